Source: an optimization exercise on an open RTL-to-GDS flow (aim: small area, a short achievable clock period and few clock cycles). Production flows keep margins and buffers that such runs may drop.
Where RTL was checked, it was by simulation tests only, not by an equivalence proof against the original.
Runs are listed by start time; runs that overlapped did not see each other's results, and the first one shown may already differ from the original design.
Some runs may be left out. An edit can pass the tests and still lose a function that they never use.
Only the layout flow was run in runs 9, 10, 14 to 16, 18, 19, 30, 33 and 34; the RTL was not checked for function there.
Power is estimated from default activity; no workload was simulated.

==> design/flow/run.sh <==
#!/bin/bash
# synth_recipe.tcl (not shown) runs the flow's synth.tcl, then flattens the netlist and writes it again
# the make line also repeats each setting of config.mk as NAME=value (left out here)
make -C /OpenROAD-flow-scripts/flow DESIGN_CONFIG=/design/flow/config.mk WORK_HOME=/design/flow/orfs CLKGATE_MAP_FILE= SYNTH_SCRIPT=/design/flow/synth_recipe.tcl finish
==> design/flow/config.mk <==
export PLATFORM = sky130hd
export DESIGN_NAME = muldiv_unit
export DESIGN_NICKNAME = muldiv_unit
export VERILOG_FILES = /design/flow/design.v
export SDC_FILE = /design/flow/constraint.sdc
export NUM_CORES = 8
export LEC_CHECK = 0
export CAP_MARGIN = 20
export CORE_MARGIN = 2
export CORE_UTILIZATION = 40
export SLEW_MARGIN = 20
==> design/flow/constraint.sdc <==
create_clock -name core_clock -period 20.0 [get_ports {clk}]
set_input_delay 4.0000 -clock core_clock [delete_from_list [all_inputs] [get_ports {clk}]]
set_output_delay 4.0000 -clock core_clock [all_outputs]
set_load 0.01 [all_outputs]
==> design/flow/design.v <==
`timescale 1ns / 1ps
module Divider16t(
    input               clk,
    input               rst,
    input               en,
    input       [31:0]  divident,
    input       [31:0]  divisor,
    output      [31:0]  quotient,
    output      [31:0]  remainder,
    output  reg         div0,
    output              done
);
    parameter kDivFree = 2'b00, kDivByZero = 2'b01,
              kDivOn = 2'b10, kDivEnd = 2'b11;
    reg[64:0] reg_result;     
    reg[64:0] reg_d;          
    reg[5:0] i;
    reg[1:0] state;
    wire[64:0] mind;          
    wire[64:0] maxd;          
    reg[31:0] last_divident, last_divisor;
    wire start_flag = {last_divident, last_divisor} != {divident, divisor};
    assign mind = reg_d >> 1;
    assign maxd = reg_d + mind;
    assign quotient = reg_result[31:0];
    assign remainder = reg_result[64:33];
    assign done = state == kDivFree;
    always @(posedge clk) begin
        if (!rst) begin
            state <= kDivFree;
            div0 <= 0;
            reg_result <= 0;
            last_divident <= 0;
            last_divisor <= 0;
        end
        else begin
            case (state)
                kDivFree: begin
                    if (en && start_flag) begin
                        last_divident <= divident;
                        last_divisor <= divisor;
                        if (!divisor) begin
                            state <= kDivByZero;
                        end
                        else begin
                            state <= kDivOn;
                            reg_result <= {32'b0, divident, 1'b0};
                            reg_d <= {1'b0, divisor, 32'b0};
                            i <= 6'b0;
                        end
                    end
                    else begin
                        state <= kDivFree;
                    end
                end
                kDivByZero: begin
                    div0 <= 1;
                    state <= kDivEnd;
                end
                kDivOn: begin
                    i <= i + 1;
                    div0 <= 0;
                    if (reg_result >= maxd) begin
                        reg_result <= ((reg_result - maxd) << 2) + 2'b11;
                    end
                    else if (reg_result < maxd && reg_result >= reg_d) begin
                        reg_result <= ((reg_result - reg_d) << 2) + 2'b10;
                    end
                    else if (reg_result < reg_d && reg_result >= mind) begin
                        reg_result <= ((reg_result - mind) << 2) + 2'b01;
                    end
                    else begin
                        reg_result <= reg_result << 2;
                    end
                    if (i == 15) begin
                        i <= 0;
                        state <= kDivEnd;
                    end
                end
                kDivEnd: begin
                    div0 <= 0;
                    state <= kDivFree;
                end
                default:;
            endcase
        end
    end
endmodule   
`timescale 1ns / 1ps
module MultDiv(
    input                           clk,
    input                           rst,
    input                           flush,
    input                           stall,       
    input       [5:0]        funct,
    input       [31:0]         operand_1,
    input       [31:0]         operand_2,
    input       [31:0]         hi,
    input       [31:0]         lo,
    output                          done,
    output  reg [63:0]  result
);
    parameter kDivCycle = 17, kMultCycle = 1;
    reg[kDivCycle - 1:0] cycle_counter;
    reg ex_new;      
    reg[63:0] mult_result;
    reg done_flag;
    wire signed_flag, result_neg_flag, remainder_neg_flag;
    wire div_div0, div_done;
    wire[31:0] op_1, op_2;
    wire[31:0] quotient, remainder;
    assign signed_flag = funct == 6'b011000 || funct == 6'b011010   || 
                        funct == 6'b111010 || funct == 6'b111000 ||
                        funct == 6'b111011;
    assign result_neg_flag = signed_flag && (operand_1[31] ^ operand_2[31]);
    assign remainder_neg_flag = signed_flag && (operand_1[31] ^ remainder[31]);
    assign op_1 = (signed_flag && operand_1[31]) ? -operand_1 : operand_1;
    assign op_2 = (signed_flag && operand_2[31]) ? -operand_2 : operand_2;
    assign done = !ex_new && (cycle_counter[0] | done_flag);
    Divider16t divider(
        clk, rst && !flush, funct == 6'b011010 || funct == 6'b011011,
        op_1, op_2, quotient, remainder,
        div_div0, div_done
    );
    always @(posedge clk) begin
        mult_result <= op_1 * op_2;
    end
    always @(*) begin
        case (funct)
            6'b011000, 6'b011001,
            6'b111010: begin
                result <= result_neg_flag ? -mult_result : mult_result;
            end
            6'b111000, 6'b111001:    begin
                result <= result_neg_flag ? -mult_result + {hi, lo} : mult_result + {hi, lo};
            end
            6'b111011, 6'b111100: begin
                result <= result_neg_flag ? mult_result + {hi, lo} : -mult_result + {hi, lo};
            end
            6'b011010, 6'b011011: begin
                result <= {
                    remainder_neg_flag ? -remainder : remainder,
                    result_neg_flag ? -quotient : quotient
                };
            end
            default: result <= 0;
        endcase
    end
    always @(posedge clk) begin
        if (!rst || flush) begin
            ex_new <= 1;
        end
        else begin
            ex_new <= !stall;
        end
    end
    always @(posedge clk) begin
        if (!rst || flush) begin
            cycle_counter <= 0;
        end
        else if (ex_new) begin
            case (funct)
                6'b011000, 6'b011001,
                6'b111010, 6'b111000, 6'b111001,
                6'b111011, 6'b111100: begin
                    cycle_counter <= 1'b1 << (kMultCycle - 1);
                end
                6'b011010, 6'b011011: begin
                    cycle_counter <= 1'b1 << (kDivCycle - 1);
                end
                default: begin
                    cycle_counter <= 0;
                end
            endcase
        end
        else if (cycle_counter) begin
            cycle_counter <= cycle_counter >> 1;
        end
    end
    always @(posedge clk) begin
        if (!rst || flush) begin
            done_flag <= 0;
        end
        else if (ex_new) begin
            done_flag <= 0;
        end
        else if (cycle_counter[0]) begin
            done_flag <= 1;
        end
    end
endmodule  
`timescale 1ns / 1ps
module muldiv_unit (
    input               clk,
    input               resetn,
    input               req_valid,
    output              req_ready,
    input       [2:0]   req_op,      
    input       [31:0]  req_a,
    input       [31:0]  req_b,
    input       [31:0]  req_hi,      
    input       [31:0]  req_lo,
    output              resp_valid,
    output      [31:0]  resp_hi,
    output      [31:0]  resp_lo
);
    reg         busy;
    reg [5:0]   funct_r;
    reg [31:0]  a_r, b_r, hi_r, lo_r;
    reg [5:0]   req_funct;
    wire        done;
    wire [63:0] result;
    always @(*) begin
        case (req_op)
            3'd0: req_funct = 6'b011000;
            3'd1: req_funct = 6'b011001;
            3'd2: req_funct = 6'b011010;
            3'd3: req_funct = 6'b011011;
            3'd4: req_funct = 6'b111000;
            3'd5: req_funct = 6'b111001;
            3'd6: req_funct = 6'b111011;
            default: req_funct = 6'b111100;
        endcase
    end
    assign resp_valid = busy && done;
    assign req_ready  = !busy || done;
    assign resp_hi    = result[63:32];
    assign resp_lo    = result[31:0];
    always @(posedge clk) begin
        if (!resetn) begin
            busy <= 1'b0;
        end
        else if (req_valid && req_ready) begin
            busy    <= 1'b1;
            funct_r <= req_funct;
            a_r     <= req_a;
            b_r     <= req_b;
            hi_r    <= req_hi;
            lo_r    <= req_lo;
        end
        else if (done) begin
            busy <= 1'b0;
        end
    end
    MultDiv u_MultDiv (
        .clk         ( clk                        ),
        .rst         ( resetn                     ),
        .flush       ( 1'b0                       ),
        .stall       ( busy && !done              ),
        .funct       ( busy ? funct_r : 6'b111111 ),
        .operand_1   ( a_r                        ),
        .operand_2   ( b_r                        ),
        .hi          ( hi_r                       ),
        .lo          ( lo_r                       ),
        .done        ( done                       ),
        .result      ( result                     )
    );
endmodule
==> impl_summary.txt, run 1 <==
----------------------------------------------------
[Outcome]
  Status ... complete, no violations

[Placement]
  Total of buffers placed on input and output ports ... approximately 200
  Global placement routability congestion ... 1.001
  Worst slack at placement ... 7.725 ns
  Detailed-placement wirelength estimate ... 215900 um
  Number of cells after detailed placement ... ~10000

[Clocking]
  Number of buffers inserted during clock tree synthesis ... 50
  Buffers inserted by post-CTS timing repair ... 0
  Clock Path Buffers ... 3
  Clock tree from TritonCTS ... built
  Cells resized by post-CTS repair ... 0
  Number of buffers inserted by hold repair at cts ... 0
  Clock root buffer master ... sky130_fd_sc_hd__clkbuf_16
  Sinks on the clock net ... 385
  Insertion delay to the later sink of the worst-skew pair ... 0.69 ns
  CTS H-tree lvls ... 2
  Clock transition at path regs ... 0.06 ns

[Worst hold path]
  Hold WC Path Type ... register to register
  Min-Delay Startpoint ... u_MultDiv.cycle_counter[2]$_SDFFE_PN0P_

[Global route]
  Overflow left after global routing ... 0
  Largest net degree at the start of global routing ... 76
  First-pass GRT wire length ... 401500 um
  Vias in the first global route ... 59030
  Initial antenna violation count ... 14
  GRT Util Overall ... 32.34%

[Critical path]
  Reg-to-Reg Start ... a_r[0]$_DFFE_PP_
  Master of the slowest instance on the critical path ... sky130_fd_sc_hd__o31ai_1
  Count of buffering cells on the critical path with inverters included ... 6
  Max Fanout on Critical Path ... 14
  Data arrival time of the critical path ... roughly 13 ns
  Launching element of the worst setup path ... a_r[0]$_DFFE_PP_
  Slowest cell delay on critical path ... about 0.72 ns
  Category of cells accounting for the largest share of critical-path delay ... adder cells
  Worst Setup End Kind ... register
  Worst setup path class ... register to register
  Cell with the most instances on the worst path ... sky130_fd_sc_hd__fa_1
  Critical path launch point type ... register
  WP data required ... 20.56 ns

[Drt]
  Via total after detailed routing ... approximately 60000
  Routed vias/inst ... approximately 6
  Drt first-iter violations ... 5908
  Number of routed nets with antenna violations ... 0
  Total wire length after detailed routing ... 277700 um
  Pre-Repair DR Iteration Count ... 9
  Average detailed-routed wire length per instance ... 27.40 um
  DRC Markers ... 0

[Timing]
  Worst slew pin tran ... between 1 and 1.5 ns
  Final setup vio count ... 0
  Maximum achievable frequency ... about 0.081 GHz
  Fin Setup TNS ... 0 ns
  RSZ-0062 raised after global routing ... false
  Worst-case headroom to the max-slew limit ... 24.56%
  Min Clock Period, post-route ... between 10 and 15 ns
  Final setup slack of the worst path ... approximately 7.6 ns
  Hold violation count in the final report ... 0
  Maximum clock skew at final layout ... 0.07952 ns
  Period utilization ... about three fifths
  Final max-slew violation count ... 0

[Logic synthesis]
  FF+latch count, synth ... 385
  Syn avg cell area ... 8.445 um^2
  Netlist cell types ... 100
  Register area share after synthesis ... ~14%
  Number of enable flip-flop cells after synthesis ... 170
  Share of flip-flops with an asynchronous set or reset ... 0%
  Count of warnings emitted by yosys ... 3
  Dominant register cell in the synthesized netlist ... sky130_fd_sc_hd__dfxtp_1
  Netlist Area Pre-Place ... between 60000 and 70000 um^2
  Number of instances in the synthesized netlist ... 7854

[Floorplan]
  Die Height ... between 400 and 500 um
  Die boundary width ... 411.2 um
  Initial Utilization ... 40.25%
  Row Count ... 149
  Die area ... 169100 um^2
  Boundary pin count ... 200
  Area of the core ... 164800 um^2

[Layout]
  Combined area of the multi-input logic cells ... 52060 um^2
  Synth-to-Final Area Change ... 10.34%
  Final net count ... 9457
  Area used by sequential logic in the layout ... between 9000 and 10000 um^2
  Fraction of layout cells with a size suffix above 1 ... 5.040%
  Post-layout instance count excluding filler cells ... 10140
  Fillcell total ... 16380

[Job]
  Count of maximum capacitance violations ... 0

----------------------------------------------------
## kinds of logic after synthesis
logic type,after synthesis,synth area share [%]
flops,385,14.19
fa+ha+maj,1430,37.18
buf+inv,1427,8.253
xor+xnor,602,8.040
compound gates,1429,13.94
simple gates,2443,16.30
mux,138,2.092
## synth_stat cells (25+ instances only)
cell type	instances	area share [%]
sky130_fd_sc_hd__inv_1	1044	5.9
sky130_fd_sc_hd__nor2_1	957	5.4
sky130_fd_sc_hd__fa_1	902	27
sky130_fd_sc_hd__nand2_1	807	4.6
sky130_fd_sc_hd__ha_1	527	9.9
sky130_fd_sc_hd__a21oi_1	410	3.1
sky130_fd_sc_hd__xnor2_1	335	4.4
sky130_fd_sc_hd__clkbuf_1	331	1.9
sky130_fd_sc_hd__o21ai_0	311	2.3
sky130_fd_sc_hd__xor2_1	260	3.4
sky130_fd_sc_hd__dfxtp_1	215	6.5
sky130_fd_sc_hd__a21o_1	171	1.9
sky130_fd_sc_hd__edfxtp_1	170	7.7
sky130_fd_sc_hd__mux2i_1	133	2.0
sky130_fd_sc_hd__nor3_1	116	0.88
sky130_fd_sc_hd__nand3_1	93	0.70
sky130_fd_sc_hd__nand4_1	71	0.67
sky130_fd_sc_hd__or3_1	55	0.52
sky130_fd_sc_hd__o21bai_1	54	0.61
sky130_fd_sc_hd__a31oi_1	49	0.46
sky130_fd_sc_hd__nand2b_1	49	0.46
sky130_fd_sc_hd__nor2b_1	47	0.44
sky130_fd_sc_hd__a222oi_1	46	0.69
sky130_fd_sc_hd__nor4_1	46	0.43
sky130_fd_sc_hd__and3_1	42	0.40
sky130_fd_sc_hd__and2_1	40	0.38
sky130_fd_sc_hd__o21a_1	39	0.44
sky130_fd_sc_hd__o22ai_1	37	0.35
sky130_fd_sc_hd__o31ai_1	36	0.41
sky130_fd_sc_hd__a211oi_1	33	0.37
sky130_fd_sc_hd__o211ai_1	30	0.34
sky130_fd_sc_hd__or2_2	25	0.24
## flip-flops by register name, indices dropped and copies added, names as in the netlist
name / cells
u_MultDiv.divider.reg_result: 65
u_MultDiv.mult_result: 64
a_r: 32
b_r: 32
hi_r: 32
lo_r: 32
u_MultDiv.divider.last_divident: 32
u_MultDiv.divider.last_divisor: 32
u_MultDiv.divider.reg_d: 32
u_MultDiv.cycle_counter: 17
u_MultDiv.divider.i: 6
funct_r: 4
u_MultDiv.divider.state: 2
busy: 1
u_MultDiv.done_flag: 1
u_MultDiv.ex_new: 1
## worst paths after layout
path	slack, ns	end	depth (start not counted)
setup / recovery	7.62	u_MultDiv.mult_result[57]$_DFF_P_	34
hold reg to reg	0.46	u_MultDiv.cycle_counter[1]$_SDFFE_PN0P_	1
setup reg to reg	7.62	u_MultDiv.mult_result[57]$_DFF_P_	34
hold / removal	0.46	u_MultDiv.cycle_counter[1]$_SDFFE_PN0P_	1
## placed cells by master (no fill, tap or decap), types with 93 or more instances in the layout
cell type	n
sky130_fd_sc_hd__xnor2_1	303
sky130_fd_sc_hd__fa_1	902
sky130_fd_sc_hd__dfxtp_1	215
sky130_fd_sc_hd__nor2_1	955
sky130_fd_sc_hd__edfxtp_1	170
sky130_fd_sc_hd__inv_1	1043
sky130_fd_sc_hd__nand2_1	806
sky130_fd_sc_hd__ha_1	526
sky130_fd_sc_hd__o21ai_0	308
sky130_fd_sc_hd__nor3_1	115
sky130_fd_sc_hd__xor2_1	232
sky130_fd_sc_hd__a21o_1	171
sky130_fd_sc_hd__a21oi_1	410
sky130_fd_sc_hd__nand3_1	93
sky130_fd_sc_hd__clkdlybuf4s50_1	199
sky130_fd_sc_hd__buf_4	160
sky130_fd_sc_hd__mux2i_1	132
## metal layers
metal  GRT usage, %  wire (um)
met1          42.69     111800
met2          50.71     122600
met3          6.614      27430
met4          15.32      15820
met5              0         60
## final cells by class
type,count,share of cell area (%)
clock buffers,59,1.826
flip-flops and latches,385,12.86
well taps,2189,3.742
repair buffers,359,4.363
diodes,11,0.03761
inverters,1056,5.419
multi-input cells,6042,71.13
clock inverters,35,0.6240
## stage by stage
step | cell area, um^2 | utilization, % | hold WS [ns]
floorplan | 66330 | - | 0.4205
global placement | 71330 | 43.28 | 0.4311
detailed placement | 71340 | 43.29 | 0.4442
CTS | 73140 | 44.38 | 0.4604
global route | 73170 | 44.40 | 0.4802
finish | 73190 | 44.41 | 0.4563
Testbench counts, summed over its fixed seeds: cycles 18,568.
Power of run 1 is not shown: default switching activity piles up to over one toggle a cycle in this logic, so the estimate is an artifact.
==> run 2: too many edits to list; what changed since run 1 <==
design/flow/design.v: 258 -> 3289 lines; modules unchanged: 0
  Divider16t: edited, 87 -> 98 lines, not shown
  MultDiv: edited, 102 -> 3118 lines, shown in part
  muldiv_unit: edited, 66 -> 71 lines
  code outside the modules changed too, not shown
==> module MultDiv, changes in run 2, first 47 of 3220 lines <==
@@ -1,102 +1,3118 @@
-module MultDiv(
-    input                           clk,
-    input                           rst,
-    input                           flush,
-    input                           stall,       
-    input       [5:0]        funct,
-    input       [31:0]         operand_1,
-    input       [31:0]         operand_2,
-    input       [31:0]         hi,
-    input       [31:0]         lo,
-    output                          done,
-    output  reg [63:0]  result
+module MultDiv (
+    input  [31:0] a,
+    input  [31:0] b,
+    input  [63:0] x,
+    input         sgn,
+    input         sub,
+    output [63:0] p
 );
-    parameter kDivCycle = 17, kMultCycle = 1;
-    reg[kDivCycle - 1:0] cycle_counter;
-    reg ex_new;      
-    reg[63:0] mult_result;
-    reg done_flag;
-    wire signed_flag, result_neg_flag, remainder_neg_flag;
-    wire div_div0, div_done;
-    wire[31:0] op_1, op_2;
-    wire[31:0] quotient, remainder;
-    assign signed_flag = funct == 6'b011000 || funct == 6'b011010   || 
-                        funct == 6'b111010 || funct == 6'b111000 ||
-                        funct == 6'b111011;
-    assign result_neg_flag = signed_flag && (operand_1[31] ^ operand_2[31]);
-    assign remainder_neg_flag = signed_flag && (operand_1[31] ^ remainder[31]);
-    assign op_1 = (signed_flag && operand_1[31]) ? -operand_1 : operand_1;
-    assign op_2 = (signed_flag && operand_2[31]) ? -operand_2 : operand_2;
-    assign done = !ex_new && (cycle_counter[0] | done_flag);
-    Divider16t divider(
-        clk, rst && !flush, funct == 6'b011010 || funct == 6'b011011,
-        op_1, op_2, quotient, remainder,
-        div_div0, div_done
-    );
-    always @(posedge clk) begin
-        mult_result <= op_1 * op_2;
-    end
-    always @(*) begin
==> module muldiv_unit as of run 2 <==
module muldiv_unit (
    input               clk,
    input               resetn,
    input               req_valid,
    output              req_ready,
    input       [2:0]   req_op,      
    input       [31:0]  req_a,
    input       [31:0]  req_b,
    input       [31:0]  req_hi,      
    input       [31:0]  req_lo,
    output              resp_valid,
    output      [31:0]  resp_hi,
    output      [31:0]  resp_lo
);
    reg         ir_valid;
    reg [2:0]   ir_op;
    reg [31:0]  ir_a, ir_b, ir_hi, ir_lo;
    reg         out_valid;
    reg [63:0]  out_res;
    wire        ir_div = !ir_op[2] && ir_op[1];
    wire        ir_sgn = !ir_op[0];
    wire        ir_sub = ir_op[2] && ir_op[1];
    wire        div_idle, div_wr;
    wire [63:0] div_res, mac_res;
    wire        mul_issue = ir_valid && !ir_div && div_idle;
    wire        div_issue = ir_valid &&  ir_div && div_idle;
    wire        consume   = mul_issue || div_issue;
    assign req_ready  = !ir_valid || consume;
    assign resp_valid = out_valid;
    assign resp_hi    = out_res[63:32];
    assign resp_lo    = out_res[31:0];
    always @(posedge clk) begin
        if (!resetn) begin
            ir_valid  <= 1'b0;
            out_valid <= 1'b0;
        end
        else begin
            ir_valid  <= req_ready ? req_valid : ir_valid;
            out_valid <= mul_issue || div_wr;
        end
    end
    always @(posedge clk) begin
        if (req_ready) begin
            ir_op <= req_op;
            ir_a  <= req_a;
            ir_b  <= req_b;
            ir_hi <= req_op[2] ? req_hi : 32'd0;
            ir_lo <= req_op[2] ? req_lo : 32'd0;
        end
        out_res <= div_wr ? div_res : mac_res;
    end
    MultDiv u_mac (
        .a   ( ir_a            ),
        .b   ( ir_b            ),
        .x   ( {ir_hi, ir_lo}  ),
        .sgn ( ir_sgn          ),
        .sub ( ir_sub          ),
        .p   ( mac_res         )
    );
    Divider16t u_div (
        .clk    ( clk       ),
        .resetn ( resetn    ),
        .start  ( div_issue ),
        .sgn    ( ir_sgn    ),
        .a      ( ir_a      ),
        .b      ( ir_b      ),
        .idle   ( div_idle  ),
        .wr     ( div_wr    ),
        .res    ( div_res   )
    );
endmodule
==> run 2 against run 1 <==
Critical endpoint is now u_div.rr[8]$_DFFE_PP_. Largest cell class unchanged. Global-route usage shrank 1.3 points. Design area shrank 14%. First-iteration DRC count is 4.0% higher. Die area shrank 13%.
==> impl_summary.txt, run 2 <==
----------------------------------------------------
[Logic synthesis]
  Area share of and/or/nand/nor cells after synthesis ... 9.836% (was 16.30%)
  Count of warnings emitted by yosys ... 2 (was 3)
  Netlist Area Pre-Place ... 57440 um^2 (was 66330 um^2)
  Area share of fa/ha/maj cells after synthesis ... 27.64% (was 37.18%)
  Leading cell type by number of instances after synthesis ... sky130_fd_sc_hd__inv_1 (unchanged)
  Most frequent cells after synthesis ... sky130_fd_sc_hd__inv_1, sky130_fd_sc_hd__xnor2_1, sky130_fd_sc_hd__fa_1 (was sky130_fd_sc_hd__inv_1, sky130_fd_sc_hd__nor2_1, sky130_fd_sc_hd__fa_1)
  Share of flip-flops with an asynchronous set or reset ... 0% (unchanged)
  Main combinational cell family by area after synthesis ... adder cells (unchanged)
  Proportion of netlist area held by the largest area contributor ... 19.27% (was 27.22%)
  Leading cell types by total area after synthesis ... sky130_fd_sc_hd__fa_1, sky130_fd_sc_hd__edfxtp_1, sky130_fd_sc_hd__xnor2_1, sky130_fd_sc_hd__ha_1, sky130_fd_sc_hd__a22oi_1 (was sky130_fd_sc_hd__fa_1, sky130_fd_sc_hd__ha_1, sky130_fd_sc_hd__edfxtp_1, sky130_fd_sc_hd__dfxtp_1, sky130_fd_sc_hd__inv_1)
  Synthesized-area fraction occupied by ao, oa, aoi and oai cells ... 22.47% (was 13.94%)
  Register area share after synthesis ... 16.27% (was 14.19%)
  Syn avg cell area ... 8.696 um^2 (was 8.445 um^2)
  Number of instances in the synthesized netlist ... 6606 (was 7854)
  Netlist cell types ... 102 (was 100)
  Cell accounting for the most synthesized area ... sky130_fd_sc_hd__fa_1 (unchanged)
  Dominant register cell in the synthesized netlist ... sky130_fd_sc_hd__edfxtp_1 (was sky130_fd_sc_hd__dfxtp_1)
  Share of the synthesized netlist area taken by xor and xnor gates ... 14.39% (was 8.040%)
  Share of cell area taken by muxes after synthesis ... 0.9954% (was 2.092%)
  FF+latch count, synth ... 334 (was 385)
  Number of enable flip-flop cells after synthesis ... 266 (was 170)

[Drt]
  DRC Markers ... 0 (unchanged)
  Drt first-iter violations ... 6142 (was 5908)
  Average detailed-routed wire length per instance ... 27.43 um (was 27.40 um)
  Via total after detailed routing ... 51810 (was 59540)
  Total wire length after detailed routing ... 233300 um (was 277700 um)
  Pre-Repair DR Iteration Count ... 6 (was 9)
  Routed vias/inst ... 6.091 (was 5.874)
  Number of routed nets with antenna violations ... 0 (unchanged)

[Clocking]
  Sinks on the clock net ... 334 (was 385)
  Clock transition at path regs ... 0.07 ns (was 0.06 ns)
  Buffers inserted by post-CTS timing repair ... 0 (unchanged)
  Clock Path Buffers ... 3 (unchanged)
  Number of buffers inserted by hold repair at cts ... 0 (unchanged)
  CTS H-tree lvls ... 2 (unchanged)
  Insertion delay to the later sink of the worst-skew pair ... 0.68 ns (was 0.69 ns)
  Clock root buffer master ... sky130_fd_sc_hd__clkbuf_16 (unchanged)
  Number of buffers inserted during clock tree synthesis ... 45 (was 50)
  Cells resized by post-CTS repair ... 0 (unchanged)
  Clock tree from TritonCTS ... built (unchanged)

[Worst hold path]
  Min-Delay Startpoint ... u_div.state[0]$_SDFFE_PN0P_ (was u_MultDiv.cycle_counter[2]$_SDFFE_PN0P_)
  Hold WC Path Type ... register to register (unchanged)

[Floorplan]
  Boundary pin count ... 200 (unchanged)
  Die area ... 146700 um^2 (was 169100 um^2)
  Die boundary width ... 383.0 um (was 411.2 um)
  Die Height ... 383.0 um (was 411.2 um)
  Row Count ... 139 (was 149)
  Area of the core ... 143100 um^2 (was 164800 um^2)
  Initial Utilization ... 40.13% (was 40.25%)

[Layout]
  Final design utilization ... 44.02% (was 44.41%)
  Count of antenna diodes in the layout ... 0 (was 11)
  Max FFs per register ... 64 (was 65)
  Most common cell after layout, fill and taps aside ... sky130_fd_sc_hd__inv_1 (unchanged)
  Registers with the most flip-flops ... out_res x64, u_div.d3 x34 (was u_MultDiv.divider.reg_result x65, u_MultDiv.mult_result x64)
  Fraction of layout cells with a size suffix above 1 ... 5.377% (was 5.040%)
  Synth-to-Final Area Change ... 9.695% (was 10.34%)
  Final net count ... 7636 (was 9457)
  Largest reg by FF count ... out_res (was u_MultDiv.divider.reg_result)
  Commonest cells after routing, fill and taps aside ... sky130_fd_sc_hd__inv_1, sky130_fd_sc_hd__xnor2_1, sky130_fd_sc_hd__fa_1, sky130_fd_sc_hd__a22oi_1, sky130_fd_sc_hd__ha_1 (was sky130_fd_sc_hd__inv_1, sky130_fd_sc_hd__nor2_1, sky130_fd_sc_hd__fa_1, sky130_fd_sc_hd__nand2_1, sky130_fd_sc_hd__ha_1)

[Timing]
  Final max-slew violation count ... 0 (unchanged)
  Maximum clock skew at final layout ... 0.05112 ns (was 0.07952 ns)
  Fin Setup TNS ... 0 ns (unchanged)
  Min Clock Period, post-route ... 10.07 ns (was 12.38 ns)
  Worst-case headroom to the max-slew limit ... 23.20% (was 24.56%)
  Final setup vio count ... 0 (unchanged)
  RSZ-0062 raised after global routing ... false (unchanged)
  Period utilization ... 50.35% (was 61.91%)
  Maximum achievable frequency ... 0.09931 GHz (was 0.08076 GHz)
  Hold violation count in the final report ... 0 (unchanged)
  Worst slew pin tran ... 1.140 ns (was 1.103 ns)
  Final setup slack of the worst path ... 9.931 ns (was 7.618 ns)

[Critical path]
  Worst reg-to-reg setup slack ... 9.93 ns (was 7.62 ns)
  WP data required ... 20.36 ns (was 20.56 ns)
  Master of the slowest instance on the critical path ... sky130_fd_sc_hd__clkinv_1 (was sky130_fd_sc_hd__o31ai_1)
  Max Fanout on Critical Path ... 40 (was 14)
  Slowest cell delay on critical path ... 0.75 ns (was 0.72 ns)
  Critical path launch point type ... register (unchanged)
  Cell with the most instances on the worst path ... sky130_fd_sc_hd__ha_1 (was sky130_fd_sc_hd__fa_1)
  Data arrival time of the critical path ... 10.43 ns (was 12.94 ns)
  Worst setup path class ... register to register (unchanged)
  Worst Setup End Kind ... register (unchanged)
  Reg-to-Reg Start ... ir_b[0]$_DFFE_PP_ (was a_r[0]$_DFFE_PP_)
  Launching element of the worst setup path ... ir_b[0]$_DFFE_PP_ (was a_r[0]$_DFFE_PP_)
  Count of buffering cells on the critical path with inverters included ... 7 (was 6)
  Category of cells accounting for the largest share of critical-path delay ... buffers and inverters (was adder cells)

[Placement]
  Detailed-placement wirelength estimate ... 166800 um (was 215900 um)
  Global placement routability congestion ... 0.9926 (was 1.001)
  Total of buffers placed on input and output ports ... 199 (unchanged)
  Worst slack at placement ... 10.22 ns (was 7.725 ns)

[Global route]
  Vias in the first global route ... 51360 (was 59030)
  First-pass GRT wire length ... 339800 um (was 401500 um)
  Overflow left after global routing ... 0 (unchanged)
  Routing usage on met1 ... 41.03% (was 42.69%)
  Met2 usage ... 47.79% (was 50.71%)
  GRT Util Overall ... 31.07% (was 32.34%)
  Initial antenna violation count ... 13 (was 14)
  Largest net degree at the start of global routing ... 113 (was 76)
  GR peak layer ... met2 (unchanged)
  Met3 track demand over resource in global routing ... 8.121% (was 6.614%)

[Job]
  Count of maximum capacitance violations ... 0 (unchanged)

[Outcome]
  Status ... complete, no violations (unchanged)

----------------------------------------------------
-- run 2: cell types whose count changed in the layout (fill, tap and decap cells not counted), sizes merged, moves of 52 or more --
cell	delta
ha	-143
xor2	-54
inv	-198
a21oi	-57
a22oi	+504
edfxtp	+96
mux2i	-86
nor3	-52
dfxtp	-147
nand2	-473
nor2	-665
fa	-349
xnor2	+397
-- run 2: per-stage QoR --
stage,std cells,area [um^2],hold WS [ns]
after floorplan,6606,57440,0.4713
after global placement,8421,61500,0.5200
after detailed placement,8421,61500,0.5346
after CTS,8505,63010,0.5381
after global routing,8505,63010,0.5522
final,8505,63010,0.5384
-- run 2: cell type report --
cell class                 instances  area (um^2)
clock inverter                    34        321.6
tap                             1903         2381
inverter                         850         3192
fill                           14010        80120
timing repair buffer             339         3050
sequential                       334         9349
clock buffer                      50         1187
multi-input combinational       4995        43530
-- run 2: layer usage --
metal | wire length [um] | vias up
met1 | 93480 | 25320
met4 | 11720 | 8
li1 | - | 22760
met5 | 48 | -
met3 | 26560 | 628
met2 | 101500 | 3090
-- run 2: worst paths after layout --
path,cells past startpoint,endpoint
worst max-delay path,34,u_div.rr[8]$_DFFE_PP_
worst min-delay path,1,u_div.state[1]$_SDFFE_PN0P_
worst max register to register,34,u_div.rr[8]$_DFFE_PP_
worst min register to register,1,u_div.state[1]$_SDFFE_PN0P_
-- run 2: cell families (layout without fill, tap and decap cells) --
family,after synthesis,in the layout
flops,334,334
simple gates,1155,1155
compound gates,1903,1903
xor+xnor,944,944
buf+inv,1277,1273
mux,56,56
fa+ha+maj,937,937
Testbench counts for the RTL of run 2, summed over its fixed seeds: cycles 6,101.
Power of run 2 is left out for the same reason.
==> inputs of run 3 (changes only) <==
--- a/design/flow/design.v
+++ b/design/flow/design.v
@@ -6,11 +6,12 @@
     input               sgn,         
     input       [31:0]  a,
     input       [31:0]  b,
+    input               take,        
     output              idle,        
-    output              wr,          
+    output              done,        
     output      [63:0]  res          
 );
-    localparam S_IDLE = 2'd0, S_ITER = 2'd1, S_POST = 2'd2;
+    localparam S_IDLE = 2'd0, S_ITER = 2'd1, S_DONE = 2'd2;
     reg [1:0]   state;
     reg [3:0]   cnt;
     reg [31:0]  rr, qq;          
@@ -63,32 +64,35 @@
     endfunction
     wire [33:0] st1 = r4(rr, qq[31:30], dd, d3);
     wire [33:0] st2 = r4(st1[33:2], qq[29:28], dd, d3);
+    wire        load = start && (state == S_IDLE || (state == S_DONE && take));
     assign idle = state == S_IDLE;
-    assign wr   = (start && qzero) || state == S_POST;
-    wire [31:0] rem_f = r_neg ? -rr : rr;
-    wire [31:0] quo_f = q_neg ? -qq : qq;
-    assign res  = state == S_POST ? {rem_f, quo_f} : {a, 32'd0};
+    assign done = state == S_DONE;
+    assign res  = {(rr ^ {32{r_neg}}) + {31'd0, r_neg},
+                   (qq ^ {32{q_neg}}) + {31'd0, q_neg}};
     always @(posedge clk) begin
         if (!resetn) begin
             state <= S_IDLE;
         end
+        else if (load) begin
+            state <= qzero ? S_DONE : S_ITER;
+        end
         else begin
             case (state)
-                S_IDLE: if (start && !qzero) state <= S_ITER;
-                S_ITER: if (cnt == 4'd1) state <= S_POST;
-                default: state <= S_IDLE;
+                S_ITER: if (cnt == 4'd1) state <= S_DONE;
+                S_DONE: if (take) state <= S_IDLE;
+                default: ;
             endcase
         end
     end
     always @(posedge clk) begin
-        if (state == S_IDLE) begin
+        if (load) begin
             cnt   <= kq;
-            rr    <= w0[63:32];
-            qq    <= w0[31:0];
+            rr    <= qzero ? a : w0[63:32];
+            qq    <= qzero ? 32'd0 : w0[31:0];
             dd    <= ab;
             d3    <= {2'b0, ab} + {1'b0, ab, 1'b0};
-            q_neg <= a_neg ^ b_neg;
-            r_neg <= a_neg;
+            q_neg <= !qzero && (a_neg ^ b_neg);
+            r_neg <= !qzero && a_neg;
         end
         else if (state == S_ITER) begin
             cnt   <= cnt - 4'd1;
@@ -3233,28 +3237,40 @@
     reg         ir_valid;
     reg [2:0]   ir_op;
     reg [31:0]  ir_a, ir_b, ir_hi, ir_lo;
-    reg         out_valid;
-    reg [63:0]  out_res;
+    reg         or_full;         
+    reg         or_wait;         
+    reg [63:0]  or_res;
     wire        ir_div = !ir_op[2] && ir_op[1];
     wire        ir_sgn = !ir_op[0];
     wire        ir_sub = ir_op[2] && ir_op[1];
-    wire        div_idle, div_wr;
+    wire        div_idle, div_done;
     wire [63:0] div_res, mac_res;
-    wire        mul_issue = ir_valid && !ir_div && div_idle;
-    wire        div_issue = ir_valid &&  ir_div && div_idle;
+    wire        or_resp   = or_full && !or_wait;
+    wire        div_resp  = div_done && !or_resp;
+    wire        mul_issue = ir_valid && !ir_div && (!or_full || or_resp);
+    wire        div_issue = ir_valid &&  ir_div && (div_idle || div_resp);
     wire        consume   = mul_issue || div_issue;
+    wire        div_busy  = div_issue || !(div_idle || div_resp);
     assign req_ready  = !ir_valid || consume;
-    assign resp_valid = out_valid;
-    assign resp_hi    = out_res[63:32];
-    assign resp_lo    = out_res[31:0];
+    assign resp_valid = or_resp || div_resp;
+    assign resp_hi    = div_resp ? div_res[63:32] : or_res[63:32];
+    assign resp_lo    = div_resp ? div_res[31:0]  : or_res[31:0];
     always @(posedge clk) begin
         if (!resetn) begin
-            ir_valid  <= 1'b0;
-            out_valid <= 1'b0;
+            ir_valid <= 1'b0;
+            or_full  <= 1'b0;
+            or_wait  <= 1'b0;
         end
         else begin
-            ir_valid  <= req_ready ? req_valid : ir_valid;
-            out_valid <= mul_issue || div_wr;
+            ir_valid <= req_ready ? req_valid : ir_valid;
+            if (mul_issue) begin
+                or_full <= 1'b1;
+                or_wait <= div_busy;
+            end
+            else begin
+                if (or_resp) or_full <= 1'b0;
+                if (div_resp) or_wait <= 1'b0;
+            end
         end
     end
     always @(posedge clk) begin
@@ -3265,7 +3281,8 @@
             ir_hi <= req_op[2] ? req_hi : 32'd0;
             ir_lo <= req_op[2] ? req_lo : 32'd0;
         end
-        out_res <= div_wr ? div_res : mac_res;
+        if (mul_issue)
+            or_res <= mac_res;
     end
     MultDiv u_mac (
         .a   ( ir_a            ),
@@ -3282,8 +3299,9 @@
         .sgn    ( ir_sgn    ),
         .a      ( ir_a      ),
         .b      ( ir_b      ),
+        .take   ( div_resp  ),
         .idle   ( div_idle  ),
-        .wr     ( div_wr    ),
+        .done   ( div_done  ),
         .res    ( div_res   )
     );
 endmodule
==> run 3 against run 2 <==
Utilization increased by 0.17 points. Still clean. Highest routed layer unchanged. Routed wire length increased by 1.0%. Register-to-register slack got worse by 0.55 ns. Synthesized cell count increased by 2.7%.
==> impl_summary.txt, run 3 <==
----------------------------------------------------
[Layout]
  Final net count ... 7818 (was 7636)
  Post-layout instance count excluding filler cells ... 8696 (was 8505)
  Synth-to-Final Area Change ... 9.452% (was 9.695%)
  Combined area of the multi-input logic cells ... 44400 um^2 (was 43530 um^2)
  Largest reg by FF count ... or_res (was out_res)
  Most common cell after layout, fill and taps aside ... sky130_fd_sc_hd__inv_1 (unchanged)
  Area used by sequential logic in the layout ... 10010 um^2 (was 9349 um^2)
  Fraction of layout cells with a size suffix above 1 ... 4.885% (was 5.377%)
  Max FFs per register ... 64 (unchanged)
  Fillcell total ... 14280 (was 14010)
  Registers with the most flip-flops ... or_res x64, u_div.d3 x34 (was out_res x64, u_div.d3 x34)
  Final design utilization ... 44.19% (was 44.02%)
  Commonest cells after routing, fill and taps aside ... sky130_fd_sc_hd__inv_1, sky130_fd_sc_hd__xnor2_1, sky130_fd_sc_hd__fa_1, sky130_fd_sc_hd__a22oi_1, sky130_fd_sc_hd__o21ai_0 (was sky130_fd_sc_hd__inv_1, sky130_fd_sc_hd__xnor2_1, sky130_fd_sc_hd__fa_1, sky130_fd_sc_hd__a22oi_1, sky130_fd_sc_hd__ha_1)

[Logic synthesis]
  Number of instances in the synthesized netlist ... 6784 (was 6606)
  Cell accounting for the most synthesized area ... sky130_fd_sc_hd__fa_1 (unchanged)
  Number of enable flip-flop cells after synthesis ... 330 (was 266)
  Netlist Area Pre-Place ... 58990 um^2 (was 57440 um^2)
  Dominant register cell in the synthesized netlist ... sky130_fd_sc_hd__edfxtp_1 (unchanged)
  Register area share after synthesis ... 16.97% (was 16.27%)
  Netlist cell types ... 99 (was 102)
  Proportion of netlist area held by the largest area contributor ... 18.77% (was 19.27%)
  Most frequent cells after synthesis ... sky130_fd_sc_hd__inv_1, sky130_fd_sc_hd__xnor2_1, sky130_fd_sc_hd__fa_1 (unchanged)
  Share of flip-flops with an asynchronous set or reset ... 0% (unchanged)
  Syn avg cell area ... 8.695 um^2 (was 8.696 um^2)
  Leading cell type by number of instances after synthesis ... sky130_fd_sc_hd__inv_1 (unchanged)
  Leading cell types by total area after synthesis ... sky130_fd_sc_hd__fa_1, sky130_fd_sc_hd__edfxtp_1, sky130_fd_sc_hd__xnor2_1, sky130_fd_sc_hd__ha_1, sky130_fd_sc_hd__a22oi_1 (unchanged)
  FF+latch count, synth ... 335 (was 334)
  Count of warnings emitted by yosys ... 2 (unchanged)

[Floorplan]
  Initial Utilization ... 40.38% (was 40.13%)
  Row Count ... 140 (was 139)
  Die Height ... 388.0 um (was 383.0 um)
  Area of the core ... 146100 um^2 (was 143100 um^2)
  Boundary pin count ... 200 (unchanged)
  Die boundary width ... 388.0 um (was 383.0 um)
  Die area ... 150600 um^2 (was 146700 um^2)

[Drt]
  Total wire length after detailed routing ... 235600 um (was 233300 um)
  Via total after detailed routing ... 52920 (was 51810)
  Drt first-iter violations ... 6108 (was 6142)
  Number of routed nets with antenna violations ... 0 (unchanged)
  Average detailed-routed wire length per instance ... 27.10 um (was 27.43 um)
  Routed vias/inst ... 6.085 (was 6.091)
  Pre-Repair DR Iteration Count ... 6 (unchanged)
  DRC Markers ... 0 (unchanged)

[Global route]
  Largest net degree at the start of global routing ... 69 (was 113)
  Vias in the first global route ... 52130 (was 51360)
  Initial antenna violation count ... 15 (was 13)
  Overflow left after global routing ... 0 (unchanged)
  First-pass GRT wire length ... 343900 um (was 339800 um)
  GRT Util Overall ... 30.38% (was 31.07%)

[Clocking]
  Clock root buffer master ... sky130_fd_sc_hd__clkbuf_16 (unchanged)
  Sinks on the clock net ... 335 (was 334)
  CTS H-tree lvls ... 2 (unchanged)
  Clock Path Buffers ... 3 (unchanged)
  Clock tree from TritonCTS ... built (unchanged)
  Number of buffers inserted by hold repair at cts ... 0 (unchanged)
  Clock transition at path regs ... 0.07 ns (about the same)
  Cells resized by post-CTS repair ... 0 (unchanged)
  Number of buffers inserted during clock tree synthesis ... 43 (was 45)
  Buffers inserted by post-CTS timing repair ... 0 (unchanged)
  Insertion delay to the later sink of the worst-skew pair ... 0.66 ns (was 0.68 ns)

[Critical path]
  Critical path launch point type ... register (unchanged)
  Slowest cell delay on critical path ... 1.14 ns (was 0.75 ns)
  Crit path capture ... u_div.rr[11]$_DFFE_PP_ (was u_div.rr[8]$_DFFE_PP_)
  Reg-to-Reg Start ... ir_b[0]$_DFFE_PP_ (unchanged)
  Crit Reg-Reg Endpoint ... u_div.rr[11]$_DFFE_PP_ (was u_div.rr[8]$_DFFE_PP_)
  Worst setup path class ... register to register (unchanged)
  Reg2Reg Depth ... 30 (was 34)
  Cell with the most instances on the worst path ... sky130_fd_sc_hd__ha_1 (unchanged)
  Max Fanout on Critical Path ... 33 (was 40)
  Worst Setup End Kind ... register (unchanged)
  Master of the slowest instance on the critical path ... sky130_fd_sc_hd__ha_1 (was sky130_fd_sc_hd__clkinv_1)
  Launching element of the worst setup path ... ir_b[0]$_DFFE_PP_ (unchanged)
  WP data required ... 20.39 ns (was 20.36 ns)
  Worst reg-to-reg setup slack ... 9.38 ns (was 9.93 ns)
  Data arrival time of the critical path ... 11.01 ns (was 10.43 ns)

[Timing]
  Worst-case headroom to the max-slew limit ... 20.49% (was 23.20%)
  Hold violation count in the final report ... 0 (unchanged)
  Final max-slew violation count ... 0 (unchanged)
  Tightest hold margin ... 0.5225 ns (was 0.5384 ns)
  Worst slew pin tran ... 1.180 ns (was 1.140 ns)
  Min Clock Period, post-route ... 10.62 ns (was 10.07 ns)
  Maximum clock skew at final layout ... 0.08012 ns (was 0.05112 ns)
  Fin Setup TNS ... 0 ns (unchanged)
  Maximum achievable frequency ... 0.09420 GHz (was 0.09931 GHz)
  RSZ-0062 raised after global routing ... false (unchanged)
  Period utilization ... 53.08% (was 50.35%)
  Final setup vio count ... 0 (unchanged)

[Job]
  Count of maximum capacitance violations ... 0 (unchanged)

[Placement]
  Global placement routability congestion ... 0.9775 (was 0.9926)
  Total of buffers placed on input and output ports ... 199 (unchanged)
  Number of cells after detailed placement ... 8614 (was 8421)
  Detailed-placement wirelength estimate ... 175600 um (was 166800 um)

[Worst hold path]
  Hold WC Path Type ... register to register (unchanged)

[Outcome]
  Status ... complete, no violations (unchanged)

----------------------------------------------------
## run 3: cell families after synthesis
logic type                 share of synthesized area (%)
adders and majority gates                          27.02
muxes                                             0.9142
and+or+nand+nor                                    10.75
buffers and inverters                              8.241
xor gates and xnor gates                           14.36
AOI/OAI and AO/OA                                  21.75
DFF                                                16.97
## run 3: per-stage QoR
step           instance area, um^2  setup WS [ns]
6_report                     64560          9.385
5_1_grt                      64550          8.586
4_1_cts                      64550          9.503
3_5_place_dp                 63080          9.528
3_3_place_gp                 63080          9.612
2_1_floorplan                58990          11.39
## run 3: area by class of cell
type | instances | share of cell area (%)
Antenna cell | 3 | 0.01163
Clock buffer | 52 | 1.719
Clock inverter | 27 | 0.5601
Inverter | 860 | 5.002
Multi-Input combinational cell | 5162 | 68.77
Sequential cell | 335 | 15.50
Tap cell | 1917 | 3.715
Timing Repair Buffer | 340 | 4.717
## run 3: worst max-delay path, delay by kind of cell (launching register included)
kind	cells	cell delay, ns
adder cells (fa/ha/maj)	5	2.31
buffers and inverters	4	1.71
multiplexers	1	0.49
AO/OA/AOI/OAI	7	1.33
XOR/XNOR	2	0.66
AND/OR/NAND/NOR	11	3.34
flip-flops	1	0.54
## run 3: how the worst min path moves through the flow
stage                     startpoint                   end  cells past startpoint
6_report        or_full$_SDFFE_PN0P_  or_full$_SDFFE_PN0P_                      2
5_1_grt         or_wait$_SDFFE_PN0P_  or_full$_SDFFE_PN0P_                      2
3_5_place_dp    or_full$_SDFFE_PN0P_  or_full$_SDFFE_PN0P_                      2
2_1_floorplan  ir_valid$_SDFFE_PN0P_  or_full$_SDFFE_PN0P_                      2
4_1_cts         or_full$_SDFFE_PN0P_  or_full$_SDFFE_PN0P_                      2
3_3_place_gp    or_full$_SDFFE_PN0P_  or_full$_SDFFE_PN0P_                      2
## run 3: routing by layer
| layer | share of wire [%] | vias up | GRT usage [%] |
|---|---|---|---|
| met5 | 0.029 | - | 0 |
| met4 | 5.8 | 10 | 14.89 |
| met3 | 10 | 652 | 6.787 |
| met2 | 44 | 2914 | 47.04 |
| met1 | 40 | 25960 | 39.98 |
| li1 | - | 23390 | - |
Testbench counts for the RTL of run 3, summed over its fixed seeds: cycles 5,426.
Power of run 3 is left out for the same reason.
## Run 4: large edit since run 3, in outline
design/flow/design.v: 3307 -> 3258 lines; modules unchanged: 0
  Divider16t: edited, 102 -> 103 lines
  MultDiv: edited, 3118 -> 3048 lines, shown in part
  muldiv_unit: edited, 85 -> 105 lines
==> module Divider16t, changes in run 4 <==
@@ -2,9 +2,10 @@
     input               clk,
     input               resetn,
     input               start,       
-    input               sgn,         
-    input       [31:0]  a,
-    input       [31:0]  b,
+    input               sa,          
+    input               sb,          
+    input       [31:0]  a,           
+    input       [31:0]  b,           
     input               take,        
     output              idle,        
     output              done,        
@@ -31,10 +32,10 @@
                 end
         end
     endfunction
-    wire        a_neg = sgn & a[31];
-    wire        b_neg = sgn & b[31];
-    wire [31:0] aa = a_neg ? -a : a;
-    wire [31:0] ab = b_neg ? -b : b;
+    wire        a_neg = sa;
+    wire        b_neg = sb;
+    wire [31:0] aa = a;
+    wire [31:0] ab = b;
     wire [5:0]  za = clz32(aa);
     wire [5:0]  zb = clz32(ab);
     wire        qzero = za > zb;                 
@@ -91,7 +92,7 @@
             dd    <= ab;
             d3    <= {2'b0, ab} + {1'b0, ab, 1'b0};
             q_neg <= !qzero && (a_neg ^ b_neg);
-            r_neg <= !qzero && a_neg;
+            r_neg <= a_neg;
         end
         else if (state == S_ITER) begin
             cnt   <= cnt - 4'd1;
==> module MultDiv as of run 4, first 125 of 3048 lines <==
module MultDiv (
    input  [31:0] a,
    input  [16:0] one,
    input  [16:0] two,
    input  [16:0] neg,
    input  [63:0] x,
    output [63:0] p
);
    wire s1;
    wire c2;
    wire s3;
    wire c4;
    wire s5;
    wire c6;
    wire s7;
    wire c8;
    wire s9;
    wire c10;
    wire s11;
    wire c12;
    wire s13;
    wire c14;
    wire s15;
    wire c16;
    wire s17;
    wire c18;
    wire s19;
    wire c20;
    wire s21;
    wire c22;
    wire s23;
    wire c24;
    wire s25;
    wire c26;
    wire s27;
    wire c28;
    wire s29;
    wire c30;
    wire s31;
    wire c32;
    wire s33;
    wire c34;
    wire s35;
    wire c36;
    wire s37;
    wire c38;
    wire s39;
    wire c40;
    wire s41;
    wire c42;
    wire s43;
    wire c44;
    wire s45;
    wire c46;
    wire s47;
    wire c48;
    wire s49;
    wire c50;
    wire s51;
    wire c52;
    wire s53;
    wire c54;
    wire s55;
    wire c56;
    wire s57;
    wire c58;
    wire s59;
    wire c60;
    wire s61;
    wire c62;
    wire s63;
    wire c64;
    wire s65;
    wire c66;
    wire s67;
    wire c68;
    wire s69;
    wire c70;
    wire s71;
    wire c72;
    wire s73;
    wire c74;
    wire s75;
    wire c76;
    wire s77;
    wire c78;
    wire s79;
    wire c80;
    wire s81;
    wire c82;
    wire s83;
    wire c84;
    wire s85;
    wire c86;
    wire s87;
    wire c88;
    wire s89;
    wire c90;
    wire s91;
    wire c92;
    wire s93;
    wire c94;
    wire s95;
    wire c96;
    wire s97;
    wire c98;
    wire s99;
    wire c100;
    wire s101;
    wire c102;
    wire s103;
    wire c104;
    wire s105;
    wire c106;
    wire s107;
    wire c108;
    wire s109;
    wire c110;
    wire s111;
    wire c112;
    wire s113;
    wire c114;
    wire s115;
    wire c116;
    wire s117;
==> module muldiv_unit, changes in run 4 <==
@@ -13,14 +13,28 @@
     output      [31:0]  resp_lo
 );
     reg         ir_valid;
-    reg [2:0]   ir_op;
+    reg         ir_div, ir_sa, ir_sb;
     reg [31:0]  ir_a, ir_b, ir_hi, ir_lo;
+    reg [16:0]  ir_one, ir_two, ir_neg;
     reg         or_full;         
     reg         or_wait;         
     reg [63:0]  or_res;
-    wire        ir_div = !ir_op[2] && ir_op[1];
-    wire        ir_sgn = !ir_op[0];
-    wire        ir_sub = ir_op[2] && ir_op[1];
+    wire        rq_sgn = !req_op[0];
+    wire        rq_sub = req_op[2] && req_op[1];
+    wire        rq_sa  = rq_sgn && req_a[31];
+    wire        rq_sb  = rq_sgn && req_b[31];
+    wire [34:0] rq_bx  = {{2{rq_sb}}, req_b, 1'b0};
+    wire        rq_flip = rq_sub ^ rq_sa;       
+    reg  [16:0] rq_one, rq_two, rq_neg;
+    integer j;
+    always @(*) begin
+        for (j = 0; j < 17; j = j + 1) begin
+            rq_one[j] = rq_bx[2*j+1] ^ rq_bx[2*j];
+            rq_two[j] = (rq_bx[2*j+2] & !rq_bx[2*j+1] & !rq_bx[2*j]) |
+                        (!rq_bx[2*j+2] & rq_bx[2*j+1] & rq_bx[2*j]);
+            rq_neg[j] = rq_bx[2*j+2] ^ rq_flip;
+        end
+    end
     wire        div_idle, div_done;
     wire [63:0] div_res, mac_res;
     wire        or_resp   = or_full && !or_wait;
@@ -53,9 +67,14 @@
     end
     always @(posedge clk) begin
         if (req_ready) begin
-            ir_op <= req_op;
-            ir_a  <= req_a;
-            ir_b  <= req_b;
+            ir_div <= !req_op[2] && req_op[1];
+            ir_sa  <= rq_sa;
+            ir_sb  <= rq_sb;
+            ir_a   <= rq_sa ? -req_a : req_a;
+            ir_b   <= rq_sb ? -req_b : req_b;
+            ir_one <= rq_one;
+            ir_two <= rq_two;
+            ir_neg <= rq_neg;
             ir_hi <= req_op[2] ? req_hi : 32'd0;
             ir_lo <= req_op[2] ? req_lo : 32'd0;
         end
@@ -64,17 +83,18 @@
     end
     MultDiv u_mac (
         .a   ( ir_a            ),
-        .b   ( ir_b            ),
+        .one ( ir_one          ),
+        .two ( ir_two          ),
+        .neg ( ir_neg          ),
         .x   ( {ir_hi, ir_lo}  ),
-        .sgn ( ir_sgn          ),
-        .sub ( ir_sub          ),
         .p   ( mac_res         )
     );
     Divider16t u_div (
         .clk    ( clk       ),
         .resetn ( resetn    ),
         .start  ( div_issue ),
-        .sgn    ( ir_sgn    ),
+        .sa     ( ir_sa     ),
+        .sb     ( ir_sb     ),
         .a      ( ir_a      ),
         .b      ( ir_b      ),
         .take   ( div_resp  ),
==> run 4 against run 3 <==
Still clean on timing, DRC and antenna. Worst setup slack improved by 1.0 ns. Critical path depth decreased by 16. Clock-buffer cell count increased by 7. Cell count increased by 1.9%. Highest routed layer unchanged.
==> impl_summary.txt, run 4 <==
----------------------------------------------------
[Placement]
  Total of buffers placed on input and output ports ... 199 (unchanged)
  Detailed-placement wirelength estimate ... 179300 um (was 175600 um)
  Number of cells after detailed placement ... 8766 (was 8614)
  Global placement routability congestion ... 0.9789 (was 0.9775)

[Clocking]
  Cells resized by post-CTS repair ... 0 (unchanged)
  Buffers inserted by post-CTS timing repair ... 0 (unchanged)
  CTS H-tree lvls ... 2 (unchanged)
  Sinks on the clock net ... 384 (was 335)
  Clock Path Buffers ... 3 (unchanged)
  Insertion delay to the later sink of the worst-skew pair ... 0.68 ns (was 0.66 ns)
  Number of buffers inserted by hold repair at cts ... 0 (unchanged)
  Clock tree from TritonCTS ... built (unchanged)
  Clock root buffer master ... sky130_fd_sc_hd__clkbuf_16 (unchanged)
  Number of buffers inserted during clock tree synthesis ... 48 (was 43)
  Clock transition at path regs ... 0.06 ns (was 0.07 ns)

[Floorplan]
  Boundary pin count ... 200 (unchanged)
  Die area ... 154600 um^2 (was 150600 um^2)
  Row Count ... 142 (was 140)
  Initial Utilization ... 40.37% (was 40.38%)
  Area of the core ... 150100 um^2 (was 146100 um^2)
  Die Height ... 393.2 um (was 388.0 um)
  Die boundary width ... 393.2 um (was 388.0 um)

[Global route]
  GRT Util Overall ... 31.00% (was 30.38%)
  Largest net degree at the start of global routing ... 116 (was 69)
  Overflow left after global routing ... 0 (unchanged)
  First-pass GRT wire length ... 355500 um (was 343900 um)
  Met2 usage ... 47.85% (was 47.04%)
  Routing usage on met1 ... 41.27% (was 39.98%)
  GR peak layer ... met2 (unchanged)
  Initial antenna violation count ... 11 (was 15)
  Vias in the first global route ... 53850 (was 52130)
  Met3 track demand over resource in global routing ... 6.673% (was 6.787%)

[Timing]
  Maximum clock skew at final layout ... 0.02962 ns (was 0.08012 ns)
  Hold violation count in the final report ... 0 (unchanged)
  Final max-slew violation count ... 0 (unchanged)
  Min Clock Period, post-route ... 9.593 ns (was 10.62 ns)
  Worst-case headroom to the max-slew limit ... 24.66% (was 20.49%)
  Final setup vio count ... 0 (unchanged)
  Maximum achievable frequency ... 0.1042 GHz (was 0.09420 GHz)
  Tightest hold margin ... 0.5151 ns (was 0.5225 ns)
  Worst slew pin tran ... 1.130 ns (was 1.180 ns)
  Period utilization ... 47.96% (was 53.08%)
  RSZ-0062 raised after global routing ... false (unchanged)
  Fin Setup TNS ... 0 ns (unchanged)

[Layout]
  Final net count ... 7878 (was 7818)
  Max FFs per register ... 64 (unchanged)
  Post-layout instance count excluding filler cells ... 8858 (was 8696)
  Most common cell after layout, fill and taps aside ... sky130_fd_sc_hd__inv_1 (unchanged)
  Final design utilization ... 44.11% (was 44.19%)
  Registers with the most flip-flops ... or_res x64, u_div.d3 x33 (was or_res x64, u_div.d3 x34)
  Largest reg by FF count ... or_res (unchanged)
  Synth-to-Final Area Change ... 9.281% (was 9.452%)
  Fillcell total ... 14650 (was 14280)
  Fraction of layout cells with a size suffix above 1 ... 4.255% (was 4.885%)
  Commonest cells after routing, fill and taps aside ... sky130_fd_sc_hd__inv_1, sky130_fd_sc_hd__xnor2_1, sky130_fd_sc_hd__fa_1, sky130_fd_sc_hd__a22oi_1, sky130_fd_sc_hd__nand2_1 (was sky130_fd_sc_hd__inv_1, sky130_fd_sc_hd__xnor2_1, sky130_fd_sc_hd__fa_1, sky130_fd_sc_hd__a22oi_1, sky130_fd_sc_hd__o21ai_0)

[Drt]
  Average detailed-routed wire length per instance ... 27.58 um (was 27.10 um)
  Routed vias/inst ... 6.138 (was 6.085)
  Drt first-iter violations ... 6441 (was 6108)
  Via total after detailed routing ... 54370 (was 52920)
  DRC Markers ... 0 (unchanged)
  Total wire length after detailed routing ... 244300 um (was 235600 um)
  Pre-Repair DR Iteration Count ... 6 (unchanged)
  Number of routed nets with antenna violations ... 0 (unchanged)

[Critical path]
  Cell chain of the critical path ... buf_4 -> ha_1 -> ha_1 -> nand2_1 -> a211oi_1 -> and2_1 -> o21ai_0 -> a21o_1 -> nor3b_1 -> a21boi_0 -> o21ai_0 -> xnor2_1 -> o21ai_0 -> clkdlybuf4s50_1
  Worst Setup End Kind ... primary output (was register)
  Count of buffering cells on the critical path with inverters included ... 2 (was 4)
  Worst setup path class ... register to primary output (was register to register)
  WP data required ... 16.00 ns (was 20.39 ns)
  Slowest cell delay on critical path ... 0.61 ns (was 1.14 ns)
  Critical path launch point type ... register (unchanged)
  Data arrival time of the critical path ... 5.59 ns (was 11.01 ns)
  Cell with the most instances on the worst path ... sky130_fd_sc_hd__o21ai_0 (was sky130_fd_sc_hd__ha_1)
  Max Fanout on Critical Path ... 61 (was 33)
  Master of the slowest instance on the critical path ... sky130_fd_sc_hd__clkdlybuf4s50_1 (was sky130_fd_sc_hd__ha_1)
  Category of cells accounting for the largest share of critical-path delay ... compound AO/OA/AOI/OAI gates (was simple AND/OR/NAND/NOR gates)

[Logic synthesis]
  Dominant register cell in the synthesized netlist ... sky130_fd_sc_hd__edfxtp_1 (unchanged)
  Leading cell types by total area after synthesis ... sky130_fd_sc_hd__edfxtp_1, sky130_fd_sc_hd__fa_1, sky130_fd_sc_hd__xnor2_1, sky130_fd_sc_hd__ha_1, sky130_fd_sc_hd__a22oi_1 (was sky130_fd_sc_hd__fa_1, sky130_fd_sc_hd__edfxtp_1, sky130_fd_sc_hd__xnor2_1, sky130_fd_sc_hd__ha_1, sky130_fd_sc_hd__a22oi_1)
  Number of instances in the synthesized netlist ... 6852 (was 6784)
  Most frequent cells after synthesis ... sky130_fd_sc_hd__inv_1, sky130_fd_sc_hd__xnor2_1, sky130_fd_sc_hd__fa_1 (unchanged)
  Share of the synthesized netlist area taken by xor and xnor gates ... 13.98% (was 14.36%)
  Syn avg cell area ... 8.844 um^2 (was 8.695 um^2)
  Netlist cell types ... 97 (was 99)
  Proportion of netlist area held by the largest area contributor ... 18.78% (was 18.77%)
  Synthesized-area fraction occupied by ao, oa, aoi and oai cells ... 20.91% (was 21.75%)
  Share of flip-flops with an asynchronous set or reset ... 0% (unchanged)
  FF+latch count, synth ... 384 (was 335)
  Register area share after synthesis ... 18.95% (was 16.97%)
  Area share of fa/ha/maj cells after synthesis ... 26.32% (was 27.02%)
  Netlist Area Pre-Place ... 60600 um^2 (was 58990 um^2)
  Leading cell type by number of instances after synthesis ... sky130_fd_sc_hd__inv_1 (unchanged)
  Share of cell area taken by muxes after synthesis ... 1.354% (was 0.9142%)
  Area share of and/or/nand/nor cells after synthesis ... 10.31% (was 10.75%)
  Number of enable flip-flop cells after synthesis ... 379 (was 330)
  Main combinational cell family by area after synthesis ... adder cells (unchanged)
  Cell accounting for the most synthesized area ... sky130_fd_sc_hd__edfxtp_1 (was sky130_fd_sc_hd__fa_1)
  Count of warnings emitted by yosys ... 2 (unchanged)

[Job]
  Count of maximum capacitance violations ... 0 (unchanged)

[Worst hold path]
  Hold WC Path Type ... register to register (unchanged)

[Outcome]
  Status ... complete, no violations (unchanged)

----------------------------------------------------
==> run 4: changes by cell type after synthesis, sizes merged, moves of 18 or more <==
cell,before,now
o21ai,403,308
nand2,373,450
edfxtp,330,379
a21o,120,165
xnor2,784,820
xor2,183,147
buf,65,91
inv,856,877
mux2i,46,67
a21oi,380,360
nor2b,66,47
nor2,294,276
==> run 4: final cells by class <==
class | count | area [um^2] | area share, %
sequential | 384 | 11480 | 17.34
inverter | 881 | 3308 | 4.995
tap | 2016 | 2522 | 3.809
clock buffer | 59 | 1252 | 1.891
multi-input combinational | 5151 | 44230 | 66.80
clock inverter | 29 | 400.4 | 0.6046
antenna | 3 | 7.507 | 0.01134
timing repair buffer | 335 | 3018 | 4.557
==> run 4: final timing paths <==
| path | startpoint | endpoint | slack (ns) | depth (start not counted) |
|---|---|---|---|---|
| setup / recovery | u_div.q_neg$_DFFE_PP_ | resp_lo[30] | 10.41 | 14 |
| hold / removal | or_full$_SDFFE_PN0P_ | or_full$_SDFFE_PN0P_ | 0.52 | 2 |
| setup reg to reg | ir_neg[9]$_DFFE_PP_ | or_res[61]$_DFFE_PP_ | 11.13 | 21 |
| hold reg to reg | or_full$_SDFFE_PN0P_ | or_full$_SDFFE_PN0P_ | 0.52 | 2 |
==> run 4: stage by stage <==
stage	setup WS (ns)	cell area (um^2)
6_report	10.41	66220
5_1_grt	10.10	66220
4_1_cts	10.55	66200
3_5_place_dp	11.33	64550
3_3_place_gp	11.23	64550
2_1_floorplan	10.45	60600
==> run 4: worst min-delay path: stages (launching register included) <==
cell	delay [ns]
sky130_fd_sc_hd__dfxtp_1	0.32
sky130_fd_sc_hd__nand2_1	0.07
sky130_fd_sc_hd__a21boi_0	0.08
==> run 4: routing by layer <==
layer	routed length [um]	vias up
met1	98930	26690
li1	-	23610
met2	106200	3304
met5	48	-
met3	25510	760
met4	13680	6
==> run 4: cells by family (layout without fill, tap and decap cells) <==
| kind of cell | count (synthesis) | after routing |
|---|---|---|
| AO/OA/AOI/OAI | 1865 | 1865 |
| XOR/XNOR | 967 | 967 |
| adder cells (fa/ha/maj) | 943 | 943 |
| buffers and inverters | 1317 | 1304 |
| flip-flops | 384 | 384 |
| multiplexers | 78 | 78 |
| other | 0 | 3 |
| AND/OR/NAND/NOR | 1298 | 1298 |
Testbench counts for the RTL of run 4, summed over its fixed seeds: cycles 5,426.
Power of run 4 is left out for the same reason.
==> inputs of run 5 (changes only) <==
==> design/flow/flow/run.sh (new file) <==
#!/bin/bash
# The standard layout (standard.sh), with ORFS's setup repair asked to leave a
# larger slack margin: the design's 20 ns clock leaves every path with slack,
# so without a margin the repair never works on the critical paths.
set -euo pipefail
MARGIN=13
sed "s|\"\${@:-finish}\"|SETUP_SLACK_MARGIN=$MARGIN \"\${@:-finish}\"|" standard.sh > standard_margin.sh
grep -q "SETUP_SLACK_MARGIN=$MARGIN" standard_margin.sh
bash standard_margin.sh > layout.log 2>&1
==> design/flow/standard.sh (new file) <==
#!/bin/bash
# synth_recipe.tcl (not shown) runs the flow's synth.tcl, then flattens the netlist and writes it again
# the make line also repeats each setting of config.mk as NAME=value (left out here)
make -C /OpenROAD-flow-scripts/flow DESIGN_CONFIG=/design/flow/config.mk WORK_HOME=/design/flow/orfs CLKGATE_MAP_FILE= SYNTH_SCRIPT=/design/flow/synth_recipe.tcl "${@:-finish}"
removed: design/flow/run.sh
==> run 5 against run 4 <==
Hold slack improved by 0.027 ns. First-iteration DRC count up 0.76%. Worst setup slack improved by 2.0 ns. Utilization increased by 3.8 points. Global-route usage rose by 1.1 points. Critical path type unchanged. Largest cell class unchanged.
==> impl_summary.txt, run 5 <==
----------------------------------------------------
[Clocking]
  Number of buffers inserted by hold repair at cts ... 0 (unchanged)
  Clock root buffer master ... sky130_fd_sc_hd__clkbuf_16 (unchanged)
  Clock Path Buffers ... 3 (unchanged)
  Sinks on the clock net ... 384 (unchanged)
  Insertion delay to the later sink of the worst-skew pair ... 0.69 ns (was 0.68 ns)
  CTS H-tree lvls ... 2 (unchanged)
  Clock tree from TritonCTS ... built (unchanged)
  Clock transition at path regs ... 0.06 ns (about the same)
  Number of buffers inserted during clock tree synthesis ... 48 (unchanged)

[Timing]
  Worst-case headroom to the max-slew limit ... 26.93% (was 24.66%)
  Maximum clock skew at final layout ... 0.04557 ns (was 0.02962 ns)
  Fin Setup TNS ... 0 ns (unchanged)
  Maximum achievable frequency ... 0.1312 GHz (was 0.1042 GHz)
  RSZ-0062 raised after global routing ... true (was false)
  Final max-slew violation count ... 0 (unchanged)
  Period utilization ... 38.10% (was 47.96%)
  Final setup slack of the worst path ... 12.38 ns (was 10.41 ns)
  Hold violation count in the final report ... 0 (unchanged)
  Final setup vio count ... 0 (unchanged)
  Min Clock Period, post-route ... 7.620 ns (was 9.593 ns)
  Worst slew pin tran ... 1.096 ns (was 1.130 ns)

[Layout]
  Largest reg by FF count ... or_res (unchanged)
  Commonest cells after routing, fill and taps aside ... sky130_fd_sc_hd__inv_1, sky130_fd_sc_hd__xnor2_1, sky130_fd_sc_hd__fa_1, sky130_fd_sc_hd__a22oi_1, sky130_fd_sc_hd__nand2_1 (unchanged)
  Fraction of layout cells with a size suffix above 1 ... 13.15% (was 4.255%)
  Final net count ... 8161 (was 7878)
  Synth-to-Final Area Change ... 18.79% (was 9.281%)
  Max FFs per register ... 64 (unchanged)
  Fillcell total ... 14150 (was 14650)
  Registers with the most flip-flops ... or_res x64, u_div.d3 x33 (unchanged)
  Most common cell after layout, fill and taps aside ... sky130_fd_sc_hd__inv_1 (unchanged)

[Logic synthesis]
  Register area share after synthesis ... 18.95% (unchanged)
  Leading cell types by total area after synthesis ... sky130_fd_sc_hd__edfxtp_1, sky130_fd_sc_hd__fa_1, sky130_fd_sc_hd__xnor2_1, sky130_fd_sc_hd__ha_1, sky130_fd_sc_hd__a22oi_1 (unchanged)
  Most frequent cells after synthesis ... sky130_fd_sc_hd__inv_1, sky130_fd_sc_hd__xnor2_1, sky130_fd_sc_hd__fa_1 (unchanged)
  Count of warnings emitted by yosys ... 2 (unchanged)
  Netlist Area Pre-Place ... 60600 um^2 (unchanged)
  Syn avg cell area ... 8.844 um^2 (unchanged)
  Dominant register cell in the synthesized netlist ... sky130_fd_sc_hd__edfxtp_1 (unchanged)
  Number of instances in the synthesized netlist ... 6852 (unchanged)
  Share of flip-flops with an asynchronous set or reset ... 0% (unchanged)
  Number of enable flip-flop cells after synthesis ... 379 (unchanged)
  Leading cell type by number of instances after synthesis ... sky130_fd_sc_hd__inv_1 (unchanged)
  Cell accounting for the most synthesized area ... sky130_fd_sc_hd__edfxtp_1 (unchanged)
  FF+latch count, synth ... 384 (unchanged)
  Netlist cell types ... 97 (unchanged)
  Proportion of netlist area held by the largest area contributor ... 18.78% (unchanged)

[Outcome]
  Status ... complete, no violations (unchanged)

[Critical path]
  Cell with the most instances on the worst path ... sky130_fd_sc_hd__and2_4 (was sky130_fd_sc_hd__o21ai_0)
  Reg2Reg Depth ... 20 (was 21)
  Max Fanout on Critical Path ... 8 (was 61)
  Data arrival time of the critical path ... 3.62 ns (was 5.59 ns)
  Worst reg-to-reg setup slack ... 13.07 ns (was 11.13 ns)
  Worst Setup End Kind ... primary output (unchanged)
  Slowest cell delay on critical path ... 0.41 ns (was 0.61 ns)
  Worst setup path class ... register to primary output (unchanged)
  Category of cells accounting for the largest share of critical-path delay ... compound AO/OA/AOI/OAI gates (unchanged)
  Cell chain of the critical path ... buf_12 -> or3b_4 -> a211o_1 -> a221oi_4 -> and2_4 -> and3_4 -> and2_4 -> nand2b_4 -> o31a_1 -> a21oi_2 -> xnor2_1 -> o21ai_1 -> buf_2 (was buf_4 -> ha_1 -> ha_1 -> nand2_1 -> a211oi_1 -> and2_1 -> o21ai_0 -> a21o_1 -> nor3b_1 -> a21boi_0 -> o21ai_0 -> xnor2_1 -> o21ai_0 -> clkdlybuf4s50_1)
  Critical path launch point type ... register (unchanged)
  WP data required ... 16.00 ns (about the same)
  Crit Reg-Reg Endpoint ... or_res[63]$_DFFE_PP_ (was or_res[61]$_DFFE_PP_)
  Count of buffering cells on the critical path with inverters included ... 2 (unchanged)
  Master of the slowest instance on the critical path ... sky130_fd_sc_hd__edfxtp_1 (was sky130_fd_sc_hd__clkdlybuf4s50_1)
  Reg-to-Reg Start ... ir_a[20]$_DFFE_PP_ (was ir_neg[9]$_DFFE_PP_)

[Drt]
  Number of routed nets with antenna violations ... 0 (unchanged)
  Drt first-iter violations ... 6490 (was 6441)
  Pre-Repair DR Iteration Count ... 6 (unchanged)
  Average detailed-routed wire length per instance ... 28.85 um (was 27.58 um)
  Via total after detailed routing ... 56540 (was 54370)
  Routed vias/inst ... 6.185 (was 6.138)
  DRC Markers ... 0 (unchanged)
  Total wire length after detailed routing ... 263800 um (was 244300 um)

[Worst hold path]
  Min-Delay Endpoint ... or_full$_SDFFE_PN0P_ (unchanged)
  Min-Delay Startpoint ... or_full$_SDFFE_PN0P_ (unchanged)
  Hold WC Path Type ... register to register (unchanged)
  Cell count of the worst hold path ... 2 (unchanged)

[Placement]
  Worst slack at placement ... 11.40 ns (was 11.33 ns)
  Detailed-placement wirelength estimate ... 180100 um (was 179300 um)
  Global placement routability congestion ... 0.9888 (was 0.9789)
  Total of buffers placed on input and output ports ... 199 (unchanged)

[Global route]
  Vias in the first global route ... 55010 (was 53850)
  Overflow left after global routing ... 0 (unchanged)
  Largest net degree at the start of global routing ... 108 (was 116)
  First-pass GRT wire length ... 365800 um (was 355500 um)
  Initial antenna violation count ... 7 (was 11)
  GRT Util Overall ... 32.06% (was 31.00%)

[Floorplan]
  Die area ... 154600 um^2 (unchanged)
  Area of the core ... 150100 um^2 (unchanged)
  Boundary pin count ... 200 (unchanged)
  Row Count ... 142 (unchanged)
  Initial Utilization ... 40.37% (unchanged)
  Die boundary width ... 393.2 um (unchanged)
  Die Height ... 393.2 um (unchanged)

[Job]
  Count of maximum capacitance violations ... 0 (unchanged)

----------------------------------------------------
[run 5: through the flow]
step / utilization [%] / hold slack (ns) / std cells / instance area (um^2)
CTS: 45.93 / 0.5278 / 8979 / 68950
finish: 47.95 / 0.5422 / 9142 / 71990
global placement: 43.06 / 0.4950 / 8772 / 64640
global route: 47.94 / 0.5620 / 9139 / 71980
detailed placement: 43.06 / 0.5080 / 8773 / 64650
floorplan: - / 0.4487 / 6852 / 60680
[run 5: cell type report]
class / count / area [um^2] / area share, %
inverters: 881 / 3376 / 4.689
well taps: 2016 / 2522 / 3.504
multi-input cells: 5154 / 46260 / 64.27
diodes: 3 / 7.507 / 0.01043
flip-flops and latches: 384 / 11480 / 15.95
clock inverters: 36 / 396.6 / 0.5510
repair buffers: 615 / 6720 / 9.335
clock buffers: 53 / 1220 / 1.695
[run 5: worst max-delay path by stage]
| stage | endpoint | depth (start not counted) | start | slack, ns |
|---|---|---|---|---|
| finish | resp_lo[31] | 13 | u_div.q_neg$_DFFE_PP_ | 12.38 |
| global route | resp_lo[31] | 13 | u_div.q_neg$_DFFE_PP_ | 12.27 |
| CTS | resp_lo[31] | 13 | u_div.q_neg$_DFFE_PP_ | 12.37 |
| detailed placement | or_res[61]$_DFFE_PP_ | 23 | ir_neg[2]$_DFFE_PP_ | 11.40 |
| global placement | or_res[61]$_DFFE_PP_ | 23 | ir_neg[2]$_DFFE_PP_ | 11.40 |
| floorplan | resp_hi[31] | 12 | u_div.rr[3]$_DFFE_PP_ | 13.00 |
[run 5: cells by family (layout without fill, tap and decap cells)]
family                     Yosys count  in the layout  share of synthesized area, %
buffers and inverters             1317           1585                         8.188
and+or+nand+nor                   1298           1301                         10.31
adders and majority gates          943            943                         26.32
muxes                               78             78                         1.354
xor gates and xnor gates           967            967                         13.98
other                                0              3                             0
DFF                                384            384                         18.95
AOI/OAI and AO/OA                 1865           1865                         20.91
[run 5: tightest hold or removal path, stage by stage (launching register included)]
cell	delay, ns
sky130_fd_sc_hd__dfxtp_1	0.33
sky130_fd_sc_hd__nand2_1	0.09
sky130_fd_sc_hd__a21boi_0	0.08
[run 5: per-layer routing]
metal  routed length [um]  GRT usage (%)  vias up
li1                     -              -    24210
met1               100300          41.74    27800
met2               113100          48.94     3631
met3                30590          7.619      893
met4                19760          17.69       10
met5                   72              0        -
[run 5: timing repair]
action	4_1_cts	5_1_grt
cloned	14	19
setup buffers	103	141
resized for setup	557	422
pin swaps	59	137
setup endpoints to repair	145	141
Power of run 5 is left out for the same reason.
==> inputs of run 6 (changes only) <==
--- a/design/flow/design.v
+++ b/design/flow/design.v
@@ -12,7 +12,7 @@
     output              done,        
     output      [63:0]  res          
 );
-    localparam S_IDLE = 2'd0, S_ITER = 2'd1, S_DONE = 2'd2;
+    localparam S_IDLE = 2'd0, S_ITER = 2'd1, S_DONE = 2'd2, S_FIX = 2'd3;
     reg [1:0]   state;
     reg [3:0]   cnt;
     reg [31:0]  rr, qq;          
@@ -68,18 +68,19 @@
     wire        load = start && (state == S_IDLE || (state == S_DONE && take));
     assign idle = state == S_IDLE;
     assign done = state == S_DONE;
-    assign res  = {(rr ^ {32{r_neg}}) + {31'd0, r_neg},
-                   (qq ^ {32{q_neg}}) + {31'd0, q_neg}};
+    assign res  = {rr, qq};
+    wire        fix = r_neg || q_neg;
     always @(posedge clk) begin
         if (!resetn) begin
             state <= S_IDLE;
         end
         else if (load) begin
-            state <= qzero ? S_DONE : S_ITER;
+            state <= !qzero ? S_ITER : a_neg ? S_FIX : S_DONE;
         end
         else begin
             case (state)
-                S_ITER: if (cnt == 4'd1) state <= S_DONE;
+                S_ITER: if (cnt == 4'd1) state <= fix ? S_FIX : S_DONE;
+                S_FIX:  state <= S_DONE;
                 S_DONE: if (take) state <= S_IDLE;
                 default: ;
             endcase
@@ -100,6 +101,10 @@
             rr    <= st2[33:2];
             qq    <= {qq[27:0], st1[1:0], st2[1:0]};
         end
+        else if (state == S_FIX) begin
+            rr    <= (rr ^ {32{r_neg}}) + {31'd0, r_neg};
+            qq    <= (qq ^ {32{q_neg}}) + {31'd0, q_neg};
+        end
     end
 endmodule
 module MultDiv (
@@ -3169,9 +3174,9 @@
     reg         ir_div, ir_sa, ir_sb;
     reg [31:0]  ir_a, ir_b, ir_hi, ir_lo;
     reg [16:0]  ir_one, ir_two, ir_neg;
-    reg         or_full;         
-    reg         or_wait;         
-    reg [63:0]  or_res;
+    reg         e0_full, e1_full;    
+    reg         e0_wait, e1_wait;    
+    reg [63:0]  e0_res, e1_res;
     wire        rq_sgn = !req_op[0];
     wire        rq_sub = req_op[2] && req_op[1];
     wire        rq_sa  = rq_sgn && req_a[31];
@@ -3190,32 +3195,40 @@
     end
     wire        div_idle, div_done;
     wire [63:0] div_res, mac_res;
-    wire        or_resp   = or_full && !or_wait;
+    wire        or_resp   = e0_full && !e0_wait;
     wire        div_resp  = div_done && !or_resp;
-    wire        mul_issue = ir_valid && !ir_div && (!or_full || or_resp);
+    wire        q_one     = or_resp ? e1_full : (e0_full && !e1_full);
+    wire        q_two     = !or_resp && e1_full;
+    wire        mul_issue = ir_valid && !ir_div && !q_two;
     wire        div_issue = ir_valid &&  ir_div && (div_idle || div_resp);
     wire        consume   = mul_issue || div_issue;
     wire        div_busy  = div_issue || !(div_idle || div_resp);
     assign req_ready  = !ir_valid || consume;
     assign resp_valid = or_resp || div_resp;
-    assign resp_hi    = div_resp ? div_res[63:32] : or_res[63:32];
-    assign resp_lo    = div_resp ? div_res[31:0]  : or_res[31:0];
+    assign resp_hi    = div_resp ? div_res[63:32] : e0_res[63:32];
+    assign resp_lo    = div_resp ? div_res[31:0]  : e0_res[31:0];
     always @(posedge clk) begin
         if (!resetn) begin
             ir_valid <= 1'b0;
-            or_full  <= 1'b0;
-            or_wait  <= 1'b0;
+            e0_full  <= 1'b0;
+            e1_full  <= 1'b0;
+            e0_wait  <= 1'b0;
+            e1_wait  <= 1'b0;
         end
         else begin
             ir_valid <= req_ready ? req_valid : ir_valid;
-            if (mul_issue) begin
-                or_full <= 1'b1;
-                or_wait <= div_busy;
-            end
-            else begin
-                if (or_resp) or_full <= 1'b0;
-                if (div_resp) or_wait <= 1'b0;
-            end
+            e0_full  <= q_one || q_two || mul_issue;
+            e1_full  <= q_two || (q_one && mul_issue);
+            if (or_resp)
+                e0_wait <= e1_full ? e1_wait : div_busy;
+            else if (!e0_full)
+                e0_wait <= div_busy;
+            else if (div_resp)
+                e0_wait <= 1'b0;
+            if (q_one)
+                e1_wait <= div_busy;
+            else if (div_resp)
+                e1_wait <= 1'b0;
         end
     end
     always @(posedge clk) begin
@@ -3231,8 +3244,12 @@
             ir_hi <= req_op[2] ? req_hi : 32'd0;
             ir_lo <= req_op[2] ? req_lo : 32'd0;
         end
-        if (mul_issue)
-            or_res <= mac_res;
+        if (or_resp && e1_full)
+            e0_res <= e1_res;
+        else if (!q_one && !q_two)
+            e0_res <= mac_res;
+        if (q_one)
+            e1_res <= mac_res;
     end
     MultDiv u_mac (
         .a   ( ir_a            ),
==> run 6 against run 5 <==
Design area is 6.3% higher. Clock-buffer cell count is 10 higher. First-iteration DRC count is 13% higher. Synthesized area is 5.1% higher.
==> impl_summary.txt, run 6 <==
----------------------------------------------------
[Drt]
  Pre-Repair DR Iteration Count ... 9 (was 6)
  DRC Markers ... 0 (unchanged)
  Number of routed nets with antenna violations ... 0 (unchanged)
  Total wire length after detailed routing ... 268300 um (was 263800 um)
  Routed vias/inst ... 6.179 (was 6.185)
  Average detailed-routed wire length per instance ... 28.38 um (was 28.85 um)
  Drt first-iter violations ... 7316 (was 6490)
  Via total after detailed routing ... 58400 (was 56540)

[Logic synthesis]
  Leading cell type by number of instances after synthesis ... sky130_fd_sc_hd__inv_1 (unchanged)
  Most frequent cells after synthesis ... sky130_fd_sc_hd__inv_1, sky130_fd_sc_hd__xnor2_1, sky130_fd_sc_hd__fa_1 (unchanged)
  Proportion of netlist area held by the largest area contributor ... 20.89% (was 18.78%)
  FF+latch count, synth ... 450 (was 384)
  Main combinational cell family by area after synthesis ... adder cells (unchanged)
  Area share of and/or/nand/nor cells after synthesis ... 10.82% (was 10.31%)
  Number of enable flip-flop cells after synthesis ... 443 (was 379)
  Share of the synthesized netlist area taken by xor and xnor gates ... 13.13% (was 13.98%)
  Register area share after synthesis ... 21.11% (was 18.95%)
  Share of flip-flops with an asynchronous set or reset ... 0% (unchanged)
  Share of cell area taken by muxes after synthesis ... 2.399% (was 1.354%)
  Leading cell types by total area after synthesis ... sky130_fd_sc_hd__edfxtp_1, sky130_fd_sc_hd__fa_1, sky130_fd_sc_hd__xnor2_1, sky130_fd_sc_hd__ha_1, sky130_fd_sc_hd__a22oi_1 (unchanged)
  Dominant register cell in the synthesized netlist ... sky130_fd_sc_hd__edfxtp_1 (unchanged)
  Synthesized-area fraction occupied by ao, oa, aoi and oai cells ... 19.87% (was 20.91%)
  Cell accounting for the most synthesized area ... sky130_fd_sc_hd__edfxtp_1 (unchanged)
  Syn avg cell area ... 8.981 um^2 (was 8.844 um^2)
  Count of warnings emitted by yosys ... 2 (unchanged)
  Number of instances in the synthesized netlist ... 7091 (was 6852)
  Netlist cell types ... 112 (was 97)
  Area share of fa/ha/maj cells after synthesis ... 24.99% (was 26.32%)
  Netlist Area Pre-Place ... 63690 um^2 (was 60600 um^2)

[Critical path]
  Data arrival time of the critical path ... 7.60 ns (was 3.62 ns)
  Worst setup path class ... register to register (was register to primary output)
  Worst Setup End Kind ... register (was primary output)
  Critical path launch point type ... register (unchanged)
  Worst reg-to-reg setup slack ... 12.82 ns (was 13.07 ns)
  Launching element of the worst setup path ... ir_a[24]$_DFFE_PP_ (was u_div.q_neg$_DFFE_PP_)
  Max Fanout on Critical Path ... 6 (was 8)
  Crit Reg-Reg Endpoint ... e0_res[62]$_DFFE_PP_ (was or_res[63]$_DFFE_PP_)
  WP data required ... 20.42 ns (was 16.00 ns)
  Reg2Reg Depth ... 24 (was 20)
  Reg-to-Reg Start ... ir_a[24]$_DFFE_PP_ (was ir_a[20]$_DFFE_PP_)

[Global route]
  Largest net degree at the start of global routing ... 122 (was 108)
  Overflow left after global routing ... 0 (unchanged)
  GRT Util Overall ... 31.92% (was 32.06%)
  Vias in the first global route ... 57440 (was 55010)
  Initial antenna violation count ... 6 (was 7)
  First-pass GRT wire length ... 384400 um (was 365800 um)

[Timing]
  RSZ-0062 raised after global routing ... true (unchanged)
  Fin Setup TNS ... 0 ns (unchanged)
  Worst slew pin tran ... 1.331 ns (was 1.096 ns)
  Maximum achievable frequency ... 0.1394 GHz (was 0.1312 GHz)
  Final max-slew violation count ... 0 (unchanged)
  Min Clock Period, post-route ... 7.176 ns (was 7.620 ns)
  Hold violation count in the final report ... 0 (unchanged)
  Worst-case headroom to the max-slew limit ... 11.25% (was 26.93%)
  Period utilization ... 35.88% (was 38.10%)
  Final setup vio count ... 0 (unchanged)
  Maximum clock skew at final layout ... 0.06910 ns (was 0.04557 ns)

[Worst hold path]
  Cell count of the worst hold path ... 2 (unchanged)
  Min-Delay Endpoint ... e0_res[24]$_DFFE_PP_ (was or_full$_SDFFE_PN0P_)
  Min-Delay Startpoint ... e1_res[24]$_DFFE_PP_ (was or_full$_SDFFE_PN0P_)
  Hold WC Path Type ... register to register (unchanged)

[Layout]
  Fraction of layout cells with a size suffix above 1 ... 14.74% (was 13.15%)
  Final design utilization ... 48.36% (was 47.95%)
  Commonest cells after routing, fill and taps aside ... sky130_fd_sc_hd__inv_1, sky130_fd_sc_hd__xnor2_1, sky130_fd_sc_hd__nand2_1, sky130_fd_sc_hd__fa_1 (was sky130_fd_sc_hd__inv_1, sky130_fd_sc_hd__xnor2_1, sky130_fd_sc_hd__fa_1, sky130_fd_sc_hd__a22oi_1, sky130_fd_sc_hd__nand2_1)
  Registers with the most flip-flops ... e0_res x64, e1_res x64, u_div.d3 x33 (was or_res x64, u_div.d3 x33)
  Post-layout instance count excluding filler cells ... 9451 (was 9142)
  Fillcell total ... 14820 (was 14150)
  Synth-to-Final Area Change ... 20.12% (was 18.79%)
  Most common cell after layout, fill and taps aside ... sky130_fd_sc_hd__inv_1 (unchanged)
  Final net count ... 8404 (was 8161)

[Placement]
  Detailed-placement wirelength estimate ... 181400 um (was 180100 um)
  Total of buffers placed on input and output ports ... 199 (unchanged)
  Number of cells after detailed placement ... 9072 (was 8773)
  Global placement routability congestion ... 0.9981 (was 0.9888)

[Job]
  Count of maximum capacitance violations ... 0 (unchanged)

[Clocking]
  Clock tree from TritonCTS ... built (unchanged)
  Sinks on the clock net ... 450 (was 384)
  Insertion delay to the later sink of the worst-skew pair ... 0.73 ns (was 0.69 ns)
  Number of buffers inserted during clock tree synthesis ... 57 (was 48)
  Clock transition at path regs ... 0.06 ns (about the same)
  Clock Path Buffers ... 3 (unchanged)
  CTS H-tree lvls ... 2 (unchanged)
  Clock root buffer master ... sky130_fd_sc_hd__clkbuf_16 (unchanged)

[Floorplan]
  Die Height ... 403.0 um (was 393.2 um)
  Initial Utilization ... 40.26% (was 40.37%)
  Die area ... 162400 um^2 (was 154600 um^2)
  Area of the core ... 158200 um^2 (was 150100 um^2)
  Die boundary width ... 403.0 um (was 393.2 um)
  Row Count ... 146 (was 142)
  Boundary pin count ... 200 (unchanged)

[Outcome]
  Status ... complete, no violations (unchanged)

----------------------------------------------------
run 6: cell count changes in the layout (fill, tap and decap cells not counted), moves of 40 or more:
cell | before | now
sky130_fd_sc_hd__nand2_1 | 441 | 507
sky130_fd_sc_hd__edfxtp_1 | 379 | 443
sky130_fd_sc_hd__mux2_2 | 8 | 62
sky130_fd_sc_hd__inv_1 | 853 | 802
sky130_fd_sc_hd__clkdlybuf4s50_1 | 144 | 194
sky130_fd_sc_hd__nor2_1 | 257 | 300
sky130_fd_sc_hd__a22oi_2 | 40 | 81
sky130_fd_sc_hd__o21ai_0 | 212 | 253
sky130_fd_sc_hd__a21o_1 | 162 | 122
run 6: critical path, cell delays in order, from the launching register on:
cell and delay [ns]:
sky130_fd_sc_hd__edfxtp_1 0.48, sky130_fd_sc_hd__buf_6 0.17, sky130_fd_sc_hd__buf_8 0.13, sky130_fd_sc_hd__buf_16 0.15
sky130_fd_sc_hd__a22oi_2 0.18, sky130_fd_sc_hd__xnor2_1 0.16, sky130_fd_sc_hd__fa_1 0.46, sky130_fd_sc_hd__fa_1 0.53
sky130_fd_sc_hd__fa_1 0.46, sky130_fd_sc_hd__fa_2 0.35, sky130_fd_sc_hd__inv_2 0.06, sky130_fd_sc_hd__fa_1 0.42
sky130_fd_sc_hd__fa_1 0.54, sky130_fd_sc_hd__ha_4 0.32, sky130_fd_sc_hd__and4_4 0.23, sky130_fd_sc_hd__nand3_2 0.09
sky130_fd_sc_hd__or4_4 0.58, sky130_fd_sc_hd__a211oi_4 0.27, sky130_fd_sc_hd__o41ai_4 0.11, sky130_fd_sc_hd__o21a_2 0.25
sky130_fd_sc_hd__o31a_1 0.31, sky130_fd_sc_hd__a21oi_2 0.14, sky130_fd_sc_hd__a21oi_2 0.08, sky130_fd_sc_hd__xnor2_2 0.14
sky130_fd_sc_hd__mux2_4 0.25
run 6: how the worst max path moves through the flow:
stage	end	slack (ns)	cells past startpoint
2_1_floorplan	req_ready	12.99	7
3_3_place_gp	e0_res[62]$_DFFE_PP_	11.38	25
3_5_place_dp	e0_res[61]$_DFFE_PP_	11.37	24
4_1_cts	e0_res[62]$_DFFE_PP_	12.86	24
5_1_grt	e0_res[59]$_DFFE_PP_	12.70	28
6_report	e0_res[62]$_DFFE_PP_	12.82	24
run 6: repair_timing:
action	CTS	global route
pin swaps	189	144
hold buffers	0	0
buffers inserted	148	85
endpoints found under the setup margin	198	103
gates cloned	32	6
resized for setup	642	214
run 6: kinds of logic after synthesis:
group | Yosys count
XOR/XNOR | 955
adder cells (fa/ha/maj) | 940
AND/OR/NAND/NOR | 1442
multiplexers | 141
flip-flops | 450
AO/OA/AOI/OAI | 1873
buffers and inverters | 1290
run 6: cell type report:
class / instances / area [um^2] / share of cell area (%)
antenna: 4 / 10.01 / 0.01308
inverter: 841 / 3262 / 4.264
timing repair buffer: 625 / 7352 / 9.611
clock inverter: 41 / 503.0 / 0.6575
clock buffer: 63 / 1449 / 1.894
multi-input combinational: 5355 / 47880 / 62.60
sequential: 450 / 13440 / 17.57
tap: 2072 / 2592 / 3.389
run 6: through the flow:
stage / worst slack (ns) / cell area, um^2 / hold WS [ns]
floorplan: 12.99 / 63840 / 0.4550
global placement: 11.38 / 67830 / 0.4853
detailed placement: 11.37 / 67830 / 0.4923
CTS: 12.86 / 74700 / 0.4895
global route: 12.70 / 76490 / 0.5089
finish: 12.82 / 76500 / 0.4830
run 6: routing by layer:
layer  wire length, um  up-vias  track usage (%)
met5                42        -                0
met4             16480        6            15.69
met3             36030      889            11.84
met2            112600     3848            47.32
met1            103100    28520            40.80
li1                  -    25140                -
Testbench counts for the RTL of run 6, summed over its fixed seeds: cycles 5,243.
Power of run 6 is left out for the same reason.
==> inputs of run 7 (changes only) <==
==> design/flow/flow/run.sh (replaced) <==
#!/bin/bash
# The standard layout (standard.sh), with ORFS's setup repair asked to leave a
# larger slack margin: the design's 20 ns clock leaves every path with slack,
# so without a margin the repair never works on the critical paths.
set -euo pipefail
MARGIN=14
sed "s|\"\${@:-finish}\"|SETUP_SLACK_MARGIN=$MARGIN \"\${@:-finish}\"|" standard.sh > standard_margin.sh
grep -q "SETUP_SLACK_MARGIN=$MARGIN" standard_margin.sh
bash standard_margin.sh > layout.log 2>&1
==> run 7 against run 6 <==
Highest routed layer unchanged. Utilization rose by 2.4 points. Still clean. Synthesized area did not move. Global-route usage is 0.77 points higher. Routed wire length increased by 3.0%. Register-to-register slack got worse by 0.04 ns.
==> impl_summary.txt, run 7 <==
----------------------------------------------------
[Outcome]
  Status ... complete, no violations (unchanged)

[Layout]
  Registers with the most flip-flops ... e0_res x64, e1_res x64, u_div.d3 x33 (unchanged)
  Fillcell total ... 14340 (was 14820)
  Most common cell after layout, fill and taps aside ... sky130_fd_sc_hd__inv_1 (unchanged)
  Fraction of layout cells with a size suffix above 1 ... 20.78% (was 14.74%)
  Final net count ... 8574 (was 8404)
  Synth-to-Final Area Change ... 26.14% (was 20.12%)
  Final design utilization ... 50.78% (was 48.36%)
  Final instance area ... 80330 um^2 (was 76500 um^2)
  Commonest cells after routing, fill and taps aside ... sky130_fd_sc_hd__inv_1, sky130_fd_sc_hd__xnor2_1, sky130_fd_sc_hd__fa_1, sky130_fd_sc_hd__nand2_1, sky130_fd_sc_hd__edfxtp_1 (was sky130_fd_sc_hd__inv_1, sky130_fd_sc_hd__xnor2_1, sky130_fd_sc_hd__nand2_1, sky130_fd_sc_hd__fa_1)

[Timing]
  Fin Setup TNS ... 0 ns (unchanged)
  Maximum achievable frequency ... 0.1386 GHz (was 0.1394 GHz)
  Final max-slew violation count ... 0 (unchanged)
  Final setup vio count ... 0 (unchanged)
  Min Clock Period, post-route ... 7.213 ns (was 7.176 ns)
  Hold violation count in the final report ... 0 (unchanged)
  Worst-case headroom to the max-slew limit ... 28.66% (was 11.25%)
  Period utilization ... 36.06% (was 35.88%)
  Worst slew pin tran ... 1.070 ns (was 1.331 ns)
  RSZ-0062 raised after global routing ... true (unchanged)
  Maximum clock skew at final layout ... 0.05240 ns (was 0.06910 ns)

[Critical path]
  Master of the slowest instance on the critical path ... sky130_fd_sc_hd__or4_4 (unchanged)
  WP data required ... 20.43 ns (was 20.42 ns)
  Category of cells accounting for the largest share of critical-path delay ... adder cells (unchanged)
  Worst setup path class ... register to register (unchanged)
  Reg-to-Reg Start ... ir_a[20]$_DFFE_PP_ (was ir_a[24]$_DFFE_PP_)
  Max Fanout on Critical Path ... 10 (was 6)
  Cell with the most instances on the worst path ... sky130_fd_sc_hd__fa_1 (unchanged)
  Cell chain of the critical path ... buf_4 -> buf_12 -> a22oi_2 -> xnor2_1 -> ha_1 -> fa_1 -> inv_1 -> fa_1 -> inv_1 -> fa_2 -> fa_1 -> fa_2 -> ha_4 -> buf_4 -> nand4_1 -> or4_4 -> a211oi_4 -> o41ai_4 -> o21a_2 -> o31a_1 -> a21oi_2 -> a21oi_1 -> xnor2_1 -> mux2_4 (was buf_6 -> buf_8 -> buf_16 -> a22oi_2 -> xnor2_1 -> fa_1 -> fa_1 -> fa_1 -> fa_2 -> inv_2 -> fa_1 -> fa_1 -> ha_4 -> and4_4 -> nand3_2 -> or4_4 -> a211oi_4 -> o41ai_4 -> o21a_2 -> o31a_1 -> a21oi_2 -> a21oi_2 -> xnor2_2 -> mux2_4)
  Worst Setup End Kind ... register (unchanged)
  Crit Reg-Reg Endpoint ... e0_res[62]$_DFFE_PP_ (unchanged)
  Critical path launch point type ... register (unchanged)
  Slowest cell delay on critical path ... 0.61 ns (was 0.58 ns)
  Reg2Reg Depth ... 24 (unchanged)
  Data arrival time of the critical path ... 7.64 ns (was 7.60 ns)
  Count of buffering cells on the critical path with inverters included ... 5 (was 4)
  Worst reg-to-reg setup slack ... 12.79 ns (was 12.82 ns)

[Logic synthesis]
  Leading cell types by total area after synthesis ... sky130_fd_sc_hd__edfxtp_1, sky130_fd_sc_hd__fa_1, sky130_fd_sc_hd__xnor2_1, sky130_fd_sc_hd__ha_1, sky130_fd_sc_hd__a22oi_1 (unchanged)
  Most frequent cells after synthesis ... sky130_fd_sc_hd__inv_1, sky130_fd_sc_hd__xnor2_1, sky130_fd_sc_hd__fa_1 (unchanged)
  FF+latch count, synth ... 450 (unchanged)
  Syn avg cell area ... 8.981 um^2 (unchanged)
  Number of enable flip-flop cells after synthesis ... 443 (unchanged)
  Cell accounting for the most synthesized area ... sky130_fd_sc_hd__edfxtp_1 (unchanged)
  Netlist cell types ... 112 (unchanged)
  Number of instances in the synthesized netlist ... 7091 (unchanged)
  Register area share after synthesis ... 21.11% (unchanged)
  Leading cell type by number of instances after synthesis ... sky130_fd_sc_hd__inv_1 (unchanged)
  Proportion of netlist area held by the largest area contributor ... 20.89% (unchanged)
  Share of the synthesized netlist area taken by xor and xnor gates ... 13.13% (unchanged)
  Share of flip-flops with an asynchronous set or reset ... 0% (unchanged)
  Dominant register cell in the synthesized netlist ... sky130_fd_sc_hd__edfxtp_1 (unchanged)
  Area share of fa/ha/maj cells after synthesis ... 24.99% (unchanged)
  Count of warnings emitted by yosys ... 2 (unchanged)
  Synthesized-area fraction occupied by ao, oa, aoi and oai cells ... 19.87% (unchanged)
  Netlist Area Pre-Place ... 63690 um^2 (unchanged)
  Share of cell area taken by muxes after synthesis ... 2.399% (unchanged)
  Main combinational cell family by area after synthesis ... adder cells (unchanged)
  Area share of and/or/nand/nor cells after synthesis ... 10.82% (unchanged)

[Drt]
  Number of routed nets with antenna violations ... 0 (unchanged)
  Total wire length after detailed routing ... 276300 um (was 268300 um)
  Drt first-iter violations ... 7672 (was 7316)
  DRC Markers ... 0 (unchanged)
  Via total after detailed routing ... 59340 (was 58400)
  Pre-Repair DR Iteration Count ... 9 (unchanged)
  Average detailed-routed wire length per instance ... 28.72 um (was 28.38 um)
  Routed vias/inst ... 6.168 (was 6.179)

[Global route]
  Initial antenna violation count ... 3 (was 6)
  Largest net degree at the start of global routing ... 71 (was 122)
  First-pass GRT wire length ... 394500 um (was 384400 um)
  Vias in the first global route ... 58530 (was 57440)
  GRT Util Overall ... 32.68% (was 31.92%)
  Overflow left after global routing ... 0 (unchanged)

[Floorplan]
  Boundary pin count ... 200 (unchanged)
  Row Count ... 146 (unchanged)
  Die Height ... 403.0 um (unchanged)
  Die area ... 162400 um^2 (unchanged)
  Area of the core ... 158200 um^2 (unchanged)
  Die boundary width ... 403.0 um (unchanged)
  Initial Utilization ... 40.26% (unchanged)

[Clocking]
  Clock Path Buffers ... 3 (unchanged)
  Sinks on the clock net ... 450 (unchanged)
  CTS H-tree lvls ... 2 (unchanged)
  Clock tree from TritonCTS ... built (unchanged)
  Number of buffers inserted by hold repair at cts ... 0 (unchanged)
  Clock root buffer master ... sky130_fd_sc_hd__clkbuf_16 (unchanged)
  Insertion delay to the later sink of the worst-skew pair ... 0.71 ns (was 0.73 ns)
  Number of buffers inserted during clock tree synthesis ... 57 (unchanged)
  Clock transition at path regs ... 0.07 ns (was 0.06 ns)

[Placement]
  Placed cell areas ... 69060 um^2 (was 67830 um^2)
  Total of buffers placed on input and output ports ... 199 (unchanged)
  Detailed-placement wirelength estimate ... 184700 um (was 181400 um)
  Global placement routability congestion ... 1.014 (was 0.9981)

[Worst hold path]
  Min-Delay Endpoint ... e0_res[37]$_DFFE_PP_ (was e0_res[24]$_DFFE_PP_)
  Min-Delay Startpoint ... e1_res[37]$_DFFE_PP_ (was e1_res[24]$_DFFE_PP_)
  Cell count of the worst hold path ... 2 (unchanged)
  Hold WC Path Type ... register to register (unchanged)

[Job]
  Count of maximum capacitance violations ... 0 (unchanged)

----------------------------------------------------
## run 7: cell counts after synthesis
No cell type changed its count.
## run 7: per-stage QoR
stage,std cells,worst slack [ns],hold slack (ns)
after floorplan,7091,13.38,0.4561
after global placement,9066,12.08,0.4809
after detailed placement,9066,12.04,0.4957
after CTS,9476,12.86,0.5002
after global routing,9618,12.64,0.5080
final,9621,12.79,0.4742
## run 7: layout make-up
type / count / area (um^2) / area share, %
Multi-Input combinational cell: 5352 / 49800 / 61.99
Timing Repair Buffer: 798 / 9259 / 11.53
Clock buffer: 68 / 1489 / 1.853
Inverter: 841 / 3312 / 4.123
Tap cell: 2072 / 2592 / 3.227
Sequential cell: 450 / 13460 / 16.75
Clock inverter: 37 / 415.4 / 0.5171
Antenna cell: 3 / 7.507 / 0.009345
## run 7: layer usage
layer	global-route usage [%]	share of wire, %	vias to the layer above
met5	0	0.052	-
met4	16.97	6.6	6
met3	10.02	13	966
met2	48.28	42	3927
met1	42.92	38	28980
li1	-	-	25460
## run 7: logic make-up (layout without fill, tap and decap cells)
family | count (synthesis) | in the layout
DFF | 450 | 450
and+or+nand+nor | 1442 | 1443
buffers and inverters | 1290 | 1744
xor gates and xnor gates | 955 | 955
muxes | 141 | 141
AOI/OAI and AO/OA | 1873 | 1873
adders and majority gates | 940 | 940
other | 0 | 3
## run 7: worst min-delay path, delay by kind of cell (launching register included)
kind | cells | cell delay, ns
simple gates | 2 | 0.10
flops | 1 | 0.32
## run 7: timing repair
action                                  4_1_cts  5_1_grt
gates cloned                                 34        9
buffers inserted                            271      133
endpoints found under the setup margin      236      231
pin swaps                                   189      178
resized for setup                          1018      410
## run 7: how the worst max path moves through the flow
stage / from / end / slack [ns] / cells after the start
final: ir_a[20]$_DFFE_PP_ / e0_res[62]$_DFFE_PP_ / 12.79 / 24
after global routing: ir_a[27]$_DFFE_PP_ / e0_res[62]$_DFFE_PP_ / 12.64 / 27
after floorplan: e0_full$_SDFF_PN0_ / req_ready / 13.38 / 7
after global placement: req_b[1] / ir_b[30]$_DFFE_PP_ / 12.08 / 14
after CTS: ir_a[27]$_DFFE_PP_ / e0_res[62]$_DFFE_PP_ / 12.86 / 27
after detailed placement: req_b[1] / ir_b[30]$_DFFE_PP_ / 12.04 / 14
Power of run 7 is left out for the same reason.
==> run 8: too many edits to list; what changed since run 7 <==
design/flow/design.v: 3275 -> 2696 lines; modules unchanged: 2
  MultDiv: edited, 3048 -> 2458 lines, shown in part
  mac_fa: new, 4 lines
  mac_ha: new, 4 lines
  mac_pp: new, 3 lines
==> module MultDiv as of run 8, first 125 of 2458 lines <==
module MultDiv (
    input  [31:0] a,
    input  [16:0] one,
    input  [16:0] two,
    input  [16:0] neg,
    input  [63:0] x,
    output [63:0] p
);
    wire s1;
    wire c2;
    wire s3;
    wire c4;
    wire s5;
    wire c6;
    wire s7;
    wire c8;
    wire s9;
    wire c10;
    wire s11;
    wire c12;
    wire s13;
    wire c14;
    wire s15;
    wire c16;
    wire s17;
    wire c18;
    wire s19;
    wire c20;
    wire s21;
    wire c22;
    wire s23;
    wire c24;
    wire s25;
    wire c26;
    wire s27;
    wire c28;
    wire s29;
    wire c30;
    wire s31;
    wire c32;
    wire s33;
    wire c34;
    wire s35;
    wire c36;
    wire s37;
    wire c38;
    wire s39;
    wire c40;
    wire s41;
    wire c42;
    wire s43;
    wire c44;
    wire s45;
    wire c46;
    wire s47;
    wire c48;
    wire s49;
    wire c50;
    wire s51;
    wire c52;
    wire s53;
    wire c54;
    wire s55;
    wire c56;
    wire s57;
    wire c58;
    wire s59;
    wire c60;
    wire s61;
    wire c62;
    wire s63;
    wire c64;
    wire s65;
    wire c66;
    wire s67;
    wire c68;
    wire s69;
    wire c70;
    wire s71;
    wire c72;
    wire s73;
    wire c74;
    wire s75;
    wire c76;
    wire s77;
    wire c78;
    wire s79;
    wire c80;
    wire s81;
    wire c82;
    wire s83;
    wire c84;
    wire s85;
    wire c86;
    wire s87;
    wire c88;
    wire s89;
    wire c90;
    wire s91;
    wire c92;
    wire s93;
    wire c94;
    wire s95;
    wire c96;
    wire s97;
    wire c98;
    wire s99;
    wire c100;
    wire s101;
    wire c102;
    wire s103;
    wire c104;
    wire s105;
    wire c106;
    wire s107;
    wire c108;
    wire s109;
    wire c110;
    wire s111;
    wire c112;
    wire s113;
    wire c114;
    wire s115;
    wire c116;
    wire s117;
==> module mac_fa as of run 8 <==
module mac_fa (input a, input b, input c, output s, output co);
    assign s  = a ^ b ^ c;
    assign co = (a & b) | (a & c) | (b & c);
endmodule
==> module mac_ha as of run 8 <==
module mac_ha (input a, input b, output s, output co);
    assign s  = a ^ b;
    assign co = a & b;
endmodule
==> module mac_pp as of run 8 <==
module mac_pp (input one, input two, input neg, input ak, input ak1, output p);
    assign p = ((one & ak) | (two & ak1)) ^ neg;
endmodule
==> design/flow/flow/run.sh (replaced) <==
#!/bin/bash
# The standard layout (standard.sh) with two changes to how it is made:
#  - ORFS's setup repair is asked to leave a larger slack margin: the design's
#    20 ns clock leaves every path with slack, so without a margin the repair
#    never works on the critical paths;
#  - the port buffers that placement inserts on every input and output are
#    plain buffers (buf_4) rather than the slow delay cells it picks by itself.
set -euo pipefail
MARGIN=13
PORTBUF=sky130_fd_sc_hd__buf_4
sed "s|\"\${@:-finish}\"|SETUP_SLACK_MARGIN=$MARGIN 'BUFFER_PORTS_ARGS=-buffer_cell $PORTBUF' \"\${@:-finish}\"|" standard.sh > standard_mod.sh
grep -q "SETUP_SLACK_MARGIN=$MARGIN" standard_mod.sh
bash standard_mod.sh > layout.log 2>&1
--- a/design/flow/config.mk
+++ b/design/flow/config.mk
@@ -9,3 +9,5 @@
 export CORE_MARGIN = 2
 export CORE_UTILIZATION = 40
 export SLEW_MARGIN = 20
+export SYNTH_HIERARCHICAL = 1
+export SYNTH_MINIMUM_KEEP_SIZE = 0
==> run 8 against run 7 <==
Critical endpoint is now e0_res[54]$_DFFE_PP_. Via count is 8.2% lower. Global-route usage fell by 2.2 points. Synthesized cell count is 14% lower. Fmax increased by 3.4%. Design area is 9.0% lower. Sequential share of layout area rose by 1.6 points. Non-clock buffer count is 350 lower. Cell count down 11%. Worst setup slack gained 0.24 ns. Die area fell by 0.15%. Clock skew is 0.020 ns lower. Sequential cell count stayed put.
==> impl_summary.txt, run 8 <==
----------------------------------------------------
[Logic synthesis]
  Leading cell type by number of instances after synthesis ... sky130_fd_sc_hd__xnor2_1 (was sky130_fd_sc_hd__inv_1)
  Share of cell area taken by muxes after synthesis ... 3.493% (was 2.399%)
  Area share of fa/ha/maj cells after synthesis ... 25.08% (was 24.99%)
  Register area share after synthesis ... 21.14% (was 21.11%)
  Netlist cell types ... 124 (was 112)
  Netlist Area Pre-Place ... 63590 um^2 (was 63690 um^2)
  Dominant register cell in the synthesized netlist ... sky130_fd_sc_hd__edfxtp_1 (unchanged)
  Cell accounting for the most synthesized area ... sky130_fd_sc_hd__edfxtp_1 (unchanged)
  Most frequent cells after synthesis ... sky130_fd_sc_hd__xnor2_1, sky130_fd_sc_hd__fa_1, sky130_fd_sc_hd__a22oi_2 (was sky130_fd_sc_hd__inv_1, sky130_fd_sc_hd__xnor2_1, sky130_fd_sc_hd__fa_1)
  FF+latch count, synth ... 450 (unchanged)
  Proportion of netlist area held by the largest area contributor ... 20.92% (was 20.89%)
  Synthesized-area fraction occupied by ao, oa, aoi and oai cells ... 24.54% (was 19.87%)
  Area share of and/or/nand/nor cells after synthesis ... 9.567% (was 10.82%)
  Leading cell types by total area after synthesis ... sky130_fd_sc_hd__edfxtp_1, sky130_fd_sc_hd__fa_1, sky130_fd_sc_hd__xnor2_1, sky130_fd_sc_hd__a22oi_2, sky130_fd_sc_hd__ha_1 (was sky130_fd_sc_hd__edfxtp_1, sky130_fd_sc_hd__fa_1, sky130_fd_sc_hd__xnor2_1, sky130_fd_sc_hd__ha_1, sky130_fd_sc_hd__a22oi_1)
  Syn avg cell area ... 10.40 um^2 (was 8.981 um^2)
  Main combinational cell family by area after synthesis ... adder cells (unchanged)
  Number of instances in the synthesized netlist ... 6112 (was 7091)
  Count of warnings emitted by yosys ... 8 (was 2)
  Share of flip-flops with an asynchronous set or reset ... 0% (unchanged)
  Number of enable flip-flop cells after synthesis ... 443 (unchanged)
  Share of the synthesized netlist area taken by xor and xnor gates ... 13.32% (was 13.13%)

[Layout]
  Fraction of layout cells with a size suffix above 1 ... 22.19% (was 20.78%)
  Commonest cells after routing, fill and taps aside ... sky130_fd_sc_hd__xnor2_1, sky130_fd_sc_hd__fa_1, sky130_fd_sc_hd__a22oi_2, sky130_fd_sc_hd__edfxtp_1, sky130_fd_sc_hd__a21oi_1 (was sky130_fd_sc_hd__inv_1, sky130_fd_sc_hd__xnor2_1, sky130_fd_sc_hd__fa_1, sky130_fd_sc_hd__nand2_1, sky130_fd_sc_hd__edfxtp_1)
  Area used by sequential logic in the layout ... 13450 um^2 (was 13460 um^2)
  Registers with the most flip-flops ... e0_res x64, e1_res x64, u_div.d3 x33 (unchanged)
  Synth-to-Final Area Change ... 14.92% (was 26.14%)
  Fillcell total ... 14750 (was 14340)
  Final net count ... 7557 (was 8574)
  Combined area of the multi-input logic cells ... 49450 um^2 (was 49800 um^2)
  Most common cell after layout, fill and taps aside ... sky130_fd_sc_hd__xnor2_1 (was sky130_fd_sc_hd__inv_1)

[Timing]
  Maximum achievable frequency ... 0.1433 GHz (was 0.1386 GHz)
  Min Clock Period, post-route ... 6.977 ns (was 7.213 ns)
  Period utilization ... 34.88% (was 36.06%)
  Maximum clock skew at final layout ... 0.03201 ns (was 0.05240 ns)
  Final setup vio count ... 0 (unchanged)
  Hold violation count in the final report ... 0 (unchanged)
  Fin Setup TNS ... 0 ns (unchanged)
  Final max-slew violation count ... 0 (unchanged)
  Worst-case headroom to the max-slew limit ... 26.94% (was 28.66%)
  Worst slew pin tran ... 1.096 ns (was 1.070 ns)
  Tightest hold margin ... 0.5032 ns (was 0.4742 ns)
  RSZ-0062 raised after global routing ... true (unchanged)

[Floorplan]
  Initial Utilization ... 40.20% (was 40.26%)
  Area of the core ... 158200 um^2 (unchanged)
  Boundary pin count ... 200 (unchanged)
  Die boundary width ... 402.7 um (was 403.0 um)
  Die Height ... 402.7 um (was 403.0 um)
  Row Count ... 146 (unchanged)
  Die area ... 162200 um^2 (was 162400 um^2)

[Job]
  Count of maximum capacitance violations ... 0 (unchanged)

[Drt]
  Pre-Repair DR Iteration Count ... 6 (was 9)
  Drt first-iter violations ... 5875 (was 7672)
  Via total after detailed routing ... 54500 (was 59340)
  DRC Markers ... 0 (unchanged)
  Total wire length after detailed routing ... 255000 um (was 276300 um)
  Routed vias/inst ... 6.336 (was 6.168)
  Average detailed-routed wire length per instance ... 29.65 um (was 28.72 um)
  Number of routed nets with antenna violations ... 0 (unchanged)

[Global route]
  Overflow left after global routing ... 0 (unchanged)
  Initial antenna violation count ... 8 (was 3)
  GRT Util Overall ... 30.49% (was 32.68%)
  First-pass GRT wire length ... 368900 um (was 394500 um)
  Vias in the first global route ... 54990 (was 58530)
  Largest net degree at the start of global routing ... 70 (was 71)

[Clocking]
  Clock tree from TritonCTS ... built (unchanged)
  Sinks on the clock net ... 450 (unchanged)
  Number of buffers inserted by hold repair at cts ... 0 (unchanged)
  Clock root buffer master ... sky130_fd_sc_hd__clkbuf_16 (unchanged)
  Clock Path Buffers ... 3 (unchanged)
  CTS H-tree lvls ... 2 (unchanged)
  Clock transition at path regs ... 0.06 ns (was 0.07 ns)
  Number of buffers inserted during clock tree synthesis ... 56 (was 57)
  Insertion delay to the later sink of the worst-skew pair ... 0.70 ns (was 0.71 ns)

[Critical path]
  WP data required ... 20.43 ns (about the same)
  Max Fanout on Critical Path ... 19 (was 10)
  Worst Setup End Kind ... register (unchanged)
  Launching element of the worst setup path ... ir_neg[14]$_DFFE_PP_ (was ir_a[20]$_DFFE_PP_)
  Reg-to-Reg Start ... ir_neg[14]$_DFFE_PP_ (was ir_a[20]$_DFFE_PP_)
  Worst setup path class ... register to register (unchanged)
  Data arrival time of the critical path ... 7.41 ns (was 7.64 ns)
  Critical path launch point type ... register (unchanged)

[Placement]
  Detailed-placement wirelength estimate ... 177300 um (was 184700 um)
  Total of buffers placed on input and output ports ... 199 (unchanged)
  Global placement routability congestion ... 0.9521 (was 1.014)

[Outcome]
  Status ... complete, no violations (unchanged)

[Worst hold path]
  Min-Delay Startpoint ... e1_wait$_SDFFE_PN0P_ (was e1_res[37]$_DFFE_PP_)
  Hold WC Path Type ... register to register (unchanged)

----------------------------------------------------
## run 8: changes by cell type after synthesis, moves of 33 or more
cell,change
sky130_fd_sc_hd__inv_1,-551
sky130_fd_sc_hd__a22oi_1,-503
sky130_fd_sc_hd__clkbuf_1,-220
sky130_fd_sc_hd__nand2_1,-186
sky130_fd_sc_hd__mux2_2,+64
sky130_fd_sc_hd__o21ai_0,-33
sky130_fd_sc_hd__buf_1,-99
sky130_fd_sc_hd__a22oi_2,+528
## run 8: repair_timing
action / 4_1_cts / 5_1_grt
buffers inserted: 37 / 49
gates resized for setup: 245 / 177
endpoints found under the setup margin: 131 / 98
hold endpoints to repair: 0 / 0
cloned: 13 / 5
pin swaps: 11 / 33
## run 8: final timing paths
| check | endpoint | slack [ns] | depth (start not counted) |
|---|---|---|---|
| worst max-delay path | e0_res[54]$_DFFE_PP_ | 13.02 | 19 |
| worst min-delay path | e1_wait$_SDFFE_PN0P_ | 0.50 | 2 |
| worst max register to register | e0_res[54]$_DFFE_PP_ | 13.02 | 19 |
| worst min register to register | e1_wait$_SDFFE_PN0P_ | 0.50 | 2 |
## run 8: logic make-up (layout without fill, tap and decap cells)
group / count (synthesis) / in the layout
compound gates: 1889 / 1889
xor+xnor: 966 / 966
fa+ha+maj: 942 / 942
buf+inv: 450 / 833
flops: 450 / 450
mux: 205 / 205
other cells: 1 / 34
simple gates: 1209 / 1210
## run 8: final cells by class
cell class | instances | area share [%]
antenna | 3 | 0.01027
tap | 2072 | 3.548
clock inverter | 32 | 0.4863
sequential | 450 | 18.40
timing repair buffer | 448 | 6.385
inverter | 282 | 1.471
multi-input combinational | 5243 | 67.67
clock buffer | 71 | 2.036
## run 8: Yosys stat by module, one instance, submodules excluded
| module | flops+latches | cell area [um^2] | times used | cells |
|---|---|---|---|---|
| Divider16t | 137 | 22760 | 1 | 2918 |
| muldiv_unit | 313 | 13640 | 1 | 865 |
| MultDiv | 0 | 4503 | 1 | 685 |
| mac_pp | 0 | 21.27 | 527 | 2 |
| mac_fa | 0 | 20.02 | 545 | 1 |
| mac_ha | 0 | 12.51 | 45 | 1 |
## run 8: stage by stage
step / instance area, um^2 / setup WS [ns] / cells / utilization, %
2_1_floorplan: 63770 / 12.42 / 6142 / -
3_3_place_gp: 68250 / 11.37 / 8391 / 43.14
3_5_place_dp: 68250 / 11.42 / 8391 / 43.14
4_1_cts: 71800 / 12.99 / 8544 / 45.39
5_1_grt: 73070 / 12.95 / 8598 / 46.19
6_report: 73080 / 13.02 / 8601 / 46.19
## run 8: per-layer routing
metal / track usage [%] / part of all wire, %
met5: 0 / 0.013
met4: 12.70 / 4.7
met3: 6.868 / 11
met2: 47.38 / 44
met1: 40.91 / 40
## run 8: critical path: stages (launching register included)
cell,delay (ns)
sky130_fd_sc_hd__edfxtp_1,0.33
sky130_fd_sc_hd__buf_4,0.37
sky130_fd_sc_hd__buf_6,0.37
sky130_fd_sc_hd__xnor2_1,0.15
sky130_fd_sc_hd__fa_1,0.47
sky130_fd_sc_hd__fa_1,0.50
sky130_fd_sc_hd__fa_1,0.51
sky130_fd_sc_hd__fa_1,0.41
sky130_fd_sc_hd__fa_1,0.46
sky130_fd_sc_hd__fa_1,0.62
sky130_fd_sc_hd__ha_2,0.37
sky130_fd_sc_hd__a21oi_1,0.29
sky130_fd_sc_hd__o21ai_0,0.21
sky130_fd_sc_hd__a21oi_1,0.24
sky130_fd_sc_hd__o41ai_4,0.18
sky130_fd_sc_hd__a21o_4,0.30
sky130_fd_sc_hd__a21bo_2,0.23
sky130_fd_sc_hd__a21oi_1,0.19
sky130_fd_sc_hd__xnor2_1,0.17
sky130_fd_sc_hd__mux2_2,0.30
Testbench counts for the RTL of run 8, summed over its fixed seeds: cycles 5,243.
Power of run 8 is left out for the same reason.
==> inputs of run 9 (changes only) <==
--- a/design/flow/design.v
+++ b/design/flow/design.v
@@ -7,6 +7,8 @@
     input               sb,          
     input       [31:0]  a,           
     input       [31:0]  b,           
+    input               qz,          
+    input       [3:0]   kq,          
     input               take,        
     output              idle,        
     output              done,        
@@ -19,52 +21,24 @@
     reg [31:0]  dd;              
     reg [33:0]  d3;              
     reg         q_neg, r_neg;
-    function [5:0] clz32;
-        input [31:0] v;
-        integer i;
-        reg found;
-        begin
-            clz32 = 6'd32;
-            found = 1'b0;
-            for (i = 31; i >= 0; i = i - 1)
-                if (!found && v[i]) begin
-                    clz32 = 31 - i;
-                    found = 1'b1;
-                end
-        end
-    endfunction
-    wire        a_neg = sa;
-    wire        b_neg = sb;
-    wire [31:0] aa = a;
-    wire [31:0] ab = b;
-    wire [5:0]  za = clz32(aa);
-    wire [5:0]  zb = clz32(ab);
-    wire        qzero = za > zb;                 
-    wire [5:0]  nq = zb - za + 6'd1;             
-    wire [3:0]  kq0 = (nq + 6'd3) >> 2;          
-    wire [3:0]  kq = kq0[3] ? 4'd8 : kq0;
     wire [2:0]  sh = 3'd0 - kq[2:0];             
-    wire [63:0] w0 = {32'd0, aa} << {sh, 2'b00};
-    function [33:0] r4;      
-        input [31:0] r;
-        input [1:0]  nb;
-        input [31:0] d;
-        input [33:0] dx3;
-        reg [33:0] x;
-        reg [34:0] t1, t2, t3;
-        begin
-            x  = {r, nb};
-            t1 = {1'b0, x} - {3'b0, d};
-            t2 = {1'b0, x} - {2'b0, d, 1'b0};
-            t3 = {1'b0, x} - {1'b0, dx3};
-            if (!t3[34])      r4 = {t3[31:0], 2'd3};
-            else if (!t2[34]) r4 = {t2[31:0], 2'd2};
-            else if (!t1[34]) r4 = {t1[31:0], 2'd1};
-            else              r4 = {x[31:0], 2'd0};
-        end
-    endfunction
-    wire [33:0] st1 = r4(rr, qq[31:30], dd, d3);
-    wire [33:0] st2 = r4(st1[33:2], qq[29:28], dd, d3);
+    wire [63:0] w0 = {32'd0, a} << {sh, 2'b00};
+    wire [33:0] x1 = {rr, qq[31:30]};
+    wire [34:0] t11, t12, t13, t21, t22, t23;
+    wire        c11, c12, c13, c21, c22, c23;
+    div_sub35 u_s11 ({1'b0, x1}, ~{3'b0, dd},       1'b1, t11, c11);
+    div_sub35 u_s12 ({1'b0, x1}, ~{2'b0, dd, 1'b0}, 1'b1, t12, c12);
+    div_sub35 u_s13 ({1'b0, x1}, ~{1'b0, d3},       1'b1, t13, c13);
+    wire [33:0] st1 = !t13[34] ? {t13[31:0], 2'd3} :
+                      !t12[34] ? {t12[31:0], 2'd2} :
+                      !t11[34] ? {t11[31:0], 2'd1} : {x1[31:0], 2'd0};
+    wire [33:0] x2 = {st1[33:2], qq[29:28]};
+    div_sub35 u_s21 ({1'b0, x2}, ~{3'b0, dd},       1'b1, t21, c21);
+    div_sub35 u_s22 ({1'b0, x2}, ~{2'b0, dd, 1'b0}, 1'b1, t22, c22);
+    div_sub35 u_s23 ({1'b0, x2}, ~{1'b0, d3},       1'b1, t23, c23);
+    wire [33:0] st2 = !t23[34] ? {t23[31:0], 2'd3} :
+                      !t22[34] ? {t22[31:0], 2'd2} :
+                      !t21[34] ? {t21[31:0], 2'd1} : {x2[31:0], 2'd0};
     wire        load = start && (state == S_IDLE || (state == S_DONE && take));
     assign idle = state == S_IDLE;
     assign done = state == S_DONE;
@@ -75,7 +49,7 @@
             state <= S_IDLE;
         end
         else if (load) begin
-            state <= !qzero ? S_ITER : a_neg ? S_FIX : S_DONE;
+            state <= !qz ? S_ITER : sa ? S_FIX : S_DONE;
         end
         else begin
             case (state)
@@ -89,12 +63,12 @@
     always @(posedge clk) begin
         if (load) begin
             cnt   <= kq;
-            rr    <= qzero ? a : w0[63:32];
-            qq    <= qzero ? 32'd0 : w0[31:0];
-            dd    <= ab;
-            d3    <= {2'b0, ab} + {1'b0, ab, 1'b0};
-            q_neg <= !qzero && (a_neg ^ b_neg);
-            r_neg <= a_neg;
+            rr    <= qz ? a : w0[63:32];
+            qq    <= qz ? 32'd0 : w0[31:0];
+            dd    <= b;
+            d3    <= {2'b0, b} + {1'b0, b, 1'b0};
+            q_neg <= !qz && (sa ^ sb);
+            r_neg <= sa;
         end
         else if (state == S_ITER) begin
             cnt   <= cnt - 4'd1;
@@ -106,6 +80,327 @@
             qq    <= (qq ^ {32{q_neg}}) + {31'd0, q_neg};
         end
     end
+endmodule  
+module div_sub35 (input [34:0] a, input [34:0] b, input cin, output [34:0] s, output cout);
+    wire g7_34;
+    wire g7_32;
+    wire g7_30;
+    wire g7_28;
+    wire g7_26;
+    wire g7_24;
+    wire g7_22;
+    wire g7_20;
+    wire g7_18;
+    wire g7_16;
+    wire g7_14;
+    wire g7_12;
+    wire g7_10;
+    wire g7_8;
+    wire g7_6;
+    wire g7_4;
+    wire g7_2;
+    wire g6_35;
+    wire g6_33;
+    wire p5_35;
+    wire g5_35;
+    wire p5_33;
+    wire g5_33;
+    wire g5_31;
+    wire g5_29;
+    wire g5_27;
+    wire g5_25;
+    wire g5_23;
+    wire g5_21;
+    wire g5_19;
+    wire g5_17;
+    wire p4_35;
+    wire g4_35;
+    wire p4_33;
+    wire g4_33;
+    wire p4_31;
+    wire g4_31;
+    wire p4_29;
+    wire g4_29;
+    wire p4_27;
+    wire g4_27;
+    wire p4_25;
+    wire g4_25;
+    wire p4_23;
+    wire g4_23;
+    wire p4_21;
+    wire g4_21;
+    wire p4_19;
+    wire g4_19;
+    wire p4_17;
+    wire g4_17;
+    wire g4_15;
+    wire g4_13;
+    wire g4_11;
+    wire g4_9;
+    wire p3_35;
+    wire g3_35;
+    wire p3_33;
+    wire g3_33;
+    wire p3_31;
+    wire g3_31;
+    wire p3_29;
+    wire g3_29;
+    wire p3_27;
+    wire g3_27;
+    wire p3_25;
+    wire g3_25;
+    wire p3_23;
+    wire g3_23;
+    wire p3_21;
+    wire g3_21;
+    wire p3_19;
+    wire g3_19;
+    wire p3_17;
+    wire g3_17;
+    wire p3_15;
+    wire g3_15;
+    wire p3_13;
+    wire g3_13;
+    wire p3_11;
+    wire g3_11;
+    wire p3_9;
+    wire g3_9;
+    wire g3_7;
+    wire g3_5;
+    wire p2_35;
+    wire g2_35;
+    wire p2_33;
+    wire g2_33;
+    wire p2_31;
+    wire g2_31;
+    wire p2_29;
+    wire g2_29;
+    wire p2_27;
+    wire g2_27;
+    wire p2_25;
+    wire g2_25;
+    wire p2_23;
+    wire g2_23;
+    wire p2_21;
+    wire g2_21;
+    wire p2_19;
+    wire g2_19;
+    wire p2_17;
+    wire g2_17;
+    wire p2_15;
+    wire g2_15;
+    wire p2_13;
+    wire g2_13;
+    wire p2_11;
+    wire g2_11;
+    wire p2_9;
+    wire g2_9;
+    wire p2_7;
+    wire g2_7;
+    wire p2_5;
+    wire g2_5;
+    wire g2_3;
+    wire p1_35;
+    wire g1_35;
+    wire p1_33;
+    wire g1_33;
+    wire p1_31;
+    wire g1_31;
+    wire p1_29;
+    wire g1_29;
+    wire p1_27;
+    wire g1_27;
+    wire p1_25;
+    wire g1_25;
+    wire p1_23;
+    wire g1_23;
+    wire p1_21;
+    wire g1_21;
+    wire p1_19;
+    wire g1_19;
+    wire p1_17;
+    wire g1_17;
+    wire p1_15;
+    wire g1_15;
+    wire p1_13;
+    wire g1_13;
+    wire p1_11;
+    wire g1_11;
+    wire p1_9;
+    wire g1_9;
+    wire p1_7;
+    wire g1_7;
+    wire p1_5;
+    wire g1_5;
+    wire p1_3;
+    wire g1_3;
+    wire g1_1;
+    wire [34:0] p0, g0;
+    pfx_pg u_pg0 (a[0], b[0], p0[0], g0[0]);
+    pfx_pg u_pg1 (a[1], b[1], p0[1], g0[1]);
+    pfx_pg u_pg2 (a[2], b[2], p0[2], g0[2]);
+    pfx_pg u_pg3 (a[3], b[3], p0[3], g0[3]);
+    pfx_pg u_pg4 (a[4], b[4], p0[4], g0[4]);
+    pfx_pg u_pg5 (a[5], b[5], p0[5], g0[5]);
+    pfx_pg u_pg6 (a[6], b[6], p0[6], g0[6]);
+    pfx_pg u_pg7 (a[7], b[7], p0[7], g0[7]);
+    pfx_pg u_pg8 (a[8], b[8], p0[8], g0[8]);
+    pfx_pg u_pg9 (a[9], b[9], p0[9], g0[9]);
+    pfx_pg u_pg10 (a[10], b[10], p0[10], g0[10]);
+    pfx_pg u_pg11 (a[11], b[11], p0[11], g0[11]);
+    pfx_pg u_pg12 (a[12], b[12], p0[12], g0[12]);
+    pfx_pg u_pg13 (a[13], b[13], p0[13], g0[13]);
+    pfx_pg u_pg14 (a[14], b[14], p0[14], g0[14]);
+    pfx_pg u_pg15 (a[15], b[15], p0[15], g0[15]);
+    pfx_pg u_pg16 (a[16], b[16], p0[16], g0[16]);
+    pfx_pg u_pg17 (a[17], b[17], p0[17], g0[17]);
+    pfx_pg u_pg18 (a[18], b[18], p0[18], g0[18]);
+    pfx_pg u_pg19 (a[19], b[19], p0[19], g0[19]);
+    pfx_pg u_pg20 (a[20], b[20], p0[20], g0[20]);
+    pfx_pg u_pg21 (a[21], b[21], p0[21], g0[21]);
+    pfx_pg u_pg22 (a[22], b[22], p0[22], g0[22]);
+    pfx_pg u_pg23 (a[23], b[23], p0[23], g0[23]);
+    pfx_pg u_pg24 (a[24], b[24], p0[24], g0[24]);
+    pfx_pg u_pg25 (a[25], b[25], p0[25], g0[25]);
+    pfx_pg u_pg26 (a[26], b[26], p0[26], g0[26]);
+    pfx_pg u_pg27 (a[27], b[27], p0[27], g0[27]);
+    pfx_pg u_pg28 (a[28], b[28], p0[28], g0[28]);
+    pfx_pg u_pg29 (a[29], b[29], p0[29], g0[29]);
+    pfx_pg u_pg30 (a[30], b[30], p0[30], g0[30]);
+    pfx_pg u_pg31 (a[31], b[31], p0[31], g0[31]);
+    pfx_pg u_pg32 (a[32], b[32], p0[32], g0[32]);
+    pfx_pg u_pg33 (a[33], b[33], p0[33], g0[33]);
+    pfx_pg u_pg34 (a[34], b[34], p0[34], g0[34]);
+    pfx_grey u_gr1_1 (g0[0], p0[0], cin, g1_1);
+    pfx_black u_bk1_3 (g0[2], p0[2], g0[1], p0[1], g1_3, p1_3);
+    pfx_black u_bk1_5 (g0[4], p0[4], g0[3], p0[3], g1_5, p1_5);
+    pfx_black u_bk1_7 (g0[6], p0[6], g0[5], p0[5], g1_7, p1_7);
+    pfx_black u_bk1_9 (g0[8], p0[8], g0[7], p0[7], g1_9, p1_9);
+    pfx_black u_bk1_11 (g0[10], p0[10], g0[9], p0[9], g1_11, p1_11);
+    pfx_black u_bk1_13 (g0[12], p0[12], g0[11], p0[11], g1_13, p1_13);
+    pfx_black u_bk1_15 (g0[14], p0[14], g0[13], p0[13], g1_15, p1_15);
+    pfx_black u_bk1_17 (g0[16], p0[16], g0[15], p0[15], g1_17, p1_17);
+    pfx_black u_bk1_19 (g0[18], p0[18], g0[17], p0[17], g1_19, p1_19);
+    pfx_black u_bk1_21 (g0[20], p0[20], g0[19], p0[19], g1_21, p1_21);
+    pfx_black u_bk1_23 (g0[22], p0[22], g0[21], p0[21], g1_23, p1_23);
+    pfx_black u_bk1_25 (g0[24], p0[24], g0[23], p0[23], g1_25, p1_25);
+    pfx_black u_bk1_27 (g0[26], p0[26], g0[25], p0[25], g1_27, p1_27);
+    pfx_black u_bk1_29 (g0[28], p0[28], g0[27], p0[27], g1_29, p1_29);
+    pfx_black u_bk1_31 (g0[30], p0[30], g0[29], p0[29], g1_31, p1_31);
+    pfx_black u_bk1_33 (g0[32], p0[32], g0[31], p0[31], g1_33, p1_33);
+    pfx_black u_bk1_35 (g0[34], p0[34], g0[33], p0[33], g1_35, p1_35);
+    pfx_grey u_gr2_3 (g1_3, p1_3, g1_1, g2_3);
+    pfx_black u_bk2_5 (g1_5, p1_5, g1_3, p1_3, g2_5, p2_5);
+    pfx_black u_bk2_7 (g1_7, p1_7, g1_5, p1_5, g2_7, p2_7);
+    pfx_black u_bk2_9 (g1_9, p1_9, g1_7, p1_7, g2_9, p2_9);
+    pfx_black u_bk2_11 (g1_11, p1_11, g1_9, p1_9, g2_11, p2_11);
+    pfx_black u_bk2_13 (g1_13, p1_13, g1_11, p1_11, g2_13, p2_13);
+    pfx_black u_bk2_15 (g1_15, p1_15, g1_13, p1_13, g2_15, p2_15);
+    pfx_black u_bk2_17 (g1_17, p1_17, g1_15, p1_15, g2_17, p2_17);
+    pfx_black u_bk2_19 (g1_19, p1_19, g1_17, p1_17, g2_19, p2_19);
+    pfx_black u_bk2_21 (g1_21, p1_21, g1_19, p1_19, g2_21, p2_21);
+    pfx_black u_bk2_23 (g1_23, p1_23, g1_21, p1_21, g2_23, p2_23);
+    pfx_black u_bk2_25 (g1_25, p1_25, g1_23, p1_23, g2_25, p2_25);
+    pfx_black u_bk2_27 (g1_27, p1_27, g1_25, p1_25, g2_27, p2_27);
+    pfx_black u_bk2_29 (g1_29, p1_29, g1_27, p1_27, g2_29, p2_29);
+    pfx_black u_bk2_31 (g1_31, p1_31, g1_29, p1_29, g2_31, p2_31);
+    pfx_black u_bk2_33 (g1_33, p1_33, g1_31, p1_31, g2_33, p2_33);
+    pfx_black u_bk2_35 (g1_35, p1_35, g1_33, p1_33, g2_35, p2_35);
+    pfx_grey u_gr3_5 (g2_5, p2_5, g1_1, g3_5);
+    pfx_grey u_gr3_7 (g2_7, p2_7, g2_3, g3_7);
+    pfx_black u_bk3_9 (g2_9, p2_9, g2_5, p2_5, g3_9, p3_9);
+    pfx_black u_bk3_11 (g2_11, p2_11, g2_7, p2_7, g3_11, p3_11);
+    pfx_black u_bk3_13 (g2_13, p2_13, g2_9, p2_9, g3_13, p3_13);
+    pfx_black u_bk3_15 (g2_15, p2_15, g2_11, p2_11, g3_15, p3_15);
+    pfx_black u_bk3_17 (g2_17, p2_17, g2_13, p2_13, g3_17, p3_17);
+    pfx_black u_bk3_19 (g2_19, p2_19, g2_15, p2_15, g3_19, p3_19);
+    pfx_black u_bk3_21 (g2_21, p2_21, g2_17, p2_17, g3_21, p3_21);
+    pfx_black u_bk3_23 (g2_23, p2_23, g2_19, p2_19, g3_23, p3_23);
+    pfx_black u_bk3_25 (g2_25, p2_25, g2_21, p2_21, g3_25, p3_25);
+    pfx_black u_bk3_27 (g2_27, p2_27, g2_23, p2_23, g3_27, p3_27);
+    pfx_black u_bk3_29 (g2_29, p2_29, g2_25, p2_25, g3_29, p3_29);
+    pfx_black u_bk3_31 (g2_31, p2_31, g2_27, p2_27, g3_31, p3_31);
+    pfx_black u_bk3_33 (g2_33, p2_33, g2_29, p2_29, g3_33, p3_33);
+    pfx_black u_bk3_35 (g2_35, p2_35, g2_31, p2_31, g3_35, p3_35);
+    pfx_grey u_gr4_9 (g3_9, p3_9, g1_1, g4_9);
+    pfx_grey u_gr4_11 (g3_11, p3_11, g2_3, g4_11);
+    pfx_grey u_gr4_13 (g3_13, p3_13, g3_5, g4_13);
+    pfx_grey u_gr4_15 (g3_15, p3_15, g3_7, g4_15);
+    pfx_black u_bk4_17 (g3_17, p3_17, g3_9, p3_9, g4_17, p4_17);
+    pfx_black u_bk4_19 (g3_19, p3_19, g3_11, p3_11, g4_19, p4_19);
+    pfx_black u_bk4_21 (g3_21, p3_21, g3_13, p3_13, g4_21, p4_21);
+    pfx_black u_bk4_23 (g3_23, p3_23, g3_15, p3_15, g4_23, p4_23);
+    pfx_black u_bk4_25 (g3_25, p3_25, g3_17, p3_17, g4_25, p4_25);
+    pfx_black u_bk4_27 (g3_27, p3_27, g3_19, p3_19, g4_27, p4_27);
+    pfx_black u_bk4_29 (g3_29, p3_29, g3_21, p3_21, g4_29, p4_29);
+    pfx_black u_bk4_31 (g3_31, p3_31, g3_23, p3_23, g4_31, p4_31);
+    pfx_black u_bk4_33 (g3_33, p3_33, g3_25, p3_25, g4_33, p4_33);
+    pfx_black u_bk4_35 (g3_35, p3_35, g3_27, p3_27, g4_35, p4_35);
+    pfx_grey u_gr5_17 (g4_17, p4_17, g1_1, g5_17);
+    pfx_grey u_gr5_19 (g4_19, p4_19, g2_3, g5_19);
+    pfx_grey u_gr5_21 (g4_21, p4_21, g3_5, g5_21);
+    pfx_grey u_gr5_23 (g4_23, p4_23, g3_7, g5_23);
+    pfx_grey u_gr5_25 (g4_25, p4_25, g4_9, g5_25);
+    pfx_grey u_gr5_27 (g4_27, p4_27, g4_11, g5_27);
+    pfx_grey u_gr5_29 (g4_29, p4_29, g4_13, g5_29);
+    pfx_grey u_gr5_31 (g4_31, p4_31, g4_15, g5_31);
+    pfx_black u_bk5_33 (g4_33, p4_33, g4_17, p4_17, g5_33, p5_33);
+    pfx_black u_bk5_35 (g4_35, p4_35, g4_19, p4_19, g5_35, p5_35);
+    pfx_grey u_gr6_33 (g5_33, p5_33, g1_1, g6_33);
+    pfx_grey u_gr6_35 (g5_35, p5_35, g2_3, g6_35);
+    pfx_grey u_gr7_2 (g0[1], p0[1], g1_1, g7_2);
+    pfx_grey u_gr7_4 (g0[3], p0[3], g2_3, g7_4);
+    pfx_grey u_gr7_6 (g0[5], p0[5], g3_5, g7_6);
+    pfx_grey u_gr7_8 (g0[7], p0[7], g3_7, g7_8);
+    pfx_grey u_gr7_10 (g0[9], p0[9], g4_9, g7_10);
+    pfx_grey u_gr7_12 (g0[11], p0[11], g4_11, g7_12);
+    pfx_grey u_gr7_14 (g0[13], p0[13], g4_13, g7_14);
+    pfx_grey u_gr7_16 (g0[15], p0[15], g4_15, g7_16);
+    pfx_grey u_gr7_18 (g0[17], p0[17], g5_17, g7_18);
+    pfx_grey u_gr7_20 (g0[19], p0[19], g5_19, g7_20);
+    pfx_grey u_gr7_22 (g0[21], p0[21], g5_21, g7_22);
+    pfx_grey u_gr7_24 (g0[23], p0[23], g5_23, g7_24);
+    pfx_grey u_gr7_26 (g0[25], p0[25], g5_25, g7_26);
+    pfx_grey u_gr7_28 (g0[27], p0[27], g5_27, g7_28);
+    pfx_grey u_gr7_30 (g0[29], p0[29], g5_29, g7_30);
+    pfx_grey u_gr7_32 (g0[31], p0[31], g5_31, g7_32);
+    pfx_grey u_gr7_34 (g0[33], p0[33], g6_33, g7_34);
+    assign s[0] = p0[0] ^ cin;
+    assign s[1] = p0[1] ^ g1_1;
+    assign s[2] = p0[2] ^ g7_2;
+    assign s[3] = p0[3] ^ g2_3;
+    assign s[4] = p0[4] ^ g7_4;
+    assign s[5] = p0[5] ^ g3_5;
+    assign s[6] = p0[6] ^ g7_6;
+    assign s[7] = p0[7] ^ g3_7;
+    assign s[8] = p0[8] ^ g7_8;
+    assign s[9] = p0[9] ^ g4_9;
+    assign s[10] = p0[10] ^ g7_10;
+    assign s[11] = p0[11] ^ g4_11;
+    assign s[12] = p0[12] ^ g7_12;
+    assign s[13] = p0[13] ^ g4_13;
+    assign s[14] = p0[14] ^ g7_14;
+    assign s[15] = p0[15] ^ g4_15;
+    assign s[16] = p0[16] ^ g7_16;
+    assign s[17] = p0[17] ^ g5_17;
+    assign s[18] = p0[18] ^ g7_18;
+    assign s[19] = p0[19] ^ g5_19;
+    assign s[20] = p0[20] ^ g7_20;
+    assign s[21] = p0[21] ^ g5_21;
+    assign s[22] = p0[22] ^ g7_22;
+    assign s[23] = p0[23] ^ g5_23;
+    assign s[24] = p0[24] ^ g7_24;
+    assign s[25] = p0[25] ^ g5_25;
+    assign s[26] = p0[26] ^ g7_26;
+    assign s[27] = p0[27] ^ g5_27;
+    assign s[28] = p0[28] ^ g7_28;
+    assign s[29] = p0[29] ^ g5_29;
+    assign s[30] = p0[30] ^ g7_30;
+    assign s[31] = p0[31] ^ g5_31;
+    assign s[32] = p0[32] ^ g7_32;
+    assign s[33] = p0[33] ^ g6_33;
+    assign s[34] = p0[34] ^ g7_34;
+    assign cout = g6_35;
 endmodule
 module MultDiv (
     input  [31:0] a,
@@ -2563,7 +2858,8 @@
     mac_fa u_s1211 (c958, s1083, c1082, s1211, c1212);
     wire [63:0] r0 = {c1210, c1208, c1206, c1204, c1202, c1200, c1198, c1196, c1194, c1192, c1190, c1188, c1186, c1184, c1182, c1180, c1178, c1176, c1174, c1172, c1170, c1168, c1166, c1164, c1162, c1160, c1158, c1156, c1154, c1152, c1150, c1148, c1146, c1144, c1142, c1140, c1138, c1136, c1134, c1132, c1130, c1128, c1126, c1124, c1122, c1120, c1118, c1116, c1114, c1112, c1110, c1108, c1106, c1104, c1102, c1100, c1098, c1096, c1094, c1092, c1090, c1088, c1086, s1085};
     wire [63:0] r1 = {s1211, s1209, s1207, s1205, s1203, s1201, s1199, s1197, s1195, s1193, s1191, s1189, s1187, s1185, s1183, s1181, s1179, s1177, s1175, s1173, s1171, s1169, s1167, s1165, s1163, s1161, s1159, s1157, s1155, s1153, s1151, s1149, s1147, s1145, s1143, s1141, s1139, s1137, s1135, s1133, s1131, s1129, s1127, s1125, s1123, s1121, s1119, s1117, s1115, s1113, s1111, s1109, s1107, s1105, s1103, s1101, s1099, s1097, s1095, s1093, s1091, s1089, s1087, pp_0[0]};
-    assign p = r0 + r1;
+    wire cpa_co;
+    mac_add64 u_cpa (r0, r1, 1'b0, p, cpa_co);
 endmodule
 module mac_fa (input a, input b, input c, output s, output co);
     assign s  = a ^ b ^ c;
@@ -2576,6 +2872,1069 @@
 module mac_pp (input one, input two, input neg, input ak, input ak1, output p);
     assign p = ((one & ak) | (two & ak1)) ^ neg;
 endmodule
+module mac_add64 (input [63:0] a, input [63:0] b, input cin, output [63:0] s, output cout);
+    wire g7_64;
+    wire p6_64;
+    wire g6_64;
+    wire g6_63;
+    wire g6_62;
+    wire g6_61;
+    wire g6_60;
+    wire g6_59;
+    wire g6_58;
+    wire g6_57;
+    wire g6_56;
+    wire g6_55;
+    wire g6_54;
+    wire g6_53;
+    wire g6_52;
+    wire g6_51;
+    wire g6_50;
+    wire g6_49;
+    wire g6_48;
+    wire g6_47;
+    wire g6_46;
+    wire g6_45;
+    wire g6_44;
+    wire g6_43;
+    wire g6_42;
+    wire g6_41;
+    wire g6_40;
+    wire g6_39;
+    wire g6_38;
+    wire g6_37;
+    wire g6_36;
+    wire g6_35;
+    wire g6_34;
+    wire g6_33;
+    wire g6_32;
+    wire p5_64;
+    wire g5_64;
+    wire p5_63;
+    wire g5_63;
+    wire p5_62;
+    wire g5_62;
+    wire p5_61;
+    wire g5_61;
+    wire p5_60;
+    wire g5_60;
+    wire p5_59;
+    wire g5_59;
+    wire p5_58;
+    wire g5_58;
+    wire p5_57;
+    wire g5_57;
+    wire p5_56;
+    wire g5_56;
+    wire p5_55;
+    wire g5_55;
+    wire p5_54;
+    wire g5_54;
+    wire p5_53;
+    wire g5_53;
+    wire p5_52;
+    wire g5_52;
+    wire p5_51;
+    wire g5_51;
+    wire p5_50;
+    wire g5_50;
+    wire p5_49;
+    wire g5_49;
+    wire p5_48;
+    wire g5_48;
+    wire p5_47;
+    wire g5_47;
+    wire p5_46;
+    wire g5_46;
+    wire p5_45;
+    wire g5_45;
+    wire p5_44;
+    wire g5_44;
+    wire p5_43;
+    wire g5_43;
+    wire p5_42;
+    wire g5_42;
+    wire p5_41;
+    wire g5_41;
+    wire p5_40;
+    wire g5_40;
+    wire p5_39;
+    wire g5_39;
+    wire p5_38;
+    wire g5_38;
+    wire p5_37;
+    wire g5_37;
+    wire p5_36;
+    wire g5_36;
+    wire p5_35;
+    wire g5_35;
+    wire p5_34;
+    wire g5_34;
+    wire p5_33;
+    wire g5_33;
+    wire p5_32;
+    wire g5_32;
+    wire g5_31;
+    wire g5_30;
+    wire g5_29;
+    wire g5_28;
+    wire g5_27;
+    wire g5_26;
+    wire g5_25;
+    wire g5_24;
+    wire g5_23;
+    wire g5_22;
+    wire g5_21;
+    wire g5_20;
+    wire g5_19;
+    wire g5_18;
+    wire g5_17;
+    wire g5_16;
+    wire p4_64;
+    wire g4_64;
+    wire p4_63;
+    wire g4_63;
+    wire p4_62;
+    wire g4_62;
+    wire p4_61;
+    wire g4_61;
+    wire p4_60;
+    wire g4_60;
+    wire p4_59;
+    wire g4_59;
+    wire p4_58;
+    wire g4_58;
+    wire p4_57;
+    wire g4_57;
+    wire p4_56;
+    wire g4_56;
+    wire p4_55;
+    wire g4_55;
+    wire p4_54;
+    wire g4_54;
+    wire p4_53;
+    wire g4_53;
+    wire p4_52;
+    wire g4_52;
+    wire p4_51;
+    wire g4_51;
+    wire p4_50;
+    wire g4_50;
+    wire p4_49;
+    wire g4_49;
+    wire p4_48;
+    wire g4_48;
+    wire p4_47;
+    wire g4_47;
+    wire p4_46;
+    wire g4_46;
+    wire p4_45;
+    wire g4_45;
+    wire p4_44;
+    wire g4_44;
+    wire p4_43;
+    wire g4_43;
+    wire p4_42;
+    wire g4_42;
+    wire p4_41;
+    wire g4_41;
+    wire p4_40;
+    wire g4_40;
+    wire p4_39;
+    wire g4_39;
+    wire p4_38;
+    wire g4_38;
+    wire p4_37;
+    wire g4_37;
+    wire p4_36;
+    wire g4_36;
+    wire p4_35;
+    wire g4_35;
+    wire p4_34;
+    wire g4_34;
+    wire p4_33;
+    wire g4_33;
+    wire p4_32;
+    wire g4_32;
+    wire p4_31;
+    wire g4_31;
+    wire p4_30;
+    wire g4_30;
+    wire p4_29;
+    wire g4_29;
+    wire p4_28;
+    wire g4_28;
+    wire p4_27;
+    wire g4_27;
+    wire p4_26;
+    wire g4_26;
+    wire p4_25;
+    wire g4_25;
+    wire p4_24;
+    wire g4_24;
+    wire p4_23;
+    wire g4_23;
+    wire p4_22;
+    wire g4_22;
+    wire p4_21;
+    wire g4_21;
+    wire p4_20;
+    wire g4_20;
+    wire p4_19;
+    wire g4_19;
+    wire p4_18;
+    wire g4_18;
+    wire p4_17;
+    wire g4_17;
+    wire p4_16;
+    wire g4_16;
+    wire g4_15;
+    wire g4_14;
+    wire g4_13;
+    wire g4_12;
+    wire g4_11;
+    wire g4_10;
+    wire g4_9;
+    wire g4_8;
+    wire p3_64;
+    wire g3_64;
+    wire p3_63;
+    wire g3_63;
+    wire p3_62;
+    wire g3_62;
+    wire p3_61;
+    wire g3_61;
+    wire p3_60;
+    wire g3_60;
+    wire p3_59;
+    wire g3_59;
+    wire p3_58;
+    wire g3_58;
+    wire p3_57;
+    wire g3_57;
+    wire p3_56;
+    wire g3_56;
+    wire p3_55;
+    wire g3_55;
+    wire p3_54;
+    wire g3_54;
+    wire p3_53;
+    wire g3_53;
+    wire p3_52;
+    wire g3_52;
+    wire p3_51;
+    wire g3_51;
+    wire p3_50;
+    wire g3_50;
+    wire p3_49;
+    wire g3_49;
+    wire p3_48;
+    wire g3_48;
+    wire p3_47;
+    wire g3_47;
+    wire p3_46;
+    wire g3_46;
+    wire p3_45;
+    wire g3_45;
+    wire p3_44;
+    wire g3_44;
+    wire p3_43;
+    wire g3_43;
+    wire p3_42;
+    wire g3_42;
+    wire p3_41;
+    wire g3_41;
+    wire p3_40;
+    wire g3_40;
+    wire p3_39;
+    wire g3_39;
+    wire p3_38;
+    wire g3_38;
+    wire p3_37;
+    wire g3_37;
+    wire p3_36;
+    wire g3_36;
+    wire p3_35;
+    wire g3_35;
+    wire p3_34;
+    wire g3_34;
+    wire p3_33;
+    wire g3_33;
+    wire p3_32;
+    wire g3_32;
+    wire p3_31;
+    wire g3_31;
+    wire p3_30;
+    wire g3_30;
+    wire p3_29;
+    wire g3_29;
+    wire p3_28;
+    wire g3_28;
+    wire p3_27;
+    wire g3_27;
+    wire p3_26;
+    wire g3_26;
+    wire p3_25;
+    wire g3_25;
+    wire p3_24;
+    wire g3_24;
+    wire p3_23;
+    wire g3_23;
+    wire p3_22;
+    wire g3_22;
+    wire p3_21;
+    wire g3_21;
+    wire p3_20;
+    wire g3_20;
+    wire p3_19;
+    wire g3_19;
+    wire p3_18;
+    wire g3_18;
+    wire p3_17;
+    wire g3_17;
+    wire p3_16;
+    wire g3_16;
+    wire p3_15;
+    wire g3_15;
+    wire p3_14;
+    wire g3_14;
+    wire p3_13;
+    wire g3_13;
+    wire p3_12;
+    wire g3_12;
+    wire p3_11;
+    wire g3_11;
+    wire p3_10;
+    wire g3_10;
+    wire p3_9;
+    wire g3_9;
+    wire p3_8;
+    wire g3_8;
+    wire g3_7;
+    wire g3_6;
+    wire g3_5;
+    wire g3_4;
+    wire p2_64;
+    wire g2_64;
+    wire p2_63;
+    wire g2_63;
+    wire p2_62;
+    wire g2_62;
+    wire p2_61;
+    wire g2_61;
+    wire p2_60;
+    wire g2_60;
+    wire p2_59;
+    wire g2_59;
+    wire p2_58;
+    wire g2_58;
+    wire p2_57;
+    wire g2_57;
+    wire p2_56;
+    wire g2_56;
+    wire p2_55;
+    wire g2_55;
+    wire p2_54;
+    wire g2_54;
+    wire p2_53;
+    wire g2_53;
+    wire p2_52;
+    wire g2_52;
+    wire p2_51;
+    wire g2_51;
+    wire p2_50;
+    wire g2_50;
+    wire p2_49;
+    wire g2_49;
+    wire p2_48;
+    wire g2_48;
+    wire p2_47;
+    wire g2_47;
+    wire p2_46;
+    wire g2_46;
+    wire p2_45;
+    wire g2_45;
+    wire p2_44;
+    wire g2_44;
+    wire p2_43;
+    wire g2_43;
+    wire p2_42;
+    wire g2_42;
+    wire p2_41;
+    wire g2_41;
+    wire p2_40;
+    wire g2_40;
+    wire p2_39;
+    wire g2_39;
+    wire p2_38;
+    wire g2_38;
+    wire p2_37;
+    wire g2_37;
+    wire p2_36;
+    wire g2_36;
+    wire p2_35;
+    wire g2_35;
+    wire p2_34;
+    wire g2_34;
+    wire p2_33;
+    wire g2_33;
+    wire p2_32;
+    wire g2_32;
+    wire p2_31;
+    wire g2_31;
+    wire p2_30;
+    wire g2_30;
+    wire p2_29;
+    wire g2_29;
+    wire p2_28;
+    wire g2_28;
+    wire p2_27;
+    wire g2_27;
+    wire p2_26;
+    wire g2_26;
+    wire p2_25;
+    wire g2_25;
+    wire p2_24;
+    wire g2_24;
+    wire p2_23;
+    wire g2_23;
+    wire p2_22;
+    wire g2_22;
+    wire p2_21;
+    wire g2_21;
+    wire p2_20;
+    wire g2_20;
+    wire p2_19;
+    wire g2_19;
+    wire p2_18;
+    wire g2_18;
+    wire p2_17;
+    wire g2_17;
+    wire p2_16;
+    wire g2_16;
+    wire p2_15;
+    wire g2_15;
+    wire p2_14;
+    wire g2_14;
+    wire p2_13;
+    wire g2_13;
+    wire p2_12;
+    wire g2_12;
+    wire p2_11;
+    wire g2_11;
+    wire p2_10;
+    wire g2_10;
+    wire p2_9;
+    wire g2_9;
+    wire p2_8;
+    wire g2_8;
+    wire p2_7;
+    wire g2_7;
+    wire p2_6;
+    wire g2_6;
+    wire p2_5;
+    wire g2_5;
+    wire p2_4;
+    wire g2_4;
+    wire g2_3;
+    wire g2_2;
+    wire p1_64;
+    wire g1_64;
+    wire p1_63;
+    wire g1_63;
+    wire p1_62;
+    wire g1_62;
+    wire p1_61;
+    wire g1_61;
+    wire p1_60;
+    wire g1_60;
+    wire p1_59;
+    wire g1_59;
+    wire p1_58;
+    wire g1_58;
+    wire p1_57;
+    wire g1_57;
+    wire p1_56;
+    wire g1_56;
+    wire p1_55;
+    wire g1_55;
+    wire p1_54;
+    wire g1_54;
+    wire p1_53;
+    wire g1_53;
+    wire p1_52;
+    wire g1_52;
+    wire p1_51;
+    wire g1_51;
+    wire p1_50;
+    wire g1_50;
+    wire p1_49;
+    wire g1_49;
+    wire p1_48;
+    wire g1_48;
+    wire p1_47;
+    wire g1_47;
+    wire p1_46;
+    wire g1_46;
+    wire p1_45;
+    wire g1_45;
+    wire p1_44;
+    wire g1_44;
+    wire p1_43;
+    wire g1_43;
+    wire p1_42;
+    wire g1_42;
+    wire p1_41;
+    wire g1_41;
+    wire p1_40;
+    wire g1_40;
+    wire p1_39;
+    wire g1_39;
+    wire p1_38;
+    wire g1_38;
+    wire p1_37;
+    wire g1_37;
+    wire p1_36;
+    wire g1_36;
+    wire p1_35;
+    wire g1_35;
+    wire p1_34;
+    wire g1_34;
+    wire p1_33;
+    wire g1_33;
+    wire p1_32;
+    wire g1_32;
+    wire p1_31;
+    wire g1_31;
+    wire p1_30;
+    wire g1_30;
+    wire p1_29;
+    wire g1_29;
+    wire p1_28;
+    wire g1_28;
+    wire p1_27;
+    wire g1_27;
+    wire p1_26;
+    wire g1_26;
+    wire p1_25;
+    wire g1_25;
+    wire p1_24;
+    wire g1_24;
+    wire p1_23;
+    wire g1_23;
+    wire p1_22;
+    wire g1_22;
+    wire p1_21;
+    wire g1_21;
+    wire p1_20;
+    wire g1_20;
+    wire p1_19;
+    wire g1_19;
+    wire p1_18;
+    wire g1_18;
+    wire p1_17;
+    wire g1_17;
+    wire p1_16;
+    wire g1_16;
+    wire p1_15;
+    wire g1_15;
+    wire p1_14;
+    wire g1_14;
+    wire p1_13;
+    wire g1_13;
+    wire p1_12;
+    wire g1_12;
+    wire p1_11;
+    wire g1_11;
+    wire p1_10;
+    wire g1_10;
+    wire p1_9;
+    wire g1_9;
+    wire p1_8;
+    wire g1_8;
+    wire p1_7;
+    wire g1_7;
+    wire p1_6;
+    wire g1_6;
+    wire p1_5;
+    wire g1_5;
+    wire p1_4;
+    wire g1_4;
+    wire p1_3;
+    wire g1_3;
+    wire p1_2;
+    wire g1_2;
+    wire g1_1;
+    wire [63:0] p0, g0;
+    pfx_pg u_pg0 (a[0], b[0], p0[0], g0[0]);
+    pfx_pg u_pg1 (a[1], b[1], p0[1], g0[1]);
+    pfx_pg u_pg2 (a[2], b[2], p0[2], g0[2]);
+    pfx_pg u_pg3 (a[3], b[3], p0[3], g0[3]);
+    pfx_pg u_pg4 (a[4], b[4], p0[4], g0[4]);
+    pfx_pg u_pg5 (a[5], b[5], p0[5], g0[5]);
+    pfx_pg u_pg6 (a[6], b[6], p0[6], g0[6]);
+    pfx_pg u_pg7 (a[7], b[7], p0[7], g0[7]);
+    pfx_pg u_pg8 (a[8], b[8], p0[8], g0[8]);
+    pfx_pg u_pg9 (a[9], b[9], p0[9], g0[9]);
+    pfx_pg u_pg10 (a[10], b[10], p0[10], g0[10]);
+    pfx_pg u_pg11 (a[11], b[11], p0[11], g0[11]);
+    pfx_pg u_pg12 (a[12], b[12], p0[12], g0[12]);
+    pfx_pg u_pg13 (a[13], b[13], p0[13], g0[13]);
+    pfx_pg u_pg14 (a[14], b[14], p0[14], g0[14]);
+    pfx_pg u_pg15 (a[15], b[15], p0[15], g0[15]);
+    pfx_pg u_pg16 (a[16], b[16], p0[16], g0[16]);
+    pfx_pg u_pg17 (a[17], b[17], p0[17], g0[17]);
+    pfx_pg u_pg18 (a[18], b[18], p0[18], g0[18]);
+    pfx_pg u_pg19 (a[19], b[19], p0[19], g0[19]);
+    pfx_pg u_pg20 (a[20], b[20], p0[20], g0[20]);
+    pfx_pg u_pg21 (a[21], b[21], p0[21], g0[21]);
+    pfx_pg u_pg22 (a[22], b[22], p0[22], g0[22]);
+    pfx_pg u_pg23 (a[23], b[23], p0[23], g0[23]);
+    pfx_pg u_pg24 (a[24], b[24], p0[24], g0[24]);
+    pfx_pg u_pg25 (a[25], b[25], p0[25], g0[25]);
+    pfx_pg u_pg26 (a[26], b[26], p0[26], g0[26]);
+    pfx_pg u_pg27 (a[27], b[27], p0[27], g0[27]);
+    pfx_pg u_pg28 (a[28], b[28], p0[28], g0[28]);
+    pfx_pg u_pg29 (a[29], b[29], p0[29], g0[29]);
+    pfx_pg u_pg30 (a[30], b[30], p0[30], g0[30]);
+    pfx_pg u_pg31 (a[31], b[31], p0[31], g0[31]);
+    pfx_pg u_pg32 (a[32], b[32], p0[32], g0[32]);
+    pfx_pg u_pg33 (a[33], b[33], p0[33], g0[33]);
+    pfx_pg u_pg34 (a[34], b[34], p0[34], g0[34]);
+    pfx_pg u_pg35 (a[35], b[35], p0[35], g0[35]);
+    pfx_pg u_pg36 (a[36], b[36], p0[36], g0[36]);
+    pfx_pg u_pg37 (a[37], b[37], p0[37], g0[37]);
+    pfx_pg u_pg38 (a[38], b[38], p0[38], g0[38]);
+    pfx_pg u_pg39 (a[39], b[39], p0[39], g0[39]);
+    pfx_pg u_pg40 (a[40], b[40], p0[40], g0[40]);
+    pfx_pg u_pg41 (a[41], b[41], p0[41], g0[41]);
+    pfx_pg u_pg42 (a[42], b[42], p0[42], g0[42]);
+    pfx_pg u_pg43 (a[43], b[43], p0[43], g0[43]);
+    pfx_pg u_pg44 (a[44], b[44], p0[44], g0[44]);
+    pfx_pg u_pg45 (a[45], b[45], p0[45], g0[45]);
+    pfx_pg u_pg46 (a[46], b[46], p0[46], g0[46]);
+    pfx_pg u_pg47 (a[47], b[47], p0[47], g0[47]);
+    pfx_pg u_pg48 (a[48], b[48], p0[48], g0[48]);
+    pfx_pg u_pg49 (a[49], b[49], p0[49], g0[49]);
+    pfx_pg u_pg50 (a[50], b[50], p0[50], g0[50]);
+    pfx_pg u_pg51 (a[51], b[51], p0[51], g0[51]);
+    pfx_pg u_pg52 (a[52], b[52], p0[52], g0[52]);
+    pfx_pg u_pg53 (a[53], b[53], p0[53], g0[53]);
+    pfx_pg u_pg54 (a[54], b[54], p0[54], g0[54]);
+    pfx_pg u_pg55 (a[55], b[55], p0[55], g0[55]);
+    pfx_pg u_pg56 (a[56], b[56], p0[56], g0[56]);
+    pfx_pg u_pg57 (a[57], b[57], p0[57], g0[57]);
+    pfx_pg u_pg58 (a[58], b[58], p0[58], g0[58]);
+    pfx_pg u_pg59 (a[59], b[59], p0[59], g0[59]);
+    pfx_pg u_pg60 (a[60], b[60], p0[60], g0[60]);
+    pfx_pg u_pg61 (a[61], b[61], p0[61], g0[61]);
+    pfx_pg u_pg62 (a[62], b[62], p0[62], g0[62]);
+    pfx_pg u_pg63 (a[63], b[63], p0[63], g0[63]);
+    pfx_grey u_gr1_1 (g0[0], p0[0], cin, g1_1);
+    pfx_black u_bk1_2 (g0[1], p0[1], g0[0], p0[0], g1_2, p1_2);
+    pfx_black u_bk1_3 (g0[2], p0[2], g0[1], p0[1], g1_3, p1_3);
+    pfx_black u_bk1_4 (g0[3], p0[3], g0[2], p0[2], g1_4, p1_4);
+    pfx_black u_bk1_5 (g0[4], p0[4], g0[3], p0[3], g1_5, p1_5);
+    pfx_black u_bk1_6 (g0[5], p0[5], g0[4], p0[4], g1_6, p1_6);
+    pfx_black u_bk1_7 (g0[6], p0[6], g0[5], p0[5], g1_7, p1_7);
+    pfx_black u_bk1_8 (g0[7], p0[7], g0[6], p0[6], g1_8, p1_8);
+    pfx_black u_bk1_9 (g0[8], p0[8], g0[7], p0[7], g1_9, p1_9);
+    pfx_black u_bk1_10 (g0[9], p0[9], g0[8], p0[8], g1_10, p1_10);
+    pfx_black u_bk1_11 (g0[10], p0[10], g0[9], p0[9], g1_11, p1_11);
+    pfx_black u_bk1_12 (g0[11], p0[11], g0[10], p0[10], g1_12, p1_12);
+    pfx_black u_bk1_13 (g0[12], p0[12], g0[11], p0[11], g1_13, p1_13);
+    pfx_black u_bk1_14 (g0[13], p0[13], g0[12], p0[12], g1_14, p1_14);
+    pfx_black u_bk1_15 (g0[14], p0[14], g0[13], p0[13], g1_15, p1_15);
+    pfx_black u_bk1_16 (g0[15], p0[15], g0[14], p0[14], g1_16, p1_16);
+    pfx_black u_bk1_17 (g0[16], p0[16], g0[15], p0[15], g1_17, p1_17);
+    pfx_black u_bk1_18 (g0[17], p0[17], g0[16], p0[16], g1_18, p1_18);
+    pfx_black u_bk1_19 (g0[18], p0[18], g0[17], p0[17], g1_19, p1_19);
+    pfx_black u_bk1_20 (g0[19], p0[19], g0[18], p0[18], g1_20, p1_20);
+    pfx_black u_bk1_21 (g0[20], p0[20], g0[19], p0[19], g1_21, p1_21);
+    pfx_black u_bk1_22 (g0[21], p0[21], g0[20], p0[20], g1_22, p1_22);
+    pfx_black u_bk1_23 (g0[22], p0[22], g0[21], p0[21], g1_23, p1_23);
+    pfx_black u_bk1_24 (g0[23], p0[23], g0[22], p0[22], g1_24, p1_24);
+    pfx_black u_bk1_25 (g0[24], p0[24], g0[23], p0[23], g1_25, p1_25);
+    pfx_black u_bk1_26 (g0[25], p0[25], g0[24], p0[24], g1_26, p1_26);
+    pfx_black u_bk1_27 (g0[26], p0[26], g0[25], p0[25], g1_27, p1_27);
+    pfx_black u_bk1_28 (g0[27], p0[27], g0[26], p0[26], g1_28, p1_28);
+    pfx_black u_bk1_29 (g0[28], p0[28], g0[27], p0[27], g1_29, p1_29);
+    pfx_black u_bk1_30 (g0[29], p0[29], g0[28], p0[28], g1_30, p1_30);
+    pfx_black u_bk1_31 (g0[30], p0[30], g0[29], p0[29], g1_31, p1_31);
+    pfx_black u_bk1_32 (g0[31], p0[31], g0[30], p0[30], g1_32, p1_32);
+    pfx_black u_bk1_33 (g0[32], p0[32], g0[31], p0[31], g1_33, p1_33);
+    pfx_black u_bk1_34 (g0[33], p0[33], g0[32], p0[32], g1_34, p1_34);
+    pfx_black u_bk1_35 (g0[34], p0[34], g0[33], p0[33], g1_35, p1_35);
+    pfx_black u_bk1_36 (g0[35], p0[35], g0[34], p0[34], g1_36, p1_36);
+    pfx_black u_bk1_37 (g0[36], p0[36], g0[35], p0[35], g1_37, p1_37);
+    pfx_black u_bk1_38 (g0[37], p0[37], g0[36], p0[36], g1_38, p1_38);
+    pfx_black u_bk1_39 (g0[38], p0[38], g0[37], p0[37], g1_39, p1_39);
+    pfx_black u_bk1_40 (g0[39], p0[39], g0[38], p0[38], g1_40, p1_40);
+    pfx_black u_bk1_41 (g0[40], p0[40], g0[39], p0[39], g1_41, p1_41);
+    pfx_black u_bk1_42 (g0[41], p0[41], g0[40], p0[40], g1_42, p1_42);
+    pfx_black u_bk1_43 (g0[42], p0[42], g0[41], p0[41], g1_43, p1_43);
+    pfx_black u_bk1_44 (g0[43], p0[43], g0[42], p0[42], g1_44, p1_44);
+    pfx_black u_bk1_45 (g0[44], p0[44], g0[43], p0[43], g1_45, p1_45);
+    pfx_black u_bk1_46 (g0[45], p0[45], g0[44], p0[44], g1_46, p1_46);
+    pfx_black u_bk1_47 (g0[46], p0[46], g0[45], p0[45], g1_47, p1_47);
+    pfx_black u_bk1_48 (g0[47], p0[47], g0[46], p0[46], g1_48, p1_48);
+    pfx_black u_bk1_49 (g0[48], p0[48], g0[47], p0[47], g1_49, p1_49);
+    pfx_black u_bk1_50 (g0[49], p0[49], g0[48], p0[48], g1_50, p1_50);
+    pfx_black u_bk1_51 (g0[50], p0[50], g0[49], p0[49], g1_51, p1_51);
+    pfx_black u_bk1_52 (g0[51], p0[51], g0[50], p0[50], g1_52, p1_52);
+    pfx_black u_bk1_53 (g0[52], p0[52], g0[51], p0[51], g1_53, p1_53);
+    pfx_black u_bk1_54 (g0[53], p0[53], g0[52], p0[52], g1_54, p1_54);
+    pfx_black u_bk1_55 (g0[54], p0[54], g0[53], p0[53], g1_55, p1_55);
+    pfx_black u_bk1_56 (g0[55], p0[55], g0[54], p0[54], g1_56, p1_56);
+    pfx_black u_bk1_57 (g0[56], p0[56], g0[55], p0[55], g1_57, p1_57);
+    pfx_black u_bk1_58 (g0[57], p0[57], g0[56], p0[56], g1_58, p1_58);
+    pfx_black u_bk1_59 (g0[58], p0[58], g0[57], p0[57], g1_59, p1_59);
+    pfx_black u_bk1_60 (g0[59], p0[59], g0[58], p0[58], g1_60, p1_60);
+    pfx_black u_bk1_61 (g0[60], p0[60], g0[59], p0[59], g1_61, p1_61);
+    pfx_black u_bk1_62 (g0[61], p0[61], g0[60], p0[60], g1_62, p1_62);
+    pfx_black u_bk1_63 (g0[62], p0[62], g0[61], p0[61], g1_63, p1_63);
+    pfx_black u_bk1_64 (g0[63], p0[63], g0[62], p0[62], g1_64, p1_64);
+    pfx_grey u_gr2_2 (g1_2, p1_2, cin, g2_2);
+    pfx_grey u_gr2_3 (g1_3, p1_3, g1_1, g2_3);
+    pfx_black u_bk2_4 (g1_4, p1_4, g1_2, p1_2, g2_4, p2_4);
+    pfx_black u_bk2_5 (g1_5, p1_5, g1_3, p1_3, g2_5, p2_5);
+    pfx_black u_bk2_6 (g1_6, p1_6, g1_4, p1_4, g2_6, p2_6);
+    pfx_black u_bk2_7 (g1_7, p1_7, g1_5, p1_5, g2_7, p2_7);
+    pfx_black u_bk2_8 (g1_8, p1_8, g1_6, p1_6, g2_8, p2_8);
+    pfx_black u_bk2_9 (g1_9, p1_9, g1_7, p1_7, g2_9, p2_9);
+    pfx_black u_bk2_10 (g1_10, p1_10, g1_8, p1_8, g2_10, p2_10);
+    pfx_black u_bk2_11 (g1_11, p1_11, g1_9, p1_9, g2_11, p2_11);
+    pfx_black u_bk2_12 (g1_12, p1_12, g1_10, p1_10, g2_12, p2_12);
+    pfx_black u_bk2_13 (g1_13, p1_13, g1_11, p1_11, g2_13, p2_13);
+    pfx_black u_bk2_14 (g1_14, p1_14, g1_12, p1_12, g2_14, p2_14);
+    pfx_black u_bk2_15 (g1_15, p1_15, g1_13, p1_13, g2_15, p2_15);
+    pfx_black u_bk2_16 (g1_16, p1_16, g1_14, p1_14, g2_16, p2_16);
+    pfx_black u_bk2_17 (g1_17, p1_17, g1_15, p1_15, g2_17, p2_17);
+    pfx_black u_bk2_18 (g1_18, p1_18, g1_16, p1_16, g2_18, p2_18);
+    pfx_black u_bk2_19 (g1_19, p1_19, g1_17, p1_17, g2_19, p2_19);
+    pfx_black u_bk2_20 (g1_20, p1_20, g1_18, p1_18, g2_20, p2_20);
+    pfx_black u_bk2_21 (g1_21, p1_21, g1_19, p1_19, g2_21, p2_21);
+    pfx_black u_bk2_22 (g1_22, p1_22, g1_20, p1_20, g2_22, p2_22);
+    pfx_black u_bk2_23 (g1_23, p1_23, g1_21, p1_21, g2_23, p2_23);
+    pfx_black u_bk2_24 (g1_24, p1_24, g1_22, p1_22, g2_24, p2_24);
+    pfx_black u_bk2_25 (g1_25, p1_25, g1_23, p1_23, g2_25, p2_25);
+    pfx_black u_bk2_26 (g1_26, p1_26, g1_24, p1_24, g2_26, p2_26);
+    pfx_black u_bk2_27 (g1_27, p1_27, g1_25, p1_25, g2_27, p2_27);
+    pfx_black u_bk2_28 (g1_28, p1_28, g1_26, p1_26, g2_28, p2_28);
+    pfx_black u_bk2_29 (g1_29, p1_29, g1_27, p1_27, g2_29, p2_29);
+    pfx_black u_bk2_30 (g1_30, p1_30, g1_28, p1_28, g2_30, p2_30);
+    pfx_black u_bk2_31 (g1_31, p1_31, g1_29, p1_29, g2_31, p2_31);
+    pfx_black u_bk2_32 (g1_32, p1_32, g1_30, p1_30, g2_32, p2_32);
+    pfx_black u_bk2_33 (g1_33, p1_33, g1_31, p1_31, g2_33, p2_33);
+    pfx_black u_bk2_34 (g1_34, p1_34, g1_32, p1_32, g2_34, p2_34);
+    pfx_black u_bk2_35 (g1_35, p1_35, g1_33, p1_33, g2_35, p2_35);
+    pfx_black u_bk2_36 (g1_36, p1_36, g1_34, p1_34, g2_36, p2_36);
+    pfx_black u_bk2_37 (g1_37, p1_37, g1_35, p1_35, g2_37, p2_37);
+    pfx_black u_bk2_38 (g1_38, p1_38, g1_36, p1_36, g2_38, p2_38);
+    pfx_black u_bk2_39 (g1_39, p1_39, g1_37, p1_37, g2_39, p2_39);
+    pfx_black u_bk2_40 (g1_40, p1_40, g1_38, p1_38, g2_40, p2_40);
+    pfx_black u_bk2_41 (g1_41, p1_41, g1_39, p1_39, g2_41, p2_41);
+    pfx_black u_bk2_42 (g1_42, p1_42, g1_40, p1_40, g2_42, p2_42);
+    pfx_black u_bk2_43 (g1_43, p1_43, g1_41, p1_41, g2_43, p2_43);
+    pfx_black u_bk2_44 (g1_44, p1_44, g1_42, p1_42, g2_44, p2_44);
+    pfx_black u_bk2_45 (g1_45, p1_45, g1_43, p1_43, g2_45, p2_45);
+    pfx_black u_bk2_46 (g1_46, p1_46, g1_44, p1_44, g2_46, p2_46);
+    pfx_black u_bk2_47 (g1_47, p1_47, g1_45, p1_45, g2_47, p2_47);
+    pfx_black u_bk2_48 (g1_48, p1_48, g1_46, p1_46, g2_48, p2_48);
+    pfx_black u_bk2_49 (g1_49, p1_49, g1_47, p1_47, g2_49, p2_49);
+    pfx_black u_bk2_50 (g1_50, p1_50, g1_48, p1_48, g2_50, p2_50);
+    pfx_black u_bk2_51 (g1_51, p1_51, g1_49, p1_49, g2_51, p2_51);
+    pfx_black u_bk2_52 (g1_52, p1_52, g1_50, p1_50, g2_52, p2_52);
+    pfx_black u_bk2_53 (g1_53, p1_53, g1_51, p1_51, g2_53, p2_53);
+    pfx_black u_bk2_54 (g1_54, p1_54, g1_52, p1_52, g2_54, p2_54);
+    pfx_black u_bk2_55 (g1_55, p1_55, g1_53, p1_53, g2_55, p2_55);
+    pfx_black u_bk2_56 (g1_56, p1_56, g1_54, p1_54, g2_56, p2_56);
+    pfx_black u_bk2_57 (g1_57, p1_57, g1_55, p1_55, g2_57, p2_57);
+    pfx_black u_bk2_58 (g1_58, p1_58, g1_56, p1_56, g2_58, p2_58);
+    pfx_black u_bk2_59 (g1_59, p1_59, g1_57, p1_57, g2_59, p2_59);
+    pfx_black u_bk2_60 (g1_60, p1_60, g1_58, p1_58, g2_60, p2_60);
+    pfx_black u_bk2_61 (g1_61, p1_61, g1_59, p1_59, g2_61, p2_61);
+    pfx_black u_bk2_62 (g1_62, p1_62, g1_60, p1_60, g2_62, p2_62);
+    pfx_black u_bk2_63 (g1_63, p1_63, g1_61, p1_61, g2_63, p2_63);
+    pfx_black u_bk2_64 (g1_64, p1_64, g1_62, p1_62, g2_64, p2_64);
+    pfx_grey u_gr3_4 (g2_4, p2_4, cin, g3_4);
+    pfx_grey u_gr3_5 (g2_5, p2_5, g1_1, g3_5);
+    pfx_grey u_gr3_6 (g2_6, p2_6, g2_2, g3_6);
+    pfx_grey u_gr3_7 (g2_7, p2_7, g2_3, g3_7);
+    pfx_black u_bk3_8 (g2_8, p2_8, g2_4, p2_4, g3_8, p3_8);
+    pfx_black u_bk3_9 (g2_9, p2_9, g2_5, p2_5, g3_9, p3_9);
+    pfx_black u_bk3_10 (g2_10, p2_10, g2_6, p2_6, g3_10, p3_10);
+    pfx_black u_bk3_11 (g2_11, p2_11, g2_7, p2_7, g3_11, p3_11);
+    pfx_black u_bk3_12 (g2_12, p2_12, g2_8, p2_8, g3_12, p3_12);
+    pfx_black u_bk3_13 (g2_13, p2_13, g2_9, p2_9, g3_13, p3_13);
+    pfx_black u_bk3_14 (g2_14, p2_14, g2_10, p2_10, g3_14, p3_14);
+    pfx_black u_bk3_15 (g2_15, p2_15, g2_11, p2_11, g3_15, p3_15);
+    pfx_black u_bk3_16 (g2_16, p2_16, g2_12, p2_12, g3_16, p3_16);
+    pfx_black u_bk3_17 (g2_17, p2_17, g2_13, p2_13, g3_17, p3_17);
+    pfx_black u_bk3_18 (g2_18, p2_18, g2_14, p2_14, g3_18, p3_18);
+    pfx_black u_bk3_19 (g2_19, p2_19, g2_15, p2_15, g3_19, p3_19);
+    pfx_black u_bk3_20 (g2_20, p2_20, g2_16, p2_16, g3_20, p3_20);
+    pfx_black u_bk3_21 (g2_21, p2_21, g2_17, p2_17, g3_21, p3_21);
+    pfx_black u_bk3_22 (g2_22, p2_22, g2_18, p2_18, g3_22, p3_22);
+    pfx_black u_bk3_23 (g2_23, p2_23, g2_19, p2_19, g3_23, p3_23);
+    pfx_black u_bk3_24 (g2_24, p2_24, g2_20, p2_20, g3_24, p3_24);
+    pfx_black u_bk3_25 (g2_25, p2_25, g2_21, p2_21, g3_25, p3_25);
+    pfx_black u_bk3_26 (g2_26, p2_26, g2_22, p2_22, g3_26, p3_26);
+    pfx_black u_bk3_27 (g2_27, p2_27, g2_23, p2_23, g3_27, p3_27);
+    pfx_black u_bk3_28 (g2_28, p2_28, g2_24, p2_24, g3_28, p3_28);
+    pfx_black u_bk3_29 (g2_29, p2_29, g2_25, p2_25, g3_29, p3_29);
+    pfx_black u_bk3_30 (g2_30, p2_30, g2_26, p2_26, g3_30, p3_30);
+    pfx_black u_bk3_31 (g2_31, p2_31, g2_27, p2_27, g3_31, p3_31);
+    pfx_black u_bk3_32 (g2_32, p2_32, g2_28, p2_28, g3_32, p3_32);
+    pfx_black u_bk3_33 (g2_33, p2_33, g2_29, p2_29, g3_33, p3_33);
+    pfx_black u_bk3_34 (g2_34, p2_34, g2_30, p2_30, g3_34, p3_34);
+    pfx_black u_bk3_35 (g2_35, p2_35, g2_31, p2_31, g3_35, p3_35);
+    pfx_black u_bk3_36 (g2_36, p2_36, g2_32, p2_32, g3_36, p3_36);
+    pfx_black u_bk3_37 (g2_37, p2_37, g2_33, p2_33, g3_37, p3_37);
+    pfx_black u_bk3_38 (g2_38, p2_38, g2_34, p2_34, g3_38, p3_38);
+    pfx_black u_bk3_39 (g2_39, p2_39, g2_35, p2_35, g3_39, p3_39);
+    pfx_black u_bk3_40 (g2_40, p2_40, g2_36, p2_36, g3_40, p3_40);
+    pfx_black u_bk3_41 (g2_41, p2_41, g2_37, p2_37, g3_41, p3_41);
+    pfx_black u_bk3_42 (g2_42, p2_42, g2_38, p2_38, g3_42, p3_42);
+    pfx_black u_bk3_43 (g2_43, p2_43, g2_39, p2_39, g3_43, p3_43);
+    pfx_black u_bk3_44 (g2_44, p2_44, g2_40, p2_40, g3_44, p3_44);
+    pfx_black u_bk3_45 (g2_45, p2_45, g2_41, p2_41, g3_45, p3_45);
+    pfx_black u_bk3_46 (g2_46, p2_46, g2_42, p2_42, g3_46, p3_46);
+    pfx_black u_bk3_47 (g2_47, p2_47, g2_43, p2_43, g3_47, p3_47);
+    pfx_black u_bk3_48 (g2_48, p2_48, g2_44, p2_44, g3_48, p3_48);
+    pfx_black u_bk3_49 (g2_49, p2_49, g2_45, p2_45, g3_49, p3_49);
+    pfx_black u_bk3_50 (g2_50, p2_50, g2_46, p2_46, g3_50, p3_50);
+    pfx_black u_bk3_51 (g2_51, p2_51, g2_47, p2_47, g3_51, p3_51);
+    pfx_black u_bk3_52 (g2_52, p2_52, g2_48, p2_48, g3_52, p3_52);
+    pfx_black u_bk3_53 (g2_53, p2_53, g2_49, p2_49, g3_53, p3_53);
+    pfx_black u_bk3_54 (g2_54, p2_54, g2_50, p2_50, g3_54, p3_54);
+    pfx_black u_bk3_55 (g2_55, p2_55, g2_51, p2_51, g3_55, p3_55);
+    pfx_black u_bk3_56 (g2_56, p2_56, g2_52, p2_52, g3_56, p3_56);
+    pfx_black u_bk3_57 (g2_57, p2_57, g2_53, p2_53, g3_57, p3_57);
+    pfx_black u_bk3_58 (g2_58, p2_58, g2_54, p2_54, g3_58, p3_58);
+    pfx_black u_bk3_59 (g2_59, p2_59, g2_55, p2_55, g3_59, p3_59);
+    pfx_black u_bk3_60 (g2_60, p2_60, g2_56, p2_56, g3_60, p3_60);
+    pfx_black u_bk3_61 (g2_61, p2_61, g2_57, p2_57, g3_61, p3_61);
+    pfx_black u_bk3_62 (g2_62, p2_62, g2_58, p2_58, g3_62, p3_62);
+    pfx_black u_bk3_63 (g2_63, p2_63, g2_59, p2_59, g3_63, p3_63);
+    pfx_black u_bk3_64 (g2_64, p2_64, g2_60, p2_60, g3_64, p3_64);
+    pfx_grey u_gr4_8 (g3_8, p3_8, cin, g4_8);
+    pfx_grey u_gr4_9 (g3_9, p3_9, g1_1, g4_9);
+    pfx_grey u_gr4_10 (g3_10, p3_10, g2_2, g4_10);
+    pfx_grey u_gr4_11 (g3_11, p3_11, g2_3, g4_11);
+    pfx_grey u_gr4_12 (g3_12, p3_12, g3_4, g4_12);
+    pfx_grey u_gr4_13 (g3_13, p3_13, g3_5, g4_13);
+    pfx_grey u_gr4_14 (g3_14, p3_14, g3_6, g4_14);
+    pfx_grey u_gr4_15 (g3_15, p3_15, g3_7, g4_15);
+    pfx_black u_bk4_16 (g3_16, p3_16, g3_8, p3_8, g4_16, p4_16);
+    pfx_black u_bk4_17 (g3_17, p3_17, g3_9, p3_9, g4_17, p4_17);
+    pfx_black u_bk4_18 (g3_18, p3_18, g3_10, p3_10, g4_18, p4_18);
+    pfx_black u_bk4_19 (g3_19, p3_19, g3_11, p3_11, g4_19, p4_19);
+    pfx_black u_bk4_20 (g3_20, p3_20, g3_12, p3_12, g4_20, p4_20);
+    pfx_black u_bk4_21 (g3_21, p3_21, g3_13, p3_13, g4_21, p4_21);
+    pfx_black u_bk4_22 (g3_22, p3_22, g3_14, p3_14, g4_22, p4_22);
+    pfx_black u_bk4_23 (g3_23, p3_23, g3_15, p3_15, g4_23, p4_23);
+    pfx_black u_bk4_24 (g3_24, p3_24, g3_16, p3_16, g4_24, p4_24);
+    pfx_black u_bk4_25 (g3_25, p3_25, g3_17, p3_17, g4_25, p4_25);
+    pfx_black u_bk4_26 (g3_26, p3_26, g3_18, p3_18, g4_26, p4_26);
+    pfx_black u_bk4_27 (g3_27, p3_27, g3_19, p3_19, g4_27, p4_27);
+    pfx_black u_bk4_28 (g3_28, p3_28, g3_20, p3_20, g4_28, p4_28);
+    pfx_black u_bk4_29 (g3_29, p3_29, g3_21, p3_21, g4_29, p4_29);
+    pfx_black u_bk4_30 (g3_30, p3_30, g3_22, p3_22, g4_30, p4_30);
+    pfx_black u_bk4_31 (g3_31, p3_31, g3_23, p3_23, g4_31, p4_31);
+    pfx_black u_bk4_32 (g3_32, p3_32, g3_24, p3_24, g4_32, p4_32);
+    pfx_black u_bk4_33 (g3_33, p3_33, g3_25, p3_25, g4_33, p4_33);
+    pfx_black u_bk4_34 (g3_34, p3_34, g3_26, p3_26, g4_34, p4_34);
+    pfx_black u_bk4_35 (g3_35, p3_35, g3_27, p3_27, g4_35, p4_35);
+    pfx_black u_bk4_36 (g3_36, p3_36, g3_28, p3_28, g4_36, p4_36);
+    pfx_black u_bk4_37 (g3_37, p3_37, g3_29, p3_29, g4_37, p4_37);
+    pfx_black u_bk4_38 (g3_38, p3_38, g3_30, p3_30, g4_38, p4_38);
+    pfx_black u_bk4_39 (g3_39, p3_39, g3_31, p3_31, g4_39, p4_39);
+    pfx_black u_bk4_40 (g3_40, p3_40, g3_32, p3_32, g4_40, p4_40);
+    pfx_black u_bk4_41 (g3_41, p3_41, g3_33, p3_33, g4_41, p4_41);
+    pfx_black u_bk4_42 (g3_42, p3_42, g3_34, p3_34, g4_42, p4_42);
+    pfx_black u_bk4_43 (g3_43, p3_43, g3_35, p3_35, g4_43, p4_43);
+    pfx_black u_bk4_44 (g3_44, p3_44, g3_36, p3_36, g4_44, p4_44);
+    pfx_black u_bk4_45 (g3_45, p3_45, g3_37, p3_37, g4_45, p4_45);
+    pfx_black u_bk4_46 (g3_46, p3_46, g3_38, p3_38, g4_46, p4_46);
+    pfx_black u_bk4_47 (g3_47, p3_47, g3_39, p3_39, g4_47, p4_47);
+    pfx_black u_bk4_48 (g3_48, p3_48, g3_40, p3_40, g4_48, p4_48);
+    pfx_black u_bk4_49 (g3_49, p3_49, g3_41, p3_41, g4_49, p4_49);
+    pfx_black u_bk4_50 (g3_50, p3_50, g3_42, p3_42, g4_50, p4_50);
+    pfx_black u_bk4_51 (g3_51, p3_51, g3_43, p3_43, g4_51, p4_51);
+    pfx_black u_bk4_52 (g3_52, p3_52, g3_44, p3_44, g4_52, p4_52);
+    pfx_black u_bk4_53 (g3_53, p3_53, g3_45, p3_45, g4_53, p4_53);
+    pfx_black u_bk4_54 (g3_54, p3_54, g3_46, p3_46, g4_54, p4_54);
+    pfx_black u_bk4_55 (g3_55, p3_55, g3_47, p3_47, g4_55, p4_55);
+    pfx_black u_bk4_56 (g3_56, p3_56, g3_48, p3_48, g4_56, p4_56);
+    pfx_black u_bk4_57 (g3_57, p3_57, g3_49, p3_49, g4_57, p4_57);
+    pfx_black u_bk4_58 (g3_58, p3_58, g3_50, p3_50, g4_58, p4_58);
+    pfx_black u_bk4_59 (g3_59, p3_59, g3_51, p3_51, g4_59, p4_59);
+    pfx_black u_bk4_60 (g3_60, p3_60, g3_52, p3_52, g4_60, p4_60);
+    pfx_black u_bk4_61 (g3_61, p3_61, g3_53, p3_53, g4_61, p4_61);
+    pfx_black u_bk4_62 (g3_62, p3_62, g3_54, p3_54, g4_62, p4_62);
+    pfx_black u_bk4_63 (g3_63, p3_63, g3_55, p3_55, g4_63, p4_63);
+    pfx_black u_bk4_64 (g3_64, p3_64, g3_56, p3_56, g4_64, p4_64);
+    pfx_grey u_gr5_16 (g4_16, p4_16, cin, g5_16);
+    pfx_grey u_gr5_17 (g4_17, p4_17, g1_1, g5_17);
+    pfx_grey u_gr5_18 (g4_18, p4_18, g2_2, g5_18);
+    pfx_grey u_gr5_19 (g4_19, p4_19, g2_3, g5_19);
+    pfx_grey u_gr5_20 (g4_20, p4_20, g3_4, g5_20);
+    pfx_grey u_gr5_21 (g4_21, p4_21, g3_5, g5_21);
+    pfx_grey u_gr5_22 (g4_22, p4_22, g3_6, g5_22);
+    pfx_grey u_gr5_23 (g4_23, p4_23, g3_7, g5_23);
+    pfx_grey u_gr5_24 (g4_24, p4_24, g4_8, g5_24);
+    pfx_grey u_gr5_25 (g4_25, p4_25, g4_9, g5_25);
+    pfx_grey u_gr5_26 (g4_26, p4_26, g4_10, g5_26);
+    pfx_grey u_gr5_27 (g4_27, p4_27, g4_11, g5_27);
+    pfx_grey u_gr5_28 (g4_28, p4_28, g4_12, g5_28);
+    pfx_grey u_gr5_29 (g4_29, p4_29, g4_13, g5_29);
+    pfx_grey u_gr5_30 (g4_30, p4_30, g4_14, g5_30);
+    pfx_grey u_gr5_31 (g4_31, p4_31, g4_15, g5_31);
+    pfx_black u_bk5_32 (g4_32, p4_32, g4_16, p4_16, g5_32, p5_32);
+    pfx_black u_bk5_33 (g4_33, p4_33, g4_17, p4_17, g5_33, p5_33);
+    pfx_black u_bk5_34 (g4_34, p4_34, g4_18, p4_18, g5_34, p5_34);
+    pfx_black u_bk5_35 (g4_35, p4_35, g4_19, p4_19, g5_35, p5_35);
+    pfx_black u_bk5_36 (g4_36, p4_36, g4_20, p4_20, g5_36, p5_36);
+    pfx_black u_bk5_37 (g4_37, p4_37, g4_21, p4_21, g5_37, p5_37);
+    pfx_black u_bk5_38 (g4_38, p4_38, g4_22, p4_22, g5_38, p5_38);
+    pfx_black u_bk5_39 (g4_39, p4_39, g4_23, p4_23, g5_39, p5_39);
+    pfx_black u_bk5_40 (g4_40, p4_40, g4_24, p4_24, g5_40, p5_40);
+    pfx_black u_bk5_41 (g4_41, p4_41, g4_25, p4_25, g5_41, p5_41);
+    pfx_black u_bk5_42 (g4_42, p4_42, g4_26, p4_26, g5_42, p5_42);
+    pfx_black u_bk5_43 (g4_43, p4_43, g4_27, p4_27, g5_43, p5_43);
+    pfx_black u_bk5_44 (g4_44, p4_44, g4_28, p4_28, g5_44, p5_44);
+    pfx_black u_bk5_45 (g4_45, p4_45, g4_29, p4_29, g5_45, p5_45);
+    pfx_black u_bk5_46 (g4_46, p4_46, g4_30, p4_30, g5_46, p5_46);
+    pfx_black u_bk5_47 (g4_47, p4_47, g4_31, p4_31, g5_47, p5_47);
+    pfx_black u_bk5_48 (g4_48, p4_48, g4_32, p4_32, g5_48, p5_48);
+    pfx_black u_bk5_49 (g4_49, p4_49, g4_33, p4_33, g5_49, p5_49);
+    pfx_black u_bk5_50 (g4_50, p4_50, g4_34, p4_34, g5_50, p5_50);
+    pfx_black u_bk5_51 (g4_51, p4_51, g4_35, p4_35, g5_51, p5_51);
+    pfx_black u_bk5_52 (g4_52, p4_52, g4_36, p4_36, g5_52, p5_52);
+    pfx_black u_bk5_53 (g4_53, p4_53, g4_37, p4_37, g5_53, p5_53);
+    pfx_black u_bk5_54 (g4_54, p4_54, g4_38, p4_38, g5_54, p5_54);
+    pfx_black u_bk5_55 (g4_55, p4_55, g4_39, p4_39, g5_55, p5_55);
+    pfx_black u_bk5_56 (g4_56, p4_56, g4_40, p4_40, g5_56, p5_56);
+    pfx_black u_bk5_57 (g4_57, p4_57, g4_41, p4_41, g5_57, p5_57);
+    pfx_black u_bk5_58 (g4_58, p4_58, g4_42, p4_42, g5_58, p5_58);
+    pfx_black u_bk5_59 (g4_59, p4_59, g4_43, p4_43, g5_59, p5_59);
+    pfx_black u_bk5_60 (g4_60, p4_60, g4_44, p4_44, g5_60, p5_60);
+    pfx_black u_bk5_61 (g4_61, p4_61, g4_45, p4_45, g5_61, p5_61);
+    pfx_black u_bk5_62 (g4_62, p4_62, g4_46, p4_46, g5_62, p5_62);
+    pfx_black u_bk5_63 (g4_63, p4_63, g4_47, p4_47, g5_63, p5_63);
+    pfx_black u_bk5_64 (g4_64, p4_64, g4_48, p4_48, g5_64, p5_64);
+    pfx_grey u_gr6_32 (g5_32, p5_32, cin, g6_32);
+    pfx_grey u_gr6_33 (g5_33, p5_33, g1_1, g6_33);
+    pfx_grey u_gr6_34 (g5_34, p5_34, g2_2, g6_34);
+    pfx_grey u_gr6_35 (g5_35, p5_35, g2_3, g6_35);
+    pfx_grey u_gr6_36 (g5_36, p5_36, g3_4, g6_36);
+    pfx_grey u_gr6_37 (g5_37, p5_37, g3_5, g6_37);
+    pfx_grey u_gr6_38 (g5_38, p5_38, g3_6, g6_38);
+    pfx_grey u_gr6_39 (g5_39, p5_39, g3_7, g6_39);
+    pfx_grey u_gr6_40 (g5_40, p5_40, g4_8, g6_40);
+    pfx_grey u_gr6_41 (g5_41, p5_41, g4_9, g6_41);
+    pfx_grey u_gr6_42 (g5_42, p5_42, g4_10, g6_42);
+    pfx_grey u_gr6_43 (g5_43, p5_43, g4_11, g6_43);
+    pfx_grey u_gr6_44 (g5_44, p5_44, g4_12, g6_44);
+    pfx_grey u_gr6_45 (g5_45, p5_45, g4_13, g6_45);
+    pfx_grey u_gr6_46 (g5_46, p5_46, g4_14, g6_46);
+    pfx_grey u_gr6_47 (g5_47, p5_47, g4_15, g6_47);
+    pfx_grey u_gr6_48 (g5_48, p5_48, g5_16, g6_48);
+    pfx_grey u_gr6_49 (g5_49, p5_49, g5_17, g6_49);
+    pfx_grey u_gr6_50 (g5_50, p5_50, g5_18, g6_50);
+    pfx_grey u_gr6_51 (g5_51, p5_51, g5_19, g6_51);
+    pfx_grey u_gr6_52 (g5_52, p5_52, g5_20, g6_52);
+    pfx_grey u_gr6_53 (g5_53, p5_53, g5_21, g6_53);
+    pfx_grey u_gr6_54 (g5_54, p5_54, g5_22, g6_54);
+    pfx_grey u_gr6_55 (g5_55, p5_55, g5_23, g6_55);
+    pfx_grey u_gr6_56 (g5_56, p5_56, g5_24, g6_56);
+    pfx_grey u_gr6_57 (g5_57, p5_57, g5_25, g6_57);
+    pfx_grey u_gr6_58 (g5_58, p5_58, g5_26, g6_58);
+    pfx_grey u_gr6_59 (g5_59, p5_59, g5_27, g6_59);
+    pfx_grey u_gr6_60 (g5_60, p5_60, g5_28, g6_60);
+    pfx_grey u_gr6_61 (g5_61, p5_61, g5_29, g6_61);
+    pfx_grey u_gr6_62 (g5_62, p5_62, g5_30, g6_62);
+    pfx_grey u_gr6_63 (g5_63, p5_63, g5_31, g6_63);
+    pfx_black u_bk6_64 (g5_64, p5_64, g5_32, p5_32, g6_64, p6_64);
+    pfx_grey u_gr7_64 (g6_64, p6_64, cin, g7_64);
+    assign s[0] = p0[0] ^ cin;
+    assign s[1] = p0[1] ^ g1_1;
+    assign s[2] = p0[2] ^ g2_2;
+    assign s[3] = p0[3] ^ g2_3;
+    assign s[4] = p0[4] ^ g3_4;
+    assign s[5] = p0[5] ^ g3_5;
+    assign s[6] = p0[6] ^ g3_6;
+    assign s[7] = p0[7] ^ g3_7;
+    assign s[8] = p0[8] ^ g4_8;
+    assign s[9] = p0[9] ^ g4_9;
+    assign s[10] = p0[10] ^ g4_10;
+    assign s[11] = p0[11] ^ g4_11;
+    assign s[12] = p0[12] ^ g4_12;
+    assign s[13] = p0[13] ^ g4_13;
+    assign s[14] = p0[14] ^ g4_14;
+    assign s[15] = p0[15] ^ g4_15;
+    assign s[16] = p0[16] ^ g5_16;
+    assign s[17] = p0[17] ^ g5_17;
+    assign s[18] = p0[18] ^ g5_18;
+    assign s[19] = p0[19] ^ g5_19;
+    assign s[20] = p0[20] ^ g5_20;
+    assign s[21] = p0[21] ^ g5_21;
+    assign s[22] = p0[22] ^ g5_22;
+    assign s[23] = p0[23] ^ g5_23;
+    assign s[24] = p0[24] ^ g5_24;
+    assign s[25] = p0[25] ^ g5_25;
+    assign s[26] = p0[26] ^ g5_26;
+    assign s[27] = p0[27] ^ g5_27;
+    assign s[28] = p0[28] ^ g5_28;
+    assign s[29] = p0[29] ^ g5_29;
+    assign s[30] = p0[30] ^ g5_30;
+    assign s[31] = p0[31] ^ g5_31;
+    assign s[32] = p0[32] ^ g6_32;
+    assign s[33] = p0[33] ^ g6_33;
+    assign s[34] = p0[34] ^ g6_34;
+    assign s[35] = p0[35] ^ g6_35;
+    assign s[36] = p0[36] ^ g6_36;
+    assign s[37] = p0[37] ^ g6_37;
+    assign s[38] = p0[38] ^ g6_38;
+    assign s[39] = p0[39] ^ g6_39;
+    assign s[40] = p0[40] ^ g6_40;
+    assign s[41] = p0[41] ^ g6_41;
+    assign s[42] = p0[42] ^ g6_42;
+    assign s[43] = p0[43] ^ g6_43;
+    assign s[44] = p0[44] ^ g6_44;
+    assign s[45] = p0[45] ^ g6_45;
+    assign s[46] = p0[46] ^ g6_46;
+    assign s[47] = p0[47] ^ g6_47;
+    assign s[48] = p0[48] ^ g6_48;
+    assign s[49] = p0[49] ^ g6_49;
+    assign s[50] = p0[50] ^ g6_50;
+    assign s[51] = p0[51] ^ g6_51;
+    assign s[52] = p0[52] ^ g6_52;
+    assign s[53] = p0[53] ^ g6_53;
+    assign s[54] = p0[54] ^ g6_54;
+    assign s[55] = p0[55] ^ g6_55;
+    assign s[56] = p0[56] ^ g6_56;
+    assign s[57] = p0[57] ^ g6_57;
+    assign s[58] = p0[58] ^ g6_58;
+    assign s[59] = p0[59] ^ g6_59;
+    assign s[60] = p0[60] ^ g6_60;
+    assign s[61] = p0[61] ^ g6_61;
+    assign s[62] = p0[62] ^ g6_62;
+    assign s[63] = p0[63] ^ g6_63;
+    assign cout = g7_64;
+endmodule
+module pfx_pg (input a, input b, output p, output g);
+    assign p = a ^ b;
+    assign g = a & b;
+endmodule
+module pfx_black (input gh, input ph, input gl, input pl, output g, output p);
+    assign g = gh | (ph & gl);
+    assign p = ph & pl;
+endmodule
+module pfx_grey (input gh, input ph, input gl, output g);
+    assign g = gh | (ph & gl);
+endmodule
 `timescale 1ns / 1ps
 module muldiv_unit (
     input               clk,
@@ -2593,6 +3952,8 @@
 );
     reg         ir_valid;
     reg         ir_div, ir_sa, ir_sb;
+    reg         ir_qz;               
+    reg [3:0]   ir_kq;               
     reg [31:0]  ir_a, ir_b, ir_hi, ir_lo;
     reg [16:0]  ir_one, ir_two, ir_neg;
     reg         e0_full, e1_full;    
@@ -2605,6 +3966,28 @@
     wire [34:0] rq_bx  = {{2{rq_sb}}, req_b, 1'b0};
     wire        rq_flip = rq_sub ^ rq_sa;       
     reg  [16:0] rq_one, rq_two, rq_neg;
+    function [5:0] lzc32;
+        input [31:0] v;
+        reg   [7:0]  nz;
+        reg   [1:0]  lz [0:7];
+        reg   [2:0]  k;
+        integer i;
+        begin
+            for (i = 0; i < 8; i = i + 1) begin
+                nz[i] = |v[4*i +: 4];
+                lz[i] = v[4*i+3] ? 2'd0 : v[4*i+2] ? 2'd1 : v[4*i+1] ? 2'd2 : 2'd3;
+            end
+            k = nz[7] ? 3'd7 : nz[6] ? 3'd6 : nz[5] ? 3'd5 : nz[4] ? 3'd4 :
+                nz[3] ? 3'd3 : nz[2] ? 3'd2 : nz[1] ? 3'd1 : 3'd0;
+            lzc32 = (nz == 8'd0) ? 6'd32 : {1'b0, 3'd7 - k, lz[k]};
+        end
+    endfunction
+    wire [5:0]  rq_lsa = lzc32(req_a ^ {32{rq_sa}});
+    wire [5:0]  rq_za  = rq_lsa - {5'd0, rq_sa};
+    wire [5:0]  rq_zb  = lzc32(req_b ^ {32{rq_sb}});
+    wire        rq_qz  = rq_za > rq_zb;
+    wire [6:0]  rq_nq  = {1'b0, rq_zb} - {1'b0, rq_za} + 7'd4;     
+    wire [3:0]  rq_kq  = rq_nq[6:2] > 5'd8 ? 4'd8 : rq_nq[5:2];
     integer j;
     always @(*) begin
         for (j = 0; j < 17; j = j + 1) begin
@@ -2657,6 +4040,8 @@
             ir_div <= !req_op[2] && req_op[1];
             ir_sa  <= rq_sa;
             ir_sb  <= rq_sb;
+            ir_qz  <= rq_qz;
+            ir_kq  <= rq_kq;
             ir_a   <= rq_sa ? -req_a : req_a;
             ir_b   <= rq_sb ? -req_b : req_b;
             ir_one <= rq_one;
@@ -2687,6 +4072,8 @@
         .sa     ( ir_sa     ),
         .sb     ( ir_sb     ),
         .a      ( ir_a      ),
+        .qz     ( ir_qz     ),
+        .kq     ( ir_kq     ),
         .b      ( ir_b      ),
         .take   ( div_resp  ),
         .idle   ( div_idle  ),
==> run 9 against run 8 <==
Still clean. Clock-buffer cell count down 6. Routed wire length up 12%. Design area increased by 7.7%. Sequential cell count is 5 higher. First-iteration DRC count up 6.5%. Worst setup slack got worse by 0.50 ns.
==> impl_summary.txt, run 9 <==
----------------------------------------------------
[Outcome]
  Status ... complete, no violations (unchanged)

[Drt]
  DRC Markers ... 0 (unchanged)
  Routed vias/inst ... 6.249 (was 6.336)
  Number of routed nets with antenna violations ... 0 (unchanged)
  Average detailed-routed wire length per instance ... 30.99 um (was 29.65 um)
  Via total after detailed routing ... 57580 (was 54500)
  Pre-Repair DR Iteration Count ... 6 (unchanged)
  Total wire length after detailed routing ... 285600 um (was 255000 um)
  Drt first-iter violations ... 6258 (was 5875)

[Timing]
  Worst-case headroom to the max-slew limit ... 24.74% (was 26.94%)
  Final max-slew violation count ... 0 (unchanged)
  Final setup slack of the worst path ... 12.52 ns (was 13.02 ns)
  Hold violation count in the final report ... 0 (unchanged)
  Worst slew pin tran ... 1.120 ns (was 1.096 ns)
  Min Clock Period, post-route ... 7.478 ns (was 6.977 ns)
  Period utilization ... 37.39% (was 34.88%)
  Final setup vio count ... 0 (unchanged)
  Maximum clock skew at final layout ... 0.04339 ns (was 0.03201 ns)
  RSZ-0062 raised after global routing ... true (unchanged)
  Maximum achievable frequency ... 0.1337 GHz (was 0.1433 GHz)
  Fin Setup TNS ... 0 ns (unchanged)

[Global route]
  Overflow left after global routing ... 0 (unchanged)
  GRT Util Overall ... 31.70% (was 30.49%)
  First-pass GRT wire length ... 403500 um (was 368900 um)
  Largest net degree at the start of global routing ... 78 (was 70)
  Vias in the first global route ... 57910 (was 54990)
  Initial antenna violation count ... 11 (was 8)

[Floorplan]
  Boundary pin count ... 200 (unchanged)
  Area of the core ... 167600 um^2 (was 158200 um^2)
  Die Height ... 415.4 um (was 402.7 um)
  Row Count ... 150 (was 146)
  Die area ... 172600 um^2 (was 162200 um^2)
  Initial Utilization ... 40.40% (was 40.20%)
  Die boundary width ... 415.4 um (was 402.7 um)

[Clocking]
  Insertion delay to the later sink of the worst-skew pair ... 0.70 ns (about the same)
  CTS H-tree lvls ... 2 (unchanged)
  Clock tree from TritonCTS ... built (unchanged)
  Clock Path Buffers ... 3 (unchanged)
  Clock root buffer master ... sky130_fd_sc_hd__clkbuf_16 (unchanged)
  Sinks on the clock net ... 455 (was 450)
  Number of buffers inserted during clock tree synthesis ... 57 (was 56)
  Number of buffers inserted by hold repair at cts ... 0 (unchanged)
  Clock transition at path regs ... 0.06 ns (about the same)

[Critical path]
  Critical path launch point type ... input port (was register)
  Worst setup path class ... input port to register (was register to register)
  Data arrival time of the critical path ... 7.92 ns (was 7.41 ns)
  Worst Setup End Kind ... register (unchanged)
  Max Fanout on Critical Path ... 7 (was 19)
  WP data required ... 20.44 ns (was 20.43 ns)

[Worst hold path]
  Hold WC Path Type ... register to register (unchanged)

[Layout]
  Post-layout instance count excluding filler cells ... 9214 (was 8601)
  Synth-to-Final Area Change ... 16.21% (was 14.92%)
  Commonest cells after routing, fill and taps aside ... sky130_fd_sc_hd__a21o_1, sky130_fd_sc_hd__xnor2_1, sky130_fd_sc_hd__and2_1, sky130_fd_sc_hd__fa_1, sky130_fd_sc_hd__a22oi_2 (was sky130_fd_sc_hd__xnor2_1, sky130_fd_sc_hd__fa_1, sky130_fd_sc_hd__a22oi_2, sky130_fd_sc_hd__edfxtp_1, sky130_fd_sc_hd__a21oi_1)
  Registers with the most flip-flops ... e0_res x64, e1_res x64, u_div.d3 x34 (was e0_res x64, e1_res x64, u_div.d3 x33)
  Most common cell after layout, fill and taps aside ... sky130_fd_sc_hd__a21o_1 (was sky130_fd_sc_hd__xnor2_1)
  Final net count ... 8045 (was 7557)
  Fraction of layout cells with a size suffix above 1 ... 22.93% (was 22.19%)
  Final instance area ... 78690 um^2 (was 73080 um^2)

[Placement]
  Detailed-placement wirelength estimate ... 204500 um (was 177300 um)
  Number of cells after detailed placement ... 8880 (was 8391)
  Global placement routability congestion ... 1.002 (was 0.9521)
  Worst slack at placement ... 10.36 ns (was 11.42 ns)
  Placed cell areas ... 72530 um^2 (was 68250 um^2)
  Total of buffers placed on input and output ports ... 199 (unchanged)

[Logic synthesis]
  Netlist Area Pre-Place ... 67710 um^2 (was 63590 um^2)
  Syn avg cell area ... 10.47 um^2 (was 10.40 um^2)
  Count of warnings emitted by yosys ... 10 (was 8)
  Number of instances in the synthesized netlist ... 6469 (was 6112)

[Job]
  Count of maximum capacitance violations ... 0 (unchanged)

----------------------------------------------------
[run 9: cell count changes in the layout (fill, tap and decap cells not counted), moves of 115 or more]
cell	change
sky130_fd_sc_hd__a21o_1	+735
sky130_fd_sc_hd__and2_1	+564
sky130_fd_sc_hd__a21oi_1	-222
sky130_fd_sc_hd__xor2_1	+183
sky130_fd_sc_hd__xnor2_1	-138
sky130_fd_sc_hd__buf_4	+128
sky130_fd_sc_hd__nor2_1	-124
sky130_fd_sc_hd__nand2_1	-115
[run 9: final timing paths]
check / slack [ns] / end / depth (start not counted) / startpoint
worst max-delay path: 12.52 / ir_kq[1]$_SDFFCE_PN0P_ / 19 / req_a[24]
worst min-delay path: 0.51 / u_div.dd[11]$_DFFE_PP_ / 0 / ir_b[11]$_DFFE_PP_
worst max register to register: 12.98 / u_div.rr[20]$_DFFE_PP_ / 28 / u_div.rr[0]$_DFFE_PP_
worst min register to register: 0.51 / u_div.dd[11]$_DFFE_PP_ / 0 / ir_b[11]$_DFFE_PP_
[run 9: critical path, cell delays in order]
cell and delay (ns):
sky130_fd_sc_hd__buf_4 0.14, sky130_fd_sc_hd__or2_2 0.32, sky130_fd_sc_hd__o32ai_4 0.29, sky130_fd_sc_hd__o21ai_1 0.16, sky130_fd_sc_hd__o21a_4 0.27, sky130_fd_sc_hd__or3_1 0.37
sky130_fd_sc_hd__o31ai_2 0.08, sky130_fd_sc_hd__a211oi_2 0.11, sky130_fd_sc_hd__ha_2 0.23, sky130_fd_sc_hd__and3_4 0.17, sky130_fd_sc_hd__a211oi_1 0.27, sky130_fd_sc_hd__ha_1 0.34
sky130_fd_sc_hd__xnor2_1 0.26, sky130_fd_sc_hd__a22oi_2 0.11, sky130_fd_sc_hd__nand2b_1 0.18, sky130_fd_sc_hd__o21ai_1 0.10, sky130_fd_sc_hd__o211ai_1 0.17, sky130_fd_sc_hd__nor3b_4 0.27
sky130_fd_sc_hd__nor2_1 0.07
[run 9: routing by layer]
layer | wire, um | track usage, %
met1 | 116600 | 42.21
met2 | 126100 | 48.73
met3 | 26580 | 6.465
met4 | 16270 | 16.05
met5 | 70 | 0
[run 9: area by class of cell]
cell class                      count  area (um^2)
Timing Repair inverter              2        13.76
Inverter                          204        855.8
Tap cell                         2204         2758
Fill cell                       15750        88910
Timing Repair Buffer              540         4867
Sequential cell                   455        13590
Multi-Input combinational cell   5698        54600
Clock inverter                     40        489.2
Antenna cell                        6        15.01
Clock buffer                       65         1498
[run 9: stage by stage]
step | hold WS, ns | util, %
after floorplan | 0.4613 | -
after global placement | 0.4941 | 43.28
after detailed placement | 0.4958 | 43.28
after CTS | 0.5115 | 45.51
after global routing | 0.5344 | 46.94
final | 0.5111 | 46.95
[run 9: timing repair]
action	4_1_cts	5_1_grt
setup endpoints to repair	95	85
setup buffers	113	89
resized for setup	154	213
pin swaps	19	51
gates cloned	7	14
Power of run 9 is left out for the same reason.
## Run 10: large edit since run 9, in outline
design/flow/design.v: 4083 -> 5321 lines; modules unchanged: 4
  Divider16t: edited, 82 -> 85 lines
  div_sub35: edited, 321 -> 841 lines, not shown
  MultDiv: edited, 2459 -> 2460 lines, shown in part
  mac_ppn: new, 3 lines
  mac_add64: edited, 1052 -> 1749 lines, not shown
  pfx_bn: new, 4 lines
  pfx_bp: new, 4 lines
  pfx_gn: new, 3 lines
  pfx_gp: new, 3 lines
  muldiv_unit: edited, 145 -> 152 lines, not shown
  removed: pfx_black, pfx_grey
==> module Divider16t, changes in run 10 <==
@@ -6,8 +6,8 @@
     input               sb,          
     input       [31:0]  a,           
     input       [31:0]  b,           
-    input               qz,          
-    input       [3:0]   kq,          
+    input       [5:0]   lza,         
+    input       [5:0]   lzb,         
     input               take,        
     output              idle,        
     output              done,        
@@ -20,7 +20,10 @@
     reg [31:0]  dd;              
     reg [33:0]  d3;              
     reg         q_neg, r_neg;
-    wire [2:0]  sh = 3'd0 - kq[2:0];             
+    wire [6:0]  nq3 = {1'b0, lzb} - {1'b0, lza} + {6'd0, sa} + 7'd4;    
+    wire        qz  = nq3[6] || nq3[5:0] < 6'd4;                       
+    wire [3:0]  kq  = nq3[5] ? 4'd8 : {1'b0, nq3[4:2]};                 
+    wire [2:0]  sh  = 3'd0 - kq[2:0];             
     wire [63:0] w0 = {32'd0, a} << {sh, 2'b00};
     wire [33:0] x1 = {rr, qq[31:30]};
     wire [34:0] t11, t12, t13, t21, t22, t23;
@@ -59,24 +62,24 @@
             endcase
         end
     end
+    wire        iter   = state == S_ITER;
+    wire        w_en   = load || iter || state == S_FIX;
+    wire [31:0] rr_alt = load ? (qz ? a : w0[63:32]) : (rr ^ {32{r_neg}}) + {31'd0, r_neg};
+    wire [31:0] qq_alt = load ? (qz ? 32'd0 : w0[31:0]) : (qq ^ {32{q_neg}}) + {31'd0, q_neg};
     always @(posedge clk) begin
+        if (w_en) begin
+            rr    <= iter ? st2[33:2] : rr_alt;
+            qq    <= iter ? {qq[27:0], st1[1:0], st2[1:0]} : qq_alt;
+        end
         if (load) begin
             cnt   <= kq;
-            rr    <= qz ? a : w0[63:32];
-            qq    <= qz ? 32'd0 : w0[31:0];
             dd    <= b;
             d3    <= {2'b0, b} + {1'b0, b, 1'b0};
             q_neg <= !qz && (sa ^ sb);
             r_neg <= sa;
         end
-        else if (state == S_ITER) begin
+        else if (iter) begin
             cnt   <= cnt - 4'd1;
-            rr    <= st2[33:2];
-            qq    <= {qq[27:0], st1[1:0], st2[1:0]};
-        end
-        else if (state == S_FIX) begin
-            rr    <= (rr ^ {32{r_neg}}) + {31'd0, r_neg};
-            qq    <= (qq ^ {32{q_neg}}) + {31'd0, q_neg};
         end
     end
 endmodule  
==> module MultDiv, changes in run 10, first 32 of 632 lines <==
@@ -1,5 +1,6 @@
 module MultDiv (
     input  [31:0] a,
+    input  [31:0] an,      
     input  [16:0] one,
     input  [16:0] two,
     input  [16:0] neg,
@@ -1507,327 +1508,327 @@
     assign pp_7[33] = (1'b0) ^ neg[7];
     assign pp_7[34] = (1'b0) ^ neg[7];
     wire [34:0] pp_8;
-    assign pp_8[0] = ((one[8] & a[0])) ^ neg[8];
-    mac_pp u_pp_8_1 (one[8], two[8], neg[8], a[1], a[0], pp_8[1]);
-    mac_pp u_pp_8_2 (one[8], two[8], neg[8], a[2], a[1], pp_8[2]);
-    mac_pp u_pp_8_3 (one[8], two[8], neg[8], a[3], a[2], pp_8[3]);
-    mac_pp u_pp_8_4 (one[8], two[8], neg[8], a[4], a[3], pp_8[4]);
-    mac_pp u_pp_8_5 (one[8], two[8], neg[8], a[5], a[4], pp_8[5]);
-    mac_pp u_pp_8_6 (one[8], two[8], neg[8], a[6], a[5], pp_8[6]);
-    mac_pp u_pp_8_7 (one[8], two[8], neg[8], a[7], a[6], pp_8[7]);
-    mac_pp u_pp_8_8 (one[8], two[8], neg[8], a[8], a[7], pp_8[8]);
-    mac_pp u_pp_8_9 (one[8], two[8], neg[8], a[9], a[8], pp_8[9]);
-    mac_pp u_pp_8_10 (one[8], two[8], neg[8], a[10], a[9], pp_8[10]);
-    mac_pp u_pp_8_11 (one[8], two[8], neg[8], a[11], a[10], pp_8[11]);
-    mac_pp u_pp_8_12 (one[8], two[8], neg[8], a[12], a[11], pp_8[12]);
-    mac_pp u_pp_8_13 (one[8], two[8], neg[8], a[13], a[12], pp_8[13]);
-    mac_pp u_pp_8_14 (one[8], two[8], neg[8], a[14], a[13], pp_8[14]);
-    mac_pp u_pp_8_15 (one[8], two[8], neg[8], a[15], a[14], pp_8[15]);
-    mac_pp u_pp_8_16 (one[8], two[8], neg[8], a[16], a[15], pp_8[16]);
-    mac_pp u_pp_8_17 (one[8], two[8], neg[8], a[17], a[16], pp_8[17]);
-    mac_pp u_pp_8_18 (one[8], two[8], neg[8], a[18], a[17], pp_8[18]);
-    mac_pp u_pp_8_19 (one[8], two[8], neg[8], a[19], a[18], pp_8[19]);
-    mac_pp u_pp_8_20 (one[8], two[8], neg[8], a[20], a[19], pp_8[20]);
==> module mac_ppn as of run 10 <==
module mac_ppn (input one, input two, input neg, input akn, input ak1n, output p);
    assign p = ((one & ~akn) | (two & ~ak1n)) ^ neg;
endmodule
==> module pfx_bn as of run 10 <==
module pfx_bn (input gh, input ph, input gl, input pl, output g_n, output p_n);
    assign g_n = ~(gh | (ph & gl));
    assign p_n = ~(ph & pl);
endmodule
==> module pfx_bp as of run 10 <==
module pfx_bp (input gh_n, input ph_n, input gl_n, input pl_n, output g, output p);
    assign g = ~(gh_n & (ph_n | gl_n));
    assign p = ~(ph_n | pl_n);
endmodule
==> module pfx_gn as of run 10 <==
module pfx_gn (input gh, input ph, input gl, output g_n);
    assign g_n = ~(gh | (ph & gl));
endmodule
==> module pfx_gp as of run 10 <==
module pfx_gp (input gh_n, input ph_n, input gl_n, output g);
    assign g = ~(gh_n & (ph_n | gl_n));
endmodule
==> run 10 against run 9 <==
Worst setup slack improved by 0.42 ns. Sequential share of layout area grew 1.6 points. Non-clock buffer count fell by 97. Clock-buffer cell count fell by 2.
==> impl_summary.txt, run 10 <==
----------------------------------------------------
[Timing]
  Min Clock Period, post-route ... 7.053 ns (was 7.478 ns)
  Fin Setup TNS ... 0 ns (unchanged)
  Final max-slew violation count ... 0 (unchanged)
  Worst slew pin tran ... 1.147 ns (was 1.120 ns)
  Period utilization ... 35.27% (was 37.39%)
  Worst-case headroom to the max-slew limit ... 21.38% (was 24.74%)
  Tightest hold margin ... 0.5087 ns (was 0.5111 ns)
  Hold violation count in the final report ... 0 (unchanged)
  Maximum clock skew at final layout ... 0.08647 ns (was 0.04339 ns)
  Final setup vio count ... 0 (unchanged)
  RSZ-0062 raised after global routing ... true (unchanged)
  Maximum achievable frequency ... 0.1418 GHz (was 0.1337 GHz)

[Floorplan]
  Initial Utilization ... 40.33% (was 40.40%)
  Area of the core ... 171900 um^2 (was 167600 um^2)
  Row Count ... 152 (was 150)
  Boundary pin count ... 200 (unchanged)
  Die area ... 176700 um^2 (was 172600 um^2)
  Die boundary width ... 420.3 um (was 415.4 um)
  Die Height ... 420.3 um (was 415.4 um)

[Clocking]
  Number of buffers inserted during clock tree synthesis ... 61 (was 57)
  Insertion delay to the later sink of the worst-skew pair ... 0.74 ns (was 0.70 ns)
  Sinks on the clock net ... 494 (was 455)
  Number of buffers inserted by hold repair at cts ... 0 (unchanged)
  Clock Path Buffers ... 3 (unchanged)
  CTS H-tree lvls ... 2 (unchanged)
  Clock root buffer master ... sky130_fd_sc_hd__clkbuf_16 (unchanged)
  Clock tree from TritonCTS ... built (unchanged)
  Clock transition at path regs ... 0.06 ns (about the same)

[Critical path]
  Worst setup path class ... register to register (was input port to register)
  Max Fanout on Critical Path ... 16 (was 7)
  Data arrival time of the critical path ... 7.49 ns (was 7.92 ns)
  Worst Setup End Kind ... register (unchanged)
  Cell with the most instances on the worst path ... sky130_fd_sc_hd__nand2_1 (was sky130_fd_sc_hd__o21ai_1)
  Slowest cell delay on critical path ... 0.45 ns (was 0.37 ns)
  Critical path launch point type ... register (was input port)
  Master of the slowest instance on the critical path ... sky130_fd_sc_hd__edfxtp_1 (was sky130_fd_sc_hd__or3_1)
  WP data required ... 20.44 ns (about the same)

[Logic synthesis]
  Number of instances in the synthesized netlist ... 6957 (was 6469)
  Count of warnings emitted by yosys ... 8 (was 10)
  Syn avg cell area ... 9.966 um^2 (was 10.47 um^2)
  Netlist Area Pre-Place ... 69330 um^2 (was 67710 um^2)

[Outcome]
  Status ... complete, no violations (unchanged)

[Global route]
  Largest net degree at the start of global routing ... 160 (was 78)
  First-pass GRT wire length ... 428200 um (was 403500 um)
  Initial antenna violation count ... 10 (was 11)
  GRT Util Overall ... 33.89% (was 31.70%)
  Vias in the first global route ... 57310 (was 57910)
  Overflow left after global routing ... 0 (unchanged)

[Placement]
  Detailed-placement wirelength estimate ... 226700 um (was 204500 um)
  Global placement routability congestion ... 1.121 (was 1.002)
  Total of buffers placed on input and output ports ... 199 (unchanged)
  Number of cells after detailed placement ... 9494 (was 8880)

[Drt]
  Via total after detailed routing ... 58820 (was 57580)
  DRC Markers ... 0 (unchanged)
  Drt first-iter violations ... 6894 (was 6258)
  Total wire length after detailed routing ... 306800 um (was 285600 um)
  Pre-Repair DR Iteration Count ... 9 (was 6)
  Routed vias/inst ... 6.059 (was 6.249)
  Average detailed-routed wire length per instance ... 31.61 um (was 30.99 um)
  Number of routed nets with antenna violations ... 0 (unchanged)

[Layout]
  Combined area of the multi-input logic cells ... 51130 um^2 (was 54600 um^2)
  Area used by sequential logic in the layout ... 14760 um^2 (was 13590 um^2)
  Fraction of layout cells with a size suffix above 1 ... 26.69% (was 22.93%)
  Registers with the most flip-flops ... e0_res x64, e1_res x64, u_div.d3 x34 (unchanged)
  Synth-to-Final Area Change ... 12.84% (was 16.21%)
  Final design utilization ... 45.51% (was 46.95%)
  Final net count ... 8422 (was 8045)
  Commonest cells after routing, fill and taps aside ... sky130_fd_sc_hd__inv_1, sky130_fd_sc_hd__xnor2_1, sky130_fd_sc_hd__fa_1, sky130_fd_sc_hd__edfxtp_1, sky130_fd_sc_hd__nand2_1 (was sky130_fd_sc_hd__a21o_1, sky130_fd_sc_hd__xnor2_1, sky130_fd_sc_hd__and2_1, sky130_fd_sc_hd__fa_1, sky130_fd_sc_hd__a22oi_2)
  Fillcell total ... 16540 (was 15750)
  Most common cell after layout, fill and taps aside ... sky130_fd_sc_hd__inv_1 (was sky130_fd_sc_hd__a21o_1)
  Post-layout instance count excluding filler cells ... 9707 (was 9214)

[Worst hold path]
  Hold WC Path Type ... register to register (unchanged)

[Job]
  Count of maximum capacitance violations ... 0 (unchanged)

----------------------------------------------------
[run 10: final timing paths]
| kind | depth (start not counted) | slack, ns | start | end |
|---|---|---|---|---|
| worst min-delay path | 0 | 0.51 | ir_b[14]$_DFFE_PP_ | u_div.dd[14]$_DFFE_PP_ |
| worst min register to register | 0 | 0.51 | ir_b[14]$_DFFE_PP_ | u_div.dd[14]$_DFFE_PP_ |
| worst max register to register | 32 | 12.95 | u_div.dd[28]$_DFFE_PP_ | u_div.rr[23]$_DFFE_PP_ |
| worst max-delay path | 32 | 12.95 | u_div.dd[28]$_DFFE_PP_ | u_div.rr[23]$_DFFE_PP_ |
[run 10: metal layers]
metal  routed length, um  part of all wire [%]  GRT usage (%)  vias to the layer above
met5                 195                 0.064         0.7502                        -
met1              117900                    38          43.00                    29230
met3               26580                   8.7          5.849                      904
met4               26260                   8.6          22.71                        4
li1                    -                     -              -                    25060
met2              136000                    44          52.80                     3612
[run 10: stage by stage]
stage	worst slack [ns]	area [um^2]
global route	12.79	78230
detailed placement	12.21	74500
CTS	12.89	77060
finish	12.95	78240
floorplan	13.37	69570
global placement	12.24	74500
[run 10: repair_timing]
action,CTS,global route
pin swaps,3,12
setup buffers,37,49
setup endpoints to repair,101,126
cloned,2,6
gates resized for setup,30,170
[run 10: layout make-up]
class                   count  share of cell area (%)
clock inverters            49                  0.7661
diodes                      6                 0.01919
multi-input cells        5410                   65.36
inverters                 932                   4.521
well taps                2310                   3.694
repair buffers            443                   4.811
flip-flops and latches    494                   18.87
clock buffers              63                   1.961
[run 10: worst max-delay path, delay by kind of cell, from the launching register on]
family | cells | cell delay [ns]
compound gates | 13 | 2.10
simple gates | 9 | 1.29
buf+inv | 4 | 1.05
fa+ha+maj | 2 | 0.75
mux | 2 | 0.61
xor+xnor | 2 | 0.50
flops | 1 | 0.45
Power of run 10 is left out for the same reason.
==> inputs of run 11 (changes only) <==
==> design/flow/design.v: back to that of run 8 <==
--- a/design/flow/config.mk
+++ b/design/flow/config.mk
@@ -7,7 +7,8 @@
 export LEC_CHECK = 0
 export CAP_MARGIN = 20
 export CORE_MARGIN = 2
-export CORE_UTILIZATION = 40
+export CORE_UTILIZATION = 55
+export PLACE_DENSITY = 0.75
 export SLEW_MARGIN = 20
 export SYNTH_HIERARCHICAL = 1
 export SYNTH_MINIMUM_KEEP_SIZE = 0
==> run 11 against run 10 <==
Still clean. Non-clock buffer count shrank 4. Routed wire length decreased by 22%. Sequential cell count decreased by 44. Highest routed layer unchanged.
==> impl_summary.txt, run 11 <==
----------------------------------------------------
[Timing]
  Fin Setup TNS ... 0 ns (unchanged)
  Hold violation count in the final report ... 0 (unchanged)
  RSZ-0062 raised after global routing ... true (unchanged)
  Final setup vio count ... 0 (unchanged)
  Min Clock Period, post-route ... 7.112 ns (was 7.053 ns)
  Period utilization ... 35.56% (was 35.27%)
  Maximum achievable frequency ... 0.1406 GHz (was 0.1418 GHz)
  Worst slew pin tran ... 1.147 ns (about the same)
  Maximum clock skew at final layout ... 0.03285 ns (was 0.08647 ns)
  Worst-case headroom to the max-slew limit ... 23.40% (was 21.38%)
  Final max-slew violation count ... 0 (unchanged)

[Logic synthesis]
  Proportion of netlist area held by the largest area contributor ... roughly a fifth
  Number of instances in the synthesized netlist ... 6112 (was 6957)
  Most frequent cells after synthesis ... sky130_fd_sc_hd__xnor2_1, sky130_fd_sc_hd__fa_1, sky130_fd_sc_hd__a22oi_2
  Leading cell type by number of instances after synthesis ... sky130_fd_sc_hd__xnor2_1
  FF+latch count, synth ... 450
  Number of enable flip-flop cells after synthesis ... 443
  Count of warnings emitted by yosys ... 8 (unchanged)
  Dominant register cell in the synthesized netlist ... sky130_fd_sc_hd__edfxtp_1
  Register area share after synthesis ... 21.14%
  Cell accounting for the most synthesized area ... sky130_fd_sc_hd__edfxtp_1
  Leading cell types by total area after synthesis ... sky130_fd_sc_hd__edfxtp_1, sky130_fd_sc_hd__fa_1, sky130_fd_sc_hd__xnor2_1, sky130_fd_sc_hd__a22oi_2, sky130_fd_sc_hd__ha_1
  Netlist Area Pre-Place ... 63590 um^2 (was 69330 um^2)
  Syn avg cell area ... 10.40 um^2 (was 9.966 um^2)
  Share of flip-flops with an asynchronous set or reset ... 0%
  Netlist cell types ... between 100 and 150

[Global route]
  Vias in the first global route ... 55400 (was 57310)
  GRT Util Overall ... 39.30% (was 33.89%)
  Largest net degree at the start of global routing ... 84 (was 160)
  First-pass GRT wire length ... 349700 um (was 428200 um)
  Overflow left after global routing ... 0 (unchanged)
  Initial antenna violation count ... 4 (was 10)

[Drt]
  DRC Markers ... 0 (unchanged)
  Routed vias/inst ... 6.978 (was 6.059)
  Via total after detailed routing ... 55980 (was 58820)
  Total wire length after detailed routing ... 239800 um (was 306800 um)
  Pre-Repair DR Iteration Count ... 8 (was 9)
  Number of routed nets with antenna violations ... 0 (unchanged)
  Drt first-iter violations ... 7321 (was 6894)
  Average detailed-routed wire length per instance ... 29.88 um (was 31.61 um)

[Layout]
  Registers with the most flip-flops ... e0_res x64, e1_res x64, u_div.d3 x33 (was e0_res x64, e1_res x64, u_div.d3 x34)
  Synth-to-Final Area Change ... 13.13% (was 12.84%)
  Area used by sequential logic in the layout ... 13450 um^2 (was 14760 um^2)
  Combined area of the multi-input logic cells ... 49320 um^2 (was 51130 um^2)
  Fraction of layout cells with a size suffix above 1 ... 21.89% (was 26.69%)
  Fillcell total ... 9161 (was 16540)
  Final net count ... 7544 (was 8422)
  Most common cell after layout, fill and taps aside ... sky130_fd_sc_hd__xnor2_1 (was sky130_fd_sc_hd__inv_1)
  Final design utilization ... 62.83% (was 45.51%)
  Commonest cells after routing, fill and taps aside ... sky130_fd_sc_hd__xnor2_1, sky130_fd_sc_hd__fa_1, sky130_fd_sc_hd__a22oi_2, sky130_fd_sc_hd__edfxtp_1, sky130_fd_sc_hd__a21oi_1 (was sky130_fd_sc_hd__inv_1, sky130_fd_sc_hd__xnor2_1, sky130_fd_sc_hd__fa_1, sky130_fd_sc_hd__edfxtp_1, sky130_fd_sc_hd__nand2_1)

[Floorplan]
  Die area ... 118400 um^2 (was 176700 um^2)
  Row Count ... 124 (was 152)
  Boundary pin count ... 200 (unchanged)
  Initial Utilization ... 55.54% (was 40.33%)
  Area of the core ... 114500 um^2 (was 171900 um^2)
  Die boundary width ... 344.0 um (was 420.3 um)
  Die Height ... 344.0 um (was 420.3 um)

[Clocking]
  Clock root buffer master ... sky130_fd_sc_hd__clkbuf_16 (unchanged)
  CTS H-tree lvls ... 2 (unchanged)
  Clock transition at path regs ... 0.06 ns (about the same)
  Sinks on the clock net ... 450 (was 494)
  Clock tree from TritonCTS ... built (unchanged)
  Number of buffers inserted during clock tree synthesis ... 52 (was 61)
  Clock Path Buffers ... 3 (unchanged)
  Insertion delay to the later sink of the worst-skew pair ... 0.68 ns (was 0.74 ns)

[Critical path]
  WP data required ... 20.41 ns (was 20.44 ns)
  Critical path launch point type ... register (unchanged)
  Max Fanout on Critical Path ... 40 (was 16)
  Worst setup path class ... register to register (unchanged)
  Worst Setup End Kind ... register (unchanged)
  Data arrival time of the critical path ... 7.52 ns (was 7.49 ns)

[Worst hold path]
  Hold WC Path Type ... register to register (unchanged)

[Placement]
  Detailed-placement wirelength estimate ... 164200 um (was 226700 um)
  Global placement routability congestion ... 1.024 (was 1.121)
  Total of buffers placed on input and output ports ... 199 (unchanged)

[Job]
  Count of maximum capacitance violations ... 0 (unchanged)

[Outcome]
  Status ... complete, no violations (unchanged)

----------------------------------------------------
## run 11: kinds of logic (layout without fill, tap and decap cells)
family          Yosys count  in the layout  synth area share, %
fa+ha+maj               942            942                25.08
xor+xnor                966            966                13.32
other cells               1             32             0.005897
mux                     205            205                3.493
flops                   450            450                21.14
compound gates         1889           1889                24.54
simple gates           1209           1210                9.567
buf+inv                 450            817                2.861
## run 11: stage by stage
step / cells / hold WS (ns) / cell area [um^2] / setup WS (ns)
after CTS: 7935 / 0.5022 / 70280 / 12.90
after global routing: 8022 / 0.5521 / 71930 / 12.92
after detailed placement: 7814 / 0.4905 / 67410 / 11.35
after global placement: 7814 / 0.4805 / 67410 / 11.43
after floorplan: 6142 / 0.4668 / 63770 / 12.42
final: 8023 / 0.5012 / 71940 / 12.89
## run 11: critical path, cell delays in order, from the launching register on
cell	delay, ns
sky130_fd_sc_hd__edfxtp_1	0.34
sky130_fd_sc_hd__clkbuf_8	0.54
sky130_fd_sc_hd__a22oi_2	0.18
sky130_fd_sc_hd__xnor2_1	0.21
sky130_fd_sc_hd__fa_1	0.52
sky130_fd_sc_hd__fa_1	0.53
sky130_fd_sc_hd__fa_1	0.56
sky130_fd_sc_hd__fa_1	0.43
sky130_fd_sc_hd__fa_1	0.49
sky130_fd_sc_hd__fa_1	0.60
sky130_fd_sc_hd__ha_2	0.34
sky130_fd_sc_hd__a21oi_1	0.28
sky130_fd_sc_hd__o21ai_1	0.19
sky130_fd_sc_hd__a21oi_2	0.20
sky130_fd_sc_hd__o41ai_4	0.10
sky130_fd_sc_hd__buf_4	0.18
sky130_fd_sc_hd__a21o_4	0.25
sky130_fd_sc_hd__a21bo_2	0.22
sky130_fd_sc_hd__a21oi_1	0.21
sky130_fd_sc_hd__xnor2_1	0.16
sky130_fd_sc_hd__mux2_2	0.29
## run 11: cell type report
cell class	count	area share, %
timing repair buffer	439	6.235
clock inverter	35	0.5009
multi-input combinational	5243	68.57
clock buffer	61	1.885
antenna	1	0.003479
inverter	282	1.489
tap	1512	2.630
sequential	450	18.69
## run 11: per-module statistics from Yosys, one instance, submodules excluded
| module | flops+latches | copies in the design |
|---|---|---|
| mac_ha | 0 | 45 |
| muldiv_unit | 313 | 1 |
| MultDiv | 0 | 1 |
| mac_fa | 0 | 545 |
| mac_pp | 0 | 527 |
| Divider16t | 137 | 1 |
## run 11: final timing paths
path	from	end	slack (ns)	cells after the start
worst min-delay path	e1_wait$_SDFFE_PN0P_	e1_wait$_SDFFE_PN0P_	0.50	2
worst min register to register	e1_wait$_SDFFE_PN0P_	e1_wait$_SDFFE_PN0P_	0.50	2
worst max-delay path	ir_a[6]$_DFFE_PP_	e0_res[54]$_DFFE_PP_	12.89	20
worst max register to register	ir_a[6]$_DFFE_PP_	e0_res[54]$_DFFE_PP_	12.89	20
## run 11: layer usage
| layer | vias to the layer above | track usage (%) | wire (um) | part of all wire [%] |
|---|---|---|---|---|
| met5 | - | 0.3205 | 178 | 0.074 |
| met4 | 14 | 19.61 | 14880 | 6.2 |
| met3 | 1055 | 13.14 | 33230 | 14 |
| met2 | 4404 | 58.67 | 101900 | 42 |
| met1 | 27230 | 50.98 | 89580 | 37 |
| li1 | 23280 | - | - | - |
## run 11: what timing repair did
item,in CTS,in global routing
pin swaps,8,31
hold buffers,0,0
endpoints found under the setup margin,127,91
gates cloned,6,7
buffers inserted,19,79
gates resized for setup,199,203
Testbench counts for the RTL of run 11, summed over its fixed seeds: cycles 5,243.
Power of run 11 is left out for the same reason.
==> inputs of run 12 (changes only) <==
--- a/design/flow/flow/run.sh
+++ b/design/flow/flow/run.sh
@@ -6,7 +6,7 @@
 #  - the port buffers that placement inserts on every input and output are
 #    plain buffers (buf_4) rather than the slow delay cells it picks by itself.
 set -euo pipefail
-MARGIN=13
+MARGIN=12.5
 PORTBUF=sky130_fd_sc_hd__buf_4
 sed "s|\"\${@:-finish}\"|SETUP_SLACK_MARGIN=$MARGIN 'BUFFER_PORTS_ARGS=-buffer_cell $PORTBUF' \"\${@:-finish}\"|" standard.sh > standard_mod.sh
 grep -q "SETUP_SLACK_MARGIN=$MARGIN" standard_mod.sh
--- a/design/flow/config.mk
+++ b/design/flow/config.mk
@@ -7,8 +7,7 @@
 export LEC_CHECK = 0
 export CAP_MARGIN = 20
 export CORE_MARGIN = 2
-export CORE_UTILIZATION = 55
-export PLACE_DENSITY = 0.75
+export CORE_UTILIZATION = 40
 export SLEW_MARGIN = 20
 export SYNTH_HIERARCHICAL = 1
 export SYNTH_MINIMUM_KEEP_SIZE = 0
==> run 12 against run 11 <==
Utilization decreased by 18 points. Clock-buffer cell count rose by 8. Routed wire length grew 4.0%. Non-clock buffer count is 81 lower. Fmax fell by 4.8%. Still clean. Cell count increased by 6.0%. Critical path depth fell by 1. Synthesized area unchanged. First-iteration DRC count decreased by 17%. Design area down 1.4%.
==> impl_summary.txt, run 12 <==
----------------------------------------------------
[Drt]
  Routed vias/inst ... 6.311 (was 6.978)
  DRC Markers ... 0 (unchanged)
  Pre-Repair DR Iteration Count ... 6 (was 8)
  Drt first-iter violations ... 6062 (was 7321)
  Average detailed-routed wire length per instance ... 29.31 um (was 29.88 um)
  Total wire length after detailed routing ... 249300 um (was 239800 um)
  Number of routed nets with antenna violations ... 0 (unchanged)
  Via total after detailed routing ... 53670 (was 55980)

[Layout]
  Fillcell total ... 15010 (was 9161)
  Registers with the most flip-flops ... e0_res x64, e1_res x64, u_div.d3 x33 (unchanged)
  Fraction of layout cells with a size suffix above 1 ... 19.98% (was 21.89%)
  Final net count ... 7465 (was 7544)
  Most common cell after layout, fill and taps aside ... sky130_fd_sc_hd__xnor2_1 (unchanged)
  Final instance area ... 70900 um^2 (was 71940 um^2)
  Post-layout instance count excluding filler cells ... 8504 (was 8023)
  Synth-to-Final Area Change ... 11.50% (was 13.13%)
  Count of antenna diodes in the layout ... 0 (was 1)
  Commonest cells after routing, fill and taps aside ... sky130_fd_sc_hd__xnor2_1, sky130_fd_sc_hd__fa_1, sky130_fd_sc_hd__a22oi_2, sky130_fd_sc_hd__edfxtp_1, sky130_fd_sc_hd__a21oi_1 (unchanged)

[Worst hold path]
  Hold WC Path Type ... register to register (unchanged)

[Floorplan]
  Initial Utilization ... 40.20% (was 55.54%)
  Area of the core ... 158200 um^2 (was 114500 um^2)
  Die area ... 162200 um^2 (was 118400 um^2)
  Die Height ... 402.7 um (was 344.0 um)
  Die boundary width ... 402.7 um (was 344.0 um)
  Boundary pin count ... 200 (unchanged)
  Row Count ... 146 (was 124)

[Logic synthesis]
  Number of enable flip-flop cells after synthesis ... 443 (unchanged)
  Syn avg cell area ... 10.40 um^2 (unchanged)
  Count of warnings emitted by yosys ... 8 (unchanged)
  Share of flip-flops with an asynchronous set or reset ... 0% (unchanged)
  Number of instances in the synthesized netlist ... 6112 (unchanged)
  Cell accounting for the most synthesized area ... sky130_fd_sc_hd__edfxtp_1 (unchanged)
  Netlist Area Pre-Place ... 63590 um^2 (unchanged)
  Leading cell type by number of instances after synthesis ... sky130_fd_sc_hd__xnor2_1 (unchanged)
  Register area share after synthesis ... 21.14% (unchanged)
  Dominant register cell in the synthesized netlist ... sky130_fd_sc_hd__edfxtp_1 (unchanged)
  Proportion of netlist area held by the largest area contributor ... 20.92% (unchanged)
  Leading cell types by total area after synthesis ... sky130_fd_sc_hd__edfxtp_1, sky130_fd_sc_hd__fa_1, sky130_fd_sc_hd__xnor2_1, sky130_fd_sc_hd__a22oi_2, sky130_fd_sc_hd__ha_1 (unchanged)
  FF+latch count, synth ... 450 (unchanged)
  Netlist cell types ... 124 (unchanged)
  Most frequent cells after synthesis ... sky130_fd_sc_hd__xnor2_1, sky130_fd_sc_hd__fa_1, sky130_fd_sc_hd__a22oi_2 (unchanged)

[Critical path]
  Critical path launch point type ... register (unchanged)
  Crit path capture ... e0_res[56]$_DFFE_PP_ (was e0_res[54]$_DFFE_PP_)
  WP data required ... 20.41 ns (about the same)
  Data arrival time of the critical path ... 7.89 ns (was 7.52 ns)
  Worst setup path class ... register to register (unchanged)
  Worst Setup End Kind ... register (unchanged)
  Worst reg-to-reg setup slack ... 12.53 ns (was 12.89 ns)
  Crit Reg-Reg Endpoint ... e0_res[56]$_DFFE_PP_ (was e0_res[54]$_DFFE_PP_)
  Reg2Reg Depth ... 19 (was 20)
  Launching element of the worst setup path ... ir_a[7]$_DFFE_PP_ (was ir_a[6]$_DFFE_PP_)
  Reg-to-Reg Start ... ir_a[7]$_DFFE_PP_ (was ir_a[6]$_DFFE_PP_)
  Max Fanout on Critical Path ... 38 (was 40)

[Global route]
  Overflow left after global routing ... 0 (unchanged)
  Initial antenna violation count ... 5 (was 4)
  Largest net degree at the start of global routing ... 73 (was 84)
  GRT Util Overall ... 29.99% (was 39.30%)
  Vias in the first global route ... 54880 (was 55400)
  First-pass GRT wire length ... 364600 um (was 349700 um)

[Timing]
  RSZ-0062 raised after global routing ... true (unchanged)
  Fin Setup TNS ... 0 ns (unchanged)
  Worst-case headroom to the max-slew limit ... 19.46% (was 23.40%)
  Final max-slew violation count ... 0 (unchanged)
  Worst slew pin tran ... 1.208 ns (was 1.147 ns)
  Min Clock Period, post-route ... 7.473 ns (was 7.112 ns)
  Maximum achievable frequency ... 0.1338 GHz (was 0.1406 GHz)
  Final setup vio count ... 0 (unchanged)
  Hold violation count in the final report ... 0 (unchanged)
  Period utilization ... 37.36% (was 35.56%)
  Maximum clock skew at final layout ... 0.03910 ns (was 0.03285 ns)

[Clocking]
  Insertion delay to the later sink of the worst-skew pair ... 0.69 ns (was 0.68 ns)
  Clock Path Buffers ... 3 (unchanged)
  Number of buffers inserted during clock tree synthesis ... 54 (was 52)
  Sinks on the clock net ... 450 (unchanged)
  Clock transition at path regs ... 0.07 ns (was 0.06 ns)
  CTS H-tree lvls ... 2 (unchanged)
  Clock root buffer master ... sky130_fd_sc_hd__clkbuf_16 (unchanged)
  Clock tree from TritonCTS ... built (unchanged)

[Placement]
  Total of buffers placed on input and output ports ... 199 (unchanged)
  Global placement routability congestion ... 0.9793 (was 1.024)
  Number of cells after detailed placement ... 8383 (was 7814)
  Detailed-placement wirelength estimate ... 176700 um (was 164200 um)
  Placed cell areas ... 68190 um^2 (was 67410 um^2)

[Job]
  Count of maximum capacitance violations ... 0 (unchanged)

[Outcome]
  Status ... complete, no violations (unchanged)

----------------------------------------------------
-- run 12: cell counts after synthesis --
No cell type changed its count.
-- run 12: cell type report --
| cell class | instances | area (um^2) | area share [%] |
|---|---|---|---|
| well taps | 2072 | 2592 | 3.657 |
| clock buffers | 69 | 1438 | 2.028 |
| multi-input cells | 5243 | 48910 | 68.99 |
| repair buffers | 358 | 3079 | 4.343 |
| inverters | 282 | 1066 | 1.504 |
| flip-flops and latches | 450 | 13450 | 18.96 |
| clock inverters | 30 | 366.6 | 0.5171 |
-- run 12: modules after synthesis (local to each module, per instance) --
module       flops+latches  cell area (um^2)  cells inside  copies in the design
MultDiv                  0              4503           685                     1
mac_pp                   0             21.27             2                   527
mac_fa                   0             20.02             1                   545
muldiv_unit            313             13640           865                     1
Divider16t             137             22760          2918                     1
mac_ha                   0             12.51             1                    45
-- run 12: kinds of logic (layout without fill, tap and decap cells) --
logic type / count (synthesis) / after routing / synth area share, %
xor+xnor: 966 / 966 / 13.32
mux: 205 / 205 / 3.493
simple gates: 1209 / 1210 / 9.567
other cells: 1 / 31 / 0.005897
flops: 450 / 450 / 21.14
compound gates: 1889 / 1889 / 24.54
buf+inv: 450 / 739 / 2.861
fa+ha+maj: 942 / 942 / 25.08
-- run 12: per-stage QoR --
stage | utilization [%] | hold slack (ns) | setup WS, ns
after floorplan | - | 0.4668 | 12.42
after detailed placement | 43.11 | 0.4857 | 11.27
after global placement | 43.10 | 0.4829 | 11.32
final | 44.82 | 0.4950 | 12.53
after CTS | 44.47 | 0.4968 | 12.50
after global routing | 44.82 | 0.5408 | 12.45
-- run 12: critical path: stages (launching register included) --
cell                       delay (ns)
sky130_fd_sc_hd__edfxtp_1        0.32
sky130_fd_sc_hd__buf_4           0.72
sky130_fd_sc_hd__a22oi_2         0.18
sky130_fd_sc_hd__xnor2_1         0.20
sky130_fd_sc_hd__fa_1            0.47
sky130_fd_sc_hd__fa_1            0.60
sky130_fd_sc_hd__fa_1            0.46
sky130_fd_sc_hd__fa_1            0.40
sky130_fd_sc_hd__fa_1            0.55
sky130_fd_sc_hd__fa_1            0.51
sky130_fd_sc_hd__ha_1            0.47
sky130_fd_sc_hd__nand4_1         0.23
sky130_fd_sc_hd__or4_1           0.61
sky130_fd_sc_hd__o22ai_2         0.25
sky130_fd_sc_hd__o31a_1          0.18
sky130_fd_sc_hd__buf_4           0.16
sky130_fd_sc_hd__a21oi_1         0.13
sky130_fd_sc_hd__o21ai_1         0.26
sky130_fd_sc_hd__xor2_2          0.15
sky130_fd_sc_hd__mux2_2          0.33
-- run 12: timing repair --
action | 4_1_cts | 5_1_grt
setup endpoints to repair | 102 | 68
hold buffers | 0 | 0
pin swaps | 1 | 4
gates cloned | 0 | 3
setup buffers | 6 | 13
gates resized for setup | 76 | 92
-- run 12: worst min path at each step --
stage,from,to,depth (start not counted)
floorplan,ir_sa$_DFFE_PP_,u_div.r_neg$_DFFE_PP_,0
global placement,e1_wait$_SDFFE_PN0P_,e1_wait$_SDFFE_PN0P_,2
detailed placement,e1_wait$_SDFFE_PN0P_,e1_wait$_SDFFE_PN0P_,2
CTS,e1_wait$_SDFFE_PN0P_,e1_wait$_SDFFE_PN0P_,2
global route,u_div.state[1]$_SDFFE_PN0P_,u_div.state[0]$_SDFFE_PN0P_,1
finish,e1_wait$_SDFFE_PN0P_,e1_wait$_SDFFE_PN0P_,2
-- run 12: layer usage --
| metal | GRT usage [%] | wire, um | vias to the layer above |
|---|---|---|---|
| li1 | - | - | 23110 |
| met1 | 40.01 | 102900 | 26890 |
| met2 | 46.77 | 110300 | 3087 |
| met3 | 7.562 | 26240 | 570 |
| met4 | 11.39 | 9751 | 6 |
| met5 | 0 | 43 | - |
Power of run 12 is left out for the same reason.
==> inputs of run 13 (changes only) <==
==> design/flow/flow/run.sh (replaced) <==
#!/bin/bash
# The standard layout (standard.sh), with ORFS's setup repair asked to leave a
# larger slack margin: the design's 20 ns clock leaves every path with slack,
# so without a margin the repair never works on the critical paths.
set -euo pipefail
MARGIN=13
sed "s|\"\${@:-finish}\"|SETUP_SLACK_MARGIN=$MARGIN \"\${@:-finish}\"|" standard.sh > standard_margin.sh
grep -q "SETUP_SLACK_MARGIN=$MARGIN" standard_margin.sh
bash standard_margin.sh > layout.log 2>&1
==> run 13 against run 12 <==
Still clean. Routed wire length rose by 1.5%. Utilization rose by 1.6 points. Largest cell class unchanged. Sequential cell count did not move. Non-clock buffer count rose by 92.
==> impl_summary.txt, run 13 <==
----------------------------------------------------
[Outcome]
  Status ... complete, no violations (unchanged)

[Critical path]
  Critical path launch point type ... register (unchanged)
  Cell chain of the critical path ... buf_6 -> a22oi_2 -> xnor2_1 -> fa_1 -> fa_1 -> fa_1 -> fa_1 -> fa_1 -> ha_1 -> nand4_1 -> or3_4 -> or4_1 -> o22ai_2 -> o31a_1 -> buf_6 -> a21oi_2 -> o21ai_2 -> xor2_2 -> mux2_2 (was buf_4 -> a22oi_2 -> xnor2_1 -> fa_1 -> fa_1 -> fa_1 -> fa_1 -> fa_1 -> fa_1 -> ha_1 -> nand4_1 -> or4_1 -> o22ai_2 -> o31a_1 -> buf_4 -> a21oi_1 -> o21ai_1 -> xor2_2 -> mux2_2)
  Max Fanout on Critical Path ... 35 (was 38)
  WP data required ... 20.42 ns (was 20.41 ns)
  Slowest cell delay on critical path ... 0.62 ns (was 0.72 ns)
  Worst Setup End Kind ... register (unchanged)
  Worst setup path class ... register to register (unchanged)
  Master of the slowest instance on the critical path ... sky130_fd_sc_hd__fa_1 (was sky130_fd_sc_hd__buf_4)
  Data arrival time of the critical path ... 7.35 ns (was 7.89 ns)
  Cell with the most instances on the worst path ... sky130_fd_sc_hd__fa_1 (unchanged)

[Placement]
  Placed cell areas ... 68630 um^2 (was 68190 um^2)
  Worst slack at placement ... 10.95 ns (was 11.27 ns)
  Global placement routability congestion ... 0.9742 (was 0.9793)
  Detailed-placement wirelength estimate ... 173800 um (was 176700 um)
  Total of buffers placed on input and output ports ... 199 (unchanged)

[Logic synthesis]
  Count of warnings emitted by yosys ... 8 (unchanged)
  Proportion of netlist area held by the largest area contributor ... 20.92% (unchanged)
  Number of enable flip-flop cells after synthesis ... 443 (unchanged)
  Area share of and/or/nand/nor cells after synthesis ... 9.567% (unchanged)
  Share of flip-flops with an asynchronous set or reset ... 0% (unchanged)
  Share of the synthesized netlist area taken by xor and xnor gates ... 13.32% (unchanged)
  Leading cell type by number of instances after synthesis ... sky130_fd_sc_hd__xnor2_1 (unchanged)
  Register area share after synthesis ... 21.14% (unchanged)
  Main combinational cell family by area after synthesis ... adder cells (unchanged)
  Syn avg cell area ... 10.40 um^2 (unchanged)
  Netlist Area Pre-Place ... 63590 um^2 (unchanged)
  Area share of fa/ha/maj cells after synthesis ... 25.08% (unchanged)
  FF+latch count, synth ... 450 (unchanged)
  Dominant register cell in the synthesized netlist ... sky130_fd_sc_hd__edfxtp_1 (unchanged)
  Cell accounting for the most synthesized area ... sky130_fd_sc_hd__edfxtp_1 (unchanged)
  Number of instances in the synthesized netlist ... 6112 (unchanged)
  Netlist cell types ... 124 (unchanged)
  Most frequent cells after synthesis ... sky130_fd_sc_hd__xnor2_1, sky130_fd_sc_hd__fa_1, sky130_fd_sc_hd__a22oi_2 (unchanged)
  Share of cell area taken by muxes after synthesis ... 3.493% (unchanged)
  Leading cell types by total area after synthesis ... sky130_fd_sc_hd__edfxtp_1, sky130_fd_sc_hd__fa_1, sky130_fd_sc_hd__xnor2_1, sky130_fd_sc_hd__a22oi_2, sky130_fd_sc_hd__ha_1 (unchanged)
  Synthesized-area fraction occupied by ao, oa, aoi and oai cells ... 24.54% (unchanged)

[Clocking]
  Insertion delay to the later sink of the worst-skew pair ... 0.70 ns (was 0.69 ns)
  Clock root buffer master ... sky130_fd_sc_hd__clkbuf_16 (unchanged)
  Clock transition at path regs ... 0.06 ns (was 0.07 ns)
  Sinks on the clock net ... 450 (unchanged)
  CTS H-tree lvls ... 2 (unchanged)
  Clock Path Buffers ... 3 (unchanged)
  Number of buffers inserted during clock tree synthesis ... 56 (was 54)
  Clock tree from TritonCTS ... built (unchanged)

[Drt]
  DRC Markers ... 0 (unchanged)
  Routed vias/inst ... 6.319 (was 6.311)
  Via total after detailed routing ... 54350 (was 53670)
  Average detailed-routed wire length per instance ... 29.41 um (was 29.31 um)
  Pre-Repair DR Iteration Count ... 7 (was 6)
  Number of routed nets with antenna violations ... 0 (unchanged)
  Drt first-iter violations ... 6286 (was 6062)
  Total wire length after detailed routing ... 252900 um (was 249300 um)

[Timing]
  Final setup slack of the worst path ... 13.07 ns (was 12.53 ns)
  Tightest hold margin ... 0.4923 ns (was 0.4950 ns)
  Period utilization ... 34.66% (was 37.36%)
  Fin Setup TNS ... 0 ns (unchanged)
  Final setup vio count ... 0 (unchanged)
  Worst-case headroom to the max-slew limit ... 27.92% (was 19.46%)
  Min Clock Period, post-route ... 6.932 ns (was 7.473 ns)
  RSZ-0062 raised after global routing ... true (unchanged)
  Hold violation count in the final report ... 0 (unchanged)
  Maximum achievable frequency ... 0.1443 GHz (was 0.1338 GHz)
  Worst slew pin tran ... 1.081 ns (was 1.208 ns)
  Final max-slew violation count ... 0 (unchanged)
  Maximum clock skew at final layout ... 0.03674 ns (was 0.03910 ns)

[Layout]
  Fillcell total ... 14710 (was 15010)
  Synth-to-Final Area Change ... 15.42% (was 11.50%)
  Most common cell after layout, fill and taps aside ... sky130_fd_sc_hd__xnor2_1 (unchanged)
  Commonest cells after routing, fill and taps aside ... sky130_fd_sc_hd__xnor2_1, sky130_fd_sc_hd__fa_1, sky130_fd_sc_hd__a22oi_2, sky130_fd_sc_hd__edfxtp_1, sky130_fd_sc_hd__a21oi_1 (unchanged)
  Registers with the most flip-flops ... e0_res x64, e1_res x64, u_div.d3 x33 (unchanged)
  Fraction of layout cells with a size suffix above 1 ... 18.80% (was 19.98%)
  Final net count ... 7559 (was 7465)
  Final instance area ... 73390 um^2 (was 70900 um^2)

[Global route]
  Largest net degree at the start of global routing ... 69 (was 73)
  Initial antenna violation count ... 7 (was 5)
  GRT Util Overall ... 30.17% (was 29.99%)
  Vias in the first global route ... 54980 (was 54880)
  First-pass GRT wire length ... 366300 um (was 364600 um)
  Overflow left after global routing ... 0 (unchanged)

[Floorplan]
  Die boundary width ... 402.7 um (unchanged)
  Initial Utilization ... 40.20% (unchanged)
  Area of the core ... 158200 um^2 (unchanged)
  Row Count ... 146 (unchanged)
  Die area ... 162200 um^2 (unchanged)
  Die Height ... 402.7 um (unchanged)
  Boundary pin count ... 200 (unchanged)

[Job]
  Count of maximum capacitance violations ... 0 (unchanged)

[Worst hold path]
  Hold WC Path Type ... register to register (unchanged)

----------------------------------------------------
==> run 13: cell families (layout without fill, tap and decap cells) <==
logic type / after synthesis / count (layout)
adders and majority gates: 942 / 942
DFF: 450 / 450
muxes: 205 / 205
xor gates and xnor gates: 966 / 966
other: 1 / 33
AOI/OAI and AO/OA: 1889 / 1889
and+or+nand+nor: 1209 / 1210
buffers and inverters: 450 / 834
==> run 13: what timing repair did <==
item	4_1_cts	5_1_grt
buffers inserted	27	76
endpoints found under the setup margin	176	87
pin swaps	10	25
resized for setup	225	179
hold buffers	0	0
gates cloned	9	9
==> run 13: worst paths after layout <==
path	end	slack (ns)	from	depth (start not counted)
min reg2reg	e1_wait$_SDFFE_PN0P_	0.49	e1_wait$_SDFFE_PN0P_	2
min	e1_wait$_SDFFE_PN0P_	0.49	e1_wait$_SDFFE_PN0P_	2
max reg2reg	e0_res[56]$_DFFE_PP_	13.07	ir_a[2]$_DFFE_PP_	19
max	e0_res[56]$_DFFE_PP_	13.07	ir_a[2]$_DFFE_PP_	19
==> run 13: routing by layer <==
layer  vias up  share of wire [%]  GRT usage (%)
li1      23340                  -              -
met3       595                 11          8.049
met5         -              0.034         0.3866
met2      3204                 44          46.35
met4         2                4.5          12.30
met1     27210                 40          40.18
==> run 13: final cells by class <==
cell class	count	area (um^2)	share of cell area [%]
Inverter	282	1075	1.464
Sequential cell	450	13450	18.32
Multi-Input combinational cell	5243	49360	67.25
Timing Repair Buffer	450	5045	6.874
Clock buffer	72	1461	1.991
Clock inverter	30	409.1	0.5575
Antenna cell	2	5.005	0.006819
Tap cell	2072	2592	3.532
==> run 13: modules after synthesis, one instance, submodules excluded <==
| module | flip-flops and latches | times used |
|---|---|---|
| Divider16t | 137 | 1 |
| muldiv_unit | 313 | 1 |
| MultDiv | 0 | 1 |
| mac_pp | 0 | 527 |
| mac_fa | 0 | 545 |
| mac_ha | 0 | 45 |
==> run 13: metrics by stage <==
step	utilization, %	instances
global route	46.39	8600
finish	46.39	8601
floorplan	-	6142
detailed placement	43.38	8376
global placement	43.38	8376
CTS	45.46	8514
==> run 13: critical path: cells and delay by family (launching register included) <==
kind,cells,cell delay (ns)
fa+ha+maj,6,2.90
simple gates,3,1.08
compound gates,5,0.90
buf+inv,2,0.63
flops,1,0.46
xor+xnor,2,0.37
mux,1,0.29
Power of run 13 is left out for the same reason.
==> run 14: too many edits to list; what changed since run 13 <==
design/flow/design.v: 2696 -> 5382 lines; modules unchanged: 3
  Divider16t: edited, 108 -> 84 lines, not shown
  div_step: new, 26 lines
  div_mux8: new, 6 lines
  div_sgn: new, 3 lines
  MultDiv: edited, 2458 -> 2458 lines, not shown
  mac_add64: new, 1751 lines, shown in part
  div_sub35: new, 843 lines, not shown
  pfx_pg: new, 4 lines
  pfx_p: new, 3 lines
  pfx_g: new, 3 lines
  pfx_bn: new, 4 lines
  pfx_bp: new, 4 lines
  pfx_gn: new, 3 lines
  pfx_gp: new, 3 lines
  muldiv_unit: edited, 117 -> 174 lines, not shown
==> module div_step as of run 14 <==
module div_step (
    input  [33:0] x,
    input  [34:0] nd1,
    input  [34:0] nd2,
    input  [34:0] nd3,
    output [31:0] r,
    output [1:0]  q
);
    wire [34:0] t1, t2, t3;
    wire        co1, co2, co3, c1, c2, c3, p1, p2, p3;
    div_sub35 u_s1 ({1'b0, x}, nd1, 1'b1, t1, co1, c1, p1);
    div_sub35 u_s2 ({1'b0, x}, nd2, 1'b1, t2, co2, c2, p2);
    div_sub35 u_s3 ({1'b0, x}, nd3, 1'b1, t3, co3, c3, p3);
    wire [3:0]  k1, k2, k3;      
    genvar g;
    generate
        for (g = 0; g < 4; g = g + 1) begin : grp
            div_sgn u_k1 (p1, c1, k1[g]);
            div_sgn u_k2 (p2, c2, k2[g]);
            div_sgn u_k3 (p3, c3, k3[g]);
            div_mux8 u_m (k3[g], k2[g], k1[g], t3[8*g +: 8], t2[8*g +: 8], t1[8*g +: 8],
                          x[8*g +: 8], r[8*g +: 8]);
        end
    endgenerate
    assign q = {k2[3], k3[3] | (!k2[3] & k1[3])};
endmodule
==> module div_mux8 as of run 14 <==
module div_mux8 (input c3, input c2, input c1, input [7:0] t3, input [7:0] t2,
                 input [7:0] t1, input [7:0] x, output [7:0] r);
    wire [7:0] u = c3 ? t3 : t2;
    wire [7:0] v = c1 ? t1 : x;
    assign r = c2 ? u : v;
endmodule
==> module div_sgn as of run 14 <==
module div_sgn (input p, input c, output nonneg);
    assign nonneg = ~(p ^ c);
endmodule
==> module mac_add64 as of run 14, first 107 of 1751 lines <==
module mac_add64 (input [63:0] a, input [63:0] b, input cin, output [63:0] s, output cout, output ctop, output ptop);
    wire g1_0;
    wire g1_1;
    wire g1_2;
    wire p1_2;
    wire g1_3;
    wire p1_3;
    wire g1_4;
    wire p1_4;
    wire g1_5;
    wire p1_5;
    wire g1_6;
    wire p1_6;
    wire g1_7;
    wire p1_7;
    wire g1_8;
    wire p1_8;
    wire g1_9;
    wire p1_9;
    wire g1_10;
    wire p1_10;
    wire g1_11;
    wire p1_11;
    wire g1_12;
    wire p1_12;
    wire g1_13;
    wire p1_13;
    wire g1_14;
    wire p1_14;
    wire g1_15;
    wire p1_15;
    wire g1_16;
    wire p1_16;
    wire g1_17;
    wire p1_17;
    wire g1_18;
    wire p1_18;
    wire g1_19;
    wire p1_19;
    wire g1_20;
    wire p1_20;
    wire g1_21;
    wire p1_21;
    wire g1_22;
    wire p1_22;
    wire g1_23;
    wire p1_23;
    wire g1_24;
    wire p1_24;
    wire g1_25;
    wire p1_25;
    wire g1_26;
    wire p1_26;
    wire g1_27;
    wire p1_27;
    wire g1_28;
    wire p1_28;
    wire g1_29;
    wire p1_29;
    wire g1_30;
    wire p1_30;
    wire g1_31;
    wire p1_31;
    wire g1_32;
    wire p1_32;
    wire g1_33;
    wire p1_33;
    wire g1_34;
    wire p1_34;
    wire g1_35;
    wire p1_35;
    wire g1_36;
    wire p1_36;
    wire g1_37;
    wire p1_37;
    wire g1_38;
    wire p1_38;
    wire g1_39;
    wire p1_39;
    wire g1_40;
    wire p1_40;
    wire g1_41;
    wire p1_41;
    wire g1_42;
    wire p1_42;
    wire g1_43;
    wire p1_43;
    wire g1_44;
    wire p1_44;
    wire g1_45;
    wire p1_45;
    wire g1_46;
    wire p1_46;
    wire g1_47;
    wire p1_47;
    wire g1_48;
    wire p1_48;
    wire g1_49;
    wire p1_49;
    wire g1_50;
    wire p1_50;
    wire g1_51;
    wire p1_51;
    wire g1_52;
    wire p1_52;
    wire g1_53;
    wire p1_53;
==> module pfx_pg as of run 14 <==
module pfx_pg (input a, input b, output p, output g);
    assign p = a ^ b;
    assign g = a & b;
endmodule
==> module pfx_p as of run 14 <==
module pfx_p (input a, input b, output p);
    assign p = a ^ b;
endmodule
==> module pfx_g as of run 14 <==
module pfx_g (input a, input b, output g);
    assign g = a & b;
endmodule
==> module pfx_bn as of run 14 <==
module pfx_bn (input gh, input ph, input gl, input pl, output g_n, output p_n);
    assign g_n = ~(gh | (ph & gl));
    assign p_n = ~(ph & pl);
endmodule
==> module pfx_bp as of run 14 <==
module pfx_bp (input gh_n, input ph_n, input gl_n, input pl_n, output g, output p);
    assign g = ~(gh_n & (ph_n | gl_n));
    assign p = ~(ph_n | pl_n);
endmodule
==> module pfx_gn as of run 14 <==
module pfx_gn (input gh, input ph, input gl, output g_n);
    assign g_n = ~(gh | (ph & gl));
endmodule
==> module pfx_gp as of run 14 <==
module pfx_gp (input gh_n, input ph_n, input gl_n, output g);
    assign g = ~(gh_n & (ph_n | gl_n));
endmodule
==> design/flow/flow/run.sh (replaced) <==
#!/bin/bash
# The standard layout (standard.sh) with two changes to how it is made:
#  - ORFS's setup repair is asked to leave a larger slack margin: the design's
#    20 ns clock leaves every path with slack, so without a margin the repair
#    never works on the critical paths;
#  - the port buffers that placement inserts on every input and output are
#    plain buffers (buf_4) rather than the slow delay cells it picks by itself.
set -euo pipefail
MARGIN=13
PORTBUF=sky130_fd_sc_hd__buf_4
sed "s|\"\${@:-finish}\"|SETUP_SLACK_MARGIN=$MARGIN 'BUFFER_PORTS_ARGS=-buffer_cell $PORTBUF' \"\${@:-finish}\"|" standard.sh > standard_mod.sh
grep -q "SETUP_SLACK_MARGIN=$MARGIN" standard_mod.sh
bash standard_mod.sh > layout.log 2>&1
==> run 14 against run 13 <==
Clock skew up 0.016 ns. Synthesized cell count up 5.3%. Fmax up 0.48%. Worst setup slack better by 0.033 ns. Global-route usage up 1.7 points. Critical path depth up 6. Sequential cell count up 146. Non-clock buffer count down 51. Routed wire length up 14%. Design area up 5.1%. Critical path type unchanged. Largest cell class unchanged.
==> impl_summary.txt, run 14 <==
----------------------------------------------------
[Worst hold path]
  Cell count of the worst hold path ... 1 (was 2)
  Hold WC Path Type ... register to register (unchanged)

[Critical path]
  Max Fanout on Critical Path ... 8 (was 35)
  Data arrival time of the critical path ... 7.36 ns (was 7.35 ns)
  Worst Setup End Kind ... register (unchanged)
  Worst setup path class ... register to register (unchanged)
  Crit Reg-Reg Endpoint ... u_div.rr[28]$_DFFE_PP_ (was e0_res[56]$_DFFE_PP_)
  Crit path capture ... u_div.rr[28]$_DFFE_PP_ (was e0_res[56]$_DFFE_PP_)
  Critical path launch point type ... register (unchanged)
  WP data required ... 20.46 ns (was 20.42 ns)
  Worst reg-to-reg setup slack ... 13.10 ns (was 13.07 ns)
  Reg2Reg Depth ... 25 (was 19)
  Reg-to-Reg Start ... u_div.rr[22]$_DFFE_PP_ (was ir_a[2]$_DFFE_PP_)
  Launching element of the worst setup path ... u_div.rr[22]$_DFFE_PP_ (was ir_a[2]$_DFFE_PP_)

[Timing]
  Worst slew pin tran ... 1.177 ns (was 1.081 ns)
  Worst-case headroom to the max-slew limit ... 21.53% (was 27.92%)
  Fin Setup TNS ... 0 ns (unchanged)
  Period utilization ... 34.50% (was 34.66%)
  Maximum achievable frequency ... 0.1449 GHz (was 0.1443 GHz)
  Maximum clock skew at final layout ... 0.05300 ns (was 0.03674 ns)
  Final max-slew violation count ... 0 (unchanged)
  RSZ-0062 raised after global routing ... false (was true)
  Min Clock Period, post-route ... 6.899 ns (was 6.932 ns)
  Final setup vio count ... 0 (unchanged)
  Hold violation count in the final report ... 0 (unchanged)

[Drt]
  Drt first-iter violations ... 5462 (was 6286)
  DRC Markers ... 0 (unchanged)
  Pre-Repair DR Iteration Count ... 8 (was 7)
  Total wire length after detailed routing ... 289500 um (was 252900 um)
  Average detailed-routed wire length per instance ... 31.92 um (was 29.41 um)
  Number of routed nets with antenna violations ... 0 (unchanged)
  Via total after detailed routing ... 55010 (was 54350)
  Routed vias/inst ... 6.064 (was 6.319)

[Floorplan]
  Area of the core ... 173400 um^2 (was 158200 um^2)
  Die boundary width ... 421.4 um (was 402.7 um)
  Row Count ... 153 (was 146)
  Boundary pin count ... 200 (unchanged)
  Die area ... 177600 um^2 (was 162200 um^2)
  Die Height ... 421.4 um (was 402.7 um)
  Initial Utilization ... 40.18% (was 40.20%)

[Clocking]
  CTS H-tree lvls ... 3 (was 2)
  Clock root buffer master ... sky130_fd_sc_hd__clkbuf_16 (unchanged)
  Clock tree from TritonCTS ... built (unchanged)
  Insertion delay to the later sink of the worst-skew pair ... 0.74 ns (was 0.70 ns)
  Clock Path Buffers ... 3 (unchanged)
  Number of buffers inserted by hold repair at cts ... 0 (unchanged)
  Sinks on the clock net ... 596 (was 450)
  Number of buffers inserted during clock tree synthesis ... 76 (was 56)
  Clock transition at path regs ... 0.06 ns (about the same)

[Logic synthesis]
  Syn avg cell area ... 10.83 um^2 (was 10.40 um^2)
  Count of warnings emitted by yosys ... 8 (unchanged)
  Number of instances in the synthesized netlist ... 6437 (was 6112)
  Netlist Area Pre-Place ... 69690 um^2 (was 63590 um^2)

[Layout]
  Synth-to-Final Area Change ... 10.68% (was 15.42%)
  Commonest cells after routing, fill and taps aside ... sky130_fd_sc_hd__xnor2_1, sky130_fd_sc_hd__fa_1, sky130_fd_sc_hd__a22oi_2, sky130_fd_sc_hd__edfxtp_1, sky130_fd_sc_hd__a21oi_2 (was sky130_fd_sc_hd__xnor2_1, sky130_fd_sc_hd__fa_1, sky130_fd_sc_hd__a22oi_2, sky130_fd_sc_hd__edfxtp_1, sky130_fd_sc_hd__a21oi_1)
  Most common cell after layout, fill and taps aside ... sky130_fd_sc_hd__xnor2_1 (unchanged)
  Fraction of layout cells with a size suffix above 1 ... 28.48% (was 18.80%)
  Fillcell total ... 16440 (was 14710)
  Final net count ... 7776 (was 7559)

[Outcome]
  Status ... complete, no violations (unchanged)

[Global route]
  First-pass GRT wire length ... 409600 um (was 366300 um)
  Overflow left after global routing ... 0 (unchanged)
  Largest net degree at the start of global routing ... 68 (was 69)
  Vias in the first global route ... 56430 (was 54980)
  Initial antenna violation count ... 12 (was 7)
  GRT Util Overall ... 31.83% (was 30.17%)

[Placement]
  Detailed-placement wirelength estimate ... 213600 um (was 173800 um)
  Total of buffers placed on input and output ports ... 199 (unchanged)
  Global placement routability congestion ... 1.008 (was 0.9742)

[Job]
  Count of maximum capacitance violations ... 0 (unchanged)

----------------------------------------------------
## run 14: layout make-up
cell class,instances,area (um^2),area share (%)
multi-input cells,5281,50720,65.76
flip-flops and latches,596,16490,21.38
repair buffers,399,3020,3.916
well taps,2325,2909,3.772
clock buffers,90,2110,2.735
inverters,325,1221,1.583
clock inverters,51,651.9,0.8452
diodes,4,10.01,0.01298
## run 14: routing by layer
layer	vias to the layer above	track usage [%]	routed length, um
met2	3001	51.01	132500
met1	27830	40.72	116000
met5	-	0	34
met4	4	16.86	17310
li1	23440	-	-
met3	733	5.967	23720
## run 14: worst max-delay path, stage by stage, from the launching register on
cell	delay [ns]
sky130_fd_sc_hd__edfxtp_1	0.55
sky130_fd_sc_hd__buf_4	0.21
sky130_fd_sc_hd__ha_1	0.34
sky130_fd_sc_hd__nand2_1	0.12
sky130_fd_sc_hd__nor2_1	0.36
sky130_fd_sc_hd__nand2_1	0.21
sky130_fd_sc_hd__nor2_1	0.22
sky130_fd_sc_hd__nand2_1	0.08
sky130_fd_sc_hd__o21ai_1	0.16
sky130_fd_sc_hd__a21oi_2	0.07
sky130_fd_sc_hd__inv_1	0.22
sky130_fd_sc_hd__xnor2_1	0.22
sky130_fd_sc_hd__buf_4	0.29
sky130_fd_sc_hd__mux2i_1	0.65
sky130_fd_sc_hd__ha_1	0.31
sky130_fd_sc_hd__nand2_1	0.12
sky130_fd_sc_hd__nor2_1	0.64
sky130_fd_sc_hd__nand2_1	0.16
sky130_fd_sc_hd__o21ai_1	0.71
sky130_fd_sc_hd__a21oi_2	0.15
sky130_fd_sc_hd__inv_1	0.11
sky130_fd_sc_hd__a21oi_2	0.06
sky130_fd_sc_hd__xnor2_1	0.13
sky130_fd_sc_hd__mux2i_1	0.15
sky130_fd_sc_hd__mux2i_1	0.10
sky130_fd_sc_hd__a221o_1	0.31
## run 14: worst min-delay path by stage
stage                           from                 end  slack (ns)
6_report         resp_div$_SDFF_PN0_  e1_wait$_SDFF_PN0_        0.45
3_5_place_dp     resp_div$_SDFF_PN0_  e1_wait$_SDFF_PN0_        0.44
5_1_grt          resp_div$_SDFF_PN0_  e1_wait$_SDFF_PN0_        0.46
2_1_floorplan  ir_valid$_SDFFE_PN0P_  b_valid$_SDFF_PN0_        0.47
3_3_place_gp     resp_div$_SDFF_PN0_  e1_wait$_SDFF_PN0_        0.44
4_1_cts          resp_div$_SDFF_PN0_  e1_wait$_SDFF_PN0_        0.45
## run 14: per-stage QoR
stage / util [%] / area (um^2) / hold WS, ns / cells / worst slack (ns)
2_1_floorplan: - / 69920 / 0.4727 / 6496 / 12.98
3_3_place_gp: 42.42 / 73570 / 0.4419 / 8858 / 12.75
3_5_place_dp: 42.44 / 73600 / 0.4432 / 8858 / 12.83
4_1_cts: 44.04 / 76380 / 0.4495 / 8999 / 13.01
5_1_grt: 44.46 / 77120 / 0.4644 / 9067 / 12.97
6_report: 44.47 / 77130 / 0.4468 / 9071 / 13.10
## run 14: what timing repair did
| action | in CTS | in global routing |
|---|---|---|
| setup endpoints to repair | 11 | 33 |
| buffers inserted | 0 | 68 |
| resized for setup | 5 | 40 |
Power of run 14 is not shown: the default activity estimate is doubtful for this run.
==> inputs of run 15 (changes only) <==
--- a/design/flow/flow/run.sh
+++ b/design/flow/flow/run.sh
@@ -6,7 +6,7 @@
 #  - the port buffers that placement inserts on every input and output are
 #    plain buffers (buf_4) rather than the slow delay cells it picks by itself.
 set -euo pipefail
-MARGIN=13
+MARGIN=14
 PORTBUF=sky130_fd_sc_hd__buf_4
 sed "s|\"\${@:-finish}\"|SETUP_SLACK_MARGIN=$MARGIN 'BUFFER_PORTS_ARGS=-buffer_cell $PORTBUF' \"\${@:-finish}\"|" standard.sh > standard_mod.sh
 grep -q "SETUP_SLACK_MARGIN=$MARGIN" standard_mod.sh
==> run 15 against run 14 <==
Still clean on timing, DRC and antenna. Synthesized area stayed put. Worst setup slack gained 0.90 ns. Register-to-register slack improved by 0.99 ns.
==> impl_summary.txt, run 15 <==
----------------------------------------------------
[Global route]
  GRT Util Overall ... 32.10% (was 31.83%)
  Overflow left after global routing ... 0 (unchanged)
  Initial antenna violation count ... 11 (was 12)
  Largest net degree at the start of global routing ... 67 (was 68)
  Vias in the first global route ... 57680 (was 56430)
  First-pass GRT wire length ... 414200 um (was 409600 um)

[Drt]
  Drt first-iter violations ... 5483 (was 5462)
  DRC Markers ... 0 (unchanged)
  Pre-Repair DR Iteration Count ... 6 (was 8)
  Via total after detailed routing ... 55900 (was 55010)
  Average detailed-routed wire length per instance ... 31.77 um (was 31.92 um)
  Routed vias/inst ... 6.053 (was 6.064)
  Number of routed nets with antenna violations ... 0 (unchanged)
  Total wire length after detailed routing ... 293300 um (was 289500 um)

[Floorplan]
  Die area ... 177600 um^2 (unchanged)
  Die boundary width ... 421.4 um (unchanged)
  Boundary pin count ... 200 (unchanged)
  Initial Utilization ... 40.18% (unchanged)
  Row Count ... 153 (unchanged)
  Area of the core ... 173400 um^2 (unchanged)
  Die Height ... 421.4 um (unchanged)

[Clocking]
  Clock tree from TritonCTS ... built (unchanged)
  Clock root buffer master ... sky130_fd_sc_hd__clkbuf_16 (unchanged)
  CTS H-tree lvls ... 3 (unchanged)
  Sinks on the clock net ... 596 (unchanged)
  Insertion delay to the later sink of the worst-skew pair ... 0.74 ns (about the same)
  Clock transition at path regs ... 0.06 ns (about the same)
  Number of buffers inserted during clock tree synthesis ... 77 (was 76)
  Clock Path Buffers ... 3 (unchanged)

[Critical path]
  Cell with the most instances on the worst path ... sky130_fd_sc_hd__buf_4 (was sky130_fd_sc_hd__nand2_1)
  Worst Setup End Kind ... primary output (was register)
  Data arrival time of the critical path ... 2.00 ns (was 7.36 ns)
  Cell chain of the critical path ... buf_4 -> buf_4 -> mux2_4 -> buf_4
  WP data required ... 16.00 ns (was 20.46 ns)
  Slowest cell delay on critical path ... 0.39 ns (was 0.71 ns)
  Master of the slowest instance on the critical path ... sky130_fd_sc_hd__edfxtp_1 (was sky130_fd_sc_hd__o21ai_1)
  Worst setup path class ... register to primary output (was register to register)
  Max Fanout on Critical Path ... 8 (unchanged)
  Critical path launch point type ... register (unchanged)

[Layout]
  Final design utilization ... 46.50% (was 44.47%)
  Fillcell total ... 16340 (was 16440)
  Commonest cells after routing, fill and taps aside ... sky130_fd_sc_hd__xnor2_1, sky130_fd_sc_hd__fa_1, sky130_fd_sc_hd__buf_4, sky130_fd_sc_hd__a22oi_2, sky130_fd_sc_hd__edfxtp_1 (was sky130_fd_sc_hd__xnor2_1, sky130_fd_sc_hd__fa_1, sky130_fd_sc_hd__a22oi_2, sky130_fd_sc_hd__edfxtp_1, sky130_fd_sc_hd__a21oi_2)
  Most common cell after layout, fill and taps aside ... sky130_fd_sc_hd__xnor2_1 (unchanged)
  Area used by sequential logic in the layout ... 16490 um^2 (unchanged)
  Final net count ... 7939 (was 7776)
  Synth-to-Final Area Change ... 15.73% (was 10.68%)
  Fraction of layout cells with a size suffix above 1 ... 33.39% (was 28.48%)
  Post-layout instance count excluding filler cells ... 9234 (was 9071)
  Combined area of the multi-input logic cells ... 53040 um^2 (was 50720 um^2)

[Job]
  Count of maximum capacitance violations ... 0 (unchanged)

[Outcome]
  Status ... complete, no violations (unchanged)

[Worst hold path]
  Hold WC Path Type ... register to register (unchanged)

[Logic synthesis]
  Syn avg cell area ... 10.83 um^2 (unchanged)
  Count of warnings emitted by yosys ... 8 (unchanged)
  Number of instances in the synthesized netlist ... 6437 (unchanged)
  Netlist Area Pre-Place ... 69690 um^2 (unchanged)

[Timing]
  Final max-slew violation count ... 0 (unchanged)
  Min Clock Period, post-route ... 5.997 ns (was 6.899 ns)
  RSZ-0062 raised after global routing ... true (was false)
  Worst slew pin tran ... 1.165 ns (was 1.177 ns)
  Maximum clock skew at final layout ... 0.06115 ns (was 0.05300 ns)
  Worst-case headroom to the max-slew limit ... 22.32% (was 21.53%)
  Hold violation count in the final report ... 0 (unchanged)
  Period utilization ... 29.98% (was 34.50%)
  Maximum achievable frequency ... 0.1668 GHz (was 0.1449 GHz)
  Final setup vio count ... 0 (unchanged)
  Fin Setup TNS ... 0 ns (unchanged)

[Placement]
  Global placement routability congestion ... 1.031 (was 1.008)
  Number of cells after detailed placement ... 8856 (was 8858)
  Detailed-placement wirelength estimate ... 209100 um (was 213600 um)
  Total of buffers placed on input and output ports ... 199 (unchanged)

----------------------------------------------------
-- run 15: repair_timing --
action / in CTS / in global routing
gates resized for setup: 210 / 259
gates cloned: 0 / 1
endpoints found under the setup margin: 99 / 43
buffers inserted: 126 / 105
pin swaps: 4 / 71
hold buffers: 0 / 0
-- run 15: per-layer routing --
metal / vias to the layer above / wire [um] / global-route usage, %
met5: - / 47 / 0
met4: 6 / 18400 / 17.34
met3: 725 / 25570 / 7.038
met2: 3076 / 131700 / 50.27
met1: 28320 / 117600 / 41.25
li1: 23770 / - / -
-- run 15: final timing paths --
path,start,endpoint,slack (ns),cells past startpoint
hold reg to reg,ir_lo[1]$_SDFFCE_PN0P_,b_r1[1]$_DFF_P_,0.50,1
hold / removal,ir_lo[1]$_SDFFCE_PN0P_,b_r1[1]$_DFF_P_,0.50,1
setup / recovery,u_div.rr[8]$_DFFE_PP_,resp_hi[8],14.00,4
setup reg to reg,u_div.rr[25]$_DFFE_PP_,u_div.rr[3]$_DFFE_PP_,14.09,30
-- run 15: stage by stage --
stage / hold slack (ns) / setup slack (ns) / cell area [um^2]
after CTS: 0.5056 / 13.96 / 78340
after global routing: 0.5256 / 13.94 / 80640
after floorplan: 0.4965 / 14.05 / 69920
final: 0.5001 / 14.00 / 80650
after global placement: 0.4802 / 12.86 / 73550
after detailed placement: 0.4944 / 12.88 / 73570
-- run 15: final cells by class --
type / instances / area share [%]
Inverter: 325 / 1.534
Sequential cell: 596 / 20.45
Timing Repair Buffer: 561 / 5.422
Antenna cell: 2 / 0.006206
Multi-Input combinational cell: 5281 / 65.77
Tap cell: 2325 / 3.607
Clock buffer: 101 / 2.578
Clock inverter: 43 / 0.6330
-- run 15: critical path: cells and delay by family, from the launching register on --
kind | cells | cell delay [ns]
flops | 1 | 0.39
buf+inv | 3 | 0.54
mux | 1 | 0.33
Power of run 15 is not shown: the default activity estimate is doubtful for this run.
==> inputs of run 16 (changes only) <==
--- a/design/flow/flow/run.sh
+++ b/design/flow/flow/run.sh
@@ -6,7 +6,7 @@
 #  - the port buffers that placement inserts on every input and output are
 #    plain buffers (buf_4) rather than the slow delay cells it picks by itself.
 set -euo pipefail
-MARGIN=14
+MARGIN=15
 PORTBUF=sky130_fd_sc_hd__buf_4
 sed "s|\"\${@:-finish}\"|SETUP_SLACK_MARGIN=$MARGIN 'BUFFER_PORTS_ARGS=-buffer_cell $PORTBUF' \"\${@:-finish}\"|" standard.sh > standard_mod.sh
 grep -q "SETUP_SLACK_MARGIN=$MARGIN" standard_mod.sh
==> run 16 against run 15 <==
Critical path depth decreased by 1. Synthesized cell count unchanged. Synthesized area unchanged. Hold slack got worse by 0.016 ns. Fmax about the same. Worst setup slack got worse by 0.0049 ns. Design area increased by 6.4%. Die area unchanged. Routed wire length increased by 0.29%.
==> impl_summary.txt, run 16 <==
----------------------------------------------------
[Floorplan]
  Row Count ... 153 (unchanged)
  Die area ... 177600 um^2 (unchanged)
  Die Height ... 421.4 um (unchanged)
  Die boundary width ... 421.4 um (unchanged)
  Boundary pin count ... 200 (unchanged)
  Area of the core ... 173400 um^2 (unchanged)
  Initial Utilization ... 40.18% (unchanged)

[Timing]
  Worst slew pin tran ... 1.168 ns (was 1.165 ns)
  Min Clock Period, post-route ... 6.002 ns (was 5.997 ns)
  Hold violation count in the final report ... 0 (unchanged)
  Worst-case headroom to the max-slew limit ... 22.15% (was 22.32%)
  RSZ-0062 raised after global routing ... true (unchanged)
  Final max-slew violation count ... 0 (unchanged)
  Period utilization ... 30.01% (was 29.98%)
  Maximum achievable frequency ... 0.1666 GHz (was 0.1668 GHz)
  Final setup vio count ... 0 (unchanged)
  Maximum clock skew at final layout ... 0.03986 ns (was 0.06115 ns)
  Fin Setup TNS ... 0 ns (unchanged)

[Layout]
  Synth-to-Final Area Change ... 23.09% (was 15.73%)
  Fraction of layout cells with a size suffix above 1 ... 39.25% (was 33.39%)
  Combined area of the multi-input logic cells ... 55870 um^2 (was 53040 um^2)
  Area used by sequential logic in the layout ... 16490 um^2 (unchanged)
  Fillcell total ... 15650 (was 16340)
  Most common cell after layout, fill and taps aside ... sky130_fd_sc_hd__xnor2_1 (unchanged)
  Final net count ... 8111 (was 7939)
  Commonest cells after routing, fill and taps aside ... sky130_fd_sc_hd__xnor2_1, sky130_fd_sc_hd__buf_4, sky130_fd_sc_hd__fa_1, sky130_fd_sc_hd__a22oi_2, sky130_fd_sc_hd__edfxtp_1 (was sky130_fd_sc_hd__xnor2_1, sky130_fd_sc_hd__fa_1, sky130_fd_sc_hd__buf_4, sky130_fd_sc_hd__a22oi_2, sky130_fd_sc_hd__edfxtp_1)

[Drt]
  Total wire length after detailed routing ... 294200 um (was 293300 um)
  Drt first-iter violations ... 6378 (was 5483)
  Via total after detailed routing ... 57390 (was 55900)
  Average detailed-routed wire length per instance ... 31.27 um (was 31.77 um)
  Routed vias/inst ... 6.101 (was 6.053)
  Pre-Repair DR Iteration Count ... 7 (was 6)
  Number of routed nets with antenna violations ... 0 (unchanged)
  DRC Markers ... 0 (unchanged)

[Placement]
  Total of buffers placed on input and output ports ... 199 (unchanged)
  Detailed-placement wirelength estimate ... 206300 um (was 209100 um)
  Global placement routability congestion ... 1.037 (was 1.031)

[Logic synthesis]
  Number of instances in the synthesized netlist ... 6437 (unchanged)
  Syn avg cell area ... 10.83 um^2 (unchanged)
  Count of warnings emitted by yosys ... 8 (unchanged)
  Netlist Area Pre-Place ... 69690 um^2 (unchanged)

[Critical path]
  Crit path capture ... resp_hi[0] (was resp_hi[8])
  Reg-to-Reg Start ... u_div.rr[28]$_DFFE_PP_ (was u_div.rr[25]$_DFFE_PP_)
  Crit Reg-Reg Endpoint ... u_div.rr[8]$_DFFE_PP_ (was u_div.rr[3]$_DFFE_PP_)
  Worst setup path class ... register to primary output (unchanged)
  Max Fanout on Critical Path ... 9 (was 8)
  Data arrival time of the critical path ... 2.00 ns (about the same)
  Launching element of the worst setup path ... resp_div$_SDFF_PN0_ (was u_div.rr[8]$_DFFE_PP_)
  WP data required ... 16.00 ns (about the same)
  Critical path launch point type ... register (unchanged)
  Cell with the most instances on the worst path ... sky130_fd_sc_hd__buf_4 (unchanged)
  Master of the slowest instance on the critical path ... sky130_fd_sc_hd__mux2_2 (was sky130_fd_sc_hd__edfxtp_1)
  Worst reg-to-reg setup slack ... 14.27 ns (was 14.09 ns)
  Slowest cell delay on critical path ... 0.44 ns (was 0.39 ns)
  Cell chain of the critical path ... buf_4 -> mux2_2 -> buf_4 (was buf_4 -> buf_4 -> mux2_4 -> buf_4)
  Worst Setup End Kind ... primary output (unchanged)
  Reg2Reg Depth ... 33 (was 30)

[Global route]
  Initial antenna violation count ... 13 (was 11)
  First-pass GRT wire length ... 420000 um (was 414200 um)
  GRT Util Overall ... 32.31% (was 32.10%)
  Vias in the first global route ... 58890 (was 57680)
  Largest net degree at the start of global routing ... 77 (was 67)
  Overflow left after global routing ... 0 (unchanged)

[Clocking]
  Clock Path Buffers ... 3 (unchanged)
  Clock transition at path regs ... 0.06 ns (about the same)
  Clock root buffer master ... sky130_fd_sc_hd__clkbuf_16 (unchanged)
  Insertion delay to the later sink of the worst-skew pair ... 0.73 ns (was 0.74 ns)
  Clock tree from TritonCTS ... built (unchanged)
  Sinks on the clock net ... 596 (unchanged)
  CTS H-tree lvls ... 3 (unchanged)
  Number of buffers inserted during clock tree synthesis ... 76 (was 77)

[Worst hold path]
  Hold WC Path Type ... register to register (unchanged)

[Job]
  Count of maximum capacitance violations ... 0 (unchanged)

[Outcome]
  Status ... complete, no violations (unchanged)

----------------------------------------------------
## run 16: per-layer routing
metal | up-vias | GRT usage (%) | part of all wire, %
met1 | 29090 | 41.61 | 39
met3 | 818 | 6.360 | 9.1
li1 | 24140 | - | -
met4 | 12 | 18.23 | 6.6
met2 | 3337 | 50.70 | 45
met5 | - | 0 | 0.026
## run 16: area by class of cell
type	count	area share, %
Antenna cell	5	0.01459
Clock buffer	94	2.331
Inverter	325	1.526
Multi-Input combinational cell	5283	65.14
Sequential cell	596	19.22
Clock inverter	47	0.7556
Tap cell	2325	3.391
Timing Repair Buffer	732	7.624
## run 16: how the worst min path moves through the flow
| stage | depth (start not counted) | slack [ns] | start | end |
|---|---|---|---|---|
| 6_report | 1 | 0.48 | ir_lo[0]$_SDFFCE_PN0P_ | b_r0[0]$_DFF_P_ |
| 3_5_place_dp | 1 | 0.46 | ir_lo[0]$_SDFFCE_PN0P_ | b_r0[0]$_DFF_P_ |
| 3_3_place_gp | 1 | 0.48 | ir_lo[0]$_SDFFCE_PN0P_ | b_r0[0]$_DFF_P_ |
| 4_1_cts | 1 | 0.48 | ir_lo[0]$_SDFFCE_PN0P_ | b_r0[0]$_DFF_P_ |
| 2_1_floorplan | 2 | 0.50 | ir_valid$_SDFFE_PN0P_ | b_valid$_SDFF_PN0_ |
| 5_1_grt | 1 | 0.53 | ir_lo[0]$_SDFFCE_PN0P_ | b_r0[1]$_DFF_P_ |
## run 16: stage by stage
stage / utilization [%] / hold WS (ns) / setup slack [ns] / instances / area (um^2)
4_1_cts: 48.51 / 0.4829 / 13.97 / 9320 / 84140
3_3_place_gp: 42.83 / 0.4802 / 13.36 / 8855 / 74280
2_1_floorplan: - / 0.4965 / 14.05 / 6496 / 70930
3_5_place_dp: 42.83 / 0.4614 / 13.25 / 8856 / 74290
6_report: 49.46 / 0.4840 / 14.00 / 9407 / 85780
5_1_grt: 49.45 / 0.5311 / 13.97 / 9402 / 85770
## run 16: repair_timing
action,in CTS,in global routing
pin swaps,169,120
endpoints found under the setup margin,185,179
gates resized for setup,720,164
hold buffers,0,0
buffers inserted,314,80
cloned,9,2
## run 16: worst max-delay path, delay by kind of cell (launching register included)
family / cells / cell delay, ns
mux: 1 / 0.44
flops: 1 / 0.41
buf+inv: 2 / 0.41
Power of run 16 is not shown: the default activity estimate is doubtful for this run.
==> inputs of run 17 (changes only) <==
--- a/design/flow/design.v
+++ b/design/flow/design.v
@@ -66,10 +66,13 @@
     wire        w_en   = load || iter || state == S_FIX;
     wire [31:0] rr_alt = load ? (qz ? a : w0[63:32]) : (rr ^ {32{r_neg}}) + {31'd0, r_neg};
     wire [31:0] qq_alt = load ? (qz ? 32'd0 : w0[31:0]) : (qq ^ {32{q_neg}}) + {31'd0, q_neg};
+    wire [31:0] rr_d, qq_d;
+    div_nsel u_nr (iter, st2[33:2], rr_alt, rr_d);
+    div_nsel u_nq (iter, {qq[27:0], st1[1:0], st2[1:0]}, qq_alt, qq_d);
     always @(posedge clk) begin
         if (w_en) begin
-            rr    <= iter ? st2[33:2] : rr_alt;
-            qq    <= iter ? {qq[27:0], st1[1:0], st2[1:0]} : qq_alt;
+            rr    <= rr_d;
+            qq    <= qq_d;
         end
         if (load) begin
             cnt   <= kq;
@@ -115,8 +118,11 @@
     wire [7:0] v = c1 ? t1 : x;
     assign r = c2 ? u : v;
 endmodule
-module div_sgn (input p, input c, output nonneg);
-    assign nonneg = ~(p ^ c);
+module div_sgn (input p, input c_n, output nonneg);
+    assign nonneg = p ^ c_n;
+endmodule
+module div_nsel (input iter, input [31:0] st, input [31:0] alt, output [31:0] d);
+    assign d = iter ? st : alt;
 endmodule
 module MultDiv (
     input  [31:0] a,
@@ -4335,7 +4341,7 @@
     assign s[62] = p0[62] ^ g8_62;
     assign s[63] = p0[63] ^ g8_63;
     assign cout = g8_64;
-    assign ctop = g8_63;
+    assign ctop = g8_63;     
     assign ptop = p0[63];
 endmodule
 module div_sub35 (input [34:0] a, input [34:0] b, input cin, output [34:0] s, output cout, output ctop, output ptop);
@@ -5178,7 +5184,7 @@
     assign s[33] = ~(p0[33] ^ g7_33);
     assign s[34] = ~(p0[34] ^ g7_34);
     assign cout = ~g7_35;
-    assign ctop = ~g7_34;
+    assign ctop = g7_34;     
     assign ptop = p0[34];
 endmodule
 module pfx_pg (input a, input b, output p, output g);
@@ -5275,7 +5281,9 @@
     reg         e0_wait, e1_wait;    
     reg [63:0]  e0_res, e1_res;
     reg         resp_e0, resp_div;   
+    reg         resp_any;            
     reg         mul_ok, div_ok;      
+    reg         rdy;                 
     wire        div_idle, div_done;
     wire        dv_idle_n, dv_done_n;    
     wire [63:0] div_res;
@@ -5286,8 +5294,8 @@
     wire        mul_issue = ir_valid && !ir_div && mul_ok;
     wire        div_issue = ir_valid &&  ir_div && div_ok;
     wire        consume   = mul_issue || div_issue;
-    assign req_ready  = !ir_valid || consume;
-    assign resp_valid = resp_e0 || resp_div;
+    assign req_ready  = rdy;             
+    assign resp_valid = resp_any;
     assign resp_hi    = resp_div ? div_res[63:32] : e0_res[63:32];
     assign resp_lo    = resp_div ? div_res[31:0]  : e0_res[31:0];
     wire        q1     = resp_e0 ? e1_full : (e0_full && !e1_full);     
@@ -5300,6 +5308,10 @@
                                  : (e0_full ? e0_wait && !resp_div : b_wait_l);
     wire        e1_nw  = q1 ? b_wait_l : (e1_wait && !resp_div);
     wire        e0_rn  = e0_nf && !e0_nw;        
+    wire        mul_ok_n = !e0_nf || (!e1_nf && (!mul_issue || e0_rn)) || (e1_nf && e0_rn && !mul_issue);
+    wire        div_ok_n = dv_idle_n || (dv_done_n && !e0_rn);
+    wire        ir_valid_n = req_ready ? req_valid : (ir_valid && !consume);
+    wire        ir_div_n   = req_ready ? (!req_op[2] && req_op[1]) : ir_div;
     always @(posedge clk) begin
         if (!resetn) begin
             ir_valid <= 1'b0;
@@ -5311,11 +5323,13 @@
             e1_wait  <= 1'b0;
             resp_e0  <= 1'b0;
             resp_div <= 1'b0;
+            resp_any <= 1'b0;
+            rdy      <= 1'b1;
             mul_ok   <= 1'b1;
             div_ok   <= 1'b1;
         end
         else begin
-            ir_valid <= req_ready ? req_valid : ir_valid;
+            ir_valid <= ir_valid_n;
             b_valid  <= mul_issue;
             b_wait   <= div_busy;
             e0_full  <= e0_nf;
@@ -5324,8 +5338,10 @@
             e1_wait  <= e1_nw;
             resp_e0  <= e0_rn;
             resp_div <= dv_done_n && !e0_rn;
-            mul_ok   <= !e0_nf || (!e1_nf && (!mul_issue || e0_rn)) || (e1_nf && e0_rn && !mul_issue);
-            div_ok   <= dv_idle_n || (dv_done_n && !e0_rn);
+            resp_any <= e0_rn || dv_done_n;
+            mul_ok   <= mul_ok_n;
+            div_ok   <= div_ok_n;
+            rdy      <= !ir_valid_n || (ir_div_n ? div_ok_n : mul_ok_n);
         end
     end
     always @(posedge clk) begin
--- a/design/flow/flow/run.sh
+++ b/design/flow/flow/run.sh
@@ -6,7 +6,7 @@
 #  - the port buffers that placement inserts on every input and output are
 #    plain buffers (buf_4) rather than the slow delay cells it picks by itself.
 set -euo pipefail
-MARGIN=15
+MARGIN=14
 PORTBUF=sky130_fd_sc_hd__buf_4
 sed "s|\"\${@:-finish}\"|SETUP_SLACK_MARGIN=$MARGIN 'BUFFER_PORTS_ARGS=-buffer_cell $PORTBUF' \"\${@:-finish}\"|" standard.sh > standard_mod.sh
 grep -q "SETUP_SLACK_MARGIN=$MARGIN" standard_mod.sh
==> run 17 against run 16 <==
Still clean on timing, DRC and antenna. Clock-buffer cell count grew 6. Synthesized cell count is essentially flat. Cell count shrank 3.1%. Design area shrank 7.9%. Synthesized area grew 1.0%. Critical path depth grew 1.
==> impl_summary.txt, run 17 <==
----------------------------------------------------
[Outcome]
  Status ... complete, no violations (unchanged)

[Critical path]
  Worst Setup End Kind ... primary output (unchanged)
  Critical path launch point type ... register (unchanged)
  Reg-to-Reg Start ... u_div.rr[9]$_DFFE_PP_ (was u_div.rr[28]$_DFFE_PP_)
  Max Fanout on Critical Path ... 9 (unchanged)
  Worst setup path class ... register to primary output (unchanged)
  Data arrival time of the critical path ... 2.00 ns (about the same)
  WP data required ... 16.00 ns (about the same)
  Reg2Reg Depth ... 27 (was 33)
  Launching element of the worst setup path ... resp_div$_SDFF_PN0_ (unchanged)

[Drt]
  Via total after detailed routing ... 55670 (was 57390)
  Routed vias/inst ... 6.110 (was 6.101)
  Average detailed-routed wire length per instance ... 30.42 um (was 31.27 um)
  Drt first-iter violations ... 6494 (was 6378)
  DRC Markers ... 0 (unchanged)
  Pre-Repair DR Iteration Count ... 6 (was 7)
  Number of routed nets with antenna violations ... 0 (unchanged)
  Total wire length after detailed routing ... 277200 um (was 294200 um)

[Timing]
  Fin Setup TNS ... 0 ns (unchanged)
  Final setup vio count ... 0 (unchanged)
  Min Clock Period, post-route ... 5.996 ns (was 6.002 ns)
  Worst-case headroom to the max-slew limit ... 24.04% (was 22.15%)
  Worst slew pin tran ... 1.136 ns (was 1.168 ns)
  Final setup slack of the worst path ... 14.00 ns (about the same)
  Period utilization ... 29.98% (was 30.01%)
  RSZ-0062 raised after global routing ... true (unchanged)
  Maximum achievable frequency ... 0.1668 GHz (was 0.1666 GHz)
  Final max-slew violation count ... 0 (unchanged)
  Hold violation count in the final report ... 0 (unchanged)
  Maximum clock skew at final layout ... 0.06031 ns (was 0.03986 ns)

[Placement]
  Global placement routability congestion ... 1.057 (was 1.037)
  Detailed-placement wirelength estimate ... 195600 um (was 206300 um)
  Worst slack at placement ... 12.83 ns (was 13.25 ns)
  Number of cells after detailed placement ... 8855 (was 8856)
  Total of buffers placed on input and output ports ... 199 (unchanged)

[Global route]
  GRT Util Overall ... 29.94% (was 32.31%)
  Vias in the first global route ... 56630 (was 58890)
  Initial antenna violation count ... 14 (was 13)
  First-pass GRT wire length ... 394500 um (was 420000 um)
  Overflow left after global routing ... 0 (unchanged)
  Largest net degree at the start of global routing ... 70 (was 77)

[Power and ir drop]
  Reported leakage power ... 28.68 nW
  VDD IR max ... 0.3267 mV
  Cell area power density ... just under 200 nW/um^2
  Power after layout ... 15.17 mW

[Logic synthesis]
  Syn avg cell area ... 10.94 um^2 (was 10.83 um^2)
  Count of warnings emitted by yosys ... 8 (unchanged)
  Number of instances in the synthesized netlist ... 6433 (was 6437)
  Netlist Area Pre-Place ... 70400 um^2 (was 69690 um^2)

[Layout]
  Post-layout instance count excluding filler cells ... 9112 (was 9407)
  Fillcell total ... 16180 (was 15650)
  Final net count ... 7817 (was 8111)
  Commonest cells after routing, fill and taps aside ... sky130_fd_sc_hd__xnor2_1, sky130_fd_sc_hd__fa_1, sky130_fd_sc_hd__a22oi_2, sky130_fd_sc_hd__edfxtp_1, sky130_fd_sc_hd__nand2_1 (was sky130_fd_sc_hd__xnor2_1, sky130_fd_sc_hd__buf_4, sky130_fd_sc_hd__fa_1, sky130_fd_sc_hd__a22oi_2, sky130_fd_sc_hd__edfxtp_1)
  Most common cell after layout, fill and taps aside ... sky130_fd_sc_hd__xnor2_1 (unchanged)
  Synth-to-Final Area Change ... 12.20% (was 23.09%)
  Final design utilization ... 45.29% (was 49.46%)
  Combined area of the multi-input logic cells ... 52210 um^2 (was 55870 um^2)
  Area used by sequential logic in the layout ... 16520 um^2 (was 16490 um^2)
  Fraction of layout cells with a size suffix above 1 ... 30.66% (was 39.25%)

[Floorplan]
  Die boundary width ... 423.5 um (was 421.4 um)
  Initial Utilization ... 40.37% (was 40.18%)
  Die area ... 179400 um^2 (was 177600 um^2)
  Row Count ... 153 (unchanged)
  Boundary pin count ... 200 (unchanged)
  Area of the core ... 174400 um^2 (was 173400 um^2)
  Die Height ... 423.5 um (was 421.4 um)

[Worst hold path]
  Min-Delay Startpoint ... ir_lo[1]$_SDFFCE_PN0P_ (was ir_lo[0]$_SDFFCE_PN0P_)
  Hold WC Path Type ... register to register (unchanged)
  Cell count of the worst hold path ... 1 (unchanged)

[Clocking]
  Insertion delay to the later sink of the worst-skew pair ... 0.72 ns (was 0.73 ns)
  Clock transition at path regs ... 0.06 ns (about the same)
  Clock tree from TritonCTS ... built (unchanged)
  CTS H-tree lvls ... 3 (unchanged)
  Sinks on the clock net ... 598 (was 596)
  Clock Path Buffers ... 3 (unchanged)
  Number of buffers inserted during clock tree synthesis ... 76 (unchanged)
  Clock root buffer master ... sky130_fd_sc_hd__clkbuf_16 (unchanged)
  Number of buffers inserted by hold repair at cts ... 0 (unchanged)

[Job]
  Count of maximum capacitance violations ... 0 (unchanged)

----------------------------------------------------
[run 17: timing repair]
item                       4_1_cts  5_1_grt
gates cloned                     2        3
setup endpoints to repair       98       76
pin swaps                       18       25
gates resized for setup        103      117
buffers inserted                66       41
[run 17: final cells by class]
type	count	share of cell area [%]
Antenna cell	4	0.01267
Clock buffer	100	2.606
Clock inverter	41	0.5481
Inverter	335	1.611
Multi-Input combinational cell	5280	66.10
Sequential cell	598	20.92
Tap cell	2325	3.683
Timing Repair Buffer	429	4.524
[run 17: report_power, final]
part | internal (mW) | leakage (nW) | switching (mW)
sequential | 2.06 | 5.81 | 0.138
combinational | 4.87 | 21.7 | 6.71
clock | 0.779 | 1.21 | 0.622
total | 7.71 | 28.7 | 7.47
[run 17: metal layers]
layer	wire length, um	GRT usage, %	up-vias
met5	46	0	-
met4	18670	16.71	6
met3	25330	6.251	829
met2	123200	46.51	3312
met1	109900	38.79	28000
li1	-	-	23530
[run 17: through the flow]
stage	cell area [um^2]	hold WS, ns
final	78990	0.5025
after global routing	78990	0.5306
after CTS	77950	0.5140
after detailed placement	74090	0.5006
after global placement	74060	0.5081
after floorplan	70630	0.5042
[run 17: worst max-delay path, stage by stage (launching register included)]
cell,delay (ns)
sky130_fd_sc_hd__dfxtp_4,0.37
sky130_fd_sc_hd__buf_12,0.15
sky130_fd_sc_hd__buf_16,0.18
sky130_fd_sc_hd__mux2_2,0.40
sky130_fd_sc_hd__buf_4,0.16
[run 17: final timing paths]
path | to | slack (ns)
min | b_r1[1]$_DFF_P_ | 0.50
max reg2reg | u_div.qq[0]$_DFFE_PP_ | 14.02
max | resp_lo[29] | 14.00
min reg2reg | b_r1[1]$_DFF_P_ | 0.50
Testbench counts for the RTL of run 17, summed over its fixed seeds: cycles 5,290.
==> inputs of run 18 (changes only) <==
--- a/design/flow/design.v
+++ b/design/flow/design.v
@@ -126,9 +126,8 @@
 endmodule
 module MultDiv (
     input  [31:0] a,
-    input  [16:0] one,
-    input  [16:0] two,
-    input  [16:0] neg,
+    input  [31:0] b,
+    input         flip,    
     input  [63:0] x,
     output [63:0] r0,      
     output [63:0] r1
@@ -1345,6 +1344,16 @@
     wire c1210;
     wire s1211;
     wire c1212;
+    wire [34:0] bx = {2'b00, b, 1'b0};
+    wire [16:0] one, two, neg;
+    genvar j;
+    generate
+        for (j = 0; j < 17; j = j + 1) begin : enc
+            assign one[j] = bx[2*j+1] ^ bx[2*j];
+            assign two[j] = (bx[2*j+2] & !bx[2*j+1] & !bx[2*j]) | (!bx[2*j+2] & bx[2*j+1] & bx[2*j]);
+            assign neg[j] = bx[2*j+2] ^ flip;
+        end
+    endgenerate
     wire [34:0] pp_0;
     assign pp_0[0] = ((one[0] & a[0])) ^ neg[0];
     mac_pp u_pp_0_1 (one[0], two[0], neg[0], a[1], a[0], pp_0[1]);
@@ -5187,6 +5196,360 @@
     assign ctop = g7_34;     
     assign ptop = p0[34];
 endmodule
+module neg32 (input [31:0] x, output [31:0] y);
+    wire z1_0;
+    wire z1_1;
+    wire z1_2;
+    wire z1_3;
+    wire z1_4;
+    wire z1_5;
+    wire z1_6;
+    wire z1_7;
+    wire z1_8;
+    wire z1_9;
+    wire z1_10;
+    wire z1_11;
+    wire z1_12;
+    wire z1_13;
+    wire z1_14;
+    wire z1_15;
+    wire z1_16;
+    wire z1_17;
+    wire z1_18;
+    wire z1_19;
+    wire z1_20;
+    wire z1_21;
+    wire z1_22;
+    wire z1_23;
+    wire z1_24;
+    wire z1_25;
+    wire z1_26;
+    wire z1_27;
+    wire z1_28;
+    wire z1_29;
+    wire z1_30;
+    wire z1_31;
+    wire z2_0;
+    wire z2_1;
+    wire z2_2;
+    wire z2_3;
+    wire z2_4;
+    wire z2_5;
+    wire z2_6;
+    wire z2_7;
+    wire z2_8;
+    wire z2_9;
+    wire z2_10;
+    wire z2_11;
+    wire z2_12;
+    wire z2_13;
+    wire z2_14;
+    wire z2_15;
+    wire z2_16;
+    wire z2_17;
+    wire z2_18;
+    wire z2_19;
+    wire z2_20;
+    wire z2_21;
+    wire z2_22;
+    wire z2_23;
+    wire z2_24;
+    wire z2_25;
+    wire z2_26;
+    wire z2_27;
+    wire z2_28;
+    wire z2_29;
+    wire z2_30;
+    wire z2_31;
+    wire z3_0;
+    wire z3_1;
+    wire z3_2;
+    wire z3_3;
+    wire z3_4;
+    wire z3_5;
+    wire z3_6;
+    wire z3_7;
+    wire z3_8;
+    wire z3_9;
+    wire z3_10;
+    wire z3_11;
+    wire z3_12;
+    wire z3_13;
+    wire z3_14;
+    wire z3_15;
+    wire z3_16;
+    wire z3_17;
+    wire z3_18;
+    wire z3_19;
+    wire z3_20;
+    wire z3_21;
+    wire z3_22;
+    wire z3_23;
+    wire z3_24;
+    wire z3_25;
+    wire z3_26;
+    wire z3_27;
+    wire z3_28;
+    wire z3_29;
+    wire z3_30;
+    wire z3_31;
+    wire z4_0;
+    wire z4_1;
+    wire z4_2;
+    wire z4_3;
+    wire z4_4;
+    wire z4_5;
+    wire z4_6;
+    wire z4_7;
+    wire z4_8;
+    wire z4_9;
+    wire z4_10;
+    wire z4_11;
+    wire z4_12;
+    wire z4_13;
+    wire z4_14;
+    wire z4_15;
+    wire z4_16;
+    wire z4_17;
+    wire z4_18;
+    wire z4_19;
+    wire z4_20;
+    wire z4_21;
+    wire z4_22;
+    wire z4_23;
+    wire z4_24;
+    wire z4_25;
+    wire z4_26;
+    wire z4_27;
+    wire z4_28;
+    wire z4_29;
+    wire z4_30;
+    wire z4_31;
+    wire z5_0;
+    wire z5_1;
+    wire z5_2;
+    wire z5_3;
+    wire z5_4;
+    wire z5_5;
+    wire z5_6;
+    wire z5_7;
+    wire z5_8;
+    wire z5_9;
+    wire z5_10;
+    wire z5_11;
+    wire z5_12;
+    wire z5_13;
+    wire z5_14;
+    wire z5_15;
+    wire z5_16;
+    wire z5_17;
+    wire z5_18;
+    wire z5_19;
+    wire z5_20;
+    wire z5_21;
+    wire z5_22;
+    wire z5_23;
+    wire z5_24;
+    wire z5_25;
+    wire z5_26;
+    wire z5_27;
+    wire z5_28;
+    wire z5_29;
+    wire z5_30;
+    wire z5_31;
+    assign z1_0 = ~x[0];
+    pfx_and_p u_z1_1 (x[1], x[0], z1_1);
+    pfx_and_p u_z1_2 (x[2], x[1], z1_2);
+    pfx_and_p u_z1_3 (x[3], x[2], z1_3);
+    pfx_and_p u_z1_4 (x[4], x[3], z1_4);
+    pfx_and_p u_z1_5 (x[5], x[4], z1_5);
+    pfx_and_p u_z1_6 (x[6], x[5], z1_6);
+    pfx_and_p u_z1_7 (x[7], x[6], z1_7);
+    pfx_and_p u_z1_8 (x[8], x[7], z1_8);
+    pfx_and_p u_z1_9 (x[9], x[8], z1_9);
+    pfx_and_p u_z1_10 (x[10], x[9], z1_10);
+    pfx_and_p u_z1_11 (x[11], x[10], z1_11);
+    pfx_and_p u_z1_12 (x[12], x[11], z1_12);
+    pfx_and_p u_z1_13 (x[13], x[12], z1_13);
+    pfx_and_p u_z1_14 (x[14], x[13], z1_14);
+    pfx_and_p u_z1_15 (x[15], x[14], z1_15);
+    pfx_and_p u_z1_16 (x[16], x[15], z1_16);
+    pfx_and_p u_z1_17 (x[17], x[16], z1_17);
+    pfx_and_p u_z1_18 (x[18], x[17], z1_18);
+    pfx_and_p u_z1_19 (x[19], x[18], z1_19);
+    pfx_and_p u_z1_20 (x[20], x[19], z1_20);
+    pfx_and_p u_z1_21 (x[21], x[20], z1_21);
+    pfx_and_p u_z1_22 (x[22], x[21], z1_22);
+    pfx_and_p u_z1_23 (x[23], x[22], z1_23);
+    pfx_and_p u_z1_24 (x[24], x[23], z1_24);
+    pfx_and_p u_z1_25 (x[25], x[24], z1_25);
+    pfx_and_p u_z1_26 (x[26], x[25], z1_26);
+    pfx_and_p u_z1_27 (x[27], x[26], z1_27);
+    pfx_and_p u_z1_28 (x[28], x[27], z1_28);
+    pfx_and_p u_z1_29 (x[29], x[28], z1_29);
+    pfx_and_p u_z1_30 (x[30], x[29], z1_30);
+    pfx_and_p u_z1_31 (x[31], x[30], z1_31);
+    assign z2_0 = ~z1_0;
+    assign z2_1 = ~z1_1;
+    pfx_and_n u_z2_2 (z1_2, z1_0, z2_2);
+    pfx_and_n u_z2_3 (z1_3, z1_1, z2_3);
+    pfx_and_n u_z2_4 (z1_4, z1_2, z2_4);
+    pfx_and_n u_z2_5 (z1_5, z1_3, z2_5);
+    pfx_and_n u_z2_6 (z1_6, z1_4, z2_6);
+    pfx_and_n u_z2_7 (z1_7, z1_5, z2_7);
+    pfx_and_n u_z2_8 (z1_8, z1_6, z2_8);
+    pfx_and_n u_z2_9 (z1_9, z1_7, z2_9);
+    pfx_and_n u_z2_10 (z1_10, z1_8, z2_10);
+    pfx_and_n u_z2_11 (z1_11, z1_9, z2_11);
+    pfx_and_n u_z2_12 (z1_12, z1_10, z2_12);
+    pfx_and_n u_z2_13 (z1_13, z1_11, z2_13);
+    pfx_and_n u_z2_14 (z1_14, z1_12, z2_14);
+    pfx_and_n u_z2_15 (z1_15, z1_13, z2_15);
+    pfx_and_n u_z2_16 (z1_16, z1_14, z2_16);
+    pfx_and_n u_z2_17 (z1_17, z1_15, z2_17);
+    pfx_and_n u_z2_18 (z1_18, z1_16, z2_18);
+    pfx_and_n u_z2_19 (z1_19, z1_17, z2_19);
+    pfx_and_n u_z2_20 (z1_20, z1_18, z2_20);
+    pfx_and_n u_z2_21 (z1_21, z1_19, z2_21);
+    pfx_and_n u_z2_22 (z1_22, z1_20, z2_22);
+    pfx_and_n u_z2_23 (z1_23, z1_21, z2_23);
+    pfx_and_n u_z2_24 (z1_24, z1_22, z2_24);
+    pfx_and_n u_z2_25 (z1_25, z1_23, z2_25);
+    pfx_and_n u_z2_26 (z1_26, z1_24, z2_26);
+    pfx_and_n u_z2_27 (z1_27, z1_25, z2_27);
+    pfx_and_n u_z2_28 (z1_28, z1_26, z2_28);
+    pfx_and_n u_z2_29 (z1_29, z1_27, z2_29);
+    pfx_and_n u_z2_30 (z1_30, z1_28, z2_30);
+    pfx_and_n u_z2_31 (z1_31, z1_29, z2_31);
+    assign z3_0 = ~z2_0;
+    assign z3_1 = ~z2_1;
+    assign z3_2 = ~z2_2;
+    assign z3_3 = ~z2_3;
+    pfx_and_p u_z3_4 (z2_4, z2_0, z3_4);
+    pfx_and_p u_z3_5 (z2_5, z2_1, z3_5);
+    pfx_and_p u_z3_6 (z2_6, z2_2, z3_6);
+    pfx_and_p u_z3_7 (z2_7, z2_3, z3_7);
+    pfx_and_p u_z3_8 (z2_8, z2_4, z3_8);
+    pfx_and_p u_z3_9 (z2_9, z2_5, z3_9);
+    pfx_and_p u_z3_10 (z2_10, z2_6, z3_10);
+    pfx_and_p u_z3_11 (z2_11, z2_7, z3_11);
+    pfx_and_p u_z3_12 (z2_12, z2_8, z3_12);
+    pfx_and_p u_z3_13 (z2_13, z2_9, z3_13);
+    pfx_and_p u_z3_14 (z2_14, z2_10, z3_14);
+    pfx_and_p u_z3_15 (z2_15, z2_11, z3_15);
+    pfx_and_p u_z3_16 (z2_16, z2_12, z3_16);
+    pfx_and_p u_z3_17 (z2_17, z2_13, z3_17);
+    pfx_and_p u_z3_18 (z2_18, z2_14, z3_18);
+    pfx_and_p u_z3_19 (z2_19, z2_15, z3_19);
+    pfx_and_p u_z3_20 (z2_20, z2_16, z3_20);
+    pfx_and_p u_z3_21 (z2_21, z2_17, z3_21);
+    pfx_and_p u_z3_22 (z2_22, z2_18, z3_22);
+    pfx_and_p u_z3_23 (z2_23, z2_19, z3_23);
+    pfx_and_p u_z3_24 (z2_24, z2_20, z3_24);
+    pfx_and_p u_z3_25 (z2_25, z2_21, z3_25);
+    pfx_and_p u_z3_26 (z2_26, z2_22, z3_26);
+    pfx_and_p u_z3_27 (z2_27, z2_23, z3_27);
+    pfx_and_p u_z3_28 (z2_28, z2_24, z3_28);
+    pfx_and_p u_z3_29 (z2_29, z2_25, z3_29);
+    pfx_and_p u_z3_30 (z2_30, z2_26, z3_30);
+    pfx_and_p u_z3_31 (z2_31, z2_27, z3_31);
+    assign z4_0 = ~z3_0;
+    assign z4_1 = ~z3_1;
+    assign z4_2 = ~z3_2;
+    assign z4_3 = ~z3_3;
+    assign z4_4 = ~z3_4;
+    assign z4_5 = ~z3_5;
+    assign z4_6 = ~z3_6;
+    assign z4_7 = ~z3_7;
+    pfx_and_n u_z4_8 (z3_8, z3_0, z4_8);
+    pfx_and_n u_z4_9 (z3_9, z3_1, z4_9);
+    pfx_and_n u_z4_10 (z3_10, z3_2, z4_10);
+    pfx_and_n u_z4_11 (z3_11, z3_3, z4_11);
+    pfx_and_n u_z4_12 (z3_12, z3_4, z4_12);
+    pfx_and_n u_z4_13 (z3_13, z3_5, z4_13);
+    pfx_and_n u_z4_14 (z3_14, z3_6, z4_14);
+    pfx_and_n u_z4_15 (z3_15, z3_7, z4_15);
+    pfx_and_n u_z4_16 (z3_16, z3_8, z4_16);
+    pfx_and_n u_z4_17 (z3_17, z3_9, z4_17);
+    pfx_and_n u_z4_18 (z3_18, z3_10, z4_18);
+    pfx_and_n u_z4_19 (z3_19, z3_11, z4_19);
+    pfx_and_n u_z4_20 (z3_20, z3_12, z4_20);
+    pfx_and_n u_z4_21 (z3_21, z3_13, z4_21);
+    pfx_and_n u_z4_22 (z3_22, z3_14, z4_22);
+    pfx_and_n u_z4_23 (z3_23, z3_15, z4_23);
+    pfx_and_n u_z4_24 (z3_24, z3_16, z4_24);
+    pfx_and_n u_z4_25 (z3_25, z3_17, z4_25);
+    pfx_and_n u_z4_26 (z3_26, z3_18, z4_26);
+    pfx_and_n u_z4_27 (z3_27, z3_19, z4_27);
+    pfx_and_n u_z4_28 (z3_28, z3_20, z4_28);
+    pfx_and_n u_z4_29 (z3_29, z3_21, z4_29);
+    pfx_and_n u_z4_30 (z3_30, z3_22, z4_30);
+    pfx_and_n u_z4_31 (z3_31, z3_23, z4_31);
+    assign z5_0 = ~z4_0;
+    assign z5_1 = ~z4_1;
+    assign z5_2 = ~z4_2;
+    assign z5_3 = ~z4_3;
+    assign z5_4 = ~z4_4;
+    assign z5_5 = ~z4_5;
+    assign z5_6 = ~z4_6;
+    assign z5_7 = ~z4_7;
+    assign z5_8 = ~z4_8;
+    assign z5_9 = ~z4_9;
+    assign z5_10 = ~z4_10;
+    assign z5_11 = ~z4_11;
+    assign z5_12 = ~z4_12;
+    assign z5_13 = ~z4_13;
+    assign z5_14 = ~z4_14;
+    assign z5_15 = ~z4_15;
+    pfx_and_p u_z5_16 (z4_16, z4_0, z5_16);
+    pfx_and_p u_z5_17 (z4_17, z4_1, z5_17);
+    pfx_and_p u_z5_18 (z4_18, z4_2, z5_18);
+    pfx_and_p u_z5_19 (z4_19, z4_3, z5_19);
+    pfx_and_p u_z5_20 (z4_20, z4_4, z5_20);
+    pfx_and_p u_z5_21 (z4_21, z4_5, z5_21);
+    pfx_and_p u_z5_22 (z4_22, z4_6, z5_22);
+    pfx_and_p u_z5_23 (z4_23, z4_7, z5_23);
+    pfx_and_p u_z5_24 (z4_24, z4_8, z5_24);
+    pfx_and_p u_z5_25 (z4_25, z4_9, z5_25);
+    pfx_and_p u_z5_26 (z4_26, z4_10, z5_26);
+    pfx_and_p u_z5_27 (z4_27, z4_11, z5_27);
+    pfx_and_p u_z5_28 (z4_28, z4_12, z5_28);
+    pfx_and_p u_z5_29 (z4_29, z4_13, z5_29);
+    pfx_and_p u_z5_30 (z4_30, z4_14, z5_30);
+    pfx_and_p u_z5_31 (z4_31, z4_15, z5_31);
+    assign y[0] = x[0];
+    assign y[1] = ~x[1] ^ z5_0;
+    assign y[2] = ~x[2] ^ z5_1;
+    assign y[3] = ~x[3] ^ z5_2;
+    assign y[4] = ~x[4] ^ z5_3;
+    assign y[5] = ~x[5] ^ z5_4;
+    assign y[6] = ~x[6] ^ z5_5;
+    assign y[7] = ~x[7] ^ z5_6;
+    assign y[8] = ~x[8] ^ z5_7;
+    assign y[9] = ~x[9] ^ z5_8;
+    assign y[10] = ~x[10] ^ z5_9;
+    assign y[11] = ~x[11] ^ z5_10;
+    assign y[12] = ~x[12] ^ z5_11;
+    assign y[13] = ~x[13] ^ z5_12;
+    assign y[14] = ~x[14] ^ z5_13;
+    assign y[15] = ~x[15] ^ z5_14;
+    assign y[16] = ~x[16] ^ z5_15;
+    assign y[17] = ~x[17] ^ z5_16;
+    assign y[18] = ~x[18] ^ z5_17;
+    assign y[19] = ~x[19] ^ z5_18;
+    assign y[20] = ~x[20] ^ z5_19;
+    assign y[21] = ~x[21] ^ z5_20;
+    assign y[22] = ~x[22] ^ z5_21;
+    assign y[23] = ~x[23] ^ z5_22;
+    assign y[24] = ~x[24] ^ z5_23;
+    assign y[25] = ~x[25] ^ z5_24;
+    assign y[26] = ~x[26] ^ z5_25;
+    assign y[27] = ~x[27] ^ z5_26;
+    assign y[28] = ~x[28] ^ z5_27;
+    assign y[29] = ~x[29] ^ z5_28;
+    assign y[30] = ~x[30] ^ z5_29;
+    assign y[31] = ~x[31] ^ z5_30;
+endmodule
 module pfx_pg (input a, input b, output p, output g);
     assign p = a ^ b;
     assign g = a & b;
@@ -5211,6 +5574,12 @@
 module pfx_gp (input gh_n, input ph_n, input gl_n, output g);
     assign g = ~(gh_n & (ph_n | gl_n));
 endmodule
+module pfx_and_n (input a, input b, output y_n);
+    assign y_n = ~(a & b);
+endmodule
+module pfx_and_p (input a_n, input b_n, output y);
+    assign y = ~(a_n | b_n);
+endmodule
 `timescale 1ns / 1ps
 module muldiv_unit (
     input               clk,
@@ -5229,53 +5598,23 @@
     reg         ir_valid;
     reg         ir_div, ir_sa, ir_sb;
     reg [31:0]  ir_a, ir_b, ir_hi, ir_lo;
-    reg [16:0]  ir_one, ir_two, ir_neg;
+    reg         ir_flip;             
     reg [5:0]   ir_lza, ir_lzb;      
     wire        rq_sgn = !req_op[0];
     wire        rq_sub = req_op[2] && req_op[1];
     wire        rq_sa  = rq_sgn && req_a[31];
     wire        rq_sb  = rq_sgn && req_b[31];
-    wire [34:0] rq_bx  = {{2{rq_sb}}, req_b, 1'b0};
-    wire        rq_flip = rq_sub ^ rq_sa;       
-    reg  [16:0] rq_one, rq_two, rq_neg;
-    integer j;
-    always @(*) begin
-        for (j = 0; j < 17; j = j + 1) begin
-            rq_one[j] = rq_bx[2*j+1] ^ rq_bx[2*j];
-            rq_two[j] = (rq_bx[2*j+2] & !rq_bx[2*j+1] & !rq_bx[2*j]) |
-                        (!rq_bx[2*j+2] & rq_bx[2*j+1] & rq_bx[2*j]);
-            rq_neg[j] = rq_bx[2*j+2] ^ rq_flip;
-        end
-    end
-    function [5:0] lzc32;
-        input [31:0] v;
-        reg   [7:0]  nz4;
-        reg   [15:0] l4;         
-        reg   [3:0]  nz8;
-        reg   [11:0] l8;         
-        reg   [1:0]  nz16;
-        reg   [7:0]  l16;        
-        integer i;
-        begin
-            for (i = 0; i < 8; i = i + 1) begin
-                nz4[i] = |v[4*i +: 4];
-                l4[2*i +: 2] = v[4*i+3] ? 2'd0 : v[4*i+2] ? 2'd1 : v[4*i+1] ? 2'd2 : 2'd3;
-            end
-            for (i = 0; i < 4; i = i + 1) begin
-                nz8[i] = nz4[2*i+1] | nz4[2*i];
-                l8[3*i +: 3] = nz4[2*i+1] ? {1'b0, l4[4*i+2 +: 2]} : {1'b1, l4[4*i +: 2]};
-            end
-            for (i = 0; i < 2; i = i + 1) begin
-                nz16[i] = nz8[2*i+1] | nz8[2*i];
-                l16[4*i +: 4] = nz8[2*i+1] ? {1'b0, l8[6*i+3 +: 3]} : {1'b1, l8[6*i +: 3]};
-            end
-            lzc32 = nz16[1] ? {2'b00, l16[7:4]} : nz16[0] ? {2'b01, l16[3:0]} : 6'd32;
-        end
-    endfunction
-    wire [5:0]  rq_lza = rq_sa ? lzc32(~req_a) : lzc32(req_a);
-    wire [5:0]  rq_lzb = rq_sb ? lzc32(~req_b) : lzc32(req_b);
-    wire [31:0] rq_na = -req_a;
-    wire [31:0] rq_nb = -req_b;
+    wire        rq_flip = rq_sub ^ rq_sa ^ rq_sb;
+    wire [5:0]  lz_a0, lz_a1, lz_b0, lz_b1;
+    lzc32 u_lza0 (req_a, lz_a0);
+    loc32 u_lza1 (req_a, lz_a1);
+    lzc32 u_lzb0 (req_b, lz_b0);
+    loc32 u_lzb1 (req_b, lz_b1);
+    wire [5:0]  rq_lza = rq_sa ? lz_a1 : lz_a0;
+    wire [5:0]  rq_lzb = rq_sb ? lz_b1 : lz_b0;
+    wire [31:0] rq_na, rq_nb;
+    neg32 u_nega (req_a, rq_na);
+    neg32 u_negb (req_b, rq_nb);
     reg         b_valid, b_wait;     
     reg         e0_full, e1_full;    
     reg         e0_wait, e1_wait;    
@@ -5296,8 +5635,17 @@
     wire        consume   = mul_issue || div_issue;
     assign req_ready  = rdy;             
     assign resp_valid = resp_any;
-    assign resp_hi    = resp_div ? div_res[63:32] : e0_res[63:32];
-    assign resp_lo    = resp_div ? div_res[31:0]  : e0_res[31:0];
+    wire        resp_div_n;
+    wire [63:0] resp_data;
+    genvar g;
+    generate
+        for (g = 0; g < 4; g = g + 1) begin : osel
+            resp_mux u_m (clk, resetn, resp_div_n, div_res[16*g +: 16], e0_res[16*g +: 16],
+                          resp_data[16*g +: 16]);
+        end
+    endgenerate
+    assign resp_hi = resp_data[63:32];
+    assign resp_lo = resp_data[31:0];
     wire        q1     = resp_e0 ? e1_full : (e0_full && !e1_full);     
     wire        q2     = !resp_e0 && e1_full;                           
     wire        e0_nf  = q1 || q2 || b_valid;
@@ -5308,6 +5656,7 @@
                                  : (e0_full ? e0_wait && !resp_div : b_wait_l);
     wire        e1_nw  = q1 ? b_wait_l : (e1_wait && !resp_div);
     wire        e0_rn  = e0_nf && !e0_nw;        
+    assign      resp_div_n = dv_done_n && !e0_rn;    
     wire        mul_ok_n = !e0_nf || (!e1_nf && (!mul_issue || e0_rn)) || (e1_nf && e0_rn && !mul_issue);
     wire        div_ok_n = dv_idle_n || (dv_done_n && !e0_rn);
     wire        ir_valid_n = req_ready ? req_valid : (ir_valid && !consume);
@@ -5337,7 +5686,7 @@
             e0_wait  <= e0_nw;
             e1_wait  <= e1_nw;
             resp_e0  <= e0_rn;
-            resp_div <= dv_done_n && !e0_rn;
+            resp_div <= resp_div_n;
             resp_any <= e0_rn || dv_done_n;
             mul_ok   <= mul_ok_n;
             div_ok   <= div_ok_n;
@@ -5351,9 +5700,7 @@
             ir_sb  <= rq_sb;
             ir_a   <= rq_sa ? rq_na : req_a;
             ir_b   <= rq_sb ? rq_nb : req_b;
-            ir_one <= rq_one;
-            ir_two <= rq_two;
-            ir_neg <= rq_neg;
+            ir_flip <= rq_flip;
             ir_lza <= rq_lza;
             ir_lzb <= rq_lzb;
             ir_hi  <= req_op[2] ? req_hi : 32'd0;
@@ -5370,9 +5717,8 @@
     end
     MultDiv u_mac (
         .a   ( ir_a            ),
-        .one ( ir_one          ),
-        .two ( ir_two          ),
-        .neg ( ir_neg          ),
+        .b   ( ir_b            ),
+        .flip( ir_flip         ),
         .x   ( {ir_hi, ir_lo}  ),
         .r0  ( mac_r0          ),
         .r1  ( mac_r1          )
@@ -5396,3 +5742,81 @@
         .res    ( div_res   )
     );
 endmodule
+module resp_mux (
+    input               clk,
+    input               resetn,
+    input               sel_n,       
+    input       [15:0]  a,           
+    input       [15:0]  b,           
+    output      [15:0]  y
+);
+    reg sel;
+    always @(posedge clk) begin
+        if (!resetn)
+            sel <= 1'b0;
+        else
+            sel <= sel_n;
+    end
+    assign y = sel ? a : b;
+endmodule
+module lzc32 (input [31:0] v, output [5:0] n);
+    wire [7:0]  z4;          
+    wire [15:0] c4;
+    genvar i;
+    generate
+        for (i = 0; i < 8; i = i + 1) begin : nib
+            lz_nib u_n (v[4*i +: 4], z4[i], c4[2*i +: 2]);
+        end
+    endgenerate
+    lz_tree u_t (z4, c4, n);
+endmodule
+module loc32 (input [31:0] v, output [5:0] n);
+    wire [7:0]  z4;          
+    wire [15:0] c4;
+    genvar i;
+    generate
+        for (i = 0; i < 8; i = i + 1) begin : nib
+            lo_nib u_n (v[4*i +: 4], z4[i], c4[2*i +: 2]);
+        end
+    endgenerate
+    lz_tree u_t (z4, c4, n);
+endmodule
+module lz_tree (input [7:0] z4, input [15:0] c4, output [5:0] n);
+    wire [3:0]  z8;
+    wire [11:0] c8;
+    wire [1:0]  z16;
+    wire [7:0]  c16;
+    wire        z32;
+    wire [4:0]  c32;
+    genvar i;
+    generate
+        for (i = 0; i < 4; i = i + 1) begin : byt
+            lz_m2 u_m (z4[2*i+1], c4[4*i+2 +: 2], z4[2*i], c4[4*i +: 2], z8[i], c8[3*i +: 3]);
+        end
+        for (i = 0; i < 2; i = i + 1) begin : hlf
+            lz_m3 u_m (z8[2*i+1], c8[6*i+3 +: 3], z8[2*i], c8[6*i +: 3], z16[i], c16[4*i +: 4]);
+        end
+    endgenerate
+    lz_m4 u_m32 (z16[1], c16[7:4], z16[0], c16[3:0], z32, c32);
+    assign n = z32 ? {1'b0, c32} : 6'd32;
+endmodule
+module lo_nib (input [3:0] v, output nz, output [1:0] c);
+    assign nz = ~&v;
+    assign c  = !v[3] ? 2'd0 : !v[2] ? 2'd1 : !v[1] ? 2'd2 : 2'd3;
+endmodule
+module lz_nib (input [3:0] v, output nz, output [1:0] c);
+    assign nz = |v;
+    assign c  = v[3] ? 2'd0 : v[2] ? 2'd1 : v[1] ? 2'd2 : 2'd3;
+endmodule
+module lz_m2 (input zh, input [1:0] ch, input zl, input [1:0] cl, output z, output [2:0] c);
+    assign z = zh | zl;
+    assign c = zh ? {1'b0, ch} : {1'b1, cl};
+endmodule
+module lz_m3 (input zh, input [2:0] ch, input zl, input [2:0] cl, output z, output [3:0] c);
+    assign z = zh | zl;
+    assign c = zh ? {1'b0, ch} : {1'b1, cl};
+endmodule
+module lz_m4 (input zh, input [3:0] ch, input zl, input [3:0] cl, output z, output [4:0] c);
+    assign z = zh | zl;
+    assign c = zh ? {1'b0, ch} : {1'b1, cl};
+endmodule
==> run 18 against run 17 <==
Global-route usage grew 1.7 points. Synthesized area increased by 2.7%. Critical path depth unchanged. Synthesized cell count grew 4.6%. Worst setup slack gained 0.034 ns. Via count grew 1.9%. Fmax grew 0.56%. Design area up 3.5%. Highest routed layer unchanged. Routed wire length rose by 7.9%. Utilization increased by 0.093 points. Hold slack got worse by 0.036 ns.
==> impl_summary.txt, run 18 <==
----------------------------------------------------
[Critical path]
  Master of the slowest instance on the critical path ... sky130_fd_sc_hd__edfxtp_1 (was sky130_fd_sc_hd__mux2_2)
  Count of buffering cells on the critical path with inverters included ... 3 (unchanged)
  Cell with the most instances on the worst path ... sky130_fd_sc_hd__buf_4
  Cell chain of the critical path ... buf_4 -> buf_4 -> mux2_2 -> buf_4 (was buf_12 -> buf_16 -> mux2_2 -> buf_4)
  Data arrival time of the critical path ... 1.96 ns (was 2.00 ns)
  Launching element of the worst setup path ... u_div.rr[3]$_DFFE_PP_ (was resp_div$_SDFF_PN0_)
  Worst setup path class ... register to primary output (unchanged)
  Max Fanout on Critical Path ... 4 (was 9)
  Reg-to-Reg Start ... u_div.ddn[4]$_DFFE_PP_ (was u_div.rr[9]$_DFFE_PP_)
  Slowest cell delay on critical path ... 0.45 ns (was 0.40 ns)
  WP data required ... 16.00 ns (about the same)
  Worst Setup End Kind ... primary output (unchanged)
  Critical path launch point type ... register (unchanged)
  Category of cells accounting for the largest share of critical-path delay ... buffers and inverters (unchanged)

[Clocking]
  CTS H-tree lvls ... 3 (unchanged)
  Insertion delay to the later sink of the worst-skew pair ... 0.70 ns (was 0.72 ns)
  Number of buffers inserted during clock tree synthesis ... 69 (was 76)
  Number of buffers inserted by hold repair at cts ... 0 (unchanged)
  Clock tree from TritonCTS ... built (unchanged)
  Clock transition at path regs ... 0.07 ns (was 0.06 ns)
  Clock root buffer master ... sky130_fd_sc_hd__clkbuf_16 (unchanged)
  Sinks on the clock net ... 554 (was 598)
  Clock Path Buffers ... 3 (unchanged)

[Drt]
  Number of routed nets with antenna violations ... 0 (unchanged)
  Routed vias/inst ... 5.959 (was 6.110)
  Total wire length after detailed routing ... 299100 um (was 277200 um)
  DRC Markers ... 0 (unchanged)
  Average detailed-routed wire length per instance ... 31.42 um (was 30.42 um)
  Drt first-iter violations ... 5559 (was 6494)
  Pre-Repair DR Iteration Count ... 6 (unchanged)
  Via total after detailed routing ... 56720 (was 55670)

[Layout]
  Synth-to-Final Area Change ... 13.12% (was 12.20%)
  Most common cell after layout, fill and taps aside ... sky130_fd_sc_hd__xnor2_1 (unchanged)
  Commonest cells after routing, fill and taps aside ... sky130_fd_sc_hd__xnor2_1, sky130_fd_sc_hd__a22oi_2, sky130_fd_sc_hd__nand2_1, sky130_fd_sc_hd__fa_1, sky130_fd_sc_hd__buf_4 (was sky130_fd_sc_hd__xnor2_1, sky130_fd_sc_hd__fa_1, sky130_fd_sc_hd__a22oi_2, sky130_fd_sc_hd__edfxtp_1, sky130_fd_sc_hd__nand2_1)
  Final net count ... 8152 (was 7817)
  Fraction of layout cells with a size suffix above 1 ... 34.97% (was 30.66%)
  Final design utilization ... 45.39% (was 45.29%)

[Job]
  Count of maximum capacitance violations ... 0 (unchanged)

[Global route]
  Overflow left after global routing ... 0 (unchanged)
  Vias in the first global route ... 56900 (was 56630)
  Initial antenna violation count ... 10 (was 14)
  GRT Util Overall ... 31.61% (was 29.94%)
  Largest net degree at the start of global routing ... 105 (was 70)
  First-pass GRT wire length ... 418300 um (was 394500 um)

[Logic synthesis]
  Netlist Area Pre-Place ... 72280 um^2 (was 70400 um^2)
  Count of warnings emitted by yosys ... 9 (was 8)
  Syn avg cell area ... 10.74 um^2 (was 10.94 um^2)
  Number of instances in the synthesized netlist ... 6732 (was 6433)

[Timing]
  Worst slew pin tran ... 1.244 ns (was 1.136 ns)
  Min Clock Period, post-route ... 5.962 ns (was 5.996 ns)
  Hold violation count in the final report ... 0 (unchanged)
  Final max-slew violation count ... 0 (unchanged)
  RSZ-0062 raised after global routing ... true (unchanged)
  Worst-case headroom to the max-slew limit ... 17.04% (was 24.04%)
  Final setup vio count ... 0 (unchanged)
  Maximum achievable frequency ... 0.1677 GHz (was 0.1668 GHz)
  Maximum clock skew at final layout ... 0.03725 ns (was 0.06031 ns)
  Fin Setup TNS ... 0 ns (unchanged)
  Period utilization ... 29.81% (was 29.98%)

[Floorplan]
  Initial Utilization ... 40.12% (was 40.37%)
  Die boundary width ... 429.1 um (was 423.5 um)
  Die Height ... 429.1 um (was 423.5 um)
  Row Count ... 156 (was 153)
  Die area ... 184100 um^2 (was 179400 um^2)
  Boundary pin count ... 200 (unchanged)
  Area of the core ... 180200 um^2 (was 174400 um^2)

[Outcome]
  Status ... complete, no violations (unchanged)

[Placement]
  Global placement routability congestion ... 0.9943 (was 1.057)
  Total of buffers placed on input and output ports ... 199 (unchanged)
  Detailed-placement wirelength estimate ... 221700 um (was 195600 um)

[Worst hold path]
  Hold WC Path Type ... register to register (unchanged)
  Min-Delay Startpoint ... resp_div$_SDFF_PN0_ (was ir_lo[1]$_SDFFCE_PN0P_)

----------------------------------------------------
-- run 18: cell types whose count changed in the layout (fill, tap and decap cells not counted), sizes merged, moves of 48 or more --
cell / change
and2: +53
buf: +74
edfxtp: -48
mux2: +147
nand2: +71
nor2: +133
-- run 18: cell type report --
cell class                 count  area (um^2)
sequential                   554        15170
inverter                     368         1385
antenna                        2        5.005
timing repair buffer         500         4104
multi-input combinational   5598        55880
fill                       16870        98390
clock buffer                  83         1863
tap                         2370         2965
clock inverter                44        395.4
-- run 18: per-stage QoR --
stage,area (um^2),worst slack [ns],hold WS [ns],cells
final,81770,14.04,0.4669,9519
after global routing,81760,14.00,0.4907,9517
after CTS,80790,14.01,0.4689,9469
after detailed placement,76770,12.84,0.4635,9235
after global placement,76760,12.86,0.4662,9234
after floorplan,72810,13.19,0.4303,6790
-- run 18: timing repair --
action / in CTS / in global routing
setup endpoints to repair: 141 / 47
gates resized for setup: 128 / 99
pin swaps: 19 / 19
gates cloned: 0 / 1
setup buffers: 107 / 46
-- run 18: path summary, 6_finish.rpt --
check	end	slack, ns	depth (start not counted)
hold reg to reg	e1_wait$_SDFF_PN0_	0.47	1
hold / removal	e1_wait$_SDFF_PN0_	0.47	1
setup / recovery	resp_hi[3]	14.04	4
setup reg to reg	u_div.rr[30]$_DFFE_PP_	14.06	25
-- run 18: routing by layer --
metal  up-vias  wire length, um  GRT usage, %
met2      2951           136700         50.78
met5         -               42             0
met3       845            24440         6.736
met4         6            23370         21.22
met1     28440           114500         38.09
li1      24480                -             -
Power of run 18 is not shown: the default activity estimate is doubtful for this run.
==> inputs of run 19 (changes only) <==
--- a/design/flow/design.v
+++ b/design/flow/design.v
@@ -126,8 +126,9 @@
 endmodule
 module MultDiv (
     input  [31:0] a,
-    input  [31:0] b,
-    input         flip,    
+    input  [16:0] one,
+    input  [16:0] two,
+    input  [16:0] neg,
     input  [63:0] x,
     output [63:0] r0,      
     output [63:0] r1
@@ -1344,16 +1345,6 @@
     wire c1210;
     wire s1211;
     wire c1212;
-    wire [34:0] bx = {2'b00, b, 1'b0};
-    wire [16:0] one, two, neg;
-    genvar j;
-    generate
-        for (j = 0; j < 17; j = j + 1) begin : enc
-            assign one[j] = bx[2*j+1] ^ bx[2*j];
-            assign two[j] = (bx[2*j+2] & !bx[2*j+1] & !bx[2*j]) | (!bx[2*j+2] & bx[2*j+1] & bx[2*j]);
-            assign neg[j] = bx[2*j+2] ^ flip;
-        end
-    endgenerate
     wire [34:0] pp_0;
     assign pp_0[0] = ((one[0] & a[0])) ^ neg[0];
     mac_pp u_pp_0_1 (one[0], two[0], neg[0], a[1], a[0], pp_0[1]);
@@ -5598,20 +5589,51 @@
     reg         ir_valid;
     reg         ir_div, ir_sa, ir_sb;
     reg [31:0]  ir_a, ir_b, ir_hi, ir_lo;
-    reg         ir_flip;             
+    reg [16:0]  ir_one, ir_two, ir_neg;
     reg [5:0]   ir_lza, ir_lzb;      
     wire        rq_sgn = !req_op[0];
     wire        rq_sub = req_op[2] && req_op[1];
     wire        rq_sa  = rq_sgn && req_a[31];
     wire        rq_sb  = rq_sgn && req_b[31];
-    wire        rq_flip = rq_sub ^ rq_sa ^ rq_sb;
-    wire [5:0]  lz_a0, lz_a1, lz_b0, lz_b1;
-    lzc32 u_lza0 (req_a, lz_a0);
-    loc32 u_lza1 (req_a, lz_a1);
-    lzc32 u_lzb0 (req_b, lz_b0);
-    loc32 u_lzb1 (req_b, lz_b1);
-    wire [5:0]  rq_lza = rq_sa ? lz_a1 : lz_a0;
-    wire [5:0]  rq_lzb = rq_sb ? lz_b1 : lz_b0;
+    wire [34:0] rq_bx  = {{2{rq_sb}}, req_b, 1'b0};
+    wire        rq_flip = rq_sub ^ rq_sa;       
+    reg  [16:0] rq_one, rq_two, rq_neg;
+    integer j;
+    always @(*) begin
+        for (j = 0; j < 17; j = j + 1) begin
+            rq_one[j] = rq_bx[2*j+1] ^ rq_bx[2*j];
+            rq_two[j] = (rq_bx[2*j+2] & !rq_bx[2*j+1] & !rq_bx[2*j]) |
+                        (!rq_bx[2*j+2] & rq_bx[2*j+1] & rq_bx[2*j]);
+            rq_neg[j] = rq_bx[2*j+2] ^ rq_flip;
+        end
+    end
+    function [5:0] lzc32;
+        input [31:0] v;
+        reg   [7:0]  nz4;
+        reg   [15:0] l4;         
+        reg   [3:0]  nz8;
+        reg   [11:0] l8;         
+        reg   [1:0]  nz16;
+        reg   [7:0]  l16;        
+        integer i;
+        begin
+            for (i = 0; i < 8; i = i + 1) begin
+                nz4[i] = |v[4*i +: 4];
+                l4[2*i +: 2] = v[4*i+3] ? 2'd0 : v[4*i+2] ? 2'd1 : v[4*i+1] ? 2'd2 : 2'd3;
+            end
+            for (i = 0; i < 4; i = i + 1) begin
+                nz8[i] = nz4[2*i+1] | nz4[2*i];
+                l8[3*i +: 3] = nz4[2*i+1] ? {1'b0, l4[4*i+2 +: 2]} : {1'b1, l4[4*i +: 2]};
+            end
+            for (i = 0; i < 2; i = i + 1) begin
+                nz16[i] = nz8[2*i+1] | nz8[2*i];
+                l16[4*i +: 4] = nz8[2*i+1] ? {1'b0, l8[6*i+3 +: 3]} : {1'b1, l8[6*i +: 3]};
+            end
+            lzc32 = nz16[1] ? {2'b00, l16[7:4]} : nz16[0] ? {2'b01, l16[3:0]} : 6'd32;
+        end
+    endfunction
+    wire [5:0]  rq_lza = rq_sa ? lzc32(~req_a) : lzc32(req_a);
+    wire [5:0]  rq_lzb = rq_sb ? lzc32(~req_b) : lzc32(req_b);
     wire [31:0] rq_na, rq_nb;
     neg32 u_nega (req_a, rq_na);
     neg32 u_negb (req_b, rq_nb);
@@ -5635,17 +5657,8 @@
     wire        consume   = mul_issue || div_issue;
     assign req_ready  = rdy;             
     assign resp_valid = resp_any;
-    wire        resp_div_n;
-    wire [63:0] resp_data;
-    genvar g;
-    generate
-        for (g = 0; g < 4; g = g + 1) begin : osel
-            resp_mux u_m (clk, resetn, resp_div_n, div_res[16*g +: 16], e0_res[16*g +: 16],
-                          resp_data[16*g +: 16]);
-        end
-    endgenerate
-    assign resp_hi = resp_data[63:32];
-    assign resp_lo = resp_data[31:0];
+    assign resp_hi    = resp_div ? div_res[63:32] : e0_res[63:32];
+    assign resp_lo    = resp_div ? div_res[31:0]  : e0_res[31:0];
     wire        q1     = resp_e0 ? e1_full : (e0_full && !e1_full);     
     wire        q2     = !resp_e0 && e1_full;                           
     wire        e0_nf  = q1 || q2 || b_valid;
@@ -5656,7 +5669,6 @@
                                  : (e0_full ? e0_wait && !resp_div : b_wait_l);
     wire        e1_nw  = q1 ? b_wait_l : (e1_wait && !resp_div);
     wire        e0_rn  = e0_nf && !e0_nw;        
-    assign      resp_div_n = dv_done_n && !e0_rn;    
     wire        mul_ok_n = !e0_nf || (!e1_nf && (!mul_issue || e0_rn)) || (e1_nf && e0_rn && !mul_issue);
     wire        div_ok_n = dv_idle_n || (dv_done_n && !e0_rn);
     wire        ir_valid_n = req_ready ? req_valid : (ir_valid && !consume);
@@ -5686,7 +5698,7 @@
             e0_wait  <= e0_nw;
             e1_wait  <= e1_nw;
             resp_e0  <= e0_rn;
-            resp_div <= resp_div_n;
+            resp_div <= dv_done_n && !e0_rn;
             resp_any <= e0_rn || dv_done_n;
             mul_ok   <= mul_ok_n;
             div_ok   <= div_ok_n;
@@ -5700,7 +5712,9 @@
             ir_sb  <= rq_sb;
             ir_a   <= rq_sa ? rq_na : req_a;
             ir_b   <= rq_sb ? rq_nb : req_b;
-            ir_flip <= rq_flip;
+            ir_one <= rq_one;
+            ir_two <= rq_two;
+            ir_neg <= rq_neg;
             ir_lza <= rq_lza;
             ir_lzb <= rq_lzb;
             ir_hi  <= req_op[2] ? req_hi : 32'd0;
@@ -5717,8 +5731,9 @@
     end
     MultDiv u_mac (
         .a   ( ir_a            ),
-        .b   ( ir_b            ),
-        .flip( ir_flip         ),
+        .one ( ir_one          ),
+        .two ( ir_two          ),
+        .neg ( ir_neg          ),
         .x   ( {ir_hi, ir_lo}  ),
         .r0  ( mac_r0          ),
         .r1  ( mac_r1          )
@@ -5742,81 +5757,3 @@
         .res    ( div_res   )
     );
 endmodule
-module resp_mux (
-    input               clk,
-    input               resetn,
-    input               sel_n,       
-    input       [15:0]  a,           
-    input       [15:0]  b,           
-    output      [15:0]  y
-);
-    reg sel;
-    always @(posedge clk) begin
-        if (!resetn)
-            sel <= 1'b0;
-        else
-            sel <= sel_n;
-    end
-    assign y = sel ? a : b;
-endmodule
-module lzc32 (input [31:0] v, output [5:0] n);
-    wire [7:0]  z4;          
-    wire [15:0] c4;
-    genvar i;
-    generate
-        for (i = 0; i < 8; i = i + 1) begin : nib
-            lz_nib u_n (v[4*i +: 4], z4[i], c4[2*i +: 2]);
-        end
-    endgenerate
-    lz_tree u_t (z4, c4, n);
-endmodule
-module loc32 (input [31:0] v, output [5:0] n);
-    wire [7:0]  z4;          
-    wire [15:0] c4;
-    genvar i;
-    generate
-        for (i = 0; i < 8; i = i + 1) begin : nib
-            lo_nib u_n (v[4*i +: 4], z4[i], c4[2*i +: 2]);
-        end
-    endgenerate
-    lz_tree u_t (z4, c4, n);
-endmodule
-module lz_tree (input [7:0] z4, input [15:0] c4, output [5:0] n);
-    wire [3:0]  z8;
-    wire [11:0] c8;
-    wire [1:0]  z16;
-    wire [7:0]  c16;
-    wire        z32;
-    wire [4:0]  c32;
-    genvar i;
-    generate
-        for (i = 0; i < 4; i = i + 1) begin : byt
-            lz_m2 u_m (z4[2*i+1], c4[4*i+2 +: 2], z4[2*i], c4[4*i +: 2], z8[i], c8[3*i +: 3]);
-        end
-        for (i = 0; i < 2; i = i + 1) begin : hlf
-            lz_m3 u_m (z8[2*i+1], c8[6*i+3 +: 3], z8[2*i], c8[6*i +: 3], z16[i], c16[4*i +: 4]);
-        end
-    endgenerate
-    lz_m4 u_m32 (z16[1], c16[7:4], z16[0], c16[3:0], z32, c32);
-    assign n = z32 ? {1'b0, c32} : 6'd32;
-endmodule
-module lo_nib (input [3:0] v, output nz, output [1:0] c);
-    assign nz = ~&v;
-    assign c  = !v[3] ? 2'd0 : !v[2] ? 2'd1 : !v[1] ? 2'd2 : 2'd3;
-endmodule
-module lz_nib (input [3:0] v, output nz, output [1:0] c);
-    assign nz = |v;
-    assign c  = v[3] ? 2'd0 : v[2] ? 2'd1 : v[1] ? 2'd2 : 2'd3;
-endmodule
-module lz_m2 (input zh, input [1:0] ch, input zl, input [1:0] cl, output z, output [2:0] c);
-    assign z = zh | zl;
-    assign c = zh ? {1'b0, ch} : {1'b1, cl};
-endmodule
-module lz_m3 (input zh, input [2:0] ch, input zl, input [2:0] cl, output z, output [3:0] c);
-    assign z = zh | zl;
-    assign c = zh ? {1'b0, ch} : {1'b1, cl};
-endmodule
-module lz_m4 (input zh, input [3:0] ch, input zl, input [3:0] cl, output z, output [4:0] c);
-    assign z = zh | zl;
-    assign c = zh ? {1'b0, ch} : {1'b1, cl};
-endmodule
==> run 19 against run 18 <==
Still clean. Die area shrank 0.99%. Register-to-register slack gained 0.02 ns. Synthesized cell count shrank 0.40%. Clock skew grew 0.029 ns. Hold slack lost 0.0012 ns. Critical path depth shrank 1. Synthesized area shrank 0.99%. Utilization grew 0.091 points. Critical path type unchanged. Highest routed layer unchanged.
==> impl_summary.txt, run 19 <==
----------------------------------------------------
[Outcome]
  Status ... complete, no violations (unchanged)

[Global route]
  First-pass GRT wire length ... 414300 um (was 418300 um)
  Initial antenna violation count ... 13 (was 10)
  GRT Util Overall ... 31.33% (was 31.61%)
  Vias in the first global route ... 58110 (was 56900)
  Largest net degree at the start of global routing ... 70 (was 105)
  Overflow left after global routing ... 0 (unchanged)

[Clocking]
  Clock root buffer master ... sky130_fd_sc_hd__clkbuf_16 (unchanged)
  Number of buffers inserted by hold repair at cts ... 0 (unchanged)
  CTS H-tree lvls ... 3 (unchanged)
  Number of buffers inserted during clock tree synthesis ... 77 (was 69)
  Clock Path Buffers ... 3 (unchanged)
  Sinks on the clock net ... 599 (was 554)
  Clock tree from TritonCTS ... built (unchanged)
  Insertion delay to the later sink of the worst-skew pair ... 0.73 ns (was 0.70 ns)
  Clock transition at path regs ... 0.06 ns (was 0.07 ns)

[Logic synthesis]
  Syn avg cell area ... 10.67 um^2 (was 10.74 um^2)
  Netlist Area Pre-Place ... 71560 um^2 (was 72280 um^2)
  Number of instances in the synthesized netlist ... 6705 (was 6732)
  Count of warnings emitted by yosys ... 8 (was 9)

[Timing]
  RSZ-0062 raised after global routing ... true (unchanged)
  Period utilization ... 29.99% (was 29.81%)
  Fin Setup TNS ... 0 ns (unchanged)
  Maximum clock skew at final layout ... 0.06617 ns (was 0.03725 ns)
  Worst-case headroom to the max-slew limit ... 21.82% (was 17.04%)
  Maximum achievable frequency ... 0.1667 GHz (was 0.1677 GHz)
  Final max-slew violation count ... 0 (unchanged)
  Hold violation count in the final report ... 0 (unchanged)
  Final setup vio count ... 0 (unchanged)
  Worst slew pin tran ... 1.173 ns (was 1.244 ns)
  Min Clock Period, post-route ... 5.997 ns (was 5.962 ns)

[Placement]
  Global placement routability congestion ... 1.014 (was 0.9943)
  Total of buffers placed on input and output ports ... 199 (unchanged)
  Detailed-placement wirelength estimate ... 214200 um (was 221700 um)

[Worst hold path]
  Cell count of the worst hold path ... 1 (unchanged)
  Min-Delay Startpoint ... ir_lo[0]$_SDFFCE_PN0P_ (was resp_div$_SDFF_PN0_)
  Min-Delay Endpoint ... b_r0[0]$_DFF_P_ (was e1_wait$_SDFF_PN0_)
  Hold WC Path Type ... register to register (unchanged)

[Critical path]
  Worst reg-to-reg setup slack ... 14.08 ns (was 14.06 ns)
  Data arrival time of the critical path ... 2.00 ns (was 1.96 ns)
  Reg-to-Reg Start ... ir_lzb[1]$_DFFE_PP_ (was u_div.ddn[4]$_DFFE_PP_)
  Cell chain of the critical path ... buf_12 -> mux2_4 -> buf_4 (was buf_4 -> buf_4 -> mux2_2 -> buf_4)
  Slowest cell delay on critical path ... 0.43 ns (was 0.45 ns)
  Category of cells accounting for the largest share of critical-path delay ... multiplexers (was buffers and inverters)
  Master of the slowest instance on the critical path ... sky130_fd_sc_hd__mux2_4 (was sky130_fd_sc_hd__edfxtp_1)
  Worst Setup End Kind ... primary output (unchanged)
  Max Fanout on Critical Path ... 17 (was 4)
  Count of buffering cells on the critical path with inverters included ... 2 (was 3)
  WP data required ... 16.00 ns (about the same)
  Reg2Reg Depth ... 16 (was 25)
  Critical path launch point type ... register (unchanged)
  Worst setup path class ... register to primary output (unchanged)
  Crit Reg-Reg Endpoint ... u_div.rr[23]$_DFFE_PP_ (was u_div.rr[30]$_DFFE_PP_)

[Layout]
  Most common cell after layout, fill and taps aside ... sky130_fd_sc_hd__xnor2_1 (unchanged)
  Area used by sequential logic in the layout ... 16550 um^2 (was 15170 um^2)
  Commonest cells after routing, fill and taps aside ... sky130_fd_sc_hd__xnor2_1, sky130_fd_sc_hd__nand2_1, sky130_fd_sc_hd__fa_1, sky130_fd_sc_hd__a22oi_2, sky130_fd_sc_hd__edfxtp_1 (was sky130_fd_sc_hd__xnor2_1, sky130_fd_sc_hd__a22oi_2, sky130_fd_sc_hd__nand2_1, sky130_fd_sc_hd__fa_1, sky130_fd_sc_hd__buf_4)
  Final net count ... 8105 (was 8152)
  Final design utilization ... 45.48% (was 45.39%)
  Combined area of the multi-input logic cells ... 53700 um^2 (was 55880 um^2)
  Fillcell total ... 16750 (was 16870)
  Fraction of layout cells with a size suffix above 1 ... 30.79% (was 34.97%)
  Synth-to-Final Area Change ... 13.14% (was 13.12%)

[Floorplan]
  Boundary pin count ... 200 (unchanged)
  Die area ... 182300 um^2 (was 184100 um^2)
  Row Count ... 155 (was 156)
  Die Height ... 427.0 um (was 429.1 um)
  Initial Utilization ... 40.20% (was 40.12%)
  Area of the core ... 178000 um^2 (was 180200 um^2)
  Die boundary width ... 427.0 um (was 429.1 um)

[Power and ir drop]
  Cell area power density ... 188.1 nW/um^2
  Comb power frac ... 75.6%
  Fraction of power consumed by sequential logic ... ~15%
  Reported leakage power ... ~30 nW
  Switching Share ... 49.04%
  Clk network pwr share ... under 10%
  VDD IR max ... around 0.33 mV
  Internal power of the cells ... 7.763 mW
  Net load switching power ... around 7.5 mW

[Drt]
  Drt first-iter violations ... 5850 (was 5559)
  Via total after detailed routing ... 56640 (was 56720)
  Pre-Repair DR Iteration Count ... 9 (was 6)
  Routed vias/inst ... 5.994 (was 5.959)
  DRC Markers ... 0 (unchanged)
  Number of routed nets with antenna violations ... 0 (unchanged)
  Average detailed-routed wire length per instance ... 30.79 um (was 31.42 um)
  Total wire length after detailed routing ... 291000 um (was 299100 um)

[Job]
  Count of maximum capacitance violations ... 0 (unchanged)

----------------------------------------------------
==> run 19: cell count changes in the layout (fill, tap and decap cells not counted), sizes merged, moves of 17 or more <==
cell    before  now
a21oi      544  521
and2       133   76
buf        500  454
clkbuf      83  109
edfxtp     406  455
inv        376  348
mux2       343  220
nand2      497  588
nand2b      55   19
nor4         5   22
o21ai      361  419
or2         48    6
xnor2      818  849
xor2       214  194
==> run 19: per-layer routing <==
metal	share of wire, %	vias to the layer above	track usage [%]
met5	0.018	-	0.1058
met4	6.1	6	16.07
met3	8.2	738	6.322
met2	46	2958	50.54
met1	40	28540	39.67
li1	-	24400	-
==> run 19: power groups by stage <==
stage	registers [mW]	clock network [mW]	logic [mW]
floorplan	2.36	0	10.1
global placement	2.27	0	10.7
detailed placement	2.27	0	10.9
CTS	2.24	1.49	11.1
global route	2.26	1.54	12.4
finish	2.24	1.47	11.5
==> run 19: how the worst max path moves through the flow <==
stage                            from                endpoint  cells past startpoint
3_3_place_gp   u_div.rr[10]$_DFFE_PP_  u_div.rr[31]$_DFFE_PP_                     23
4_1_cts           resp_div$_SDFF_PN0_             resp_hi[19]                      3
2_1_floorplan          rdy$_SDFF_PN1_               req_ready                      0
3_5_place_dp   u_div.rr[10]$_DFFE_PP_   u_div.rr[4]$_DFFE_PP_                     23
5_1_grt         u_div.rr[1]$_DFFE_PP_  u_div.rr[20]$_DFFE_PP_                     26
6_report          resp_div$_SDFF_PN0_             resp_hi[18]                      3
==> run 19: layout make-up <==
class                      instances  area share [%]
multi-input combinational       5552           66.33
sequential                       599           20.45
timing repair buffer             454           4.727
tap                             2355           3.639
clock buffer                     109           2.656
inverter                         344           1.606
clock inverter                    35          0.5934
antenna                            2        0.006181
==> run 19: worst reg2reg max path: cells and delay by family, from the launching register on <==
family	cells	cell delay, ns
AO/OA/AOI/OAI	5	2.10
AND/OR/NAND/NOR	3	1.06
adder cells (fa/ha/maj)	3	0.85
buffers and inverters	3	0.67
flip-flops	1	0.48
multiplexers	1	0.34
XOR/XNOR	1	0.17
==> run 19: repair_timing <==
action	in CTS	in global routing
buffers inserted	76	50
pin swaps	27	7
setup endpoints to repair	99	36
gates cloned	4	1
resized for setup	152	123
==> run 19: metrics by stage <==
| stage | setup WS [ns] | cells | instance area, um^2 | hold slack [ns] | power [mW] |
|---|---|---|---|---|---|
| 4_1_cts | 13.99 | 9397 | 79780 | 0.4679 | 14.85 |
| 2_1_floorplan | 13.42 | 6764 | 71790 | 0.4446 | 12.44 |
| 6_report | 14.00 | 9450 | 80970 | 0.4657 | 15.23 |
| 3_3_place_gp | 12.45 | 9172 | 75270 | 0.4491 | 13.02 |
| 3_5_place_dp | 12.54 | 9173 | 75320 | 0.4484 | 13.17 |
| 5_1_grt | 13.94 | 9448 | 80960 | 0.4929 | 16.24 |
==> inputs of run 20 (changes only) <==
==> design/flow/design.v: back to that of run 17 <==
--- a/design/flow/flow/run.sh
+++ b/design/flow/flow/run.sh
@@ -6,7 +6,7 @@
 #  - the port buffers that placement inserts on every input and output are
 #    plain buffers (buf_4) rather than the slow delay cells it picks by itself.
 set -euo pipefail
-MARGIN=14
+MARGIN=14.25
 PORTBUF=sky130_fd_sc_hd__buf_4
 sed "s|\"\${@:-finish}\"|SETUP_SLACK_MARGIN=$MARGIN 'BUFFER_PORTS_ARGS=-buffer_cell $PORTBUF' \"\${@:-finish}\"|" standard.sh > standard_mod.sh
 grep -q "SETUP_SLACK_MARGIN=$MARGIN" standard_mod.sh
==> run 20 against run 19 <==
Still clean on timing, DRC and antenna. Clock power hardly changed. Global-route usage rose by 0.57 points. Synthesized cell count down 4.1%. Combinational power up 3%. Sequential power is essentially flat. Utilization grew 1.9 points. Clock skew up 0.0076 ns. Critical path depth stayed put. Critical path type unchanged. Via count down 1.3%. Largest cell class unchanged. Design area grew 2.1%. Register-to-register slack improved by 0.20 ns. Sequential cell count is 1 lower.
==> impl_summary.txt, run 20 <==
----------------------------------------------------
[Critical path]
  Cell chain of the critical path ... buf_16 -> mux2_4 -> buf_4 (was buf_12 -> mux2_4 -> buf_4)
  Reg-to-Reg Start ... u_div.rr[26]$_DFFE_PP_ (was ir_lzb[1]$_DFFE_PP_)
  Reg2Reg Depth ... 29 (was 16)
  Slowest cell delay on critical path ... 0.45 ns (was 0.43 ns)
  WP data required ... 16.00 ns (about the same)
  Data arrival time of the critical path ... 2.02 ns (was 2.00 ns)
  Master of the slowest instance on the critical path ... sky130_fd_sc_hd__mux2_4 (unchanged)
  Worst setup path class ... register to primary output (unchanged)
  Crit path capture ... resp_hi[27] (was resp_hi[18])
  Worst Setup End Kind ... primary output (unchanged)
  Worst reg-to-reg setup slack ... 14.28 ns (was 14.08 ns)
  Max Fanout on Critical Path ... 28 (was 17)
  Launching element of the worst setup path ... resp_div$_SDFF_PN0_ (unchanged)
  Crit Reg-Reg Endpoint ... u_div.rr[8]$_DFFE_PP_ (was u_div.rr[23]$_DFFE_PP_)
  Critical path launch point type ... register (unchanged)

[Floorplan]
  Initial Utilization ... 40.37% (was 40.20%)
  Boundary pin count ... 200 (unchanged)
  Die area ... 179400 um^2 (was 182300 um^2)
  Die boundary width ... 423.5 um (was 427.0 um)
  Row Count ... 153 (was 155)
  Die Height ... 423.5 um (was 427.0 um)
  Area of the core ... 174400 um^2 (was 178000 um^2)

[Drt]
  Drt first-iter violations ... 5701 (was 5850)
  Routed vias/inst ... 6.044 (was 5.994)
  DRC Markers ... 0 (unchanged)
  Average detailed-routed wire length per instance ... 31.80 um (was 30.79 um)
  Via total after detailed routing ... 55920 (was 56640)
  Pre-Repair DR Iteration Count ... 6 (was 9)
  Total wire length after detailed routing ... 294300 um (was 291000 um)
  Number of routed nets with antenna violations ... 0 (unchanged)

[Timing]
  Hold violation count in the final report ... 0 (unchanged)
  Final setup vio count ... 0 (unchanged)
  RSZ-0062 raised after global routing ... true (unchanged)
  Worst slew pin tran ... 1.115 ns (was 1.173 ns)
  Final max-slew violation count ... 0 (unchanged)
  Tightest hold margin ... 0.4669 ns (was 0.4657 ns)
  Worst-case headroom to the max-slew limit ... 25.66% (was 21.82%)
  Period utilization ... 30.08% (was 29.99%)
  Maximum clock skew at final layout ... 0.07380 ns (was 0.06617 ns)
  Fin Setup TNS ... 0 ns (unchanged)
  Min Clock Period, post-route ... 6.015 ns (was 5.997 ns)
  Maximum achievable frequency ... 0.1662 GHz (was 0.1667 GHz)

[Outcome]
  Status ... complete, no violations (unchanged)

[Layout]
  Most common cell after layout, fill and taps aside ... sky130_fd_sc_hd__xnor2_1 (unchanged)
  Synth-to-Final Area Change ... 17.41% (was 13.14%)
  Commonest cells after routing, fill and taps aside ... sky130_fd_sc_hd__xnor2_1, sky130_fd_sc_hd__fa_1, sky130_fd_sc_hd__a22oi_2, sky130_fd_sc_hd__buf_4, sky130_fd_sc_hd__edfxtp_1 (was sky130_fd_sc_hd__xnor2_1, sky130_fd_sc_hd__nand2_1, sky130_fd_sc_hd__fa_1, sky130_fd_sc_hd__a22oi_2, sky130_fd_sc_hd__edfxtp_1)
  Fraction of layout cells with a size suffix above 1 ... 34.69% (was 30.79%)
  Final net count ... 7958 (was 8105)
  Post-layout instance count excluding filler cells ... 9253 (was 9450)
  Final design utilization ... 47.40% (was 45.48%)

[Clocking]
  Clock transition at path regs ... 0.06 ns (about the same)
  Clock Path Buffers ... 3 (unchanged)
  Clock root buffer master ... sky130_fd_sc_hd__clkbuf_16 (unchanged)
  Number of buffers inserted during clock tree synthesis ... 79 (was 77)
  Sinks on the clock net ... 598 (was 599)
  Insertion delay to the later sink of the worst-skew pair ... 0.71 ns (was 0.73 ns)
  Number of buffers inserted by hold repair at cts ... 0 (unchanged)
  CTS H-tree lvls ... 3 (unchanged)
  Clock tree from TritonCTS ... built (unchanged)

[Logic synthesis]
  Syn avg cell area ... 10.94 um^2 (was 10.67 um^2)
  Count of warnings emitted by yosys ... 8 (unchanged)
  Number of instances in the synthesized netlist ... 6433 (was 6705)
  Netlist Area Pre-Place ... 70400 um^2 (was 71560 um^2)

[Global route]
  GRT Util Overall ... 31.90% (was 31.33%)
  First-pass GRT wire length ... 415000 um (was 414300 um)
  Overflow left after global routing ... 0 (unchanged)
  Initial antenna violation count ... 6 (was 13)
  Vias in the first global route ... 57360 (was 58110)
  Largest net degree at the start of global routing ... 70 (unchanged)

[Power and ir drop]
  Power after layout ... 15.63 mW (was 15.23 mW)
  Cell area power density ... 189.0 nW/um^2 (was 188.1 nW/um^2)
  Reported leakage power ... 29.78 nW (was 29.16 nW)
  VDD IR max ... 0.2119 mV (was 0.3258 mV)

[Placement]
  Global placement routability congestion ... 1.013 (was 1.014)
  Total of buffers placed on input and output ports ... 199 (unchanged)
  Number of cells after detailed placement ... 8855 (was 9173)
  Detailed-placement wirelength estimate ... 210500 um (was 214200 um)

[Job]
  Count of maximum capacitance violations ... 0 (unchanged)

[Worst hold path]
  Hold WC Path Type ... register to register (unchanged)

----------------------------------------------------
-- run 20: metrics by stage --
stage                     area (um^2)  setup slack, ns
after CTS                       79860            13.97
after floorplan                 70630            13.43
after global routing            82660            13.97
after detailed placement        74100            12.48
after global placement          74060            12.51
final                           82660            13.98
-- run 20: power breakdown --
part	switching, mW	total [mW]	leakage (nW)	internal (mW)
logic	6.87	11.9	22.7	5.07
registers	0.168	2.23	5.81	2.06
clock network	0.616	1.46	1.27	0.841
total	7.66	15.6	29.8	7.97
-- run 20: layer usage --
metal / share of wire [%] / vias to the layer above / GRT usage (%)
met1: 41 / 28420 / 41.75
met2: 46 / 2975 / 50.80
met5: 0.012 / - / 0
met3: 7.8 / 704 / 5.237
met4: 5.9 / 6 / 16.36
li1: - / 23820 / -
-- run 20: cell type report --
type | count | area (um^2)
diodes | 1 | 2.502
clock inverters | 36 | 394.1
clock buffers | 111 | 2232
flip-flops and latches | 598 | 16520
fillers | 15980 | 91740
inverters | 335 | 1266
well taps | 2325 | 2909
multi-input cells | 5281 | 54390
repair buffers | 566 | 4941
-- run 20: worst max-delay path, delay by kind of cell (launching register included) --
kind,cells,cell delay [ns]
flip-flops,1,0.39
buffers and inverters,2,0.41
multiplexers,1,0.45
-- run 20: how the worst min path moves through the flow --
stage | cells after the start | startpoint | slack, ns | to
floorplan | 2 | e1_wait$_SDFF_PN0_ | 0.50 | e1_wait$_SDFF_PN0_
global placement | 1 | ir_lo[0]$_SDFFCE_PN0P_ | 0.46 | b_r0[0]$_DFF_P_
detailed placement | 1 | ir_lo[0]$_SDFFCE_PN0P_ | 0.46 | b_r0[0]$_DFF_P_
CTS | 1 | ir_lo[0]$_SDFFCE_PN0P_ | 0.47 | b_r0[0]$_DFF_P_
global route | 1 | ir_lo[0]$_SDFFCE_PN0P_ | 0.48 | b_r0[0]$_DFF_P_
finish | 1 | ir_lo[0]$_SDFFCE_PN0P_ | 0.47 | b_r0[0]$_DFF_P_
-- run 20: timing repair --
action / 4_1_cts / 5_1_grt
setup endpoints to repair: 106 / 125
gates resized for setup: 294 / 301
buffers inserted: 132 / 108
cloned: 7 / 2
pin swaps: 34 / 43
Testbench counts for the RTL of run 20, summed over its fixed seeds: cycles 5,290.
==> inputs of run 21 (changes only) <==
--- a/design/flow/flow/run.sh
+++ b/design/flow/flow/run.sh
@@ -6,7 +6,7 @@
 #  - the port buffers that placement inserts on every input and output are
 #    plain buffers (buf_4) rather than the slow delay cells it picks by itself.
 set -euo pipefail
-MARGIN=14.25
+MARGIN=14
 PORTBUF=sky130_fd_sc_hd__buf_4
 sed "s|\"\${@:-finish}\"|SETUP_SLACK_MARGIN=$MARGIN 'BUFFER_PORTS_ARGS=-buffer_cell $PORTBUF' \"\${@:-finish}\"|" standard.sh > standard_mod.sh
 grep -q "SETUP_SLACK_MARGIN=$MARGIN" standard_mod.sh
--- a/design/flow/config.mk
+++ b/design/flow/config.mk
@@ -8,6 +8,7 @@
 export CAP_MARGIN = 20
 export CORE_MARGIN = 2
 export CORE_UTILIZATION = 40
+export CTS_BUF_LIST = sky130_fd_sc_hd__clkbuf_8
 export SLEW_MARGIN = 20
 export SYNTH_HIERARCHICAL = 1
 export SYNTH_MINIMUM_KEEP_SIZE = 0
==> run 21 against run 20 <==
Still clean. Clock-buffer cell count increased by 20. Fmax shrank 2.7%. Design area fell by 4.3%. Via count about the same. Synthesized area did not move. Die area unchanged. Non-clock buffer count down 144. Hold slack better by 0.036 ns. First-iteration DRC count rose by 9.7%. Global-route usage down 2.0 points. Synthesized cell count unchanged. Largest cell class unchanged.
==> impl_summary.txt, run 21 <==
----------------------------------------------------
[Timing]
  RSZ-0062 raised after global routing ... true (unchanged)
  Maximum achievable frequency ... 0.1618 GHz (was 0.1662 GHz)
  Worst-case headroom to the max-slew limit ... 23.73% (was 25.66%)
  Maximum clock skew at final layout ... 0.09640 ns (was 0.07380 ns)
  Hold violation count in the final report ... 0 (unchanged)
  Min Clock Period, post-route ... 6.179 ns (was 6.015 ns)
  Worst slew pin tran ... 1.141 ns (was 1.115 ns)
  Fin Setup TNS ... 0 ns (unchanged)
  Final max-slew violation count ... 0 (unchanged)
  Period utilization ... 30.90% (was 30.08%)
  Final setup vio count ... 0 (unchanged)

[Floorplan]
  Row Count ... 153 (unchanged)
  Die Height ... 423.5 um (unchanged)
  Initial Utilization ... 40.37% (unchanged)
  Area of the core ... 174400 um^2 (unchanged)
  Die area ... 179400 um^2 (unchanged)
  Boundary pin count ... 200 (unchanged)
  Die boundary width ... 423.5 um (unchanged)

[Global route]
  Overflow left after global routing ... 0 (unchanged)
  Vias in the first global route ... 57200 (was 57360)
  Initial antenna violation count ... 16 (was 6)
  First-pass GRT wire length ... 394200 um (was 415000 um)
  GRT Util Overall ... 29.86% (was 31.90%)
  Largest net degree at the start of global routing ... 70 (unchanged)

[Power and ir drop]
  VDD IR max ... 0.3265 mV (was 0.2119 mV)
  Reported leakage power ... 28.87 nW (was 29.78 nW)
  Cell area power density ... 190.6 nW/um^2 (was 189.0 nW/um^2)

[Outcome]
  Status ... complete, no violations (unchanged)

[Critical path]
  Worst setup path class ... register to primary output (unchanged)
  Reg-to-Reg Start ... u_div.rr[21]$_DFFE_PP_ (was u_div.rr[26]$_DFFE_PP_)
  WP data required ... 16.00 ns (about the same)
  Slowest cell delay on critical path ... 0.39 ns (was 0.45 ns)
  Count of buffering cells on the critical path with inverters included ... 3 (was 2)
  Category of cells accounting for the largest share of critical-path delay ... buffers and inverters (was multiplexers)
  Launching element of the worst setup path ... resp_div$_SDFF_PN0_ (unchanged)
  Critical path launch point type ... register (unchanged)
  Master of the slowest instance on the critical path ... sky130_fd_sc_hd__mux2_2 (was sky130_fd_sc_hd__mux2_4)
  Data arrival time of the critical path ... 2.18 ns (was 2.02 ns)
  Max Fanout on Critical Path ... 9 (was 28)
  Cell chain of the critical path ... buf_12 -> buf_16 -> mux2_2 -> buf_4 (was buf_16 -> mux2_4 -> buf_4)
  Worst Setup End Kind ... primary output (unchanged)

[Drt]
  DRC Markers ... 0 (unchanged)
  Routed vias/inst ... 6.092 (was 6.044)
  Drt first-iter violations ... 6252 (was 5701)
  Via total after detailed routing ... 55920 (about the same)
  Number of routed nets with antenna violations ... 0 (unchanged)
  Pre-Repair DR Iteration Count ... 6 (unchanged)
  Total wire length after detailed routing ... 276100 um (was 294300 um)
  Average detailed-routed wire length per instance ... 30.08 um (was 31.80 um)

[Logic synthesis]
  Count of warnings emitted by yosys ... 8 (unchanged)
  Syn avg cell area ... 10.94 um^2 (unchanged)
  Number of instances in the synthesized netlist ... 6433 (unchanged)
  Netlist Area Pre-Place ... 70400 um^2 (unchanged)

[Placement]
  Total of buffers placed on input and output ports ... 199 (unchanged)
  Global placement routability congestion ... 1.057 (was 1.013)
  Detailed-placement wirelength estimate ... 195600 um (was 210500 um)

[Worst hold path]
  Hold WC Path Type ... register to register (unchanged)
  Min-Delay Startpoint ... ir_lo[1]$_SDFFCE_PN0P_ (was ir_lo[0]$_SDFFCE_PN0P_)

[Clocking]
  Clock root buffer master ... sky130_fd_sc_hd__clkbuf_8 (was sky130_fd_sc_hd__clkbuf_16)
  Insertion delay to the later sink of the worst-skew pair ... 0.91 ns (was 0.71 ns)
  CTS H-tree lvls ... 3 (unchanged)
  Number of buffers inserted during clock tree synthesis ... 114 (was 79)
  Clock transition at path regs ... 0.06 ns (about the same)
  Clock Path Buffers ... 3 (unchanged)
  Sinks on the clock net ... 598 (unchanged)
  Clock tree from TritonCTS ... built (unchanged)

[Layout]
  Synth-to-Final Area Change ... 12.31% (was 17.41%)
  Fillcell total ... 16220 (was 15980)
  Fraction of layout cells with a size suffix above 1 ... 31.11% (was 34.69%)
  Final net count ... 7847 (was 7958)
  Most common cell after layout, fill and taps aside ... sky130_fd_sc_hd__xnor2_1 (unchanged)
  Commonest cells after routing, fill and taps aside ... sky130_fd_sc_hd__xnor2_1, sky130_fd_sc_hd__fa_1, sky130_fd_sc_hd__a22oi_2, sky130_fd_sc_hd__edfxtp_1, sky130_fd_sc_hd__nand2_1 (was sky130_fd_sc_hd__xnor2_1, sky130_fd_sc_hd__fa_1, sky130_fd_sc_hd__a22oi_2, sky130_fd_sc_hd__buf_4, sky130_fd_sc_hd__edfxtp_1)
  Final design utilization ... 45.34% (was 47.40%)

[Job]
  Count of maximum capacitance violations ... 0 (unchanged)

----------------------------------------------------
## run 21: timing repair
item,in CTS,in global routing
gates cloned,1,3
endpoints found under the setup margin,98,107
resized for setup,112,135
setup buffers,76,24
pin swaps,23,18
hold buffers,0,0
## run 21: path summary, 6_finish.rpt
check | slack, ns | depth (start not counted) | to
setup / recovery | 13.82 | 4 | resp_hi[25]
hold / removal | 0.50 | 1 | b_r1[1]$_DFF_P_
setup reg to reg | 14.10 | 26 | u_div.rr[27]$_DFFE_PP_
hold reg to reg | 0.50 | 1 | b_r1[1]$_DFF_P_
## run 21: cell type report
cell class | count | area, um^2 | area share (%)
diodes | 7 | 17.52 | 0.02215
clock buffers | 131 | 1803 | 2.280
clock inverters | 82 | 715.7 | 0.9052
inverters | 335 | 1272 | 1.609
multi-input cells | 5279 | 52260 | 66.10
flip-flops and latches | 598 | 16520 | 20.90
well taps | 2325 | 2909 | 3.679
repair buffers | 422 | 3563 | 4.507
## run 21: per-stage QoR
step | instances | worst slack, ns | hold WS (ns) | total power [mW] | instance area (um^2)
2_1_floorplan | 6492 | 13.43 | 0.5042 | 12.53 | 70630
3_3_place_gp | 8854 | 12.88 | 0.5081 | 12.96 | 74060
3_5_place_dp | 8855 | 12.83 | 0.5006 | 13.16 | 74090
4_1_cts | 9145 | 13.74 | 0.5034 | 14.67 | 78110
5_1_grt | 9177 | 13.77 | 0.5292 | 16.05 | 79060
6_report | 9179 | 13.82 | 0.5030 | 15.07 | 79070
## run 21: routing by layer
layer	global-route usage, %	wire length (um)	up-vias
met5	0	59	-
met4	17.63	19400	8
met3	6.419	25310	848
met2	46.06	122000	3347
met1	38.46	109300	28080
li1	-	-	23640
## run 21: power breakdown
group	switching (mW)	internal (mW)	leakage (nW)
Clock	0.625	0.726	1.40
Sequential	0.138	2.06	5.81
Combinational	6.67	4.85	21.7
==> inputs of run 22 (changes only) <==
--- a/design/flow/design.v
+++ b/design/flow/design.v
@@ -5277,9 +5277,8 @@
     wire [31:0] rq_na = -req_a;
     wire [31:0] rq_nb = -req_b;
     reg         b_valid, b_wait;     
-    reg         e0_full, e1_full;    
-    reg         e0_wait, e1_wait;    
-    reg [63:0]  e0_res, e1_res;
+    reg         e0_full, e0_wait;    
+    reg [63:0]  e0_res;
     reg         resp_e0, resp_div;   
     reg         resp_any;            
     reg         mul_ok, div_ok;      
@@ -5298,17 +5297,14 @@
     assign resp_valid = resp_any;
     assign resp_hi    = resp_div ? div_res[63:32] : e0_res[63:32];
     assign resp_lo    = resp_div ? div_res[31:0]  : e0_res[31:0];
-    wire        q1     = resp_e0 ? e1_full : (e0_full && !e1_full);     
-    wire        q2     = !resp_e0 && e1_full;                           
-    wire        e0_nf  = q1 || q2 || b_valid;
-    wire        e1_nf  = q2 || (q1 && b_valid);
+    wire        b_land   = b_valid && (!e0_full || resp_e0);
     wire        div_busy = !dv_idle_n;
-    wire        b_wait_l = b_wait && !resp_div;
-    wire        e0_nw  = resp_e0 ? (e1_full ? e1_wait && !resp_div : b_wait_l)
-                                 : (e0_full ? e0_wait && !resp_div : b_wait_l);
-    wire        e1_nw  = q1 ? b_wait_l : (e1_wait && !resp_div);
-    wire        e0_rn  = e0_nf && !e0_nw;        
-    wire        mul_ok_n = !e0_nf || (!e1_nf && (!mul_issue || e0_rn)) || (e1_nf && e0_rn && !mul_issue);
+    wire        e0_nf    = b_land || (e0_full && !resp_e0);
+    wire        e0_nw    = b_land ? b_wait && !resp_div : e0_wait && !resp_div;
+    wire        b_nv     = mul_issue || (b_valid && !b_land);
+    wire        b_nw     = mul_issue ? div_busy : b_wait && !resp_div;
+    wire        e0_rn    = e0_nf && !e0_nw;      
+    wire        mul_ok_n = !b_nv || (!e0_nf || e0_rn);
     wire        div_ok_n = dv_idle_n || (dv_done_n && !e0_rn);
     wire        ir_valid_n = req_ready ? req_valid : (ir_valid && !consume);
     wire        ir_div_n   = req_ready ? (!req_op[2] && req_op[1]) : ir_div;
@@ -5318,9 +5314,7 @@
             b_valid  <= 1'b0;
             b_wait   <= 1'b0;
             e0_full  <= 1'b0;
-            e1_full  <= 1'b0;
             e0_wait  <= 1'b0;
-            e1_wait  <= 1'b0;
             resp_e0  <= 1'b0;
             resp_div <= 1'b0;
             resp_any <= 1'b0;
@@ -5330,12 +5324,10 @@
         end
         else begin
             ir_valid <= ir_valid_n;
-            b_valid  <= mul_issue;
-            b_wait   <= div_busy;
+            b_valid  <= b_nv;
+            b_wait   <= b_nw;
             e0_full  <= e0_nf;
-            e1_full  <= e1_nf;
             e0_wait  <= e0_nw;
-            e1_wait  <= e1_nw;
             resp_e0  <= e0_rn;
             resp_div <= dv_done_n && !e0_rn;
             resp_any <= e0_rn || dv_done_n;
@@ -5359,14 +5351,12 @@
             ir_hi  <= req_op[2] ? req_hi : 32'd0;
             ir_lo  <= req_op[2] ? req_lo : 32'd0;
         end
-        b_r0 <= mac_r0;
-        b_r1 <= mac_r1;
-        if (resp_e0 && e1_full)
-            e0_res <= e1_res;
-        else if (!e0_full || resp_e0)
+        if (mul_issue) begin
+            b_r0 <= mac_r0;
+            b_r1 <= mac_r1;
+        end
+        if (b_land)
             e0_res <= mac_res;
-        if (q1)
-            e1_res <= mac_res;
     end
     MultDiv u_mac (
         .a   ( ir_a            ),
--- a/design/flow/flow/run.sh
+++ b/design/flow/flow/run.sh
@@ -6,7 +6,7 @@
 #  - the port buffers that placement inserts on every input and output are
 #    plain buffers (buf_4) rather than the slow delay cells it picks by itself.
 set -euo pipefail
-MARGIN=14
+MARGIN=13.75
 PORTBUF=sky130_fd_sc_hd__buf_4
 sed "s|\"\${@:-finish}\"|SETUP_SLACK_MARGIN=$MARGIN 'BUFFER_PORTS_ARGS=-buffer_cell $PORTBUF' \"\${@:-finish}\"|" standard.sh > standard_mod.sh
 grep -q "SETUP_SLACK_MARGIN=$MARGIN" standard_mod.sh
--- a/design/flow/config.mk
+++ b/design/flow/config.mk
@@ -8,7 +8,6 @@
 export CAP_MARGIN = 20
 export CORE_MARGIN = 2
 export CORE_UTILIZATION = 40
-export CTS_BUF_LIST = sky130_fd_sc_hd__clkbuf_8
 export SLEW_MARGIN = 20
 export SYNTH_HIERARCHICAL = 1
 export SYNTH_MINIMUM_KEEP_SIZE = 0
==> run 22 against run 21 <==
Still clean on timing, DRC and antenna. Routed wire length is 6.1% higher. Power is 0.17% higher. Register-to-register slack worse by 0.23 ns. Die area is 2.0% lower. Non-clock buffer count is 32 higher. Utilization is 0.24 points lower. Worst setup slack worse by 0.0098 ns. Clock-buffer cell count is 54 lower. Synthesized cell count is 2.1% lower. Hold slack better by 0.042 ns. Clock skew is 0.062 ns lower. Critical endpoint is now resp_lo[7].
==> impl_summary.txt, run 22 <==
----------------------------------------------------
[Worst hold path]
  Min-Delay Startpoint ... b_valid$_SDFF_PN0_ (was ir_lo[1]$_SDFFCE_PN0P_)
  Hold WC Path Type ... register to register (unchanged)
  Cell count of the worst hold path ... 3 (was 1)
  Min-Delay Endpoint ... mul_ok$_SDFF_PN1_ (was b_r1[1]$_DFF_P_)

[Clocking]
  Clock Path Buffers ... 3 (unchanged)
  Sinks on the clock net ... 532 (was 598)
  Clock transition at path regs ... 0.06 ns (about the same)
  Number of buffers inserted by hold repair at cts ... 0 (unchanged)
  CTS H-tree lvls ... 3 (unchanged)
  Clock root buffer master ... sky130_fd_sc_hd__clkbuf_16 (was sky130_fd_sc_hd__clkbuf_8)
  Insertion delay to the later sink of the worst-skew pair ... 0.71 ns (was 0.91 ns)
  Number of buffers inserted during clock tree synthesis ... 73 (was 114)
  Clock tree from TritonCTS ... built (unchanged)

[Drt]
  Pre-Repair DR Iteration Count ... 8 (was 6)
  Drt first-iter violations ... 5437 (was 6252)
  DRC Markers ... 0 (unchanged)
  Number of routed nets with antenna violations ... 0 (unchanged)
  Total wire length after detailed routing ... 293000 um (was 276100 um)
  Via total after detailed routing ... 54560 (was 55920)
  Average detailed-routed wire length per instance ... 32.63 um (was 30.08 um)
  Routed vias/inst ... 6.075 (was 6.092)

[Layout]
  Synth-to-Final Area Change ... 12.18% (was 12.31%)
  Final net count ... 7706 (was 7847)
  Area used by sequential logic in the layout ... 15840 um^2 (was 16520 um^2)
  Registers with the most flip-flops ... b_r0 x64, b_r1 x64, e0_res x64
  Fillcell total ... 16280 (was 16220)
  Fraction of layout cells with a size suffix above 1 ... 30.09% (was 31.11%)
  Most common cell after layout, fill and taps aside ... sky130_fd_sc_hd__xnor2_1 (unchanged)
  Combined area of the multi-input logic cells ... 51120 um^2 (was 52260 um^2)
  Commonest cells after routing, fill and taps aside ... sky130_fd_sc_hd__xnor2_1, sky130_fd_sc_hd__fa_1, sky130_fd_sc_hd__a22oi_2, sky130_fd_sc_hd__edfxtp_1, sky130_fd_sc_hd__buf_4 (was sky130_fd_sc_hd__xnor2_1, sky130_fd_sc_hd__fa_1, sky130_fd_sc_hd__a22oi_2, sky130_fd_sc_hd__edfxtp_1, sky130_fd_sc_hd__nand2_1)

[Global route]
  GRT Util Overall ... 32.74% (was 29.86%)
  Largest net degree at the start of global routing ... 76 (was 70)
  Initial antenna violation count ... 13 (was 16)
  First-pass GRT wire length ... 409000 um (was 394200 um)
  Overflow left after global routing ... 0 (unchanged)
  Vias in the first global route ... 55300 (was 57200)

[Power and ir drop]
  VDD IR max ... 0.2226 mV (was 0.3265 mV)
  Cell area power density ... 195.1 nW/um^2 (was 190.6 nW/um^2)
  Reported leakage power ... 27.96 nW (was 28.87 nW)
  Power after layout ... 15.10 mW (was 15.07 mW)

[Critical path]
  Data arrival time of the critical path ... 2.19 ns (was 2.18 ns)
  Cell chain of the critical path ... buf_16 -> mux2_2 -> buf_4 (was buf_12 -> buf_16 -> mux2_2 -> buf_4)
  Slowest cell delay on critical path ... 0.61 ns (was 0.39 ns)
  Reg-to-Reg Start ... u_div.qq[31]$_DFFE_PP_ (was u_div.rr[21]$_DFFE_PP_)
  Launching element of the worst setup path ... resp_div$_SDFF_PN0_ (unchanged)
  Max Fanout on Critical Path ... 34 (was 9)
  Reg2Reg Depth ... 24 (was 26)
  Critical path launch point type ... register (unchanged)
  Worst reg-to-reg setup slack ... 13.87 ns (was 14.10 ns)
  Worst Setup End Kind ... primary output (unchanged)
  Count of buffering cells on the critical path with inverters included ... 2 (was 3)
  Crit Reg-Reg Endpoint ... u_div.rr[26]$_DFFE_PP_ (was u_div.rr[27]$_DFFE_PP_)
  Category of cells accounting for the largest share of critical-path delay ... flip-flops (was buffers and inverters)
  Master of the slowest instance on the critical path ... sky130_fd_sc_hd__dfxtp_4 (was sky130_fd_sc_hd__mux2_2)
  WP data required ... 16.00 ns (about the same)
  Worst setup path class ... register to primary output (unchanged)

[Timing]
  Period utilization ... 30.95% (was 30.90%)
  Worst slew pin tran ... 1.220 ns (was 1.141 ns)
  Worst-case headroom to the max-slew limit ... 18.69% (was 23.73%)
  Maximum clock skew at final layout ... 0.03398 ns (was 0.09640 ns)
  Min Clock Period, post-route ... 6.189 ns (was 6.179 ns)
  Final max-slew violation count ... 0 (unchanged)
  Maximum achievable frequency ... 0.1616 GHz (was 0.1618 GHz)
  Hold violation count in the final report ... 0 (unchanged)
  Final setup vio count ... 0 (unchanged)
  Tightest hold margin ... 0.5453 ns (was 0.5030 ns)
  RSZ-0062 raised after global routing ... true (unchanged)
  Fin Setup TNS ... 0 ns (unchanged)

[Floorplan]
  Initial Utilization ... 40.21% (was 40.37%)
  Die Height ... 419.3 um (was 423.5 um)
  Boundary pin count ... 200 (unchanged)
  Die area ... 175800 um^2 (was 179400 um^2)
  Area of the core ... 171500 um^2 (was 174400 um^2)
  Die boundary width ... 419.3 um (was 423.5 um)
  Row Count ... 152 (was 153)

[Placement]
  Total of buffers placed on input and output ports ... 199 (unchanged)
  Detailed-placement wirelength estimate ... 217400 um (was 195600 um)
  Global placement routability congestion ... 1.000 (was 1.057)

[Outcome]
  Status ... complete, no violations (unchanged)

[Logic synthesis]
  Number of instances in the synthesized netlist ... 6296 (was 6433)
  Netlist Area Pre-Place ... 68970 um^2 (was 70400 um^2)
  Syn avg cell area ... 10.95 um^2 (was 10.94 um^2)
  Count of warnings emitted by yosys ... 8 (unchanged)

[Job]
  Count of maximum capacitance violations ... 0 (unchanged)

----------------------------------------------------
-- run 22: where the power goes --
group	switching (mW)	internal (mW)	total (mW)
registers	0.123	2.28	2.40
logic	6.66	4.63	11.3
clock network	0.605	0.804	1.41
-- run 22: per-layer routing --
layer / vias up / track usage [%] / share of wire (%)
met2: 3007 / 52.23 / 46
met3: 958 / 8.019 / 8.5
met4: 8 / 21.68 / 7.7
met1: 27390 / 39.19 / 38
met5: - / 0 / 0.016
li1: 23200 / - / -
-- run 22: worst max path at each step --
| stage | endpoint | depth (start not counted) | slack [ns] |
|---|---|---|---|
| 2_1_floorplan | ir_b[30]$_DFFE_PP_ | 8 | 14.30 |
| 3_3_place_gp | u_div.rr[24]$_DFFE_PP_ | 23 | 12.50 |
| 3_5_place_dp | u_div.rr[1]$_DFFE_PP_ | 23 | 12.75 |
| 4_1_cts | u_div.rr[20]$_DFFE_PP_ | 24 | 13.75 |
| 5_1_grt | u_div.rr[20]$_DFFE_PP_ | 27 | 13.66 |
| 6_report | resp_lo[7] | 3 | 13.81 |
-- run 22: cell type report --
type,instances,share of cell area (%)
inverters,335,1.633
clock buffers,77,2.393
repair buffers,454,4.855
diodes,3,0.009703
clock inverters,56,0.8247
multi-input cells,5213,66.07
well taps,2310,3.736
flip-flops and latches,532,20.48
-- run 22: repair_timing --
action | 4_1_cts | 5_1_grt
setup buffers | 25 | 96
pin swaps | 15 | 16
endpoints found under the setup margin | 98 | 34
gates cloned | 2 | 0
resized for setup | 88 | 40
-- run 22: stage by stage --
step                      util, %  cell area [um^2]  setup WS [ns]  instances
after floorplan                 -             69200          14.30       6355
after global placement      42.42             72770          12.50       8721
after detailed placement    42.44             72800          12.75       8721
after CTS                   44.47             76290          13.75       8881
after global routing        45.10             77370          13.66       8979
final                       45.10             77370          13.81       8980
-- run 22: worst reg2reg max path: cells and delay by family (launching register included) --
family          cells  cell delay, ns
simple gates        8            1.40
flops               1            0.60
compound gates      5            1.19
fa+ha+maj           2            0.87
mux                 5            1.20
buf+inv             2            0.27
xor+xnor            2            0.35
Testbench counts for the RTL of run 22, summed over its fixed seeds: cycles 5,290.
==> inputs of run 23 (changes only) <==
--- a/design/flow/flow/run.sh
+++ b/design/flow/flow/run.sh
@@ -6,7 +6,7 @@
 #  - the port buffers that placement inserts on every input and output are
 #    plain buffers (buf_4) rather than the slow delay cells it picks by itself.
 set -euo pipefail
-MARGIN=13.75
+MARGIN=14
 PORTBUF=sky130_fd_sc_hd__buf_4
 sed "s|\"\${@:-finish}\"|SETUP_SLACK_MARGIN=$MARGIN 'BUFFER_PORTS_ARGS=-buffer_cell $PORTBUF' \"\${@:-finish}\"|" standard.sh > standard_mod.sh
 grep -q "SETUP_SLACK_MARGIN=$MARGIN" standard_mod.sh
==> run 23 against run 22 <==
Synthesized cell count unchanged. Critical path depth up 1. Design area up 0.73%. Utilization up 0.33 points. Die area unchanged. Clock power about the same. Combinational power about the same. Clock-buffer cell count unchanged. Critical endpoint is now resp_lo[31]. Largest power group unchanged. Highest routed layer unchanged.
==> impl_summary.txt, run 23 <==
----------------------------------------------------
[Outcome]
  Status ... complete, no violations (unchanged)

[Placement]
  Global placement routability congestion ... 1.000 (unchanged)
  Detailed-placement wirelength estimate ... 217400 um (unchanged)
  Total of buffers placed on input and output ports ... 199 (unchanged)

[Critical path]
  Critical path launch point type ... register (unchanged)
  Worst Setup End Kind ... primary output (unchanged)
  Category of cells accounting for the largest share of critical-path delay ... buffers and inverters (was flip-flops)
  Worst setup path class ... register to primary output (unchanged)
  Max Fanout on Critical Path ... 3 (was 34)
  Slowest cell delay on critical path ... 0.43 ns (was 0.61 ns)
  Count of buffering cells on the critical path with inverters included ... 3 (was 2)
  WP data required ... 16.00 ns (about the same)
  Master of the slowest instance on the critical path ... sky130_fd_sc_hd__edfxtp_1 (was sky130_fd_sc_hd__dfxtp_4)
  Cell chain of the critical path ... buf_4 -> buf_4 -> mux2_2 -> buf_4 (was buf_16 -> mux2_2 -> buf_4)
  Cell with the most instances on the worst path ... sky130_fd_sc_hd__buf_4
  Data arrival time of the critical path ... 1.97 ns (was 2.19 ns)

[Layout]
  Final net count ... 7733 (was 7706)
  Commonest cells after routing, fill and taps aside ... sky130_fd_sc_hd__xnor2_1, sky130_fd_sc_hd__fa_1, sky130_fd_sc_hd__a22oi_2, sky130_fd_sc_hd__edfxtp_1, sky130_fd_sc_hd__buf_4 (unchanged)
  Synth-to-Final Area Change ... 12.99% (was 12.18%)
  Registers with the most flip-flops ... b_r0 x64, b_r1 x64, e0_res x64 (unchanged)
  Most common cell after layout, fill and taps aside ... sky130_fd_sc_hd__xnor2_1 (unchanged)
  Fraction of layout cells with a size suffix above 1 ... 31.06% (was 30.09%)

[Global route]
  Overflow left after global routing ... 0 (unchanged)
  GRT Util Overall ... 32.94% (was 32.74%)
  First-pass GRT wire length ... 411400 um (was 409000 um)
  Initial antenna violation count ... 12 (was 13)
  Vias in the first global route ... 55610 (was 55300)
  Largest net degree at the start of global routing ... 76 (unchanged)

[Clocking]
  Clock transition at path regs ... 0.07 ns (was 0.06 ns)
  Sinks on the clock net ... 532 (unchanged)
  Clock tree from TritonCTS ... built (unchanged)
  Insertion delay to the later sink of the worst-skew pair ... 0.71 ns (about the same)
  Number of buffers inserted during clock tree synthesis ... 73 (unchanged)
  CTS H-tree lvls ... 3 (unchanged)
  Clock Path Buffers ... 3 (unchanged)
  Clock root buffer master ... sky130_fd_sc_hd__clkbuf_16 (unchanged)

[Worst hold path]
  Hold WC Path Type ... register to register (unchanged)

[Timing]
  Final max-slew violation count ... 0 (unchanged)
  Maximum clock skew at final layout ... 0.03517 ns (was 0.03398 ns)
  Worst slew pin tran ... 1.232 ns (was 1.220 ns)
  Hold violation count in the final report ... 0 (unchanged)
  Worst-case headroom to the max-slew limit ... 17.84% (was 18.69%)
  Final setup vio count ... 0 (unchanged)
  Period utilization ... 29.87% (was 30.95%)
  Maximum achievable frequency ... 0.1674 GHz (was 0.1616 GHz)
  RSZ-0062 raised after global routing ... true (unchanged)
  Tightest hold margin ... 0.5366 ns (was 0.5453 ns)
  Min Clock Period, post-route ... 5.975 ns (was 6.189 ns)
  Fin Setup TNS ... 0 ns (unchanged)

[Drt]
  Via total after detailed routing ... 54870 (was 54560)
  Average detailed-routed wire length per instance ... 32.64 um (was 32.63 um)
  Number of routed nets with antenna violations ... 0 (unchanged)
  Total wire length after detailed routing ... 294100 um (was 293000 um)
  Pre-Repair DR Iteration Count ... 6 (was 8)
  DRC Markers ... 0 (unchanged)
  Routed vias/inst ... 6.090 (was 6.075)
  Drt first-iter violations ... 5389 (was 5437)

[Floorplan]
  Die area ... 175800 um^2 (unchanged)
  Area of the core ... 171500 um^2 (unchanged)
  Die boundary width ... 419.3 um (unchanged)
  Die Height ... 419.3 um (unchanged)
  Row Count ... 152 (unchanged)
  Initial Utilization ... 40.21% (unchanged)
  Boundary pin count ... 200 (unchanged)

[Logic synthesis]
  Netlist Area Pre-Place ... 68970 um^2 (unchanged)
  Syn avg cell area ... 10.95 um^2 (unchanged)
  Number of instances in the synthesized netlist ... 6296 (unchanged)
  Count of warnings emitted by yosys ... 8 (unchanged)

[Power and ir drop]
  Reported leakage power ... 28.11 nW (was 27.96 nW)
  Power after layout ... 15.12 mW (was 15.10 mW)
  Cell area power density ... 194.1 nW/um^2 (was 195.1 nW/um^2)
  VDD IR max ... 0.2192 mV (was 0.2226 mV)

[Job]
  Count of maximum capacitance violations ... 0 (unchanged)

----------------------------------------------------
[run 23: per-stage QoR]
stage,cell area [um^2],setup slack (ns),utilization [%],std cells
final,77930,14.03,45.43,9010
after global routing,77930,13.97,45.43,9007
after CTS,77100,14.00,44.94,8957
after detailed placement,72800,12.75,42.44,8721
after global placement,72770,12.50,42.42,8721
after floorplan,69200,14.30,-,6355
[run 23: what timing repair did]
item,4_1_cts,5_1_grt
pin swaps,27,6
gates resized for setup,98,87
hold endpoints to repair,0,0
buffers inserted,101,47
hold buffers,0,0
cloned,2,0
endpoints found under the setup margin,98,35
[run 23: final timing paths]
| kind | from | to | slack, ns | depth (start not counted) |
|---|---|---|---|---|
| worst max-delay path | u_div.qq[31]$_DFFE_PP_ | resp_lo[31] | 14.03 | 4 |
| worst min register to register | b_valid$_SDFF_PN0_ | mul_ok$_SDFF_PN1_ | 0.54 | 3 |
| worst max register to register | ir_lzb[3]$_DFFE_PP_ | u_div.rr[21]$_DFFE_PP_ | 14.10 | 15 |
| worst min-delay path | b_valid$_SDFF_PN0_ | mul_ok$_SDFF_PN1_ | 0.54 | 3 |
[run 23: worst min-delay path, cell delays in order, from the launching register on]
cell	delay [ns]
sky130_fd_sc_hd__dfxtp_1	0.32
sky130_fd_sc_hd__o21ai_0	0.07
sky130_fd_sc_hd__a21oi_1	0.08
sky130_fd_sc_hd__nand2_1	0.06
[run 23: layer usage]
layer / GRT usage [%] / vias to the layer above / routed length (um)
li1: - / 23260 / -
met1: 39.32 / 27460 / 111100
met2: 52.63 / 3178 / 134300
met3: 8.093 / 965 / 25540
met4: 21.84 / 8 / 23130
met5: 0 / - / 60
[run 23: layout make-up]
| class | count | area (um^2) |
|---|---|---|
| multi-input combinational | 5213 | 51430 |
| clock buffer | 77 | 1852 |
| clock inverter | 56 | 638.1 |
| sequential | 532 | 15840 |
| timing repair buffer | 481 | 4006 |
| tap | 2310 | 2890 |
| inverter | 335 | 1264 |
| fill | 16230 | 93610 |
| antenna | 6 | 15.01 |
[run 23: power by group]
part           leakage [nW]  switching (mW)  internal [mW]
logic                  21.7            6.67           4.64
registers              5.24           0.119           2.28
clock network          1.21           0.605          0.804
total                  28.1            7.39           7.73
==> inputs of run 24 (changes only) <==
--- a/design/flow/config.mk
+++ b/design/flow/config.mk
@@ -8,6 +8,8 @@
 export CAP_MARGIN = 20
 export CORE_MARGIN = 2
 export CORE_UTILIZATION = 40
+export CTS_CLUSTER_DIAMETER = 100
+export CTS_CLUSTER_SIZE = 20
 export SLEW_MARGIN = 20
 export SYNTH_HIERARCHICAL = 1
 export SYNTH_MINIMUM_KEEP_SIZE = 0
==> run 24 against run 23 <==
Clock skew decreased by 0.0068 ns. Combinational power about the same. Via count decreased by 0.38%. Sequential cell count unchanged. Power decreased by 2.5%. Cell count decreased by 0.62%. Critical path type unchanged. Critical endpoint is now resp_hi[31]. Largest cell class unchanged. Largest power group unchanged.
==> impl_summary.txt, run 24 <==
----------------------------------------------------
[Critical path]
  Master of the slowest instance on the critical path ... sky130_fd_sc_hd__edfxtp_1 (unchanged)
  Slowest cell delay on critical path ... 0.72 ns (was 0.43 ns)
  Worst Setup End Kind ... primary output (unchanged)
  Data arrival time of the critical path ... 1.97 ns (about the same)
  Crit path capture ... resp_hi[31] (was resp_lo[31])
  Reg-to-Reg Start ... u_div.ddn[5]$_DFFE_PP_ (was ir_lzb[3]$_DFFE_PP_)
  Critical path launch point type ... register (unchanged)
  Cell chain of the critical path ... mux2_2 -> buf_4 (was buf_4 -> buf_4 -> mux2_2 -> buf_4)
  Crit Reg-Reg Endpoint ... u_div.rr[28]$_DFFE_PP_ (was u_div.rr[21]$_DFFE_PP_)
  Reg2Reg Depth ... 25 (was 15)
  Worst setup path class ... register to primary output (unchanged)
  WP data required ... 16.00 ns (about the same)
  Worst reg-to-reg setup slack ... 14.06 ns (was 14.10 ns)
  Launching element of the worst setup path ... u_div.rr[31]$_DFFE_PP_ (was u_div.qq[31]$_DFFE_PP_)
  Max Fanout on Critical Path ... 5 (was 3)

[Timing]
  Min Clock Period, post-route ... 5.973 ns (was 5.975 ns)
  Maximum clock skew at final layout ... 0.02836 ns (was 0.03517 ns)
  Tightest hold margin ... 0.5584 ns (was 0.5366 ns)
  Worst slew pin tran ... 1.221 ns (was 1.232 ns)
  Final setup vio count ... 0 (unchanged)
  Final max-slew violation count ... 0 (unchanged)
  Period utilization ... 29.87% (about the same)
  Maximum achievable frequency ... 0.1674 GHz (about the same)
  Fin Setup TNS ... 0 ns (unchanged)
  Final setup slack of the worst path ... 14.03 ns (about the same)
  Hold violation count in the final report ... 0 (unchanged)
  RSZ-0062 raised after global routing ... false (was true)
  Worst-case headroom to the max-slew limit ... 18.61% (was 17.84%)

[Drt]
  Routed met3 length ... 24580 um (was 25540 um)
  Drt first-iter violations ... 5491 (was 5389)
  Average detailed-routed wire length per instance ... 32.71 um (was 32.64 um)
  Top layer reached by signal wires ... met5 (unchanged)
  Met1 routed wirelength after detailed routing ... 111400 um (was 111100 um)
  Total wire length after detailed routing ... 292900 um (was 294100 um)
  DRC Markers ... 0 (unchanged)
  Number of routed nets with antenna violations ... 0 (unchanged)
  Routed vias/inst ... 6.105 (was 6.090)
  Via total after detailed routing ... 54660 (was 54870)
  Routed length on met2 ... 133800 um (was 134300 um)
  Pre-Repair DR Iteration Count ... 9 (was 6)

[Clocking]
  Number of buffers inserted during clock tree synthesis ... 44 (was 73)
  CTS H-tree lvls ... 2 (was 3)
  Clock transition at path regs ... 0.09 ns (was 0.07 ns)
  Clock Path Buffers ... 3 (unchanged)
  Clock root buffer master ... sky130_fd_sc_hd__clkbuf_16 (unchanged)
  Number of buffers inserted by hold repair at cts ... 0 (unchanged)
  Sinks on the clock net ... 532 (unchanged)
  Insertion delay to the later sink of the worst-skew pair ... 0.70 ns (was 0.71 ns)
  Clock tree from TritonCTS ... built (unchanged)

[Power and ir drop]
  Cell area power density ... 191.8 nW/um^2 (was 194.1 nW/um^2)
  VDD IR max ... 0.2335 mV (was 0.2192 mV)
  Clk network pwr share ... 6.6% (was 9.3%)
  Comb power frac ... 77.1% (was 74.8%)
  Internal power of the cells ... 7.380 mW (was 7.729 mW)
  Reported leakage power ... 27.62 nW (was 28.11 nW)
  Switching Share ... 49.96% (was 48.89%)
  Fraction of power consumed by sequential logic ... 16.3% (was 15.9%)
  Net load switching power ... 7.367 mW (was 7.394 mW)

[Global route]
  Initial antenna violation count ... 11 (was 12)
  GRT Util Overall ... 32.73% (was 32.94%)
  Vias in the first global route ... 55470 (was 55610)
  Largest net degree at the start of global routing ... 76 (unchanged)
  First-pass GRT wire length ... 409600 um (was 411400 um)
  Overflow left after global routing ... 0 (unchanged)

[Floorplan]
  Die Height ... 419.3 um (unchanged)
  Initial Utilization ... 40.21% (unchanged)
  Die area ... 175800 um^2 (unchanged)
  Boundary pin count ... 200 (unchanged)
  Area of the core ... 171500 um^2 (unchanged)
  Row Count ... 152 (unchanged)
  Die boundary width ... 419.3 um (unchanged)

[Placement]
  Total of buffers placed on input and output ports ... 199 (unchanged)
  Worst slack at placement ... 12.75 ns (unchanged)
  Detailed-placement wirelength estimate ... 217400 um (unchanged)
  Global placement routability congestion ... 1.000 (unchanged)

[Layout]
  Combined area of the multi-input logic cells ... 51410 um^2 (was 51430 um^2)
  Fillcell total ... 16300 (was 16230)
  Most common cell after layout, fill and taps aside ... sky130_fd_sc_hd__xnor2_1 (unchanged)
  Final net count ... 7702 (was 7733)
  Area used by sequential logic in the layout ... 15840 um^2 (unchanged)
  Commonest cells after routing, fill and taps aside ... sky130_fd_sc_hd__xnor2_1, sky130_fd_sc_hd__fa_1, sky130_fd_sc_hd__a22oi_2, sky130_fd_sc_hd__edfxtp_1, sky130_fd_sc_hd__buf_4 (unchanged)
  Synth-to-Final Area Change ... 11.50% (was 12.99%)
  Registers with the most flip-flops ... b_r0 x64, b_r1 x64, e0_res x64 (unchanged)
  Fraction of layout cells with a size suffix above 1 ... 30.46% (was 31.06%)

[Worst hold path]
  Hold WC Path Type ... register to register (unchanged)

[Job]
  Count of maximum capacitance violations ... 0 (unchanged)

[Logic synthesis]
  Syn avg cell area ... 10.95 um^2 (unchanged)
  Netlist Area Pre-Place ... 68970 um^2 (unchanged)
  Count of warnings emitted by yosys ... 8 (unchanged)
  Number of instances in the synthesized netlist ... 6296 (unchanged)

[Outcome]
  Status ... complete, no violations (unchanged)

----------------------------------------------------
==> run 24: repair_timing <==
item / in CTS / in global routing
setup buffers: 109 / 37
gates resized for setup: 99 / 89
gates cloned: 2 / 0
pin swaps: 26 / 6
setup endpoints to repair: 98 / 37
==> run 24: per-layer routing <==
layer | track usage, % | vias up
met2 | 52.42 | 3059
met5 | 0 | -
met3 | 7.356 | 981
li1 | - | 23190
met1 | 39.29 | 27430
met4 | 22.05 | 6
==> run 24: area by class of cell <==
cell class	count	area share, %
inverter	335	1.643
sequential	532	20.60
multi-input combinational	5213	66.86
clock inverter	25	0.4295
antenna	6	0.01952
timing repair buffer	479	5.200
tap	2310	3.758
clock buffer	54	1.494
==> run 24: stage by stage <==
stage,cell area (um^2),util (%),std cells,power [mW]
floorplan,69200,-,6355,12.41
global placement,72770,42.42,8721,13.01
detailed placement,72800,42.44,8721,13.16
CTS,76150,44.39,8911,14.35
global route,76890,44.82,8950,15.55
finish,76900,44.83,8954,14.75
==> run 24: worst min path at each step <==
stage                                       from                end  slack, ns  cells past startpoint
final                     ir_lo[0]$_SDFFCE_PN0P_  b_r0[0]$_DFFE_PP_       0.56                      1
after global routing      ir_lo[0]$_SDFFCE_PN0P_  b_r0[0]$_DFFE_PP_       0.57                      1
after CTS                 ir_lo[0]$_SDFFCE_PN0P_  b_r0[0]$_DFFE_PP_       0.56                      1
after detailed placement  ir_lo[0]$_SDFFCE_PN0P_  b_r0[0]$_DFFE_PP_       0.54                      1
after global placement    ir_lo[0]$_SDFFCE_PN0P_  b_r0[0]$_DFFE_PP_       0.53                      1
after floorplan               b_valid$_SDFF_PN0_  mul_ok$_SDFF_PN1_       0.49                      3
==> run 24: power groups by stage <==
stage	Clock, mW	Sequential [mW]	Combinational, mW
2_1_floorplan	0	2.59	9.82
3_3_place_gp	0	2.43	10.6
3_5_place_dp	0	2.43	10.7
4_1_cts	0.999	2.40	11.0
5_1_grt	1.03	2.42	12.1
6_report	0.978	2.40	11.4
==> run 24: critical path: cells and delay by family, from the launching register on <==
kind / cells / cell delay [ns]
flip-flops: 1 / 0.72
multiplexers: 1 / 0.41
buffers and inverters: 1 / 0.15
==> inputs of run 25 (changes only) <==
--- a/design/flow/config.mk
+++ b/design/flow/config.mk
@@ -8,8 +8,8 @@
 export CAP_MARGIN = 20
 export CORE_MARGIN = 2
 export CORE_UTILIZATION = 40
-export CTS_CLUSTER_DIAMETER = 100
-export CTS_CLUSTER_SIZE = 20
+export CTS_CLUSTER_DIAMETER = 80
+export CTS_CLUSTER_SIZE = 25
 export SLEW_MARGIN = 20
 export SYNTH_HIERARCHICAL = 1
 export SYNTH_MINIMUM_KEEP_SIZE = 0
==> run 25 against run 24 <==
Worst setup slack got worse by 0.044 ns. Register-to-register slack better by 0.02 ns. Hold slack worse by 0.022 ns. Non-clock buffer count rose by 4. Die area is the same. Power increased by 2.1%. Synthesized cell count unchanged. First-iteration DRC count decreased by 0.69%. Clock power up 28%. Via count hardly changed. Cell count is 0.28% higher. Sequential cell count stayed put. Critical path type unchanged. Largest cell class unchanged. Highest routed layer unchanged.
==> impl_summary.txt, run 25 <==
----------------------------------------------------
[Outcome]
  Status ... complete, no violations (unchanged)

[Global route]
  Met3 track demand over resource in global routing ... 7.857% (was 7.356%)
  Vias in the first global route ... 55710 (was 55470)
  Met2 usage ... 52.37% (was 52.42%)
  GR peak layer ... met2 (unchanged)
  First-pass GRT wire length ... 410700 um (was 409600 um)
  Initial antenna violation count ... 9 (was 11)
  Overflow left after global routing ... 0 (unchanged)
  Largest net degree at the start of global routing ... 76 (unchanged)
  GRT Util Overall ... 32.82% (was 32.73%)
  Routing usage on met1 ... 38.97% (was 39.29%)

[Layout]
  Registers with the most flip-flops ... b_r0 x64, b_r1 x64, e0_res x64 (unchanged)
  Final net count ... 7716 (was 7702)
  Final instance area ... 77650 um^2 (was 76900 um^2)
  Final design utilization ... 45.27% (was 44.83%)
  Fraction of layout cells with a size suffix above 1 ... 30.95% (was 30.46%)
  Synth-to-Final Area Change ... 12.59% (was 11.50%)
  Area used by sequential logic in the layout ... 15840 um^2 (unchanged)
  Post-layout instance count excluding filler cells ... 8979 (was 8954)
  Commonest cells after routing, fill and taps aside ... sky130_fd_sc_hd__xnor2_1, sky130_fd_sc_hd__fa_1, sky130_fd_sc_hd__a22oi_2, sky130_fd_sc_hd__edfxtp_1, sky130_fd_sc_hd__buf_4 (unchanged)
  Most common cell after layout, fill and taps aside ... sky130_fd_sc_hd__xnor2_1 (unchanged)
  Fillcell total ... 16200 (was 16300)
  Combined area of the multi-input logic cells ... 51400 um^2 (was 51410 um^2)

[Worst hold path]
  Hold WC Path Type ... register to register (unchanged)
  Cell count of the worst hold path ... 3 (was 1)

[Clocking]
  CTS H-tree lvls ... 2 (unchanged)
  Sinks on the clock net ... 532 (unchanged)
  Clock tree from TritonCTS ... built (unchanged)
  Clock root buffer master ... sky130_fd_sc_hd__clkbuf_16 (unchanged)
  Number of buffers inserted by hold repair at cts ... 0 (unchanged)
  Insertion delay to the later sink of the worst-skew pair ... 0.76 ns (was 0.70 ns)
  Clock Path Buffers ... 3 (unchanged)
  Clock transition at path regs ... 0.10 ns (was 0.09 ns)
  Number of buffers inserted during clock tree synthesis ... 55 (was 44)

[Placement]
  Worst slack at placement ... 12.75 ns (unchanged)
  Detailed-placement wirelength estimate ... 217400 um (unchanged)
  Placed cell areas ... 72800 um^2 (unchanged)
  Number of cells after detailed placement ... 8721 (unchanged)
  Total of buffers placed on input and output ports ... 199 (unchanged)
  Global placement routability congestion ... 1.000 (unchanged)

[Critical path]
  Slowest cell delay on critical path ... 0.47 ns (was 0.72 ns)
  Max Fanout on Critical Path ... 4 (was 5)
  Reg2Reg Depth ... 25 (unchanged)
  Number of stages on the worst setup path ... 4 (was 2)
  Master of the slowest instance on the critical path ... sky130_fd_sc_hd__edfxtp_1 (unchanged)
  Category of cells accounting for the largest share of critical-path delay ... buffers and inverters (was flip-flops)
  Worst setup path class ... register to primary output (unchanged)
  Critical path launch point type ... register (unchanged)
  Count of buffering cells on the critical path with inverters included ... 3 (was 1)
  WP data required ... 16.00 ns (about the same)
  Cell with the most instances on the worst path ... sky130_fd_sc_hd__buf_4
  Cell chain of the critical path ... buf_4 -> buf_4 -> mux2_2 -> buf_4 (was mux2_2 -> buf_4)
  Worst Setup End Kind ... primary output (unchanged)
  Data arrival time of the critical path ... 2.02 ns (was 1.97 ns)

[Power and ir drop]
  Internal power of the cells ... 7.535 mW (was 7.380 mW)
  Reported leakage power ... 27.97 nW (was 27.62 nW)
  Switching Share ... 49.95% (was 49.96%)
  Net load switching power ... 7.521 mW (was 7.367 mW)
  Fraction of power consumed by sequential logic ... 15.9% (was 16.3%)
  Clk network pwr share ... 8.3% (was 6.6%)
  VDD IR max ... 0.2359 mV (was 0.2335 mV)
  Cell area power density ... 193.9 nW/um^2 (was 191.8 nW/um^2)
  Comb power frac ... 75.8% (was 77.1%)

[Floorplan]
  Initial Utilization ... 40.21% (unchanged)
  Boundary pin count ... 200 (unchanged)
  Die boundary width ... 419.3 um (unchanged)
  Die area ... 175800 um^2 (unchanged)
  Row Count ... 152 (unchanged)
  Die Height ... 419.3 um (unchanged)
  Area of the core ... 171500 um^2 (unchanged)

[Timing]
  Final max-slew violation count ... 0 (unchanged)
  Final setup vio count ... 0 (unchanged)
  Worst-case headroom to the max-slew limit ... 17.85% (was 18.61%)
  Min Clock Period, post-route ... 6.018 ns (was 5.973 ns)
  Maximum achievable frequency ... 0.1662 GHz (was 0.1674 GHz)
  Worst slew pin tran ... 1.232 ns (was 1.221 ns)
  Fin Setup TNS ... 0 ns (unchanged)
  Period utilization ... 30.09% (was 29.87%)
  RSZ-0062 raised after global routing ... true (was false)
  Maximum clock skew at final layout ... 0.05211 ns (was 0.02836 ns)
  Hold violation count in the final report ... 0 (unchanged)
  Final setup slack of the worst path ... 13.98 ns (was 14.03 ns)

[Drt]
  Pre-Repair DR Iteration Count ... 6 (was 9)
  Total wire length after detailed routing ... 293500 um (was 292900 um)
  Number of routed nets with antenna violations ... 0 (unchanged)
  Average detailed-routed wire length per instance ... 32.69 um (was 32.71 um)
  DRC Markers ... 0 (unchanged)
  Routed vias/inst ... 6.090 (was 6.105)
  Drt first-iter violations ... 5453 (was 5491)
  Via total after detailed routing ... 54680 (was 54660)

[Logic synthesis]
  Syn avg cell area ... 10.95 um^2 (unchanged)
  Number of instances in the synthesized netlist ... 6296 (unchanged)
  Netlist Area Pre-Place ... 68970 um^2 (unchanged)
  Count of warnings emitted by yosys ... 8 (unchanged)

[Job]
  Count of maximum capacitance violations ... 0 (unchanged)

----------------------------------------------------
run 25: final timing paths:
check	startpoint	end	slack, ns
worst max-delay path	u_div.qq[31]$_DFFE_PP_	resp_lo[31]	13.98
worst min-delay path	b_valid$_SDFF_PN0_	mul_ok$_SDFF_PN1_	0.54
worst max register to register	u_div.ddn[3]$_DFFE_PP_	u_div.rr[28]$_DFFE_PP_	14.08
worst min register to register	b_valid$_SDFF_PN0_	mul_ok$_SDFF_PN1_	0.54
run 25: what timing repair did:
| action | 4_1_cts | 5_1_grt |
|---|---|---|
| buffers inserted | 109 | 41 |
| gates resized for setup | 97 | 97 |
| cloned | 1 | 0 |
| pin swaps | 25 | 11 |
| setup endpoints to repair | 98 | 44 |
run 25: worst min-delay path, stage by stage, from the launching register on:
cell and delay (ns):
sky130_fd_sc_hd__dfxtp_1 0.33, sky130_fd_sc_hd__o21ai_0 0.07, sky130_fd_sc_hd__a21oi_1 0.08, sky130_fd_sc_hd__nand2_1 0.06
run 25: power by group through the flow:
stage	combinational [mW]	clock (mW)	sequential [mW]
after floorplan	9.82	0	2.59
after global placement	10.6	0	2.43
after detailed placement	10.7	0	2.43
after CTS	11.0	1.27	2.40
after global routing	12.2	1.31	2.41
final	11.4	1.25	2.40
run 25: cell type report:
| class | instances | area share, % |
|---|---|---|
| clock inverters | 48 | 1.051 |
| clock buffers | 56 | 1.777 |
| well taps | 2310 | 3.722 |
| multi-input cells | 5212 | 66.19 |
| diodes | 3 | 0.009668 |
| inverters | 335 | 1.627 |
| flip-flops and latches | 532 | 20.40 |
| repair buffers | 483 | 5.224 |
run 25: stage by stage:
step                      hold slack, ns  power, mW
after floorplan                   0.4923      12.41
after global placement            0.5334      13.01
after detailed placement          0.5404      13.16
after CTS                         0.5469      14.66
after global routing              0.5743      15.90
final                             0.5365      15.06
run 25: metal layers:
metal	routed length, um	up-vias
met5	44	-
met4	24280	8
met3	25600	988
met2	133400	3150
met1	110300	27340
li1	-	23200
==> inputs of run 26 (changes only) <==
--- a/design/flow/config.mk
+++ b/design/flow/config.mk
@@ -8,8 +8,9 @@
 export CAP_MARGIN = 20
 export CORE_MARGIN = 2
 export CORE_UTILIZATION = 40
-export CTS_CLUSTER_DIAMETER = 80
-export CTS_CLUSTER_SIZE = 25
+export CTS_CLUSTER_DIAMETER = 100
+export CTS_CLUSTER_SIZE = 20
 export SLEW_MARGIN = 20
 export SYNTH_HIERARCHICAL = 1
 export SYNTH_MINIMUM_KEEP_SIZE = 0
+export TNS_END_PERCENT = 10
==> run 26 against run 25 <==
Still clean. Cell count down 0.23%. First-iteration DRC count up 1.9%. Global-route usage down 0.097 points. Sequential cell count unchanged. Via count about the same. Routed wire length down 0.21%. Synthesized area unchanged. Critical endpoint is now resp_hi[4]. Largest cell class unchanged. Largest power group unchanged. Highest routed layer unchanged.
==> impl_summary.txt, run 26 <==
----------------------------------------------------
[Drt]
  Number of routed nets with antenna violations ... 0 (unchanged)
  Pre-Repair DR Iteration Count ... 6 (unchanged)
  Drt first-iter violations ... 5559 (was 5453)
  DRC Markers ... 0 (unchanged)
  Average detailed-routed wire length per instance ... 32.70 um (was 32.69 um)
  Routed vias/inst ... 6.101 (was 6.090)
  Total wire length after detailed routing ... 292900 um (was 293500 um)
  Via total after detailed routing ... 54650 (was 54680)

[Global route]
  Vias in the first global route ... 55370 (was 55710)
  Overflow left after global routing ... 0 (unchanged)
  Initial antenna violation count ... 12 (was 9)
  First-pass GRT wire length ... 409400 um (was 410700 um)
  GRT Util Overall ... 32.73% (was 32.82%)
  Largest net degree at the start of global routing ... 76 (unchanged)

[Logic synthesis]
  Syn avg cell area ... 10.95 um^2 (unchanged)
  Number of instances in the synthesized netlist ... 6296 (unchanged)
  Count of warnings emitted by yosys ... 8 (unchanged)
  Netlist Area Pre-Place ... 68970 um^2 (unchanged)

[Critical path]
  Master of the slowest instance on the critical path ... sky130_fd_sc_hd__edfxtp_1 (unchanged)
  Worst Setup End Kind ... primary output (unchanged)
  WP data required ... 16.00 ns (about the same)
  Slowest cell delay on critical path ... 0.45 ns (was 0.47 ns)
  Critical path launch point type ... register (unchanged)
  Worst setup path class ... register to primary output (unchanged)
  Data arrival time of the critical path ... 2.00 ns (was 2.02 ns)
  Cell chain of the critical path ... buf_4 -> buf_4 -> mux2_2 -> buf_4 (unchanged)
  Max Fanout on Critical Path ... 5 (was 4)
  Cell with the most instances on the worst path ... sky130_fd_sc_hd__buf_4 (unchanged)

[Clocking]
  Sinks on the clock net ... 532 (unchanged)
  Number of buffers inserted by hold repair at cts ... 0 (unchanged)
  CTS H-tree lvls ... 2 (unchanged)
  Insertion delay to the later sink of the worst-skew pair ... 0.69 ns (was 0.76 ns)
  Clock transition at path regs ... 0.09 ns (was 0.10 ns)
  Clock tree from TritonCTS ... built (unchanged)
  Number of buffers inserted during clock tree synthesis ... 44 (was 55)
  Clock root buffer master ... sky130_fd_sc_hd__clkbuf_16 (unchanged)
  Clock Path Buffers ... 3 (unchanged)

[Floorplan]
  Die boundary width ... 419.3 um (unchanged)
  Initial Utilization ... 40.21% (unchanged)
  Die Height ... 419.3 um (unchanged)
  Area of the core ... 171500 um^2 (unchanged)
  Boundary pin count ... 200 (unchanged)
  Die area ... 175800 um^2 (unchanged)
  Row Count ... 152 (unchanged)

[Layout]
  Fraction of layout cells with a size suffix above 1 ... 30.75% (was 30.95%)
  Most common cell after layout, fill and taps aside ... sky130_fd_sc_hd__xnor2_1 (unchanged)
  Synth-to-Final Area Change ... 11.80% (was 12.59%)
  Final net count ... 7707 (was 7716)
  Fillcell total ... 16300 (was 16200)
  Commonest cells after routing, fill and taps aside ... sky130_fd_sc_hd__xnor2_1, sky130_fd_sc_hd__fa_1, sky130_fd_sc_hd__a22oi_2, sky130_fd_sc_hd__edfxtp_1, sky130_fd_sc_hd__buf_4 (unchanged)
  Final instance area ... 77110 um^2 (was 77650 um^2)
  Registers with the most flip-flops ... b_r0 x64, b_r1 x64, e0_res x64 (unchanged)

[Timing]
  Worst slew pin tran ... 1.221 ns (was 1.232 ns)
  Min Clock Period, post-route ... 6.003 ns (was 6.018 ns)
  Maximum clock skew at final layout ... 0.02670 ns (was 0.05211 ns)
  Final setup vio count ... 0 (unchanged)
  Hold violation count in the final report ... 0 (unchanged)
  Fin Setup TNS ... 0 ns (unchanged)
  Worst-case headroom to the max-slew limit ... 18.62% (was 17.85%)
  RSZ-0062 raised after global routing ... true (unchanged)
  Maximum achievable frequency ... 0.1666 GHz (was 0.1662 GHz)
  Period utilization ... 30.02% (was 30.09%)
  Final max-slew violation count ... 0 (unchanged)

[Power and ir drop]
  Cell area power density ... 190.7 nW/um^2 (was 193.9 nW/um^2)
  Reported leakage power ... 27.63 nW (was 27.97 nW)
  VDD IR max ... 0.2276 mV (was 0.2359 mV)

[Worst hold path]
  Hold WC Path Type ... register to register (unchanged)

[Placement]
  Total of buffers placed on input and output ports ... 199 (unchanged)
  Global placement routability congestion ... 1.000 (unchanged)
  Detailed-placement wirelength estimate ... 217400 um (unchanged)
  Placed cell areas ... 72800 um^2 (unchanged)

[Job]
  Count of maximum capacitance violations ... 0 (unchanged)

[Outcome]
  Status ... complete, no violations (unchanged)

----------------------------------------------------
run 26: worst max-delay path, delay by kind of cell, from the launching register on:
kind / cells / cell delay, ns
mux: 1 / 0.35
flops: 1 / 0.45
buf+inv: 3 / 0.53
run 26: what timing repair did:
action,4_1_cts,5_1_grt
pin swaps,23,9
gates cloned,2,0
buffers inserted,100,51
endpoints found under the setup margin,98,39
resized for setup,97,116
run 26: report_power, final:
part / switching [mW] / total, mW / internal, mW / leakage [nW]
clock: 0.536 / 0.978 / 0.443 / 0.717
sequential: 0.119 / 2.40 / 2.28 / 5.24
combinational: 6.69 / 11.3 / 4.64 / 21.7
run 26: metal layers:
metal | part of all wire, % | track usage (%) | up-vias
li1 | - | - | 23170
met1 | 38 | 39.22 | 27350
met2 | 46 | 52.22 | 3158
met3 | 8.8 | 7.529 | 966
met4 | 8.0 | 22.32 | 8
met5 | 0.016 | 0 | -
run 26: through the flow:
step / worst slack (ns) / power (mW) / hold WS, ns / utilization (%) / cells
5_1_grt: 13.88 / 15.55 / 0.5714 / 44.95 / 8954
3_5_place_dp: 12.75 / 13.16 / 0.5404 / 42.44 / 8721
4_1_cts: 13.90 / 14.34 / 0.5602 / 44.33 / 8902
3_3_place_gp: 12.50 / 13.01 / 0.5334 / 42.42 / 8721
6_report: 14.00 / 14.71 / 0.5604 / 44.95 / 8958
2_1_floorplan: 14.30 / 12.41 / 0.4923 / - / 6355
run 26: final cells by class:
| cell class | count | area (um^2) | area share [%] |
|---|---|---|---|
| multi-input cells | 5213 | 51640 | 66.97 |
| flip-flops and latches | 532 | 15840 | 20.54 |
| repair buffers | 484 | 3983 | 5.165 |
| well taps | 2310 | 2890 | 3.748 |
| inverters | 335 | 1264 | 1.639 |
| clock buffers | 54 | 1149 | 1.489 |
| clock inverters | 25 | 330.3 | 0.4283 |
| diodes | 5 | 12.51 | 0.01623 |
run 26: final timing paths:
| kind | start | end | slack (ns) | depth (start not counted) |
|---|---|---|---|---|
| worst max-delay path | u_div.rr[4]$_DFFE_PP_ | resp_hi[4] | 14.00 | 4 |
| worst min-delay path | ir_lo[0]$_SDFFCE_PN0P_ | b_r0[0]$_DFFE_PP_ | 0.56 | 1 |
| worst max register to register | u_div.ddn[19]$_DFFE_PP_ | u_div.rr[26]$_DFFE_PP_ | 14.08 | 25 |
| worst min register to register | ir_lo[0]$_SDFFCE_PN0P_ | b_r0[0]$_DFFE_PP_ | 0.56 | 1 |
==> inputs of run 27 (changes only) <==
--- a/design/flow/design.v
+++ b/design/flow/design.v
@@ -126,9 +126,8 @@
 endmodule
 module MultDiv (
     input  [31:0] a,
-    input  [16:0] one,
-    input  [16:0] two,
-    input  [16:0] neg,
+    input  [31:0] b,
+    input         flip,    
     input  [63:0] x,
     output [63:0] r0,      
     output [63:0] r1
@@ -1345,6 +1344,16 @@
     wire c1210;
     wire s1211;
     wire c1212;
+    wire [34:0] bx = {2'b00, b, 1'b0};
+    wire [16:0] one, two, neg;
+    genvar j;
+    generate
+        for (j = 0; j < 17; j = j + 1) begin : enc
+            assign one[j] = bx[2*j+1] ^ bx[2*j];
+            assign two[j] = (bx[2*j+2] & !bx[2*j+1] & !bx[2*j]) | (!bx[2*j+2] & bx[2*j+1] & bx[2*j]);
+            assign neg[j] = bx[2*j+2] ^ flip;
+        end
+    endgenerate
     wire [34:0] pp_0;
     assign pp_0[0] = ((one[0] & a[0])) ^ neg[0];
     mac_pp u_pp_0_1 (one[0], two[0], neg[0], a[1], a[0], pp_0[1]);
@@ -5229,24 +5238,13 @@
     reg         ir_valid;
     reg         ir_div, ir_sa, ir_sb;
     reg [31:0]  ir_a, ir_b, ir_hi, ir_lo;
-    reg [16:0]  ir_one, ir_two, ir_neg;
+    reg         ir_flip;             
     reg [5:0]   ir_lza, ir_lzb;      
     wire        rq_sgn = !req_op[0];
     wire        rq_sub = req_op[2] && req_op[1];
     wire        rq_sa  = rq_sgn && req_a[31];
     wire        rq_sb  = rq_sgn && req_b[31];
-    wire [34:0] rq_bx  = {{2{rq_sb}}, req_b, 1'b0};
-    wire        rq_flip = rq_sub ^ rq_sa;       
-    reg  [16:0] rq_one, rq_two, rq_neg;
-    integer j;
-    always @(*) begin
-        for (j = 0; j < 17; j = j + 1) begin
-            rq_one[j] = rq_bx[2*j+1] ^ rq_bx[2*j];
-            rq_two[j] = (rq_bx[2*j+2] & !rq_bx[2*j+1] & !rq_bx[2*j]) |
-                        (!rq_bx[2*j+2] & rq_bx[2*j+1] & rq_bx[2*j]);
-            rq_neg[j] = rq_bx[2*j+2] ^ rq_flip;
-        end
-    end
+    wire        rq_flip = rq_sub ^ rq_sa ^ rq_sb;
     function [5:0] lzc32;
         input [31:0] v;
         reg   [7:0]  nz4;
@@ -5343,9 +5341,7 @@
             ir_sb  <= rq_sb;
             ir_a   <= rq_sa ? rq_na : req_a;
             ir_b   <= rq_sb ? rq_nb : req_b;
-            ir_one <= rq_one;
-            ir_two <= rq_two;
-            ir_neg <= rq_neg;
+            ir_flip <= rq_flip;
             ir_lza <= rq_lza;
             ir_lzb <= rq_lzb;
             ir_hi  <= req_op[2] ? req_hi : 32'd0;
@@ -5360,9 +5356,8 @@
     end
     MultDiv u_mac (
         .a   ( ir_a            ),
-        .one ( ir_one          ),
-        .two ( ir_two          ),
-        .neg ( ir_neg          ),
+        .b   ( ir_b            ),
+        .flip( ir_flip         ),
         .x   ( {ir_hi, ir_lo}  ),
         .r0  ( mac_r0          ),
         .r1  ( mac_r1          )
--- a/design/flow/config.mk
+++ b/design/flow/config.mk
@@ -13,4 +13,3 @@
 export SLEW_MARGIN = 20
 export SYNTH_HIERARCHICAL = 1
 export SYNTH_MINIMUM_KEEP_SIZE = 0
-export TNS_END_PERCENT = 10
==> run 27 against run 26 <==
Clock skew is 0.013 ns higher. Fmax shrank 0.96%. Hold slack improved by 0.0060 ns. Non-clock buffer count shrank 60. Critical path type unchanged. Highest routed layer unchanged.
==> impl_summary.txt, run 27 <==
----------------------------------------------------
[Floorplan]
  Initial Utilization ... 40.29% (was 40.21%)
  Die boundary width ... 416.9 um (was 419.3 um)
  Row Count ... 151 (was 152)
  Die Height ... 416.9 um (was 419.3 um)
  Boundary pin count ... 200 (unchanged)
  Die area ... 173800 um^2 (was 175800 um^2)
  Area of the core ... 169300 um^2 (was 171500 um^2)

[Timing]
  Maximum clock skew at final layout ... 0.04017 ns (was 0.02670 ns)
  RSZ-0062 raised after global routing ... true (unchanged)
  Hold violation count in the final report ... 0 (unchanged)
  Period utilization ... 30.31% (was 30.02%)
  Final max-slew violation count ... 0 (unchanged)
  Min Clock Period, post-route ... 6.061 ns (was 6.003 ns)
  Final setup vio count ... 0 (unchanged)
  Fin Setup TNS ... 0 ns (unchanged)
  Maximum achievable frequency ... 0.1650 GHz (was 0.1666 GHz)
  Worst-case headroom to the max-slew limit ... 27.54% (was 18.62%)
  Worst slew pin tran ... 1.059 ns (was 1.221 ns)

[Placement]
  Placed cell areas ... 72290 um^2 (was 72800 um^2)
  Total of buffers placed on input and output ports ... 199 (unchanged)
  Global placement routability congestion ... 1.021 (was 1.000)
  Detailed-placement wirelength estimate ... 196600 um (was 217400 um)

[Worst hold path]
  Cell count of the worst hold path ... 2 (was 1)
  Hold WC Path Type ... register to register (unchanged)

[Drt]
  DRC Markers ... 0 (unchanged)
  Total wire length after detailed routing ... 268700 um (was 292900 um)
  Routed vias/inst ... 6.115 (was 6.101)
  Drt first-iter violations ... 4997 (was 5559)
  Pre-Repair DR Iteration Count ... 6 (unchanged)
  Number of routed nets with antenna violations ... 0 (unchanged)
  Average detailed-routed wire length per instance ... 30.54 um (was 32.70 um)
  Via total after detailed routing ... 53810 (was 54650)

[Layout]
  Synth-to-Final Area Change ... 11.33% (was 11.80%)
  Final instance area ... 75930 um^2 (was 77110 um^2)
  Fraction of layout cells with a size suffix above 1 ... 31.64% (was 30.75%)
  Combined area of the multi-input logic cells ... 52780 um^2 (was 51640 um^2)
  Most common cell after layout, fill and taps aside ... sky130_fd_sc_hd__xnor2_1 (unchanged)
  Area used by sequential logic in the layout ... 14400 um^2 (was 15840 um^2)
  Final net count ... 7620 (was 7707)
  Fillcell total ... 15950 (was 16300)
  Registers with the most flip-flops ... b_r0 x64, b_r1 x64, e0_res x64 (unchanged)
  Commonest cells after routing, fill and taps aside ... sky130_fd_sc_hd__xnor2_1, sky130_fd_sc_hd__a22oi_2, sky130_fd_sc_hd__edfxtp_1, sky130_fd_sc_hd__fa_1, sky130_fd_sc_hd__nand2_1 (was sky130_fd_sc_hd__xnor2_1, sky130_fd_sc_hd__fa_1, sky130_fd_sc_hd__a22oi_2, sky130_fd_sc_hd__edfxtp_1, sky130_fd_sc_hd__buf_4)

[Global route]
  First-pass GRT wire length ... 385200 um (was 409400 um)
  Initial antenna violation count ... 2 (was 12)
  Overflow left after global routing ... 0 (unchanged)
  Largest net degree at the start of global routing ... 70 (was 76)
  Vias in the first global route ... 54840 (was 55370)
  GRT Util Overall ... 30.23% (was 32.73%)

[Logic synthesis]
  Netlist Area Pre-Place ... 68200 um^2 (was 68970 um^2)
  Count of warnings emitted by yosys ... 8 (unchanged)
  Syn avg cell area ... 10.77 um^2 (was 10.95 um^2)
  Number of instances in the synthesized netlist ... 6334 (was 6296)

[Clocking]
  CTS H-tree lvls ... 2 (unchanged)
  Clock Path Buffers ... 3 (unchanged)
  Number of buffers inserted during clock tree synthesis ... 37 (was 44)
  Insertion delay to the later sink of the worst-skew pair ... 0.67 ns (was 0.69 ns)
  Clock root buffer master ... sky130_fd_sc_hd__clkbuf_16 (unchanged)
  Clock tree from TritonCTS ... built (unchanged)
  Sinks on the clock net ... 484 (was 532)
  Clock transition at path regs ... 0.09 ns (about the same)

[Critical path]
  Number of stages on the worst setup path ... 4 (unchanged)
  Worst setup path class ... register to primary output (unchanged)
  Master of the slowest instance on the critical path ... sky130_fd_sc_hd__edfxtp_1 (unchanged)
  Max Fanout on Critical Path ... 5 (unchanged)
  Worst Setup End Kind ... primary output (unchanged)
  Cell chain of the critical path ... buf_4 -> buf_4 -> mux2_2 -> buf_4 (unchanged)
  Data arrival time of the critical path ... 2.06 ns (was 2.00 ns)
  Slowest cell delay on critical path ... 0.52 ns (was 0.45 ns)
  Count of buffering cells on the critical path with inverters included ... 3 (unchanged)
  WP data required ... 16.00 ns (about the same)
  Category of cells accounting for the largest share of critical-path delay ... buffers and inverters (unchanged)
  Critical path launch point type ... register (unchanged)
  Cell with the most instances on the worst path ... sky130_fd_sc_hd__buf_4 (unchanged)
  Reg2Reg Depth ... 17 (was 25)

[Outcome]
  Status ... complete, no violations (unchanged)

[Job]
  Count of maximum capacitance violations ... 0 (unchanged)

----------------------------------------------------
==> run 27: cell count changes in the layout (fill, tap and decap cells not counted), moves of 21 or more <==
cell and delta:
sky130_fd_sc_hd__edfxtp_1 -48, sky130_fd_sc_hd__fa_2 +87, sky130_fd_sc_hd__nand2b_1 +37, sky130_fd_sc_hd__fa_1 -87
sky130_fd_sc_hd__inv_1 -21, sky130_fd_sc_hd__a21oi_1 +35, sky130_fd_sc_hd__xor2_4 +28, sky130_fd_sc_hd__ha_1 -22
sky130_fd_sc_hd__buf_4 -70, sky130_fd_sc_hd__xnor2_1 -31
==> run 27: cell type report <==
type | count | share of cell area (%)
Antenna cell | 2 | 0.006592
Clock buffer | 42 | 1.244
Clock inverter | 22 | 0.3181
Inverter | 313 | 1.559
Multi-Input combinational cell | 5295 | 69.52
Sequential cell | 484 | 18.97
Tap cell | 2218 | 3.655
Timing Repair Buffer | 424 | 4.730
==> run 27: tightest hold or removal path, cell delays in order (launching register included) <==
cell                       delay, ns
sky130_fd_sc_hd__edfxtp_1       0.35
sky130_fd_sc_hd__xnor2_1        0.06
sky130_fd_sc_hd__nor2_1         0.08
==> run 27: through the flow <==
step | utilization, % | instances | worst slack, ns | hold slack (ns)
6_report | 44.85 | 8800 | 13.94 | 0.5664
5_1_grt | 44.85 | 8798 | 13.93 | 0.5954
4_1_cts | 44.34 | 8760 | 13.96 | 0.5682
3_5_place_dp | 42.70 | 8622 | 12.74 | 0.5731
3_3_place_gp | 42.70 | 8622 | 12.79 | 0.5529
2_1_floorplan | - | 6392 | 13.09 | 0.5096
==> run 27: path summary, 6_finish.rpt <==
| path | from | end | slack [ns] |
|---|---|---|---|
| hold / removal | ir_sb$_DFFE_PP_ | u_div.q_neg$_DFFE_PP_ | 0.57 |
| hold reg to reg | ir_sb$_DFFE_PP_ | u_div.q_neg$_DFFE_PP_ | 0.57 |
| setup / recovery | u_div.rr[9]$_DFFE_PP_ | resp_hi[9] | 13.94 |
| setup reg to reg | ir_lza[3]$_DFFE_PP_ | u_div.rr[20]$_DFFE_PP_ | 14.02 |
==> run 27: repair_timing <==
action	in CTS	in global routing
pin swaps	27	5
resized for setup	107	106
setup buffers	74	38
hold buffers	0	0
endpoints found under the setup margin	143	51
==> run 27: layer usage <==
metal  vias to the layer above  global-route usage (%)  routed length (um)
met4                         2                   16.33               16420
li1                      23060                       -                   -
met1                     27330                   39.53              109400
met2                      2792                   47.57              121800
met5                         -                       0                  13
met3                       634                   5.326               21110
Testbench counts for the RTL of run 27, summed over its fixed seeds: cycles 5,290.
Power of run 27 is not shown: the default activity estimate is doubtful for this run.
==> inputs of run 28 (changes only) <==
--- a/design/flow/config.mk
+++ b/design/flow/config.mk
@@ -7,9 +7,10 @@
 export LEC_CHECK = 0
 export CAP_MARGIN = 20
 export CORE_MARGIN = 2
-export CORE_UTILIZATION = 40
+export CORE_UTILIZATION = 50
 export CTS_CLUSTER_DIAMETER = 100
 export CTS_CLUSTER_SIZE = 20
+export PLACE_DENSITY = 0.7
 export SLEW_MARGIN = 20
 export SYNTH_HIERARCHICAL = 1
 export SYNTH_MINIMUM_KEEP_SIZE = 0
==> run 28 against run 27 <==
Cell count down 4.7%. Hold slack improved by 0.020 ns. Global-route usage rose by 6.4 points. Synthesized area is the same. Clock-buffer cell count grew 6. Critical endpoint is now resp_hi[11]. Routed wire length fell by 2.4%. Critical path type unchanged. Non-clock buffer count up 12. Clock skew shrank 0.00082 ns.
==> impl_summary.txt, run 28 <==
----------------------------------------------------
[Outcome]
  Status ... complete, no violations (unchanged)

[Critical path]
  Worst setup path class ... register to primary output (unchanged)
  Data arrival time of the critical path ... 2.01 ns (was 2.06 ns)
  Cell with the most instances on the worst path ... sky130_fd_sc_hd__buf_4 (unchanged)
  Worst Setup End Kind ... primary output (unchanged)
  Master of the slowest instance on the critical path ... sky130_fd_sc_hd__edfxtp_1 (unchanged)
  Crit Reg-Reg Endpoint ... u_div.rr[1]$_DFFE_PP_ (was u_div.rr[20]$_DFFE_PP_)
  Category of cells accounting for the largest share of critical-path delay ... flip-flops (was buffers and inverters)
  Slowest cell delay on critical path ... 0.54 ns (was 0.52 ns)
  WP data required ... 16.00 ns (about the same)
  Cell chain of the critical path ... buf_4 -> buf_4 -> mux2_2 -> buf_4 (unchanged)
  Reg-to-Reg Start ... u_div.qq[30]$_DFFE_PP_ (was ir_lza[3]$_DFFE_PP_)
  Reg2Reg Depth ... 26 (was 17)
  Max Fanout on Critical Path ... 6 (was 5)
  Count of buffering cells on the critical path with inverters included ... 3 (unchanged)
  Worst reg-to-reg setup slack ... 14.03 ns (was 14.02 ns)
  Critical path launch point type ... register (unchanged)

[Layout]
  Fraction of layout cells with a size suffix above 1 ... 32.31% (was 31.64%)
  Synth-to-Final Area Change ... 11.57% (was 11.33%)
  Fillcell total ... 11680 (was 15950)
  Registers with the most flip-flops ... b_r0 x64, b_r1 x64, e0_res x64 (unchanged)
  Most common cell after layout, fill and taps aside ... sky130_fd_sc_hd__xnor2_1 (unchanged)
  Commonest cells after routing, fill and taps aside ... sky130_fd_sc_hd__xnor2_1, sky130_fd_sc_hd__a22oi_2, sky130_fd_sc_hd__edfxtp_1, sky130_fd_sc_hd__fa_1, sky130_fd_sc_hd__nand2_1 (unchanged)
  Final net count ... 7640 (was 7620)

[Global route]
  Overflow left after global routing ... 0 (unchanged)
  Vias in the first global route ... 55280 (was 54840)
  Initial antenna violation count ... 11 (was 2)
  GRT Util Overall ... 36.65% (was 30.23%)
  Largest net degree at the start of global routing ... 96 (was 70)
  First-pass GRT wire length ... 376100 um (was 385200 um)

[Timing]
  Tightest hold margin ... 0.5864 ns (was 0.5664 ns)
  Maximum clock skew at final layout ... 0.03935 ns (was 0.04017 ns)
  Final max-slew violation count ... 0 (unchanged)
  Min Clock Period, post-route ... 6.009 ns (was 6.061 ns)
  Hold violation count in the final report ... 0 (unchanged)
  Final setup vio count ... 0 (unchanged)
  Period utilization ... 30.04% (was 30.31%)
  Fin Setup TNS ... 0 ns (unchanged)
  Maximum achievable frequency ... 0.1664 GHz (was 0.1650 GHz)
  Worst slew pin tran ... 1.113 ns (was 1.059 ns)
  RSZ-0062 raised after global routing ... true (unchanged)
  Worst-case headroom to the max-slew limit ... 25.81% (was 27.54%)

[Placement]
  Detailed-placement wirelength estimate ... 193500 um (was 196600 um)
  Total of buffers placed on input and output ports ... 199 (unchanged)
  Global placement routability congestion ... 1.069 (was 1.021)

[Drt]
  Total wire length after detailed routing ... 262100 um (was 268700 um)
  Pre-Repair DR Iteration Count ... 6 (unchanged)
  Average detailed-routed wire length per instance ... 31.25 um (was 30.54 um)
  Drt first-iter violations ... 6143 (was 4997)
  DRC Markers ... 0 (unchanged)
  Via total after detailed routing ... 54550 (was 53810)
  Number of routed nets with antenna violations ... 0 (unchanged)
  Routed vias/inst ... 6.503 (was 6.115)

[Logic synthesis]
  Netlist Area Pre-Place ... 68200 um^2 (unchanged)
  Syn avg cell area ... 10.77 um^2 (unchanged)
  Count of warnings emitted by yosys ... 8 (unchanged)
  Number of instances in the synthesized netlist ... 6334 (unchanged)

[Clocking]
  Sinks on the clock net ... 484 (unchanged)
  Insertion delay to the later sink of the worst-skew pair ... 0.69 ns (was 0.67 ns)
  Clock tree from TritonCTS ... built (unchanged)
  CTS H-tree lvls ... 2 (unchanged)
  Clock root buffer master ... sky130_fd_sc_hd__clkbuf_16 (unchanged)
  Clock Path Buffers ... 3 (unchanged)
  Number of buffers inserted during clock tree synthesis ... 42 (was 37)
  Clock transition at path regs ... 0.09 ns (about the same)

[Floorplan]
  Boundary pin count ... 200 (unchanged)
  Area of the core ... 135500 um^2 (was 169300 um^2)
  Die Height ... 373.3 um (was 416.9 um)
  Die area ... 139400 um^2 (was 173800 um^2)
  Initial Utilization ... 50.34% (was 40.29%)
  Die boundary width ... 373.3 um (was 416.9 um)
  Row Count ... 135 (was 151)

[Worst hold path]
  Cell count of the worst hold path ... 2 (unchanged)
  Min-Delay Endpoint ... b_valid$_SDFF_PN0_ (was u_div.q_neg$_DFFE_PP_)
  Min-Delay Startpoint ... b_valid$_SDFF_PN0_ (was ir_sb$_DFFE_PP_)
  Hold WC Path Type ... register to register (unchanged)

[Job]
  Count of maximum capacitance violations ... 0 (unchanged)

----------------------------------------------------
## run 28: how the worst max path moves through the flow
stage / to / cells past startpoint / from
floorplan: b_r1[34]$_DFFE_PP_ / 11 / ir_b[31]$_DFFE_PP_
global placement: u_div.rr[29]$_DFFE_PP_ / 23 / u_div.rr[9]$_DFFE_PP_
detailed placement: u_div.rr[19]$_DFFE_PP_ / 23 / u_div.rr[10]$_DFFE_PP_
CTS: resp_hi[25] / 3 / resp_div$_SDFF_PN0_
global route: u_div.rr[31]$_DFFE_PP_ / 24 / u_div.qq[31]$_DFFE_PP_
finish: resp_hi[11] / 4 / u_div.rr[11]$_DFFE_PP_
## run 28: worst reg2reg max path, delay by kind of cell (launching register included)
kind | cells | cell delay, ns
and+or+nand+nor | 5 | 0.85
adders and majority gates | 2 | 0.65
AOI/OAI and AO/OA | 7 | 1.64
DFF | 1 | 0.55
xor gates and xnor gates | 2 | 0.26
buffers and inverters | 5 | 0.81
muxes | 5 | 0.97
## run 28: metal layers
metal / GRT usage, % / part of all wire, %
met1: 47.96 / 40
met4: 17.53 / 5.6
met5: 0 / 0.0076
met3: 8.506 / 10
met2: 57.33 / 45
## run 28: cell type report
| type | count | area [um^2] | share of cell area (%) |
|---|---|---|---|
| multi-input cells | 5298 | 53170 | 69.87 |
| diodes | 4 | 10.01 | 0.01315 |
| clock buffers | 48 | 1074 | 1.411 |
| well taps | 1781 | 2228 | 2.929 |
| flip-flops and latches | 484 | 14400 | 18.93 |
| clock inverters | 25 | 365.4 | 0.4801 |
| inverters | 313 | 1179 | 1.549 |
| repair buffers | 436 | 3669 | 4.821 |
## run 28: stage by stage
stage | utilization [%] | setup slack, ns | cells | instance area, um^2
finish | 56.17 | 13.99 | 8389 | 76090
CTS | 55.25 | 13.98 | 8332 | 74840
global route | 56.16 | 13.93 | 8385 | 76080
global placement | 52.98 | 12.81 | 8189 | 71780
detailed placement | 53.00 | 12.77 | 8189 | 71800
floorplan | - | 13.09 | 6392 | 68820
## run 28: what timing repair did
action                     in CTS  in global routing
buffers inserted               65                 52
gates cloned                    5                  1
gates resized for setup       124                127
pin swaps                      21                  9
setup endpoints to repair      98                 40
hold buffers                    0                  0
Power of run 28 is not shown: the default activity estimate is doubtful for this run.
==> inputs of run 29 (changes only) <==
--- a/design/flow/flow/run.sh
+++ b/design/flow/flow/run.sh
@@ -6,7 +6,7 @@
 #  - the port buffers that placement inserts on every input and output are
 #    plain buffers (buf_4) rather than the slow delay cells it picks by itself.
 set -euo pipefail
-MARGIN=14
+MARGIN=14.1
 PORTBUF=sky130_fd_sc_hd__buf_4
 sed "s|\"\${@:-finish}\"|SETUP_SLACK_MARGIN=$MARGIN 'BUFFER_PORTS_ARGS=-buffer_cell $PORTBUF' \"\${@:-finish}\"|" standard.sh > standard_mod.sh
 grep -q "SETUP_SLACK_MARGIN=$MARGIN" standard_mod.sh
--- a/design/flow/config.mk
+++ b/design/flow/config.mk
@@ -7,10 +7,9 @@
 export LEC_CHECK = 0
 export CAP_MARGIN = 20
 export CORE_MARGIN = 2
-export CORE_UTILIZATION = 50
+export CORE_UTILIZATION = 40
 export CTS_CLUSTER_DIAMETER = 100
 export CTS_CLUSTER_SIZE = 20
-export PLACE_DENSITY = 0.7
 export SLEW_MARGIN = 20
 export SYNTH_HIERARCHICAL = 1
 export SYNTH_MINIMUM_KEEP_SIZE = 0
==> run 29 against run 28 <==
Synthesized cell count stayed put. Critical path type unchanged. Still clean on timing, DRC and antenna. Highest routed layer unchanged. Fmax hardly changed. Clock skew is 0.0039 ns lower.
==> impl_summary.txt, run 29 <==
----------------------------------------------------
[Placement]
  Worst slack at placement ... 12.68 ns (was 12.77 ns)
  Global placement routability congestion ... 1.017 (was 1.069)
  Total of buffers placed on input and output ports ... 199 (unchanged)
  Detailed-placement wirelength estimate ... 191400 um (was 193500 um)

[Critical path]
  Count of buffering cells on the critical path with inverters included ... 3 (unchanged)
  WP data required ... 16.00 ns (about the same)
  Slowest cell delay on critical path ... 0.55 ns (was 0.54 ns)
  Worst Setup End Kind ... primary output (unchanged)
  Worst setup path class ... register to primary output (unchanged)
  Cell chain of the critical path ... buf_4 -> buf_6 -> mux2_4 -> buf_4 (was buf_4 -> buf_4 -> mux2_2 -> buf_4)
  Cell with the most instances on the worst path ... sky130_fd_sc_hd__buf_4 (unchanged)
  Data arrival time of the critical path ... 2.01 ns (about the same)
  Critical path launch point type ... register (unchanged)
  Max Fanout on Critical Path ... 5 (was 6)
  Master of the slowest instance on the critical path ... sky130_fd_sc_hd__edfxtp_1 (unchanged)
  Category of cells accounting for the largest share of critical-path delay ... flip-flops (unchanged)

[Timing]
  Worst-case headroom to the max-slew limit ... 28.08% (was 25.81%)
  Maximum achievable frequency ... 0.1663 GHz (was 0.1664 GHz)
  Final setup vio count ... 0 (unchanged)
  Final max-slew violation count ... 0 (unchanged)
  Fin Setup TNS ... 0 ns (unchanged)
  RSZ-0062 raised after global routing ... true (unchanged)
  Maximum clock skew at final layout ... 0.03542 ns (was 0.03935 ns)
  Period utilization ... 30.07% (was 30.04%)
  Hold violation count in the final report ... 0 (unchanged)
  Final setup slack of the worst path ... 13.99 ns (about the same)
  Min Clock Period, post-route ... 6.014 ns (was 6.009 ns)
  Worst slew pin tran ... 1.079 ns (was 1.113 ns)

[Global route]
  Initial antenna violation count ... 5 (was 11)
  GRT Util Overall ... 29.65% (was 36.65%)
  First-pass GRT wire length ... 378900 um (was 376100 um)
  Largest net degree at the start of global routing ... 70 (was 96)
  Vias in the first global route ... 55050 (was 55280)
  Overflow left after global routing ... 0 (unchanged)

[Floorplan]
  Row Count ... 151 (was 135)
  Area of the core ... 169300 um^2 (was 135500 um^2)
  Die area ... 173800 um^2 (was 139400 um^2)
  Initial Utilization ... 40.29% (was 50.34%)
  Die Height ... 416.9 um (was 373.3 um)
  Boundary pin count ... 200 (unchanged)
  Die boundary width ... 416.9 um (was 373.3 um)

[Clocking]
  Sinks on the clock net ... 484 (unchanged)
  Clock Path Buffers ... 3 (unchanged)
  Insertion delay to the later sink of the worst-skew pair ... 0.67 ns (was 0.69 ns)
  Clock tree from TritonCTS ... built (unchanged)
  CTS H-tree lvls ... 2 (unchanged)
  Clock transition at path regs ... 0.08 ns (was 0.09 ns)
  Number of buffers inserted during clock tree synthesis ... 35 (was 42)
  Clock root buffer master ... sky130_fd_sc_hd__clkbuf_16 (unchanged)
  Number of buffers inserted by hold repair at cts ... 0 (unchanged)

[Drt]
  DRC Markers ... 0 (unchanged)
  Pre-Repair DR Iteration Count ... 12 (was 6)
  Average detailed-routed wire length per instance ... 30.06 um (was 31.25 um)
  Total wire length after detailed routing ... 266300 um (was 262100 um)
  Drt first-iter violations ... 5114 (was 6143)
  Number of routed nets with antenna violations ... 0 (unchanged)
  Routed vias/inst ... 6.079 (was 6.503)
  Via total after detailed routing ... 53840 (was 54550)

[Logic synthesis]
  Count of warnings emitted by yosys ... 8 (unchanged)
  Netlist Area Pre-Place ... 68200 um^2 (unchanged)
  Syn avg cell area ... 10.77 um^2 (unchanged)
  Number of instances in the synthesized netlist ... 6334 (unchanged)

[Layout]
  Commonest cells after routing, fill and taps aside ... sky130_fd_sc_hd__xnor2_1, sky130_fd_sc_hd__a22oi_2, sky130_fd_sc_hd__edfxtp_1, sky130_fd_sc_hd__fa_1, sky130_fd_sc_hd__buf_4 (was sky130_fd_sc_hd__xnor2_1, sky130_fd_sc_hd__a22oi_2, sky130_fd_sc_hd__edfxtp_1, sky130_fd_sc_hd__fa_1, sky130_fd_sc_hd__nand2_1)
  Most common cell after layout, fill and taps aside ... sky130_fd_sc_hd__xnor2_1 (unchanged)
  Registers with the most flip-flops ... b_r0 x64, b_r1 x64, e0_res x64 (unchanged)
  Final net count ... 7679 (was 7640)
  Synth-to-Final Area Change ... 12.64% (was 11.57%)
  Fraction of layout cells with a size suffix above 1 ... 32.98% (was 32.31%)

[Worst hold path]
  Hold WC Path Type ... register to register (unchanged)

[Job]
  Count of maximum capacitance violations ... 0 (unchanged)

[Outcome]
  Status ... complete, no violations (unchanged)

----------------------------------------------------
-- run 29: tightest hold or removal path, stage by stage (launching register included) --
cell,delay [ns]
sky130_fd_sc_hd__dfxtp_1,0.34
sky130_fd_sc_hd__nand3_1,0.07
sky130_fd_sc_hd__a21oi_1,0.08
sky130_fd_sc_hd__nand2_1,0.06
-- run 29: routing by layer --
metal	up-vias	track usage, %	wire length (um)
li1	23160	-	-
met2	2746	46.82	120100
met3	703	4.915	20770
met1	27230	38.16	106600
met5	-	0	23
met4	4	17.74	18760
-- run 29: area by class of cell --
cell class                      instances  area (um^2)
Sequential cell                       484        14400
Inverter                              313         1184
Timing Repair Buffer                  483         4172
Fill cell                           15740        92460
Antenna cell                            1        2.502
Clock inverter                         14        188.9
Tap cell                             2218         2775
Multi-Input combinational cell       5297        53150
Clock buffer                           46        948.4
-- run 29: metrics by stage --
stage,cells,hold WS [ns],cell area (um^2),utilization (%)
2_1_floorplan,6392,0.5096,68890,-
3_3_place_gp,8621,0.5457,72300,42.71
4_1_cts,8766,0.5685,75240,44.45
3_5_place_dp,8621,0.5441,72310,42.72
6_report,8856,0.5640,76820,45.38
5_1_grt,8855,0.6164,76820,45.38
-- run 29: repair_timing --
item | CTS | global route
buffers inserted | 83 | 84
pin swaps | 27 | 17
setup endpoints to repair | 106 | 90
gates cloned | 2 | 5
gates resized for setup | 139 | 147
-- run 29: final timing paths --
check	endpoint	startpoint	slack (ns)	cells after the start
setup reg to reg	u_div.qq[0]$_DFFE_PP_	u_div.rr[27]$_DFFE_PP_	14.17	27
hold / removal	mul_ok$_SDFF_PN1_	b_wait$_SDFF_PN0_	0.56	3
setup / recovery	resp_hi[6]	u_div.rr[6]$_DFFE_PP_	13.99	4
hold reg to reg	mul_ok$_SDFF_PN1_	b_wait$_SDFF_PN0_	0.56	3
Power of run 29 is not shown: the default activity estimate is doubtful for this run.
==> inputs of run 30 (changes only) <==
--- a/design/flow/design.v
+++ b/design/flow/design.v
@@ -5276,7 +5276,8 @@
     wire [31:0] rq_nb = -req_b;
     reg         b_valid, b_wait;     
     reg         e0_full, e0_wait;    
-    reg [63:0]  e0_res;
+    reg         e1_full, e1_wait;    
+    reg [63:0]  e0_res, e1_res;
     reg         resp_e0, resp_div;   
     reg         resp_any;            
     reg         mul_ok, div_ok;      
@@ -5295,14 +5296,20 @@
     assign resp_valid = resp_any;
     assign resp_hi    = resp_div ? div_res[63:32] : e0_res[63:32];
     assign resp_lo    = resp_div ? div_res[31:0]  : e0_res[31:0];
-    wire        b_land   = b_valid && (!e0_full || resp_e0);
+    wire        q_one    = resp_e0 ? e1_full : (e0_full && !e1_full);   
+    wire        q_two    = !resp_e0 && e1_full;                         
+    wire        b_land   = b_valid && !q_two;
     wire        div_busy = !dv_idle_n;
-    wire        e0_nf    = b_land || (e0_full && !resp_e0);
-    wire        e0_nw    = b_land ? b_wait && !resp_div : e0_wait && !resp_div;
+    wire        b_wl     = b_wait && !resp_div;
+    wire        e0_nf    = q_one || q_two || b_land;
+    wire        e1_nf    = q_two || (q_one && b_land);
+    wire        e0_nw    = resp_e0 ? (e1_full ? e1_wait && !resp_div : b_wl)
+                                   : (e0_full ? e0_wait && !resp_div : b_wl);
+    wire        e1_nw    = q_one ? b_wl : e1_wait && !resp_div;
     wire        b_nv     = mul_issue || (b_valid && !b_land);
-    wire        b_nw     = mul_issue ? div_busy : b_wait && !resp_div;
+    wire        b_nw     = mul_issue ? div_busy : b_wl;
     wire        e0_rn    = e0_nf && !e0_nw;      
-    wire        mul_ok_n = !b_nv || (!e0_nf || e0_rn);
+    wire        mul_ok_n = !b_nv || !e1_nf || e0_rn;
     wire        div_ok_n = dv_idle_n || (dv_done_n && !e0_rn);
     wire        ir_valid_n = req_ready ? req_valid : (ir_valid && !consume);
     wire        ir_div_n   = req_ready ? (!req_op[2] && req_op[1]) : ir_div;
@@ -5313,6 +5320,8 @@
             b_wait   <= 1'b0;
             e0_full  <= 1'b0;
             e0_wait  <= 1'b0;
+            e1_full  <= 1'b0;
+            e1_wait  <= 1'b0;
             resp_e0  <= 1'b0;
             resp_div <= 1'b0;
             resp_any <= 1'b0;
@@ -5326,6 +5335,8 @@
             b_wait   <= b_nw;
             e0_full  <= e0_nf;
             e0_wait  <= e0_nw;
+            e1_full  <= e1_nf;
+            e1_wait  <= e1_nw;
             resp_e0  <= e0_rn;
             resp_div <= dv_done_n && !e0_rn;
             resp_any <= e0_rn || dv_done_n;
@@ -5351,8 +5362,12 @@
             b_r0 <= mac_r0;
             b_r1 <= mac_r1;
         end
-        if (b_land)
+        if (resp_e0 && e1_full)
+            e0_res <= e1_res;
+        else if (!q_one && !q_two)
             e0_res <= mac_res;
+        if (q_one)
+            e1_res <= mac_res;
     end
     MultDiv u_mac (
         .a   ( ir_a            ),
--- a/design/flow/flow/run.sh
+++ b/design/flow/flow/run.sh
@@ -6,7 +6,7 @@
 #  - the port buffers that placement inserts on every input and output are
 #    plain buffers (buf_4) rather than the slow delay cells it picks by itself.
 set -euo pipefail
-MARGIN=14.1
+MARGIN=14
 PORTBUF=sky130_fd_sc_hd__buf_4
 sed "s|\"\${@:-finish}\"|SETUP_SLACK_MARGIN=$MARGIN 'BUFFER_PORTS_ARGS=-buffer_cell $PORTBUF' \"\${@:-finish}\"|" standard.sh > standard_mod.sh
 grep -q "SETUP_SLACK_MARGIN=$MARGIN" standard_mod.sh
==> run 30 against run 29 <==
Clock-buffer cell count increased by 8. Synthesized cell count is 2.5% higher. Utilization is 0.25 points lower. Largest cell class unchanged. Fmax decreased by 0.64%. Critical path type unchanged. Highest routed layer unchanged. First-iteration DRC count grew 13%. Clock skew is 0.0061 ns lower. Still clean. Critical endpoint is now resp_hi[18].
==> impl_summary.txt, run 30 <==
----------------------------------------------------
[Clocking]
  Clock Path Buffers ... 3 (unchanged)
  Number of buffers inserted during clock tree synthesis ... 44 (was 35)
  CTS H-tree lvls ... 2 (unchanged)
  Clock tree from TritonCTS ... built (unchanged)
  Number of buffers inserted by hold repair at cts ... 0 (unchanged)
  Clock transition at path regs ... 0.10 ns (was 0.08 ns)
  Sinks on the clock net ... 550 (was 484)
  Clock root buffer master ... sky130_fd_sc_hd__clkbuf_16 (unchanged)
  Insertion delay to the later sink of the worst-skew pair ... 0.71 ns (was 0.67 ns)

[Drt]
  DRC Markers ... 0 (unchanged)
  Pre-Repair DR Iteration Count ... 6 (was 12)
  Via total after detailed routing ... 55760 (was 53840)
  Drt first-iter violations ... 5763 (was 5114)
  Number of routed nets with antenna violations ... 0 (unchanged)
  Routed vias/inst ... 6.112 (was 6.079)
  Total wire length after detailed routing ... 295700 um (was 266300 um)
  Average detailed-routed wire length per instance ... 32.42 um (was 30.06 um)

[Floorplan]
  Area of the core ... 176500 um^2 (was 169300 um^2)
  Die Height ... 425.7 um (was 416.9 um)
  Initial Utilization ... 40.30% (was 40.29%)
  Row Count ... 154 (was 151)
  Die boundary width ... 425.7 um (was 416.9 um)
  Die area ... 181200 um^2 (was 173800 um^2)
  Boundary pin count ... 200 (unchanged)

[Timing]
  Maximum clock skew at final layout ... 0.02933 ns (was 0.03542 ns)
  Hold violation count in the final report ... 0 (unchanged)
  Final setup vio count ... 0 (unchanged)
  RSZ-0062 raised after global routing ... true (unchanged)
  Worst slew pin tran ... 1.284 ns (was 1.079 ns)
  Period utilization ... 30.26% (was 30.07%)
  Final setup slack of the worst path ... 13.95 ns (was 13.99 ns)
  Min Clock Period, post-route ... 6.053 ns (was 6.014 ns)
  Fin Setup TNS ... 0 ns (unchanged)
  Worst-case headroom to the max-slew limit ... 14.39% (was 28.08%)
  Maximum achievable frequency ... 0.1652 GHz (was 0.1663 GHz)
  Final max-slew violation count ... 0 (unchanged)
  Tightest hold margin ... 0.5292 ns (was 0.5640 ns)

[Critical path]
  Master of the slowest instance on the critical path ... sky130_fd_sc_hd__mux2_2 (was sky130_fd_sc_hd__edfxtp_1)
  Worst Setup End Kind ... primary output (unchanged)
  Worst setup path class ... register to primary output (unchanged)
  Reg2Reg Depth ... 11 (was 27)
  Worst reg-to-reg setup slack ... 14.02 ns (was 14.17 ns)
  Cell chain of the critical path ... buf_12 -> buf_16 -> mux2_2 -> buf_4 (was buf_4 -> buf_6 -> mux2_4 -> buf_4)
  Slowest cell delay on critical path ... 0.44 ns (was 0.55 ns)
  Critical path launch point type ... register (unchanged)
  Max Fanout on Critical Path ... 8 (was 5)
  Data arrival time of the critical path ... 2.05 ns (was 2.01 ns)
  WP data required ... 16.00 ns (about the same)

[Placement]
  Worst slack at placement ... 12.80 ns (was 12.68 ns)
  Global placement routability congestion ... 0.9965 (was 1.017)
  Detailed-placement wirelength estimate ... 222200 um (was 191400 um)
  Placed cell areas ... 75550 um^2 (was 72310 um^2)
  Total of buffers placed on input and output ports ... 199 (unchanged)

[Logic synthesis]
  Netlist Area Pre-Place ... 71130 um^2 (was 68200 um^2)
  Number of instances in the synthesized netlist ... 6491 (was 6334)
  Count of warnings emitted by yosys ... 8 (unchanged)
  Syn avg cell area ... 10.96 um^2 (was 10.77 um^2)

[Layout]
  Synth-to-Final Area Change ... 11.97% (was 12.64%)
  Final net count ... 7811 (was 7679)
  Commonest cells after routing, fill and taps aside ... sky130_fd_sc_hd__xnor2_1, sky130_fd_sc_hd__edfxtp_1, sky130_fd_sc_hd__a22oi_2, sky130_fd_sc_hd__fa_1, sky130_fd_sc_hd__nand2_1 (was sky130_fd_sc_hd__xnor2_1, sky130_fd_sc_hd__a22oi_2, sky130_fd_sc_hd__edfxtp_1, sky130_fd_sc_hd__fa_1, sky130_fd_sc_hd__buf_4)
  Most common cell after layout, fill and taps aside ... sky130_fd_sc_hd__xnor2_1 (unchanged)
  Combined area of the multi-input logic cells ... 53700 um^2 (was 53150 um^2)
  Fillcell total ... 16540 (was 15740)
  Final instance area ... 79650 um^2 (was 76820 um^2)
  Fraction of layout cells with a size suffix above 1 ... 32.63% (was 32.98%)
  Area used by sequential logic in the layout ... 16360 um^2 (was 14400 um^2)

[Job]
  Count of maximum capacitance violations ... 0 (unchanged)

[Global route]
  First-pass GRT wire length ... 413900 um (was 378900 um)
  Largest net degree at the start of global routing ... 71 (was 70)
  GRT Util Overall ... 31.87% (was 29.65%)
  Initial antenna violation count ... 10 (was 5)
  Vias in the first global route ... 55710 (was 55050)
  Overflow left after global routing ... 0 (unchanged)

[Worst hold path]
  Hold WC Path Type ... register to register (unchanged)
  Cell count of the worst hold path ... 1 (was 3)

[Outcome]
  Status ... complete, no violations (unchanged)

----------------------------------------------------
-- run 30: changes by cell type in the layout (fill, tap and decap cells not counted), sizes merged, moves of 5 or more --
cell | previous run | this run
xnor2 | 817 | 811
inv | 317 | 322
o21ai | 390 | 377
buf | 479 | 467
mux2 | 133 | 197
a21boi | 8 | 3
edfxtp | 470 | 534
nor2 | 307 | 292
clkbuf | 50 | 56
nand3 | 47 | 41
o221ai | 23 | 30
nor4 | 20 | 25
-- run 30: stage by stage --
| stage | instances | util, % |
|---|---|---|
| finish | 9122 | 45.13 |
| global route | 9119 | 45.12 |
| CTS | 9074 | 44.60 |
| detailed placement | 8910 | 42.80 |
| global placement | 8909 | 42.78 |
| floorplan | 6549 | - |
-- run 30: cell type report --
type / count / area share [%]
Sequential cell: 550 / 20.54
Inverter: 312 / 1.480
Tap cell: 2340 / 3.676
Antenna cell: 4 / 0.01257
Timing Repair Buffer: 469 / 5.079
Multi-Input combinational cell: 5369 / 67.42
Clock buffer: 54 / 1.430
Clock inverter: 24 / 0.3613
-- run 30: repair_timing --
action	4_1_cts	5_1_grt
gates resized for setup	128	113
cloned	3	1
endpoints found under the setup margin	128	74
buffers inserted	83	41
pin swaps	24	13
-- run 30: path summary, 6_finish.rpt --
check,start,end
worst max-delay path,resp_div$_SDFF_PN0_,resp_hi[18]
worst min-delay path,e1_res[18]$_DFFE_PP_,e0_res[18]$_DFFE_PP_
worst max register to register,ir_b[24]$_DFFE_PP_,b_r1[36]$_DFFE_PP_
worst min register to register,e1_res[18]$_DFFE_PP_,e0_res[18]$_DFFE_PP_
-- run 30: layer usage --
layer,track usage [%],vias to the layer above,share of wire [%]
met5,0,-,0.0085
met4,16.81,4,6.1
met3,7.198,655,9.2
met2,48.37,3018,44
met1,42.29,28270,41
li1,-,23810,-
-- run 30: worst max-delay path: cells and delay by family, from the launching register on --
family                 cells  cell delay (ns)
flip-flops                 1             0.38
buffers and inverters      3             0.52
multiplexers               1             0.44
Power of run 30 is not shown: the default activity estimate is doubtful for this run.
==> inputs of run 31 (changes only) <==
==> design/flow/design.v: back to that of run 27 <==
--- a/design/flow/config.mk
+++ b/design/flow/config.mk
@@ -10,6 +10,7 @@
 export CORE_UTILIZATION = 40
 export CTS_CLUSTER_DIAMETER = 100
 export CTS_CLUSTER_SIZE = 20
+export GPL_TIMING_DRIVEN = 0
 export SLEW_MARGIN = 20
 export SYNTH_HIERARCHICAL = 1
 export SYNTH_MINIMUM_KEEP_SIZE = 0
==> run 31 against run 30 <==
Routed wire length shrank 3.3%. Sequential share of layout area shrank 3.4 points. Register-to-register slack gained 0.04 ns. Sequential cell count shrank 66. Critical path type unchanged.
==> impl_summary.txt, run 31 <==
----------------------------------------------------
[Outcome]
  Status ... complete, no violations (unchanged)

[Drt]
  Via total after detailed routing ... 56120 (was 55760)
  Total wire length after detailed routing ... 286000 um (was 295700 um)
  DRC Markers ... 0 (unchanged)
  Number of routed nets with antenna violations ... 0 (unchanged)
  Drt first-iter violations ... 5706 (was 5763)
  Pre-Repair DR Iteration Count ... 7 (was 6)
  Average detailed-routed wire length per instance ... 30.78 um (was 32.42 um)
  Routed vias/inst ... 6.040 (was 6.112)

[Placement]
  Detailed-placement wirelength estimate ... 230200 um (was 222200 um)
  Global placement routability congestion ... 1.059 (was 0.9965)
  Total of buffers placed on input and output ports ... 162 (was 199)

[Timing]
  Final max-slew violation count ... 0 (unchanged)
  Worst-case headroom to the max-slew limit ... 16.54% (was 14.39%)
  Final setup vio count ... 0 (unchanged)
  RSZ-0062 raised after global routing ... true (unchanged)
  Fin Setup TNS ... 0 ns (unchanged)
  Worst slew pin tran ... 1.217 ns (was 1.284 ns)
  Hold violation count in the final report ... 0 (unchanged)
  Min Clock Period, post-route ... 5.989 ns (was 6.053 ns)
  Period utilization ... 29.94% (was 30.26%)
  Maximum achievable frequency ... 0.1670 GHz (was 0.1652 GHz)
  Maximum clock skew at final layout ... 0.04878 ns (was 0.02933 ns)

[Logic synthesis]
  Count of warnings emitted by yosys ... 8 (unchanged)
  Syn avg cell area ... 10.77 um^2 (was 10.96 um^2)
  Number of instances in the synthesized netlist ... 6334 (was 6491)
  Netlist Area Pre-Place ... 68200 um^2 (was 71130 um^2)

[Clocking]
  Sinks on the clock net ... 484 (was 550)
  Clock tree from TritonCTS ... built (unchanged)
  Number of buffers inserted during clock tree synthesis ... 34 (was 44)
  Clock root buffer master ... sky130_fd_sc_hd__clkbuf_16 (unchanged)
  Clock Path Buffers ... 3 (unchanged)
  Number of buffers inserted by hold repair at cts ... 0 (unchanged)
  CTS H-tree lvls ... 2 (unchanged)
  Clock transition at path regs ... 0.09 ns (was 0.10 ns)
  Insertion delay to the later sink of the worst-skew pair ... 0.65 ns (was 0.71 ns)

[Global route]
  Largest net degree at the start of global routing ... 59 (was 71)
  Overflow left after global routing ... 0 (unchanged)
  Vias in the first global route ... 56490 (was 55710)
  GRT Util Overall ... 32.05% (was 31.87%)
  First-pass GRT wire length ... 404800 um (was 413900 um)
  Initial antenna violation count ... 8 (was 10)

[Layout]
  Final net count ... 8119 (was 7811)
  Fillcell total ... 15170 (was 16540)
  Most common cell after layout, fill and taps aside ... sky130_fd_sc_hd__xnor2_1 (unchanged)
  Synth-to-Final Area Change ... 23.22% (was 11.97%)
  Fraction of layout cells with a size suffix above 1 ... 37.14% (was 32.63%)
  Registers with the most flip-flops ... b_r0 x64, b_r1 x64, e0_res x64
  Commonest cells after routing, fill and taps aside ... sky130_fd_sc_hd__xnor2_1, sky130_fd_sc_hd__a22oi_2, sky130_fd_sc_hd__buf_4, sky130_fd_sc_hd__edfxtp_1, sky130_fd_sc_hd__fa_1 (was sky130_fd_sc_hd__xnor2_1, sky130_fd_sc_hd__edfxtp_1, sky130_fd_sc_hd__a22oi_2, sky130_fd_sc_hd__fa_1, sky130_fd_sc_hd__nand2_1)

[Critical path]
  Worst Setup End Kind ... primary output (unchanged)
  Data arrival time of the critical path ... 1.99 ns (was 2.05 ns)
  Critical path launch point type ... register (unchanged)
  Slowest cell delay on critical path ... 0.45 ns (was 0.44 ns)
  Master of the slowest instance on the critical path ... sky130_fd_sc_hd__mux2_2 (unchanged)
  WP data required ... 16.00 ns (about the same)
  Worst setup path class ... register to primary output (unchanged)
  Cell with the most instances on the worst path ... sky130_fd_sc_hd__buf_4
  Cell chain of the critical path ... clkbuf_8 -> buf_4 -> mux2_2 -> buf_4 (was buf_12 -> buf_16 -> mux2_2 -> buf_4)
  Category of cells accounting for the largest share of critical-path delay ... buffers and inverters (unchanged)
  Max Fanout on Critical Path ... 10 (was 8)
  Count of buffering cells on the critical path with inverters included ... 3 (unchanged)

[Job]
  Count of maximum capacitance violations ... 0 (unchanged)

[Floorplan]
  Area of the core ... 169300 um^2 (was 176500 um^2)
  Boundary pin count ... 200 (unchanged)
  Row Count ... 151 (was 154)
  Die area ... 173800 um^2 (was 181200 um^2)
  Die boundary width ... 416.9 um (was 425.7 um)
  Die Height ... 416.9 um (was 425.7 um)
  Initial Utilization ... 40.29% (was 40.30%)

[Worst hold path]
  Hold WC Path Type ... register to register (unchanged)

----------------------------------------------------
[run 31: per-stage QoR]
step	cell area, um^2	instances	utilization [%]	hold WS [ns]	setup WS (ns)
2_1_floorplan	68820	6392	-	0.5096	13.09
5_1_grt	84030	9291	49.64	0.6225	13.88
4_1_cts	82020	9245	48.45	0.5823	13.97
6_report	84030	9292	49.64	0.5865	14.01
3_5_place_dp	78420	9020	46.32	0.5525	12.36
3_3_place_gp	72810	8772	43.01	0.5476	10.39
[run 31: routing by layer]
metal  global-route usage, %  wire [um]  part of all wire [%]
met3                   5.870      24800                   8.7
met2                   50.41     128400                    45
met1                   42.30     115200                    40
met4                   15.94      17570                   6.1
met5                       0         47                 0.016
[run 31: path summary, 6_finish.rpt]
kind                                             from  slack (ns)  cells past startpoint                      to
worst min register to register     b_valid$_SDFF_PN0_        0.59                      1      e0_full$_SDFF_PN0_
worst min-delay path               b_valid$_SDFF_PN0_        0.59                      1      e0_full$_SDFF_PN0_
worst max-delay path              resp_div$_SDFF_PN0_       14.01                      4             resp_hi[16]
worst max register to register  u_div.rr[4]$_DFFE_PP_       14.06                     26  u_div.rr[13]$_DFFE_PP_
[run 31: area by class of cell]
type | count | area (um^2) | share of cell area (%)
Multi-Input combinational cell | 5295 | 53920 | 64.16
Clock buffer | 40 | 873.3 | 1.039
Antenna cell | 1 | 2.502 | 0.002978
Sequential cell | 484 | 14400 | 17.13
Timing Repair Buffer | 626 | 8476 | 10.09
Buffer | 300 | 2238 | 2.664
Tap cell | 2218 | 2775 | 3.302
Clock inverter | 15 | 177.7 | 0.2114
Inverter | 313 | 1175 | 1.398
[run 31: timing repair]
item | 4_1_cts | 5_1_grt
resized for setup | 213 | 255
pin swaps | 7 | 21
setup endpoints to repair | 98 | 50
hold endpoints to repair | 0 | 0
gates cloned | 1 | 0
setup buffers | 169 | 46
Testbench counts for the RTL of run 31, summed over its fixed seeds: cycles 5,290.
Power of run 31 is left out: the tool's default activity adds up to more than one toggle a clock period on the data nets, which glitch-free logic cannot reach.
==> inputs of run 32 (changes only) <==
--- a/design/flow/config.mk
+++ b/design/flow/config.mk
@@ -10,7 +10,7 @@
 export CORE_UTILIZATION = 40
 export CTS_CLUSTER_DIAMETER = 100
 export CTS_CLUSTER_SIZE = 20
-export GPL_TIMING_DRIVEN = 0
+export PLACE_DENSITY = 0.5
 export SLEW_MARGIN = 20
 export SYNTH_HIERARCHICAL = 1
 export SYNTH_MINIMUM_KEEP_SIZE = 0
==> run 32 against run 31 <==
Via count is 4.1% lower. Clock-buffer cell count increased by 10. Clock skew decreased by 0.0020 ns. Critical path type unchanged. Global-route usage grew 1.5 points. Cell count decreased by 4.0%. Register-to-register slack worse by 0.02 ns. Sequential share of layout area is 1.4 points higher.
==> impl_summary.txt, run 32 <==
----------------------------------------------------
[Critical path]
  Worst setup path class ... register to primary output (unchanged)
  Critical path launch point type ... register (unchanged)
  Master of the slowest instance on the critical path ... sky130_fd_sc_hd__edfxtp_1 (was sky130_fd_sc_hd__mux2_2)
  Cell chain of the critical path ... buf_4 -> buf_4 -> mux2_4 -> buf_4 (was clkbuf_8 -> buf_4 -> mux2_2 -> buf_4)
  WP data required ... 16.00 ns (about the same)
  Count of buffering cells on the critical path with inverters included ... 3 (unchanged)
  Worst Setup End Kind ... primary output (unchanged)
  Max Fanout on Critical Path ... 6 (was 10)
  Worst reg-to-reg setup slack ... 14.04 ns (was 14.06 ns)
  Cell with the most instances on the worst path ... sky130_fd_sc_hd__buf_4 (unchanged)
  Category of cells accounting for the largest share of critical-path delay ... flip-flops (was buffers and inverters)
  Data arrival time of the critical path ... 2.06 ns (was 1.99 ns)
  Slowest cell delay on critical path ... 0.53 ns (was 0.45 ns)

[Timing]
  Maximum clock skew at final layout ... 0.04673 ns (was 0.04878 ns)
  Worst-case headroom to the max-slew limit ... 24.88% (was 16.54%)
  Final max-slew violation count ... 0 (unchanged)
  Fin Setup TNS ... 0 ns (unchanged)
  Maximum achievable frequency ... 0.1650 GHz (was 0.1670 GHz)
  Worst slew pin tran ... 1.127 ns (was 1.217 ns)
  Final setup vio count ... 0 (unchanged)
  Final setup slack of the worst path ... 13.94 ns (was 14.01 ns)
  RSZ-0062 raised after global routing ... true (unchanged)
  Period utilization ... 30.30% (was 29.94%)
  Min Clock Period, post-route ... 6.060 ns (was 5.989 ns)
  Hold violation count in the final report ... 0 (unchanged)

[Clocking]
  Number of buffers inserted during clock tree synthesis ... 44 (was 34)
  Sinks on the clock net ... 484 (unchanged)
  Insertion delay to the later sink of the worst-skew pair ... 0.70 ns (was 0.65 ns)
  Clock transition at path regs ... 0.09 ns (about the same)
  Clock tree from TritonCTS ... built (unchanged)
  Clock root buffer master ... sky130_fd_sc_hd__clkbuf_16 (unchanged)
  Clock Path Buffers ... 3 (unchanged)
  Number of buffers inserted by hold repair at cts ... 0 (unchanged)
  CTS H-tree lvls ... 2 (unchanged)

[Placement]
  Worst slack at placement ... 12.64 ns (was 12.36 ns)
  Global placement routability congestion ... 0.9412 (was 1.059)
  Total of buffers placed on input and output ports ... 199 (was 162)
  Detailed-placement wirelength estimate ... 222400 um (was 230200 um)

[Global route]
  GRT Util Overall ... 33.58% (was 32.05%)
  Vias in the first global route ... 54720 (was 56490)
  Overflow left after global routing ... 0 (unchanged)
  First-pass GRT wire length ... 416900 um (was 404800 um)
  Initial antenna violation count ... 9 (was 8)
  Largest net degree at the start of global routing ... 95 (was 59)

[Drt]
  Met1 routed wirelength after detailed routing ... 127200 um (was 115200 um)
  Number of routed nets with antenna violations ... 0 (unchanged)
  Drt first-iter violations ... 5010 (was 5706)
  Via total after detailed routing ... 53830 (was 56120)
  Routed length on met2 ... 137000 um (was 128400 um)
  Top layer reached by signal wires ... met5 (unchanged)
  Total wire length after detailed routing ... 298700 um (was 286000 um)
  Average detailed-routed wire length per instance ... 33.49 um (was 30.78 um)
  Pre-Repair DR Iteration Count ... 6 (was 7)
  Routed vias/inst ... 6.035 (was 6.040)
  DRC Markers ... 0 (unchanged)
  Routed met3 length ... 20840 um (was 24800 um)

[Layout]
  Commonest cells after routing, fill and taps aside ... sky130_fd_sc_hd__xnor2_1, sky130_fd_sc_hd__a22oi_2, sky130_fd_sc_hd__edfxtp_1, sky130_fd_sc_hd__buf_4, sky130_fd_sc_hd__fa_1 (was sky130_fd_sc_hd__xnor2_1, sky130_fd_sc_hd__a22oi_2, sky130_fd_sc_hd__buf_4, sky130_fd_sc_hd__edfxtp_1, sky130_fd_sc_hd__fa_1)
  Most common cell after layout, fill and taps aside ... sky130_fd_sc_hd__xnor2_1 (unchanged)
  Final net count ... 7730 (was 8119)
  Fraction of layout cells with a size suffix above 1 ... 33.72% (was 37.14%)
  Synth-to-Final Area Change ... 14.13% (was 23.22%)
  Fillcell total ... 15910 (was 15170)
  Registers with the most flip-flops ... b_r0 x64, b_r1 x64, e0_res x64 (unchanged)

[Floorplan]
  Initial Utilization ... 40.29% (unchanged)
  Boundary pin count ... 200 (unchanged)
  Die area ... 173800 um^2 (unchanged)
  Area of the core ... 169300 um^2 (unchanged)
  Die boundary width ... 416.9 um (unchanged)
  Row Count ... 151 (unchanged)
  Die Height ... 416.9 um (unchanged)

[Job]
  Count of maximum capacitance violations ... 0 (unchanged)

[Worst hold path]
  Hold WC Path Type ... register to register (unchanged)

[Logic synthesis]
  Count of warnings emitted by yosys ... 8 (unchanged)
  Number of instances in the synthesized netlist ... 6334 (unchanged)
  Syn avg cell area ... 10.77 um^2 (unchanged)
  Netlist Area Pre-Place ... 68200 um^2 (unchanged)

[Outcome]
  Status ... complete, no violations (unchanged)

----------------------------------------------------
## run 32: area by class of cell
class                   instances  area [um^2]  area share (%)
multi-input cells            5297        53420           68.62
flip-flops and latches        484        14400           18.50
repair buffers                525         4521           5.808
well taps                    2218         2775           3.565
inverters                     313         1179           1.514
clock buffers                  50         1124           1.444
clock inverters                31        420.4          0.5401
diodes                          1        2.502        0.003215
## run 32: through the flow
step | area (um^2) | util [%] | cells | hold slack [ns]
after floorplan | 68820 | - | 6392 | 0.5096
after global placement | 72550 | 42.86 | 8654 | 0.5500
after detailed placement | 72560 | 42.87 | 8654 | 0.5438
after CTS | 76400 | 45.13 | 8864 | 0.5792
after global routing | 77830 | 45.98 | 8918 | 0.5996
final | 77840 | 45.98 | 8919 | 0.5833
## run 32: path summary, 6_finish.rpt
| kind | startpoint | endpoint | cells after the start |
|---|---|---|---|
| hold / removal | b_valid$_SDFF_PN0_ | b_valid$_SDFF_PN0_ | 2 |
| setup / recovery | u_div.rr[9]$_DFFE_PP_ | resp_hi[9] | 4 |
| setup reg to reg | ir_lzb[1]$_DFFE_PP_ | u_div.rr[20]$_DFFE_PP_ | 16 |
| hold reg to reg | b_valid$_SDFF_PN0_ | b_valid$_SDFF_PN0_ | 2 |
## run 32: worst register-to-register path, delay by kind of cell (launching register included)
| kind | cells | cell delay [ns] |
|---|---|---|
| and+or+nand+nor | 4 | 1.38 |
| buffers and inverters | 2 | 0.78 |
| DFF | 1 | 0.53 |
| muxes | 1 | 0.23 |
| AOI/OAI and AO/OA | 6 | 1.90 |
| adders and majority gates | 3 | 1.03 |
## run 32: timing repair
| item | in CTS | in global routing |
|---|---|---|
| endpoints found under the hold margin | 0 | 0 |
| setup buffers | 123 | 51 |
| cloned | 6 | 3 |
| resized for setup | 197 | 166 |
| endpoints found under the setup margin | 89 | 70 |
| pin swaps | 20 | 32 |
## run 32: metal layers
metal	track usage [%]	vias up
met5	0	-
met4	12.78	8
met3	5.041	540
met2	54.15	2321
met1	45.41	27690
li1	-	23270
Power of run 32 is not shown: the default activity estimate is doubtful for this run.
--- run 33: outline of the changes from run 32 ---
design/flow/design.v: 5383 -> 5388 lines; modules unchanged: 17
  MultDiv: edited, 2467 -> 2472 lines, shown in part
  mac_pp: edited, 3 -> 3 lines
==> module MultDiv, changes in run 33, first 35 of 1230 lines <==
@@ -1219,627 +1219,632 @@
     wire s1211;
     wire c1212;
     wire [34:0] bx = {2'b00, b, 1'b0};
-    wire [16:0] one, two, neg;
+    wire [31:0] an = ~a;
+    wire [16:0] one, two, neg, sp1, sn1, sp2, sn2;
     genvar j;
     generate
         for (j = 0; j < 17; j = j + 1) begin : enc
             assign one[j] = bx[2*j+1] ^ bx[2*j];
             assign two[j] = (bx[2*j+2] & !bx[2*j+1] & !bx[2*j]) | (!bx[2*j+2] & bx[2*j+1] & bx[2*j]);
-            assign neg[j] = bx[2*j+2] ^ flip;
+            assign neg[j] = (one[j] | two[j]) & (bx[2*j+2] ^ flip);
+            assign sp1[j] = one[j] & !neg[j];
+            assign sn1[j] = one[j] & neg[j];
+            assign sp2[j] = two[j] & !neg[j];
+            assign sn2[j] = two[j] & neg[j];
         end
     endgenerate
     wire [34:0] pp_0;
-    assign pp_0[0] = ((one[0] & a[0])) ^ neg[0];
-    mac_pp u_pp_0_1 (one[0], two[0], neg[0], a[1], a[0], pp_0[1]);
-    mac_pp u_pp_0_2 (one[0], two[0], neg[0], a[2], a[1], pp_0[2]);
-    mac_pp u_pp_0_3 (one[0], two[0], neg[0], a[3], a[2], pp_0[3]);
-    mac_pp u_pp_0_4 (one[0], two[0], neg[0], a[4], a[3], pp_0[4]);
-    mac_pp u_pp_0_5 (one[0], two[0], neg[0], a[5], a[4], pp_0[5]);
-    mac_pp u_pp_0_6 (one[0], two[0], neg[0], a[6], a[5], pp_0[6]);
-    mac_pp u_pp_0_7 (one[0], two[0], neg[0], a[7], a[6], pp_0[7]);
-    mac_pp u_pp_0_8 (one[0], two[0], neg[0], a[8], a[7], pp_0[8]);
-    mac_pp u_pp_0_9 (one[0], two[0], neg[0], a[9], a[8], pp_0[9]);
-    mac_pp u_pp_0_10 (one[0], two[0], neg[0], a[10], a[9], pp_0[10]);
-    mac_pp u_pp_0_11 (one[0], two[0], neg[0], a[11], a[10], pp_0[11]);
-    mac_pp u_pp_0_12 (one[0], two[0], neg[0], a[12], a[11], pp_0[12]);
-    mac_pp u_pp_0_13 (one[0], two[0], neg[0], a[13], a[12], pp_0[13]);
==> module mac_pp as of run 33 <==
module mac_pp (input sp1, input sn1, input sp2, input sn2, input ak, input akn, input ak1, input ak1n, output p);
    assign p = (sp1 & ak) | (sn1 & akn) | (sp2 & ak1) | (sn2 & ak1n);
endmodule
--- a/design/flow/config.mk
+++ b/design/flow/config.mk
@@ -10,7 +10,6 @@
 export CORE_UTILIZATION = 40
 export CTS_CLUSTER_DIAMETER = 100
 export CTS_CLUSTER_SIZE = 20
-export PLACE_DENSITY = 0.5
 export SLEW_MARGIN = 20
 export SYNTH_HIERARCHICAL = 1
 export SYNTH_MINIMUM_KEEP_SIZE = 0
==> run 33 against run 32 <==
Cell count increased by 8.1%. Global-route usage rose by 3.7 points. Register-to-register slack improved by 0.02 ns. Critical path depth did not move. Fmax rose by 0.16%. Synthesized cell count is 11% higher. Clock skew is 0.014 ns lower. Hold slack worse by 0.0030 ns. Sequential share of layout area is 0.33 points higher. Largest cell class unchanged.
==> impl_summary.txt, run 33 <==
----------------------------------------------------
[Outcome]
  Status ... complete, no violations (unchanged)

[Timing]
  Worst-case headroom to the max-slew limit ... 22.15% (was 24.88%)
  Fin Setup TNS ... 0 ns (unchanged)
  Worst slew pin tran ... 1.135 ns (was 1.127 ns)
  Period utilization ... 30.25% (was 30.30%)
  Min Clock Period, post-route ... 6.050 ns (was 6.060 ns)
  Maximum clock skew at final layout ... 0.03300 ns (was 0.04673 ns)
  Final setup slack of the worst path ... 13.95 ns (was 13.94 ns)
  Maximum achievable frequency ... 0.1653 GHz (was 0.1650 GHz)
  Final max-slew violation count ... 0 (unchanged)
  Final setup vio count ... 0 (unchanged)
  RSZ-0062 raised after global routing ... true (unchanged)
  Hold violation count in the final report ... 0 (unchanged)

[Worst hold path]
  Hold WC Path Type ... register to register (unchanged)
  Cell count of the worst hold path ... 1 (was 2)

[Floorplan]
  Die Height ... 415.2 um (was 416.9 um)
  Row Count ... 150 (was 151)
  Die boundary width ... 415.2 um (was 416.9 um)
  Initial Utilization ... 40.36% (was 40.29%)
  Area of the core ... 167600 um^2 (was 169300 um^2)
  Boundary pin count ... 200 (unchanged)
  Die area ... 172400 um^2 (was 173800 um^2)

[Critical path]
  Slowest cell delay on critical path ... 0.57 ns (was 0.53 ns)
  Count of buffering cells on the critical path with inverters included ... 3 (unchanged)
  Cell chain of the critical path ... buf_4 -> buf_4 -> mux2_4 -> buf_4 (unchanged)
  Critical path launch point type ... register (unchanged)
  Data arrival time of the critical path ... 2.05 ns (was 2.06 ns)
  Reg2Reg Depth ... 13 (was 16)
  Cell with the most instances on the worst path ... sky130_fd_sc_hd__buf_4 (unchanged)
  WP data required ... 16.00 ns (about the same)
  Max Fanout on Critical Path ... 4 (was 6)
  Category of cells accounting for the largest share of critical-path delay ... flip-flops (unchanged)
  Number of stages on the worst setup path ... 4 (unchanged)
  Worst Setup End Kind ... primary output (unchanged)
  Worst setup path class ... register to primary output (unchanged)
  Master of the slowest instance on the critical path ... sky130_fd_sc_hd__edfxtp_1 (unchanged)

[Drt]
  Average detailed-routed wire length per instance ... 34.67 um (was 33.49 um)
  Total wire length after detailed routing ... 334300 um (was 298700 um)
  Drt first-iter violations ... 9063 (was 5010)
  Number of routed nets with antenna violations ... 0 (unchanged)
  Pre-Repair DR Iteration Count ... 11 (was 6)
  DRC Markers ... 0 (unchanged)
  Routed vias/inst ... 6.679 (was 6.035)
  Via total after detailed routing ... 64420 (was 53830)

[Logic synthesis]
  Syn avg cell area ... 9.601 um^2 (was 10.77 um^2)
  Netlist Area Pre-Place ... 67650 um^2 (was 68200 um^2)
  Count of warnings emitted by yosys ... 8 (unchanged)
  Number of instances in the synthesized netlist ... 7046 (was 6334)

[Clocking]
  Clock root buffer master ... sky130_fd_sc_hd__clkbuf_16 (unchanged)
  Clock Path Buffers ... 3 (unchanged)
  CTS H-tree lvls ... 2 (unchanged)
  Insertion delay to the later sink of the worst-skew pair ... 0.65 ns (was 0.70 ns)
  Sinks on the clock net ... 484 (unchanged)
  Clock tree from TritonCTS ... built (unchanged)
  Clock transition at path regs ... 0.08 ns (was 0.09 ns)
  Number of buffers inserted during clock tree synthesis ... 37 (was 44)

[Global route]
  Largest net degree at the start of global routing ... 105 (was 95)
  First-pass GRT wire length ... 464500 um (was 416900 um)
  Initial antenna violation count ... 25 (was 9)
  Overflow left after global routing ... 0 (unchanged)
  GRT Util Overall ... 37.28% (was 33.58%)
  Vias in the first global route ... 63110 (was 54720)

[Layout]
  Synth-to-Final Area Change ... 13.05% (was 14.13%)
  Commonest cells after routing, fill and taps aside ... sky130_fd_sc_hd__a22oi_1, sky130_fd_sc_hd__nand2_1, sky130_fd_sc_hd__fa_1, sky130_fd_sc_hd__buf_4, sky130_fd_sc_hd__edfxtp_1 (was sky130_fd_sc_hd__xnor2_1, sky130_fd_sc_hd__a22oi_2, sky130_fd_sc_hd__edfxtp_1, sky130_fd_sc_hd__buf_4, sky130_fd_sc_hd__fa_1)
  Most common cell after layout, fill and taps aside ... sky130_fd_sc_hd__a22oi_1 (was sky130_fd_sc_hd__xnor2_1)
  Final net count ... 8470 (was 7730)
  Registers with the most flip-flops ... b_r0 x64, b_r1 x64, e0_res x64 (unchanged)
  Fraction of layout cells with a size suffix above 1 ... 22.44% (was 33.72%)

[Placement]
  Total of buffers placed on input and output ports ... 199 (unchanged)
  Detailed-placement wirelength estimate ... 235700 um (was 222400 um)
  Global placement routability congestion ... 1.047 (was 0.9412)
  Worst slack at placement ... 12.65 ns (was 12.64 ns)

[Job]
  Count of maximum capacitance violations ... 0 (unchanged)

----------------------------------------------------
run 33: repair_timing:
| action | in CTS | in global routing |
|---|---|---|
| hold buffers | 0 | 0 |
| buffers inserted | 73 | 83 |
| pin swaps | 17 | 12 |
| resized for setup | 144 | 150 |
| endpoints found under the setup margin | 117 | 80 |
| cloned | 5 | 1 |
run 33: area by class of cell:
cell class / count / area, um^2
timing repair buffer: 542 / 4576
clock inverter: 19 / 230.2
fill: 15990 / 91120
antenna: 16 / 40.04
tap: 2204 / 2758
inverter: 345 / 1310
clock buffer: 42 / 954.7
multi-input combinational: 5993 / 52210
sequential: 484 / 14400
run 33: path summary, 6_finish.rpt:
| kind | slack [ns] | end | start |
|---|---|---|---|
| setup reg to reg | 14.06 | b_r1[40]$_DFFE_PP_ | ir_flip$_DFFE_PP_ |
| setup / recovery | 13.95 | resp_hi[0] | u_div.rr[0]$_DFFE_PP_ |
| hold reg to reg | 0.58 | b_r1[1]$_DFFE_PP_ | ir_lo[1]$_SDFFCE_PN0P_ |
| hold / removal | 0.58 | b_r1[1]$_DFFE_PP_ | ir_lo[1]$_SDFFCE_PN0P_ |
run 33: through the flow:
stage	hold WS (ns)	std cells	util (%)	instance area, um^2
2_1_floorplan	0.5096	7135	-	68010
3_3_place_gp	0.5231	9401	42.90	71900
3_5_place_dp	0.5632	9402	42.91	71920
4_1_cts	0.5824	9541	44.59	74740
5_1_grt	0.5969	9630	45.61	76440
6_report	0.5803	9645	45.63	76480
run 33: worst reg2reg max path, delay by kind of cell (launching register included):
kind / cells / cell delay [ns]
adder cells (fa/ha/maj): 6 / 3.00
buffers and inverters: 3 / 1.40
AND/OR/NAND/NOR: 2 / 0.46
AO/OA/AOI/OAI: 2 / 0.44
flip-flops: 1 / 0.34
run 33: routing by layer:
metal / track usage, % / part of all wire [%]
met1: 44.27 / 37
met2: 57.68 / 44
met3: 13.60 / 12
met4: 22.00 / 7.9
met5: 0.5279 / 0.10
Power of run 33 is not shown: the default activity estimate is doubtful for this run.
--- run 34: outline of the changes from run 33 ---
design/flow/design.v: 5388 -> 5376 lines; modules unchanged: 15
  Divider16t: edited, 87 -> 112 lines
  MultDiv: edited, 2472 -> 2467 lines, shown in part
  mac_pp: edited, 3 -> 3 lines
  muldiv_unit: edited, 160 -> 128 lines, not shown
==> module Divider16t, changes in run 34 <==
@@ -6,8 +6,6 @@
     input               sb,          
     input       [31:0]  a,           
     input       [31:0]  b,           
-    input       [5:0]   lza,         
-    input       [5:0]   lzb,         
     input               take,        
     output              idle,        
     output              done,        
@@ -22,7 +20,34 @@
     reg [31:0]  ddn;             
     reg [33:0]  d3n;             
     reg         q_neg, r_neg;
-    wire [6:0]  nq3 = {1'b0, lzb} - {1'b0, lza} + {6'd0, sa} + 7'd4;    
+    function [5:0] lzc32;
+        input [31:0] v;
+        reg   [7:0]  nz4;
+        reg   [15:0] l4;         
+        reg   [3:0]  nz8;
+        reg   [11:0] l8;         
+        reg   [1:0]  nz16;
+        reg   [7:0]  l16;        
+        integer i;
+        begin
+            for (i = 0; i < 8; i = i + 1) begin
+                nz4[i] = |v[4*i +: 4];
+                l4[2*i +: 2] = v[4*i+3] ? 2'd0 : v[4*i+2] ? 2'd1 : v[4*i+1] ? 2'd2 : 2'd3;
+            end
+            for (i = 0; i < 4; i = i + 1) begin
+                nz8[i] = nz4[2*i+1] | nz4[2*i];
+                l8[3*i +: 3] = nz4[2*i+1] ? {1'b0, l4[4*i+2 +: 2]} : {1'b1, l4[4*i +: 2]};
+            end
+            for (i = 0; i < 2; i = i + 1) begin
+                nz16[i] = nz8[2*i+1] | nz8[2*i];
+                l16[4*i +: 4] = nz8[2*i+1] ? {1'b0, l8[6*i+3 +: 3]} : {1'b1, l8[6*i +: 3]};
+            end
+            lzc32 = nz16[1] ? {2'b00, l16[7:4]} : nz16[0] ? {2'b01, l16[3:0]} : 6'd32;
+        end
+    endfunction
+    wire [5:0]  za  = lzc32(a);
+    wire [5:0]  zb  = lzc32(b);
+    wire [6:0]  nq3 = {1'b0, zb} - {1'b0, za} + 7'd4;                   
     wire        qz  = nq3[6] || nq3[5:0] < 6'd4;                       
     wire [3:0]  kq  = nq3[5] ? 4'd8 : {1'b0, nq3[4:2]};                 
     wire [2:0]  sh  = 3'd0 - kq[2:0];             
==> module MultDiv as of run 34, first 124 of 2467 lines <==
module MultDiv (
    input  [31:0] a,
    input  [31:0] b,
    input         flip,    
    input  [63:0] x,
    output [63:0] r0,      
    output [63:0] r1
);
    wire s1;
    wire c2;
    wire s3;
    wire c4;
    wire s5;
    wire c6;
    wire s7;
    wire c8;
    wire s9;
    wire c10;
    wire s11;
    wire c12;
    wire s13;
    wire c14;
    wire s15;
    wire c16;
    wire s17;
    wire c18;
    wire s19;
    wire c20;
    wire s21;
    wire c22;
    wire s23;
    wire c24;
    wire s25;
    wire c26;
    wire s27;
    wire c28;
    wire s29;
    wire c30;
    wire s31;
    wire c32;
    wire s33;
    wire c34;
    wire s35;
    wire c36;
    wire s37;
    wire c38;
    wire s39;
    wire c40;
    wire s41;
    wire c42;
    wire s43;
    wire c44;
    wire s45;
    wire c46;
    wire s47;
    wire c48;
    wire s49;
    wire c50;
    wire s51;
    wire c52;
    wire s53;
    wire c54;
    wire s55;
    wire c56;
    wire s57;
    wire c58;
    wire s59;
    wire c60;
    wire s61;
    wire c62;
    wire s63;
    wire c64;
    wire s65;
    wire c66;
    wire s67;
    wire c68;
    wire s69;
    wire c70;
    wire s71;
    wire c72;
    wire s73;
    wire c74;
    wire s75;
    wire c76;
    wire s77;
    wire c78;
    wire s79;
    wire c80;
    wire s81;
    wire c82;
    wire s83;
    wire c84;
    wire s85;
    wire c86;
    wire s87;
    wire c88;
    wire s89;
    wire c90;
    wire s91;
    wire c92;
    wire s93;
    wire c94;
    wire s95;
    wire c96;
    wire s97;
    wire c98;
    wire s99;
    wire c100;
    wire s101;
    wire c102;
    wire s103;
    wire c104;
    wire s105;
    wire c106;
    wire s107;
    wire c108;
    wire s109;
    wire c110;
    wire s111;
    wire c112;
    wire s113;
    wire c114;
    wire s115;
    wire c116;
==> module mac_pp as of run 34 <==
module mac_pp (input one, input two, input neg, input ak, input ak1, output p);
    assign p = ((one & ak) | (two & ak1)) ^ neg;
endmodule
==> run 34 against run 33 <==
Critical endpoint is now resp_hi[1]. Cell count down 6.9%. Hold slack worse by 0.019 ns. Critical path depth down 1. Design area up 2.4%. Critical path type unchanged. Sequential share of layout area down 0.90 points. Via count down 14%. Synthesized area up 1.2%. Clock skew up 0.016 ns.
==> impl_summary.txt, run 34 <==
----------------------------------------------------
[Drt]
  Total wire length after detailed routing ... 289700 um (was 334300 um)
  Drt first-iter violations ... 5734 (was 9063)
  Pre-Repair DR Iteration Count ... 6 (was 11)
  Number of routed nets with antenna violations ... 0 (unchanged)
  Routed vias/inst ... 6.174 (was 6.679)
  Routed met3 length ... 21450 um (was 39010 um)
  Met1 routed wirelength after detailed routing ... 116000 um (was 122800 um)
  Average detailed-routed wire length per instance ... 32.27 um (was 34.67 um)
  Via total after detailed routing ... 55420 (was 64420)
  Routed length on met2 ... 133500 um (was 145900 um)
  DRC Markers ... 0 (unchanged)
  Top layer reached by signal wires ... met5 (unchanged)

[Placement]
  Global placement routability congestion ... 1.041 (was 1.047)
  Detailed-placement wirelength estimate ... 211200 um (was 235700 um)
  Total of buffers placed on input and output ports ... 199 (unchanged)

[Layout]
  Commonest cells after routing, fill and taps aside ... sky130_fd_sc_hd__xnor2_1, sky130_fd_sc_hd__a22oi_2, sky130_fd_sc_hd__buf_4, sky130_fd_sc_hd__edfxtp_1, sky130_fd_sc_hd__fa_1 (was sky130_fd_sc_hd__a22oi_1, sky130_fd_sc_hd__nand2_1, sky130_fd_sc_hd__fa_1, sky130_fd_sc_hd__buf_4, sky130_fd_sc_hd__edfxtp_1)
  Synth-to-Final Area Change ... 14.36% (was 13.05%)
  Fraction of layout cells with a size suffix above 1 ... 34.97% (was 22.44%)
  Registers with the most flip-flops ... b_r0 x64, b_r1 x64, e0_res x64 (unchanged)
  Most common cell after layout, fill and taps aside ... sky130_fd_sc_hd__xnor2_1 (was sky130_fd_sc_hd__a22oi_1)
  Final net count ... 7817 (was 8470)

[Critical path]
  Crit Reg-Reg Endpoint ... u_div.rr[20]$_DFFE_PP_ (was b_r1[40]$_DFFE_PP_)
  Launching element of the worst setup path ... resp_div$_SDFF_PN0_ (was u_div.rr[0]$_DFFE_PP_)
  Slowest cell delay on critical path ... 0.50 ns (was 0.57 ns)
  Cell chain of the critical path ... clkbuf_16 -> mux2_2 -> buf_4 (was buf_4 -> buf_4 -> mux2_4 -> buf_4)
  Worst Setup End Kind ... primary output (unchanged)
  WP data required ... 16.00 ns (about the same)
  Worst setup path class ... register to primary output (unchanged)
  Reg2Reg Depth ... 25 (was 13)
  Data arrival time of the critical path ... 2.02 ns (was 2.05 ns)
  Reg-to-Reg Start ... u_div.rr[0]$_DFFE_PP_ (was ir_flip$_DFFE_PP_)
  Critical path launch point type ... register (unchanged)
  Crit path capture ... resp_hi[1] (was resp_hi[0])
  Worst reg-to-reg setup slack ... 14.07 ns (was 14.06 ns)
  Master of the slowest instance on the critical path ... sky130_fd_sc_hd__dfxtp_4 (was sky130_fd_sc_hd__edfxtp_1)
  Max Fanout on Critical Path ... 14 (was 4)

[Logic synthesis]
  Number of instances in the synthesized netlist ... 6354 (was 7046)
  Netlist Area Pre-Place ... 68480 um^2 (was 67650 um^2)
  Count of warnings emitted by yosys ... 8 (unchanged)
  Syn avg cell area ... 10.78 um^2 (was 9.601 um^2)

[Timing]
  Maximum achievable frequency ... 0.1661 GHz (was 0.1653 GHz)
  Hold violation count in the final report ... 0 (unchanged)
  RSZ-0062 raised after global routing ... true (unchanged)
  Maximum clock skew at final layout ... 0.04933 ns (was 0.03300 ns)
  Period utilization ... 30.10% (was 30.25%)
  Fin Setup TNS ... 0 ns (unchanged)
  Final setup vio count ... 0 (unchanged)
  Worst slew pin tran ... 1.084 ns (was 1.135 ns)
  Final max-slew violation count ... 0 (unchanged)
  Worst-case headroom to the max-slew limit ... 27.18% (was 22.15%)
  Min Clock Period, post-route ... 6.019 ns (was 6.050 ns)

[Clocking]
  Number of buffers inserted by hold repair at cts ... 0 (unchanged)
  CTS H-tree lvls ... 2 (unchanged)
  Sinks on the clock net ... 472 (was 484)
  Clock Path Buffers ... 3 (unchanged)
  Insertion delay to the later sink of the worst-skew pair ... 0.66 ns (was 0.65 ns)
  Clock root buffer master ... sky130_fd_sc_hd__clkbuf_16 (unchanged)
  Clock tree from TritonCTS ... built (unchanged)
  Number of buffers inserted during clock tree synthesis ... 39 (was 37)
  Clock transition at path regs ... 0.09 ns (was 0.08 ns)

[Global route]
  First-pass GRT wire length ... 409900 um (was 464500 um)
  Vias in the first global route ... 56590 (was 63110)
  Largest net degree at the start of global routing ... 96 (was 105)
  Initial antenna violation count ... 8 (was 25)
  GRT Util Overall ... 32.43% (was 37.28%)
  Overflow left after global routing ... 0 (unchanged)

[Floorplan]
  Boundary pin count ... 200 (unchanged)
  Area of the core ... 169700 um^2 (was 167600 um^2)
  Initial Utilization ... 40.36% (about the same)
  Die Height ... 417.8 um (was 415.2 um)
  Die area ... 174500 um^2 (was 172400 um^2)
  Die boundary width ... 417.8 um (was 415.2 um)
  Row Count ... 151 (was 150)

[Job]
  Count of maximum capacitance violations ... 0 (unchanged)

[Worst hold path]
  Hold WC Path Type ... register to register (unchanged)
  Cell count of the worst hold path ... 1 (unchanged)

[Outcome]
  Status ... complete, no violations (unchanged)

----------------------------------------------------
-- run 34: worst max-delay path, delay by kind of cell, from the launching register on --
| family | cells | cell delay [ns] |
|---|---|---|
| DFF | 1 | 0.50 |
| buffers and inverters | 2 | 0.44 |
| muxes | 1 | 0.42 |
-- run 34: metal layers --
metal | global-route usage (%) | up-vias
li1 | - | 23520
met1 | 41.66 | 28310
met2 | 52.27 | 2846
met3 | 5.370 | 731
met4 | 17.29 | 10
met5 | 0 | -
-- run 34: final cells by class --
type	instances	area, um^2
fill	15760	91350
timing repair buffer	558	4638
multi-input combinational	5359	54340
tap	2218	2775
inverter	301	1156
clock buffer	46	1023
clock inverter	22	330.3
sequential	472	14040
antenna	1	2.502
-- run 34: repair_timing --
| item | in CTS | in global routing |
|---|---|---|
| cloned | 3 | 3 |
| pin swaps | 24 | 28 |
| setup buffers | 124 | 92 |
| resized for setup | 144 | 224 |
| endpoints found under the setup margin | 126 | 67 |
-- run 34: worst min path at each step --
| stage | start | to |
|---|---|---|
| after floorplan | ir_sa$_DFFE_PP_ | u_div.r_neg$_DFFE_PP_ |
| after global placement | ir_lo[0]$_SDFFCE_PN0P_ | b_r0[0]$_DFFE_PP_ |
| after detailed placement | ir_lo[0]$_SDFFCE_PN0P_ | b_r0[0]$_DFFE_PP_ |
| after CTS | ir_lo[0]$_SDFFCE_PN0P_ | b_r0[0]$_DFFE_PP_ |
| after global routing | ir_lo[0]$_SDFFCE_PN0P_ | b_r0[0]$_DFFE_PP_ |
| final | ir_lo[0]$_SDFFCE_PN0P_ | b_r0[0]$_DFFE_PP_ |
-- run 34: through the flow --
| step | setup slack (ns) | cells | utilization (%) | hold WS, ns | instance area (um^2) |
|---|---|---|---|---|---|
| after detailed placement | 12.03 | 8685 | 43.02 | 0.5348 | 72980 |
| after floorplan | 13.02 | 6412 | - | 0.4892 | 69290 |
| final | 13.98 | 8977 | 46.16 | 0.5617 | 78310 |
| after global routing | 13.90 | 8976 | 46.15 | 0.6012 | 78310 |
| after global placement | 11.55 | 8684 | 43.01 | 0.5304 | 72960 |
| after CTS | 13.96 | 8880 | 44.97 | 0.5609 | 76290 |
Power of run 34 is not shown: the default activity estimate is doubtful for this run.
==> inputs of run 35 (changes only) <==
==> design/flow/design.v: back to that of run 27 <==
==> design/flow/flow/run.sh (replaced) <==
#!/bin/bash
# The standard layout (standard.sh) with changes to how it is made:
#  - ORFS's setup repair is asked to leave a larger slack margin after clock
#    tree synthesis and global routing: the design's 20 ns clock leaves every
#    path with slack, so without a margin the repair never works on the
#    critical paths (the repair after synthesis keeps a smaller margin);
#  - the port buffers that placement inserts on every input and output are
#    plain buffers (buf_4) rather than the slow delay cells it picks by itself.
set -euo pipefail
EARLY=10
MARGIN=14
PORTBUF=sky130_fd_sc_hd__buf_4
mk() {
  sed "s|\"\${@:-finish}\"|SETUP_SLACK_MARGIN=$1 'BUFFER_PORTS_ARGS=-buffer_cell $PORTBUF' \"\${@:-finish}\"|" standard.sh > standard_m$1.sh
  grep -q "SETUP_SLACK_MARGIN=$1" standard_m$1.sh
}
mk $EARLY
mk $MARGIN
bash standard_m$EARLY.sh synth floorplan place > layout_early.log 2>&1
bash standard_m$MARGIN.sh > layout.log 2>&1
==> run 35 against run 34 <==
Fmax shrank 0.51%. Non-clock buffer count shrank 72. Critical path depth grew 2. Utilization shrank 0.88 points. Sequential cell count grew 12. Clock-buffer cell count is the same. Hold slack lost 0.0033 ns. Worst setup slack lost 0.031 ns. Design area shrank 2.1%. Sequential share of layout area grew 0.86 points. Die area shrank 0.40%. Register-to-register slack is essentially flat. Critical path type unchanged. Largest cell class unchanged.
==> impl_summary.txt, run 35 <==
----------------------------------------------------
[Outcome]
  Status ... complete, no violations (unchanged)

[Logic synthesis]
  Netlist Area Pre-Place ... 68200 um^2 (was 68480 um^2)
  Syn avg cell area ... 10.77 um^2 (was 10.78 um^2)
  Number of instances in the synthesized netlist ... 6334 (was 6354)
  Count of warnings emitted by yosys ... 8 (unchanged)

[Floorplan]
  Die Height ... 416.9 um (was 417.8 um)
  Area of the core ... 169300 um^2 (was 169700 um^2)
  Boundary pin count ... 200 (unchanged)
  Initial Utilization ... 40.29% (was 40.36%)
  Die area ... 173800 um^2 (was 174500 um^2)
  Row Count ... 151 (unchanged)
  Die boundary width ... 416.9 um (was 417.8 um)

[Layout]
  Final net count ... 7684 (was 7817)
  Area used by sequential logic in the layout ... 14400 um^2 (was 14040 um^2)
  Most common cell after layout, fill and taps aside ... sky130_fd_sc_hd__xnor2_1 (unchanged)
  Commonest cells after routing, fill and taps aside ... sky130_fd_sc_hd__xnor2_1, sky130_fd_sc_hd__fa_1, sky130_fd_sc_hd__a22oi_2, sky130_fd_sc_hd__edfxtp_1, sky130_fd_sc_hd__buf_4 (was sky130_fd_sc_hd__xnor2_1, sky130_fd_sc_hd__a22oi_2, sky130_fd_sc_hd__buf_4, sky130_fd_sc_hd__edfxtp_1, sky130_fd_sc_hd__fa_1)
  Fraction of layout cells with a size suffix above 1 ... 31.62% (was 34.97%)
  Combined area of the multi-input logic cells ... 53050 um^2 (was 54340 um^2)
  Registers with the most flip-flops ... b_r0 x64, b_r1 x64, e0_res x64 (unchanged)
  Final design utilization ... 45.28% (was 46.16%)
  Fillcell total ... 15850 (was 15760)
  Synth-to-Final Area Change ... 12.39% (was 14.36%)

[Worst hold path]
  Hold WC Path Type ... register to register (unchanged)

[Clocking]
  Clock tree from TritonCTS ... built (unchanged)
  Number of buffers inserted by hold repair at cts ... 0 (unchanged)
  Insertion delay to the later sink of the worst-skew pair ... 0.67 ns (was 0.66 ns)
  Clock transition at path regs ... 0.09 ns (about the same)
  Clock root buffer master ... sky130_fd_sc_hd__clkbuf_16 (unchanged)
  Clock Path Buffers ... 3 (unchanged)
  Number of buffers inserted during clock tree synthesis ... 37 (was 39)
  CTS H-tree lvls ... 2 (unchanged)
  Sinks on the clock net ... 484 (was 472)

[Critical path]
  Data arrival time of the critical path ... 2.05 ns (was 2.02 ns)
  Worst setup path class ... register to primary output (unchanged)
  Critical path launch point type ... register (unchanged)
  WP data required ... 16.00 ns (about the same)
  Worst Setup End Kind ... primary output (unchanged)
  Max Fanout on Critical Path ... 6 (was 14)
  Worst reg-to-reg setup slack ... 14.07 ns (about the same)

[Placement]
  Detailed-placement wirelength estimate ... 194100 um (was 211200 um)
  Global placement routability congestion ... 0.9984 (was 1.041)
  Total of buffers placed on input and output ports ... 199 (unchanged)

[Timing]
  Maximum achievable frequency ... 0.1653 GHz (was 0.1661 GHz)
  Worst-case headroom to the max-slew limit ... 26.85% (was 27.18%)
  Maximum clock skew at final layout ... 0.05379 ns (was 0.04933 ns)
  Hold violation count in the final report ... 0 (unchanged)
  Worst slew pin tran ... 1.097 ns (was 1.084 ns)
  Final setup vio count ... 0 (unchanged)
  Final max-slew violation count ... 0 (unchanged)
  RSZ-0062 raised after global routing ... true (unchanged)
  Period utilization ... 30.25% (was 30.10%)
  Fin Setup TNS ... 0 ns (unchanged)
  Min Clock Period, post-route ... 6.050 ns (was 6.019 ns)

[Global route]
  Overflow left after global routing ... 0 (unchanged)
  GRT Util Overall ... 29.96% (was 32.43%)
  Largest net degree at the start of global routing ... 72 (was 96)
  First-pass GRT wire length ... 381800 um (was 409900 um)
  Initial antenna violation count ... 7 (was 8)
  Vias in the first global route ... 55170 (was 56590)

[Drt]
  DRC Markers ... 0 (unchanged)
  Drt first-iter violations ... 5372 (was 5734)
  Via total after detailed routing ... 54050 (was 55420)
  Number of routed nets with antenna violations ... 0 (unchanged)
  Total wire length after detailed routing ... 267800 um (was 289700 um)
  Pre-Repair DR Iteration Count ... 6 (unchanged)
  Average detailed-routed wire length per instance ... 30.21 um (was 32.27 um)
  Routed vias/inst ... 6.098 (was 6.174)

[Job]
  Count of maximum capacitance violations ... 0 (unchanged)

----------------------------------------------------
==> run 35: layer usage <==
layer / track usage [%] / part of all wire (%) / up-vias / wire [um]
met5: 0 / 0.0045 / - / 12
met3: 5.530 / 8.1 / 679 / 21560
li1: - / - / 23210 / -
met1: 38.29 / 40 / 27410 / 106600
met4: 17.43 / 6.9 / 2 / 18420
met2: 47.45 / 45 / 2756 / 121200
==> run 35: metrics by stage <==
stage	instance area [um^2]	hold slack, ns	std cells	worst slack (ns)
floorplan	68420	0.5096	6392	12.48
global placement	72020	0.5444	8616	12.88
detailed placement	72030	0.5398	8616	12.76
CTS	74880	0.5617	8772	13.96
global route	76650	0.6279	8864	13.93
finish	76650	0.5583	8864	13.95
==> run 35: critical path, cell delays in order, from the launching register on <==
cell and delay [ns]:
sky130_fd_sc_hd__edfxtp_1 0.37, sky130_fd_sc_hd__buf_4 0.19, sky130_fd_sc_hd__buf_4 0.14, sky130_fd_sc_hd__buf_4 0.12, sky130_fd_sc_hd__mux2_2 0.37, sky130_fd_sc_hd__buf_4 0.19
==> run 35: repair_timing <==
| action | CTS | global route |
|---|---|---|
| resized for setup | 104 | 159 |
| cloned | 2 | 1 |
| setup endpoints to repair | 158 | 53 |
| setup buffers | 89 | 90 |
| pin swaps | 23 | 21 |
==> run 35: final cells by class <==
type,count,area share [%]
diodes,1,0.003265
clock buffers,46,1.252
clock inverters,19,0.3150
inverters,313,1.544
multi-input cells,5297,69.21
flip-flops and latches,484,18.79
well taps,2218,3.621
repair buffers,486,5.266
==> run 35: final timing paths <==
| path | from | endpoint | cells after the start |
|---|---|---|---|
| min reg2reg | b_wait$_SDFF_PN0_ | mul_ok$_SDFF_PN1_ | 3 |
| max | u_div.rr[5]$_DFFE_PP_ | resp_hi[5] | 5 |
| max reg2reg | u_div.ddn[2]$_DFFE_PP_ | u_div.rr[3]$_DFFE_PP_ | 26 |
| min | b_wait$_SDFF_PN0_ | mul_ok$_SDFF_PN1_ | 3 |
Testbench counts for the RTL of run 35, summed over its fixed seeds: cycles 5,290.
Power of run 35 is not shown: the default activity estimate is doubtful for this run.

re-timing with driven ports:
The results above use ideal ports. As a check the final layouts listed here were re-extracted and re-timed, cells and wires unchanged.
Step 1, drivers: a clkbuf_16 drives clk and a buf_2 each remaining input, both assumed.
Step 2, shift: input delay + t, output delay - t, t = (earliest + latest rising clock arrival at the registers) / 2. This alone moves slack from input paths to output paths.
Slacks: ideal ports / drivers / drivers and shift; pairs: ideal ports / drivers.
| run | shift t [ns] | setup slack, ns | worst register clock-pin slew, ns |
|---|---|---|---|
| run 1 | 0.725 | 7.618 / 7.618 / 7.618 | 0.07 / 0.07 |
| run 2 | 0.738 | 9.931 / 9.931 / 9.931 | 0.07 / 0.07 |
| run 3 | 0.695 | 9.385 / 9.385 / 9.385 | 0.07 / 0.07 |
| run 4 | 0.746 | 10.407 / 10.328 / 11.074 | 0.07 / 0.07 |
| run 5 | 0.744 | 12.380 / 12.299 / 12.612 | 0.07 / 0.07 |
| run 6 | 0.779 | 12.824 / 12.824 / 12.459 | 0.07 / 0.07 |
| run 7 | 0.768 | 12.787 / 12.787 / 12.785 | 0.07 / 0.07 |
| run 8 | 0.772 | 13.023 / 13.023 / 13.023 | 0.07 / 0.07 |
| run 9 | 0.760 | 12.522 / 12.545 / 11.784 | 0.09 / 0.09 |
| run 10 | 0.797 | 12.947 / 12.947 / 12.904 | 0.08 / 0.08 |
| run 11 | 0.742 | 12.888 / 12.888 / 12.888 | 0.07 / 0.07 |
| run 12 | 0.752 | 12.527 / 12.527 / 12.527 | 0.07 / 0.07 |
| run 13 | 0.768 | 13.068 / 13.033 / 12.959 | 0.08 / 0.08 |
| run 14 | 0.794 | 13.101 / 13.101 / 13.101 | 0.07 / 0.07 |
| run 15 | 0.782 | 14.003 / 13.926 / 13.556 | 0.07 / 0.07 |
| run 16 | 0.788 | 13.999 / 13.918 / 14.061 | 0.08 / 0.08 |
| run 17 | 0.763 | 14.004 / 13.928 / 13.442 | 0.08 / 0.08 |
| run 18 | 0.776 | 14.038 / 13.947 / 13.674 | 0.07 / 0.07 |
| run 19 | 0.773 | 14.003 / 13.923 / 13.474 | 0.07 / 0.07 |
| run 20 | 0.754 | 13.984 / 13.902 / 13.677 | 0.07 / 0.07 |
| run 21 | 0.939 | 13.821 / 13.744 / 13.394 | 0.08 / 0.08 |
| run 22 | 0.780 | 13.811 / 13.722 / 13.466 | 0.07 / 0.07 |
| run 23 | 0.779 | 14.025 / 13.937 / 13.477 | 0.07 / 0.07 |
| run 24 | 0.772 | 14.027 / 13.936 / 13.475 | 0.10 / 0.10 |
| run 25 | 0.822 | 13.982 / 13.891 / 13.413 | 0.10 / 0.10 |
| run 26 | 0.773 | 13.997 / 13.903 / 13.445 | 0.10 / 0.10 |
| run 27 | 0.740 | 13.939 / 13.850 / 13.344 | 0.09 / 0.09 |
| run 28 | 0.749 | 13.991 / 13.911 / 13.505 | 0.09 / 0.09 |
| run 29 | 0.730 | 13.986 / 13.899 / 13.400 | 0.10 / 0.10 |
| run 30 | 0.780 | 13.947 / 13.863 / 13.626 | 0.10 / 0.10 |
| run 31 | 0.707 | 14.011 / 13.930 / 13.454 | 0.09 / 0.09 |
| run 32 | 0.765 | 13.940 / 13.854 / 13.516 | 0.10 / 0.10 |
| run 33 | 0.726 | 13.949 / 13.862 / 13.662 | 0.09 / 0.09 |
| run 34 | 0.728 | 13.981 / 13.894 / 13.608 | 0.10 / 0.10 |
| run 35 | 0.727 | 13.950 / 13.866 / 13.469 | 0.10 / 0.10 |
After both steps every run listed still meets setup and hold. For run 9, which loses most, drivers alone change the setup slack by +0.023 ns; drivers and shift together by -0.738 ns.
